This is an optimization exercise on Yosys and OpenROAD, whose aim is small area and a short achievable clock period, not a production implementation. At most, simulation tests tie the RTL to the original design; equivalence was not proved. Order is by start time. A run may have started before the one above it ended, and the first run may already hold edits. Some runs may be left out. An edit can pass the tests and still lose a function that they never use. The RTL of runs 4 to 20, 22, 23, 25, 27, 30, 34, 36 to 38, 40, 44, 45, 52 and 54 to 56 was laid out without a check of its function. Power and IR drop assume default switching activity.

--- design/flow/design.v ---
`timescale 1ns / 1ps
module HalfAdder(
    input a,  
    input b,  
    output f,  
    output carryOut  
    );
    xor(f, a, b);
    and(carryOut, a, b);
endmodule
`timescale 1ns / 1ps
module FullAdder(
    input a,
    input b,
    input carryIn,
    output sum,
    output carryOut
    );
    wire ha1Sum, ha1CarryOut, ha2CarryOut;
    HalfAdder halfAdder1(a, b, ha1Sum, ha1CarryOut);
    HalfAdder halfAdder2(ha1Sum, carryIn, sum, ha2CarryOut);
    or(carryOut, ha1CarryOut, ha2CarryOut);
endmodule
`timescale 1ns / 1ps
module MultiAnd16(
    input [15:0] a,
    input b,
    output [15:0] c
    );
    and(c[0], a[0], b);
    and(c[1], a[1], b);
    and(c[2], a[2], b);
    and(c[3], a[3], b);
    and(c[4], a[4], b);
    and(c[5], a[5], b);
    and(c[6], a[6], b);
    and(c[7], a[7], b);
    and(c[8], a[8], b);
    and(c[9], a[9], b);
    and(c[10], a[10], b);
    and(c[11], a[11], b);
    and(c[12], a[12], b);
    and(c[13], a[13], b);
    and(c[14], a[14], b);
    and(c[15], a[15], b);
endmodule
`timescale 1ns / 1ps
module MultiAdd15(
    input [14:0] a,
    input [14:0] b,
    input [14:0] carryIn,
    output [14:0] sum,
    output [14:0] carryOut
    );
    FullAdder fa0(a[0], b[0], carryIn[0], sum[0], carryOut[0]);  
    FullAdder fa1(a[1], b[1], carryIn[1], sum[1], carryOut[1]);
    FullAdder fa2(a[2], b[2], carryIn[2], sum[2], carryOut[2]);
    FullAdder fa3(a[3], b[3], carryIn[3], sum[3], carryOut[3]);
    FullAdder fa4(a[4], b[4], carryIn[4], sum[4], carryOut[4]);
    FullAdder fa5(a[5], b[5], carryIn[5], sum[5], carryOut[5]);
    FullAdder fa6(a[6], b[6], carryIn[6], sum[6], carryOut[6]);
    FullAdder fa7(a[7], b[7], carryIn[7], sum[7], carryOut[7]);
    FullAdder fa8(a[8], b[8], carryIn[8], sum[8], carryOut[8]);
    FullAdder fa9(a[9], b[9], carryIn[9], sum[9], carryOut[9]);
    FullAdder fa10(a[10], b[10], carryIn[10], sum[10], carryOut[10]);
    FullAdder fa11(a[11], b[11], carryIn[11], sum[11], carryOut[11]);
    FullAdder fa12(a[12], b[12], carryIn[12], sum[12], carryOut[12]);
    FullAdder fa13(a[13], b[13], carryIn[13], sum[13], carryOut[13]);
    FullAdder fa14(a[14], b[14], carryIn[14], sum[14], carryOut[14]);
endmodule
`timescale 1ns / 1ps
module ArrayMultiplier(
    input [15:0] a,
    input [15:0] b,
    output [31:0] f
    );
    wire [15:0] tmpAnd [0:15];
    wire [14:0] tmpSum [0:14];
    wire [14:0] tmpCarry [0:15];
    MultiAnd16 and0(a, b[0], tmpAnd[0]);
    MultiAnd16 and1(a, b[1], tmpAnd[1]);
    MultiAnd16 and2(a, b[2], tmpAnd[2]);
    MultiAnd16 and3(a, b[3], tmpAnd[3]);
    MultiAnd16 and4(a, b[4], tmpAnd[4]);
    MultiAnd16 and5(a, b[5], tmpAnd[5]);
    MultiAnd16 and6(a, b[6], tmpAnd[6]);
    MultiAnd16 and7(a, b[7], tmpAnd[7]);
    MultiAnd16 and8(a, b[8], tmpAnd[8]);
    MultiAnd16 and9(a, b[9], tmpAnd[9]);
    MultiAnd16 and10(a, b[10], tmpAnd[10]);
    MultiAnd16 and11(a, b[11], tmpAnd[11]);
    MultiAnd16 and12(a, b[12], tmpAnd[12]);
    MultiAnd16 and13(a, b[13], tmpAnd[13]);
    MultiAnd16 and14(a, b[14], tmpAnd[14]);
    MultiAnd16 and15(a, b[15], tmpAnd[15]);
    MultiAdd15 add0(tmpAnd[0][15:1], tmpAnd[1][14:0], 15'd0, tmpSum[0], tmpCarry[0]);
    MultiAdd15 add1({tmpAnd[1][15], tmpSum[0][14:1]}, tmpAnd[2][14:0], tmpCarry[0], tmpSum[1], tmpCarry[1]);
    MultiAdd15 add2({tmpAnd[2][15], tmpSum[1][14:1]}, tmpAnd[3][14:0], tmpCarry[1], tmpSum[2], tmpCarry[2]);
    MultiAdd15 add3({tmpAnd[3][15], tmpSum[2][14:1]}, tmpAnd[4][14:0], tmpCarry[2], tmpSum[3], tmpCarry[3]);
    MultiAdd15 add4({tmpAnd[4][15], tmpSum[3][14:1]}, tmpAnd[5][14:0], tmpCarry[3], tmpSum[4], tmpCarry[4]);
    MultiAdd15 add5({tmpAnd[5][15], tmpSum[4][14:1]}, tmpAnd[6][14:0], tmpCarry[4], tmpSum[5], tmpCarry[5]);
    MultiAdd15 add6({tmpAnd[6][15], tmpSum[5][14:1]}, tmpAnd[7][14:0], tmpCarry[5], tmpSum[6], tmpCarry[6]);
    MultiAdd15 add7({tmpAnd[7][15], tmpSum[6][14:1]}, tmpAnd[8][14:0], tmpCarry[6], tmpSum[7], tmpCarry[7]);
    MultiAdd15 add8({tmpAnd[8][15], tmpSum[7][14:1]}, tmpAnd[9][14:0], tmpCarry[7], tmpSum[8], tmpCarry[8]);
    MultiAdd15 add9({tmpAnd[9][15], tmpSum[8][14:1]}, tmpAnd[10][14:0], tmpCarry[8], tmpSum[9], tmpCarry[9]);
    MultiAdd15 add10({tmpAnd[10][15], tmpSum[9][14:1]}, tmpAnd[11][14:0], tmpCarry[9], tmpSum[10], tmpCarry[10]);
    MultiAdd15 add11({tmpAnd[11][15], tmpSum[10][14:1]}, tmpAnd[12][14:0], tmpCarry[10], tmpSum[11], tmpCarry[11]);
    MultiAdd15 add12({tmpAnd[12][15], tmpSum[11][14:1]}, tmpAnd[13][14:0], tmpCarry[11], tmpSum[12], tmpCarry[12]);
    MultiAdd15 add13({tmpAnd[13][15], tmpSum[12][14:1]}, tmpAnd[14][14:0], tmpCarry[12], tmpSum[13], tmpCarry[13]);
    MultiAdd15 add14({tmpAnd[14][15], tmpSum[13][14:1]}, tmpAnd[15][14:0], tmpCarry[13], tmpSum[14], tmpCarry[14]);
    FullAdder add15(tmpSum[14][1], tmpCarry[14][0], 1'b0, f[16], tmpCarry[15][0]);
    FullAdder add16(tmpSum[14][2], tmpCarry[14][1], tmpCarry[15][0], f[17], tmpCarry[15][1]);
    FullAdder add17(tmpSum[14][3], tmpCarry[14][2], tmpCarry[15][1], f[18], tmpCarry[15][2]);
    FullAdder add18(tmpSum[14][4], tmpCarry[14][3], tmpCarry[15][2], f[19], tmpCarry[15][3]);
    FullAdder add19(tmpSum[14][5], tmpCarry[14][4], tmpCarry[15][3], f[20], tmpCarry[15][4]);
    FullAdder add20(tmpSum[14][6], tmpCarry[14][5], tmpCarry[15][4], f[21], tmpCarry[15][5]);
    FullAdder add21(tmpSum[14][7], tmpCarry[14][6], tmpCarry[15][5], f[22], tmpCarry[15][6]);
    FullAdder add22(tmpSum[14][8], tmpCarry[14][7], tmpCarry[15][6], f[23], tmpCarry[15][7]);
    FullAdder add23(tmpSum[14][9], tmpCarry[14][8], tmpCarry[15][7], f[24], tmpCarry[15][8]);
    FullAdder add24(tmpSum[14][10], tmpCarry[14][9], tmpCarry[15][8], f[25], tmpCarry[15][9]);
    FullAdder add25(tmpSum[14][11], tmpCarry[14][10], tmpCarry[15][9], f[26], tmpCarry[15][10]);
    FullAdder add26(tmpSum[14][12], tmpCarry[14][11], tmpCarry[15][10], f[27], tmpCarry[15][11]);
    FullAdder add27(tmpSum[14][13], tmpCarry[14][12], tmpCarry[15][11], f[28], tmpCarry[15][12]);
    FullAdder add28(tmpSum[14][14], tmpCarry[14][13], tmpCarry[15][12], f[29], tmpCarry[15][13]);
    FullAdder add29(tmpAnd[15][15], tmpCarry[14][14], tmpCarry[15][13], f[30], f[31]);
    assign f[0] = tmpAnd[0][0];
    assign f[1] = tmpSum[0][0];
    assign f[2] = tmpSum[1][0];
    assign f[3] = tmpSum[2][0];
    assign f[4] = tmpSum[3][0];
    assign f[5] = tmpSum[4][0];
    assign f[6] = tmpSum[5][0];
    assign f[7] = tmpSum[6][0];
    assign f[8] = tmpSum[7][0];
    assign f[9] = tmpSum[8][0];
    assign f[10] = tmpSum[9][0];
    assign f[11] = tmpSum[10][0];
    assign f[12] = tmpSum[11][0];
    assign f[13] = tmpSum[12][0];
    assign f[14] = tmpSum[13][0];
    assign f[15] = tmpSum[14][0];
endmodule
`timescale 1ns / 1ps
module RippleAdder8(
    input [7:0] a,
    input [7:0] b,
    input carryIn,
    output [7:0] sum,
    output carryOut
    );
    wire tmpCarry [0:6];
    FullAdder fa0(a[0], b[0], carryIn, sum[0], tmpCarry[0]);  
    FullAdder fa1(a[1], b[1], tmpCarry[0], sum[1], tmpCarry[1]);
    FullAdder fa2(a[2], b[2], tmpCarry[1], sum[2], tmpCarry[2]);
    FullAdder fa3(a[3], b[3], tmpCarry[2], sum[3], tmpCarry[3]);
    FullAdder fa4(a[4], b[4], tmpCarry[3], sum[4], tmpCarry[4]);
    FullAdder fa5(a[5], b[5], tmpCarry[4], sum[5], tmpCarry[5]);
    FullAdder fa6(a[6], b[6], tmpCarry[5], sum[6], tmpCarry[6]);
    FullAdder fa7(a[7], b[7], tmpCarry[6], sum[7], carryOut);  
endmodule
`timescale 1ns / 1ps
module Adder32(
    input [31:0] a,
    input [31:0] b,
    output [31:0] sum,
    output carryOut
    );
    wire tmpCarry [0:2];
    RippleAdder8 add0(a[7:0], b[7:0], 1'b0, sum[7:0], tmpCarry[0]);
    RippleAdder8 add1(a[15:8], b[15:8], tmpCarry[0], sum[15:8], tmpCarry[1]);
    RippleAdder8 add2(a[23:16], b[23:16], tmpCarry[1], sum[23:16], tmpCarry[2]);
    RippleAdder8 add3(a[31:24], b[31:24], tmpCarry[2], sum[31:24], carryOut);
endmodule
`timescale 1ns / 1ps
module MACRegister(
    input clk,
    input rst,
    input [1:0] opcode,
    input [15:0] a,
    input [15:0] b,
    output [31:0] dataOut
    );
    reg [31:0] register;
    assign dataOut = register;
    wire [31:0] product;
    wire [31:0] sum;
    ArrayMultiplier multiplier(a, b, product);
    Adder32 adder(register, product, sum);
    always @ (posedge clk) begin
        if (rst)
            register <= 32'd0;
        else case (opcode)
            2'd1:  
                register <= {a, b};
            2'd2:  
                register <= sum;
        endcase
    end
endmodule
--- design/flow/run.sh ---
#!/bin/bash
# synth_recipe.tcl (not shown) runs the flow's synth.tcl, then flattens the netlist and writes it again
# the make line also repeats each setting of config.mk as NAME=value (left out here)
make -C /OpenROAD-flow-scripts/flow DESIGN_CONFIG=/design/flow/config.mk WORK_HOME=/design/flow/orfs CLKGATE_MAP_FILE= SYNTH_SCRIPT=/design/flow/synth_recipe.tcl finish
--- design/flow/config.mk ---
export PLATFORM = sky130hd
export DESIGN_NAME = MACRegister
export DESIGN_NICKNAME = MACRegister
export VERILOG_FILES = /design/flow/design.v
export SDC_FILE = /design/flow/constraint.sdc
export NUM_CORES = 4
export LEC_CHECK = 0
export CAP_MARGIN = 20
export CORE_MARGIN = 2
export CORE_UTILIZATION = 40
export SETUP_SLACK_MARGIN = 1.0
export SLEW_MARGIN = 20
--- design/flow/constraint.sdc ---
create_clock -name core_clock -period 19.0 [get_ports {clk}]
set_input_delay 3.8000 -clock core_clock [delete_from_list [all_inputs] [get_ports {clk}]]
set_output_delay 3.8000 -clock core_clock [all_outputs]
set_load 0.01 [all_outputs]
==> results of run 1 <==
==> stage by stage <==
| stage | std cells | setup slack (ns) |
|---|---|---|
| floorplan | 934 | 1.008 |
| global placement | 1215 | 0.1704 |
| detailed placement | 1215 | 0.02410 |
| CTS | 1223 | 1.018 |
| global route | 1225 | 1.002 |
| finish | 1225 | 1.365 |
==> what timing repair did <==
action / in CTS / in global routing
buffers inserted: 0 / 1
resized for setup: 33 / 52
endpoints found under the setup margin: 3 / 3
hold buffers: 0 / 0
gates cloned: 0 / 1
pin swaps: 40 / 70
==> cell type report <==
type	instances	area (um2)	share of cell area [%]
Clock inverter	3	18.77	0.1843
Clock buffer	5	125.1	1.229
Inverter	161	604.3	5.935
Multi-Input combinational cell	658	7651	75.14
Timing Repair Buffer	81	785.8	7.717
Sequential cell	32	640.6	6.291
Tap cell	285	356.6	3.502
==> cells by family (layout without fill, tap and decap cells) <==
family          count (synthesis)  in the layout  share of synthesized area (%)
simple gates                  324            324                          18.76
buf+inv                       244            250                          11.67
mux                             2              2                         0.2316
xor+xnor                        1              1                        0.09537
flops                          32             32                          6.974
compound gates                 59             59                          4.455
fa+ha+maj                     272            272                          57.81
==> critical path, delay by kind of cell <==
kind / cells / cell delay [ns]
AND/OR/NAND/NOR: 2 / 0.26
buffers and inverters: 5 / 0.45
AO/OA/AOI/OAI: 1 / 0.12
adder cells (fa/ha/maj): 31 / 12.96
XOR/XNOR: 1 / 0.20
==> final timing paths <==
path	from	slack [ns]	cells past startpoint	end
worst max-delay path	b[0]	1.36	40	register[31]
worst min-delay path	register[3]	0.48	2	register[3]
worst max register to register	register[0]	6.16	35	register[31]
worst min register to register	register[3]	0.48	2	register[3]
==> layer usage <==
metal / vias up / track usage, % / share of wire (%)
li1: 2693 / - / -
met3: 6 / 1.667 / 2.0
met1: 3073 / 18.06 / 46
met4: 0 / 2.097 / 0.60
met2: 56 / 27.16 / 51
met5: - / 0 / 0
==> Yosys cell counts <==
library cell,number
nor2_1,29
mux2i_1,1
buf_6,4
a31oi_1,1
xor2_1,1
a21oi_1,27
and2_1,192
buf_2,5
nor3_1,3
mux2_2,1
a211oi_1,3
dfxtp_1,32
inv_1,161
nand2_1,92
buf_4,32
nand4_1,1
ha_1,18
fa_1,254
a211o_1,27
nor2b_1,6
nor4b_1,1
clkbuf_1,42
o311ai_0,1
==> impl_metrics.csv, run 1 <==
group,metric,value,unit
flow_run,cap_violations,0,
yosys,synth.distinct_cells,23,
detailed_routing,via_count,5828,
yosys,syn_inst,934,
worst_setup_path,cp_max_fo,9,
finish,stdcell_area,10180,um2
yosys,synth_top_area_cell,"fa_1",
clock_tree,cts_sinks,32,
die,io_pins,68,
yosys,seq_area_frac_synth,6.975,%
timing,fin_tns_setup,0,ns
worst_setup_path,cp_common_cell,"fa_2",
worst_setup_path,slowest_delay,0.59,ns
die,fp.dieW,155.5,um
timing,grt_setup_unrepaired,"false",
yosys,synthTopCellsByArea,"fa_1 (55%), and2_1 (13%), dfxtp_1 (7.0%)",
placement,gp_congestion,0.7584,
timing,setup_violations,0,
detailed_routing,firstDrtPassIters,4,
worst_setup_path,cp-start-kind,"input port",
timing,worstMarginPinSlew,0.6683,ns
finish,largestRegisters,"register x32",
yosys,synth_top_area_share,55.36,%
timing,hold_slack,0.4800,ns
finish,top_register,"register",
finish,fin_nets,1247,
yosys,ys_ff_latch,32,
global_route,grt_pass1_wl,29.20,mm
yosys,syn_area,9185,um2
detailed_routing,ant_nets,0,
yosys,synth_warnings,4,
worst_setup_path,worstSetupPathType,"in2reg",
finish,final_common_cell,"and2_1",
worst_hold_path,hold_class,"reg2reg",
clock_tree,cts.clk_slew.worst_paths,0.06,ns
clock_tree,cts_root_buffer,"clkbuf_16",
clock_tree,numCtsBuffers,5,
global_route,grt_usage,14.38,%
placement,port-buffer-count,67,
finish,mostFrequentLayoutCells,"and2_1 (192), fa_1 (190), inv_1 (159)",
worst_setup_path,cp-end-kind,"flip-flop",
timing,finalHoldViolations,0,
detailed_routing,drt-total-wl,15.51,mm
global_route,first_global_vias,6578,
finish,largest_register_ffs,32,
finish,fillCellCount,2219,
timing,period_share,92.82,%
detailed_routing,drt_iter0_drc,159,
worst_setup_path,cp.arrival,17.83,ns
finish,area_growth,10.86,%
timing,final_max_slew_viol_count,0,
yosys,syn_area_per_cell,9.834,um2
detailed_routing,wl_per_cell,12.66,um
finish,drive_gt1_share,10.74,%
die,start_util,40.69,%
detailed_routing,viasPerCell,4.758,
detailed_routing,drc,0,
placement,placed_area,9907,um2
timing,fin_crit,17.64,ns
worst_setup_path,cp.required,19.20,ns
worst_setup_path,slowest_stage,"fa_2",
die,rows,55,
global_route,antenna_found_initial,0,
global_route,grt_max_degree,65,
die,dieArea,24190,um2
timing,finClkSkew,0.003451,ns
run_status,status,"timing/DRC/antenna clean",
timing,clock.fmax,56.70,MHz
clock_tree,cts_buffer_depth,2,
clock_tree,cts_tree,"built",
die,core,22570,um2
global_route,grt-ovfl-total,0,
finish,final_util,45.11,%
clock_tree,h-tree-depth,2,
finish,antennaDiodeCount,0,
timing,max_slew_margin,55.45,%
clock_tree,clkLatencyLatePin,0.29,ns
die,die_h,155.5,um
placement,hpwl,13.55,mm
Power of run 1 is left out: the tool's default activity adds up to more than one toggle a clock period on the data nets, which glitch-free logic cannot reach.
--- run 2: outline of the changes from run 1 ---
design/flow/design.v: 199 -> 1226 lines; modules unchanged: 0
  HalfAdder: edited, 9 -> 9 lines
  HalfAdderN: new, 9 lines
  FullAdder: edited, 12 -> 10 lines, not shown
  MACRegister: edited, 25 -> 1195 lines, shown in part
  removed: MultiAnd16, MultiAdd15, ArrayMultiplier, RippleAdder8, Adder32
  code outside the modules changed too, not shown
==> module HalfAdder as of run 2 <==
module HalfAdder(
    input a,
    input b,
    output f,
    output carryOut
    );
    assign f = a ^ b;
    assign carryOut = a & b;
endmodule
==> module HalfAdderN as of run 2 <==
module HalfAdderN(
    input an,
    input bn,
    output fn,
    output carryOutN
    );
    assign fn = ~(an ^ bn);
    assign carryOutN = an | bn;
endmodule
==> module MACRegister, changes in run 2, first 14 of 1195 lines <==
@@ -9,16 +9,1186 @@
     reg [31:0] register;
     assign dataOut = register;
-    wire [31:0] product;
-    wire [31:0] sum;
-    ArrayMultiplier multiplier(a, b, product);
-    Adder32 adder(register, product, sum);
+    wire [31:0] rt;
+    assign rt = ~register;
+    wire pp_0_0 = ~(a[0] & b[0]);
+    wire pp_0_1 = ~(a[0] & b[1]);
+    wire pp_0_2 = ~(a[0] & b[2]);
+    wire pp_0_3 = ~(a[0] & b[3]);
+    wire pp_0_4 = ~(a[0] & b[4]);
--- a/design/flow/config.mk
+++ b/design/flow/config.mk
@@ -11,2 +11,4 @@
 export SETUP_SLACK_MARGIN = 1.0
 export SLEW_MARGIN = 20
+export SYNTH_HIERARCHICAL = 1
+export SYNTH_MINIMUM_KEEP_SIZE = 0
==> run 2 against run 1 <==
Routed wire length up 73%. Hold slack better by 0.013 ns. Via count grew 23%. First-iteration DRC count increased to 3.1 times the previous value. Cell count up 5.4%. Critical path type unchanged. Cell area fell by 2.0%. Non-clock buffer count grew 1. Synthesized cell count increased by 7.2%. Count of clock-buffer cells in the layout is 3 higher.
==> impl_metrics.csv, run 2 <==
group,metric,value,unit
clock_tree,cts_sinks,32,
yosys,synth_warnings,7,
global_route,antenna_found_initial,0,
clock_tree,h-tree-depth,2,
worst_setup_path,critPathBufInv,1,
worst_setup_path,cp_common_cell,"fa_1",
die,fp.dieW,154,um
finish,antennaDiodeCount,0,
detailed_routing,viasPerCell,5.571,
worst_setup_path,slowest_delay,1.12,ns
worst_setup_path,crit_start,"a[2]",
clock_tree,holdBufCountCts,0,
timing,max_slew_margin,28.65,%
placement,dp_slack,8.690,ns
global_route,grt_max_degree,58,
finish,stdcell_count,1291,
finish,final_common_cell,"nand2_1",
global_route,first_global_vias,7756,
die,dieArea,23720,um2
detailed_routing,wl_per_cell,20.81,um
flow_run,cap_violations,0,
worst_setup_path,cp.arrival,10.25,ns
yosys,synth_commonest_cells,"nand2_1 (275), fa_1 (229), inv_1 (111)",
placement,hpwl,19.67,mm
placement,port-buffer-count,67,
finish,area_growth,10.91,%
worst_hold_path,hold_class,"reg2reg",
global_route,grt_pass1_wl,43.30,mm
global_route,busiest_layer,"met2",
timing,final_max_slew_viol_count,0,
finish,fin_nets,1322,
timing,fin_tns_setup,0,ns
yosys,synth.distinct_cells,57,
die,core,21960,um2
yosys,synth_top_area_cell,"fa_1",
worst_setup_path,cp_cell_sequence,"clkdlybuf4s50_1 -> nand2_1 -> fa_1 -> fa_1 -> fa_1 -> fa_1 -> fa_1 -> fa_1 -> fa_1 -> ha_1 -> nand3_1 -> nand2_1 -> a221o_1 -> a22o_1 -> o31a_1 -> or3_1 -> a31oi_1 -> a31o_1",
global_route,grt_use_met1,32.31,%
timing,hold_slack,0.4927,ns
timing,grt_setup_unrepaired,"false",
yosys,ys.flop_type,"dfxtp_1",
global_route,grt_usage,23.83,%
yosys,synthTopCellsByArea,"fa_1 (51%), nand2_1 (11%), dfxtp_1 (7.1%)",
finish,top_register,"register",
detailed_routing,ant_nets,0,
die,start_util,40.99,%
global_route,grt-ovfl-total,0,
worst_setup_path,slowest_stage,"clkdlybuf4s50_1",
clock_tree,cts_buffer_depth,2,
clock_tree,cts_resized,0,
clock_tree,cts_tree,"built",
finish,largest_register_ffs,32,
yosys,synth_edf_count,0,
clock_tree,cts_root_buffer,"clkbuf_16",
die,rows,54,
timing,clock.fmax,99.82,MHz
finish,fillCellCount,2136,
timing,worstMarginPinSlew,1.066,ns
detailed_routing,drt-total-wl,26.86,mm
clock_tree,cts_setup_buffers,0,
timing,finalHoldViolations,0,
worst_setup_path,cp-end-kind,"flip-flop",
global_route,use_met2,40.74,%
detailed_routing,firstDrtPassIters,5,
yosys,seq_area_frac_synth,7.118,%
finish,drive_gt1_share,3.264,%
worst_setup_path,cp-start-kind,"input port",
timing,finalWorstSetupSlack,8.982,ns
worst_hold_path,hold_start,"register[19]",
clock_tree,numCtsBuffers,5,
detailed_routing,drt_iter0_drc,492,
yosys,syn_inst,1001,
global_route,grt_use_met3,3.044,%
worst_setup_path,cp.required,19.23,ns
worst_setup_path,r2r-start,"register[13]",
clock_tree,clkLatencyLatePin,0.29,ns
timing,finClkSkew,0.004353,ns
detailed_routing,drc,0,
placement,dp_cells,1283,
finish,largestRegisters,"register x32",
detailed_routing,via_count,7192,
yosys,ys_ff_latch,32,
yosys,syn_area,9000,um2
yosys,synth_top_area_share,50.94,%
finish,mostFrequentLayoutCells,"nand2_1 (275), fa_1 (229), inv_1 (111)",
timing,fin_crit,10.02,ns
clock_tree,cts.clk_slew.worst_paths,0.06,ns
die,die_h,154,um
worst_setup_path,cpLargestDelayFamily,"adder cells",
die,io_pins,68,
worst_setup_path,cp_max_fo,17,
placement,gp_congestion,0.8733,
run_status,status,"timing/DRC/antenna clean",
yosys,yosysMostFrequentCell,"nand2_1",
timing,setup_violations,0,
worst_setup_path,worstSetupPathType,"in2reg",
timing,period_share,52.73,%
yosys,syn_area_per_cell,8.991,um2
yosys,async_flop_share,0,%
==> run 2: worst reg2reg max path, delay by kind of cell (launching register included) <==
| family | cells | cell delay (ns) |
|---|---|---|
| fa+ha+maj | 8 | 3.44 |
| compound gates | 5 | 1.18 |
| simple gates | 3 | 0.51 |
| flops | 1 | 0.42 |
| buf+inv | 1 | 0.11 |
==> run 2: cells by family (layout without fill, tap and decap cells) <==
group	count (synthesis)	count (layout)	share of synthesized area [%]
and+or+nand+nor	363	363	16.50
adders and majority gates	276	276	57.47
buffers and inverters	191	201	7.966
AOI/OAI and AO/OA	125	125	9.565
DFF	32	32	7.118
xor gates and xnor gates	13	13	1.265
muxes	1	1	0.1112
==> run 2: final timing paths <==
check                                     to  slack [ns]  depth (start not counted)
worst max-delay path            register[29]        8.98                         18
worst min-delay path            register[19]        0.49                          2
worst max register to register  register[29]       13.30                         17
worst min register to register  register[19]        0.49                          2
==> run 2: layout make-up <==
type	instances	area, um2	share of cell area [%]
clock buffer	8	146.4	1.467
inverter	111	416.7	4.174
multi-input combinational	778	7645	76.59
sequential	32	640.6	6.418
tap	280	350.3	3.510
timing repair buffer	82	783.3	7.847
==> run 2: stage by stage <==
step	instance area [um2]	util [%]
3_3_place_gp	9836	44.79
6_report	9982	45.46
2_1_floorplan	9000	-
3_5_place_dp	9836	44.79
4_1_cts	9982	45.46
5_1_grt	9982	45.46
==> run 2: layer usage <==
metal | vias to the layer above | wire, um
met3 | 45 | 2019
met1 | 3694 | 10980
met2 | 313 | 13250
met5 | - | 0
met4 | 0 | 614
li1 | 3140 | -
==> run 2: per-module statistics from Yosys (local to each module, per instance) <==
module	area [um2]	cells inside
MACRegister	4075	697
HalfAdderN	27.53	5
FullAdder	20.02	1
Power of run 2 is left out for the same reason.
==> run 3, diff against run 2 <==
==> design/flow/flow/run.sh (new file) <==
#!/bin/bash
# Standard ORFS layout, with the port buffers made of buf_2 cells instead of the default choice.
set -euo pipefail
bash standard.sh "BUFFER_PORTS_ARGS=-buffer_cell sky130_fd_sc_hd__buf_2" finish > make_finish.log 2>&1
==> design/flow/standard.sh (new file) <==
#!/bin/bash
# synth_recipe.tcl (not shown) runs the flow's synth.tcl, then flattens the netlist and writes it again
# the make line also repeats each setting of config.mk as NAME=value (left out here)
make -C /OpenROAD-flow-scripts/flow DESIGN_CONFIG=/design/flow/config.mk WORK_HOME=/design/flow/orfs CLKGATE_MAP_FILE= SYNTH_SCRIPT=/design/flow/synth_recipe.tcl "${@:-finish}"
removed: design/flow/run.sh
==> run 3 against run 2 <==
First-iteration DRC count fell by 0.41%. Count of clock-buffer cells in the layout fell by 2. Fmax rose by 8.1%. Global-route usage rose by 0.13 points. Non-clock buffer count fell by 13. Cell count fell by 1.0%. Hold slack improved by 0.0018 ns. Critical endpoint unchanged.
==> impl_metrics.csv, run 3 <==
group,metric,value,unit
run_status,status,"timing/DRC/antenna clean",
global_route,grt-ovfl-total,0,
die,fp.dieW,154,um
detailed_routing,drt_iter0_drc,490,
detailed_routing,viasPerCell,5.628,
detailed_routing,firstDrtPassIters,5,
placement,hpwl,19.76,mm
clock_tree,numCtsBuffers,5,
yosys,syn_area_per_cell,8.991,um2
die,core,21960,um2
yosys,synth_top_area_cell,"fa_1",
clock_tree,holdBufCountCts,0,
detailed_routing,m1WireLength,11.05,mm
worst_setup_path,slowest_stage,"fa_1",
detailed_routing,dr_wl_met2,13.34,mm
detailed_routing,drc,0,
timing,hold_slack,0.4945,ns
yosys,synth.distinct_cells,57,
global_route,grt_usage,23.96,%
global_route,grt_pass1_wl,43.57,mm
yosys,ys.flop_type,"dfxtp_1",
worst_setup_path,crit_path_end,"register[29]",
yosys,ys_ff_latch,32,
detailed_routing,drt-total-wl,27.03,mm
worst_setup_path,cp.arrival,9.50,ns
timing,grt_setup_unrepaired,"false",
worst_setup_path,worstSetupPathType,"in2reg",
clock_tree,cts_resized,0,
placement,gp_congestion,0.8737,
yosys,syn_inst,1001,
worst_setup_path,cp_common_cell,"fa_1",
finish,mostFrequentLayoutCells,"nand2_1 (275), fa_1 (229), inv_1 (111)",
worst_setup_path,cp-start-kind,"input port",
clock_tree,clkLatencyLatePin,0.29,ns
timing,finClkSkew,0.008258,ns
detailed_routing,top_layer,"met4",
worst_setup_path,cp_max_fo,17,
yosys,synth_warnings,7,
worst_setup_path,cp-end-kind,"flip-flop",
clock_tree,cts_sinks,32,
detailed_routing,dr_wl_met3,1.959,mm
finish,fin_nets,1309,
yosys,seq_area_frac_synth,7.118,%
clock_tree,cts_tree,"built",
die,rows,54,
yosys,synthTopCellsByArea,"fa_1 (51%), nand2_1 (11%), dfxtp_1 (7.1%)",
placement,port-buffer-count,67,
worst_setup_path,rr_endpoint,"register[29]",
timing,finalHoldViolations,0,
clock_tree,cts_root_buffer,"clkbuf_16",
yosys,syn_area,9000,um2
yosys,synth_commonest_cells,"nand2_1 (275), fa_1 (229), inv_1 (111)",
timing,fin_crit,9.270,ns
timing,fin_tns_setup,0,ns
global_route,antenna_found_initial,0,
die,dieArea,23720,um2
global_route,grt_max_degree,58,
finish,fillCellCount,2165,
worst_setup_path,reg2reg_slack,13.32,ns
detailed_routing,ant_nets,0,
finish,largestRegisters,"register x32",
flow_run,cap_violations,0,
die,start_util,40.99,%
timing,setup_violations,0,
yosys,synth_edf_count,0,
yosys,yosysMostFrequentCell,"nand2_1",
finish,top_register,"register",
timing,worstMarginPinSlew,1.128,ns
worst_setup_path,cp.required,19.23,ns
timing,period_share,48.79,%
die,die_h,154,um
worst_setup_path,slowest_delay,0.53,ns
detailed_routing,wl_per_cell,21.15,um
yosys,synth_top_area_share,50.94,%
clock_tree,h-tree-depth,2,
finish,drive_gt1_share,8.918,%
finish,antennaDiodeCount,0,
die,io_pins,68,
clock_tree,cts.clk_slew.worst_paths,0.06,ns
finish,largest_register_ffs,32,
worst_setup_path,r2r-start,"register[13]",
yosys,async_flop_share,0,%
timing,clock.fmax,107.9,MHz
worst_hold_path,hold_class,"reg2reg",
timing,max_slew_margin,24.49,%
finish,area_growth,6.131,%
finish,final_common_cell,"nand2_1",
detailed_routing,via_count,7192,
clock_tree,cts_buffer_depth,2,
worst_setup_path,cp_cell_sequence,"buf_2 -> nand2_1 -> fa_1 -> fa_1 -> fa_1 -> fa_1 -> fa_1 -> fa_1 -> fa_1 -> ha_1 -> a21oi_1 -> nand2_1 -> a221o_1 -> a22o_1 -> o31a_1 -> or3_1 -> a31oi_1 -> a31o_1",
worst_setup_path,reg2reg_depth,17,
worst_setup_path,crit_start,"a[1]",
timing,final_max_slew_viol_count,0,
global_route,first_global_vias,7837,
finish,multiInputGateArea,7645,um2
finish,seq_area,640.6,um2
clock_tree,cts_setup_buffers,0,
## run 3: cell counts after synthesis
No cell type changed its count.
## run 3: layout make-up
type	instances	share of cell area, %
Tap cell	280	3.668
Inverter	111	4.362
Sequential cell	32	6.707
Clock buffer	6	1.454
Clock inverter	2	0.1048
Multi-Input combinational cell	778	80.04
Timing Repair Buffer	69	3.668
## run 3: metal layers
layer | GRT usage, % | up-vias
met5 | 0 | -
met4 | 6.320 | 0
met3 | 3.608 | 57
met2 | 41.19 | 330
met1 | 31.77 | 3688
li1 | - | 3117
## run 3: worst min path at each step
stage                 start  cells past startpoint      endpoint  slack [ns]
6_report       register[20]                      2  register[20]        0.49
5_1_grt        register[15]                      2  register[15]        0.51
4_1_cts        register[12]                      2  register[12]        0.49
3_5_place_dp   register[12]                      2  register[12]        0.48
3_3_place_gp   register[12]                      2  register[12]        0.47
2_1_floorplan  register[12]                      2  register[12]        0.50
## run 3: worst max-delay path: cells and delay by family
family	cells	cell delay [ns]
and+or+nand+nor	3	0.57
AOI/OAI and AO/OA	6	1.34
buffers and inverters	1	0.39
adders and majority gates	8	3.40
## run 3: cell families after synthesis
logic type | share of synthesized area [%]
AND/OR/NAND/NOR | 16.50
XOR/XNOR | 1.265
multiplexers | 0.1112
AO/OA/AOI/OAI | 9.565
adder cells (fa/ha/maj) | 57.47
buffers and inverters | 7.966
flip-flops | 7.118
## run 3: per-module statistics from Yosys, one instance, submodules excluded
module,cell area (um2),copies in the design
FullAdder,20.02,224
HalfAdderN,27.53,16
MACRegister,4075,1
## run 3: per-stage QoR
step | instance area (um2) | instances | worst slack (ns) | utilization [%]
finish | 9552 | 1278 | 9.730 | 43.50
global route | 9552 | 1278 | 9.457 | 43.50
CTS | 9552 | 1278 | 9.734 | 43.50
detailed placement | 9403 | 1270 | 9.436 | 42.82
global placement | 9403 | 1270 | 9.514 | 42.82
floorplan | 9000 | 1001 | 9.681 | -
Power of run 3 is left out for the same reason.
## Run 4: large edit since run 3, in outline
design/flow/design.v: 1226 -> 451 lines; modules unchanged: 2
  MACRegister: edited, 1195 -> 429 lines, shown in part
  removed: HalfAdderN
==> module MACRegister as of run 4, first 12 of 429 lines <==
module MACRegister(
    input clk,
    input rst,
    input [1:0] opcode,
    input [15:0] a,
    input [15:0] b,
    output [31:0] dataOut
    );
    reg [31:0] register;
    assign dataOut = register;
    wire [31:0] rt = ~register;
    wire pp0_0 = ~(a[0] & b[0]), pp0_1 = ~(a[0] & b[1]), pp0_2 = ~(a[0] & b[2]), pp0_3 = ~(a[0] & b[3]), pp0_4 = ~(a[0] & b[4]), pp0_5 = ~(a[0] & b[5]), pp0_6 = ~(a[0] & b[6]), pp0_7 = ~(a[0] & b[7]), pp0_8 = ~(a[0] & b[8]), pp0_9 = ~(a[0] & b[9]), pp0_10 = ~(a[0] & b[10]), pp0_11 = ~(a[0] & b[11]), pp0_12 = ~(a[0] & b[12]), pp0_13 = ~(a[0] & b[13]), pp0_14 = ~(a[0] & b[14]), pp0_15 = ~(a[0] & b[15]);
==> run 4 against run 3 <==
Still clean. Cell area shrank 1.1%. Synthesized cell count shrank 9.7%. Register-to-register slack lost 0.88 ns. Die area shrank 1.6%. Fmax shrank 8.4%. Worst setup slack lost 0.85 ns. Routed wire length shrank 12%. Count of clock-buffer cells in the layout is the same. Sequential cell count is the same. Hold slack gained 0.028 ns. Utilization shrank 0.089 points. Non-clock buffer count is the same. Critical endpoint is now register[31]. Highest routed layer unchanged.
==> impl_metrics.csv, run 4 <==
group,metric,value,unit
timing,fin_tns_setup,0,ns
worst_setup_path,slowest_delay,0.52,ns
worst_setup_path,cp_cell_sequence,"buf_2 -> nand2_1 -> fa_1 -> fa_1 -> fa_1 -> fa_1 -> fa_1 -> fa_1 -> fa_1 -> ha_1 -> and4_1 -> nand3_1 -> or3_4 -> a21boi_4 -> o31ai_4 -> o21ai_1 -> a31oi_1 -> fa_1 -> xor2_1 -> nor2_1 -> mux2i_1 -> nor2_1 -> a21oi_1 -> nor2_1",
clock_tree,h-tree-depth,2,
worst_setup_path,cp_max_fo,17,
timing,worstMarginPinSlew,0.7970,ns
worst_setup_path,worstSetupPathType,"in2reg",
timing,clock.fmax,98.79,MHz
yosys,synth_top_area_share,57.90,%
yosys,synth_edf_count,0,
worst_setup_path,slowest_stage,"fa_1",
worst_setup_path,rr_endpoint,"register[31]",
worst_setup_path,cp-end-kind,"flip-flop",
worst_setup_path,reg2reg_slack,12.44,ns
worst_setup_path,reg2reg_depth,23,
finish,area_growth,6.701,%
flow_run,cap_violations,0,
clock_tree,holdBufCountCts,0,
timing,final_max_slew_viol_count,0,
clock_tree,cts_root_buffer,"clkbuf_16",
clock_tree,cts.clk_slew.worst_paths,0.06,ns
finish,final_common_cell,"nand2_1",
worst_setup_path,crit_start,"a[10]",
worst_hold_path,hold_start,"register[15]",
yosys,synth_commonest_cells,"nand2_1 (263), fa_1 (256), clkbuf_1 (72)",
worst_setup_path,cp-start-kind,"input port",
yosys,synth_top_area_cell,"fa_1",
yosys,synth.distinct_cells,38,
placement,port-buffer-count,67,
clock_tree,cts_sinks,32,
die,io_pins,68,
clock_tree,cts_resized,0,
clock_tree,cts_tree,"built",
detailed_routing,drt-total-wl,23.81,mm
die,core,21760,um2
finish,largestRegisters,"register x32",
clock_tree,cts_setup_buffers,0,
global_route,grt-ovfl-total,0,
finish,largest_register_ffs,32,
finish,top_register,"register",
worst_setup_path,cp.required,19.15,ns
timing,grt_setup_unrepaired,"false",
yosys,syn_area,8851,um2
yosys,ys.flop_type,"dfxtp_1",
timing,finalHoldViolations,0,
detailed_routing,via_count,6412,
worst_hold_path,hold_class,"reg2reg",
timing,max_slew_margin,46.86,%
yosys,seq_area_frac_synth,7.238,%
worst_hold_path,whs_endpoint,"register[15]",
global_route,grt_usage,21.67,%
yosys,yosysMostFrequentCell,"nand2_1",
run_status,status,"timing/DRC/antenna clean",
yosys,ys_ff_latch,32,
worst_setup_path,cp_common_cell,"fa_1",
yosys,synth_warnings,7,
yosys,synthTopCellsByArea,"fa_1 (58%), nand2_1 (11%), dfxtp_1 (7.2%)",
clock_tree,numCtsBuffers,5,
worst_setup_path,critPathBufInv,1,
die,fp.dieW,152.8,um
timing,setup_violations,0,
timing,finClkSkew,0.007251,ns
yosys,syn_inst,904,
finish,drive_gt1_share,9.180,%
worst_setup_path,r2r-start,"register[12]",
global_route,grt_max_degree,65,
detailed_routing,viasPerCell,5.366,
clock_tree,cts_buffer_depth,2,
placement,gp_congestion,0.8981,
finish,fin_nets,1237,
clock_tree,clkLatencyLatePin,0.29,ns
finish,fillCellCount,2123,
die,rows,54,
timing,fin_crit,10.12,ns
worst_setup_path,cpLargestDelayFamily,"adder cells",
worst_hold_path,whs_path_depth,2,
detailed_routing,drt_iter0_drc,503,
detailed_routing,wl_per_cell,19.92,um
global_route,antenna_found_initial,0,
die,dieArea,23330,um2
die,start_util,40.68,%
detailed_routing,ant_nets,0,
finish,antennaDiodeCount,0,
placement,hpwl,18.36,mm
detailed_routing,firstDrtPassIters,5,
yosys,syn_area_per_cell,9.791,um2
worst_setup_path,cp.arrival,10.27,ns
die,die_h,152.8,um
yosys,async_flop_share,0,%
detailed_routing,drc,0,
global_route,first_global_vias,7074,
timing,period_share,53.28,%
global_route,grt_pass1_wl,39.41,mm
finish,mostFrequentLayoutCells,"nand2_1 (263), fa_1 (256), buf_2 (67)",
run 4: worst max-delay path by stage:
stage                               to  slack [ns]  depth (start not counted)
after detailed placement  register[31]        8.59                         24
final                     register[31]        8.88                         24
after CTS                 register[31]        8.87                         24
after global routing      register[31]        8.51                         24
after floorplan           register[31]        8.93                         25
after global placement    register[31]        8.74                         24
run 4: through the flow:
| stage | utilization [%] | worst slack (ns) | cells | hold slack, ns | instance area, um2 |
|---|---|---|---|---|---|
| after floorplan | - | 8.935 | 919 | 0.5321 | 8907 |
| after global placement | 42.79 | 8.737 | 1188 | 0.5032 | 9310 |
| after detailed placement | 42.79 | 8.586 | 1188 | 0.5104 | 9310 |
| after CTS | 43.41 | 8.865 | 1195 | 0.5282 | 9444 |
| after global routing | 43.41 | 8.514 | 1195 | 0.5648 | 9444 |
| final | 43.41 | 8.878 | 1195 | 0.5229 | 9444 |
run 4: logic make-up (layout without fill, tap and decap cells):
group | Yosys count | in the layout | share of synthesized area (%)
compound gates | 100 | 100 | 8.001
fa+ha+maj | 286 | 286 | 62.14
buf+inv | 144 | 140 | 6.107
flops | 32 | 32 | 7.238
xor+xnor | 15 | 15 | 1.484
simple gates | 320 | 320 | 14.31
other cells | 1 | 16 | 0.04237
mux | 6 | 6 | 0.6786
run 4: routing by layer:
metal  global-route usage, %  part of all wire (%)  up-vias
met1                   30.59                    42     3317
li1                        -                     -     2784
met5                       0                     0        -
met4                   7.496                   3.7        0
met3                   2.418                   6.7       49
met2                   35.06                    48      262
run 4: final cells by class:
class                      count  area, um2  share of cell area, %
multi-input combinational    743       7729                  81.84
sequential                    32      640.6                  6.783
timing repair buffer          69      350.3                  3.710
tap                          280      350.3                  3.710
inverter                      64      240.2                  2.544
clock buffer                   6      128.9                  1.365
clock inverter                 1      5.005                0.05299
run 4: worst register-to-register path: cells and delay by family, from the launching register on:
family | cells | cell delay [ns]
AOI/OAI and AO/OA | 5 | 0.85
xor gates and xnor gates | 1 | 0.18
and+or+nand+nor | 6 | 0.90
buffers and inverters | 1 | 0.10
DFF | 1 | 0.31
adders and majority gates | 9 | 3.92
muxes | 1 | 0.14
Power of run 4 is left out for the same reason.
==> run 5, diff against run 4 <==
--- a/design/flow/design.v
+++ b/design/flow/design.v
@@ -355,88 +355,134 @@
     wire G510 = g[31] | (p[31] & g[30]);
     wire P511 = p[31] & p[30];
-    wire G512 = G482 | (P483 & G481);
-    wire G513 = G486 | (P487 & G484);
-    wire P514 = P487 & P485;
-    wire G515 = G490 | (P491 & G488);
-    wire P516 = P491 & P489;
-    wire G517 = G494 | (P495 & G492);
-    wire P518 = P495 & P493;
-    wire G519 = G498 | (P499 & G496);
-    wire P520 = P499 & P497;
-    wire G521 = G502 | (P503 & G500);
-    wire P522 = P503 & P501;
-    wire G523 = G506 | (P507 & G504);
-    wire P524 = P507 & P505;
-    wire G525 = G510 | (P511 & G508);
-    wire P526 = P511 & P509;
-    wire G527 = G513 | (P514 & G512);
-    wire G528 = G517 | (P518 & G515);
-    wire P529 = P518 & P516;
-    wire G530 = G521 | (P522 & G519);
-    wire P531 = P522 & P520;
-    wire G532 = G525 | (P526 & G523);
-    wire P533 = P526 & P524;
-    wire G534 = G528 | (P529 & G527);
-    wire G535 = G532 | (P533 & G530);
-    wire P536 = P533 & P531;
-    wire G537 = G535 | (P536 & G534);
-    wire G538 = G530 | (P531 & G534);
-    wire G539 = G515 | (P516 & G527);
-    wire G540 = G519 | (P520 & G534);
-    wire G541 = G523 | (P524 & G538);
-    wire G542 = G484 | (P485 & G512);
-    wire G543 = G488 | (P489 & G527);
-    wire G544 = G492 | (P493 & G539);
-    wire G545 = G496 | (P497 & G534);
-    wire G546 = G500 | (P501 & G540);
-    wire G547 = G504 | (P505 & G538);
-    wire G548 = G508 | (P509 & G541);
-    wire G549 = g[2] | (p[2] & G481);
-    wire G550 = g[4] | (p[4] & G512);
-    wire G551 = g[6] | (p[6] & G542);
-    wire G552 = g[8] | (p[8] & G527);
-    wire G553 = g[10] | (p[10] & G543);
-    wire G554 = g[12] | (p[12] & G539);
-    wire G555 = g[14] | (p[14] & G544);
-    wire G556 = g[16] | (p[16] & G534);
-    wire G557 = g[18] | (p[18] & G545);
-    wire G558 = g[20] | (p[20] & G540);
-    wire G559 = g[22] | (p[22] & G546);
-    wire G560 = g[24] | (p[24] & G538);
-    wire G561 = g[26] | (p[26] & G547);
-    wire G562 = g[28] | (p[28] & G541);
-    wire G563 = g[30] | (p[30] & G548);
+    wire G512 = g[2] | (p[2] & G481);
+    wire G513 = G482 | (P483 & G481);
+    wire G514 = g[6] | (p[6] & G484);
+    wire P515 = p[6] & P485;
+    wire G516 = G486 | (P487 & G484);
+    wire P517 = P487 & P485;
+    wire G518 = g[10] | (p[10] & G488);
+    wire P519 = p[10] & P489;
+    wire G520 = G490 | (P491 & G488);
+    wire P521 = P491 & P489;
+    wire G522 = g[14] | (p[14] & G492);
+    wire P523 = p[14] & P493;
+    wire G524 = G494 | (P495 & G492);
+    wire P525 = P495 & P493;
+    wire G526 = g[18] | (p[18] & G496);
+    wire P527 = p[18] & P497;
+    wire G528 = G498 | (P499 & G496);
+    wire P529 = P499 & P497;
+    wire G530 = g[22] | (p[22] & G500);
+    wire P531 = p[22] & P501;
+    wire G532 = G502 | (P503 & G500);
+    wire P533 = P503 & P501;
+    wire G534 = g[26] | (p[26] & G504);
+    wire P535 = p[26] & P505;
+    wire G536 = G506 | (P507 & G504);
+    wire P537 = P507 & P505;
+    wire G538 = g[30] | (p[30] & G508);
+    wire P539 = p[30] & P509;
+    wire G540 = G510 | (P511 & G508);
+    wire P541 = P511 & P509;
+    wire G542 = g[4] | (p[4] & G513);
+    wire G543 = G484 | (P485 & G513);
+    wire G544 = G514 | (P515 & G513);
+    wire G545 = G516 | (P517 & G513);
+    wire G546 = g[12] | (p[12] & G520);
+    wire P547 = p[12] & P521;
+    wire G548 = G492 | (P493 & G520);
+    wire P549 = P493 & P521;
+    wire G550 = G522 | (P523 & G520);
+    wire P551 = P523 & P521;
+    wire G552 = G524 | (P525 & G520);
+    wire P553 = P525 & P521;
+    wire G554 = g[20] | (p[20] & G528);
+    wire P555 = p[20] & P529;
+    wire G556 = G500 | (P501 & G528);
+    wire P557 = P501 & P529;
+    wire G558 = G530 | (P531 & G528);
+    wire P559 = P531 & P529;
+    wire G560 = G532 | (P533 & G528);
+    wire P561 = P533 & P529;
+    wire G562 = g[28] | (p[28] & G536);
+    wire P563 = p[28] & P537;
+    wire G564 = G508 | (P509 & G536);
+    wire P565 = P509 & P537;
+    wire G566 = G538 | (P539 & G536);
+    wire P567 = P539 & P537;
+    wire G568 = G540 | (P541 & G536);
+    wire P569 = P541 & P537;
+    wire G570 = g[8] | (p[8] & G545);
+    wire G571 = G488 | (P489 & G545);
+    wire G572 = G518 | (P519 & G545);
+    wire G573 = G520 | (P521 & G545);
+    wire G574 = G546 | (P547 & G545);
+    wire G575 = G548 | (P549 & G545);
+    wire G576 = G550 | (P551 & G545);
+    wire G577 = G552 | (P553 & G545);
+    wire G578 = g[24] | (p[24] & G560);
+    wire P579 = p[24] & P561;
+    wire G580 = G504 | (P505 & G560);
+    wire P581 = P505 & P561;
+    wire G582 = G534 | (P535 & G560);
+    wire P583 = P535 & P561;
+    wire G584 = G536 | (P537 & G560);
+    wire P585 = P537 & P561;
+    wire G586 = G562 | (P563 & G560);
+    wire P587 = P563 & P561;
+    wire G588 = G564 | (P565 & G560);
+    wire P589 = P565 & P561;
+    wire G590 = G566 | (P567 & G560);
+    wire P591 = P567 & P561;
+    wire G592 = G568 | (P569 & G560);
+    wire P593 = P569 & P561;
+    wire G594 = g[16] | (p[16] & G577);
+    wire G595 = G496 | (P497 & G577);
+    wire G596 = G526 | (P527 & G577);
+    wire G597 = G528 | (P529 & G577);
+    wire G598 = G554 | (P555 & G577);
+    wire G599 = G556 | (P557 & G577);
+    wire G600 = G558 | (P559 & G577);
+    wire G601 = G560 | (P561 & G577);
+    wire G602 = G578 | (P579 & G577);
+    wire G603 = G580 | (P581 & G577);
+    wire G604 = G582 | (P583 & G577);
+    wire G605 = G584 | (P585 & G577);
+    wire G606 = G586 | (P587 & G577);
+    wire G607 = G588 | (P589 & G577);
+    wire G608 = G590 | (P591 & G577);
+    wire G609 = G592 | (P593 & G577);
     assign st[0] = p[0] ^ 1'b1;
     assign st[1] = p[1] ^ gc;
     assign st[2] = p[2] ^ G481;
-    assign st[3] = p[3] ^ G549;
-    assign st[4] = p[4] ^ G512;
-    assign st[5] = p[5] ^ G550;
-    assign st[6] = p[6] ^ G542;
-    assign st[7] = p[7] ^ G551;
-    assign st[8] = p[8] ^ G527;
-    assign st[9] = p[9] ^ G552;
-    assign st[10] = p[10] ^ G543;
-    assign st[11] = p[11] ^ G553;
-    assign st[12] = p[12] ^ G539;
-    assign st[13] = p[13] ^ G554;
-    assign st[14] = p[14] ^ G544;
-    assign st[15] = p[15] ^ G555;
-    assign st[16] = p[16] ^ G534;
-    assign st[17] = p[17] ^ G556;
-    assign st[18] = p[18] ^ G545;
-    assign st[19] = p[19] ^ G557;
-    assign st[20] = p[20] ^ G540;
-    assign st[21] = p[21] ^ G558;
-    assign st[22] = p[22] ^ G546;
-    assign st[23] = p[23] ^ G559;
-    assign st[24] = p[24] ^ G538;
-    assign st[25] = p[25] ^ G560;
-    assign st[26] = p[26] ^ G547;
-    assign st[27] = p[27] ^ G561;
-    assign st[28] = p[28] ^ G541;
-    assign st[29] = p[29] ^ G562;
-    assign st[30] = p[30] ^ G548;
-    assign st[31] = p[31] ^ G563;
+    assign st[3] = p[3] ^ G512;
+    assign st[4] = p[4] ^ G513;
+    assign st[5] = p[5] ^ G542;
+    assign st[6] = p[6] ^ G543;
+    assign st[7] = p[7] ^ G544;
+    assign st[8] = p[8] ^ G545;
+    assign st[9] = p[9] ^ G570;
+    assign st[10] = p[10] ^ G571;
+    assign st[11] = p[11] ^ G572;
+    assign st[12] = p[12] ^ G573;
+    assign st[13] = p[13] ^ G574;
+    assign st[14] = p[14] ^ G575;
+    assign st[15] = p[15] ^ G576;
+    assign st[16] = p[16] ^ G577;
+    assign st[17] = p[17] ^ G594;
+    assign st[18] = p[18] ^ G595;
+    assign st[19] = p[19] ^ G596;
+    assign st[20] = p[20] ^ G597;
+    assign st[21] = p[21] ^ G598;
+    assign st[22] = p[22] ^ G599;
+    assign st[23] = p[23] ^ G600;
+    assign st[24] = p[24] ^ G601;
+    assign st[25] = p[25] ^ G602;
+    assign st[26] = p[26] ^ G603;
+    assign st[27] = p[27] ^ G604;
+    assign st[28] = p[28] ^ G605;
+    assign st[29] = p[29] ^ G606;
+    assign st[30] = p[30] ^ G607;
+    assign st[31] = p[31] ^ G608;
     always @ (posedge clk) begin
         if (rst)
==> run 5 against run 4 <==
Still clean. Global-route usage increased by 2.3 points. Die area is 0.35% higher. Fmax is 7.6% higher. Cell area grew 0.45%. Utilization rose by 0.061 points. Synthesized area is 0.37% higher. Count of clock-buffer cells in the layout is the same. First-iteration DRC count down 17%. Cell count rose by 3.0%. Non-clock buffer count up 1. Register-to-register slack improved by 0.57 ns.
==> impl_metrics.csv, run 5 <==
group,metric,value,unit
worst_setup_path,rr_endpoint,"register[30]",
yosys,synth_compound_gate_area_share,9.690,%
die,core,21820,um2
worst_setup_path,cp_max_fo,17,
finish,area_growth,6.789,%
detailed_routing,drt-total-wl,26.59,mm
placement,hpwl,19.94,mm
global_route,grt_pass1_wl,42.67,mm
clock_tree,holdBufCountCts,0,
clock_tree,cts_buffer_depth,2,
yosys,synthTopCellsByArea,"fa_1 (55%), nand2_1 (12%), dfxtp_1 (7.2%)",
finish,fillCellCount,2144,
yosys,async_flop_share,0,%
yosys,synth_xor_area_share,1.282,%
clock_tree,cts_setup_buffers,0,
timing,period_share,49.53,%
die,dieArea,23420,um2
global_route,first_global_vias,7525,
yosys,syn_inst,938,
yosys,synth.distinct_cells,58,
clock_tree,cts_tree,"built",
placement,gp_congestion,0.8722,
worst_hold_path,whs_endpoint,"register[15]",
timing,final_max_slew_viol_count,0,
yosys,syn_area_per_cell,9.471,um2
timing,finClkSkew,0.01038,ns
clock_tree,cts_sinks,32,
detailed_routing,firstDrtPassIters,5,
yosys,seq_area_frac_synth,7.211,%
detailed_routing,drt_iter0_drc,415,
clock_tree,numCtsBuffers,5,
worst_hold_path,hold_start,"register[15]",
die,start_util,40.71,%
worst_setup_path,cp-end-kind,"flip-flop",
worst_setup_path,cp-start-kind,"input port",
worst_hold_path,hold_class,"reg2reg",
yosys,yosysMostFrequentCell,"nand2_1",
placement,port-buffer-count,67,
finish,final_common_cell,"nand2_1",
worst_setup_path,reg2reg_depth,17,
run_status,status,"timing/DRC/antenna clean",
worst_setup_path,reg2reg_slack,13.01,ns
finish,largestRegisters,"register x32",
timing,fin_crit,9.411,ns
finish,drive_gt1_share,9.263,%
yosys,syn_area,8884,um2
yosys,yosys.area_share.adder,59.58,%
detailed_routing,drc,0,
finish,mostFrequentLayoutCells,"nand2_1 (275), fa_1 (245), buf_2 (67)",
timing,max_slew_margin,38.17,%
clock_tree,h-tree-depth,2,
timing,worstMarginPinSlew,0.9241,ns
yosys,synth_mux_area_share,0.1127,%
yosys,yosys.area_share.simple,16.72,%
worst_setup_path,cp.required,19.17,ns
detailed_routing,viasPerCell,5.653,
detailed_routing,via_count,6959,
yosys,synth_warnings,7,
detailed_routing,wl_per_cell,21.60,um
yosys,synth_top_area_share,55.21,%
timing,fin_tns_setup,0,ns
clock_tree,cts_resized,0,
flow_run,cap_violations,0,
finish,multiInputGateArea,7825,um2
die,rows,54,
worst_setup_path,cp.arrival,9.58,ns
finish,largest_register_ffs,32,
worst_setup_path,worstSetupPathType,"in2reg",
worst_hold_path,whs_path_depth,2,
finish,fin_nets,1262,
yosys,synth_top_area_cell,"fa_1",
timing,grt_setup_unrepaired,"false",
timing,setup_violations,0,
clock_tree,cts_root_buffer,"clkbuf_16",
die,io_pins,68,
worst_setup_path,crit_start,"b[12]",
detailed_routing,ant_nets,0,
global_route,grt_max_degree,58,
worst_setup_path,r2r-start,"register[12]",
global_route,antenna_found_initial,0,
yosys,synth_edf_count,0,
yosys,ys_ff_latch,32,
yosys,synth_top_family_by_area,"adder cells",
die,fp.dieW,153.0,um
clock_tree,cts.clk_slew.worst_paths,0.07,ns
die,die_h,153.0,um
clock_tree,clkLatencyLatePin,0.31,ns
yosys,ys.flop_type,"dfxtp_1",
finish,top_register,"register",
timing,clock.fmax,106.3,MHz
global_route,grt_usage,23.97,%
finish,seq_area,640.6,um2
timing,finalHoldViolations,0,
yosys,synth_commonest_cells,"nand2_1 (275), fa_1 (245), clkbuf_1 (75)",
global_route,grt-ovfl-total,0,
==> run 5: modules after synthesis (local to each module, per instance) <==
module	times used	cells inside
MACRegister	1	698
FullAdder	240	1
==> run 5: through the flow <==
stage / hold slack, ns / setup slack (ns) / instance area, um2 / utilization (%) / cells
3_3_place_gp: 0.4679 / 9.396 / 9350 / 42.84 / 1223
5_1_grt: 0.5236 / 9.346 / 9484 / 43.46 / 1230
2_1_floorplan: 0.4978 / 9.539 / 8940 / - / 953
3_5_place_dp: 0.4714 / 9.329 / 9350 / 42.84 / 1223
4_1_cts: 0.4827 / 9.646 / 9484 / 43.46 / 1230
6_report: 0.4812 / 9.589 / 9487 / 43.47 / 1231
==> run 5: how the worst max path moves through the flow <==
stage / cells past startpoint / to
final: 18 / register[30]
after detailed placement: 18 / register[25]
after CTS: 18 / register[25]
after global placement: 18 / register[25]
after global routing: 18 / register[30]
after floorplan: 18 / register[25]
==> run 5: area by class of cell <==
class	instances	area share, %
clock buffer	6	1.358
clock inverter	1	0.05276
multi-input combinational	794	82.48
inverter	47	1.860
timing repair buffer	70	3.772
tap	280	3.693
antenna	1	0.02638
sequential	32	6.753
==> run 5: layer usage <==
metal  track usage, %  vias to the layer above  part of all wire, %
met1            32.83                     3630                   42
met5                0                        -                    0
met2            38.39                      284                   47
met3            3.487                       51                  6.7
li1                 -                     2994                    -
met4            10.05                        0                  4.0
==> run 5: cell families (layout without fill, tap and decap cells) <==
logic type | Yosys count | count (layout)
buffers and inverters | 127 | 124
flip-flops | 32 | 32
AND/OR/NAND/NOR | 363 | 363
adder cells (fa/ha/maj) | 276 | 276
AO/OA/AOI/OAI | 125 | 125
XOR/XNOR | 13 | 13
multiplexers | 1 | 1
other | 1 | 17
==> run 5: worst max-delay path, stage by stage <==
cell      delay, ns
buf_2          0.36
nand2_1        0.14
fa_1           0.44
fa_1           0.44
fa_1           0.45
fa_1           0.39
fa_1           0.53
fa_1           0.44
fa_1           0.46
ha_1           0.35
a21oi_1        0.17
o21a_1         0.15
o21ai_0        0.16
o211ai_1       0.51
nand3_1        0.25
and3_1         0.24
nor3_1         0.17
o22ai_1        0.10
Power of run 5 is left out for the same reason.
## Run 6: large edit since run 5, in outline
design/flow/design.v: 497 -> 433 lines; modules unchanged: 2
  MACRegister: edited, 475 -> 411 lines, shown in part
==> module MACRegister as of run 6, first 12 of 411 lines <==
module MACRegister(
    input clk,
    input rst,
    input [1:0] opcode,
    input [15:0] a,
    input [15:0] b,
    output [31:0] dataOut
    );
    reg [31:0] register;
    assign dataOut = register;
    wire [31:0] rt = ~register;
    wire pp0_0 = ~(a[0] & b[0]), pp0_1 = ~(a[0] & b[1]), pp0_2 = ~(a[0] & b[2]), pp0_3 = ~(a[0] & b[3]), pp0_4 = ~(a[0] & b[4]), pp0_5 = ~(a[0] & b[5]), pp0_6 = ~(a[0] & b[6]), pp0_7 = ~(a[0] & b[7]), pp0_8 = ~(a[0] & b[8]), pp0_9 = ~(a[0] & b[9]), pp0_10 = ~(a[0] & b[10]), pp0_11 = ~(a[0] & b[11]), pp0_12 = ~(a[0] & b[12]), pp0_13 = ~(a[0] & b[13]), pp0_14 = ~(a[0] & b[14]), pp0_15 = ~(a[0] & b[15]);
==> run 6 against run 5 <==
Still clean. Utilization up 0.36 points. Register-to-register slack worse by 0.41 ns. Worst setup slack worse by 0.53 ns. Clock skew up 0.0089 ns. Die area down 2.0%. Critical path depth up 3. Non-clock buffer count down 1. Global-route usage down 1.2 points. Sequential cell count unchanged. Fmax down 5.3%. Synthesized cell count down 6.0%. Cell count down 5.0%. Critical endpoint is now register[24]. Largest cell class unchanged.
==> impl_metrics.csv, run 6 <==
group,metric,value,unit
run_status,status,"timing/DRC/antenna clean",
worst_setup_path,rr_endpoint,"register[24]",
worst_setup_path,cp-end-kind,"flip-flop",
detailed_routing,wl_per_cell,20.78,um
global_route,grt_max_degree,65,
die,core,21220,um2
timing,clock.fmax,100.6,MHz
worst_setup_path,r2r-start,"register[2]",
worst_setup_path,cp-start-kind,"input port",
die,rows,53,
finish,final_common_cell,"nand2_1",
clock_tree,numCtsBuffers,5,
die,start_util,41.01,%
finish,largest_register_ffs,32,
finish,drive_gt1_share,9.060,%
clock_tree,cts_setup_buffers,0,
detailed_routing,drt_iter0_drc,364,
finish,fin_nets,1212,
timing,fin_crit,9.936,ns
timing,final_max_slew_viol_count,0,
timing,period_share,52.30,%
yosys,synth_top_area_cell,"fa_1",
yosys,yosys.area_share.adder,63.02,%
yosys,synth_xor_area_share,1.208,%
placement,gp_congestion,0.8134,
yosys,ys_ff_latch,32,
finish,largestRegisters,"register x32",
detailed_routing,drt-total-wl,24.29,mm
yosys,synth_warnings,7,
yosys,synthTopCellsByArea,"fa_1 (60%), nand2_1 (11%), dfxtp_1 (7.4%)",
clock_tree,cts_buffer_depth,2,
detailed_routing,viasPerCell,5.444,
detailed_routing,firstDrtPassIters,5,
yosys,syn_inst,882,
clock_tree,cts_tree,"built",
yosys,synth_commonest_cells,"nand2_1 (264), fa_1 (259), clkbuf_1 (68)",
detailed_routing,ant_nets,0,
clock_tree,cts_root_buffer,"clkbuf_16",
die,die_h,151.5,um
yosys,synth.distinct_cells,32,
timing,grt_setup_unrepaired,"false",
finish,top_register,"register",
yosys,synth_top_area_share,59.57,%
flow_run,cap_violations,0,
timing,max_slew_margin,27.38,%
clock_tree,cts_sinks,32,
worst_setup_path,cp.arrival,10.14,ns
clock_tree,clkLatencyLatePin,0.31,ns
global_route,grt_pass1_wl,38.78,mm
yosys,seq_area_frac_synth,7.361,%
worst_setup_path,cp_max_fo,17,
clock_tree,holdBufCountCts,0,
finish,area_growth,6.857,%
worst_setup_path,reg2reg_depth,20,
yosys,yosys.area_share.simple,14.78,%
worst_hold_path,hold_start,"register[24]",
die,io_pins,68,
worst_setup_path,worstSetupPathType,"in2reg",
global_route,first_global_vias,6855,
global_route,antenna_found_initial,0,
yosys,syn_area,8703,um2
worst_setup_path,cp.required,19.21,ns
yosys,ys.flop_type,"dfxtp_1",
yosys,syn_area_per_cell,9.868,um2
global_route,grt-ovfl-total,0,
finish,antennaDiodeCount,0,
placement,hpwl,18.15,mm
timing,fin_tns_setup,0,ns
placement,port-buffer-count,67,
global_route,grt_usage,22.76,%
worst_setup_path,reg2reg_slack,12.60,ns
die,dieArea,22950,um2
timing,finalHoldViolations,0,
timing,finClkSkew,0.01928,ns
timing,setup_violations,0,
clock_tree,cts.clk_slew.worst_paths,0.06,ns
yosys,yosysMostFrequentCell,"nand2_1",
detailed_routing,drc,0,
clock_tree,h-tree-depth,2,
yosys,synth_top_family_by_area,"adder cells",
worst_hold_path,whs_endpoint,"register[24]",
timing,worstMarginPinSlew,1.080,ns
finish,mostFrequentLayoutCells,"nand2_1 (264), fa_1 (259), buf_2 (67)",
yosys,async_flop_share,0,%
yosys,synth_compound_gate_area_share,6.095,%
clock_tree,cts_resized,0,
worst_hold_path,whs_path_depth,2,
yosys,synth_mux_area_share,1.265,%
die,fp.dieW,151.5,um
yosys,synth_edf_count,0,
detailed_routing,via_count,6364,
worst_hold_path,hold_class,"reg2reg",
==> run 6: area by class of cell <==
class | instances | area, um2
Clock buffer | 6 | 138.9
Clock inverter | 2 | 10.01
Fill cell | 2090 | 11920
Inverter | 63 | 236.5
Multi-Input combinational cell | 722 | 7580
Sequential cell | 32 | 640.6
Tap cell | 275 | 344.1
Timing Repair Buffer | 69 | 350.3
==> run 6: worst max-delay path by stage <==
stage | from | end | slack [ns]
final | a[0] | register[24] | 9.06
after global routing | a[0] | register[26] | 8.80
after CTS | a[0] | register[24] | 9.09
after detailed placement | a[0] | register[24] | 8.79
after global placement | a[0] | register[24] | 8.86
after floorplan | b[2] | register[31] | 9.29
==> run 6: logic make-up (layout without fill, tap and decap cells) <==
family                   Yosys count  after routing
other                              1             16
multiplexers                      11             11
flip-flops                        32             32
XOR/XNOR                          12             12
buffers and inverters            143            140
adder cells (fa/ha/maj)          283            283
AO/OA/AOI/OAI                     78             78
AND/OR/NAND/NOR                  322            322
==> run 6: metrics by stage <==
stage / instances / instance area [um2] / setup WS [ns] / utilization [%] / hold WS [ns]
global placement: 1161 / 9151 / 8.859 / 43.13 / 0.5001
CTS: 1169 / 9300 / 9.089 / 43.83 / 0.5285
floorplan: 897 / 8760 / 9.292 / - / 0.5293
detailed placement: 1161 / 9151 / 8.786 / 43.13 / 0.5214
finish: 1169 / 9300 / 9.064 / 43.83 / 0.5243
global route: 1169 / 9300 / 8.796 / 43.83 / 0.5415
==> run 6: worst max-delay path, cell delays in order <==
cell and delay (ns):
buf_2 0.31, nand2_1 0.14, fa_1 0.49, fa_1 0.40, fa_1 0.44, fa_1 0.42, fa_1 0.41, fa_1 0.49
inv_1 0.04, ha_1 0.18, fa_1 0.40, nand2b_1 0.23, a21oi_2 0.21, o2111ai_1 0.23, o31ai_1 0.92, nand3_1 0.15
nand2_1 0.13, fa_1 0.41, mux2i_1 0.14, nor2_1 0.05, a211oi_1 0.17
==> run 6: Yosys stat by module (local to each module, per instance) <==
module       cells inside  area, um2  copies in the design
MACRegister           636       3779                     1
FullAdder               1      20.02                   246
==> run 6: routing by layer <==
metal	wire, um	GRT usage [%]
met1	9918	30.97
met2	12330	39.03
met3	1596	2.754
met4	446	5.741
met5	0	0
Power of run 6 is left out for the same reason.
==> run 7, diff against run 6 <==
--- a/design/flow/design.v
+++ b/design/flow/design.v
@@ -357,68 +357,94 @@
     wire G516 = g[31] | (p[31] & g[30]);
     wire P517 = p[31] & p[30];
-    wire G518 = G494 | (P495 & G493);
-    wire G519 = G498 | (P499 & G496);
-    wire P520 = P499 & P497;
-    wire G521 = G502 | (P503 & G500);
-    wire P522 = P503 & P501;
-    wire G523 = G506 | (P507 & G504);
-    wire P524 = P507 & P505;
-    wire G525 = G510 | (P511 & G508);
-    wire P526 = P511 & P509;
-    wire G527 = G514 | (P515 & G512);
-    wire P528 = P515 & P513;
-    wire G529 = G519 | (P520 & G518);
-    wire G530 = G523 | (P524 & G521);
-    wire P531 = P524 & P522;
-    wire G532 = G527 | (P528 & G525);
-    wire P533 = P528 & P526;
-    wire G534 = G530 | (P531 & G529);
-    wire G535 = G532 | (P533 & G534);
-    wire G536 = G521 | (P522 & G529);
-    wire G537 = G525 | (P526 & G534);
-    wire G538 = G496 | (P497 & G518);
-    wire G539 = G500 | (P501 & G529);
-    wire G540 = G504 | (P505 & G536);
-    wire G541 = G508 | (P509 & G534);
-    wire G542 = G512 | (P513 & G537);
-    wire G543 = G516 | (P517 & G535);
-    wire G544 = g[8] | (p[8] & G493);
-    wire G545 = g[10] | (p[10] & G518);
-    wire G546 = g[12] | (p[12] & G538);
-    wire G547 = g[14] | (p[14] & G529);
-    wire G548 = g[16] | (p[16] & G539);
-    wire G549 = g[18] | (p[18] & G536);
-    wire G550 = g[20] | (p[20] & G540);
-    wire G551 = g[22] | (p[22] & G534);
-    wire G552 = g[24] | (p[24] & G541);
-    wire G553 = g[26] | (p[26] & G537);
-    wire G554 = g[28] | (p[28] & G542);
-    wire G555 = g[30] | (p[30] & G535);
+    wire G518 = g[8] | (p[8] & G493);
+    wire G519 = G494 | (P495 & G493);
+    wire G520 = g[12] | (p[12] & G496);
+    wire P521 = p[12] & P497;
+    wire G522 = G498 | (P499 & G496);
+    wire P523 = P499 & P497;
+    wire G524 = g[16] | (p[16] & G500);
+    wire P525 = p[16] & P501;
+    wire G526 = G502 | (P503 & G500);
+    wire P527 = P503 & P501;
+    wire G528 = g[20] | (p[20] & G504);
+    wire P529 = p[20] & P505;
+    wire G530 = G506 | (P507 & G504);
+    wire P531 = P507 & P505;
+    wire G532 = g[24] | (p[24] & G508);
+    wire P533 = p[24] & P509;
+    wire G534 = G510 | (P511 & G508);
+    wire P535 = P511 & P509;
+    wire G536 = g[28] | (p[28] & G512);
+    wire P537 = p[28] & P513;
+    wire G538 = G514 | (P515 & G512);
+    wire P539 = P515 & P513;
+    wire G540 = g[10] | (p[10] & G519);
+    wire G541 = G496 | (P497 & G519);
+    wire G542 = G520 | (P521 & G519);
+    wire G543 = G522 | (P523 & G519);
+    wire G544 = g[18] | (p[18] & G526);
+    wire P545 = p[18] & P527;
+    wire G546 = G504 | (P505 & G526);
+    wire P547 = P505 & P527;
+    wire G548 = G528 | (P529 & G526);
+    wire P549 = P529 & P527;
+    wire G550 = G530 | (P531 & G526);
+    wire P551 = P531 & P527;
+    wire G552 = g[26] | (p[26] & G534);
+    wire P553 = p[26] & P535;
+    wire G554 = G512 | (P513 & G534);
+    wire P555 = P513 & P535;
+    wire G556 = G536 | (P537 & G534);
+    wire P557 = P537 & P535;
+    wire G558 = G538 | (P539 & G534);
+    wire P559 = P539 & P535;
+    wire G560 = g[14] | (p[14] & G543);
+    wire G561 = G500 | (P501 & G543);
+    wire G562 = G524 | (P525 & G543);
+    wire G563 = G526 | (P527 & G543);
+    wire G564 = G544 | (P545 & G543);
+    wire G565 = G546 | (P547 & G543);
+    wire G566 = G548 | (P549 & G543);
+    wire G567 = G550 | (P551 & G543);
+    wire G568 = g[30] | (p[30] & G558);
+    wire P569 = p[30] & P559;
+    wire G570 = G516 | (P517 & G558);
+    wire P571 = P517 & P559;
+    wire G572 = g[22] | (p[22] & G567);
+    wire G573 = G508 | (P509 & G567);
+    wire G574 = G532 | (P533 & G567);
+    wire G575 = G534 | (P535 & G567);
+    wire G576 = G552 | (P553 & G567);
+    wire G577 = G554 | (P555 & G567);
+    wire G578 = G556 | (P557 & G567);
+    wire G579 = G558 | (P559 & G567);
+    wire G580 = G568 | (P569 & G567);
+    wire G581 = G570 | (P571 & G567);
     assign st[6] = p[6] ^ 1'b1;
     assign st[7] = p[7] ^ gc;
     assign st[8] = p[8] ^ G493;
-    assign st[9] = p[9] ^ G544;
-    assign st[10] = p[10] ^ G518;
-    assign st[11] = p[11] ^ G545;
-    assign st[12] = p[12] ^ G538;
-    assign st[13] = p[13] ^ G546;
-    assign st[14] = p[14] ^ G529;
-    assign st[15] = p[15] ^ G547;
-    assign st[16] = p[16] ^ G539;
-    assign st[17] = p[17] ^ G548;
-    assign st[18] = p[18] ^ G536;
-    assign st[19] = p[19] ^ G549;
-    assign st[20] = p[20] ^ G540;
-    assign st[21] = p[21] ^ G550;
-    assign st[22] = p[22] ^ G534;
-    assign st[23] = p[23] ^ G551;
-    assign st[24] = p[24] ^ G541;
-    assign st[25] = p[25] ^ G552;
-    assign st[26] = p[26] ^ G537;
-    assign st[27] = p[27] ^ G553;
-    assign st[28] = p[28] ^ G542;
-    assign st[29] = p[29] ^ G554;
-    assign st[30] = p[30] ^ G535;
-    assign st[31] = p[31] ^ G555;
+    assign st[9] = p[9] ^ G518;
+    assign st[10] = p[10] ^ G519;
+    assign st[11] = p[11] ^ G540;
+    assign st[12] = p[12] ^ G541;
+    assign st[13] = p[13] ^ G542;
+    assign st[14] = p[14] ^ G543;
+    assign st[15] = p[15] ^ G560;
+    assign st[16] = p[16] ^ G561;
+    assign st[17] = p[17] ^ G562;
+    assign st[18] = p[18] ^ G563;
+    assign st[19] = p[19] ^ G564;
+    assign st[20] = p[20] ^ G565;
+    assign st[21] = p[21] ^ G566;
+    assign st[22] = p[22] ^ G567;
+    assign st[23] = p[23] ^ G572;
+    assign st[24] = p[24] ^ G573;
+    assign st[25] = p[25] ^ G574;
+    assign st[26] = p[26] ^ G575;
+    assign st[27] = p[27] ^ G576;
+    assign st[28] = p[28] ^ G577;
+    assign st[29] = p[29] ^ G578;
+    assign st[30] = p[30] ^ G579;
+    assign st[31] = p[31] ^ G580;
     always @ (posedge clk) begin
         if (rst)
==> run 7 against run 6 <==
First-iteration DRC count up 18%. Sequential share of layout area about the same. Fmax up 3.0%. Cell count up 2.1%. Die area up 0.34%. Clock skew down 0.014 ns. Largest cell class unchanged. Synthesized cell count up 2.4%. Hold slack worse by 0.049 ns. Sequential cell count unchanged. Register-to-register slack better by 0.24 ns.
==> impl_metrics.csv, run 7 <==
group,metric,value,unit
run_status,status,"timing/DRC/antenna clean",
yosys,syn_inst,903,
placement,gp_congestion,0.8681,
detailed_routing,drt-total-wl,25.53,mm
yosys,synth_edf_count,0,
yosys,synth_top_area_share,57.54,%
global_route,grt_pass1_wl,41.67,mm
global_route,grt_use_met3,3.353,%
detailed_routing,drt_iter0_drc,428,
flow_run,cap_violations,0,
global_route,grt_usage,24.56,%
clock_tree,cts_setup_buffers,0,
detailed_routing,ant_nets,0,
detailed_routing,dr_wl_met2,12.45,mm
die,rows,54,
yosys,ys.flop_type,"dfxtp_1",
worst_hold_path,hold_start,"register[25]",
timing,fin_tns_setup,0,ns
yosys,seq_area_frac_synth,7.335,%
detailed_routing,drc,0,
timing,setup_violations,0,
worst_setup_path,cp_common_cell,"fa_1",
detailed_routing,m1WireLength,10.14,mm
worst_setup_path,cp.required,19.24,ns
finish,drive_gt1_share,9.628,%
timing,period_share,50.76,%
timing,finalWorstSetupSlack,9.355,ns
finish,stdcell_area,9343,um2
die,die_h,151.8,um
worst_setup_path,cp.arrival,9.88,ns
global_route,grt_use_met1,32.13,%
clock_tree,clkLatencyLatePin,0.30,ns
worst_setup_path,critPathBufInv,1,
die,fp.dieW,151.8,um
die,core,21620,um2
worst_setup_path,worstSetupPathType,"in2reg",
yosys,synthTopCellsByArea,"fa_1 (58%), nand2_1 (12%), dfxtp_1 (7.3%)",
global_route,use_met2,41.19,%
finish,area_growth,6.977,%
yosys,ys_ff_latch,32,
placement,hpwl,19.04,mm
die,dieArea,23030,um2
timing,fin_crit,9.645,ns
die,start_util,40.39,%
timing,finalHoldViolations,0,
detailed_routing,top_layer,"met4",
worst_setup_path,slowest_delay,0.53,ns
detailed_routing,wl_per_cell,21.38,um
timing,clock.fmax,103.7,MHz
clock_tree,cts_sinks,32,
finish,fin_nets,1225,
worst_setup_path,crit_start,"b[12]",
timing,final_max_slew_viol_count,0,
detailed_routing,dr_wl_met3,1.791,mm
global_route,first_global_vias,7376,
global_route,grt_max_degree,56,
yosys,syn_area_per_cell,9.672,um2
yosys,synth.distinct_cells,56,
yosys,syn_area,8733,um2
finish,final_util,43.21,%
yosys,synth_top_area_cell,"fa_1",
worst_setup_path,cp_max_fo,17,
clock_tree,holdBufCountCts,0,
worst_setup_path,cp_cell_sequence,"buf_2 -> nand2_1 -> fa_1 -> fa_1 -> fa_1 -> fa_1 -> fa_1 -> fa_1 -> fa_1 -> ha_1 -> nand2_1 -> o21ai_0 -> a31oi_1 -> a31oi_1 -> o21a_1 -> nor2_1 -> fa_1 -> xnor2_1 -> a211oi_1 -> a21oi_1 -> nor2_1",
finish,largest_register_ffs,32,
finish,largestRegisters,"register x32",
detailed_routing,via_count,6698,
timing,max_slew_margin,41.97,%
worst_setup_path,cp-start-kind,"input port",
clock_tree,numCtsBuffers,5,
worst_setup_path,r2r-start,"register[13]",
finish,final_common_cell,"nand2_1",
placement,port-buffer-count,67,
finish,mostFrequentLayoutCells,"nand2_1 (270), fa_1 (251), buf_2 (67)",
timing,worstMarginPinSlew,0.8695,ns
global_route,grt-ovfl-total,0,
global_route,antenna_found_initial,0,
die,io_pins,68,
clock_tree,cts_resized,0,
clock_tree,cts.clk_slew.worst_paths,0.06,ns
placement,placed_area,9175,um2
worst_setup_path,cp-end-kind,"flip-flop",
global_route,busiest_layer,"met2",
worst_setup_path,cpLargestDelayFamily,"adder cells",
yosys,yosysMostFrequentCell,"nand2_1",
finish,fillCellCount,2125,
placement,dp_slack,9.115,ns
clock_tree,h-tree-depth,2,
detailed_routing,viasPerCell,5.610,
clock_tree,cts_tree,"built",
detailed_routing,firstDrtPassIters,5,
clock_tree,cts_buffer_depth,2,
clock_tree,cts_root_buffer,"clkbuf_16",
finish,top_register,"register",
worst_setup_path,slowest_stage,"fa_1",
yosys,synth_warnings,7,
yosys,async_flop_share,0,%
worst_hold_path,hold_class,"reg2reg",
finish,antennaDiodeCount,0,
timing,grt_setup_unrepaired,"false",
timing,finClkSkew,0.005232,ns
yosys,synth_commonest_cells,"nand2_1 (270), fa_1 (251), clkbuf_1 (70)",
-- run 7: cell types whose count changed in the layout (fill, tap and decap cells not counted), moves of 8 or more --
cell      change
nor3_1        +9
inv_1         -8
mux2i_1      -11
nor2b_1       -8
fa_1          -8
a211oi_1     -12
-- run 7: cell type report --
| type | count | area, um2 | area share (%) |
|---|---|---|---|
| Clock buffer | 5 | 125.1 | 1.339 |
| Clock inverter | 3 | 42.54 | 0.4553 |
| Inverter | 55 | 206.4 | 2.210 |
| Multi-Input combinational cell | 750 | 7627 | 81.64 |
| Sequential cell | 32 | 640.6 | 6.857 |
| Tap cell | 280 | 350.3 | 3.750 |
| Timing Repair Buffer | 69 | 350.3 | 3.750 |
-- run 7: cell families after synthesis --
| group | count (synthesis) | synth area share [%] |
|---|---|---|
| and+or+nand+nor | 345 | 15.96 |
| adders and majority gates | 276 | 61.12 |
| buffers and inverters | 136 | 6.003 |
| AOI/OAI and AO/OA | 103 | 8.539 |
| DFF | 32 | 7.335 |
| xor gates and xnor gates | 10 | 1.003 |
| other | 1 | 0.04294 |
-- run 7: Yosys stat by module, one instance, submodules excluded --
| module | flops+latches | copies in the design | area [um2] |
|---|---|---|---|
| FullAdder | 0 | 246 | 20.02 |
| MACRegister | 32 | 1 | 3809 |
-- run 7: worst reg2reg max path: stages, from the launching register on --
cell,delay (ns)
dfxtp_1,0.44
inv_1,0.11
fa_1,0.45
fa_1,0.50
fa_1,0.45
fa_1,0.39
fa_1,0.50
fa_1,0.43
fa_1,0.47
ha_1,0.36
nand2_1,0.07
o21ai_0,0.30
a31oi_1,0.18
a31oi_1,0.30
o21a_1,0.17
nor2_1,0.05
fa_1,0.37
xnor2_1,0.14
a211oi_1,0.24
a21oi_1,0.07
nor2_1,0.11
-- run 7: per-stage QoR --
step / hold WS (ns) / cells
2_1_floorplan: 0.4978 / 918
3_3_place_gp: 0.4661 / 1186
3_5_place_dp: 0.4668 / 1186
4_1_cts: 0.4810 / 1194
5_1_grt: 0.5051 / 1194
6_report: 0.4751 / 1194
-- run 7: path summary, 6_finish.rpt --
kind / end / slack, ns / depth (start not counted)
max: register[23] / 9.36 / 21
min: register[25] / 0.48 / 2
max reg2reg: register[23] / 12.84 / 20
min reg2reg: register[25] / 0.48 / 2
Power of run 7 is left out for the same reason.
## Run 8: large edit since run 7, in outline
design/flow/design.v: 459 -> 429 lines; modules unchanged: 2
  MACRegister: edited, 437 -> 407 lines, shown in part
==> module MACRegister as of run 8, first 12 of 407 lines <==
module MACRegister(
    input clk,
    input rst,
    input [1:0] opcode,
    input [15:0] a,
    input [15:0] b,
    output [31:0] dataOut
    );
    reg [31:0] register;
    assign dataOut = register;
    wire [31:0] rt = ~register;
    wire pp0_0 = ~(a[0] & b[0]), pp0_1 = ~(a[0] & b[1]), pp0_2 = ~(a[0] & b[2]), pp0_3 = ~(a[0] & b[3]), pp0_4 = ~(a[0] & b[4]), pp0_5 = ~(a[0] & b[5]), pp0_6 = ~(a[0] & b[6]), pp0_7 = ~(a[0] & b[7]), pp0_8 = ~(a[0] & b[8]), pp0_9 = ~(a[0] & b[9]), pp0_10 = ~(a[0] & b[10]), pp0_11 = ~(a[0] & b[11]), pp0_12 = ~(a[0] & b[12]), pp0_13 = ~(a[0] & b[13]), pp0_14 = ~(a[0] & b[14]), pp0_15 = ~(a[0] & b[15]);
==> run 8 against run 7 <==
Worst setup slack got worse by 0.36 ns. Still clean on timing, DRC and antenna. Hold slack gained 0.046 ns. Die area is essentially flat. Largest cell class unchanged. Via count decreased by 4.0%.
==> impl_metrics.csv, run 8 <==
group,metric,value,unit
worst_setup_path,cp-end-kind,"flip-flop",
clock_tree,clkLatencyLatePin,0.30,ns
clock_tree,cts_tree,"built",
clock_tree,cts_setup_buffers,0,
finish,fillCellCount,2135,
clock_tree,cts_root_buffer,"clkbuf_16",
timing,worstMarginPinSlew,0.8154,ns
yosys,async_flop_share,0,%
die,fp.dieW,151.7,um
placement,port-buffer-count,67,
yosys,yosys.area_share.adder,62.77,%
worst_setup_path,cp.required,19.15,ns
die,rows,54,
global_route,grt_usage,23.82,%
yosys,yosys.area_share.simple,14.35,%
die,start_util,40.38,%
finish,largestRegisters,"register x32",
finish,largest_register_ffs,32,
detailed_routing,wl_per_cell,21.08,um
timing,setup_violations,0,
yosys,synth_mux_area_share,1.261,%
global_route,first_global_vias,7148,
worst_hold_path,hold_class,"reg2reg",
yosys,synthTopCellsByArea,"fa_1 (60%), nand2_1 (11%), dfxtp_1 (7.3%)",
finish,final_common_cell,"nand2_1",
placement,hpwl,18.23,mm
detailed_routing,firstDrtPassIters,5,
yosys,syn_area_per_cell,9.877,um2
timing,final_max_slew_viol_count,0,
yosys,synth_top_area_cell,"fa_1",
yosys,synth_top_family_by_area,"adder cells",
finish,top_register,"register",
timing,period_share,52.64,%
timing,finClkSkew,0.009082,ns
timing,finalHoldViolations,0,
global_route,grt_pass1_wl,40.25,mm
detailed_routing,drt_iter0_drc,323,
die,die_h,151.7,um
yosys,yosysMostFrequentCell,"nand2_1",
clock_tree,cts_sinks,32,
worst_setup_path,cp.arrival,10.15,ns
die,dieArea,23030,um2
worst_setup_path,worstSetupPathType,"in2reg",
die,core,21620,um2
finish,fin_nets,1213,
detailed_routing,drt-total-wl,24.79,mm
clock_tree,numCtsBuffers,5,
finish,multiInputGateArea,7594,um2
detailed_routing,viasPerCell,5.469,
yosys,ys.flop_type,"dfxtp_1",
yosys,syn_area,8731,um2
finish,area_growth,7.137,%
finish,drive_gt1_share,9.710,%
yosys,synth_xor_area_share,1.103,%
timing,grt_setup_unrepaired,"false",
yosys,syn_inst,884,
timing,fin_tns_setup,0,ns
flow_run,cap_violations,0,
global_route,grt_max_degree,65,
run_status,status,"timing/DRC/antenna clean",
global_route,grt-ovfl-total,0,
worst_setup_path,cp-start-kind,"input port",
timing,max_slew_margin,45.64,%
yosys,synth.distinct_cells,36,
worst_hold_path,whs_path_depth,2,
clock_tree,cts_resized,0,
finish,mostFrequentLayoutCells,"nand2_1 (261), fa_1 (260), buf_2 (67)",
clock_tree,holdBufCountCts,0,
detailed_routing,via_count,6432,
placement,gp_congestion,0.8612,
finish,seq_area,640.6,um2
detailed_routing,ant_nets,0,
clock_tree,cts_buffer_depth,2,
timing,fin_crit,10.00,ns
yosys,synth_commonest_cells,"nand2_1 (261), fa_1 (260), clkbuf_1 (67)",
die,io_pins,68,
yosys,ys_ff_latch,32,
finish,antennaDiodeCount,0,
clock_tree,cts.clk_slew.worst_paths,0.07,ns
yosys,synth_edf_count,0,
yosys,seq_area_frac_synth,7.337,%
worst_setup_path,reg2reg_depth,21,
clock_tree,h-tree-depth,2,
global_route,antenna_found_initial,1,
timing,clock.fmax,99.99,MHz
yosys,synth_top_area_share,59.62,%
yosys,synth_compound_gate_area_share,6.778,%
yosys,synth_warnings,7,
detailed_routing,drc,0,
worst_setup_path,cp_max_fo,17,
run 8: critical path, stage by stage:
cell      delay (ns)
buf_2           0.34
nand2_1         0.12
fa_1            0.52
fa_1            0.44
fa_1            0.44
fa_1            0.44
fa_1            0.44
fa_1            0.44
fa_1            0.42
fa_1            0.39
inv_1           0.06
ha_1            0.16
fa_1            0.22
nand2b_1        0.17
a21oi_2         0.09
o31ai_4         0.38
o21ai_2         0.14
a211o_1         0.32
fa_1            0.38
xnor2_1         0.14
a211oi_1        0.24
a211oi_1        0.06
run 8: path summary, 6_finish.rpt:
kind | slack (ns) | end | from
setup / recovery | 9.00 | register[29] | a[1]
hold / removal | 0.52 | register[11] | register[11]
setup reg to reg | 12.50 | register[29] | register[2]
hold reg to reg | 0.52 | register[11] | register[11]
run 8: metrics by stage:
step                instance area [um2]  setup slack (ns)  instances  hold WS, ns  util (%)
floorplan                          8787             8.918        899       0.5321         -
global placement                   9183             8.732       1168       0.5100     42.47
detailed placement                 9183             8.638       1168       0.5130     42.47
CTS                                9354             8.962       1176       0.5285     43.26
global route                       9354             8.665       1176       0.5590     43.26
finish                             9354             8.999       1176       0.5211     43.26
run 8: kinds of logic after synthesis:
family / count (synthesis)
and+or+nand+nor: 319
adders and majority gates: 282
buffers and inverters: 146
AOI/OAI and AO/OA: 82
DFF: 32
xor gates and xnor gates: 11
muxes: 11
other: 1
run 8: per-module statistics from Yosys, one instance, submodules excluded:
module	cell area, um2	flops+latches	cells
FullAdder	20.02	0	1
MACRegister	3766	32	636
run 8: final cells by class:
cell class | count | area share [%]
clock buffers | 5 | 1.338
clock inverters | 3 | 0.4949
inverters | 66 | 2.648
multi-input cells | 721 | 81.18
flip-flops and latches | 32 | 6.849
well taps | 280 | 3.745
repair buffers | 69 | 3.745
run 8: per-layer routing:
| metal | vias up | routed length, um | global-route usage (%) |
|---|---|---|---|
| met2 | 301 | 12020 | 39.10 |
| met3 | 71 | 2214 | 7.216 |
| li1 | 2699 | - | - |
| met5 | - | 13 | 0 |
| met4 | 2 | 784 | 7.546 |
| met1 | 3359 | 9751 | 30.39 |
Power of run 8 is left out for the same reason.
==> run 9, diff against run 8 <==
--- a/design/flow/design.v
+++ b/design/flow/design.v
@@ -357,64 +357,86 @@
     wire G518 = g[31] | (p[31] & g[30]);
     wire P519 = p[31] & p[30];
-    wire G520 = G498 | (P499 & G497);
-    wire G521 = G502 | (P503 & G500);
-    wire P522 = P503 & P501;
-    wire G523 = G506 | (P507 & G504);
-    wire P524 = P507 & P505;
-    wire G525 = G510 | (P511 & G508);
-    wire P526 = P511 & P509;
-    wire G527 = G514 | (P515 & G512);
-    wire P528 = P515 & P513;
-    wire G529 = G518 | (P519 & G516);
-    wire P530 = P519 & P517;
-    wire G531 = G521 | (P522 & G520);
-    wire G532 = G525 | (P526 & G523);
-    wire P533 = P526 & P524;
-    wire G534 = G529 | (P530 & G527);
-    wire P535 = P530 & P528;
-    wire G536 = G532 | (P533 & G531);
-    wire G537 = G534 | (P535 & G536);
-    wire G538 = G523 | (P524 & G531);
-    wire G539 = G527 | (P528 & G536);
-    wire G540 = G500 | (P501 & G520);
-    wire G541 = G504 | (P505 & G531);
-    wire G542 = G508 | (P509 & G538);
-    wire G543 = G512 | (P513 & G536);
-    wire G544 = G516 | (P517 & G539);
-    wire G545 = g[10] | (p[10] & G497);
-    wire G546 = g[12] | (p[12] & G520);
-    wire G547 = g[14] | (p[14] & G540);
-    wire G548 = g[16] | (p[16] & G531);
-    wire G549 = g[18] | (p[18] & G541);
-    wire G550 = g[20] | (p[20] & G538);
-    wire G551 = g[22] | (p[22] & G542);
-    wire G552 = g[24] | (p[24] & G536);
-    wire G553 = g[26] | (p[26] & G543);
-    wire G554 = g[28] | (p[28] & G539);
-    wire G555 = g[30] | (p[30] & G544);
+    wire G520 = g[10] | (p[10] & G497);
+    wire G521 = G498 | (P499 & G497);
+    wire G522 = g[14] | (p[14] & G500);
+    wire P523 = p[14] & P501;
+    wire G524 = G502 | (P503 & G500);
+    wire P525 = P503 & P501;
+    wire G526 = g[18] | (p[18] & G504);
+    wire P527 = p[18] & P505;
+    wire G528 = G506 | (P507 & G504);
+    wire P529 = P507 & P505;
+    wire G530 = g[22] | (p[22] & G508);
+    wire P531 = p[22] & P509;
+    wire G532 = G510 | (P511 & G508);
+    wire P533 = P511 & P509;
+    wire G534 = g[26] | (p[26] & G512);
+    wire P535 = p[26] & P513;
+    wire G536 = G514 | (P515 & G512);
+    wire P537 = P515 & P513;
+    wire G538 = g[30] | (p[30] & G516);
+    wire P539 = p[30] & P517;
+    wire G540 = G518 | (P519 & G516);
+    wire P541 = P519 & P517;
+    wire G542 = g[12] | (p[12] & G521);
+    wire G543 = G500 | (P501 & G521);
+    wire G544 = G522 | (P523 & G521);
+    wire G545 = G524 | (P525 & G521);
+    wire G546 = g[20] | (p[20] & G528);
+    wire P547 = p[20] & P529;
+    wire G548 = G508 | (P509 & G528);
+    wire P549 = P509 & P529;
+    wire G550 = G530 | (P531 & G528);
+    wire P551 = P531 & P529;
+    wire G552 = G532 | (P533 & G528);
+    wire P553 = P533 & P529;
+    wire G554 = g[28] | (p[28] & G536);
+    wire P555 = p[28] & P537;
+    wire G556 = G516 | (P517 & G536);
+    wire P557 = P517 & P537;
+    wire G558 = G538 | (P539 & G536);
+    wire P559 = P539 & P537;
+    wire G560 = G540 | (P541 & G536);
+    wire P561 = P541 & P537;
+    wire G562 = g[16] | (p[16] & G545);
+    wire G563 = G504 | (P505 & G545);
+    wire G564 = G526 | (P527 & G545);
+    wire G565 = G528 | (P529 & G545);
+    wire G566 = G546 | (P547 & G545);
+    wire G567 = G548 | (P549 & G545);
+    wire G568 = G550 | (P551 & G545);
+    wire G569 = G552 | (P553 & G545);
+    wire G570 = g[24] | (p[24] & G569);
+    wire G571 = G512 | (P513 & G569);
+    wire G572 = G534 | (P535 & G569);
+    wire G573 = G536 | (P537 & G569);
+    wire G574 = G554 | (P555 & G569);
+    wire G575 = G556 | (P557 & G569);
+    wire G576 = G558 | (P559 & G569);
+    wire G577 = G560 | (P561 & G569);
     assign st[8] = p[8] ^ 1'b1;
     assign st[9] = p[9] ^ gc;
     assign st[10] = p[10] ^ G497;
-    assign st[11] = p[11] ^ G545;
-    assign st[12] = p[12] ^ G520;
-    assign st[13] = p[13] ^ G546;
-    assign st[14] = p[14] ^ G540;
-    assign st[15] = p[15] ^ G547;
-    assign st[16] = p[16] ^ G531;
-    assign st[17] = p[17] ^ G548;
-    assign st[18] = p[18] ^ G541;
-    assign st[19] = p[19] ^ G549;
-    assign st[20] = p[20] ^ G538;
-    assign st[21] = p[21] ^ G550;
-    assign st[22] = p[22] ^ G542;
-    assign st[23] = p[23] ^ G551;
-    assign st[24] = p[24] ^ G536;
-    assign st[25] = p[25] ^ G552;
-    assign st[26] = p[26] ^ G543;
-    assign st[27] = p[27] ^ G553;
-    assign st[28] = p[28] ^ G539;
-    assign st[29] = p[29] ^ G554;
-    assign st[30] = p[30] ^ G544;
-    assign st[31] = p[31] ^ G555;
+    assign st[11] = p[11] ^ G520;
+    assign st[12] = p[12] ^ G521;
+    assign st[13] = p[13] ^ G542;
+    assign st[14] = p[14] ^ G543;
+    assign st[15] = p[15] ^ G544;
+    assign st[16] = p[16] ^ G545;
+    assign st[17] = p[17] ^ G562;
+    assign st[18] = p[18] ^ G563;
+    assign st[19] = p[19] ^ G564;
+    assign st[20] = p[20] ^ G565;
+    assign st[21] = p[21] ^ G566;
+    assign st[22] = p[22] ^ G567;
+    assign st[23] = p[23] ^ G568;
+    assign st[24] = p[24] ^ G569;
+    assign st[25] = p[25] ^ G570;
+    assign st[26] = p[26] ^ G571;
+    assign st[27] = p[27] ^ G572;
+    assign st[28] = p[28] ^ G573;
+    assign st[29] = p[29] ^ G574;
+    assign st[30] = p[30] ^ G575;
+    assign st[31] = p[31] ^ G576;
     always @ (posedge clk) begin
         if (rst)
==> run 9 against run 8 <==
Still clean on timing, DRC and antenna. Register-to-register slack improved by 0.17 ns. Die area fell by 0.87%. Cell count fell by 0.34%. Worst setup slack improved by 0.094 ns. Global-route usage rose by 0.56 points. Clock skew fell by 0.0026 ns. Count of clock-buffer cells in the layout did not move. Utilization rose by 0.55 points. Routed wire length rose by 2.9%. Sequential cell count did not move. Via count rose by 0.89%. Fmax rose by 0.95%.
==> impl_metrics.csv, run 9 <==
group,metric,value,unit
detailed_routing,via_count,6489,
global_route,antenna_found_initial,0,
yosys,synth_warnings,7,
timing,finalHoldViolations,0,
detailed_routing,top_layer,"met4",
clock_tree,cts_setup_buffers,0,
yosys,synth_edf_count,0,
yosys,syn_area_per_cell,9.756,um2
placement,gp_congestion,0.8542,
worst_setup_path,cp.required,19.21,ns
finish,multiInputGateArea,7594,um2
global_route,first_global_vias,7190,
clock_tree,clkLatencyLatePin,0.30,ns
clock_tree,cts_buffer_depth,2,
clock_tree,cts_resized,0,
finish,final_common_cell,"nand2_1",
worst_setup_path,slowest_stage,"fa_1",
finish,top_register,"register",
timing,fin_tns_setup,0,ns
run_status,status,"timing/DRC/antenna clean",
worst_setup_path,cpLargestDelayFamily,"adder cells",
yosys,seq_area_frac_synth,7.403,%
worst_hold_path,hold_class,"reg2reg",
detailed_routing,m1WireLength,10.38,mm
detailed_routing,dr_wl_met3,2.267,mm
timing,final_max_slew_viol_count,0,
finish,stdcell_count,1172,
clock_tree,holdBufCountCts,0,
finish,largest_register_ffs,32,
placement,port-buffer-count,67,
detailed_routing,viasPerCell,5.537,
worst_setup_path,worstSetupPathType,"in2reg",
die,rows,53,
yosys,synthTopCellsByArea,"fa_1 (59%), nand2_1 (12%), dfxtp_1 (7.4%)",
die,dieArea,22830,um2
detailed_routing,firstDrtPassIters,5,
global_route,grt_max_degree,61,
clock_tree,cts_root_buffer,"clkbuf_16",
timing,period_share,52.14,%
yosys,syn_area,8653,um2
clock_tree,h-tree-depth,2,
detailed_routing,wl_per_cell,21.76,um
placement,hpwl,18.38,mm
flow_run,cap_violations,0,
clock_tree,cts_tree,"built",
timing,grt_setup_unrepaired,"false",
timing,finClkSkew,0.006489,ns
die,start_util,40.91,%
yosys,async_flop_share,0,%
finish,largestRegisters,"register x32",
global_route,grt_pass1_wl,41.10,mm
finish,drive_gt1_share,9.699,%
die,io_pins,68,
detailed_routing,drt-total-wl,25.50,mm
worst_setup_path,cp-end-kind,"flip-flop",
timing,fin_crit,9.907,ns
finish,fillCellCount,2055,
timing,worstMarginPinSlew,0.8681,ns
yosys,synth_commonest_cells,"nand2_1 (270), fa_1 (253), clkbuf_1 (78)",
worst_setup_path,slowest_delay,0.50,ns
finish,stdcell_area,9269,um2
worst_setup_path,cp.arrival,10.12,ns
die,core,21150,um2
yosys,ys_ff_latch,32,
yosys,ys.flop_type,"dfxtp_1",
die,fp.dieW,151.1,um
global_route,grt_usage,24.38,%
worst_setup_path,critPathBufInv,2,
finish,seq_area,640.6,um2
clock_tree,numCtsBuffers,5,
finish,antennaDiodeCount,0,
worst_setup_path,cp_max_fo,17,
worst_setup_path,cp_common_cell,"fa_1",
yosys,synth_top_area_cell,"fa_1",
detailed_routing,dr_wl_met2,12.13,mm
yosys,synth_top_area_share,58.53,%
detailed_routing,drc,0,
detailed_routing,drt_iter0_drc,381,
finish,fin_nets,1208,
yosys,syn_inst,887,
timing,setup_violations,0,
finish,mostFrequentLayoutCells,"nand2_1 (270), fa_1 (253), buf_2 (67)",
placement,placed_area,9091,um2
clock_tree,cts.clk_slew.worst_paths,0.07,ns
yosys,yosysMostFrequentCell,"nand2_1",
global_route,grt-ovfl-total,0,
worst_setup_path,cp-start-kind,"input port",
detailed_routing,ant_nets,0,
die,die_h,151.1,um
clock_tree,cts_sinks,32,
finish,area_growth,7.114,%
yosys,synth.distinct_cells,46,
timing,max_slew_margin,41.77,%
placement,dp_cells,1164,
worst_setup_path,cp_cell_sequence,"buf_2 -> nand2_1 -> fa_1 -> fa_1 -> fa_1 -> fa_1 -> fa_1 -> fa_1 -> fa_1 -> fa_1 -> inv_1 -> ha_1 -> fa_1 -> nand2b_1 -> a211oi_2 -> o21ai_2 -> a21oi_2 -> o2111a_1 -> or4_4 -> a211o_1 -> o31ai_1",
timing,clock.fmax,100.9,MHz
==> run 9: changes by cell type after synthesis, moves of 6 or more <==
| cell | before | now |
|---|---|---|
| fa_1 | 260 | 253 |
| clkbuf_1 | 67 | 78 |
| inv_1 | 66 | 49 |
| a211oi_1 | 45 | 35 |
| buf_2 | 6 | 0 |
| nand2_1 | 261 | 270 |
| nor2b_1 | 14 | 7 |
| nor3_1 | 2 | 9 |
| mux2i_1 | 11 | 0 |
==> run 9: worst paths after layout <==
check / start / endpoint / slack [ns] / depth (start not counted)
max: a[1] / register[31] / 9.09 / 21
min: register[27] / register[27] / 0.49 / 2
max reg2reg: register[2] / register[31] / 12.67 / 20
min reg2reg: register[27] / register[27] / 0.49 / 2
==> run 9: kinds of logic (layout without fill, tap and decap cells) <==
group | after synthesis | after routing | share of synthesized area [%]
buf+inv | 130 | 125 | 5.639
other cells | 1 | 16 | 0.04334
fa+ha+maj | 276 | 276 | 61.86
flops | 32 | 32 | 7.403
compound gates | 96 | 96 | 8.257
xor+xnor | 11 | 11 | 1.113
simple gates | 341 | 341 | 15.69
==> run 9: per-layer routing <==
layer	up-vias	GRT usage, %
met3	58	5.000
met2	304	40.55
met5	-	0
met4	0	5.841
li1	2755	-
met1	3372	33.03
==> run 9: final cells by class <==
type,count,area share (%)
Multi-Input combinational cell,740,81.92
Sequential cell,32,6.911
Tap cell,275,3.712
Timing Repair Buffer,67,3.618
Inverter,50,2.025
Clock buffer,5,1.350
Clock inverter,3,0.4590
==> run 9: metrics by stage <==
| step | hold WS (ns) | utilization (%) | setup WS, ns |
|---|---|---|---|
| final | 0.4914 | 43.82 | 9.093 |
| after CTS | 0.4861 | 43.77 | 9.109 |
| after detailed placement | 0.4700 | 42.98 | 8.797 |
| after floorplan | 0.4978 | - | 9.080 |
| after global placement | 0.4739 | 42.98 | 8.899 |
| after global routing | 0.5195 | 43.82 | 8.777 |
==> run 9: Yosys stat by module, one instance, submodules excluded <==
module / flip-flops and latches / area [um2]
FullAdder: 0 / 20.02
MACRegister: 32 / 3689
Power of run 9 is left out for the same reason.
==> run 10, diff against run 9 <==
==> design/flow/design.v: back to that of run 6 <==
==> design/flow/flow/run.sh (replaced) <==
#!/bin/bash
# Standard ORFS layout, with the port buffers made of buf_4 cells instead of the default choice.
set -euo pipefail
bash standard.sh "BUFFER_PORTS_ARGS=-buffer_cell sky130_fd_sc_hd__buf_4" finish > make_finish.log 2>&1
==> run 10 against run 9 <==
Utilization rose by 0.96 points. Routed wire length fell by 2.7%. Still clean on timing, DRC and antenna. Cell count fell by 0.26%. Sequential cell count did not move. First-iteration DRC count rose by 8.4%. Global-route usage fell by 0.86 points. Worst setup slack improved by 0.13 ns.
==> impl_metrics.csv, run 10 <==
group,metric,value,unit
run_status,status,"timing/DRC/antenna clean",
placement,port-buffer-count,67,
die,fp.dieW,151.5,um
finish,area_growth,9.172,%
yosys,ys.flop_type,"dfxtp_1",
detailed_routing,drt-total-wl,24.80,mm
clock_tree,holdBufCountCts,0,
yosys,syn_area,8703,um2
yosys,synth_commonest_cells,"nand2_1 (264), fa_1 (259), clkbuf_1 (68)",
worst_setup_path,cp_cell_sequence,"buf_4 -> nand2_1 -> fa_1 -> fa_1 -> fa_1 -> fa_1 -> fa_1 -> fa_1 -> inv_1 -> ha_1 -> fa_1 -> nand2b_1 -> a21oi_2 -> o2111ai_1 -> o31ai_1 -> nand3_1 -> nand2_1 -> fa_1 -> mux2i_1 -> nor2_1 -> a211oi_1",
die,rows,53,
clock_tree,cts_resized,0,
worst_setup_path,slowest_stage,"o31ai_1",
detailed_routing,viasPerCell,5.423,
timing,final_max_slew_viol_count,0,
finish,mostFrequentLayoutCells,"nand2_1 (264), fa_1 (259), buf_4 (69)",
worst_setup_path,cp_common_cell,"fa_1",
yosys,ys_ff_latch,32,
clock_tree,clkLatencyLatePin,0.31,ns
worst_hold_path,hold_class,"reg2reg",
timing,grt_setup_unrepaired,"false",
timing,finalHoldViolations,0,
finish,stdcell_count,1169,
yosys,seq_area_frac_synth,7.361,%
yosys,synth_warnings,7,
die,core,21220,um2
yosys,yosysMostFrequentCell,"nand2_1",
timing,finClkSkew,0.02002,ns
worst_setup_path,reg2reg_slack,12.61,ns
detailed_routing,wl_per_cell,21.21,um
timing,fin_tns_setup,0,ns
clock_tree,cts_tree,"built",
global_route,first_global_vias,7218,
detailed_routing,firstDrtPassIters,5,
worst_setup_path,cp.arrival,9.99,ns
die,die_h,151.5,um
worst_setup_path,worstSetupPathType,"in2reg",
placement,dp_cells,1161,
finish,drive_gt1_share,9.060,%
flow_run,cap_violations,0,
clock_tree,numCtsBuffers,5,
worst_setup_path,cp-start-kind,"input port",
clock_tree,cts_root_buffer,"clkbuf_16",
clock_tree,cts.clk_slew.worst_paths,0.06,ns
die,io_pins,68,
worst_setup_path,rr_endpoint,"register[24]",
worst_setup_path,crit_start,"a[0]",
worst_setup_path,cpLargestDelayFamily,"adder cells",
yosys,synth_top_area_share,59.57,%
clock_tree,h-tree-depth,2,
detailed_routing,m1WireLength,9.789,mm
detailed_routing,top_layer,"met4",
detailed_routing,dr_wl_met3,1.634,mm
finish,stdcell_area,9502,um2
finish,fin_nets,1212,
global_route,grt-ovfl-total,0,
worst_setup_path,cp.required,19.22,ns
worst_setup_path,cp-end-kind,"flip-flop",
worst_setup_path,slowest_delay,0.85,ns
yosys,synthTopCellsByArea,"fa_1 (60%), nand2_1 (11%), dfxtp_1 (7.4%)",
yosys,synth_top_area_cell,"fa_1",
worst_setup_path,cp_max_fo,17,
timing,setup_violations,0,
detailed_routing,via_count,6339,
yosys,syn_area_per_cell,9.868,um2
worst_setup_path,cp.depth,21,
timing,worstMarginPinSlew,1.003,ns
clock_tree,cts_sinks,32,
placement,hpwl,18.37,mm
finish,top_register,"register",
timing,period_share,51.44,%
placement,placed_area,9319,um2
yosys,syn_inst,882,
timing,clock.fmax,102.3,MHz
finish,antennaDiodeCount,0,
timing,fin_crit,9.773,ns
finish,largest_register_ffs,32,
global_route,grt_usage,23.52,%
clock_tree,cts_setup_buffers,0,
die,dieArea,22950,um2
worst_setup_path,r2r-start,"register[2]",
placement,gp_congestion,0.8333,
yosys,async_flop_share,0,%
die,start_util,41.01,%
timing,max_slew_margin,32.53,%
detailed_routing,drt_iter0_drc,413,
finish,final_common_cell,"nand2_1",
worst_hold_path,hold_start,"register[30]",
detailed_routing,drc,0,
yosys,synth.distinct_cells,32,
yosys,synth_edf_count,0,
global_route,grt_max_degree,65,
clock_tree,cts_buffer_depth,2,
worst_setup_path,critPathBufInv,2,
worst_setup_path,crit_path_end,"register[24]",
global_route,grt_pass1_wl,39.91,mm
detailed_routing,dr_wl_met2,12.43,mm
finish,largestRegisters,"register x32",
worst_setup_path,reg2reg_depth,20,
detailed_routing,ant_nets,0,
global_route,antenna_found_initial,0,
[run 10: cell count changes after synthesis, sizes merged, moves of 7 or more]
cell    change
mux2i      +11
nor2b       +7
buf        +10
nor2       -11
a211oi      +9
inv        +14
nor3        -9
clkbuf     -10
[run 10: worst min-delay path by stage]
stage	cells past startpoint	to	slack, ns
finish	2	register[30]	0.53
global route	2	register[29]	0.56
CTS	2	register[30]	0.53
detailed placement	2	register[30]	0.52
global placement	2	register[9]	0.50
floorplan	2	register[12]	0.53
[run 10: per-module statistics from Yosys (local to each module, per instance)]
module | cells inside | area [um2]
MACRegister | 636 | 3779
FullAdder | 1 | 20.02
[run 10: cell families after synthesis]
logic type / synth area share (%)
AOI/OAI and AO/OA: 6.095
xor gates and xnor gates: 1.208
adders and majority gates: 63.02
buffers and inverters: 6.225
DFF: 7.361
muxes: 1.265
other: 0.04309
and+or+nand+nor: 14.78
[run 10: through the flow]
step / setup WS (ns) / hold slack, ns / util [%]
after global routing: 8.897 / 0.5614 / 44.78
after global placement: 8.994 / 0.5039 / 43.92
after floorplan: 9.292 / 0.5293 / -
after CTS: 9.191 / 0.5321 / 44.78
after detailed placement: 8.890 / 0.5222 / 43.92
final: 9.227 / 0.5258 / 44.78
[run 10: worst min-delay path: stages (launching register included)]
cell,delay [ns]
dfxtp_1,0.31
inv_1,0.09
a211oi_1,0.07
[run 10: layout make-up]
class / instances / area (um2)
clock buffers: 7 / 152.6
clock inverters: 1 / 30.03
fillers: 2087 / 11720
inverters: 63 / 236.5
repair buffers: 69 / 518.0
flip-flops and latches: 32 / 640.6
well taps: 275 / 344.1
multi-input cells: 722 / 7580
[run 10: metal layers]
metal	global-route usage (%)	vias up
met4	9.444	0
li1	-	2702
met5	0	-
met1	30.81	3322
met2	39.07	253
met3	4.132	62
Power of run 10 is left out for the same reason.
## Run 11: large edit since run 10, in outline
design/flow/design.v: 433 -> 636 lines; modules unchanged: 2
  Inv: new, 3 lines
  Nand2: new, 3 lines
  Nor2: new, 3 lines
  Aoi21: new, 3 lines, not shown
  Oai21: new, 3 lines, not shown
  Xor2: new, 3 lines
  MACRegister: edited, 411 -> 595 lines, shown in part
  code outside the modules changed too, not shown
==> module Inv as of run 11 <==
module Inv(input a, output y);
    assign y = ~a;
endmodule
==> module Nand2 as of run 11 <==
module Nand2(input a, input b, output y);
    assign y = ~(a & b);
endmodule
==> module Nor2 as of run 11 <==
module Nor2(input a, input b, output y);
    assign y = ~(a | b);
endmodule
==> module Xor2 as of run 11 <==
module Xor2(input a, input b, output y);
    assign y = a ^ b;
endmodule
==> module MACRegister as of run 11, first 11 of 595 lines <==
module MACRegister(
    input clk,
    input rst,
    input [1:0] opcode,
    input [15:0] a,
    input [15:0] b,
    output [31:0] dataOut
    );
    reg [31:0] register;
    assign dataOut = register;
    wire [31:0] rt = ~register;
==> design/flow/flow/run.sh (replaced) <==
#!/bin/bash
# Standard ORFS layout, with the port buffers made of buf_2 cells instead of the default choice.
set -euo pipefail
bash standard.sh "BUFFER_PORTS_ARGS=-buffer_cell sky130_fd_sc_hd__buf_2" finish > make_finish.log 2>&1
==> run 11 against run 10 <==
Die area rose by 7.9%. Critical path depth decreased by 3. Hold slack gained 0.0032 ns. Clock skew is 0.012 ns lower. Cell area up 5.2%. Synthesized cell count rose by 15%. Worst setup slack better by 0.38 ns. Sequential share of layout area shrank 0.33 points. Synthesized area is 8.1% higher. Via count increased by 14%. Largest cell class unchanged.
==> impl_metrics.csv, run 11 <==
group,metric,value,unit
die,io_pins,68,
clock_tree,cts_sinks,32,
worst_setup_path,cp.arrival,9.55,ns
worst_setup_path,cp_max_fo,17,
detailed_routing,drt_iter0_drc,476,
finish,area_growth,6.252,%
worst_setup_path,critPathBufInv,2,
placement,port-buffer-count,67,
finish,fin_nets,1301,
global_route,grt_max_degree,66,
yosys,syn_inst,1015,
flow_run,cap_violations,0,
clock_tree,clkLatencyLatePin,0.29,ns
yosys,synthTopCellsByArea,"fa_1 (51%), nand2_1 (13%), dfxtp_1 (6.8%)",
worst_setup_path,cpLargestDelayFamily,"adder cells",
worst_setup_path,cp-start-kind,"input port",
yosys,syn_area_per_cell,9.266,um2
finish,drive_gt1_share,13.56,%
global_route,grt-ovfl-total,0,
die,rows,56,
die,dieArea,24760,um2
yosys,seq_area_frac_synth,6.811,%
timing,fin_tns_setup,0,ns
clock_tree,cts_root_buffer,"clkbuf_16",
die,fp.dieW,157.3,um
global_route,grt_usage,22.65,%
worst_setup_path,cp_common_cell,"fa_1",
yosys,yosysMostFrequentCell,"nand2_1",
clock_tree,cts_buffer_depth,2,
detailed_routing,drc,0,
die,start_util,40.43,%
yosys,ys_ff_latch,32,
timing,setup_violations,0,
detailed_routing,via_count,7251,
finish,mostFrequentLayoutCells,"nand2_1 (317), fa_1 (240), buf_2 (67)",
worst_setup_path,rr_endpoint,"register[24]",
global_route,first_global_vias,7698,
yosys,synth_warnings,7,
clock_tree,cts.clk_slew.worst_paths,0.06,ns
yosys,syn_area,9405,um2
timing,max_slew_margin,45.32,%
worst_setup_path,cp-end-kind,"flip-flop",
worst_setup_path,worstSetupPathType,"in2reg",
worst_hold_path,hold_class,"reg2reg",
worst_setup_path,slowest_delay,0.53,ns
global_route,grt_pass1_wl,42.49,mm
die,die_h,157.3,um
clock_tree,cts_resized,0,
yosys,synth_commonest_cells,"nand2_1 (317), fa_1 (240), clkbuf_1 (65)",
worst_setup_path,cp.required,19.15,ns
detailed_routing,wl_per_cell,19.96,um
timing,worstMarginPinSlew,0.8202,ns
timing,finClkSkew,0.008110,ns
worst_hold_path,whs_path_depth,2,
finish,largestRegisters,"register x32",
finish,stdcell_count,1344,
clock_tree,numCtsBuffers,5,
timing,finalHoldViolations,0,
placement,hpwl,20.17,mm
finish,final_common_cell,"nand2_1",
detailed_routing,firstDrtPassIters,8,
worst_hold_path,whs_endpoint,"register[1]",
timing,hold_slack,0.5290,ns
timing,period_share,49.45,%
worst_setup_path,reg2reg_slack,13.12,ns
yosys,synth_edf_count,0,
detailed_routing,drt-total-wl,26.82,mm
worst_setup_path,cp_cell_sequence,"buf_2 -> nand2_1 -> fa_1 -> fa_1 -> fa_1 -> fa_1 -> fa_1 -> fa_1 -> fa_1 -> nor2_1 -> nor2_1 -> a21oi_2 -> o21ai_1 -> a21oi_2 -> inv_1 -> a21oi_2 -> xnor2_1 -> o221ai_2",
finish,antennaDiodeCount,0,
worst_setup_path,slowest_stage,"fa_1",
timing,fin_crit,9.396,ns
finish,largest_register_ffs,32,
timing,grt_setup_unrepaired,"false",
yosys,synth_top_area_cell,"fa_1",
detailed_routing,viasPerCell,5.395,
run_status,status,"timing/DRC/antenna clean",
finish,fillCellCount,2351,
finish,top_register,"register",
finish,final_util,42.96,%
timing,final_max_slew_viol_count,0,
clock_tree,cts_tree,"built",
clock_tree,holdBufCountCts,0,
global_route,antenna_found_initial,0,
yosys,ys.flop_type,"dfxtp_1",
worst_hold_path,hold_start,"register[1]",
placement,gp_congestion,0.8852,
die,core,23260,um2
timing,clock.fmax,106.4,MHz
yosys,synth.distinct_cells,25,
clock_tree,h-tree-depth,2,
placement,dp_cells,1336,
yosys,synth_top_area_share,51.08,%
yosys,async_flop_share,0,%
detailed_routing,ant_nets,0,
worst_setup_path,r2r-start,"register[12]",
worst_setup_path,reg2reg_depth,17,
clock_tree,cts_setup_buffers,0,
-- run 11: per-module statistics from Yosys, one instance, submodules excluded, excerpt --
module       cell area (um2)  flip-flops and latches  cells inside
Xor2                   8.758                       0             1
Nand2                  3.754                       0             1
MACRegister             3337                      32           536
Inv                    3.754                       0             1
FullAdder              20.02                       0             1
Aoi21                  8.758                       0             1
Oai21                  5.005                       0             1
-- run 11: stage by stage --
step,area (um2),setup WS [ns]
detailed placement,9847,9.321
CTS,9993,9.609
global placement,9847,9.343
finish,9993,9.604
floorplan,9462,9.827
global route,9993,9.279
-- run 11: worst max-delay path by stage --
stage / from / to / cells after the start
3_5_place_dp: b[7] / register[25] / 18
3_3_place_gp: a[11] / register[24] / 18
5_1_grt: a[4] / register[31] / 18
6_report: b[12] / register[24] / 18
2_1_floorplan: b[13] / register[28] / 19
4_1_cts: b[7] / register[25] / 18
-- run 11: final cells by class --
| cell class | count | area [um2] | area share [%] |
|---|---|---|---|
| Sequential cell | 32 | 640.6 | 6.410 |
| Inverter | 60 | 225.2 | 2.254 |
| Multi-Input combinational cell | 854 | 8217 | 82.22 |
| Tap cell | 319 | 399.1 | 3.994 |
| Timing Repair Buffer | 71 | 365.4 | 3.656 |
| Clock buffer | 8 | 146.4 | 1.465 |
-- run 11: worst register-to-register path: cells and delay by family, from the launching register on --
| kind | cells | cell delay (ns) |
|---|---|---|
| DFF | 1 | 0.36 |
| AOI/OAI and AO/OA | 5 | 1.10 |
| buffers and inverters | 2 | 0.57 |
| adders and majority gates | 7 | 3.29 |
| xor gates and xnor gates | 1 | 0.17 |
| and+or+nand+nor | 2 | 0.25 |
-- run 11: cell families after synthesis --
logic type | after synthesis | synth area share (%)
AOI/OAI and AO/OA | 107 | 9.765
DFF | 32 | 6.811
buffers and inverters | 144 | 6.452
muxes | 1 | 0.1064
other | 1 | 0.03987
xor gates and xnor gates | 63 | 5.867
adders and majority gates | 241 | 51.22
and+or+nand+nor | 426 | 19.74
-- run 11: layer usage --
layer  GRT usage (%)  routed length, um
met3           2.643               1601
met4           9.134               1136
met5               0                  0
met1           30.25              11020
met2           37.70              13070
Power of run 11 is left out for the same reason.
==> run 12, diff against run 11 <==
==> design/flow/design.v: back to that of run 6 <==
==> design/flow/flow/run.sh (replaced) <==
#!/bin/bash
# Standard ORFS layout, with the port buffers made of buf_1 cells instead of the default choice.
set -euo pipefail
bash standard.sh "BUFFER_PORTS_ARGS=-buffer_cell sky130_fd_sc_hd__buf_1" finish > make_finish.log 2>&1
==> run 12 against run 11 <==
Critical path depth is 6 higher. Still clean on timing, DRC and antenna. Largest cell class unchanged. Synthesized cell count is 13% lower. Cell count is 12% lower.
==> impl_metrics.csv, run 12 <==
group,metric,value,unit
run_status,status,"timing/DRC/antenna clean",
clock_tree,cts_buffer_depth,2,
detailed_routing,wl_per_cell,20.92,um
yosys,seq_area_frac_synth,7.361,%
worst_setup_path,cp_max_fo,17,
yosys,synth.distinct_cells,32,
yosys,synth_commonest_cells,"nand2_1 (264), fa_1 (259), clkbuf_1 (68)",
global_route,grt_max_degree,65,
yosys,synth_edf_count,0,
finish,mostFrequentLayoutCells,"nand2_1 (264), fa_1 (259), buf_1 (66)",
finish,fillCellCount,2093,
global_route,grt-ovfl-total,0,
yosys,syn_area_per_cell,9.868,um2
worst_setup_path,cp.depth,24,
timing,clock.fmax,96.24,MHz
clock_tree,cts_tree,"built",
detailed_routing,drc,0,
worst_hold_path,whs_path_depth,2,
yosys,synth_top_family_by_area,"adder cells",
worst_hold_path,whs_endpoint,"register[28]",
global_route,antenna_found_initial,0,
worst_hold_path,hold_start,"register[28]",
worst_setup_path,worstSetupPathType,"in2reg",
worst_setup_path,critPathBufInv,2,
die,io_pins,68,
timing,grt_setup_unrepaired,"false",
worst_setup_path,cp-end-kind,"flip-flop",
die,fp.dieW,151.5,um
die,core,21220,um2
timing,finClkSkew,0.01637,ns
worst_setup_path,cp_common_cell,"fa_1",
placement,placed_area,9211,um2
yosys,synthTopCellsByArea,"fa_1 (60%), nand2_1 (11%), dfxtp_1 (7.4%)",
global_route,grt_usage,22.77,%
worst_setup_path,reg2reg_depth,23,
die,start_util,41.01,%
finish,fin_nets,1231,
timing,final_max_slew_viol_count,0,
yosys,synth_warnings,7,
flow_run,cap_violations,0,
clock_tree,cts_resized,0,
yosys,syn_inst,882,
worst_setup_path,slowest_stage,"buf_1",
clock_tree,clkLatencyLatePin,0.30,ns
timing,finalHoldViolations,0,
finish,top_register,"register",
clock_tree,cts.clk_slew.worst_paths,0.06,ns
detailed_routing,drt-total-wl,24.85,mm
finish,area_growth,7.547,%
yosys,yosys.area_share.simple,14.78,%
finish,largestRegisters,"register x32",
finish,largest_register_ffs,32,
worst_setup_path,cp_cell_sequence,"buf_1 -> nand2_1 -> fa_1 -> fa_1 -> fa_1 -> fa_1 -> fa_1 -> fa_1 -> inv_1 -> ha_1 -> fa_1 -> nand2b_1 -> a21oi_2 -> o2111ai_1 -> or4_1 -> nand4b_1 -> o211ai_1 -> fa_1 -> xor2_1 -> nor2_1 -> mux2i_1 -> nor2_1 -> a21oi_1 -> nor2_1",
clock_tree,cts_setup_buffers,0,
timing,finalWorstSetupSlack,8.610,ns
yosys,yosys.area_share.adder,63.02,%
die,die_h,151.5,um
finish,stdcell_area,9360,um2
timing,period_share,54.69,%
clock_tree,cts_sinks,32,
yosys,synth_mux_area_share,1.265,%
detailed_routing,ant_nets,0,
global_route,first_global_vias,6816,
detailed_routing,firstDrtPassIters,5,
global_route,grt_pass1_wl,38.85,mm
worst_setup_path,reg2reg_slack,12.59,ns
timing,fin_tns_setup,0,ns
placement,dp_slack,8.360,ns
finish,drive_gt1_share,3.724,%
worst_setup_path,slowest_delay,0.72,ns
finish,antennaDiodeCount,0,
yosys,ys.flop_type,"dfxtp_1",
timing,fin_crit,10.39,ns
die,rows,53,
worst_hold_path,hold_class,"reg2reg",
yosys,async_flop_share,0,%
yosys,synth_top_area_cell,"fa_1",
detailed_routing,viasPerCell,5.423,
timing,setup_violations,0,
yosys,synth_xor_area_share,1.208,%
yosys,synth_compound_gate_area_share,6.095,%
clock_tree,holdBufCountCts,0,
placement,hpwl,18.08,mm
yosys,ys_ff_latch,32,
worst_setup_path,cp-start-kind,"input port",
placement,gp_congestion,0.8484,
worst_setup_path,rr_endpoint,"register[31]",
worst_setup_path,r2r-start,"register[2]",
worst_setup_path,cp.arrival,10.53,ns
yosys,synth_top_area_share,59.57,%
clock_tree,h-tree-depth,2,
yosys,syn_area,8703,um2
clock_tree,numCtsBuffers,5,
detailed_routing,via_count,6443,
timing,max_slew_margin,22.11,%
yosys,yosysMostFrequentCell,"nand2_1",
clock_tree,cts_root_buffer,"clkbuf_16",
worst_setup_path,cpLargestDelayFamily,"adder cells",
timing,worstMarginPinSlew,1.168,ns
finish,final_common_cell,"nand2_1",
timing,hold_slack,0.5284,ns
die,dieArea,22950,um2
placement,port-buffer-count,67,
worst_setup_path,cp.required,19.14,ns
detailed_routing,drt_iter0_drc,493,
==> run 12: cell type report <==
type	instances	area (um2)	area share (%)
tap	275	344.1	3.676
timing repair buffer	88	410.4	4.384
multi-input combinational	722	7580	80.98
sequential	32	640.6	6.844
inverter	63	236.5	2.526
clock buffer	6	138.9	1.484
clock inverter	2	10.01	0.1069
==> run 12: worst register-to-register path, stage by stage, from the launching register on <==
cell,delay [ns]
dfxtp_1,0.34
inv_1,0.08
fa_1,0.50
fa_1,0.41
fa_1,0.45
fa_1,0.40
fa_1,0.40
fa_1,0.49
inv_1,0.04
ha_1,0.18
fa_1,0.39
nand2b_1,0.21
a21oi_2,0.22
o2111ai_1,0.24
or4_1,0.61
nand4b_1,0.14
o211ai_1,0.12
fa_1,0.39
xor2_1,0.20
nor2_1,0.06
mux2i_1,0.13
nor2_1,0.05
a21oi_1,0.14
nor2_1,0.05
==> run 12: worst max-delay path by stage <==
stage               startpoint           end  slack, ns
floorplan                 b[2]  register[31]       9.29
global placement          a[0]  register[24]       8.44
detailed placement        a[1]  register[31]       8.36
CTS                       a[1]  register[31]       8.62
global route              a[1]  register[31]       8.25
finish                    a[1]  register[31]       8.61
==> run 12: per-stage QoR <==
| step | cells | utilization, % |
|---|---|---|
| 6_report | 1188 | 44.11 |
| 5_1_grt | 1188 | 44.11 |
| 4_1_cts | 1188 | 44.11 |
| 3_5_place_dp | 1180 | 43.41 |
| 3_3_place_gp | 1180 | 43.41 |
| 2_1_floorplan | 897 | - |
==> run 12: layer usage <==
metal	global-route usage (%)	wire length, um	vias to the layer above
li1	-	-	2739
met1	31.04	10090	3388
met2	38.53	12430	273
met3	3.293	1723	43
met4	5.880	601	0
met5	0	0	-
==> run 12: kinds of logic (layout without fill, tap and decap cells) <==
| family | count (synthesis) | in the layout |
|---|---|---|
| XOR/XNOR | 12 | 12 |
| other | 1 | 16 |
| adder cells (fa/ha/maj) | 283 | 283 |
| AO/OA/AOI/OAI | 78 | 78 |
| multiplexers | 11 | 11 |
| AND/OR/NAND/NOR | 322 | 322 |
| buffers and inverters | 143 | 159 |
| flip-flops | 32 | 32 |
==> run 12: Yosys stat by module (local to each module, per instance) <==
module | cell area (um2) | flip-flops and latches | copies in the design
FullAdder | 20.02 | 0 | 246
MACRegister | 3779 | 32 | 1
Power of run 12 is left out for the same reason.
## Run 13: large edit since run 12, in outline
design/flow/design.v: 433 -> 569 lines; modules unchanged: 2
  Inv: new, 3 lines
  Nand2: new, 3 lines
  Nor2: new, 3 lines
  Aoi21: new, 3 lines, not shown
  Oai21: new, 3 lines, not shown
  Xor2: new, 3 lines
  MACRegister: edited, 411 -> 528 lines, shown in part
  code outside the modules changed too, not shown
==> module Inv as of run 13 <==
module Inv(input a, output y);
    assign y = ~a;
endmodule
==> module Nand2 as of run 13 <==
module Nand2(input a, input b, output y);
    assign y = ~(a & b);
endmodule
==> module Nor2 as of run 13 <==
module Nor2(input a, input b, output y);
    assign y = ~(a | b);
endmodule
==> module Xor2 as of run 13 <==
module Xor2(input a, input b, output y);
    assign y = a ^ b;
endmodule
==> module MACRegister as of run 13, first 11 of 528 lines <==
module MACRegister(
    input clk,
    input rst,
    input [1:0] opcode,
    input [15:0] a,
    input [15:0] b,
    output [31:0] dataOut
    );
    reg [31:0] register;
    assign dataOut = register;
    wire mac = ~rst & (opcode == 2'd2);
==> design/flow/flow/run.sh (replaced) <==
#!/bin/bash
# Standard ORFS layout, with the port buffers made of buf_2 cells instead of the default choice.
set -euo pipefail
bash standard.sh "BUFFER_PORTS_ARGS=-buffer_cell sky130_fd_sc_hd__buf_2" finish > make_finish.log 2>&1
==> run 13 against run 12 <==
Non-clock buffer count down 3. Cell count up 4.1%. Utilization down 1.3 points. Hold slack better by 0.28 ns. Critical path type unchanged. Count of clock-buffer cells in the layout up 1. Register-to-register slack better by 0.88 ns. Die area up 5.6%. Via count up 1.8%. Global-route usage down 1.6 points. Still clean. Clock skew down 0.0050 ns. Highest routed layer unchanged. Routed wire length down 3.6%. Cell area up 3.5%.
==> impl_metrics.csv, run 13 <==
group,metric,value,unit
worst_setup_path,reg2reg_slack,13.47,ns
yosys,yosys.area_share.adder,53.51,%
finish,fin_nets,1233,
flow_run,cap_violations,0,
timing,max_slew_margin,34.80,%
clock_tree,cts_buffer_depth,2,
pwr,power,0.7176,mW
die,fp.dieW,155.7,um
detailed_routing,ant_nets,0,
finish,fillCellCount,2194,
placement,hpwl,18.49,mm
placement,dp_cells,1229,
yosys,syn_inst,924,
detailed_routing,drt_iter0_drc,530,
placement,gp_congestion,0.8527,
timing,setup_violations,0,
yosys,synth_mux_area_share,1.740,%
finish,top_register,"register",
yosys,synth_top_area_cell,"fa_1",
timing,clock.fmax,101.2,MHz
detailed_routing,viasPerCell,5.305,
worst_hold_path,hold_start,"register[0]",
yosys,ys.flop_type,"dfxtp_1",
finish,largest_register_ffs,32,
global_route,grt_usage,21.16,%
yosys,synthTopCellsByArea,"fa_1 (54%), nand2_1 (10%), dfxtp_1 (7.0%)",
worst_setup_path,r2r-start,"register[13]",
global_route,first_global_vias,7276,
detailed_routing,firstDrtPassIters,6,
finish,area_growth,5.261,%
timing,hold_slack,0.8126,ns
detailed_routing,wl_per_cell,19.37,um
yosys,yosysMostFrequentCell,"fa_1",
timing,worstMarginPinSlew,0.9780,ns
yosys,seq_area_frac_synth,6.960,%
timing,finalHoldViolations,0,
placement,port-buffer-count,67,
worst_setup_path,reg2reg_depth,16,
worst_setup_path,rr_endpoint,"register[25]",
clock_tree,cts_tree,"built",
yosys,synth_warnings,7,
global_route,grt-ovfl-total,0,
die,core,22640,um2
yosys,synth_xor_area_share,4.853,%
clock_tree,cts_setup_buffers,0,
yosys,ys_ff_latch,32,
clock_tree,numCtsBuffers,5,
timing,period_share,52.03,%
worst_setup_path,cp.required,19.23,ns
timing,fin_crit,9.885,ns
clock_tree,cts_root_buffer,"clkbuf_16",
yosys,syn_area_per_cell,9.961,um2
clock_tree,clkLatencyLatePin,0.31,ns
clock_tree,holdBufCountCts,0,
timing,grt_setup_unrepaired,"false",
finish,largestRegisters,"register x32",
global_route,grt_pass1_wl,39.37,mm
clock_tree,h-tree-depth,2,
timing,fin_tns_setup,0,ns
worst_setup_path,cp-start-kind,"input port",
die,start_util,40.65,%
yosys,synth_top_family_by_area,"adder cells",
detailed_routing,drc,0,
yosys,synth_compound_gate_area_share,4.880,%
yosys,yosys.area_share.simple,20.60,%
worst_hold_path,hold_class,"reg2reg",
finish,stdcell_count,1237,
timing,finClkSkew,0.01140,ns
yosys,synth_edf_count,0,
yosys,synth.distinct_cells,27,
worst_setup_path,worstSetupPathType,"in2reg",
global_route,grt_max_degree,50,
die,io_pins,68,
finish,final_common_cell,"fa_1",
finish,final_util,42.79,%
die,dieArea,24240,um2
worst_setup_path,cp-end-kind,"flip-flop",
yosys,async_flop_share,0,%
yosys,syn_area,9204,um2
worst_hold_path,whs_endpoint,"register[0]",
clock_tree,cts.clk_slew.worst_paths,0.06,ns
die,rows,55,
yosys,synth_top_area_share,53.51,%
pwr,p_leak,2.580,nW
finish,mostFrequentLayoutCells,"fa_1 (246), nand2_1 (244), buf_2 (67)",
pwr,vdd.ir_drop.worst,0.04131,mV
worst_setup_path,cp.arrival,10.12,ns
global_route,antenna_found_initial,0,
detailed_routing,via_count,6562,
worst_hold_path,whs_path_depth,3,
finish,antennaDiodeCount,0,
detailed_routing,drt-total-wl,23.96,mm
timing,final_max_slew_viol_count,0,
worst_setup_path,cp_max_fo,34,
run_status,status,"timing/DRC/antenna clean",
clock_tree,cts_resized,0,
die,die_h,155.7,um
pwr,power.density,74.07,nW/um2
finish,drive_gt1_share,17.23,%
yosys,synth_commonest_cells,"fa_1 (246), nand2_1 (244), nor2_1 (46)",
clock_tree,cts_sinks,32,
[run 13: worst max-delay path: stages]
cell and delay [ns]:
buf_2 0.40, and3b_1 0.87, nand2_1 0.18, fa_1 0.45
fa_1 0.50, fa_1 0.48, fa_1 0.40, fa_1 0.50
fa_1 0.43, fa_1 0.52, nor2_1 0.20, nor2_1 0.10
a21oi_2 0.21, o21ai_1 0.11, a21oi_2 0.37, inv_1 0.26
a21oi_2 0.18, xor2_1 0.15
[run 13: layout make-up]
cell class	instances	area, um2	share of cell area, %
inverter	27	101.3	1.046
sequential	32	640.6	6.612
multi-input combinational	800	7936	81.92
clock inverter	1	30.03	0.3100
clock buffer	7	152.6	1.576
tap	285	356.6	3.681
timing repair buffer	85	470.5	4.856
[run 13: worst max-delay path by stage]
stage	from	endpoint	slack, ns
after floorplan	rst	register[24]	10.03
final	opcode[1]	register[25]	9.11
after global routing	opcode[1]	register[27]	8.74
after CTS	opcode[1]	register[25]	9.09
after detailed placement	opcode[1]	register[25]	8.80
after global placement	opcode[1]	register[31]	8.96
[run 13: per-stage QoR]
| stage | instance area (um2) | worst slack (ns) |
|---|---|---|
| 6_report | 9688 | 9.115 |
| 5_1_grt | 9688 | 8.743 |
| 4_1_cts | 9688 | 9.094 |
| 3_5_place_dp | 9505 | 8.804 |
| 3_3_place_gp | 9505 | 8.958 |
| 2_1_floorplan | 9260 | 10.03 |
[run 13: logic make-up after synthesis]
logic type | after synthesis
adders and majority gates | 246
xor gates and xnor gates | 51
DFF | 32
muxes | 16
buffers and inverters | 107
and+or+nand+nor | 401
other | 1
AOI/OAI and AO/OA | 70
[run 13: power by group]
part | internal, mW | total (mW) | switching (mW) | leakage (nW)
logic | 0.203 | 0.478 | 0.276 | 2.22
clock network | 0.0693 | 0.108 | 0.0391 | 0.0901
registers | 0.102 | 0.131 | 0.0285 | 0.269
[run 13: routing by layer]
layer  up-vias  global-route usage [%]  share of wire [%]
met1      3351                   29.39                 42
met3        56                   3.083                6.9
met2       286                   33.67                 47
met4         0                   8.301                3.7
met5         -                       0                  0
li1       2869                       -                  -
==> run 14: too many edits to list; what changed since run 13 <==
design/flow/design.v: 569 -> 574 lines; modules unchanged: 8
  MACRegister: edited, 528 -> 533 lines, shown in part
==> module MACRegister, changes in run 14, first 8 of 58 lines <==
@@ -9,24 +9,21 @@
     reg [31:0] register;
     assign dataOut = register;
-    wire mac = ~rst & (opcode == 2'd2);
-    wire [31:0] base = rst ? 32'd0 : (opcode == 2'd1) ? {a, b} : register;
-    wire [15:0] bg = b & {16{mac}};
-    wire [31:0] rt = ~base;
-    wire pp0_0 = ~(a[0] & bg[0]), pp0_1 = ~(a[0] & bg[1]), pp0_2 = ~(a[0] & bg[2]), pp0_3 = ~(a[0] & bg[3]), pp0_4 = ~(a[0] & bg[4]), pp0_5 = ~(a[0] & bg[5]), pp0_6 = ~(a[0] & bg[6]), pp0_7 = ~(a[0] & bg[7]), pp0_8 = ~(a[0] & bg[8]), pp0_9 = ~(a[0] & bg[9]), pp0_10 = ~(a[0] & bg[10]), pp0_11 = ~(a[0] & bg[11]), pp0_12 = ~(a[0] & bg[12]), pp0_13 = ~(a[0] & bg[13]), pp0_14 = ~(a[0] & bg[14]), pp0_15 = ~(a[0] & bg[15]);
==> run 14 against run 13 <==
Highest routed layer unchanged. Routed wire length is 7.6% higher. Sequential share of layout area is essentially flat. First-iteration DRC count down 3.8%. Register-to-register slack worse by 0.17 ns. Fmax increased by 7.7%. Critical path depth unchanged. Critical endpoint is now register[30]. Still clean.
==> impl_metrics.csv, run 14 <==
group,metric,value,unit
die,start_util,40.63,%
worst_setup_path,cp-end-kind,"flip-flop",
die,io_pins,68,
yosys,ys_ff_latch,32,
yosys,synth_top_area_share,53.70,%
worst_setup_path,cp_cell_sequence,"buf_2 -> nand2_1 -> fa_1 -> fa_1 -> fa_1 -> fa_1 -> fa_1 -> fa_1 -> fa_1 -> nor2_1 -> o21ai_1 -> a21oi_2 -> o21ai_1 -> a21oi_2 -> inv_1 -> a21oi_2 -> xnor2_1 -> o221ai_2",
placement,hpwl,18.97,mm
detailed_routing,drt-total-wl,25.79,mm
die,core,22570,um2
worst_hold_path,hold_class,"reg2reg",
global_route,grt_max_degree,60,
global_route,grt_pass1_wl,41.81,mm
timing,worstMarginPinSlew,0.7851,ns
global_route,first_global_vias,7389,
detailed_routing,dr_wl_met3,1.604,mm
clock_tree,cts_setup_buffers,0,
finish,fin_nets,1253,
global_route,grt-ovfl-total,0,
timing,finClkSkew,0.01524,ns
flow_run,cap_violations,0,
run_status,status,"timing/DRC/antenna clean",
worst_setup_path,reg2reg_slack,13.30,ns
global_route,antenna_found_initial,0,
detailed_routing,via_count,6825,
detailed_routing,wl_per_cell,20.53,um
finish,antennaDiodeCount,0,
worst_setup_path,cp.required,19.15,ns
worst_setup_path,worstSetupPathType,"in2reg",
timing,final_max_slew_viol_count,0,
yosys,syn_area,9170,um2
timing,hold_slack,0.5263,ns
detailed_routing,top_layer,"met4",
yosys,synth_edf_count,0,
yosys,async_flop_share,0,%
timing,fin_crit,9.181,ns
worst_setup_path,slowest_stage,"fa_1",
timing,setup_violations,0,
yosys,synthTopCellsByArea,"fa_1 (54%), nand2_1 (12%), dfxtp_1 (7.0%)",
detailed_routing,ant_nets,0,
worst_setup_path,cp_max_fo,17,
clock_tree,cts_tree,"built",
detailed_routing,drc,0,
clock_tree,cts_resized,0,
timing,max_slew_margin,47.31,%
detailed_routing,viasPerCell,5.434,
timing,fin_tns_setup,0,ns
yosys,syn_area_per_cell,9.552,um2
worst_setup_path,cp-start-kind,"input port",
placement,gp_congestion,0.8480,
finish,drive_gt1_share,13.08,%
die,dieArea,24150,um2
finish,mostFrequentLayoutCells,"nand2_1 (302), fa_1 (246), buf_2 (67)",
global_route,grt_usage,22.76,%
finish,largestRegisters,"register x32",
clock_tree,cts_root_buffer,"clkbuf_16",
die,fp.dieW,155.4,um
detailed_routing,drt_iter0_drc,510,
worst_setup_path,cp_common_cell,"fa_1",
clock_tree,h-tree-depth,2,
finish,area_growth,6.072,%
clock_tree,cts.clk_slew.worst_paths,0.07,ns
finish,top_register,"register",
detailed_routing,firstDrtPassIters,6,
clock_tree,numCtsBuffers,5,
worst_setup_path,cpLargestDelayFamily,"adder cells",
finish,largest_register_ffs,32,
clock_tree,cts_sinks,32,
clock_tree,cts_buffer_depth,2,
timing,clock.fmax,108.9,MHz
clock_tree,clkLatencyLatePin,0.31,ns
clock_tree,holdBufCountCts,0,
yosys,synth_warnings,7,
timing,period_share,48.32,%
yosys,yosysMostFrequentCell,"nand2_1",
timing,finalHoldViolations,0,
placement,port-buffer-count,67,
worst_setup_path,critPathBufInv,2,
finish,final_common_cell,"nand2_1",
yosys,syn_inst,960,
detailed_routing,dr_wl_met2,12.77,mm
timing,grt_setup_unrepaired,"false",
detailed_routing,m1WireLength,10.68,mm
die,rows,55,
yosys,synth_top_area_cell,"fa_1",
yosys,seq_area_frac_synth,6.986,%
worst_setup_path,slowest_delay,0.53,ns
yosys,synth.distinct_cells,32,
die,die_h,155.4,um
yosys,ys.flop_type,"dfxtp_1",
yosys,synth_commonest_cells,"nand2_1 (302), fa_1 (246), clkbuf_1 (64)",
worst_setup_path,cp.arrival,9.33,ns
==> run 14: cell types whose count changed after synthesis, sizes merged, moves of 15 or more <==
| cell | before | now |
|---|---|---|
| or4b | 0 | 25 |
| and3b | 16 | 0 |
| buf | 71 | 13 |
| a31oi | 16 | 0 |
| nor2b | 33 | 7 |
| nor4bb | 16 | 0 |
| mux2i | 16 | 1 |
| inv | 27 | 54 |
| clkbuf | 9 | 69 |
==> run 14: worst register-to-register path, stage by stage (launching register included) <==
cell and delay (ns):
dfxtp_1 0.42, inv_1 0.09, fa_1 0.46, fa_1 0.45, fa_1 0.49, fa_1 0.39
fa_1 0.50, fa_1 0.45, fa_1 0.53, nor2_1 0.16, o21ai_1 0.14, a21oi_2 0.23
o21ai_1 0.11, a21oi_2 0.39, inv_1 0.27, a21oi_2 0.19, xnor2_1 0.15, o221ai_2 0.13
==> run 14: kinds of logic after synthesis <==
family	count (synthesis)	synth area share (%)
xor+xnor	51	4.871
compound gates	86	7.955
other cells	1	0.04089
simple gates	405	19.55
fa+ha+maj	247	53.84
flops	32	6.986
buf+inv	137	6.645
mux	1	0.1092
==> run 14: layout make-up <==
type / instances / area (um2)
multi-input cells: 806 / 7979
clock inverters: 1 / 30.03
repair buffers: 71 / 365.4
fillers: 2188 / 12840
well taps: 285 / 356.6
inverters: 54 / 202.7
flip-flops and latches: 32 / 640.6
clock buffers: 7 / 152.6
==> run 14: through the flow <==
stage | instance area (um2) | util (%) | setup WS (ns) | cells
detailed placement | 9544 | 42.28 | 9.515 | 1248
finish | 9727 | 43.09 | 9.819 | 1256
CTS | 9727 | 43.09 | 9.819 | 1256
global placement | 9544 | 42.28 | 9.597 | 1248
floorplan | 9226 | - | 10.00 | 975
global route | 9727 | 43.09 | 9.561 | 1256
==> run 14: layer usage <==
metal | GRT usage [%] | vias to the layer above
met1 | 30.42 | 3547
met5 | 0 | -
met2 | 39.11 | 261
met4 | 6.728 | 0
li1 | - | 2968
met3 | 2.730 | 49
==> run 14: worst paths after layout <==
path / endpoint / depth (start not counted) / startpoint
max: register[30] / 18 / a[11]
min: register[10] / 2 / register[10]
min reg2reg: register[10] / 2 / register[10]
max reg2reg: register[30] / 17 / register[12]
Power of run 14 is left out: the tool's default activity adds up to more than one toggle a clock period on the data nets, which glitch-free logic cannot reach.
## Run 15: large edit since run 14, in outline
design/flow/design.v: 574 -> 631 lines; modules unchanged: 8
  MACRegister: edited, 533 -> 590 lines, shown in part
==> module MACRegister as of run 15, first 15 of 590 lines <==
module MACRegister(
    input clk,
    input rst,
    input [1:0] opcode,
    input [15:0] a,
    input [15:0] b,
    output [31:0] dataOut
    );
    reg [31:0] register;
    assign dataOut = register;
    wire mac = ~rst & (opcode == 2'd2);
    wire [31:0] base = rst ? 32'd0 : (opcode == 2'd1) ? {a, b} : register;
    wire [15:0] bg = b & {16{mac}};
    wire [31:0] rt = ~base;
    wire pp0_0 = ~(a[0] & bg[0]), pp0_1 = ~(a[0] & bg[1]), pp0_2 = ~(a[0] & bg[2]), pp0_3 = ~(a[0] & bg[3]), pp0_4 = ~(a[0] & bg[4]), pp0_5 = ~(a[0] & bg[5]), pp0_6 = ~(a[0] & bg[6]), pp0_7 = ~(a[0] & bg[7]), pp0_8 = ~(a[0] & bg[8]), pp0_9 = ~(a[0] & bg[9]), pp0_10 = ~(a[0] & bg[10]), pp0_11 = ~(a[0] & bg[11]), pp0_12 = ~(a[0] & bg[12]), pp0_13 = ~(a[0] & bg[13]), pp0_14 = ~(a[0] & bg[14]), pp0_15 = ~(a[0] & bg[15]);
==> run 15 against run 14 <==
Global-route usage is 1.5 points lower. Via count is 0.40% higher. Utilization is 0.52 points lower. Worst setup slack worse by 1.1 ns. Critical endpoint is now register[31]. Count of clock-buffer cells in the layout stayed put. Largest cell class unchanged. Cell count is 5.5% higher. Fmax is 10% lower.
==> impl_metrics.csv, run 15 <==
group,metric,value,unit
run_status,status,"timing/DRC/antenna clean",
global_route,grt_usage,21.30,%
detailed_routing,wl_per_cell,18.62,um
finish,final_common_cell,"nand2_1",
timing,setup_violations,0,
worst_setup_path,reg2reg_depth,16,
yosys,seq_area_frac_synth,6.794,%
finish,inv_count,27,
worst_setup_path,r2r-start,"register[13]",
finish,stdcell_count,1325,
finish,drive_gt1_share,17.20,%
timing,final_max_slew_viol_count,0,
detailed_routing,viasPerCell,5.171,
die,fp.dieW,157.5,um
die,core,23330,um2
finish,multi_input_cells,854,
pwr,power.density,76.64,nW/um2
timing,grt_setup_unrepaired,"false",
timing,worstMarginPinSlew,0.9747,ns
die,dieArea,24820,um2
worst_setup_path,cp.arrival,10.43,ns
die,start_util,40.41,%
placement,dp_cells,1318,
die,taps,319,
finish,nonClockBufferCount,86,
clock_tree,cts.clk_slew.worst_paths,0.06,ns
pwr,vdd.ir_drop.worst,0.04950,mV
global_route,grt_use_met1,27.31,%
yosys,synth_top_area_share,50.96,%
finish,numSequentialCells,32,
clock_tree,numCtsBuffers,5,
worst_setup_path,cp_max_fo,34,
clock_tree,cts_root_buffer,"clkbuf_16",
yosys,ys_ff_latch,32,
finish,nonClkBufAreaFrac,4.812,%
worst_setup_path,cp_common_cell,"fa_1",
clock_tree,cts_resized,0,
worst_setup_path,crit_path_end,"register[31]",
yosys,synth_edf_count,0,
finish,area_growth,5.348,%
finish,multiInputGateArea,8162,um2
yosys,async_flop_share,0,%
die,rows,56,
finish,clock_cell_area_share,1.537,%
placement,dp_slack,8.496,ns
global_route,busiest_layer,"met2",
clock_tree,holdBufCountCts,0,
worst_setup_path,worstSetupPathType,"in2reg",
finish,multi_input_area_share,82.16,%
die,io_pins,68,
global_route,grt_max_degree,50,
global_route,grt_pass1_wl,39.95,mm
yosys,syn_inst,978,
yosys,synth_commonest_cells,"nand2_1 (256), fa_1 (240), nor2_1 (61)",
finish,stdcell_area,9933,um2
yosys,yosysMostFrequentCell,"nand2_1",
placement,gp_congestion,0.8810,
finish,top_register,"register",
pwr,p_leak,2.690,nW
finish,final_util,42.57,%
worst_setup_path,reg2reg_slack,13.12,ns
worst_setup_path,cp-start-kind,"input port",
timing,clock.fmax,97.60,MHz
placement,port-buffer-count,67,
placement,hpwl,19.25,mm
clock_tree,clkLatencyLatePin,0.30,ns
worst_hold_path,whs_path_depth,2,
global_route,grt-ovfl-total,0,
global_route,use_met2,35.48,%
finish,largest_register_ffs,32,
detailed_routing,drt_iter0_drc,412,
worst_setup_path,cp.required,19.19,ns
timing,finalWorstSetupSlack,8.754,ns
finish,seq_share,6.449,%
global_route,first_global_vias,7386,
detailed_routing,via_count,6852,
finish,largestRegisters,"register x32",
clock_tree,cts_setup_buffers,0,
yosys,syn_area,9429,um2
finish,fillCellCount,2268,
detailed_routing,drt-total-wl,24.68,mm
worst_hold_path,whs_endpoint,"register[0]",
finish,clockBufferCount,7,
finish,layout.cells.largest_class,"multi-input combinational cells",
yosys,ys.flop_type,"dfxtp_1",
timing,hold_slack,0.6524,ns
global_route,grt_use_met3,3.414,%
worst_setup_path,cp_cell_sequence,"buf_2 -> and3b_1 -> nand2_1 -> fa_1 -> fa_1 -> fa_1 -> fa_1 -> fa_1 -> fa_1 -> fa_1 -> nand2_1 -> o21ai_1 -> a21oi_2 -> o21ai_1 -> inv_1 -> o21ai_1 -> a21oi_2 -> xor2_1",
global_route,antenna_found_initial,0,
pwr,power,0.7613,mW
timing,finalHoldViolations,0,
clock_tree,cts_sinks,32,
finish,seq_area,640.6,um2
timing,fin_tns_setup,0,ns
detailed_routing,firstDrtPassIters,5,
timing,fin_crit,10.25,ns
worst_setup_path,cp-end-kind,"flip-flop",
worst_setup_path,rr_endpoint,"register[31]",
timing,finClkSkew,0.004312,ns
worst_setup_path,slowest_delay,0.86,ns
detailed_routing,ant_nets,0,
timing,max_slew_margin,35.02,%
run 15: changes by cell type in the layout (fill, tap and decap cells not counted), sizes merged, moves of 12 or more:
| cell | before | now |
|---|---|---|
| nor4bb | 0 | 16 |
| o211ai | 12 | 0 |
| or4b | 25 | 0 |
| nor2 | 46 | 61 |
| o21ai | 33 | 45 |
| nand3b | 12 | 0 |
| and3b | 0 | 16 |
| a31oi | 0 | 16 |
| buf | 71 | 86 |
| nor2b | 7 | 33 |
| mux2i | 1 | 16 |
| inv | 54 | 27 |
| o221ai | 13 | 0 |
run 15: report_power, final:
group	switching (mW)	total (mW)	internal, mW
clock network	0.0372	0.0924	0.0552
registers	0.0256	0.127	0.101
logic	0.323	0.542	0.219
total	0.385	0.761	0.376
run 15: critical path, delay by kind of cell:
family	cells	cell delay, ns
buf+inv	2	0.61
simple gates	3	1.14
xor+xnor	1	0.15
compound gates	5	1.39
fa+ha+maj	7	3.31
run 15: cells by family (layout without fill, tap and decap cells):
| kind of cell | Yosys count | after routing | share of synthesized area (%) |
|---|---|---|---|
| AOI/OAI and AO/OA | 91 | 91 | 6.237 |
| xor gates and xnor gates | 63 | 63 | 5.852 |
| adders and majority gates | 240 | 240 | 50.96 |
| buffers and inverters | 107 | 120 | 7.245 |
| DFF | 32 | 32 | 6.794 |
| muxes | 16 | 16 | 1.698 |
| other | 1 | 16 | 0.03977 |
| and+or+nand+nor | 428 | 428 | 21.18 |
run 15: layer usage:
| layer | vias to the layer above | share of wire (%) |
|---|---|---|
| li1 | 3053 | - |
| met1 | 3475 | 40 |
| met2 | 256 | 49 |
| met3 | 68 | 5.9 |
| met4 | 0 | 4.6 |
| met5 | - | 0 |
run 15: modules after synthesis, one instance, submodules excluded:
| module | flip-flops and latches | area, um2 |
|---|---|---|
| Oai21 | 0 | 5.005 |
| Nor2 | 0 | 3.754 |
| FullAdder | 0 | 20.02 |
| Inv | 0 | 3.754 |
| Aoi21 | 0 | 8.758 |
| Nand2 | 0 | 3.754 |
| MACRegister | 32 | 3361 |
| Xor2 | 0 | 8.758 |
==> run 16, diff against run 15 <==
==> design/flow/design.v: back to that of run 14 <==
==> design/flow/flow/run.sh (replaced) <==
#!/bin/bash
# Standard ORFS layout, with buf_2 port buffers, and timing repair aiming for 10 ns of
# setup slack at the design's clock period (i.e. a tighter internal target).
set -euo pipefail
bash standard.sh "BUFFER_PORTS_ARGS=-buffer_cell sky130_fd_sc_hd__buf_2" "SETUP_SLACK_MARGIN=10" finish > make_finish.log 2>&1
==> run 16 against run 15 <==
Worst setup slack gained 1.5 ns. Clock skew grew 0.012 ns. Fmax grew 17%. Cell count fell by 5.1%. Via count increased by 2.0%. Register-to-register slack improved by 0.41 ns. Sequential cell count stayed put. Synthesized cell count shrank 1.8%. Routed wire length is 3.6% higher. First-iteration DRC count increased by 34%. Sequential share of layout area up 0.070 points.
==> impl_metrics.csv, run 16 <==
group,metric,value,unit
flow_run,cap_violations,0,
global_route,grt_max_degree,60,
finish,final_common_cell,"nand2_1",
detailed_routing,drt_iter0_drc,551,
finish,final_util,43.54,%
yosys,ys_ff_latch,32,
timing,final_max_slew_viol_count,0,
yosys,syn_area,9170,um2
yosys,yosysMostFrequentCell,"nand2_1",
worst_setup_path,cp_max_fo,17,
placement,gp_congestion,0.8501,
global_route,grt-ovfl-total,0,
clock_tree,cts_root_buffer,"clkbuf_16",
yosys,synth_commonest_cells,"nand2_1 (302), fa_1 (246), clkbuf_1 (64)",
clock_tree,holdBufCountCts,0,
timing,setup_violations,0,
yosys,synth.distinct_cells,32,
worst_setup_path,cpLargestDelayFamily,"adder cells",
die,dieArea,24150,um2
worst_setup_path,cp_cell_sequence,"clkbuf_4 -> nand2_1 -> fa_1 -> fa_1 -> fa_1 -> fa_1 -> fa_1 -> fa_1 -> fa_1 -> nor2_1 -> o21ai_1 -> a21oi_2 -> o21ai_1 -> a21oi_4 -> inv_2 -> a21oi_2 -> xnor2_1 -> o221ai_2",
global_route,antenna_found_initial,0,
finish,area_growth,7.163,%
yosys,synth_top_area_share,53.70,%
yosys,synth_edf_count,0,
die,start_util,40.63,%
worst_setup_path,rr_endpoint,"register[31]",
placement,placed_area,9544,um2
worst_hold_path,whs_endpoint,"register[0]",
worst_hold_path,whs_path_depth,2,
detailed_routing,drt-total-wl,25.56,mm
clock_tree,cts_buffer_depth,2,
placement,port-buffer-count,67,
die,core,22570,um2
timing,fin_tns_setup,0,ns
timing,period_share,46.20,%
clock_tree,cts_sinks,32,
die,die_h,155.4,um
finish,stdcell_area,9827,um2
worst_setup_path,critPathBufInv,2,
global_route,first_global_vias,7339,
detailed_routing,drc,0,
finish,largest_register_ffs,32,
worst_setup_path,cp.required,19.16,ns
timing,finClkSkew,0.01616,ns
finish,largestRegisters,"register x32",
timing,grt_setup_unrepaired,"true",
detailed_routing,viasPerCell,5.556,
yosys,synthTopCellsByArea,"fa_1 (54%), nand2_1 (12%), dfxtp_1 (7.0%)",
worst_setup_path,cp-start-kind,"input port",
clock_tree,cts.clk_slew.worst_paths,0.07,ns
worst_hold_path,hold_class,"reg2reg",
worst_hold_path,hold_start,"register[0]",
timing,finalHoldViolations,0,
detailed_routing,ant_nets,0,
global_route,grt_usage,22.35,%
yosys,seq_area_frac_synth,6.986,%
yosys,synth_top_area_cell,"fa_1",
placement,hpwl,18.89,mm
yosys,async_flop_share,0,%
clock_tree,h-tree-depth,2,
yosys,synth_warnings,7,
timing,clock.fmax,113.9,MHz
worst_setup_path,cp.arrival,8.94,ns
finish,mostFrequentLayoutCells,"nand2_1 (302), fa_1 (246), inv_1 (52)",
run_status,status,"timing/DRC/antenna clean",
yosys,ys.flop_type,"dfxtp_1",
finish,antennaDiodeCount,0,
global_route,grt_pass1_wl,41.35,mm
finish,seq_area,640.6,um2
clock_tree,clkLatencyLatePin,0.31,ns
worst_setup_path,slowest_delay,0.53,ns
finish,top_register,"register",
worst_setup_path,slowest_stage,"fa_1",
finish,multiInputGateArea,7998,um2
worst_setup_path,cp_common_cell,"fa_1",
finish,drive_gt1_share,13.46,%
worst_setup_path,r2r-start,"register[12]",
worst_setup_path,worstSetupPathType,"in2reg",
finish,fillCellCount,2211,
die,rows,55,
worst_setup_path,reg2reg_depth,17,
worst_setup_path,reg2reg_slack,13.53,ns
timing,max_slew_margin,50.60,%
yosys,syn_area_per_cell,9.552,um2
timing,fin_crit,8.778,ns
die,fp.dieW,155.4,um
timing,worstMarginPinSlew,0.7410,ns
clock_tree,cts_tree,"built",
clock_tree,numCtsBuffers,5,
worst_setup_path,cp-end-kind,"flip-flop",
yosys,syn_inst,960,
timing,hold_slack,0.5280,ns
detailed_routing,wl_per_cell,20.32,um
detailed_routing,firstDrtPassIters,5,
die,io_pins,68,
detailed_routing,via_count,6990,
finish,fin_nets,1255,
-- run 16: how the worst max path moves through the flow --
stage / startpoint / end / slack [ns] / depth (start not counted)
finish: b[10] / register[31] / 10.22 / 18
global placement: b[12] / register[30] / 9.59 / 18
CTS: a[5] / register[31] / 10.0 / 18
floorplan: a[11] / register[24] / 10.00 / 19
global route: b[7] / register[25] / 10.0 / 18
detailed placement: b[12] / register[31] / 9.50 / 18
-- run 16: kinds of logic after synthesis --
logic type	Yosys count	synth area share, %
AND/OR/NAND/NOR	405	19.55
adder cells (fa/ha/maj)	247	53.84
AO/OA/AOI/OAI	86	7.955
flip-flops	32	6.986
other	1	0.04089
XOR/XNOR	51	4.871
buffers and inverters	137	6.645
multiplexers	1	0.1092
-- run 16: metal layers --
metal / part of all wire [%] / GRT usage, %
met5: 0 / 0
met4: 3.4 / 7.296
met3: 6.3 / 1.643
met2: 48 / 36.43
met1: 42 / 31.95
-- run 16: Yosys stat by module (local to each module, per instance) --
| module | flops+latches | copies in the design | cell area, um2 | cells |
|---|---|---|---|---|
| Oai21 | 0 | 33 | 5.005 | 1 |
| MACRegister | 32 | 1 | 3297 | 535 |
| Nand2 | 0 | 33 | 3.754 | 1 |
| FullAdder | 0 | 246 | 20.02 | 1 |
| Inv | 0 | 20 | 3.754 | 1 |
| Nor2 | 0 | 46 | 3.754 | 1 |
| Aoi21 | 0 | 21 | 8.758 | 1 |
| Xor2 | 0 | 26 | 8.758 | 1 |
-- run 16: metrics by stage --
| step | cells | setup slack, ns |
|---|---|---|
| 2_1_floorplan | 975 | 10.00 |
| 3_3_place_gp | 1248 | 9.595 |
| 3_5_place_dp | 1248 | 9.500 |
| 4_1_cts | 1256 | 9.999 |
| 5_1_grt | 1258 | 9.999 |
| 6_report | 1258 | 10.22 |
-- run 16: cell type report --
class,count,share of cell area [%]
multi-input combinational,806,81.39
clock inverter,1,0.3056
sequential,32,6.519
timing repair buffer,73,4.545
tap,285,3.629
inverter,54,2.063
clock buffer,7,1.553
-- run 16: what timing repair did --
item	4_1_cts	5_1_grt
pin swaps	0	1
setup buffers	0	2
gates resized for setup	5	28
setup endpoints to repair	7	9
Power of run 16 is left out: the tool's default activity adds up to more than one toggle a clock period on the data nets, which glitch-free logic cannot reach.
==> run 17, diff against run 16 <==
==> design/flow/flow/run.sh (replaced) <==
#!/bin/bash
# Standard ORFS layout, with buf_2 port buffers, and timing repair aiming for 11 ns of
# setup slack at the design's clock period (i.e. a tighter internal target).
set -euo pipefail
bash standard.sh "BUFFER_PORTS_ARGS=-buffer_cell sky130_fd_sc_hd__buf_2" "SETUP_SLACK_MARGIN=11" finish > make_finish.log 2>&1
==> run 17 against run 16 <==
Utilization rose by 9.7 points. Global-route usage up 3.2 points. Still clean on timing, DRC and antenna. Register-to-register slack gained 0.35 ns. Synthesized cell count did not move. Synthesized area stayed put. Sequential share of layout area down 1.2 points. Hold slack got worse by 0.0071 ns. Routed wire length up 15%. Count of clock-buffer cells in the layout fell by 1.
==> impl_metrics.csv, run 17 <==
group,metric,value,unit
run_status,status,"timing/DRC/antenna clean",
die,die_h,155.4,um
global_route,grt-ovfl-total,0,
finish,final_common_cell,"nand2_1",
finish,final_util,53.25,%
worst_setup_path,cp-start-kind,"input port",
yosys,seq_area_frac_synth,6.986,%
worst_setup_path,slowest_delay,0.55,ns
finish,area_growth,31.08,%
detailed_routing,viasPerCell,5.532,
yosys,async_flop_share,0,%
yosys,syn_area,9170,um2
timing,setup_violations,0,
timing,finalWorstSetupSlack,10.77,ns
timing,clock.fmax,121.5,MHz
global_route,antenna_found_initial,1,
worst_setup_path,slowest_stage,"fa_2",
placement,hpwl,18.63,mm
finish,fin_nets,1357,
yosys,synth_top_area_share,53.70,%
finish,stdcell_count,1360,
worst_setup_path,critPathBufInv,3,
timing,hold_slack,0.5209,ns
placement,placed_area,9661,um2
yosys,yosysMostFrequentCell,"nand2_1",
global_route,grt_pass1_wl,46.50,mm
clock_tree,cts.clk_slew.worst_paths,0.06,ns
detailed_routing,firstDrtPassIters,5,
timing,finClkSkew,0.01351,ns
global_route,grt_usage,25.57,%
worst_setup_path,cp_cell_sequence,"buf_16 -> nand2_4 -> fa_2 -> fa_2 -> fa_1 -> fa_2 -> fa_1 -> fa_2 -> fa_2 -> nor2_4 -> o21ai_4 -> a21oi_4 -> o21ai_2 -> a21oi_4 -> buf_12 -> inv_8 -> a21oi_2 -> xnor2_1 -> o221ai_2",
yosys,synth_commonest_cells,"nand2_1 (302), fa_1 (246), clkbuf_1 (64)",
timing,fin_tns_setup,0,ns
clock_tree,clkLatencyLatePin,0.31,ns
placement,dp_cells,1248,
worst_setup_path,cp.arrival,8.40,ns
detailed_routing,drt-total-wl,29.40,mm
worst_setup_path,worstSetupPathType,"in2reg",
die,start_util,40.63,%
detailed_routing,via_count,7524,
placement,port-buffer-count,67,
detailed_routing,drt_iter0_drc,578,
worst_setup_path,cp-end-kind,"flip-flop",
timing,final_max_slew_viol_count,0,
finish,mostFrequentLayoutCells,"nand2_1 (272), fa_1 (194), buf_4 (82)",
clock_tree,numCtsBuffers,5,
finish,fillCellCount,1942,
clock_tree,cts_sinks,32,
die,dieArea,24150,um2
yosys,synth_edf_count,0,
die,rows,55,
yosys,syn_area_per_cell,9.552,um2
detailed_routing,wl_per_cell,21.62,um
detailed_routing,drc,0,
worst_setup_path,cp_max_fo,6,
timing,grt_setup_unrepaired,"true",
die,fp.dieW,155.4,um
finish,antennaDiodeCount,0,
finish,largest_register_ffs,32,
flow_run,cap_violations,0,
die,io_pins,68,
worst_hold_path,hold_class,"reg2reg",
yosys,synth.distinct_cells,32,
worst_setup_path,cp.required,19.17,ns
finish,drive_gt1_share,33.49,%
timing,finalHoldViolations,0,
clock_tree,h-tree-depth,2,
yosys,synth_warnings,7,
clock_tree,cts_tree,"built",
global_route,grt_max_degree,60,
timing,worstMarginPinSlew,0.7767,ns
detailed_routing,ant_nets,0,
die,core,22570,um2
yosys,ys_ff_latch,32,
placement,gp_congestion,0.8215,
timing,fin_crit,8.229,ns
yosys,synthTopCellsByArea,"fa_1 (54%), nand2_1 (12%), dfxtp_1 (7.0%)",
placement,dp_slack,9.950,ns
yosys,syn_inst,960,
finish,top_register,"register",
worst_setup_path,cp_common_cell,"fa_2",
global_route,first_global_vias,8092,
yosys,ys.flop_type,"dfxtp_1",
clock_tree,cts_root_buffer,"clkbuf_16",
worst_setup_path,cpLargestDelayFamily,"adder cells",
timing,max_slew_margin,48.22,%
finish,largestRegisters,"register x32",
yosys,synth_top_area_cell,"fa_1",
timing,period_share,43.31,%
clock_tree,cts_buffer_depth,2,
finish,stdcell_area,12020,um2
## run 17: cell counts after synthesis
Identical to the previous run, type by type.
## run 17: timing repair
action	4_1_cts	5_1_grt
cloned	7	0
setup endpoints to repair	20	20
hold endpoints to repair	0	0
setup buffers	81	16
gates resized for setup	190	99
hold buffers	0	0
pin swaps	32	43
## run 17: final timing paths
kind | start | end | slack, ns | cells past startpoint
worst max-delay path | b[11] | register[24] | 10.77 | 19
worst min-delay path | register[8] | register[8] | 0.52 | 2
worst max register to register | register[15] | register[24] | 13.88 | 17
worst min register to register | register[8] | register[8] | 0.52 | 2
## run 17: cells by family after synthesis
family	share of synthesized area [%]
multiplexers	0.1092
buffers and inverters	6.645
flip-flops	6.986
other	0.04089
AO/OA/AOI/OAI	7.955
AND/OR/NAND/NOR	19.55
XOR/XNOR	4.871
adder cells (fa/ha/maj)	53.84
## run 17: final cells by class
cell class	instances	area, um2	area share [%]
multi-input cells	806	8594	71.50
repair buffers	175	2064	17.17
flip-flops and latches	32	640.6	5.329
well taps	285	356.6	2.967
inverters	54	215.2	1.790
clock buffers	6	138.9	1.155
clock inverters	2	10.01	0.08327
## run 17: modules after synthesis, one instance, submodules excluded, a selection
module  flops+latches  times used  cells  area [um2]
Xor2                0          26      1       8.758
Oai21               0          33      1       5.005
Aoi21               0          21      1       8.758
Nor2                0          46      1       3.754
Inv                 0          20      1       3.754
Nand2               0          33      1       3.754
## run 17: worst min-delay path, delay by kind of cell, from the launching register on
kind	cells	cell delay, ns
AND/OR/NAND/NOR	1	0.08
flip-flops	1	0.33
AO/OA/AOI/OAI	1	0.07
## run 17: per-layer routing
metal | track usage (%) | wire length [um] | share of wire [%] | vias to the layer above
li1 | - | - | - | 3177
met1 | 35.32 | 11810 | 40 | 3915
met2 | 40.71 | 14370 | 49 | 358
met3 | 4.373 | 2290 | 7.8 | 74
met4 | 9.480 | 931 | 3.2 | 0
met5 | 0 | 0 | 0 | -
Power of run 17 is left out for the same reason.
## Run 18: large edit since run 17, in outline
design/flow/design.v: 574 -> 367 lines; modules unchanged: 8
  HalfAdderN: new, 9 lines
  Xnor2: new, 3 lines
  Or2: new, 3 lines
  MACRegister: edited, 533 -> 311 lines, shown in part
==> module HalfAdderN as of run 18 <==
module HalfAdderN(
    input an,
    input bn,
    output fn,
    output carryOutN
    );
    Xnor2 x(an, bn, fn);
    Or2 o(an, bn, carryOutN);
endmodule
==> module Xnor2 as of run 18 <==
module Xnor2(input a, input b, output y);
    assign y = ~(a ^ b);
endmodule
==> module Or2 as of run 18 <==
module Or2(input a, input b, output y);
    assign y = a | b;
endmodule
==> module MACRegister as of run 18, first 11 of 311 lines <==
module MACRegister(
    input clk,
    input rst,
    input [1:0] opcode,
    input [15:0] a,
    input [15:0] b,
    output [31:0] dataOut
    );
    reg [31:0] register;
    assign dataOut = register;
    wire [31:0] rt = ~register;
==> design/flow/flow/run.sh (replaced) <==
#!/bin/bash
# Standard ORFS layout, with the port buffers made of buf_2 cells instead of the default choice.
set -euo pipefail
bash standard.sh "BUFFER_PORTS_ARGS=-buffer_cell sky130_fd_sc_hd__buf_2" finish > make_finish.log 2>&1
==> run 18 against run 17 <==
Sequential cell count unchanged. Synthesized area up 0.74%. Via count down 1.2%. First-iteration DRC count down 32%. Utilization down 10 points.
==> impl_metrics.csv, run 18 <==
group,metric,value,unit
global_route,grt_usage,23.63,%
timing,max_slew_margin,48.59,%
clock_tree,cts_tree,"built",
clock_tree,cts_sinks,32,
finish,area_growth,5.594,%
yosys,seq_area_frac_synth,6.935,%
clock_tree,cts_buffer_depth,2,
finish,final_common_cell,"nand2_1",
timing,final_max_slew_viol_count,0,
timing,finalHoldViolations,0,
die,die_h,156.0,um
detailed_routing,viasPerCell,5.716,
worst_setup_path,cp_max_fo,17,
flow_run,cap_violations,0,
clock_tree,cts_root_buffer,"clkbuf_16",
yosys,yosysMostFrequentCell,"nand2_1",
clock_tree,cts.clk_slew.worst_paths,0.06,ns
placement,gp_congestion,0.9246,
worst_setup_path,cp.arrival,9.16,ns
detailed_routing,wl_per_cell,20.69,um
detailed_routing,firstDrtPassIters,5,
yosys,syn_inst,1025,
finish,antennaDiodeCount,0,
finish,mostFrequentLayoutCells,"nand2_1 (298), fa_1 (225), buf_2 (67)",
die,io_pins,68,
detailed_routing,drt_iter0_drc,395,
worst_hold_path,hold_class,"reg2reg",
worst_setup_path,cp-start-kind,"input port",
clock_tree,h-tree-depth,2,
yosys,synth.distinct_cells,64,
finish,top_register,"register",
clock_tree,cts_resized,0,
worst_setup_path,cp.required,19.14,ns
global_route,first_global_vias,7998,
detailed_routing,top_layer,"met4",
worst_setup_path,worstSetupPathType,"in2reg",
clock_tree,cts_setup_buffers,0,
detailed_routing,dr_wl_met3,1.856,mm
finish,drive_gt1_share,9.449,%
detailed_routing,dr_wl_met2,13.36,mm
global_route,grt-ovfl-total,0,
timing,fin_crit,9.022,ns
global_route,grt_pass1_wl,44.22,mm
global_route,grt_max_degree,55,
die,start_util,40.80,%
clock_tree,numCtsBuffers,5,
yosys,synthTopCellsByArea,"fa_1 (49%), nand2_1 (12%), dfxtp_1 (6.9%)",
die,fp.dieW,156.0,um
timing,period_share,47.48,%
yosys,synth_edf_count,0,
timing,setup_violations,0,
yosys,syn_area,9238,um2
yosys,synth_commonest_cells,"nand2_1 (298), fa_1 (225), clkbuf_1 (77)",
finish,fillCellCount,2240,
clock_tree,holdBufCountCts,0,
timing,worstMarginPinSlew,0.7712,ns
yosys,syn_area_per_cell,9.012,um2
placement,port-buffer-count,67,
finish,largestRegisters,"register x32",
yosys,synth_warnings,7,
yosys,ys.flop_type,"dfxtp_1",
finish,largest_register_ffs,32,
timing,clock.fmax,110.8,MHz
yosys,async_flop_share,0,%
detailed_routing,m1WireLength,11.02,mm
die,rows,55,
timing,fin_tns_setup,0,ns
yosys,synth_top_area_share,48.76,%
detailed_routing,ant_nets,0,
yosys,ys_ff_latch,32,
placement,hpwl,20.62,mm
global_route,antenna_found_initial,0,
die,dieArea,24330,um2
finish,fin_nets,1309,
placement,dp_cells,1293,
die,core,22640,um2
timing,grt_setup_unrepaired,"false",
timing,finClkSkew,0.01001,ns
yosys,synth_top_area_cell,"fa_1",
detailed_routing,via_count,7437,
detailed_routing,drc,0,
finish,final_util,43.08,%
clock_tree,clkLatencyLatePin,0.29,ns
run_status,status,"timing/DRC/antenna clean",
worst_setup_path,cp-end-kind,"flip-flop",
detailed_routing,drt-total-wl,26.92,mm
finish,stdcell_count,1301,
==> run 18: changes by cell type after synthesis, sizes merged, moves of 11 or more <==
cell / delta
o211ai: -11
or2: +18
a211oi: +22
ha: +32
a21o: +15
or4b: -24
xnor2: +21
fa: -21
a21oi: +19
inv: -15
xor2: -30
==> run 18: path summary, 6_finish.rpt <==
kind,from,endpoint,slack (ns),cells past startpoint
min reg2reg,register[18],register[18],0.49,2
max,b[14],register[30],9.98,18
max reg2reg,register[14],register[30],13.52,17
min,register[18],register[18],0.49,2
==> run 18: cell families (layout without fill, tap and decap cells) <==
family,after synthesis,after routing,share of synthesized area (%)
AOI/OAI and AO/OA,148,148,11.13
DFF,32,32,6.935
adders and majority gates,258,258,53.23
muxes,3,3,0.3251
xor gates and xnor gates,42,42,3.982
buffers and inverters,125,116,5.486
and+or+nand+nor,417,417,18.91
==> run 18: Yosys stat by module (local to each module, per instance), a selection <==
module,copies in the design,area (um2)
Xnor2,16,8.758
FullAdder,224,20.02
Or2,16,6.256
MACRegister,1,4513
==> run 18: final cells by class <==
cell class	instances	area, um2	share of cell area [%]
inverters	39	146.4	1.501
flip-flops and latches	32	640.6	6.567
well taps	285	356.6	3.656
clock inverters	3	42.54	0.4361
multi-input cells	868	8093	82.97
clock buffers	5	125.1	1.283
repair buffers	69	350.3	3.592
==> run 18: routing by layer <==
metal	vias up	track usage [%]
met2	287	40.98
met3	46	4.194
li1	3264	-
met1	3840	30.80
met4	0	5.723
met5	-	0
==> run 18: critical path, cell delays in order <==
cell      delay (ns)
buf_2           0.36
nand2_1         0.15
fa_1            0.50
fa_1            0.51
fa_1            0.43
fa_1            0.40
fa_1            0.52
fa_1            0.42
ha_1            0.39
a21oi_2         0.20
o21ai_0         0.15
a21oi_1         0.20
nor2_1          0.06
a211oi_1        0.26
o41ai_2         0.19
a221o_1         0.33
xor2_1          0.13
o221ai_1        0.13
==> run 18: through the flow <==
stage	area [um2]	setup slack, ns	hold WS (ns)
after CTS	9754	10.00	0.4891
after global routing	9754	9.694	0.5360
after detailed placement	9587	9.718	0.4802
final	9754	9.978	0.4896
after floorplan	9238	10.01	0.4978
after global placement	9587	9.786	0.4776
Power of run 18 is left out for the same reason.
==> run 19, diff against run 18 <==
==> design/flow/design.v: back to that of run 13 <==
==> design/flow/flow/run.sh (replaced) <==
#!/bin/bash
# Standard ORFS layout, with buf_2 port buffers, and timing repair aiming for 10 ns of
# setup slack at the design's clock period (i.e. a tighter internal target).
set -euo pipefail
bash standard.sh "BUFFER_PORTS_ARGS=-buffer_cell sky130_fd_sc_hd__buf_2" "SETUP_SLACK_MARGIN=10" finish > make_finish.log 2>&1
==> run 19 against run 18 <==
Cell count rose by 0.77%. Hold slack improved by 0.33 ns. Routed wire length down 5.8%. Critical endpoint is now register[28]. Critical path depth grew 2. Worst setup slack improved by 0.22 ns. Critical path type unchanged. Clock skew rose by 0.0032 ns.
==> impl_metrics.csv, run 19 <==
group,metric,value,unit
yosys,async_flop_share,0,%
detailed_routing,wl_per_cell,19.34,um
die,start_util,40.65,%
placement,gp_congestion,0.8527,
yosys,synth.distinct_cells,27,
finish,fillCellCount,2123,
worst_setup_path,cp-start-kind,"input port",
flow_run,cap_violations,0,
worst_setup_path,reg2reg_depth,16,
die,fp.dieW,155.7,um
yosys,synth_edf_count,0,
timing,period_share,46.32,%
clock_tree,cts_buffer_depth,2,
yosys,synth_commonest_cells,"fa_1 (246), nand2_1 (244), nor2_1 (46)",
placement,dp_slack,8.804,ns
timing,grt_setup_unrepaired,"false",
timing,finalHoldViolations,0,
placement,placed_area,9505,um2
yosys,synth_top_area_cell,"fa_1",
die,io_pins,68,
finish,mostFrequentLayoutCells,"nand2_1 (243), fa_1 (243), buf_4 (72)",
run_status,status,"timing/DRC/antenna clean",
pwr,vdd.ir_drop.worst,0.04276,mV
global_route,grt_pass1_wl,40.43,mm
worst_setup_path,crit_path_end,"register[28]",
yosys,synthTopCellsByArea,"fa_1 (54%), nand2_1 (10%), dfxtp_1 (7.0%)",
worst_setup_path,reg2reg_slack,13.90,ns
yosys,syn_area,9204,um2
timing,hold_slack,0.8168,ns
timing,clock.fmax,113.6,MHz
yosys,yosysMostFrequentCell,"fa_1",
worst_setup_path,cp-end-kind,"flip-flop",
placement,port-buffer-count,67,
finish,final_util,46.74,%
clock_tree,clkLatencyLatePin,0.31,ns
detailed_routing,via_count,6970,
finish,drive_gt1_share,26.51,%
yosys,seq_area_frac_synth,6.960,%
finish,top_register,"register",
global_route,grt-ovfl-total,0,
worst_setup_path,slowest_delay,0.51,ns
placement,dp_cells,1229,
detailed_routing,drt-total-wl,25.36,mm
global_route,antenna_found_initial,0,
worst_setup_path,cpLargestDelayFamily,"adder cells",
detailed_routing,drt_iter0_drc,606,
worst_setup_path,slowest_stage,"fa_1",
pwr,power,0.7644,mW
worst_setup_path,cp.arrival,8.99,ns
die,rows,55,
timing,finalWorstSetupSlack,10.20,ns
die,dieArea,24240,um2
timing,setup_violations,0,
detailed_routing,firstDrtPassIters,7,
detailed_routing,ant_nets,0,
pwr,power.density,72.23,nW/um2
worst_setup_path,rr_endpoint,"register[28]",
yosys,ys.flop_type,"dfxtp_1",
yosys,synth_warnings,7,
worst_setup_path,cp_common_cell,"fa_1",
global_route,first_global_vias,7579,
worst_setup_path,worstSetupPathType,"in2reg",
finish,largest_register_ffs,32,
pwr,p_leak,2.999,nW
timing,fin_tns_setup,0,ns
die,die_h,155.7,um
finish,area_growth,14.98,%
timing,finClkSkew,0.01323,ns
worst_setup_path,cp_max_fo,25,
yosys,ys_ff_latch,32,
clock_tree,cts_setup_buffers,36,
timing,final_max_slew_viol_count,0,
yosys,synth_top_area_share,53.51,%
finish,stdcell_count,1311,
worst_setup_path,cp.depth,20,
finish,stdcell_area,10580,um2
yosys,syn_area_per_cell,9.961,um2
global_route,grt_max_degree,50,
timing,fin_crit,8.801,ns
finish,largestRegisters,"register x32",
yosys,syn_inst,924,
finish,antennaDiodeCount,0,
clock_tree,cts_sinks,32,
detailed_routing,viasPerCell,5.317,
clock_tree,cts_root_buffer,"clkbuf_16",
worst_setup_path,critPathBufInv,5,
worst_setup_path,cp.required,19.19,ns
die,core,22640,um2
placement,hpwl,18.49,mm
worst_setup_path,crit_start,"rst",
global_route,grt_usage,21.76,%
clock_tree,cts_resized,47,
worst_setup_path,r2r-start,"register[13]",
detailed_routing,drc,0,
clock_tree,holdBufCountCts,0,
worst_setup_path,cp_cell_sequence,"buf_2 -> buf_12 -> clkinvlp_4 -> buf_4 -> a31oi_1 -> fa_2 -> fa_1 -> fa_1 -> fa_1 -> fa_1 -> fa_1 -> fa_1 -> nor2_2 -> o21ai_2 -> a21oi_2 -> o21ai_2 -> a21oi_4 -> buf_6 -> o21ai_1 -> xnor2_1",
clock_tree,numCtsBuffers,5,
clock_tree,cts_tree,"built",
worst_hold_path,hold_class,"reg2reg",
clock_tree,cts.clk_slew.worst_paths,0.06,ns
clock_tree,h-tree-depth,2,
finish,fin_nets,1307,
## run 19: changes by cell type after synthesis, moves of 31 or more
cell | previous run | this run
xor2_1 | 8 | 39
nand2_2 | 1 | 45
nand2_1 | 298 | 244
ha_1 | 33 | 0
buf_2 | 0 | 42
o21ai_1 | 2 | 33
clkbuf_1 | 77 | 5
a21oi_1 | 38 | 0
## run 19: worst register-to-register path, delay by kind of cell, from the launching register on
| kind | cells | cell delay (ns) |
|---|---|---|
| DFF | 1 | 0.43 |
| AOI/OAI and AO/OA | 5 | 0.79 |
| adders and majority gates | 7 | 3.25 |
| buffers and inverters | 1 | 0.16 |
| xor gates and xnor gates | 1 | 0.14 |
| and+or+nand+nor | 2 | 0.22 |
## run 19: layer usage
| metal | part of all wire, % | wire [um] | track usage (%) |
|---|---|---|---|
| met1 | 41 | 10290 | 29.18 |
| met2 | 48 | 12220 | 34.85 |
| met3 | 6.6 | 1677 | 3.194 |
| met4 | 4.6 | 1173 | 10.57 |
| met5 | 0 | 0 | 0 |
## run 19: power by group
part | switching [mW] | total [mW] | internal, mW
Clock | 0.0393 | 0.109 | 0.0693
Combinational | 0.294 | 0.524 | 0.230
Sequential | 0.0296 | 0.132 | 0.102
## run 19: cell type report
cell class | count | area (um2) | share of cell area (%)
clock buffer | 7 | 152.6 | 1.442
multi-input combinational | 800 | 8110 | 76.64
sequential | 32 | 640.6 | 6.053
clock inverter | 1 | 30.03 | 0.2838
timing repair buffer | 159 | 1187 | 11.22
inverter | 27 | 105.1 | 0.9931
tap | 285 | 356.6 | 3.370
## run 19: cells by family (layout without fill, tap and decap cells)
logic type                 Yosys count  after routing  share of synthesized area, %
AOI/OAI and AO/OA                   70             70                         4.880
xor gates and xnor gates            51             51                         4.853
adders and majority gates          246            246                         53.51
buffers and inverters              107            194                         7.422
DFF                                 32             32                         6.960
muxes                               16             16                         1.740
other                                1             16                       0.04074
and+or+nand+nor                    401            401                         20.60
## run 19: worst min path at each step
stage	slack [ns]	to	cells past startpoint	startpoint
floorplan	0.80	register[0]	3	register[0]
global placement	0.81	register[0]	3	register[0]
detailed placement	0.80	register[0]	3	register[0]
CTS	0.81	register[0]	3	register[0]
global route	0.91	register[0]	3	register[0]
finish	0.82	register[0]	3	register[0]
==> run 20, diff against run 19 <==
==> design/flow/flow/run.sh (replaced) <==
#!/bin/bash
# Standard ORFS layout, with buf_2 port buffers, and timing repair aiming for 11 ns of
# setup slack at the design's clock period (i.e. a tighter internal target).
set -euo pipefail
bash standard.sh "BUFFER_PORTS_ARGS=-buffer_cell sky130_fd_sc_hd__buf_2" "SETUP_SLACK_MARGIN=11" finish > make_finish.log 2>&1
==> run 20 against run 19 <==
Register-to-register slack better by 0.15 ns. Hold slack better by 0.057 ns. Cell area is 14% higher. Power is 18% higher. Fmax is 2.4% higher. Sequential power hardly changed. Synthesized cell count stayed put. Via count is 11% higher. Still clean. Sequential cell count stayed put. Die area stayed put. Count of clock-buffer cells in the layout stayed put. Non-clock buffer count is 98 higher.
==> impl_metrics.csv, run 20 <==
group,metric,value,unit
detailed_routing,ant_nets,0,
yosys,synth_mux_area_share,1.740,%
worst_setup_path,crit_path_end,"register[23]",
finish,area_growth,31.63,%
worst_setup_path,slowest_stage,"fa_2",
clock_tree,cts_root_buffer,"clkbuf_16",
worst_hold_path,hold_class,"reg2reg",
pwr,power.density,74.16,nW/um2
die,start_util,40.65,%
yosys,syn_area,9204,um2
worst_setup_path,cp-start-kind,"input port",
finish,multiInputGateArea,8667,um2
detailed_routing,drt-total-wl,29.76,mm
worst_setup_path,cpLargestDelayFamily,"adder cells",
clock_tree,cts_buffer_depth,2,
worst_setup_path,reg2reg_depth,17,
yosys,synth_edf_count,0,
yosys,syn_inst,924,
worst_setup_path,cp.required,19.23,ns
yosys,syn_area_per_cell,9.961,um2
placement,port-buffer-count,67,
yosys,yosys.area_share.simple,20.60,%
worst_setup_path,slowest_delay,0.61,ns
flow_run,cap_violations,0,
timing,fin_crit,8.591,ns
clock_tree,holdBufCountCts,0,
yosys,yosysMostFrequentCell,"fa_1",
die,fp.dieW,155.7,um
placement,hpwl,18.59,mm
worst_setup_path,r2r-start,"register[16]",
finish,fin_nets,1409,
global_route,grt_pass1_wl,44.91,mm
worst_setup_path,cp_max_fo,8,
global_route,first_global_vias,8078,
timing,finalHoldViolations,0,
detailed_routing,via_count,7709,
timing,finClkSkew,0.01471,ns
finish,fillCellCount,1944,
die,dieArea,24240,um2
yosys,ys_ff_latch,32,
yosys,synth_xor_area_share,4.853,%
yosys,synth_top_family_by_area,"adder cells",
worst_setup_path,cp.depth,21,
worst_setup_path,cp.arrival,8.82,ns
finish,final_common_cell,"nand2_1",
worst_setup_path,rr_endpoint,"register[23]",
timing,clock.fmax,116.4,MHz
timing,final_max_slew_viol_count,0,
finish,largestRegisters,"register x32",
worst_setup_path,reg2reg_slack,14.05,ns
timing,setup_violations,0,
detailed_routing,drt_iter0_drc,697,
detailed_routing,drc,0,
die,rows,55,
worst_setup_path,cp_common_cell,"fa_2",
yosys,seq_area_frac_synth,6.960,%
finish,seq_area,640.6,um2
pwr,power,0.8985,mW
finish,stdcell_area,12120,um2
yosys,async_flop_share,0,%
timing,period_share,45.21,%
yosys,synth_compound_gate_area_share,4.880,%
placement,dp_cells,1228,
pwr,vdd.ir_drop.worst,0.05581,mV
detailed_routing,wl_per_cell,21.07,um
worst_setup_path,critPathBufInv,5,
finish,stdcell_count,1412,
yosys,ys.flop_type,"dfxtp_1",
global_route,grt_usage,24.51,%
die,core,22640,um2
finish,antennaDiodeCount,0,
finish,largest_register_ffs,32,
worst_setup_path,crit_start,"rst",
pwr,p_leak,3.767,nW
yosys,yosys.area_share.adder,53.51,%
clock_tree,cts.clk_slew.worst_paths,0.06,ns
detailed_routing,firstDrtPassIters,6,
finish,drive_gt1_share,41.61,%
yosys,synth_top_area_share,53.51,%
timing,fin_tns_setup,0,ns
clock_tree,h-tree-depth,2,
worst_setup_path,cp-end-kind,"flip-flop",
yosys,synth_warnings,7,
worst_setup_path,cp_cell_sequence,"buf_12 -> buf_16 -> nor2b_1 -> buf_6 -> nand2_1 -> fa_2 -> fa_1 -> fa_2 -> fa_2 -> fa_1 -> fa_2 -> fa_2 -> nor2_4 -> nor2_4 -> a21oi_4 -> o21ai_2 -> a21oi_4 -> buf_12 -> buf_6 -> o21ai_4 -> xnor2_1",
detailed_routing,viasPerCell,5.460,
global_route,grt-ovfl-total,0,
yosys,synth_top_area_cell,"fa_1",
clock_tree,clkLatencyLatePin,0.31,ns
timing,grt_setup_unrepaired,"true",
global_route,antenna_found_initial,0,
die,io_pins,68,
clock_tree,numCtsBuffers,5,
placement,placed_area,9646,um2
clock_tree,cts_sinks,32,
yosys,synthTopCellsByArea,"fa_1 (54%), nand2_1 (10%), dfxtp_1 (7.0%)",
global_route,grt_max_degree,39,
die,die_h,155.7,um
yosys,synth.distinct_cells,27,
placement,gp_congestion,0.8410,
run_status,status,"timing/DRC/antenna clean",
finish,top_register,"register",
clock_tree,cts_tree,"built",
yosys,synth_commonest_cells,"fa_1 (246), nand2_1 (244), nor2_1 (46)",
worst_setup_path,worstSetupPathType,"in2reg",
finish,mostFrequentLayoutCells,"nand2_1 (236), fa_1 (194), buf_4 (142)",
==> run 20: cell counts after synthesis <==
No cell type changed its count.
==> run 20: cell type report <==
type / instances / area share (%)
multi-input cells: 804 / 71.54
inverters: 27 / 0.9708
flip-flops and latches: 32 / 5.288
clock buffers: 7 / 1.260
repair buffers: 257 / 18.00
well taps: 285 / 2.943
==> run 20: how the worst min path moves through the flow <==
stage / end / slack [ns] / startpoint / cells past startpoint
after CTS: register[31] / 0.87 / register[31] / 4
after global placement: register[0] / 0.80 / register[0] / 3
after detailed placement: register[0] / 0.82 / register[0] / 3
after floorplan: register[0] / 0.80 / register[0] / 3
after global routing: register[31] / 0.93 / register[31] / 4
final: register[0] / 0.87 / register[0] / 3
==> run 20: stage by stage <==
stage	utilization [%]	setup slack [ns]	hold slack, ns
CTS	49.46	10.41	0.8671
global route	53.51	10.30	0.9262
finish	53.51	10.41	0.8739
floorplan	-	10.59	0.8041
global placement	42.60	9.187	0.8034
detailed placement	42.60	9.106	0.8157
==> run 20: per-module statistics from Yosys, one instance, submodules excluded <==
module / cell area, um2 / cells / copies in the design / flip-flops and latches
Aoi21: 8.758 / 1 / 21 / 0
Oai21: 5.005 / 1 / 33 / 0
Inv: 3.754 / 1 / 20 / 0
Nor2: 3.754 / 1 / 46 / 0
Nand2: 3.754 / 1 / 33 / 0
FullAdder: 20.02 / 1 / 246 / 0
Xor2: 8.758 / 1 / 26 / 0
MACRegister: 3331 / 499 / 1 / 32
==> run 20: what timing repair did <==
item	in CTS	in global routing
setup buffers	112	52
cloned	8	5
setup endpoints to repair	25	22
pin swaps	18	40
gates resized for setup	104	94
==> run 20: power breakdown <==
part | switching, mW | internal, mW | leakage (nW) | total [mW]
clock network | 0.0401 | 0.0554 | 0.0760 | 0.0955
registers | 0.0305 | 0.102 | 0.269 | 0.133
logic | 0.357 | 0.313 | 3.42 | 0.670
total | 0.427 | 0.471 | 3.77 | 0.898
==> run 20: per-layer routing <==
layer	global-route usage [%]	share of wire (%)	wire length, um
met1	31.28	38	11260
met2	41.26	50	14760
met3	4.472	7.5	2218
met4	10.22	5.1	1524
met5	0	0	0
## Run 21: large edit since run 20, in outline
design/flow/design.v: 569 -> 376 lines; modules unchanged: 8
  HalfAdderN: new, 9 lines
  Xnor2: new, 3 lines
  Or2: new, 3 lines
  MACRegister: edited, 528 -> 320 lines, shown in part
==> module HalfAdderN as of run 21 <==
module HalfAdderN(
    input an,
    input bn,
    output fn,
    output carryOutN
    );
    Xnor2 x(an, bn, fn);
    Or2 o(an, bn, carryOutN);
endmodule
==> module Xnor2 as of run 21 <==
module Xnor2(input a, input b, output y);
    assign y = ~(a ^ b);
endmodule
==> module Or2 as of run 21 <==
module Or2(input a, input b, output y);
    assign y = a | b;
endmodule
==> module MACRegister as of run 21, first 11 of 320 lines <==
module MACRegister(
    input clk,
    input rst,
    input [1:0] opcode,
    input [15:0] a,
    input [15:0] b,
    output [31:0] dataOut
    );
    reg [31:0] register;
    assign dataOut = register;
    wire [31:0] rt = ~register;
==> design/flow/flow/run.sh (replaced) <==
#!/bin/bash
# Standard ORFS layout, with the port buffers made of buf_2 cells instead of the default choice.
set -euo pipefail
bash standard.sh "BUFFER_PORTS_ARGS=-buffer_cell sky130_fd_sc_hd__buf_2" finish > make_finish.log 2>&1
==> run 21 against run 20 <==
Count of clock-buffer cells in the layout down 1. Highest routed layer unchanged. Die area shrank 1.8%. Synthesized cell count is 7.3% higher. Worst setup slack lost 0.53 ns. Still clean on timing, DRC and antenna. Non-clock buffer count down 190. Routed wire length is 11% lower. Register-to-register slack worse by 0.52 ns.
==> impl_metrics.csv, run 21 <==
group,metric,value,unit
run_status,status,"timing/DRC/antenna clean",
placement,hpwl,20.11,mm
worst_setup_path,cp.required,19.23,ns
detailed_routing,via_count,7207,
clock_tree,holdBufCountCts,0,
finish,largest_register_ffs,32,
placement,dp_cells,1251,
clock_tree,h-tree-depth,2,
clock_tree,cts_resized,0,
yosys,seq_area_frac_synth,7.093,%
finish,antennaDiodeCount,0,
worst_setup_path,critPathBufInv,1,
worst_setup_path,slowest_stage,"a311oi_1",
yosys,synth_top_area_share,51.21,%
finish,top_register,"register",
worst_hold_path,whs_path_depth,2,
detailed_routing,drt-total-wl,26.40,mm
timing,finClkSkew,0.006374,ns
clock_tree,cts_buffer_depth,2,
yosys,syn_area_per_cell,9.113,um2
worst_setup_path,worstSetupPathType,"in2reg",
worst_hold_path,hold_class,"reg2reg",
die,die_h,154.3,um
die,io_pins,68,
detailed_routing,drt_iter0_drc,457,
worst_setup_path,cp.arrival,9.35,ns
timing,finalHoldViolations,0,
yosys,synthTopCellsByArea,"fa_1 (51%), nand2_1 (12%), dfxtp_1 (7.1%)",
die,core,22030,um2
finish,final_util,43.37,%
global_route,grt-ovfl-total,0,
yosys,ys.flop_type,"dfxtp_1",
worst_setup_path,reg2reg_slack,13.53,ns
yosys,async_flop_share,0,%
timing,max_slew_margin,30.12,%
detailed_routing,drc,0,
clock_tree,cts_root_buffer,"clkbuf_16",
finish,stdcell_count,1259,
detailed_routing,viasPerCell,5.724,
detailed_routing,firstDrtPassIters,5,
worst_hold_path,whs_endpoint,"register[24]",
worst_setup_path,slowest_delay,0.46,ns
timing,clock.fmax,109.7,MHz
finish,drive_gt1_share,8.478,%
flow_run,cap_violations,0,
worst_setup_path,cp.depth,17,
yosys,syn_area,9031,um2
yosys,synth_top_area_cell,"fa_1",
worst_setup_path,cp_common_cell,"fa_1",
worst_setup_path,rr_endpoint,"register[16]",
finish,mostFrequentLayoutCells,"nand2_1 (284), fa_1 (231), buf_2 (67)",
timing,period_share,48.00,%
finish,area_growth,5.777,%
die,dieArea,23800,um2
clock_tree,clkLatencyLatePin,0.29,ns
finish,largestRegisters,"register x32",
finish,final_common_cell,"nand2_1",
global_route,first_global_vias,7684,
yosys,synth.distinct_cells,63,
timing,worstMarginPinSlew,1.048,ns
timing,fin_tns_setup,0,ns
worst_setup_path,cp_max_fo,17,
global_route,grt_usage,23.33,%
worst_hold_path,hold_start,"register[24]",
yosys,synth_edf_count,0,
clock_tree,cts_tree,"built",
worst_setup_path,r2r-start,"register[0]",
die,fp.dieW,154.3,um
worst_setup_path,cp_cell_sequence,"buf_2 -> nand2_1 -> or2_1 -> fa_1 -> fa_1 -> fa_1 -> fa_1 -> fa_1 -> fa_1 -> fa_1 -> a21o_1 -> a221o_1 -> a311oi_1 -> o21bai_1 -> or2_0 -> a311oi_1 -> a31o_1",
timing,fin_crit,9.119,ns
finish,stdcell_area,9553,um2
timing,final_max_slew_viol_count,0,
yosys,syn_inst,991,
global_route,antenna_found_initial,0,
worst_setup_path,crit_start,"a[0]",
timing,grt_setup_unrepaired,"false",
worst_setup_path,cp-end-kind,"flip-flop",
detailed_routing,ant_nets,0,
yosys,ys_ff_latch,32,
placement,placed_area,9389,um2
detailed_routing,wl_per_cell,20.97,um
placement,gp_congestion,0.8651,
worst_setup_path,cp-start-kind,"input port",
clock_tree,numCtsBuffers,5,
die,start_util,41.00,%
yosys,synth_commonest_cells,"nand2_1 (284), fa_1 (231), clkbuf_1 (81)",
timing,setup_violations,0,
clock_tree,cts.clk_slew.worst_paths,0.06,ns
worst_setup_path,cpLargestDelayFamily,"adder cells",
yosys,synth_warnings,7,
clock_tree,cts_setup_buffers,0,
clock_tree,cts_sinks,32,
die,rows,54,
worst_setup_path,reg2reg_depth,16,
placement,port-buffer-count,67,
global_route,grt_max_degree,53,
finish,fin_nets,1270,
global_route,grt_pass1_wl,42.95,mm
yosys,yosysMostFrequentCell,"nand2_1",
## run 21: modules after synthesis (local to each module, per instance), a selection
module | cell area [um2] | flops+latches | cells inside | times used
FullAdder | 20.02 | 0 | 1 | 229
MACRegister | 4192 | 32 | 728 | 1
Or2 | 6.256 | 0 | 1 | 17
Xnor2 | 8.758 | 0 | 1 | 17
## run 21: area by class of cell
| cell class | instances | area [um2] |
|---|---|---|
| multi-input cells | 829 | 7901 |
| clock buffers | 6 | 128.9 |
| inverters | 43 | 161.4 |
| flip-flops and latches | 32 | 640.6 |
| clock inverters | 2 | 35.03 |
| fillers | 2216 | 12470 |
| well taps | 280 | 350.3 |
| repair buffers | 67 | 335.3 |
## run 21: how the worst max path moves through the flow
stage,endpoint,slack [ns]
after floorplan,register[16],9.98
after global placement,register[22],9.67
after detailed placement,register[16],9.66
after CTS,register[16],9.91
after global routing,register[16],9.64
final,register[16],9.88
## run 21: worst min-delay path: stages, from the launching register on
cell	delay, ns
dfxtp_1	0.33
nand2_1	0.07
o21ai_1	0.05
## run 21: kinds of logic (layout without fill, tap and decap cells)
group,Yosys count,after routing,share of synthesized area [%]
muxes,5,5,0.5542
AOI/OAI and AO/OA,141,141,10.93
DFF,32,32,7.093
buffers and inverters,130,118,5.445
and+or+nand+nor,396,396,18.30
xor gates and xnor gates,31,31,3.006
adders and majority gates,256,256,54.67
## run 21: metrics by stage
stage,worst slack (ns),hold slack (ns)
final,9.881,0.4959
after detailed placement,9.655,0.4806
after global routing,9.643,0.5160
after global placement,9.671,0.4762
after CTS,9.906,0.4957
after floorplan,9.982,0.4825
## run 21: metal layers
metal | global-route usage (%) | vias up | wire (um)
met5 | 0 | - | 0
met4 | 5.423 | 0 | 473
met3 | 3.082 | 40 | 1420
met2 | 38.93 | 238 | 12880
met1 | 32.64 | 3780 | 11620
li1 | - | 3149 | -
Power of run 21 is not shown: default switching activity piles up to over one toggle a cycle in this logic, so the estimate is an artifact.
==> run 22, diff against run 21 <==
--- a/design/flow/design.v
+++ b/design/flow/design.v
@@ -112,5 +112,4 @@
     wire s449, c450, s451, c452, s453, c454, s455, c456, s457, c458, s459, c460, s461, c462, s463, c464;
     wire s465, c466, s467, c468, s469, c470, s471, c472, s473, c474, s475, c476, s477, c478, s479, c480;
-    wire s481, c482, s483, c484, s485, c486, s487, c488, s489, c490, s491, c492;
     HalfAdderN ha0(rt[12], pp0_12, s1, c2);
     FullAdder fa0(rt[13], pp0_13, pp10_3, s3, c4);
@@ -353,15 +352,7 @@
     FullAdder fa222(c364, s419, c418, s477, c478);
     FullAdder fa223(rt[30], pp15_15, c420, s479, c480);
-    HalfAdderN ha16(rt[0], pp0_0, s481, c482);
-    FullAdder fa224(pp1_0, c482, s421, s483, c484);
-    FullAdder fa225(c422, c484, s423, s485, c486);
-    FullAdder fa226(c424, s425, c486, s487, c488);
-    FullAdder fa227(c426, s427, c488, s489, c490);
-    FullAdder fa228(c428, s429, c490, s491, c492);
-    wire [31:0] x = {c480, c478, c476, c474, c472, c470, c468, c466, c464, c462, c460, c458, c456, c454, c452, c450, c448, c446, c444, c442, c440, c438, c436, c434, c432, c430, s491, s489, s487, s485, s483, s481};
-    wire [31:0] y = {rt[31], s479, s477, s475, s473, s471, s469, s467, s465, s463, s461, s459, s457, s455, s453, s451, s449, s447, s445, s443, s441, s439, s437, s435, s433, s431, 1'b1, 1'b1, 1'b1, 1'b1, 1'b1, 1'b1};
-    wire [31:0] st;
-    assign st[5:0] = x[5:0];
-    assign st[31:6] = x[31:6] + y[31:6] + c492;
+    wire [31:0] x = {c480, c478, c476, c474, c472, c470, c468, c466, c464, c462, c460, c458, c456, c454, c452, c450, c448, c446, c444, c442, c440, c438, c436, c434, c432, c430, c428, c426, c424, c422, s421, rt[0]};
+    wire [31:0] y = {rt[31], s479, s477, s475, s473, s471, s469, s467, s465, s463, s461, s459, s457, s455, s453, s451, s449, s447, s445, s443, s441, s439, s437, s435, s433, s431, s429, s427, s425, s423, pp1_0, pp0_0};
+    wire [31:0] st = x + y + 1'b1;
     always @ (posedge clk) begin
         if (rst)
==> design/flow/flow/run.sh (replaced) <==
#!/bin/bash
# Standard ORFS layout, with buf_2 port buffers, and timing repair aiming for 10.5 ns of
# setup slack at the design's clock period (i.e. a tighter internal target).
set -euo pipefail
bash standard.sh "BUFFER_PORTS_ARGS=-buffer_cell sky130_fd_sc_hd__buf_2" "SETUP_SLACK_MARGIN=10.5" finish > make_finish.log 2>&1
==> run 22 against run 21 <==
Worst setup slack gained 0.66 ns. Synthesized area grew 2.3%. Utilization grew 3.5 points. Largest cell class unchanged. Routed wire length grew 6.7%. Count of clock-buffer cells in the layout is the same. Synthesized cell count grew 3.4%. Critical endpoint is now register[31]. Non-clock buffer count grew 26. Still clean.
==> impl_metrics.csv, run 22 <==
group,metric,value,unit
run_status,status,"timing/DRC/antenna clean",
timing,fin_tns_setup,0,ns
yosys,synth_edf_count,0,
yosys,ys_ff_latch,32,
worst_setup_path,critPathBufInv,3,
finish,mostFrequentLayoutCells,"nand2_1 (291), fa_1 (215), nor2_1 (47)",
worst_setup_path,r2r-start,"register[16]",
yosys,syn_area_per_cell,9.012,um2
worst_setup_path,slowest_delay,0.54,ns
finish,largestRegisters,"register x32",
detailed_routing,viasPerCell,5.674,
worst_setup_path,cp.required,19.14,ns
worst_hold_path,hold_class,"reg2reg",
clock_tree,cts_sinks,32,
finish,top_register,"register",
timing,final_max_slew_viol_count,0,
worst_setup_path,cp.arrival,8.60,ns
timing,finalHoldViolations,0,
timing,worstMarginPinSlew,0.9397,ns
clock_tree,clkLatencyLatePin,0.29,ns
yosys,synth_commonest_cells,"nand2_1 (298), fa_1 (225), clkbuf_1 (77)",
clock_tree,numCtsBuffers,5,
timing,clock.fmax,118.2,MHz
global_route,grt_usage,24.27,%
yosys,ys.flop_type,"dfxtp_1",
finish,fillCellCount,2101,
detailed_routing,ant_nets,0,
yosys,syn_area,9238,um2
finish,largest_register_ffs,32,
timing,grt_setup_unrepaired,"true",
timing,hold_slack,0.4921,ns
placement,port-buffer-count,67,
detailed_routing,drt-total-wl,28.16,mm
detailed_routing,drt_iter0_drc,426,
clock_tree,cts_root_buffer,"clkbuf_16",
worst_setup_path,worstSetupPathType,"in2reg",
yosys,synth_warnings,7,
yosys,syn_inst,1025,
worst_hold_path,hold_start,"register[10]",
worst_hold_path,whs_endpoint,"register[10]",
flow_run,cap_violations,0,
detailed_routing,drc,0,
finish,final_util,46.86,%
worst_setup_path,slowest_stage,"fa_1",
detailed_routing,via_count,7518,
finish,fin_nets,1333,
die,io_pins,68,
detailed_routing,wl_per_cell,21.25,um
yosys,synth_top_area_cell,"fa_1",
yosys,synth.distinct_cells,64,
clock_tree,cts_buffer_depth,2,
clock_tree,h-tree-depth,2,
die,rows,55,
placement,placed_area,9691,um2
die,die_h,156.0,um
placement,dp_cells,1292,
placement,hpwl,20.95,mm
timing,max_slew_margin,37.36,%
yosys,yosysMostFrequentCell,"nand2_1",
worst_setup_path,reg2reg_slack,13.78,ns
yosys,async_flop_share,0,%
clock_tree,cts_tree,"built",
yosys,synthTopCellsByArea,"fa_1 (49%), nand2_1 (12%), dfxtp_1 (6.9%)",
finish,stdcell_count,1325,
die,fp.dieW,156.0,um
placement,dp_slack,9.863,ns
worst_setup_path,cp_cell_sequence,"buf_16 -> buf_4 -> nand2_2 -> fa_1 -> fa_1 -> fa_2 -> fa_2 -> fa_2 -> fa_1 -> ha_4 -> a211oi_2 -> o211ai_1 -> o21ai_1 -> o22ai_1 -> a21o_1 -> buf_4 -> nand4_1 -> o21ai_0 -> a221oi_1 -> o32ai_1",
worst_hold_path,whs_path_depth,2,
finish,drive_gt1_share,16.35,%
global_route,grt_max_degree,55,
worst_setup_path,cpLargestDelayFamily,"adder cells",
timing,period_share,44.54,%
detailed_routing,firstDrtPassIters,5,
timing,fin_crit,8.462,ns
worst_setup_path,cp-end-kind,"flip-flop",
timing,finalWorstSetupSlack,10.54,ns
die,start_util,40.80,%
die,dieArea,24330,um2
timing,finClkSkew,0.006714,ns
global_route,grt-ovfl-total,0,
worst_setup_path,cp-start-kind,"input port",
global_route,antenna_found_initial,0,
clock_tree,holdBufCountCts,0,
worst_setup_path,reg2reg_depth,18,
finish,antennaDiodeCount,0,
die,core,22640,um2
finish,final_common_cell,"nand2_1",
yosys,synth_top_area_share,48.76,%
timing,setup_violations,0,
finish,stdcell_area,10610,um2
placement,gp_congestion,0.9396,
worst_setup_path,rr_endpoint,"register[31]",
finish,area_growth,14.84,%
clock_tree,cts.clk_slew.worst_paths,0.06,ns
global_route,first_global_vias,8101,
yosys,seq_area_frac_synth,6.935,%
global_route,grt_pass1_wl,45.43,mm
worst_setup_path,cp_max_fo,5,
## run 22: cell count changes in the layout (fill, tap and decap cells not counted), moves of 6 or more
| cell | before | now |
|---|---|---|
| buf_6 | 0 | 15 |
| buf_2 | 67 | 35 |
| fa_1 | 231 | 215 |
| xnor2_1 | 25 | 33 |
| nand2_2 | 0 | 6 |
| buf_4 | 0 | 27 |
| buf_8 | 0 | 7 |
| o21ai_2 | 0 | 6 |
| fa_2 | 0 | 10 |
| nand2_1 | 284 | 291 |
| o211ai_1 | 9 | 1 |
| ha_4 | 0 | 8 |
## run 22: tightest hold or removal path, cell delays in order, from the launching register on
cell     delay, ns
dfxtp_1       0.33
nand2_1       0.06
o22ai_1       0.06
## run 22: layout make-up
| cell class | instances | area (um2) | share of cell area (%) |
|---|---|---|---|
| clock inverters | 2 | 35.03 | 0.3302 |
| flip-flops and latches | 32 | 640.6 | 6.038 |
| repair buffers | 93 | 862.1 | 8.126 |
| clock buffers | 6 | 128.9 | 1.215 |
| multi-input cells | 868 | 8439 | 79.55 |
| inverters | 39 | 146.4 | 1.380 |
| well taps | 285 | 356.6 | 3.361 |
## run 22: metal layers
metal	up-vias	global-route usage, %	wire length, um
li1	3318	-	-
met1	3856	31.34	11410
met2	296	42.48	14240
met3	48	3.778	1801
met4	0	6.640	701
met5	-	0	0
## run 22: worst max path at each step
stage          startpoint           end  slack, ns  cells after the start
2_1_floorplan        b[2]  register[26]      10.40                     19
3_3_place_gp         b[5]  register[31]       9.92                     17
3_5_place_dp         b[5]  register[29]       9.86                     17
4_1_cts             a[10]  register[30]      10.48                     18
5_1_grt              a[6]  register[31]      10.35                     16
6_report            a[10]  register[31]      10.54                     20
## run 22: repair_timing
action | CTS | global route
setup buffers | 17 | 8
resized for setup | 84 | 49
pin swaps | 20 | 17
endpoints found under the setup margin | 15 | 15
## run 22: kinds of logic (layout without fill, tap and decap cells)
group | count (synthesis) | count (layout) | synth area share [%]
AOI/OAI and AO/OA | 148 | 148 | 11.13
xor gates and xnor gates | 42 | 42 | 3.982
adders and majority gates | 258 | 258 | 53.23
buffers and inverters | 125 | 140 | 5.486
DFF | 32 | 32 | 6.935
muxes | 3 | 3 | 0.3251
and+or+nand+nor | 417 | 417 | 18.91
Power of run 22 is left out for the same reason.
==> run 23, diff against run 22 <==
==> design/flow/flow/run.sh (replaced) <==
#!/bin/bash
# Standard ORFS layout, with buf_2 port buffers, and timing repair aiming for 10 ns of
# setup slack at the design's clock period (i.e. a tighter internal target).
set -euo pipefail
bash standard.sh "BUFFER_PORTS_ARGS=-buffer_cell sky130_fd_sc_hd__buf_2" "SETUP_SLACK_MARGIN=10" finish > make_finish.log 2>&1
==> run 23 against run 22 <==
Hold slack got worse by 0.0025 ns. Still clean. Die area unchanged. Highest routed layer unchanged. Sequential cell count is the same. First-iteration DRC count fell by 7.7%.
==> impl_metrics.csv, run 23 <==
group,metric,value,unit
die,dieArea,24330,um2
timing,fin_tns_setup,0,ns
worst_hold_path,hold_class,"reg2reg",
worst_setup_path,cp.required,19.14,ns
finish,fillCellCount,2243,
clock_tree,holdBufCountCts,0,
clock_tree,cts.clk_slew.worst_paths,0.06,ns
timing,final_max_slew_viol_count,0,
finish,largestRegisters,"register x32",
flow_run,cap_violations,0,
die,fp.dieW,156.0,um
finish,area_growth,6.786,%
worst_setup_path,cpLargestDelayFamily,"adder cells",
clock_tree,cts_tree,"built",
finish,fin_nets,1310,
timing,max_slew_margin,48.23,%
placement,hpwl,20.62,mm
detailed_routing,wl_per_cell,20.81,um
yosys,synth.distinct_cells,64,
global_route,grt_max_degree,55,
timing,worstMarginPinSlew,0.7766,ns
clock_tree,numCtsBuffers,5,
run_status,status,"timing/DRC/antenna clean",
yosys,synth_top_area_share,48.76,%
die,io_pins,68,
global_route,first_global_vias,8000,
worst_setup_path,slowest_stage,"fa_1",
clock_tree,cts_sinks,32,
detailed_routing,via_count,7420,
global_route,grt-ovfl-total,0,
timing,finalWorstSetupSlack,10.22,ns
timing,setup_violations,0,
worst_setup_path,worstSetupPathType,"in2reg",
placement,port-buffer-count,67,
timing,finalHoldViolations,0,
finish,final_common_cell,"nand2_1",
finish,largest_register_ffs,32,
clock_tree,cts_buffer_depth,2,
finish,final_util,43.57,%
yosys,syn_area,9238,um2
yosys,yosysMostFrequentCell,"nand2_1",
yosys,syn_area_per_cell,9.012,um2
worst_setup_path,cp-start-kind,"input port",
finish,antennaDiodeCount,0,
finish,mostFrequentLayoutCells,"nand2_1 (297), fa_1 (225), nor2_1 (49)",
die,rows,55,
timing,period_share,46.20,%
detailed_routing,firstDrtPassIters,4,
clock_tree,cts_root_buffer,"clkbuf_16",
detailed_routing,ant_nets,0,
detailed_routing,drc,0,
placement,gp_congestion,0.9246,
timing,clock.fmax,113.9,MHz
global_route,grt_usage,23.64,%
timing,finClkSkew,0.007774,ns
die,core,22640,um2
yosys,seq_area_frac_synth,6.935,%
worst_setup_path,cp_common_cell,"fa_1",
worst_setup_path,cp.arrival,8.91,ns
finish,stdcell_area,9864,um2
die,die_h,156.0,um
yosys,synth_warnings,7,
finish,drive_gt1_share,10.13,%
yosys,ys_ff_latch,32,
yosys,ys.flop_type,"dfxtp_1",
global_route,antenna_found_initial,0,
yosys,synth_commonest_cells,"nand2_1 (298), fa_1 (225), clkbuf_1 (77)",
finish,top_register,"register",
detailed_routing,drt-total-wl,27.10,mm
timing,grt_setup_unrepaired,"true",
clock_tree,clkLatencyLatePin,0.29,ns
detailed_routing,drt_iter0_drc,393,
yosys,synth_edf_count,0,
placement,dp_slack,9.718,ns
worst_setup_path,slowest_delay,0.59,ns
worst_setup_path,cp_max_fo,17,
timing,fin_crit,8.778,ns
worst_setup_path,critPathBufInv,1,
die,start_util,40.80,%
yosys,synth_top_area_cell,"fa_1",
yosys,async_flop_share,0,%
yosys,synthTopCellsByArea,"fa_1 (49%), nand2_1 (12%), dfxtp_1 (6.9%)",
finish,multiInputGateArea,8124,um2
finish,seq_area,640.6,um2
detailed_routing,viasPerCell,5.699,
worst_setup_path,cp_cell_sequence,"buf_4 -> nand2_1 -> fa_1 -> fa_1 -> fa_1 -> fa_1 -> fa_1 -> fa_1 -> ha_1 -> nand2_2 -> o21ai_0 -> a21oi_1 -> nor2_1 -> a211oi_2 -> o41ai_4 -> a221o_1 -> xor2_1 -> o221ai_1",
global_route,grt_pass1_wl,44.23,mm
placement,placed_area,9587,um2
worst_setup_path,cp-end-kind,"flip-flop",
yosys,syn_inst,1025,
clock_tree,h-tree-depth,2,
run 23: cell counts after synthesis:
Identical to the previous run, type by type.
run 23: kinds of logic (layout without fill, tap and decap cells):
family,count (synthesis),after routing,synth area share [%]
simple gates,417,417,18.91
fa+ha+maj,258,258,53.23
flops,32,32,6.935
xor+xnor,42,42,3.982
buf+inv,125,117,5.486
compound gates,148,148,11.13
mux,3,3,0.3251
run 23: path summary, 6_finish.rpt:
path,startpoint,endpoint,slack (ns),cells after the start
worst max-delay path,a[12],register[30],10.22,18
worst min register to register,register[18],register[18],0.49,2
worst min-delay path,register[18],register[18],0.49,2
worst max register to register,register[16],register[30],13.58,17
run 23: metal layers:
| layer | up-vias | part of all wire, % | global-route usage (%) |
|---|---|---|---|
| met3 | 41 | 6.3 | 4.194 |
| met4 | 0 | 2.4 | 5.723 |
| met2 | 255 | 50 | 40.98 |
| li1 | 3267 | - | - |
| met5 | - | 0 | 0 |
| met1 | 3857 | 41 | 30.81 |
run 23: what timing repair did:
action                                  in CTS  in global routing
endpoints found under the setup margin       1                 11
buffers inserted                             0                  1
resized for setup                            1                 50
pin swaps                                    0                  0
run 23: stage by stage:
stage                     hold slack, ns  cells
after floorplan                   0.4978   1025
after global placement            0.4776   1293
after detailed placement          0.4802   1293
after CTS                         0.4891   1301
after global routing              0.5329   1302
final                             0.4896   1302
run 23: worst register-to-register path, cell delays in order (launching register included):
cell and delay (ns):
dfxtp_1 0.44, inv_1 0.11, fa_1 0.51, fa_1 0.54, fa_1 0.43, fa_1 0.40
fa_1 0.51, fa_1 0.41, ha_1 0.35, nand2_2 0.16, o21ai_0 0.13, a21oi_1 0.19
nor2_1 0.08, a211oi_2 0.27, o41ai_4 0.16, a221o_1 0.33, xor2_1 0.13, o221ai_1 0.13
run 23: layout make-up:
type / instances / share of cell area [%]
Sequential cell: 32 / 6.494
Inverter: 39 / 1.484
Clock buffer: 5 / 1.268
Tap cell: 285 / 3.615
Clock inverter: 3 / 0.4313
Timing Repair Buffer: 70 / 4.351
Multi-Input combinational cell: 868 / 82.36
run 23: per-module statistics from Yosys, one instance, submodules excluded, excerpt:
module | cell area (um2) | flip-flops and latches
FullAdder | 20.02 | 0
Or2 | 6.256 | 0
Xnor2 | 8.758 | 0
MACRegister | 4513 | 32
Power of run 23 is left out for the same reason.
==> run 24, diff against run 23 <==
--- a/design/flow/design.v
+++ b/design/flow/design.v
@@ -112,4 +112,5 @@
     wire s449, c450, s451, c452, s453, c454, s455, c456, s457, c458, s459, c460, s461, c462, s463, c464;
     wire s465, c466, s467, c468, s469, c470, s471, c472, s473, c474, s475, c476, s477, c478, s479, c480;
+    wire s481, c482, s483, c484, s485, c486, s487, c488, s489, c490, s491, c492;
     HalfAdderN ha0(rt[12], pp0_12, s1, c2);
     FullAdder fa0(rt[13], pp0_13, pp10_3, s3, c4);
@@ -352,7 +353,15 @@
     FullAdder fa222(c364, s419, c418, s477, c478);
     FullAdder fa223(rt[30], pp15_15, c420, s479, c480);
-    wire [31:0] x = {c480, c478, c476, c474, c472, c470, c468, c466, c464, c462, c460, c458, c456, c454, c452, c450, c448, c446, c444, c442, c440, c438, c436, c434, c432, c430, c428, c426, c424, c422, s421, rt[0]};
-    wire [31:0] y = {rt[31], s479, s477, s475, s473, s471, s469, s467, s465, s463, s461, s459, s457, s455, s453, s451, s449, s447, s445, s443, s441, s439, s437, s435, s433, s431, s429, s427, s425, s423, pp1_0, pp0_0};
-    wire [31:0] st = x + y + 1'b1;
+    HalfAdderN ha16(rt[0], pp0_0, s481, c482);
+    FullAdder fa224(pp1_0, c482, s421, s483, c484);
+    FullAdder fa225(c422, c484, s423, s485, c486);
+    FullAdder fa226(c424, s425, c486, s487, c488);
+    FullAdder fa227(c426, s427, c488, s489, c490);
+    FullAdder fa228(c428, s429, c490, s491, c492);
+    wire [31:0] x = {c480, c478, c476, c474, c472, c470, c468, c466, c464, c462, c460, c458, c456, c454, c452, c450, c448, c446, c444, c442, c440, c438, c436, c434, c432, c430, s491, s489, s487, s485, s483, s481};
+    wire [31:0] y = {rt[31], s479, s477, s475, s473, s471, s469, s467, s465, s463, s461, s459, s457, s455, s453, s451, s449, s447, s445, s443, s441, s439, s437, s435, s433, s431, 1'b1, 1'b1, 1'b1, 1'b1, 1'b1, 1'b1};
+    wire [31:0] st;
+    assign st[5:0] = x[5:0];
+    assign st[31:6] = x[31:6] + y[31:6] + c492;
     always @ (posedge clk) begin
         if (rst)
==> design/flow/flow/run.sh (replaced) <==
#!/bin/bash
# Standard ORFS layout, with the port buffers made of buf_2 cells instead of the default choice.
set -euo pipefail
bash standard.sh "BUFFER_PORTS_ARGS=-buffer_cell sky130_fd_sc_hd__buf_2" finish > make_finish.log 2>&1
--- a/design/flow/config.mk
+++ b/design/flow/config.mk
@@ -8,5 +8,6 @@
 export CAP_MARGIN = 20
 export CORE_MARGIN = 2
-export CORE_UTILIZATION = 40
+export CORE_UTILIZATION = 55
+export PLACE_DENSITY = 0.75
 export SETUP_SLACK_MARGIN = 1.0
 export SLEW_MARGIN = 20
==> run 24 against run 23 <==
Fmax decreased by 2.7%. Count of clock-buffer cells in the layout increased by 1. Worst setup slack got worse by 0.24 ns. Synthesized area decreased by 2.2%. First-iteration DRC count increased by 63%. Sequential share of layout area increased by 0.27 points. Sequential cell count unchanged. Still clean on timing, DRC and antenna. Cell area decreased by 4.0%. Global-route usage increased by 7.6 points. Utilization increased by 16 points. Hold slack improved by 0.0083 ns. Critical path depth decreased by 1.
==> impl_metrics.csv, run 24 <==
group,metric,value,unit
timing,final_max_slew_viol_count,0,
clock_tree,h-tree-depth,2,
timing,fin_crit,9.017,ns
global_route,grt-ovfl-total,0,
detailed_routing,drt_iter0_drc,639,
finish,top_register,"register",
clock_tree,clkLatencyLatePin,0.30,ns
yosys,synth_edf_count,0,
worst_setup_path,cp_max_fo,17,
clock_tree,cts_setup_buffers,0,
global_route,grt_use_met1,42.49,%
yosys,synth_warnings,7,
yosys,syn_area,9031,um2
die,dieArea,17460,um2
timing,finalHoldViolations,0,
finish,fillCellCount,1394,
worst_setup_path,cp-start-kind,"input port",
timing,setup_violations,0,
global_route,busiest_layer,"met2",
detailed_routing,drc,0,
worst_setup_path,cp-end-kind,"flip-flop",
yosys,ys_ff_latch,32,
finish,largestRegisters,"register x32",
clock_tree,cts_sinks,32,
run_status,status,"timing/DRC/antenna clean",
finish,final_util,59.42,%
detailed_routing,firstDrtPassIters,5,
finish,fin_nets,1270,
global_route,first_global_vias,7817,
die,fp.dieW,132.1,um
yosys,synth_top_area_share,51.21,%
global_route,use_met2,51.79,%
yosys,synth.distinct_cells,63,
global_route,antenna_found_initial,0,
yosys,syn_area_per_cell,9.113,um2
timing,finClkSkew,0.01243,ns
clock_tree,cts.clk_slew.worst_paths,0.06,ns
placement,gp_congestion,0.9676,
finish,mostFrequentLayoutCells,"nand2_1 (284), fa_1 (231), buf_2 (67)",
finish,final_common_cell,"nand2_1",
global_route,grt_pass1_wl,42.45,mm
timing,clock.fmax,110.9,MHz
yosys,synthTopCellsByArea,"fa_1 (51%), nand2_1 (12%), dfxtp_1 (7.1%)",
yosys,syn_inst,991,
yosys,synth_top_area_cell,"fa_1",
timing,hold_slack,0.4979,ns
detailed_routing,viasPerCell,6.175,
die,rows,46,
finish,area_growth,4.891,%
finish,stdcell_area,9473,um2
yosys,async_flop_share,0,%
clock_tree,cts_tree,"built",
yosys,seq_area_frac_synth,7.093,%
timing,finalWorstSetupSlack,9.983,ns
detailed_routing,drt-total-wl,25.55,mm
worst_setup_path,cp.required,19.15,ns
worst_setup_path,worstSetupPathType,"in2reg",
finish,largest_register_ffs,32,
yosys,yosysMostFrequentCell,"nand2_1",
global_route,grt_usage,31.21,%
clock_tree,cts_resized,0,
worst_setup_path,cp.arrival,9.16,ns
flow_run,cap_violations,0,
yosys,ys.flop_type,"dfxtp_1",
yosys,synth_commonest_cells,"nand2_1 (284), fa_1 (231), clkbuf_1 (81)",
global_route,grt_use_met3,5.921,%
worst_hold_path,hold_class,"reg2reg",
timing,max_slew_margin,33.58,%
finish,antennaDiodeCount,0,
detailed_routing,via_count,7379,
finish,stdcell_count,1195,
placement,dp_cells,1187,
timing,worstMarginPinSlew,0.9963,ns
timing,grt_setup_unrepaired,"false",
global_route,grt_max_degree,53,
detailed_routing,ant_nets,0,
detailed_routing,wl_per_cell,21.38,um
clock_tree,cts_buffer_depth,2,
finish,drive_gt1_share,8.478,%
die,io_pins,68,
clock_tree,holdBufCountCts,0,
timing,period_share,47.46,%
clock_tree,cts_root_buffer,"clkbuf_16",
placement,placed_area,9309,um2
die,die_h,132.1,um
clock_tree,numCtsBuffers,5,
placement,port-buffer-count,67,
placement,dp_slack,9.743,ns
die,core,15940,um2
die,start_util,56.65,%
timing,fin_tns_setup,0,ns
placement,hpwl,19.37,mm
## run 24: cell families (layout without fill, tap and decap cells)
logic type / count (synthesis) / count (layout) / share of synthesized area, %
flip-flops: 32 / 32 / 7.093
buffers and inverters: 130 / 118 / 5.445
XOR/XNOR: 31 / 31 / 3.006
adder cells (fa/ha/maj): 256 / 256 / 54.67
AO/OA/AOI/OAI: 141 / 141 / 10.93
AND/OR/NAND/NOR: 396 / 396 / 18.30
multiplexers: 5 / 5 / 0.5542
## run 24: final timing paths
| kind | cells past startpoint | startpoint | endpoint | slack, ns |
|---|---|---|---|---|
| worst max register to register | 16 | register[0] | register[20] | 13.55 |
| worst min register to register | 2 | register[28] | register[28] | 0.50 |
| worst max-delay path | 17 | a[0] | register[20] | 9.98 |
| worst min-delay path | 2 | register[28] | register[28] | 0.50 |
## run 24: layout make-up
| cell class | instances | area [um2] | area share [%] |
|---|---|---|---|
| Clock inverter | 2 | 35.03 | 0.3698 |
| Inverter | 43 | 161.4 | 1.704 |
| Tap cell | 216 | 270.3 | 2.853 |
| Timing Repair Buffer | 67 | 335.3 | 3.540 |
| Multi-Input combinational cell | 829 | 7901 | 83.41 |
| Sequential cell | 32 | 640.6 | 6.763 |
| Clock buffer | 6 | 128.9 | 1.360 |
## run 24: metal layers
metal	vias up	share of wire [%]
met5	-	0
met4	0	2.4
met3	54	9.0
met2	381	49
met1	3793	39
li1	3151	-
## run 24: worst max-delay path, cell delays in order
cell	delay (ns)
buf_2	0.35
nand2_1	0.14
or2_1	0.27
fa_1	0.41
fa_1	0.42
fa_1	0.38
fa_1	0.39
fa_1	0.39
fa_1	0.46
fa_1	0.44
a21o_1	0.23
a221o_1	0.37
a311oi_1	0.43
o21ai_0	0.23
xnor2_1	0.16
mux2i_1	0.17
o22ai_1	0.12
## run 24: modules after synthesis (local to each module, per instance), excerpt
module       cell area (um2)  flip-flops and latches  cells inside
MACRegister             4192                      32           728
FullAdder              20.02                       0             1
Or2                    6.256                       0             1
Xnor2                  8.758                       0             1
Power of run 24 is left out for the same reason.
==> run 25, diff against run 24 <==
--- a/design/flow/design.v
+++ b/design/flow/design.v
@@ -112,5 +112,4 @@
     wire s449, c450, s451, c452, s453, c454, s455, c456, s457, c458, s459, c460, s461, c462, s463, c464;
     wire s465, c466, s467, c468, s469, c470, s471, c472, s473, c474, s475, c476, s477, c478, s479, c480;
-    wire s481, c482, s483, c484, s485, c486, s487, c488, s489, c490, s491, c492;
     HalfAdderN ha0(rt[12], pp0_12, s1, c2);
     FullAdder fa0(rt[13], pp0_13, pp10_3, s3, c4);
@@ -353,15 +352,7 @@
     FullAdder fa222(c364, s419, c418, s477, c478);
     FullAdder fa223(rt[30], pp15_15, c420, s479, c480);
-    HalfAdderN ha16(rt[0], pp0_0, s481, c482);
-    FullAdder fa224(pp1_0, c482, s421, s483, c484);
-    FullAdder fa225(c422, c484, s423, s485, c486);
-    FullAdder fa226(c424, s425, c486, s487, c488);
-    FullAdder fa227(c426, s427, c488, s489, c490);
-    FullAdder fa228(c428, s429, c490, s491, c492);
-    wire [31:0] x = {c480, c478, c476, c474, c472, c470, c468, c466, c464, c462, c460, c458, c456, c454, c452, c450, c448, c446, c444, c442, c440, c438, c436, c434, c432, c430, s491, s489, s487, s485, s483, s481};
-    wire [31:0] y = {rt[31], s479, s477, s475, s473, s471, s469, s467, s465, s463, s461, s459, s457, s455, s453, s451, s449, s447, s445, s443, s441, s439, s437, s435, s433, s431, 1'b1, 1'b1, 1'b1, 1'b1, 1'b1, 1'b1};
-    wire [31:0] st;
-    assign st[5:0] = x[5:0];
-    assign st[31:6] = x[31:6] + y[31:6] + c492;
+    wire [31:0] x = {c480, c478, c476, c474, c472, c470, c468, c466, c464, c462, c460, c458, c456, c454, c452, c450, c448, c446, c444, c442, c440, c438, c436, c434, c432, c430, c428, c426, c424, c422, s421, rt[0]};
+    wire [31:0] y = {rt[31], s479, s477, s475, s473, s471, s469, s467, s465, s463, s461, s459, s457, s455, s453, s451, s449, s447, s445, s443, s441, s439, s437, s435, s433, s431, s429, s427, s425, s423, pp1_0, pp0_0};
+    wire [31:0] st = x + y + 1'b1;
     always @ (posedge clk) begin
         if (rst)
==> design/flow/flow/run.sh (replaced) <==
#!/bin/bash
# Standard ORFS layout, with buf_2 port buffers, and timing repair aiming for 10.25 ns of
# setup slack at the design's clock period (i.e. a tighter internal target).
set -euo pipefail
bash standard.sh "BUFFER_PORTS_ARGS=-buffer_cell sky130_fd_sc_hd__buf_2" "SETUP_SLACK_MARGIN=10.25" finish > make_finish.log 2>&1
--- a/design/flow/config.mk
+++ b/design/flow/config.mk
@@ -8,6 +8,5 @@
 export CAP_MARGIN = 20
 export CORE_MARGIN = 2
-export CORE_UTILIZATION = 55
-export PLACE_DENSITY = 0.75
+export CORE_UTILIZATION = 40
 export SETUP_SLACK_MARGIN = 1.0
 export SLEW_MARGIN = 20
==> run 25 against run 24 <==
Clock skew shrank 0.0026 ns. Register-to-register slack improved by 0.12 ns. Critical path type unchanged. Still clean on timing, DRC and antenna. Hold slack lost 0.0068 ns. Die area grew 39%. Sequential share of layout area decreased by 0.41 points. Largest cell class unchanged. Worst setup slack improved by 0.46 ns. Count of clock-buffer cells in the layout fell by 1.
==> impl_metrics.csv, run 25 <==
group,metric,value,unit
run_status,status,"timing/DRC/antenna clean",
flow_run,cap_violations,0,
timing,clock.fmax,116.9,MHz
placement,dp_cells,1292,
timing,final_max_slew_viol_count,0,
detailed_routing,viasPerCell,5.718,
worst_setup_path,cp-end-kind,"flip-flop",
yosys,syn_area,9238,um2
yosys,syn_area_per_cell,9.012,um2
finish,seq_area,640.6,um2
worst_setup_path,worstSetupPathType,"in2reg",
detailed_routing,wl_per_cell,21.34,um
yosys,synth_edf_count,0,
clock_tree,cts.clk_slew.worst_paths,0.06,ns
die,io_pins,68,
detailed_routing,drc,0,
finish,final_common_cell,"nand2_1",
yosys,synthTopCellsByArea,"fa_1 (49%), nand2_1 (12%), dfxtp_1 (6.9%)",
finish,top_register,"register",
clock_tree,numCtsBuffers,5,
finish,stdcell_count,1301,
die,start_util,40.80,%
placement,hpwl,20.93,mm
timing,finalHoldViolations,0,
finish,fillCellCount,2189,
yosys,ys.flop_type,"dfxtp_1",
timing,period_share,45.03,%
die,rows,55,
timing,fin_crit,8.556,ns
detailed_routing,firstDrtPassIters,5,
yosys,synth_top_area_cell,"fa_1",
timing,worstMarginPinSlew,0.9578,ns
yosys,async_flop_share,0,%
timing,finalWorstSetupSlack,10.44,ns
yosys,syn_inst,1025,
worst_hold_path,hold_class,"reg2reg",
clock_tree,cts_root_buffer,"clkbuf_16",
worst_setup_path,cp-start-kind,"input port",
clock_tree,cts_tree,"built",
yosys,yosysMostFrequentCell,"nand2_1",
timing,finClkSkew,0.009782,ns
detailed_routing,ant_nets,0,
finish,mostFrequentLayoutCells,"nand2_1 (296), fa_1 (224), nor2_1 (48)",
finish,area_growth,9.089,%
worst_setup_path,reg2reg_slack,13.67,ns
finish,multiInputGateArea,8218,um2
clock_tree,cts_buffer_depth,2,
global_route,antenna_found_initial,0,
yosys,ys_ff_latch,32,
placement,dp_slack,9.602,ns
timing,setup_violations,0,
yosys,synth_top_area_share,48.76,%
clock_tree,cts_sinks,32,
worst_setup_path,cp_max_fo,17,
timing,fin_tns_setup,0,ns
detailed_routing,drt_iter0_drc,496,
detailed_routing,drt-total-wl,27.77,mm
yosys,synth_warnings,7,
global_route,first_global_vias,7949,
finish,largestRegisters,"register x32",
placement,gp_congestion,0.9376,
yosys,seq_area_frac_synth,6.935,%
finish,antennaDiodeCount,0,
timing,grt_setup_unrepaired,"false",
finish,fin_nets,1309,
finish,final_util,44.51,%
clock_tree,h-tree-depth,2,
global_route,grt_max_degree,55,
timing,max_slew_margin,36.15,%
yosys,synth.distinct_cells,64,
worst_setup_path,cp_common_cell,"fa_1",
die,die_h,156.0,um
worst_setup_path,cp.required,19.15,ns
finish,largest_register_ffs,32,
global_route,grt_usage,23.96,%
die,fp.dieW,156.0,um
placement,port-buffer-count,67,
worst_setup_path,cp.arrival,8.70,ns
die,core,22640,um2
finish,drive_gt1_share,11.42,%
yosys,synth_commonest_cells,"nand2_1 (298), fa_1 (225), clkbuf_1 (77)",
clock_tree,clkLatencyLatePin,0.29,ns
worst_setup_path,slowest_delay,0.56,ns
worst_setup_path,slowest_stage,"fa_1",
global_route,grt-ovfl-total,0,
clock_tree,holdBufCountCts,0,
global_route,grt_pass1_wl,44.55,mm
die,dieArea,24330,um2
worst_setup_path,cp_cell_sequence,"buf_8 -> nand2_1 -> fa_1 -> fa_1 -> fa_1 -> fa_1 -> fa_1 -> fa_1 -> ha_4 -> a211oi_2 -> o211ai_1 -> o21ai_1 -> o22ai_1 -> a21o_1 -> nand4_1 -> o41ai_2 -> a211oi_1 -> o32ai_1",
detailed_routing,via_count,7439,
run 25: what timing repair did:
action | CTS | global route
buffers inserted | 0 | 1
resized for setup | 38 | 49
pin swaps | 0 | 10
endpoints found under the hold margin | 0 | 0
setup endpoints to repair | 13 | 15
run 25: final cells by class:
class / count / area share [%]
repair buffers: 69 / 5.401
flip-flops and latches: 32 / 6.357
well taps: 285 / 3.539
inverters: 39 / 1.453
clock buffers: 5 / 1.242
multi-input cells: 868 / 81.55
clock inverters: 3 / 0.4594
run 25: routing by layer:
metal  vias to the layer above  GRT usage, %  part of all wire, %
met1                      3859         32.05                   43
met3                        51         3.222                  5.2
li1                       3257             -                    -
met2                       272         41.02                   49
met4                         0         6.553                  2.8
met5                         -             0                    0
run 25: through the flow:
stage                     hold WS (ns)  cell area [um2]
after global placement          0.4879             9604
after detailed placement        0.4903             9604
after floorplan                 0.4978             9343
final                           0.4912            10080
after global routing            0.5135            10080
after CTS                       0.5003             9884
run 25: path summary, 6_finish.rpt:
path                            cells past startpoint    startpoint           end
worst max-delay path                               18          b[5]  register[31]
worst min-delay path                                2  register[12]  register[12]
worst max register to register                     17  register[16]  register[31]
worst min register to register                      2  register[12]  register[12]
run 25: cell families (layout without fill, tap and decap cells):
logic type	after synthesis	in the layout	synth area share, %
buffers and inverters	125	116	5.486
AND/OR/NAND/NOR	417	417	18.91
XOR/XNOR	42	42	3.982
flip-flops	32	32	6.935
adder cells (fa/ha/maj)	258	258	53.23
multiplexers	3	3	0.3251
AO/OA/AOI/OAI	148	148	11.13
run 25: worst max-delay path: cells and delay by family:
kind                       cells  cell delay, ns
adders and majority gates      7            3.10
buffers and inverters          1            0.16
and+or+nand+nor                2            0.24
AOI/OAI and AO/OA              8            1.37
run 25: modules after synthesis (local to each module, per instance), excerpt:
module       flops+latches  cells
FullAdder                0      1
MACRegister             32    769
Or2                      0      1
Xnor2                    0      1
Power of run 25 is left out for the same reason.
==> run 26, diff against run 25 <==
--- a/design/flow/design.v
+++ b/design/flow/design.v
@@ -112,4 +112,5 @@
     wire s449, c450, s451, c452, s453, c454, s455, c456, s457, c458, s459, c460, s461, c462, s463, c464;
     wire s465, c466, s467, c468, s469, c470, s471, c472, s473, c474, s475, c476, s477, c478, s479, c480;
+    wire s481, c482, s483, c484, s485, c486, s487, c488, s489, c490, s491, c492;
     HalfAdderN ha0(rt[12], pp0_12, s1, c2);
     FullAdder fa0(rt[13], pp0_13, pp10_3, s3, c4);
@@ -352,7 +353,15 @@
     FullAdder fa222(c364, s419, c418, s477, c478);
     FullAdder fa223(rt[30], pp15_15, c420, s479, c480);
-    wire [31:0] x = {c480, c478, c476, c474, c472, c470, c468, c466, c464, c462, c460, c458, c456, c454, c452, c450, c448, c446, c444, c442, c440, c438, c436, c434, c432, c430, c428, c426, c424, c422, s421, rt[0]};
-    wire [31:0] y = {rt[31], s479, s477, s475, s473, s471, s469, s467, s465, s463, s461, s459, s457, s455, s453, s451, s449, s447, s445, s443, s441, s439, s437, s435, s433, s431, s429, s427, s425, s423, pp1_0, pp0_0};
-    wire [31:0] st = x + y + 1'b1;
+    HalfAdderN ha16(rt[0], pp0_0, s481, c482);
+    FullAdder fa224(pp1_0, c482, s421, s483, c484);
+    FullAdder fa225(c422, c484, s423, s485, c486);
+    FullAdder fa226(c424, s425, c486, s487, c488);
+    FullAdder fa227(c426, s427, c488, s489, c490);
+    FullAdder fa228(c428, s429, c490, s491, c492);
+    wire [31:0] x = {c480, c478, c476, c474, c472, c470, c468, c466, c464, c462, c460, c458, c456, c454, c452, c450, c448, c446, c444, c442, c440, c438, c436, c434, c432, c430, s491, s489, s487, s485, s483, s481};
+    wire [31:0] y = {rt[31], s479, s477, s475, s473, s471, s469, s467, s465, s463, s461, s459, s457, s455, s453, s451, s449, s447, s445, s443, s441, s439, s437, s435, s433, s431, 1'b1, 1'b1, 1'b1, 1'b1, 1'b1, 1'b1};
+    wire [31:0] st;
+    assign st[5:0] = x[5:0];
+    assign st[31:6] = x[31:6] + y[31:6] + c492;
     always @ (posedge clk) begin
         if (rst)
==> design/flow/flow/run.sh (replaced) <==
#!/bin/bash
# Standard ORFS layout, with the port buffers made of buf_2 cells instead of the default choice.
set -euo pipefail
bash standard.sh "BUFFER_PORTS_ARGS=-buffer_cell sky130_fd_sc_hd__buf_2" finish > make_finish.log 2>&1
--- a/design/flow/config.mk
+++ b/design/flow/config.mk
@@ -8,5 +8,6 @@
 export CAP_MARGIN = 20
 export CORE_MARGIN = 2
-export CORE_UTILIZATION = 40
+export CORE_UTILIZATION = 70
+export PLACE_DENSITY = 0.85
 export SETUP_SLACK_MARGIN = 1.0
 export SLEW_MARGIN = 20
==> run 26 against run 25 <==
Still clean on timing, DRC and antenna. Critical path type unchanged. Hold slack worse by 0.0060 ns. Critical path depth fell by 1. Cell area fell by 6.5%. First-iteration DRC count increased by 81%. Non-clock buffer count fell by 2. Count of clock-buffer cells in the layout up 1. Register-to-register slack got worse by 0.07 ns. Highest routed layer unchanged. Worst setup slack worse by 0.53 ns. Via count increased by 2.5%. Cell count is 12% lower.
==> impl_metrics.csv, run 26 <==
group,metric,value,unit
yosys,synth.distinct_cells,63,
global_route,grt_usage,40.27,%
finish,antennaDiodeCount,0,
die,core,12620,um2
detailed_routing,drt-total-wl,25.99,mm
clock_tree,holdBufCountCts,0,
worst_setup_path,cp-start-kind,"input port",
yosys,syn_area,9031,um2
placement,gp_congestion,0.9397,
worst_setup_path,r2r-start,"register[0]",
global_route,grt_max_degree,53,
worst_setup_path,crit_start,"a[0]",
die,dieArea,13830,um2
worst_setup_path,critPathBufInv,1,
flow_run,cap_violations,0,
run_status,status,"timing/DRC/antenna clean",
worst_setup_path,slowest_delay,0.45,ns
clock_tree,cts.clk_slew.worst_paths,0.06,ns
global_route,grt_pass1_wl,42.92,mm
yosys,syn_inst,991,
yosys,synthTopCellsByArea,"fa_1 (51%), nand2_1 (12%), dfxtp_1 (7.1%)",
timing,fin_crit,9.082,ns
finish,largest_register_ffs,32,
worst_hold_path,hold_class,"reg2reg",
detailed_routing,wl_per_cell,22.58,um
finish,drive_gt1_share,8.478,%
worst_setup_path,cp-end-kind,"flip-flop",
die,fp.dieW,117.6,um
yosys,synth_edf_count,0,
worst_setup_path,cp_max_fo,17,
worst_setup_path,worstSetupPathType,"in2reg",
yosys,syn_area_per_cell,9.113,um2
finish,top_register,"register",
timing,final_max_slew_viol_count,0,
timing,clock.fmax,110.1,MHz
placement,hpwl,19.31,mm
worst_setup_path,slowest_stage,"fa_1",
detailed_routing,via_count,7626,
detailed_routing,drt_iter0_drc,896,
global_route,first_global_vias,8250,
finish,mostFrequentLayoutCells,"nand2_1 (284), fa_1 (231), buf_2 (67)",
worst_setup_path,reg2reg_depth,16,
timing,period_share,47.80,%
clock_tree,numCtsBuffers,5,
die,die_h,117.6,um
yosys,seq_area_frac_synth,7.093,%
yosys,ys_ff_latch,32,
die,rows,41,
timing,finClkSkew,0.002511,ns
clock_tree,h-tree-depth,2,
clock_tree,cts_root_buffer,"clkbuf_16",
yosys,synth_warnings,7,
worst_setup_path,cp_common_cell,"fa_1",
timing,worstMarginPinSlew,0.9792,ns
clock_tree,cts_tree,"built",
placement,placed_area,9254,um2
detailed_routing,ant_nets,0,
placement,port-buffer-count,67,
clock_tree,cts_buffer_depth,2,
finish,largestRegisters,"register x32",
worst_setup_path,crit_path_end,"register[16]",
finish,final_common_cell,"nand2_1",
timing,fin_tns_setup,0,ns
die,io_pins,68,
detailed_routing,firstDrtPassIters,5,
worst_setup_path,cp_cell_sequence,"buf_2 -> nand2_1 -> or2_1 -> fa_1 -> fa_1 -> fa_1 -> fa_1 -> fa_1 -> fa_1 -> fa_1 -> a21o_1 -> a221o_1 -> a311oi_1 -> o21bai_1 -> or2_0 -> a311oi_1 -> a31o_1",
worst_setup_path,cp.depth,17,
yosys,ys.flop_type,"dfxtp_1",
timing,finalHoldViolations,0,
global_route,grt-ovfl-total,0,
timing,grt_setup_unrepaired,"false",
clock_tree,cts_sinks,32,
die,start_util,71.56,%
finish,fin_nets,1270,
finish,fillCellCount,951,
yosys,synth_top_area_share,51.21,%
placement,dp_cells,1143,
detailed_routing,drc,0,
yosys,yosysMostFrequentCell,"nand2_1",
timing,max_slew_margin,34.72,%
finish,stdcell_area,9418,um2
worst_setup_path,reg2reg_slack,13.60,ns
clock_tree,cts_resized,0,
global_route,antenna_found_initial,0,
yosys,synth_top_area_cell,"fa_1",
worst_setup_path,cp.required,19.23,ns
yosys,async_flop_share,0,%
worst_setup_path,cp.arrival,9.31,ns
finish,stdcell_count,1151,
finish,area_growth,4.281,%
worst_setup_path,cpLargestDelayFamily,"adder cells",
timing,setup_violations,0,
clock_tree,cts_setup_buffers,0,
worst_setup_path,rr_endpoint,"register[16]",
yosys,synth_commonest_cells,"nand2_1 (284), fa_1 (231), clkbuf_1 (81)",
detailed_routing,viasPerCell,6.626,
clock_tree,clkLatencyLatePin,0.28,ns
==> run 26: changes by cell type after synthesis, sizes merged, moves of 4 or more <==
cell and change:
a21o -5, a21oi -4, a311oi +5, fa +6, ha -8, nand2 -15, nand3b -5, nor2 -6
o211ai +8, o21a -5, o221ai -5, o22ai -4, o31ai -4, xnor2 -9
==> run 26: kinds of logic after synthesis <==
logic type / after synthesis / synth area share [%]
AOI/OAI and AO/OA: 141 / 10.93
muxes: 5 / 0.5542
and+or+nand+nor: 396 / 18.30
xor gates and xnor gates: 31 / 3.006
buffers and inverters: 130 / 5.445
DFF: 32 / 7.093
adders and majority gates: 256 / 54.67
==> run 26: routing by layer <==
metal  wire length, um  vias to the layer above  global-route usage (%)
li1                  -                     3147                       -
met1              9045                     3816                   52.21
met2             12780                      540                   66.96
met3              2871                      123                   7.510
met4              1285                        0                   17.77
met5                 0                        -                       0
==> run 26: area by class of cell <==
class                   count  area [um2]  share of cell area, %
flip-flops and latches     32       640.6                  6.802
well taps                 172       215.2                  2.285
inverters                  43       161.4                  1.714
repair buffers             67       335.3                  3.561
clock buffers               6       128.9                  1.368
clock inverters             2       35.03                 0.3720
multi-input cells         829        7901                  83.90
==> run 26: worst min-delay path by stage <==
| stage | start | endpoint | slack, ns | cells after the start |
|---|---|---|---|---|
| 5_1_grt | register[24] | register[24] | 0.52 | 2 |
| 3_3_place_gp | register[24] | register[24] | 0.47 | 2 |
| 6_report | register[28] | register[28] | 0.49 | 2 |
| 4_1_cts | register[28] | register[28] | 0.49 | 2 |
| 3_5_place_dp | register[28] | register[28] | 0.48 | 2 |
| 2_1_floorplan | register[24] | register[24] | 0.48 | 2 |
==> run 26: modules after synthesis, one instance, submodules excluded, excerpt <==
module | cells inside | cell area, um2 | flops+latches
FullAdder | 1 | 20.02 | 0
Or2 | 1 | 6.256 | 0
Xnor2 | 1 | 8.758 | 0
MACRegister | 728 | 4192 | 32
==> run 26: metrics by stage <==
step	utilization (%)	hold WS [ns]	setup WS, ns
2_1_floorplan	-	0.4825	9.982
3_3_place_gp	73.33	0.4671	9.764
3_5_place_dp	73.33	0.4783	9.727
4_1_cts	74.63	0.4927	9.999
5_1_grt	74.63	0.5226	9.721
6_report	74.63	0.4851	9.918
Power of run 26 is left out for the same reason.
==> run 27, diff against run 26 <==
--- a/design/flow/design.v
+++ b/design/flow/design.v
@@ -112,5 +112,4 @@
     wire s449, c450, s451, c452, s453, c454, s455, c456, s457, c458, s459, c460, s461, c462, s463, c464;
     wire s465, c466, s467, c468, s469, c470, s471, c472, s473, c474, s475, c476, s477, c478, s479, c480;
-    wire s481, c482, s483, c484, s485, c486, s487, c488, s489, c490, s491, c492;
     HalfAdderN ha0(rt[12], pp0_12, s1, c2);
     FullAdder fa0(rt[13], pp0_13, pp10_3, s3, c4);
@@ -353,15 +352,112 @@
     FullAdder fa222(c364, s419, c418, s477, c478);
     FullAdder fa223(rt[30], pp15_15, c420, s479, c480);
-    HalfAdderN ha16(rt[0], pp0_0, s481, c482);
-    FullAdder fa224(pp1_0, c482, s421, s483, c484);
-    FullAdder fa225(c422, c484, s423, s485, c486);
-    FullAdder fa226(c424, s425, c486, s487, c488);
-    FullAdder fa227(c426, s427, c488, s489, c490);
-    FullAdder fa228(c428, s429, c490, s491, c492);
-    wire [31:0] x = {c480, c478, c476, c474, c472, c470, c468, c466, c464, c462, c460, c458, c456, c454, c452, c450, c448, c446, c444, c442, c440, c438, c436, c434, c432, c430, s491, s489, s487, s485, s483, s481};
-    wire [31:0] y = {rt[31], s479, s477, s475, s473, s471, s469, s467, s465, s463, s461, s459, s457, s455, s453, s451, s449, s447, s445, s443, s441, s439, s437, s435, s433, s431, 1'b1, 1'b1, 1'b1, 1'b1, 1'b1, 1'b1};
+    wire [31:0] x = {c480, c478, c476, c474, c472, c470, c468, c466, c464, c462, c460, c458, c456, c454, c452, c450, c448, c446, c444, c442, c440, c438, c436, c434, c432, c430, c428, c426, c424, c422, s421, rt[0]};
+    wire [31:0] y = {rt[31], s479, s477, s475, s473, s471, s469, s467, s465, s463, s461, s459, s457, s455, s453, s451, s449, s447, s445, s443, s441, s439, s437, s435, s433, s431, s429, s427, s425, s423, pp1_0, pp0_0};
+    wire [31:0] gn, tn, p;
+    Nand2 u_g0(x[0], y[0], gn[0]);
+    Nor2 u_t0(x[0], y[0], tn[0]);
+    Xor2 u_p0(x[0], y[0], p[0]);
+    Nand2 u_g1(x[1], y[1], gn[1]);
+    Nor2 u_t1(x[1], y[1], tn[1]);
+    Xor2 u_p1(x[1], y[1], p[1]);
+    Nand2 u_g2(x[2], y[2], gn[2]);
+    Nor2 u_t2(x[2], y[2], tn[2]);
+    Xor2 u_p2(x[2], y[2], p[2]);
+    Nand2 u_g3(x[3], y[3], gn[3]);
+    Nor2 u_t3(x[3], y[3], tn[3]);
+    Xor2 u_p3(x[3], y[3], p[3]);
+    Nand2 u_g4(x[4], y[4], gn[4]);
+    Nor2 u_t4(x[4], y[4], tn[4]);
+    Xor2 u_p4(x[4], y[4], p[4]);
+    Nand2 u_g5(x[5], y[5], gn[5]);
+    Nor2 u_t5(x[5], y[5], tn[5]);
+    Xor2 u_p5(x[5], y[5], p[5]);
+    Nand2 u_g6(x[6], y[6], gn[6]);
+    Nor2 u_t6(x[6], y[6], tn[6]);
+    Xor2 u_p6(x[6], y[6], p[6]);
+    Nand2 u_g7(x[7], y[7], gn[7]);
+    Nor2 u_t7(x[7], y[7], tn[7]);
+    Xor2 u_p7(x[7], y[7], p[7]);
+    Nand2 u_g8(x[8], y[8], gn[8]);
+    Nor2 u_t8(x[8], y[8], tn[8]);
+    Xor2 u_p8(x[8], y[8], p[8]);
+    Nand2 u_g9(x[9], y[9], gn[9]);
+    Nor2 u_t9(x[9], y[9], tn[9]);
+    Xor2 u_p9(x[9], y[9], p[9]);
+    Nand2 u_g10(x[10], y[10], gn[10]);
+    Nor2 u_t10(x[10], y[10], tn[10]);
+    Xor2 u_p10(x[10], y[10], p[10]);
+    Nand2 u_g11(x[11], y[11], gn[11]);
+    Nor2 u_t11(x[11], y[11], tn[11]);
+    Xor2 u_p11(x[11], y[11], p[11]);
+    Nand2 u_g12(x[12], y[12], gn[12]);
+    Nor2 u_t12(x[12], y[12], tn[12]);
+    Xor2 u_p12(x[12], y[12], p[12]);
+    Nand2 u_g13(x[13], y[13], gn[13]);
+    Nor2 u_t13(x[13], y[13], tn[13]);
+    Xor2 u_p13(x[13], y[13], p[13]);
+    Nand2 u_g14(x[14], y[14], gn[14]);
+    Nor2 u_t14(x[14], y[14], tn[14]);
+    Xor2 u_p14(x[14], y[14], p[14]);
+    Nand2 u_g15(x[15], y[15], gn[15]);
+    Nor2 u_t15(x[15], y[15], tn[15]);
+    Xor2 u_p15(x[15], y[15], p[15]);
+    Nand2 u_g16(x[16], y[16], gn[16]);
+    Nor2 u_t16(x[16], y[16], tn[16]);
+    Xor2 u_p16(x[16], y[16], p[16]);
+    Nand2 u_g17(x[17], y[17], gn[17]);
+    Nor2 u_t17(x[17], y[17], tn[17]);
+    Xor2 u_p17(x[17], y[17], p[17]);
+    Nand2 u_g18(x[18], y[18], gn[18]);
+    Nor2 u_t18(x[18], y[18], tn[18]);
+    Xor2 u_p18(x[18], y[18], p[18]);
+    Nand2 u_g19(x[19], y[19], gn[19]);
+    Nor2 u_t19(x[19], y[19], tn[19]);
+    Xor2 u_p19(x[19], y[19], p[19]);
+    Nand2 u_g20(x[20], y[20], gn[20]);
+    Nor2 u_t20(x[20], y[20], tn[20]);
+    Xor2 u_p20(x[20], y[20], p[20]);
+    Nand2 u_g21(x[21], y[21], gn[21]);
+    Nor2 u_t21(x[21], y[21], tn[21]);
+    Xor2 u_p21(x[21], y[21], p[21]);
+    Nand2 u_g22(x[22], y[22], gn[22]);
+    Nor2 u_t22(x[22], y[22], tn[22]);
+    Xor2 u_p22(x[22], y[22], p[22]);
+    Nand2 u_g23(x[23], y[23], gn[23]);
+    Nor2 u_t23(x[23], y[23], tn[23]);
+    Xor2 u_p23(x[23], y[23], p[23]);
+    Nand2 u_g24(x[24], y[24], gn[24]);
+    Nor2 u_t24(x[24], y[24], tn[24]);
+    Xor2 u_p24(x[24], y[24], p[24]);
+    Nand2 u_g25(x[25], y[25], gn[25]);
+    Nor2 u_t25(x[25], y[25], tn[25]);
+    Xor2 u_p25(x[25], y[25], p[25]);
+    Nand2 u_g26(x[26], y[26], gn[26]);
+    Nor2 u_t26(x[26], y[26], tn[26]);
+    Xor2 u_p26(x[26], y[26], p[26]);
+    Nand2 u_g27(x[27], y[27], gn[27]);
+    Nor2 u_t27(x[27], y[27], tn[27]);
+    Xor2 u_p27(x[27], y[27], p[27]);
+    Nand2 u_g28(x[28], y[28], gn[28]);
+    Nor2 u_t28(x[28], y[28], tn[28]);
+    Xor2 u_p28(x[28], y[28], p[28]);
+    Nand2 u_g29(x[29], y[29], gn[29]);
+    Nor2 u_t29(x[29], y[29], tn[29]);
+    Xor2 u_p29(x[29], y[29], p[29]);
+    Nand2 u_g30(x[30], y[30], gn[30]);
+    Nor2 u_t30(x[30], y[30], tn[30]);
+    Xor2 u_p30(x[30], y[30], p[30]);
+    Nand2 u_g31(x[31], y[31], gn[31]);
+    Nor2 u_t31(x[31], y[31], tn[31]);
+    Xor2 u_p31(x[31], y[31], p[31]);
+    wire [31:0] g = ~gn, t = ~tn;
+    wire [32:0] c;   
+    assign c[0] = 1'b1;
+    genvar k;
+    generate for (k = 0; k < 32; k = k + 1) begin : carries
+        assign c[k + 1] = g[k] | (t[k] & c[k]);
+    end endgenerate
     wire [31:0] st;
-    assign st[5:0] = x[5:0];
-    assign st[31:6] = x[31:6] + y[31:6] + c492;
+    assign st[31:0] = p ^ c[31:0];
     always @ (posedge clk) begin
         if (rst)
--- a/design/flow/config.mk
+++ b/design/flow/config.mk
@@ -8,6 +8,5 @@
 export CAP_MARGIN = 20
 export CORE_MARGIN = 2
-export CORE_UTILIZATION = 70
-export PLACE_DENSITY = 0.85
+export CORE_UTILIZATION = 40
 export SETUP_SLACK_MARGIN = 1.0
 export SLEW_MARGIN = 20
==> run 27 against run 26 <==
Fmax is 0.15% lower. Synthesized cell count grew 2.7%. Via count decreased by 5.0%. Non-clock buffer count grew 1. Cell area is 0.81% higher. Routed wire length up 7.4%. Cell count rose by 13%. Synthesized area is 0.91% lower. Sequential cell count unchanged. Global-route usage is 16 points lower. Critical path type unchanged. Highest routed layer unchanged.
==> impl_metrics.csv, run 27 <==
group,metric,value,unit
run_status,status,"timing/DRC/antenna clean",
timing,max_slew_margin,30.65,%
placement,dp_cells,1287,
clock_tree,cts.clk_slew.worst_paths,0.06,ns
placement,port-buffer-count,67,
finish,top_register,"register",
timing,period_share,47.87,%
yosys,yosysMostFrequentCell,"nand2_1",
die,rows,54,
yosys,synth_top_area_share,50.11,%
yosys,synth_commonest_cells,"nand2_1 (305), fa_1 (224), clkbuf_1 (74)",
yosys,synthTopCellsByArea,"fa_1 (50%), nand2_1 (13%), dfxtp_1 (7.2%)",
flow_run,cap_violations,0,
detailed_routing,wl_per_cell,21.55,um
detailed_routing,via_count,7245,
yosys,synth_edf_count,0,
die,dieArea,23580,um2
detailed_routing,viasPerCell,5.595,
clock_tree,clkLatencyLatePin,0.29,ns
die,start_util,40.88,%
yosys,syn_area_per_cell,8.790,um2
finish,largest_register_ffs,32,
clock_tree,cts_tree,"built",
clock_tree,numCtsBuffers,5,
detailed_routing,ant_nets,0,
timing,grt_setup_unrepaired,"false",
global_route,grt-ovfl-total,0,
global_route,grt_max_degree,53,
worst_setup_path,slowest_stage,"fa_1",
timing,setup_violations,0,
detailed_routing,drt_iter0_drc,574,
yosys,seq_area_frac_synth,7.159,%
worst_setup_path,cp-end-kind,"flip-flop",
clock_tree,cts_buffer_depth,2,
timing,final_max_slew_viol_count,0,
worst_hold_path,whs_path_depth,2,
yosys,ys_ff_latch,32,
worst_setup_path,cp.required,19.14,ns
finish,fin_nets,1275,
clock_tree,holdBufCountCts,0,
finish,largestRegisters,"register x32",
worst_setup_path,reg2reg_slack,13.49,ns
yosys,syn_inst,1018,
worst_hold_path,hold_start,"register[8]",
clock_tree,cts_resized,0,
placement,hpwl,20.84,mm
worst_setup_path,crit_start,"b[5]",
timing,hold_slack,0.4889,ns
timing,finalHoldViolations,0,
global_route,grt_pass1_wl,44.51,mm
detailed_routing,drt-total-wl,27.91,mm
yosys,ys.flop_type,"dfxtp_1",
finish,drive_gt1_share,8.571,%
finish,antennaDiodeCount,0,
worst_setup_path,crit_path_end,"register[27]",
timing,fin_tns_setup,0,ns
yosys,synth.distinct_cells,52,
timing,finClkSkew,0.006646,ns
finish,fillCellCount,2186,
die,die_h,153.6,um
worst_setup_path,r2r-start,"register[15]",
timing,fin_crit,9.096,ns
worst_setup_path,reg2reg_depth,16,
finish,final_common_cell,"nand2_1",
yosys,synth_top_area_cell,"fa_1",
die,fp.dieW,153.6,um
die,io_pins,68,
global_route,antenna_found_initial,0,
clock_tree,cts_setup_buffers,0,
clock_tree,cts_sinks,32,
clock_tree,h-tree-depth,2,
detailed_routing,drc,0,
worst_setup_path,worstSetupPathType,"in2reg",
finish,mostFrequentLayoutCells,"nand2_1 (305), fa_1 (224), nor2_1 (72)",
yosys,async_flop_share,0,%
worst_hold_path,hold_class,"reg2reg",
global_route,grt_usage,24.62,%
global_route,first_global_vias,7632,
timing,clock.fmax,109.9,MHz
detailed_routing,firstDrtPassIters,5,
yosys,synth_warnings,7,
placement,gp_congestion,0.8881,
worst_setup_path,cp_max_fo,17,
timing,worstMarginPinSlew,1.040,ns
finish,stdcell_count,1295,
worst_setup_path,cp_common_cell,"fa_1",
worst_setup_path,cp-start-kind,"input port",
worst_setup_path,rr_endpoint,"register[27]",
yosys,syn_area,8949,um2
die,core,21890,um2
worst_hold_path,whs_endpoint,"register[8]",
worst_setup_path,slowest_delay,0.55,ns
finish,area_growth,6.096,%
worst_setup_path,cp_cell_sequence,"buf_2 -> nand2_1 -> fa_1 -> fa_1 -> fa_1 -> fa_1 -> fa_1 -> fa_1 -> nand2_1 -> a21o_1 -> a2111oi_4 -> a21oi_2 -> or3_4 -> o21a_1 -> o21ai_1 -> mux2i_1 -> o32ai_1",
clock_tree,cts_root_buffer,"clkbuf_16",
worst_setup_path,cp.arrival,9.23,ns
-- run 27: changes by cell type in the layout (fill, tap and decap cells not counted), sizes merged, moves of 5 or more --
| cell | previous run | this run |
|---|---|---|
| a21o | 10 | 3 |
| a21oi | 36 | 30 |
| a311oi | 5 | 0 |
| and2 | 6 | 1 |
| fa | 231 | 224 |
| ha | 25 | 1 |
| nand2 | 284 | 305 |
| nand3 | 10 | 4 |
| nor2 | 45 | 72 |
| o21a | 2 | 12 |
| xnor2 | 25 | 30 |
| xor2 | 6 | 46 |
-- run 27: cells by family (layout without fill, tap and decap cells) --
kind of cell               count (synthesis)  in the layout  share of synthesized area [%]
buffers and inverters                    122            119                          5.117
DFF                                       32             32                          7.159
and+or+nand+nor                          430            430                          19.49
adders and majority gates                225            225                          50.25
AOI/OAI and AO/OA                        131            131                          10.32
xor gates and xnor gates                  76             76                          7.438
muxes                                      2              2                         0.2237
-- run 27: cell type report --
class | instances | area, um2 | area share [%]
multi-input cells | 864 | 7853 | 82.71
flip-flops and latches | 32 | 640.6 | 6.747
well taps | 280 | 350.3 | 3.690
repair buffers | 68 | 342.8 | 3.611
inverters | 43 | 161.4 | 1.700
clock buffers | 8 | 146.4 | 1.542
-- run 27: critical path, delay by kind of cell --
kind	cells	cell delay, ns
AOI/OAI and AO/OA	6	1.24
adders and majority gates	6	2.89
and+or+nand+nor	3	0.69
buffers and inverters	1	0.41
muxes	1	0.20
-- run 27: metrics by stage --
step | cell area (um2) | utilization, % | setup WS, ns
finish | 9494 | 43.37 | 9.904
CTS | 9494 | 43.37 | 9.916
global placement | 9348 | 42.70 | 9.680
floorplan | 8949 | - | 9.867
global route | 9494 | 43.37 | 9.646
detailed placement | 9348 | 42.70 | 9.624
-- run 27: per-layer routing --
| layer | GRT usage [%] | routed length [um] | part of all wire (%) | vias to the layer above |
|---|---|---|---|---|
| met4 | 8.825 | 1024 | 3.7 | 0 |
| met5 | 0 | 0 | 0 | - |
| met2 | 40.66 | 13670 | 49 | 331 |
| met3 | 3.241 | 2136 | 7.7 | 54 |
| met1 | 33.49 | 11080 | 40 | 3677 |
| li1 | - | - | - | 3183 |
Power of run 27 is left out for the same reason.
==> run 28, diff against run 27 <==
==> design/flow/design.v: back to that of run 21 <==
==> design/flow/flow/run.sh (replaced) <==
#!/bin/bash
# Standard ORFS layout, with buf_2 port buffers; timing repair aims for 10 ns of setup slack
# at the design's clock period, then power recovery downsizes cells off the critical paths.
set -euo pipefail
bash standard.sh "BUFFER_PORTS_ARGS=-buffer_cell sky130_fd_sc_hd__buf_2" "SETUP_SLACK_MARGIN=10" "RECOVER_POWER=100" finish > make_finish.log 2>&1
--- a/design/flow/config.mk
+++ b/design/flow/config.mk
@@ -8,5 +8,6 @@
 export CAP_MARGIN = 20
 export CORE_MARGIN = 2
-export CORE_UTILIZATION = 40
+export CORE_UTILIZATION = 55
+export PLACE_DENSITY = 0.75
 export SETUP_SLACK_MARGIN = 1.0
 export SLEW_MARGIN = 20
==> run 28 against run 27 <==
The layout now fails its checks (max-capacitance violations, max-slew violations). Fmax shrank 7.5%. First-iteration DRC count rose by 24%. Via count is 2.9% higher. Clock skew down 0.0023 ns. Cell area about the same. Critical endpoint is now register[26]. Synthesized cell count decreased by 2.7%. Register-to-register slack worse by 0.20 ns. Die area shrank 26%. Cell count shrank 7.6%.
==> impl_metrics.csv, run 28 <==
group,metric,value,unit
detailed_routing,via_count,7453,
timing,clock.fmax,101.7,MHz
clock_tree,h-tree-depth,2,
global_route,grt-ovfl-total,0,
yosys,synth.distinct_cells,63,
timing,finalHoldViolations,0,
clock_tree,numCtsBuffers,5,
clock_tree,clkLatencyLatePin,0.28,ns
detailed_routing,drt-total-wl,25.71,mm
timing,fin_tns_setup,0,ns
placement,placed_area,9316,um2
yosys,synth_mux_area_share,0.5542,%
flow_run,cap_violations,2,
finish,mostFrequentLayoutCells,"nand2_1 (284), fa_1 (231), nor2_1 (45)",
yosys,yosys.area_share.adder,54.67,%
die,io_pins,68,
timing,grt_setup_unrepaired,"false",
die,dieArea,17460,um2
timing,period_share,51.77,%
yosys,synth_commonest_cells,"nand2_1 (284), fa_1 (231), clkbuf_1 (81)",
finish,stdcell_area,9495,um2
timing,final_max_slew_viol_count,103,
worst_setup_path,cp-start-kind,"input port",
yosys,synth_top_area_share,51.21,%
clock_tree,cts_root_buffer,"clkbuf_16",
clock_tree,cts_tree,"built",
die,fp.dieW,132.1,um
yosys,syn_inst,991,
yosys,syn_area,9031,um2
finish,fin_nets,1271,
timing,fin_crit,9.836,ns
yosys,synth_edf_count,0,
yosys,synth_warnings,7,
finish,stdcell_count,1196,
run_status,so_faults,"max-capacitance violations, max-slew violations",
worst_setup_path,cp.arrival,10.05,ns
die,core,15940,um2
yosys,ys.flop_type,"dfxtp_1",
detailed_routing,ant_nets,0,
placement,hpwl,19.13,mm
yosys,synth_compound_gate_area_share,10.93,%
yosys,synth_top_area_cell,"fa_1",
timing,setup_violations,0,
global_route,grt_max_degree,53,
clock_tree,cts.clk_slew.worst_paths,0.06,ns
detailed_routing,wl_per_cell,21.50,um
detailed_routing,drt_iter0_drc,713,
clock_tree,cts_sinks,32,
yosys,seq_area_frac_synth,7.093,%
yosys,ys_ff_latch,32,
finish,antennaDiodeCount,0,
worst_setup_path,worstSetupPathType,"in2reg",
worst_setup_path,cp.required,19.21,ns
worst_hold_path,hold_class,"reg2reg",
yosys,synth_xor_area_share,3.006,%
detailed_routing,viasPerCell,6.232,
timing,worstMarginPinSlew,2.187,ns
clock_tree,cts_buffer_depth,2,
detailed_routing,firstDrtPassIters,6,
finish,area_growth,5.140,%
yosys,syn_area_per_cell,9.113,um2
finish,largestRegisters,"register x32",
global_route,first_global_vias,7929,
yosys,yosys.area_share.simple,18.30,%
yosys,synthTopCellsByArea,"fa_1 (51%), nand2_1 (12%), dfxtp_1 (7.1%)",
yosys,yosysMostFrequentCell,"nand2_1",
finish,final_common_cell,"nand2_1",
timing,finClkSkew,0.004309,ns
placement,gp_congestion,0.9339,
finish,largest_register_ffs,32,
yosys,async_flop_share,0,%
placement,port-buffer-count,67,
timing,max_slew_margin,-45.81,%
finish,drive_gt1_share,4.898,%
global_route,antenna_found_initial,0,
clock_tree,cts_setup_buffers,0,
die,rows,46,
placement,dp_cells,1188,
worst_setup_path,cp_max_fo,17,
clock_tree,holdBufCountCts,0,
die,die_h,132.1,um
detailed_routing,drc,0,
die,start_util,56.65,%
run_status,status,"finished with violations",
worst_setup_path,reg2reg_depth,16,
worst_hold_path,whs_path_depth,2,
finish,top_register,"register",
global_route,grt_usage,31.04,%
worst_setup_path,cp-end-kind,"flip-flop",
yosys,synth_top_family_by_area,"adder cells",
global_route,grt_pass1_wl,42.40,mm
[run 28: cell families (layout without fill, tap and decap cells)]
logic type	after synthesis	after routing
AND/OR/NAND/NOR	396	396
adder cells (fa/ha/maj)	256	256
AO/OA/AOI/OAI	141	141
buffers and inverters	130	119
flip-flops	32	32
XOR/XNOR	31	31
multiplexers	5	5
[run 28: layout make-up]
type	count	area [um2]
clock buffers	7	152.6
clock inverters	1	30.03
fillers	1410	6447
inverters	43	161.4
multi-input cells	829	7888
flip-flops and latches	32	640.6
well taps	216	270.3
repair buffers	68	352.8
[run 28: what timing repair did]
item	4_1_cts	5_1_grt
gates resized for setup	4	27
endpoints found under the setup margin	5	10
pin swaps	0	2
[run 28: final timing paths]
check | start | end | slack (ns)
max | a[0] | register[26] | 9.16
min | register[28] | register[28] | 0.50
max reg2reg | register[0] | register[26] | 13.29
min reg2reg | register[28] | register[28] | 0.50
[run 28: modules after synthesis (local to each module, per instance), excerpt]
module | times used | flip-flops and latches | cells
Or2 | 17 | 0 | 1
Xnor2 | 17 | 0 | 1
FullAdder | 229 | 0 | 1
MACRegister | 1 | 32 | 728
[run 28: routing by layer]
metal | global-route usage [%] | wire, um | vias to the layer above
met5 | 0 | 0 | -
met1 | 41.71 | 10090 | 3840
li1 | - | - | 3147
met4 | 11.17 | 964 | 0
met2 | 51.71 | 12590 | 391
met3 | 4.614 | 2075 | 75
[run 28: per-stage QoR]
step	setup slack, ns	utilization, %	hold WS (ns)
2_1_floorplan	10.01	-	0.4825
3_3_place_gp	9.740	58.44	0.4689
3_5_place_dp	9.687	58.44	0.4707
4_1_cts	10.05	59.67	0.4785
5_1_grt	8.934	59.56	0.5314
6_report	9.165	59.56	0.4965
[run 28: worst max-delay path, stage by stage]
cell      delay, ns
clkbuf_1       0.74
nand2_1        0.21
or2_0          0.31
fa_1           0.44
fa_1           0.42
fa_1           0.38
fa_1           0.39
fa_1           0.39
fa_1           0.46
fa_1           0.44
a21o_1         0.24
a221o_1        0.40
a211oi_1       0.47
o21ai_0        0.29
xor2_1         0.20
a211o_1        0.31
a21oi_1        0.13
Power of run 28 is left out for the same reason.
==> run 29, diff against run 28 <==
==> design/flow/flow/run.sh (replaced) <==
#!/bin/bash
# Standard ORFS layout, with buf_2 port buffers, and timing repair aiming for 10 ns of
# setup slack at the design's clock period (i.e. a tighter internal target).
set -euo pipefail
bash standard.sh "BUFFER_PORTS_ARGS=-buffer_cell sky130_fd_sc_hd__buf_2" "SETUP_SLACK_MARGIN=10" finish > make_finish.log 2>&1
--- a/design/flow/config.mk
+++ b/design/flow/config.mk
@@ -8,6 +8,5 @@
 export CAP_MARGIN = 20
 export CORE_MARGIN = 2
-export CORE_UTILIZATION = 55
-export PLACE_DENSITY = 0.75
+export CORE_UTILIZATION = 40
 export SETUP_SLACK_MARGIN = 1.0
 export SLEW_MARGIN = 20
==> run 29 against run 28 <==
The run now finishes clean. Fmax rose by 12%. Global-route usage decreased by 7.5 points. Count of clock-buffer cells in the layout decreased by 1. Highest routed layer unchanged.
==> impl_metrics.csv, run 29 <==
group,metric,value,unit
run_status,status,"timing/DRC/antenna clean",
global_route,antenna_found_initial,0,
yosys,synth_top_area_share,51.21,%
die,start_util,41.00,%
die,io_pins,68,
timing,fin_tns_setup,0,ns
global_route,grt_pass1_wl,43.44,mm
finish,antennaDiodeCount,0,
global_route,first_global_vias,7767,
yosys,async_flop_share,0,%
yosys,syn_inst,991,
finish,fin_nets,1271,
worst_setup_path,cp_max_fo,17,
clock_tree,cts_tree,"built",
finish,final_common_cell,"nand2_1",
detailed_routing,viasPerCell,5.736,
die,die_h,154.3,um
timing,final_max_slew_viol_count,0,
die,core,22030,um2
yosys,syn_area_per_cell,9.113,um2
finish,top_register,"register",
yosys,synthTopCellsByArea,"fa_1 (51%), nand2_1 (12%), dfxtp_1 (7.1%)",
clock_tree,numCtsBuffers,5,
die,rows,54,
detailed_routing,drc,0,
worst_setup_path,cp-start-kind,"input port",
clock_tree,h-tree-depth,2,
placement,gp_congestion,0.8620,
global_route,grt-ovfl-total,0,
finish,fillCellCount,2178,
detailed_routing,drt-total-wl,26.70,mm
timing,finalHoldViolations,0,
yosys,ys.flop_type,"dfxtp_1",
finish,largest_register_ffs,32,
global_route,grt_max_degree,53,
global_route,grt_usage,23.54,%
yosys,seq_area_frac_synth,7.093,%
clock_tree,cts.clk_slew.worst_paths,0.06,ns
worst_setup_path,worstSetupPathType,"in2reg",
timing,finClkSkew,0.008704,ns
clock_tree,cts_root_buffer,"clkbuf_16",
flow_run,cap_violations,0,
finish,area_growth,7.135,%
yosys,synth_warnings,7,
die,fp.dieW,154.3,um
yosys,synth_edf_count,0,
detailed_routing,wl_per_cell,21.19,um
yosys,synth.distinct_cells,63,
timing,max_slew_margin,32.45,%
timing,fin_crit,8.801,ns
die,dieArea,23800,um2
placement,port-buffer-count,67,
worst_setup_path,cp-end-kind,"flip-flop",
yosys,ys_ff_latch,32,
yosys,synth_top_area_cell,"fa_1",
worst_setup_path,cp.required,19.19,ns
detailed_routing,firstDrtPassIters,5,
worst_setup_path,cp.arrival,8.99,ns
timing,clock.fmax,113.6,MHz
detailed_routing,ant_nets,0,
detailed_routing,drt_iter0_drc,524,
finish,mostFrequentLayoutCells,"nand2_1 (284), fa_1 (230), buf_2 (46)",
timing,worstMarginPinSlew,1.013,ns
clock_tree,cts_sinks,32,
timing,hold_slack,0.4920,ns
finish,final_util,43.93,%
clock_tree,holdBufCountCts,0,
worst_hold_path,hold_class,"reg2reg",
clock_tree,clkLatencyLatePin,0.29,ns
clock_tree,cts_buffer_depth,2,
yosys,yosysMostFrequentCell,"nand2_1",
timing,period_share,46.32,%
placement,hpwl,20.11,mm
finish,largestRegisters,"register x32",
timing,setup_violations,0,
finish,drive_gt1_share,9.184,%
yosys,synth_commonest_cells,"nand2_1 (284), fa_1 (231), clkbuf_1 (81)",
timing,grt_setup_unrepaired,"false",
yosys,syn_area,9031,um2
detailed_routing,via_count,7227,
## run 29: cell counts after synthesis
No cell type changed its count.
## run 29: per-stage QoR
step / area [um2] / instances / setup slack, ns
3_3_place_gp: 9397 / 1252 / 9.785
3_5_place_dp: 9397 / 1252 / 9.573
5_1_grt: 9676 / 1260 / 10.02
6_report: 9676 / 1260 / 10.20
2_1_floorplan: 9034 / 991 / 10.01
4_1_cts: 9573 / 1260 / 10.00
## run 29: critical path, stage by stage
cell,delay [ns]
buf_2,0.41
nand2_1,0.15
fa_1,0.45
fa_1,0.44
fa_1,0.51
fa_1,0.40
fa_1,0.53
fa_1,0.42
ha_1,0.29
or3_1,0.39
a31o_2,0.25
a31oi_4,0.24
o21bai_2,0.10
or3_1,0.35
a32o_1,0.26
## run 29: logic make-up after synthesis
logic type	share of synthesized area [%]
muxes	0.5542
AOI/OAI and AO/OA	10.93
adders and majority gates	54.67
and+or+nand+nor	18.30
buffers and inverters	5.445
xor gates and xnor gates	3.006
DFF	7.093
## run 29: worst paths after layout
check,start,end,slack (ns),depth (start not counted)
setup / recovery,b[13],register[23],10.20,15
hold / removal,register[24],register[24],0.49,2
setup reg to reg,register[0],register[26],13.64,16
hold reg to reg,register[24],register[24],0.49,2
## run 29: modules after synthesis (local to each module, per instance), a selection
module	flip-flops and latches	times used	cell area (um2)
MACRegister	32	1	4192
FullAdder	0	229	20.02
Xnor2	0	17	8.758
Or2	0	17	6.256
## run 29: layer usage
layer	part of all wire, %	global-route usage, %	vias to the layer above
li1	-	-	3154
met1	43	32.59	3778
met2	50	39.48	255
met3	5.3	2.998	40
met4	2.0	6.129	0
met5	0	0	-
## run 29: area by class of cell
class / count / area [um2] / area share (%)
multi-input cells: 829 / 7945 / 82.12
well taps: 280 / 350.3 / 3.621
inverters: 43 / 161.4 / 1.668
flip-flops and latches: 32 / 640.6 / 6.621
clock inverters: 2 / 35.03 / 0.3621
clock buffers: 6 / 128.9 / 1.332
repair buffers: 68 / 414.1 / 4.280
## run 29: repair_timing
item,CTS,global route
gates resized for setup,5,31
pin swaps,0,1
setup endpoints to repair,5,12
setup buffers,0,0
hold endpoints to repair,0,0
Power of run 29 is left out for the same reason.
==> run 30, diff against run 29 <==
--- a/design/flow/design.v
+++ b/design/flow/design.v
@@ -361,7 +361,93 @@
     wire [31:0] x = {c480, c478, c476, c474, c472, c470, c468, c466, c464, c462, c460, c458, c456, c454, c452, c450, c448, c446, c444, c442, c440, c438, c436, c434, c432, c430, s491, s489, s487, s485, s483, s481};
     wire [31:0] y = {rt[31], s479, s477, s475, s473, s471, s469, s467, s465, s463, s461, s459, s457, s455, s453, s451, s449, s447, s445, s443, s441, s439, s437, s435, s433, s431, 1'b1, 1'b1, 1'b1, 1'b1, 1'b1, 1'b1};
+    wire [31:6] gn, tn, p;
+    Nand2 u_g6(x[6], y[6], gn[6]);
+    Nor2 u_t6(x[6], y[6], tn[6]);
+    Xor2 u_p6(x[6], y[6], p[6]);
+    Nand2 u_g7(x[7], y[7], gn[7]);
+    Nor2 u_t7(x[7], y[7], tn[7]);
+    Xor2 u_p7(x[7], y[7], p[7]);
+    Nand2 u_g8(x[8], y[8], gn[8]);
+    Nor2 u_t8(x[8], y[8], tn[8]);
+    Xor2 u_p8(x[8], y[8], p[8]);
+    Nand2 u_g9(x[9], y[9], gn[9]);
+    Nor2 u_t9(x[9], y[9], tn[9]);
+    Xor2 u_p9(x[9], y[9], p[9]);
+    Nand2 u_g10(x[10], y[10], gn[10]);
+    Nor2 u_t10(x[10], y[10], tn[10]);
+    Xor2 u_p10(x[10], y[10], p[10]);
+    Nand2 u_g11(x[11], y[11], gn[11]);
+    Nor2 u_t11(x[11], y[11], tn[11]);
+    Xor2 u_p11(x[11], y[11], p[11]);
+    Nand2 u_g12(x[12], y[12], gn[12]);
+    Nor2 u_t12(x[12], y[12], tn[12]);
+    Xor2 u_p12(x[12], y[12], p[12]);
+    Nand2 u_g13(x[13], y[13], gn[13]);
+    Nor2 u_t13(x[13], y[13], tn[13]);
+    Xor2 u_p13(x[13], y[13], p[13]);
+    Nand2 u_g14(x[14], y[14], gn[14]);
+    Nor2 u_t14(x[14], y[14], tn[14]);
+    Xor2 u_p14(x[14], y[14], p[14]);
+    Nand2 u_g15(x[15], y[15], gn[15]);
+    Nor2 u_t15(x[15], y[15], tn[15]);
+    Xor2 u_p15(x[15], y[15], p[15]);
+    Nand2 u_g16(x[16], y[16], gn[16]);
+    Nor2 u_t16(x[16], y[16], tn[16]);
+    Xor2 u_p16(x[16], y[16], p[16]);
+    Nand2 u_g17(x[17], y[17], gn[17]);
+    Nor2 u_t17(x[17], y[17], tn[17]);
+    Xor2 u_p17(x[17], y[17], p[17]);
+    Nand2 u_g18(x[18], y[18], gn[18]);
+    Nor2 u_t18(x[18], y[18], tn[18]);
+    Xor2 u_p18(x[18], y[18], p[18]);
+    Nand2 u_g19(x[19], y[19], gn[19]);
+    Nor2 u_t19(x[19], y[19], tn[19]);
+    Xor2 u_p19(x[19], y[19], p[19]);
+    Nand2 u_g20(x[20], y[20], gn[20]);
+    Nor2 u_t20(x[20], y[20], tn[20]);
+    Xor2 u_p20(x[20], y[20], p[20]);
+    Nand2 u_g21(x[21], y[21], gn[21]);
+    Nor2 u_t21(x[21], y[21], tn[21]);
+    Xor2 u_p21(x[21], y[21], p[21]);
+    Nand2 u_g22(x[22], y[22], gn[22]);
+    Nor2 u_t22(x[22], y[22], tn[22]);
+    Xor2 u_p22(x[22], y[22], p[22]);
+    Nand2 u_g23(x[23], y[23], gn[23]);
+    Nor2 u_t23(x[23], y[23], tn[23]);
+    Xor2 u_p23(x[23], y[23], p[23]);
+    Nand2 u_g24(x[24], y[24], gn[24]);
+    Nor2 u_t24(x[24], y[24], tn[24]);
+    Xor2 u_p24(x[24], y[24], p[24]);
+    Nand2 u_g25(x[25], y[25], gn[25]);
+    Nor2 u_t25(x[25], y[25], tn[25]);
+    Xor2 u_p25(x[25], y[25], p[25]);
+    Nand2 u_g26(x[26], y[26], gn[26]);
+    Nor2 u_t26(x[26], y[26], tn[26]);
+    Xor2 u_p26(x[26], y[26], p[26]);
+    Nand2 u_g27(x[27], y[27], gn[27]);
+    Nor2 u_t27(x[27], y[27], tn[27]);
+    Xor2 u_p27(x[27], y[27], p[27]);
+    Nand2 u_g28(x[28], y[28], gn[28]);
+    Nor2 u_t28(x[28], y[28], tn[28]);
+    Xor2 u_p28(x[28], y[28], p[28]);
+    Nand2 u_g29(x[29], y[29], gn[29]);
+    Nor2 u_t29(x[29], y[29], tn[29]);
+    Xor2 u_p29(x[29], y[29], p[29]);
+    Nand2 u_g30(x[30], y[30], gn[30]);
+    Nor2 u_t30(x[30], y[30], tn[30]);
+    Xor2 u_p30(x[30], y[30], p[30]);
+    Nand2 u_g31(x[31], y[31], gn[31]);
+    Nor2 u_t31(x[31], y[31], tn[31]);
+    Xor2 u_p31(x[31], y[31], p[31]);
+    wire [31:6] g = ~gn, t = ~tn;
+    wire [32:6] c;   
+    assign c[6] = c492;
+    genvar k;
+    generate for (k = 6; k < 32; k = k + 1) begin : carries
+        assign c[k + 1] = g[k] | (t[k] & c[k]);
+    end endgenerate
     wire [31:0] st;
     assign st[5:0] = x[5:0];
-    assign st[31:6] = x[31:6] + y[31:6] + c492;
+    assign st[31:6] = p ^ c[31:6];
     always @ (posedge clk) begin
         if (rst)
==> design/flow/flow/run.sh (replaced) <==
#!/bin/bash
# Standard ORFS layout, with the port buffers made of buf_2 cells instead of the default choice.
set -euo pipefail
bash standard.sh "BUFFER_PORTS_ARGS=-buffer_cell sky130_fd_sc_hd__buf_2" finish > make_finish.log 2>&1
==> run 30 against run 29 <==
Synthesized cell count fell by 1.6%. Utilization fell by 0.82 points. Global-route usage is 0.42 points lower. First-iteration DRC count fell by 2.9%. Critical path type unchanged. Largest cell class unchanged.
==> impl_metrics.csv, run 30 <==
group,metric,value,unit
clock_tree,numCtsBuffers,5,
timing,fin_crit,9.118,ns
worst_setup_path,crit_path_end,"register[21]",
global_route,antenna_found_initial,0,
timing,finalHoldViolations,0,
yosys,syn_area_per_cell,8.996,um2
timing,fin_tns_setup,0,ns
finish,fillCellCount,2147,
die,core,21690,um2
finish,final_util,43.11,%
yosys,synth_top_area_cell,"fa_1",
worst_setup_path,cp.required,19.22,ns
global_route,first_global_vias,7286,
detailed_routing,via_count,6842,
yosys,synth_top_area_share,52.27,%
die,die_h,152.1,um
finish,fin_nets,1239,
yosys,synth_warnings,7,
detailed_routing,drt_iter0_drc,509,
finish,mostFrequentLayoutCells,"nand2_1 (296), fa_1 (229), buf_2 (67)",
finish,area_growth,6.591,%
run_status,status,"timing/DRC/antenna clean",
worst_setup_path,reg2reg_depth,15,
yosys,seq_area_frac_synth,7.304,%
timing,final_max_slew_viol_count,0,
timing,finClkSkew,0.01504,ns
detailed_routing,ant_nets,0,
worst_setup_path,reg2reg_slack,13.34,ns
yosys,synth_commonest_cells,"nand2_1 (296), fa_1 (229), clkbuf_1 (75)",
yosys,synth.distinct_cells,50,
flow_run,cap_violations,0,
timing,max_slew_margin,33.75,%
timing,hold_slack,0.5212,ns
finish,largestRegisters,"register x32",
detailed_routing,drc,0,
yosys,syn_area,8771,um2
clock_tree,h-tree-depth,2,
die,fp.dieW,152.1,um
global_route,grt-ovfl-total,0,
detailed_routing,drt-total-wl,25.87,mm
yosys,synth_edf_count,0,
die,rows,54,
global_route,grt_usage,23.12,%
placement,gp_congestion,0.8693,
finish,antennaDiodeCount,0,
clock_tree,cts.clk_slew.worst_paths,0.06,ns
finish,stdcell_count,1254,
yosys,async_flop_share,0,%
yosys,ys_ff_latch,32,
detailed_routing,wl_per_cell,20.63,um
finish,drive_gt1_share,9.240,%
clock_tree,cts_buffer_depth,2,
worst_setup_path,cp.arrival,9.34,ns
placement,hpwl,19.75,mm
detailed_routing,viasPerCell,5.456,
clock_tree,holdBufCountCts,0,
worst_setup_path,worstSetupPathType,"in2reg",
yosys,yosysMostFrequentCell,"nand2_1",
clock_tree,cts_sinks,32,
global_route,grt_pass1_wl,41.51,mm
worst_setup_path,cp-end-kind,"flip-flop",
placement,port-buffer-count,67,
timing,clock.fmax,109.7,MHz
die,start_util,40.44,%
timing,grt_setup_unrepaired,"false",
yosys,synthTopCellsByArea,"fa_1 (52%), nand2_1 (13%), dfxtp_1 (7.3%)",
detailed_routing,firstDrtPassIters,5,
clock_tree,clkLatencyLatePin,0.30,ns
clock_tree,cts_setup_buffers,0,
timing,setup_violations,0,
die,dieArea,23130,um2
timing,period_share,47.99,%
placement,dp_cells,1246,
finish,top_register,"register",
timing,worstMarginPinSlew,0.9901,ns
yosys,ys.flop_type,"dfxtp_1",
yosys,syn_inst,975,
worst_setup_path,crit_start,"b[6]",
global_route,grt_max_degree,57,
worst_setup_path,cp-start-kind,"input port",
clock_tree,cts_resized,0,
clock_tree,cts_root_buffer,"clkbuf_16",
worst_setup_path,cp_max_fo,17,
worst_setup_path,rr_endpoint,"register[21]",
worst_hold_path,hold_class,"reg2reg",
die,io_pins,68,
finish,largest_register_ffs,32,
clock_tree,cts_tree,"built",
finish,final_common_cell,"nand2_1",
worst_setup_path,r2r-start,"register[16]",
run 30: critical path, cell delays in order:
cell	delay, ns
buf_2	0.36
nand2_1	0.14
fa_1	0.51
fa_1	0.55
fa_1	0.46
fa_1	0.40
fa_1	0.50
fa_1	0.46
nor2_1	0.21
o21a_1	0.19
o21ai_0	0.20
nor4_1	0.61
o311ai_2	0.23
a21o_1	0.22
a311o_1	0.35
a21oi_1	0.14
run 30: how the worst min path moves through the flow:
stage	to	slack, ns	cells past startpoint	start
after floorplan	register[15]	0.50	2	register[15]
after global placement	register[12]	0.49	2	register[12]
after detailed placement	register[13]	0.51	1	register[13]
after CTS	register[7]	0.52	2	register[7]
after global routing	register[3]	0.54	2	register[3]
final	register[3]	0.52	2	register[3]
run 30: per-module statistics from Yosys, one instance, submodules excluded, excerpt:
module / flip-flops and latches / copies in the design / cells inside
FullAdder: 0 / 229 / 1
MACRegister: 32 / 1 / 636
Nand2: 0 / 25 / 1
Nor2: 0 / 25 / 1
Or2: 0 / 17 / 1
Xnor2: 0 / 17 / 1
Xor2: 0 / 26 / 1
run 30: logic make-up after synthesis:
group	Yosys count	share of synthesized area, %
xor+xnor	63	6.291
buf+inv	125	5.350
compound gates	115	9.030
fa+ha+maj	230	52.41
mux	9	1.027
simple gates	401	18.59
flops	32	7.304
run 30: final cells by class:
cell class                      count  area, um2  area share, %
Clock inverter                      2      35.03         0.3747
Tap cell                          280      350.3          3.747
Inverter                           46      172.7          1.847
Timing Repair Buffer               70      357.8          3.828
Multi-Input combinational cell    818       7664          81.97
Clock buffer                        6      128.9          1.378
Sequential cell                    32      640.6          6.852
run 30: through the flow:
stage | setup WS (ns) | instance area [um2]
floorplan | 10.05 | 8771
global placement | 9.681 | 9185
detailed placement | 9.620 | 9185
CTS | 9.899 | 9349
global route | 9.597 | 9349
finish | 9.882 | 9349
run 30: layer usage:
metal	wire [um]	up-vias	global-route usage (%)
met3	1390	41	2.767
met4	746	0	7.388
met1	11180	3539	32.31
met5	0	-	0
met2	12550	237	37.86
li1	-	3025	-
Power of run 30 is left out for the same reason.
==> run 31: too many edits to list; what changed since run 30 <==
design/flow/design.v: 462 -> 656 lines; modules unchanged: 11
  Ao21: new, 3 lines
  Ao22: new, 3 lines
  MACRegister: edited, 406 -> 594 lines, not shown
==> module Ao21 as of run 31 <==
module Ao21(input a, input b, input c, output y);
    assign y = (a & b) | c;
endmodule
==> module Ao22 as of run 31 <==
module Ao22(input a, input b, input c, input d, output y);
    assign y = (a & b) | (c & d);
endmodule
==> design/flow/flow/run.sh (replaced) <==
#!/bin/bash
# Standard ORFS layout, with buf_2 port buffers, and timing repair aiming for 10 ns of
# setup slack at the design's clock period (i.e. a tighter internal target).
set -euo pipefail
bash standard.sh "BUFFER_PORTS_ARGS=-buffer_cell sky130_fd_sc_hd__buf_2" "SETUP_SLACK_MARGIN=10" finish > make_finish.log 2>&1
--- a/design/flow/config.mk
+++ b/design/flow/config.mk
@@ -8,5 +8,6 @@
 export CAP_MARGIN = 20
 export CORE_MARGIN = 2
-export CORE_UTILIZATION = 40
+export CORE_UTILIZATION = 55
+export PLACE_DENSITY = 0.75
 export SETUP_SLACK_MARGIN = 1.0
 export SLEW_MARGIN = 20
==> run 31 against run 30 <==
Utilization up 14 points. Critical path depth up 1. Global-route usage up 4.4 points. Register-to-register slack better by 0.41 ns. Cell area down 2.5%. Fmax up 4.3%.
==> impl_metrics.csv, run 31 <==
group,metric,value,unit
timing,worstMarginPinSlew,0.5196,ns
worst_setup_path,slowest_stage,"fa_1",
die,fp.dieW,132,um
yosys,synth_warnings,7,
detailed_routing,drt_iter0_drc,594,
detailed_routing,wl_per_cell,19.16,um
global_route,grt_pass1_wl,37.19,mm
worst_setup_path,cp-end-kind,"flip-flop",
yosys,synthTopCellsByArea,"fa_1 (51%), nand2_1 (12%), dfxtp_1 (7.1%)",
finish,fin_nets,1209,
clock_tree,numCtsBuffers,5,
worst_setup_path,worstSetupPathType,"in2reg",
yosys,syn_area_per_cell,9.710,um2
yosys,synth_top_area_cell,"fa_1",
timing,fin_tns_setup,0,ns
finish,top_register,"register",
worst_setup_path,cp-start-kind,"input port",
yosys,synth.distinct_cells,20,
finish,area_growth,1.194,%
global_route,antenna_found_initial,0,
die,io_pins,68,
clock_tree,clkLatencyLatePin,0.30,ns
die,start_util,56.52,%
clock_tree,cts_sinks,32,
clock_tree,h-tree-depth,2,
detailed_routing,drc,0,
worst_setup_path,reg2reg_slack,13.75,ns
worst_setup_path,critPathBufInv,2,
global_route,grt_max_degree,33,
placement,gp_congestion,0.8903,
timing,grt_setup_unrepaired,"false",
global_route,grt-ovfl-total,0,
yosys,synth_top_area_share,50.87,%
global_route,first_global_vias,6978,
detailed_routing,ant_nets,0,
flow_run,cap_violations,0,
worst_setup_path,crit_start,"a[11]",
timing,period_share,46.02,%
finish,final_common_cell,"nand2_1",
detailed_routing,viasPerCell,5.670,
worst_setup_path,slowest_delay,0.57,ns
clock_tree,cts_setup_buffers,0,
detailed_routing,drt-total-wl,22.19,mm
yosys,seq_area_frac_synth,7.109,%
clock_tree,cts_tree,"built",
yosys,yosysMostFrequentCell,"nand2_1",
worst_setup_path,cp.required,19.19,ns
clock_tree,holdBufCountCts,0,
timing,finalHoldViolations,0,
timing,max_slew_margin,65.32,%
worst_hold_path,whs_path_depth,2,
worst_setup_path,cp_cell_sequence,"buf_2 -> nand2_1 -> fa_1 -> fa_1 -> fa_1 -> fa_1 -> fa_1 -> fa_1 -> nor2_1 -> nor2_1 -> a21oi_2 -> o21ai_1 -> a21oi_2 -> inv_1 -> a21oi_2 -> xor2_1 -> a21o_1",
run_status,status,"timing/DRC/antenna clean",
clock_tree,cts_resized,0,
finish,largestRegisters,"register x32",
worst_hold_path,hold_class,"reg2reg",
die,core,15940,um2
placement,port-buffer-count,67,
worst_setup_path,cp.arrival,8.93,ns
global_route,grt_usage,27.50,%
timing,clock.fmax,114.4,MHz
worst_setup_path,cp.depth,17,
worst_setup_path,reg2reg_depth,16,
placement,hpwl,16.93,mm
die,die_h,132,um
detailed_routing,firstDrtPassIters,5,
clock_tree,cts.clk_slew.worst_paths,0.06,ns
worst_setup_path,cp_common_cell,"fa_1",
yosys,ys.flop_type,"dfxtp_1",
yosys,syn_area,9011,um2
worst_setup_path,rr_endpoint,"register[24]",
yosys,async_flop_share,0,%
timing,fin_crit,8.743,ns
worst_hold_path,whs_endpoint,"register[31]",
worst_setup_path,cpLargestDelayFamily,"adder cells",
worst_hold_path,hold_start,"register[31]",
yosys,synth_edf_count,0,
finish,drive_gt1_share,11.04,%
clock_tree,cts_buffer_depth,2,
yosys,syn_inst,928,
timing,final_max_slew_viol_count,0,
worst_setup_path,cp_max_fo,17,
timing,finClkSkew,0.006437,ns
finish,mostFrequentLayoutCells,"nand2_1 (287), fa_1 (229), buf_2 (67)",
timing,setup_violations,0,
clock_tree,cts_root_buffer,"clkbuf_16",
die,dieArea,17420,um2
finish,largest_register_ffs,32,
finish,antennaDiodeCount,0,
yosys,ys_ff_latch,32,
yosys,synth_commonest_cells,"nand2_1 (287), fa_1 (229), inv_1 (57)",
worst_setup_path,r2r-start,"register[15]",
die,rows,46,
detailed_routing,via_count,6566,
## run 31: final cells by class
cell class,count,area (um2)
Inverter,57,214.0
Timing Repair Buffer,71,365.4
Fill cell,1417,6824
Multi-Input combinational cell,775,7495
Clock buffer,6,128.9
Tap cell,216,270.3
Sequential cell,32,640.6
Clock inverter,1,5.005
## run 31: per-stage QoR
| step | cells | hold WS [ns] | instance area [um2] | utilization, % | worst slack [ns] |
|---|---|---|---|---|---|
| 3_5_place_dp | 1151 | 0.5494 | 8985 | 56.36 | 9.975 |
| 3_3_place_gp | 1151 | 0.5493 | 8985 | 56.36 | 10.15 |
| 4_1_cts | 1158 | 0.5706 | 9119 | 57.20 | 10.27 |
| 2_1_floorplan | 928 | 0.6041 | 9011 | - | 10.78 |
| 6_report | 1158 | 0.5720 | 9119 | 57.20 | 10.26 |
| 5_1_grt | 1158 | 0.5941 | 9119 | 57.20 | 10.02 |
## run 31: modules after synthesis, one instance, submodules excluded, a selection
module	area, um2	cells	times used
Ao22	8.758	1	32
Aoi21	8.758	1	21
Xor2	8.758	1	38
Or2	6.256	1	17
Oai21	5.005	1	34
Nand2	3.754	1	34
## run 31: layer usage
metal  track usage [%]  share of wire [%]
met4             10.69                4.2
met2             43.75                 48
met3             6.113                9.3
met5                 0                  0
met1             37.14                 39
## run 31: cells by family (layout without fill, tap and decap cells)
logic type               count (synthesis)  in the layout  synth area share, %
flip-flops                              32             32                7.109
AO/OA/AOI/OAI                          119            119                9.706
buffers and inverters                  121            135                9.775
XOR/XNOR                                69             69                6.706
adder cells (fa/ha/maj)                231            231                51.15
AND/OR/NAND/NOR                        356            356                15.55
## run 31: worst max path at each step
stage,endpoint
final,register[24]
after global routing,register[27]
after CTS,register[25]
after detailed placement,register[27]
after global placement,register[31]
after floorplan,register[24]
## run 31: tightest hold or removal path, delay by kind of cell (launching register included)
family             cells  cell delay [ns]
AOI/OAI and AO/OA      2             0.20
DFF                    1             0.34
Power of run 31 is left out for the same reason.
==> run 32, diff against run 31 <==
==> design/flow/design.v: back to that of run 21 <==
==> design/flow/flow/run.sh (replaced) <==
#!/bin/bash
# Standard ORFS layout, with buf_2 port buffers; timing repair aims for 9.5 ns of setup slack
# at the design's clock period, then power recovery downsizes cells off the critical paths.
set -euo pipefail
bash standard.sh "BUFFER_PORTS_ARGS=-buffer_cell sky130_fd_sc_hd__buf_2" "SETUP_SLACK_MARGIN=9.5" "RECOVER_POWER=100" finish > make_finish.log 2>&1
==> run 32 against run 31 <==
The layout now fails its checks (max-capacitance violations, max-slew violations). Clock skew is 0.0047 ns higher. Fmax is 8.7% lower. Cell area is 3.0% higher.
==> impl_metrics.csv, run 32 <==
group,metric,value,unit
run_status,status,"finished with violations",
run_status,so_faults,"max-capacitance violations, max-slew violations",
yosys,syn_area,9031,um2
finish,largestRegisters,"register x32",
clock_tree,holdBufCountCts,0,
timing,worstMarginPinSlew,1.751,ns
global_route,grt-ovfl-total,0,
timing,final_max_slew_viol_count,103,
yosys,synth_edf_count,0,
clock_tree,numCtsBuffers,5,
placement,hpwl,19.37,mm
finish,area_growth,4.045,%
die,fp.dieW,132.1,um
yosys,async_flop_share,0,%
die,start_util,56.65,%
yosys,synth_top_area_share,51.21,%
clock_tree,clkLatencyLatePin,0.29,ns
timing,fin_tns_setup,0,ns
timing,grt_setup_unrepaired,"false",
global_route,antenna_found_initial,0,
yosys,synth_top_area_cell,"fa_1",
yosys,seq_area_frac_synth,7.093,%
worst_setup_path,reg2reg_slack,13.40,ns
clock_tree,cts_resized,0,
finish,drive_gt1_share,4.597,%
timing,max_slew_margin,-16.73,%
detailed_routing,ant_nets,0,
worst_setup_path,cp_max_fo,17,
yosys,synth.distinct_cells,63,
clock_tree,h-tree-depth,2,
finish,fin_nets,1270,
timing,setup_violations,0,
global_route,grt_usage,31.21,%
timing,period_share,50.41,%
finish,top_register,"register",
yosys,synthTopCellsByArea,"fa_1 (51%), nand2_1 (12%), dfxtp_1 (7.1%)",
global_route,first_global_vias,7817,
clock_tree,cts_root_buffer,"clkbuf_16",
detailed_routing,via_count,7394,
yosys,syn_area_per_cell,9.113,um2
detailed_routing,drt_iter0_drc,577,
die,rows,46,
worst_setup_path,rr_endpoint,"register[26]",
clock_tree,cts_sinks,32,
detailed_routing,viasPerCell,6.187,
yosys,ys.flop_type,"dfxtp_1",
worst_setup_path,cp.required,19.22,ns
yosys,synth_warnings,7,
placement,port-buffer-count,67,
worst_hold_path,hold_class,"reg2reg",
detailed_routing,wl_per_cell,21.39,um
worst_setup_path,cp-end-kind,"flip-flop",
clock_tree,cts.clk_slew.worst_paths,0.07,ns
finish,antennaDiodeCount,0,
worst_setup_path,reg2reg_depth,16,
global_route,grt_pass1_wl,42.45,mm
worst_setup_path,r2r-start,"register[0]",
worst_setup_path,crit_start,"b[0]",
die,dieArea,17460,um2
detailed_routing,drc,0,
worst_setup_path,cp.arrival,9.80,ns
clock_tree,cts_tree,"built",
worst_setup_path,crit_path_end,"register[26]",
die,io_pins,68,
flow_run,cap_violations,2,
timing,finClkSkew,0.01113,ns
finish,final_common_cell,"nand2_1",
finish,final_util,58.94,%
yosys,yosysMostFrequentCell,"nand2_1",
timing,finalHoldViolations,0,
worst_setup_path,worstSetupPathType,"in2reg",
yosys,syn_inst,991,
die,die_h,132.1,um
worst_setup_path,cp-start-kind,"input port",
global_route,grt_max_degree,53,
detailed_routing,drt-total-wl,25.56,mm
detailed_routing,firstDrtPassIters,5,
yosys,synth_commonest_cells,"nand2_1 (284), fa_1 (231), clkbuf_1 (81)",
finish,mostFrequentLayoutCells,"nand2_1 (284), fa_1 (231), nor2_1 (45)",
clock_tree,cts_setup_buffers,0,
timing,clock.fmax,104.4,MHz
placement,gp_congestion,0.9676,
clock_tree,cts_buffer_depth,2,
die,core,15940,um2
finish,largest_register_ffs,32,
yosys,ys_ff_latch,32,
timing,fin_crit,9.579,ns
==> run 32: layout make-up <==
type	instances	area [um2]
multi-input cells	829	7866
fillers	1418	6546
flip-flops and latches	32	640.6
repair buffers	67	294.0
well taps	216	270.3
inverters	43	161.4
clock buffers	6	128.9
clock inverters	2	35.03
==> run 32: layer usage <==
layer	share of wire, %	routed length (um)	vias to the layer above	GRT usage (%)
met5	0	0	-	0
met4	2.4	609	0	8.273
met3	8.4	2155	52	5.921
met2	50	12700	366	51.79
met1	39	10090	3820	42.49
li1	-	-	3156	-
==> run 32: Yosys stat by module, one instance, submodules excluded, a selection <==
module	cells	flops+latches
FullAdder	1	0
MACRegister	728	32
Or2	1	0
Xnor2	1	0
==> run 32: through the flow <==
step           worst slack, ns  cells  hold slack [ns]  cell area, um2
6_report                 9.421   1195           0.4968            9397
5_1_grt                  9.191   1195           0.5372            9397
4_1_cts                  10.05   1195           0.4834            9473
3_5_place_dp             9.743   1187           0.4754            9309
3_3_place_gp             9.816   1187           0.4688            9309
2_1_floorplan            9.982    991           0.4825            9031
==> run 32: logic make-up after synthesis <==
family / after synthesis / synth area share (%)
and+or+nand+nor: 396 / 18.30
DFF: 32 / 7.093
AOI/OAI and AO/OA: 141 / 10.93
adders and majority gates: 256 / 54.67
buffers and inverters: 130 / 5.445
muxes: 5 / 0.5542
xor gates and xnor gates: 31 / 3.006
==> run 32: critical path, cell delays in order <==
cell and delay [ns]:
clkbuf_1 0.71, nand2_1 0.18, or2_0 0.29, fa_1 0.42, fa_1 0.42, fa_1 0.38
fa_1 0.39, fa_1 0.39, fa_1 0.45, fa_1 0.44, a21o_1 0.23, a221o_1 0.36
a211oi_1 0.41, o21ai_0 0.29, xor2_1 0.20, a211o_1 0.30, a21oi_1 0.13
==> run 32: how the worst min path moves through the flow <==
stage / cells after the start / from / endpoint
5_1_grt: 2 / register[27] / register[27]
2_1_floorplan: 2 / register[24] / register[24]
3_3_place_gp: 2 / register[24] / register[24]
3_5_place_dp: 2 / register[24] / register[24]
6_report: 2 / register[27] / register[27]
4_1_cts: 2 / register[24] / register[24]
Power of run 32 is left out for the same reason.
==> run 33, diff against run 32 <==
==> design/flow/design.v: back to that of run 31 <==
==> design/flow/flow/run.sh (replaced) <==
#!/bin/bash
# Standard ORFS layout, with the port buffers made of buf_2 cells instead of the default choice.
set -euo pipefail
bash standard.sh "BUFFER_PORTS_ARGS=-buffer_cell sky130_fd_sc_hd__buf_2" finish > make_finish.log 2>&1
==> run 33 against run 32 <==
Synthesized area is 0.22% lower. Cell area is 3.0% lower. Sequential cell count stayed put. Largest cell class unchanged. Cell count is 3.1% lower. Worst setup slack better by 0.84 ns. The run now finishes clean. Routed wire length is 13% lower. Register-to-register slack better by 0.35 ns. Via count is 11% lower. Clock skew is 0.0047 ns lower. Die area is 0.21% lower. Count of clock-buffer cells in the layout stayed put.
==> impl_metrics.csv, run 33 <==
group,metric,value,unit
finish,seq_area,640.6,um2
global_route,grt-ovfl-total,0,
worst_setup_path,cp.required,19.19,ns
clock_tree,numCtsBuffers,5,
clock_tree,cts_resized,0,
yosys,yosys.area_share.simple,15.55,%
worst_setup_path,cp.arrival,8.93,ns
finish,top_register,"register",
worst_setup_path,cp_max_fo,17,
die,io_pins,68,
timing,grt_setup_unrepaired,"false",
yosys,ys_ff_latch,32,
detailed_routing,viasPerCell,5.670,
yosys,synth_xor_area_share,6.706,%
worst_setup_path,critPathBufInv,2,
flow_run,cap_violations,0,
worst_setup_path,slowest_delay,0.57,ns
timing,fin_crit,8.743,ns
worst_hold_path,whs_path_depth,2,
finish,fillCellCount,1417,
die,start_util,56.52,%
clock_tree,cts_tree,"built",
yosys,synth_edf_count,0,
finish,antennaDiodeCount,0,
worst_setup_path,cp-start-kind,"input port",
timing,finClkSkew,0.006437,ns
finish,largest_register_ffs,32,
clock_tree,h-tree-depth,2,
clock_tree,clkLatencyLatePin,0.30,ns
worst_setup_path,cpLargestDelayFamily,"adder cells",
yosys,synthTopCellsByArea,"fa_1 (51%), nand2_1 (12%), dfxtp_1 (7.1%)",
detailed_routing,drt-total-wl,22.19,mm
worst_setup_path,slowest_stage,"fa_1",
global_route,grt_usage,27.50,%
timing,setup_violations,0,
yosys,synth.distinct_cells,20,
yosys,yosysMostFrequentCell,"nand2_1",
yosys,synth_top_area_cell,"fa_1",
detailed_routing,drc,0,
detailed_routing,firstDrtPassIters,5,
worst_setup_path,worstSetupPathType,"in2reg",
yosys,synth_top_family_by_area,"adder cells",
timing,period_share,46.02,%
clock_tree,cts_root_buffer,"clkbuf_16",
yosys,synth_mux_area_share,0,%
finish,mostFrequentLayoutCells,"nand2_1 (287), fa_1 (229), buf_2 (67)",
timing,fin_tns_setup,0,ns
detailed_routing,ant_nets,0,
die,die_h,132,um
clock_tree,cts_sinks,32,
die,core,15940,um2
placement,port-buffer-count,67,
yosys,synth_top_area_share,50.87,%
global_route,grt_max_degree,33,
finish,drive_gt1_share,11.04,%
clock_tree,holdBufCountCts,0,
yosys,syn_area,9011,um2
die,fp.dieW,132,um
timing,clock.fmax,114.4,MHz
worst_setup_path,cp.depth,17,
worst_setup_path,cp_cell_sequence,"buf_2 -> nand2_1 -> fa_1 -> fa_1 -> fa_1 -> fa_1 -> fa_1 -> fa_1 -> nor2_1 -> nor2_1 -> a21oi_2 -> o21ai_1 -> a21oi_2 -> inv_1 -> a21oi_2 -> xor2_1 -> a21o_1",
yosys,synth_commonest_cells,"nand2_1 (287), fa_1 (229), inv_1 (57)",
die,rows,46,
worst_hold_path,hold_start,"register[31]",
yosys,syn_inst,928,
placement,hpwl,16.93,mm
finish,multiInputGateArea,7495,um2
worst_setup_path,cp_common_cell,"fa_1",
global_route,first_global_vias,6978,
finish,final_common_cell,"nand2_1",
yosys,synth_warnings,7,
run_status,status,"timing/DRC/antenna clean",
clock_tree,cts_setup_buffers,0,
worst_setup_path,r2r-start,"register[15]",
worst_setup_path,cp-end-kind,"flip-flop",
die,dieArea,17420,um2
yosys,async_flop_share,0,%
finish,area_growth,1.194,%
yosys,synth_compound_gate_area_share,9.706,%
clock_tree,cts_buffer_depth,2,
yosys,seq_area_frac_synth,7.109,%
detailed_routing,drt_iter0_drc,594,
finish,fin_nets,1209,
timing,finalHoldViolations,0,
detailed_routing,via_count,6566,
timing,final_max_slew_viol_count,0,
worst_setup_path,crit_start,"a[11]",
yosys,syn_area_per_cell,9.710,um2
yosys,ys.flop_type,"dfxtp_1",
timing,worstMarginPinSlew,0.5196,ns
timing,max_slew_margin,65.32,%
clock_tree,cts.clk_slew.worst_paths,0.06,ns
yosys,yosys.area_share.adder,51.15,%
worst_hold_path,hold_class,"reg2reg",
worst_setup_path,reg2reg_depth,16,
detailed_routing,wl_per_cell,19.16,um
placement,gp_congestion,0.8903,
global_route,antenna_found_initial,0,
global_route,grt_pass1_wl,37.19,mm
finish,largestRegisters,"register x32",
==> run 33: changes by cell type after synthesis, moves of 21 or more <==
cell | before | now
clkbuf_1 | 81 | 0
a21oi_1 | 36 | 0
buf_6 | 0 | 43
o21ai_1 | 2 | 34
a211oi_1 | 22 | 0
a21oi_2 | 0 | 21
xor2_1 | 6 | 38
ha_1 | 25 | 2
a22o_1 | 1 | 32
==> run 33: metrics by stage <==
stage / area (um2) / utilization, % / cells / setup WS [ns] / hold WS (ns)
after floorplan: 9011 / - / 928 / 10.78 / 0.6041
after global placement: 8985 / 56.36 / 1151 / 10.15 / 0.5493
after detailed placement: 8985 / 56.36 / 1151 / 9.975 / 0.5494
after CTS: 9119 / 57.20 / 1158 / 10.27 / 0.5706
after global routing: 9119 / 57.20 / 1158 / 10.02 / 0.5941
final: 9119 / 57.20 / 1158 / 10.26 / 0.5720
==> run 33: worst paths after layout <==
| path | endpoint | slack [ns] |
|---|---|---|
| hold / removal | register[31] | 0.57 |
| hold reg to reg | register[31] | 0.57 |
| setup reg to reg | register[24] | 13.75 |
| setup / recovery | register[24] | 10.26 |
==> run 33: modules after synthesis (local to each module, per instance), a selection <==
module       copies in the design  cells inside  flip-flops and latches  cell area, um2
Ao21                           26             1                       0           7.507
Aoi21                          21             1                       0           8.758
FullAdder                     229             1                       0           20.02
Inv                            22             1                       0           3.754
MACRegister                     1           398                      32            2504
Nand2                          34             1                       0           3.754
Nor2                           46             1                       0           3.754
Oai21                          34             1                       0           5.005
Xnor2                          31             1                       0           8.758
Xor2                           38             1                       0           8.758
==> run 33: final cells by class <==
type / instances / share of cell area [%]
multi-input combinational: 775 / 82.19
tap: 216 / 2.964
inverter: 57 / 2.346
clock buffer: 6 / 1.413
sequential: 32 / 7.025
clock inverter: 1 / 0.05488
timing repair buffer: 71 / 4.007
==> run 33: routing by layer <==
layer | share of wire [%] | GRT usage (%) | up-vias | routed length [um]
met5 | 0 | 0 | - | 0
met4 | 4.2 | 10.69 | 0 | 928
met3 | 9.3 | 6.113 | 67 | 2069
met2 | 48 | 43.75 | 350 | 10580
met1 | 39 | 37.14 | 3292 | 8616
li1 | - | - | 2857 | -
Power of run 33 is left out for the same reason.
## Run 34: large edit since run 33, in outline
design/flow/design.v: 656 -> 598 lines; modules unchanged: 13
  MACRegister: edited, 594 -> 536 lines, shown in part
==> module MACRegister, changes in run 34, first 5 of 181 lines <==
@@ -9,21 +9,24 @@
     reg [31:0] register;
     assign dataOut = register;
-    wire [31:0] rt = ~register;
-    wire pp0_0 = ~(a[0] & b[0]), pp0_1 = ~(a[0] & b[1]), pp0_2 = ~(a[0] & b[2]), pp0_3 = ~(a[0] & b[3]), pp0_4 = ~(a[0] & b[4]), pp0_5 = ~(a[0] & b[5]), pp0_6 = ~(a[0] & b[6]), pp0_7 = ~(a[0] & b[7]), pp0_8 = ~(a[0] & b[8]), pp0_9 = ~(a[0] & b[9]), pp0_10 = ~(a[0] & b[10]), pp0_11 = ~(a[0] & b[11]), pp0_12 = ~(a[0] & b[12]), pp0_13 = ~(a[0] & b[13]), pp0_14 = ~(a[0] & b[14]), pp0_15 = ~(a[0] & b[15]);
==> design/flow/flow/run.sh (replaced) <==
#!/bin/bash
# Standard ORFS layout, with buf_2 port buffers, and timing repair aiming for 10 ns of
# setup slack at the design's clock period (i.e. a tighter internal target).
set -euo pipefail
bash standard.sh "BUFFER_PORTS_ARGS=-buffer_cell sky130_fd_sc_hd__buf_2" "SETUP_SLACK_MARGIN=10" finish > make_finish.log 2>&1
==> run 34 against run 33 <==
Register-to-register slack better by 0.18 ns. Cell area up 5.4%. Utilization up 3.5 points. Synthesized cell count up 1.7%. Worst setup slack worse by 0.011 ns. Highest routed layer unchanged. Cell count up 2.7%. Die area down 1.2%. Sequential share of layout area down 0.36 points. Synthesized area down 1.3%. Count of clock-buffer cells in the layout up 1.
==> impl_metrics.csv, run 34 <==
group,metric,value,unit
run_status,status,"timing/DRC/antenna clean",
finish,largest_register_ffs,32,
timing,clock.fmax,114.2,MHz
detailed_routing,top_layer,"met4",
detailed_routing,drt-total-wl,23.50,mm
finish,stdcell_area,9609,um2
timing,worstMarginPinSlew,0.9614,ns
placement,port-buffer-count,67,
global_route,antenna_found_initial,0,
clock_tree,cts_sinks,32,
pwr,power.density,57.05,nW/um2
timing,hold_slack,0.6471,ns
clock_tree,numCtsBuffers,5,
finish,antennaDiodeCount,0,
yosys,seq_area_frac_synth,7.201,%
detailed_routing,drc,0,
global_route,grt_max_degree,50,
worst_setup_path,slowest_stage,"fa_1",
clock_tree,cts.clk_slew.worst_paths,0.05,ns
die,die_h,131.2,um
die,fp.dieW,131.2,um
worst_setup_path,worstSetupPathType,"in2reg",
worst_setup_path,cp.required,19.22,ns
detailed_routing,via_count,6889,
yosys,synth.distinct_cells,26,
timing,fin_crit,8.754,ns
yosys,syn_inst,944,
detailed_routing,dr_wl_met2,11.32,mm
placement,dp_slack,8.874,ns
timing,finClkSkew,0.007818,ns
finish,final_common_cell,"nand2_1",
worst_setup_path,slowest_delay,0.61,ns
yosys,synthTopCellsByArea,"fa_1 (52%), nand2_1 (12%), dfxtp_1 (7.2%)",
yosys,synth_edf_count,0,
timing,finalHoldViolations,0,
yosys,yosysMostFrequentCell,"nand2_1",
detailed_routing,firstDrtPassIters,7,
finish,area_growth,8.017,%
timing,fin_tns_setup,0,ns
worst_setup_path,cp_cell_sequence,"clkbuf_4 -> and4bb_4 -> nand2_1 -> fa_1 -> fa_1 -> fa_1 -> fa_1 -> fa_1 -> fa_1 -> nor2_1 -> nor2_1 -> a21oi_2 -> o21ai_1 -> a21oi_4 -> inv_1 -> a21oi_2 -> xor2_1",
worst_setup_path,critPathBufInv,2,
worst_setup_path,cp_common_cell,"fa_1",
flow_run,cap_violations,0,
detailed_routing,ant_nets,0,
yosys,synth_commonest_cells,"nand2_1 (290), fa_1 (229), nor2_1 (46)",
finish,stdcell_count,1189,
finish,fin_nets,1238,
timing,final_max_slew_viol_count,0,
worst_setup_path,cpLargestDelayFamily,"adder cells",
global_route,grt_pass1_wl,38.02,mm
finish,top_register,"register",
global_route,first_global_vias,7191,
detailed_routing,drt_iter0_drc,632,
pwr,vdd.ir_drop.worst,0.03525,mV
placement,hpwl,17.85,mm
pwr,power,0.5482,mW
worst_setup_path,cp_max_fo,38,
timing,period_share,46.08,%
yosys,async_flop_share,0,%
yosys,synth_top_area_cell,"fa_1",
placement,placed_area,9188,um2
finish,largestRegisters,"register x32",
die,dieArea,17210,um2
yosys,ys.flop_type,"dfxtp_1",
placement,dp_cells,1160,
finish,seq_area,640.6,um2
placement,gp_congestion,0.8972,
timing,setup_violations,0,
die,start_util,56.21,%
clock_tree,h-tree-depth,2,
clock_tree,cts_buffer_depth,2,
pwr,p_leak,2.651,nW
timing,grt_setup_unrepaired,"false",
detailed_routing,m1WireLength,9.018,mm
finish,mostFrequentLayoutCells,"nand2_1 (290), fa_1 (229), buf_2 (64)",
worst_setup_path,cp.arrival,8.98,ns
die,rows,46,
clock_tree,clkLatencyLatePin,0.30,ns
die,core,15830,um2
finish,drive_gt1_share,16.86,%
detailed_routing,wl_per_cell,19.76,um
global_route,grt-ovfl-total,0,
yosys,synth_top_area_share,51.53,%
finish,multiInputGateArea,7820,um2
finish,final_util,60.71,%
yosys,syn_area,8896,um2
clock_tree,cts_tree,"built",
clock_tree,cts_root_buffer,"clkbuf_16",
yosys,synth_warnings,7,
worst_hold_path,hold_class,"reg2reg",
yosys,ys_ff_latch,32,
detailed_routing,viasPerCell,5.794,
timing,finalWorstSetupSlack,10.25,ns
detailed_routing,dr_wl_met3,2.249,mm
die,io_pins,68,
finish,fillCellCount,1321,
worst_setup_path,cp-start-kind,"input port",
timing,max_slew_margin,35.62,%
worst_setup_path,cp-end-kind,"flip-flop",
yosys,syn_area_per_cell,9.424,um2
global_route,grt_usage,28.28,%
==> run 34: cell types whose count changed after synthesis, sizes merged, moves of 21 or more <==
cell	previous run	this run
inv	57	28
clkbuf	4	41
a22o	32	0
a21o	26	0
nor2b	2	28
buf	60	39
==> run 34: layout make-up <==
cell class                      count  share of cell area [%]
Inverter                           29                   1.159
Multi-Input combinational cell    804                   81.38
Sequential cell                    32                   6.667
Clock buffer                        7                   1.589
Tap cell                          216                   2.812
Timing Repair Buffer              101                   6.393
==> run 34: logic make-up (layout without fill, tap and decap cells) <==
logic type	Yosys count	count (layout)	share of synthesized area (%)
compound gates	73	73	5.246
simple gates	418	419	21.74
buf+inv	109	137	5.907
fa+ha+maj	229	229	51.53
flops	32	32	7.201
mux	14	14	1.575
xor+xnor	69	69	6.793
==> run 34: power by group <==
part           switching (mW)  internal [mW]
combinational           0.194          0.147
clock                  0.0342         0.0551
sequential             0.0234         0.0946
total                   0.252          0.296
==> run 34: final timing paths <==
| kind | slack (ns) | start | end | cells after the start |
|---|---|---|---|---|
| worst max-delay path | 10.25 | opcode[0] | register[25] | 17 |
| worst min register to register | 0.65 | register[0] | register[0] | 3 |
| worst min-delay path | 0.65 | register[0] | register[0] | 3 |
| worst max register to register | 13.93 | register[16] | register[25] | 16 |
==> run 34: Yosys stat by module (local to each module, per instance), a selection <==
module / times used / cell area (um2) / flops+latches
Aoi21: 21 / 8.758 / 0
MACRegister: 1 / 2864 / 32
Nand2: 34 / 3.754 / 0
Oai21: 34 / 5.005 / 0
Or2: 17 / 6.256 / 0
Xnor2: 31 / 8.758 / 0
Xor2: 38 / 8.758 / 0
==> run 34: worst min-delay path, stage by stage (launching register included) <==
cell	delay [ns]
dfxtp_1	0.33
a31oi_1	0.11
xnor2_1	0.13
inv_1	0.05
==> run 34: layer usage <==
layer / vias up / GRT usage, %
met2: 414 / 44.77
met1: 3444 / 38.32
li1: 2955 / -
met3: 76 / 5.594
met5: - / 0
met4: 0 / 12.20
==> run 34: what timing repair did <==
item | in CTS | in global routing
gates resized for setup | 13 | 25
buffers inserted | 0 | 21
setup endpoints to repair | 13 | 9
hold buffers | 0 | 0
pin swaps | 0 | 2
cloned | 1 | 0
==> run 35, diff against run 34 <==
==> design/flow/design.v: back to that of run 31 <==
==> design/flow/flow/run.sh (replaced) <==
#!/bin/bash
# Standard ORFS layout, with buf_2 port buffers, and timing repair aiming for 10.5 ns of
# setup slack at the design's clock period (i.e. a tighter internal target).
set -euo pipefail
bash standard.sh "BUFFER_PORTS_ARGS=-buffer_cell sky130_fd_sc_hd__buf_2" "SETUP_SLACK_MARGIN=10.5" finish > make_finish.log 2>&1
==> run 35 against run 34 <==
Hold slack worse by 0.075 ns. Critical path depth stayed put. Largest cell class unchanged. Highest routed layer unchanged. Die area is 1.3% higher.
==> impl_metrics.csv, run 35 <==
group,metric,value,unit
finish,seq_area,640.6,um2
yosys,synth_warnings,7,
detailed_routing,wl_per_cell,19.19,um
timing,finClkSkew,0.005852,ns
timing,period_share,43.81,%
worst_setup_path,slowest_stage,"fa_1",
die,rows,46,
finish,final_common_cell,"nand2_1",
yosys,synth_top_area_share,50.87,%
finish,largest_register_ffs,32,
yosys,synthTopCellsByArea,"fa_1 (51%), nand2_1 (12%), dfxtp_1 (7.1%)",
die,dieArea,17420,um2
placement,port-buffer-count,67,
detailed_routing,drt_iter0_drc,589,
clock_tree,cts_root_buffer,"clkbuf_16",
clock_tree,holdBufCountCts,0,
die,fp.dieW,132,um
finish,multiInputGateArea,7510,um2
detailed_routing,firstDrtPassIters,7,
yosys,synth.distinct_cells,20,
finish,antennaDiodeCount,0,
yosys,ys.flop_type,"dfxtp_1",
finish,fin_nets,1212,
finish,mostFrequentLayoutCells,"nand2_1 (287), fa_1 (229), inv_1 (56)",
placement,hpwl,16.93,mm
timing,finalHoldViolations,0,
detailed_routing,drt-total-wl,22.28,mm
finish,fillCellCount,1398,
worst_setup_path,cp-end-kind,"flip-flop",
die,die_h,132,um
placement,gp_congestion,0.8903,
clock_tree,numCtsBuffers,5,
worst_setup_path,cp_common_cell,"fa_1",
timing,fin_tns_setup,0,ns
timing,fin_crit,8.324,ns
yosys,async_flop_share,0,%
worst_setup_path,cp.arrival,8.52,ns
finish,top_register,"register",
worst_setup_path,worstSetupPathType,"in2reg",
finish,area_growth,2.222,%
die,io_pins,68,
timing,grt_setup_unrepaired,"false",
clock_tree,cts_sinks,32,
yosys,synth_edf_count,0,
clock_tree,cts_tree,"built",
yosys,synth_commonest_cells,"nand2_1 (287), fa_1 (229), inv_1 (57)",
clock_tree,cts.clk_slew.worst_paths,0.06,ns
clock_tree,clkLatencyLatePin,0.30,ns
timing,max_slew_margin,66.14,%
die,start_util,56.52,%
global_route,grt-ovfl-total,0,
run_status,status,"timing/DRC/antenna clean",
yosys,syn_area_per_cell,9.710,um2
yosys,syn_inst,928,
timing,clock.fmax,120.1,MHz
finish,drive_gt1_share,11.75,%
finish,largestRegisters,"register x32",
detailed_routing,ant_nets,0,
worst_setup_path,cp_cell_sequence,"buf_4 -> nand2_1 -> fa_1 -> fa_1 -> fa_1 -> fa_1 -> fa_1 -> fa_1 -> nor2_1 -> nor2_1 -> a21oi_2 -> o21ai_1 -> a21oi_4 -> buf_4 -> o21ai_1 -> xnor2_1 -> a21o_1",
clock_tree,cts_buffer_depth,2,
detailed_routing,drc,0,
worst_setup_path,r2r-start,"register[15]",
worst_setup_path,critPathBufInv,2,
clock_tree,h-tree-depth,2,
timing,worstMarginPinSlew,0.5073,ns
worst_setup_path,cp.required,19.19,ns
worst_setup_path,cp-start-kind,"input port",
yosys,ys_ff_latch,32,
global_route,first_global_vias,6981,
global_route,grt_pass1_wl,37.19,mm
worst_setup_path,slowest_delay,0.57,ns
timing,setup_violations,0,
worst_hold_path,hold_class,"reg2reg",
global_route,antenna_found_initial,0,
worst_setup_path,crit_start,"a[11]",
worst_hold_path,hold_start,"register[31]",
detailed_routing,via_count,6583,
yosys,synth_top_area_cell,"fa_1",
yosys,yosysMostFrequentCell,"nand2_1",
global_route,grt_usage,27.51,%
global_route,grt_max_degree,33,
detailed_routing,viasPerCell,5.670,
worst_setup_path,cp_max_fo,17,
timing,final_max_slew_viol_count,0,
flow_run,cap_violations,0,
die,core,15940,um2
worst_setup_path,cpLargestDelayFamily,"adder cells",
yosys,syn_area,9011,um2
yosys,seq_area_frac_synth,7.109,%
## run 35: cell types whose count changed after synthesis, moves of 14 or more
cell      change
clkbuf_1     -39
mux2i_1      -14
buf_2        -27
a31oi_1      -18
a22o_1       +32
nor2b_1      -26
buf_6        +37
inv_1        +29
a21o_1       +26
## run 35: through the flow
step                      util, %  worst slack [ns]  std cells  area (um2)  hold slack (ns)
final                       57.78             10.68       1161        9211           0.5725
after global routing        57.78             10.50       1161        9211           0.5941
after CTS                   57.39             10.51       1158        9149           0.5706
after detailed placement    56.36             9.975       1151        8985           0.5494
after global placement      56.36             10.15       1151        8985           0.5493
after floorplan                 -             10.78        928        9011           0.6041
## run 35: per-module statistics from Yosys, one instance, submodules excluded, a selection
module | cells inside | copies in the design | flops+latches
Inv | 1 | 22 | 0
Aoi21 | 1 | 21 | 0
Ao22 | 1 | 32 | 0
Nand2 | 1 | 34 | 0
Oai21 | 1 | 34 | 0
Xor2 | 1 | 38 | 0
Or2 | 1 | 17 | 0
Nor2 | 1 | 46 | 0
## run 35: cell families after synthesis
family                   Yosys count  synth area share [%]
AND/OR/NAND/NOR                  356                 15.55
XOR/XNOR                          69                 6.706
flip-flops                        32                 7.109
AO/OA/AOI/OAI                    119                 9.706
adder cells (fa/ha/maj)          231                 51.15
buffers and inverters            121                 9.775
## run 35: path summary, 6_finish.rpt
check | to | slack [ns] | cells after the start
setup / recovery | register[28] | 10.68 | 17
hold / removal | register[31] | 0.57 | 2
setup reg to reg | register[28] | 14.03 | 16
hold reg to reg | register[31] | 0.57 | 2
## run 35: repair_timing
action                                 in CTS  in global routing
setup endpoints to repair                   9                  9
endpoints found under the hold margin       0                  0
setup buffers                               0                  3
pin swaps                                   0                  1
resized for setup                          10                 17
## run 35: layout make-up
class	count	area share, %
clock buffers	6	1.399
repair buffers	74	4.808
clock inverters	1	0.05433
inverters	57	2.323
flip-flops and latches	32	6.955
well taps	216	2.934
multi-input cells	775	81.53
## run 35: per-layer routing
layer / share of wire [%] / GRT usage, % / vias up / routed length, um
li1: - / - / 2863 / -
met1: 39 / 37.11 / 3332 / 8771
met2: 48 / 43.66 / 325 / 10630
met3: 8.7 / 6.113 / 63 / 1949
met4: 4.2 / 10.99 / 0 / 928
met5: 0 / 0 / - / 0
Power of run 35 is not shown: default switching activity piles up to over one toggle a cycle in this logic, so the estimate is an artifact.
==> run 36: too many edits to list; what changed since run 35 <==
design/flow/design.v: 656 -> 371 lines; modules unchanged: 11
  MACRegister: edited, 594 -> 315 lines, shown in part
  removed: Ao21, Ao22
==> module MACRegister as of run 36, first 14 of 315 lines <==
module MACRegister(
    input clk,
    input rst,
    input [1:0] opcode,
    input [15:0] a,
    input [15:0] b,
    output [31:0] dataOut
    );
    reg [31:0] register;
    assign dataOut = register;
    wire mac = ~rst & (opcode == 2'd2);
    wire [31:0] base = rst ? 32'd0 : (opcode == 2'd1) ? {a, b} : register;
    wire [15:0] bg = b & {16{mac}};
    wire [31:0] rt = ~base;
==> design/flow/flow/run.sh (replaced) <==
#!/bin/bash
# Standard ORFS layout, with buf_2 port buffers, and timing repair aiming for 10 ns of
# setup slack at the design's clock period (i.e. a tighter internal target).
set -euo pipefail
bash standard.sh "BUFFER_PORTS_ARGS=-buffer_cell sky130_fd_sc_hd__buf_2" "SETUP_SLACK_MARGIN=10" finish > make_finish.log 2>&1
==> run 36 against run 35 <==
Still clean on timing, DRC and antenna. Sequential cell count unchanged. Fmax down 7.3%. First-iteration DRC count shrank 2.0%. Clock skew is 0.0031 ns lower. Worst setup slack worse by 0.65 ns. Cell area rose by 8.4%. Synthesized cell count rose by 1.8%. Cell count rose by 4.0%. Hold slack gained 0.056 ns. Critical path depth is 2 higher. Sequential share of layout area fell by 0.54 points.
==> impl_metrics.csv, run 36 <==
group,metric,value,unit
worst_setup_path,r2r-start,"register[14]",
die,die_h,130.5,um
placement,dp_slack,8.934,ns
timing,period_share,47.24,%
yosys,syn_area_per_cell,9.317,um2
clock_tree,cts_sinks,32,
placement,gp_congestion,0.9533,
worst_setup_path,cp-end-kind,"flip-flop",
worst_hold_path,whs_path_depth,4,
worst_hold_path,whs_endpoint,"register[0]",
yosys,seq_area_frac_synth,7.276,%
worst_setup_path,reg2reg_depth,15,
clock_tree,cts_tree,"built",
run_status,status,"timing/DRC/antenna clean",
pwr,power,0.8355,mW
timing,clock.fmax,111.4,MHz
detailed_routing,wl_per_cell,21.45,um
timing,setup_violations,0,
clock_tree,clkLatencyLatePin,0.28,ns
timing,finalWorstSetupSlack,10.02,ns
finish,area_growth,13.46,%
finish,antennaDiodeCount,0,
finish,drive_gt1_share,19.56,%
yosys,syn_inst,945,
yosys,async_flop_share,0,%
clock_tree,h-tree-depth,2,
worst_setup_path,slowest_stage,"fa_2",
global_route,grt-ovfl-total,0,
detailed_routing,ant_nets,0,
finish,final_common_cell,"nand2_1",
yosys,synth.distinct_cells,49,
die,rows,46,
timing,worstMarginPinSlew,0.6323,ns
timing,fin_tns_setup,0,ns
timing,max_slew_margin,57.40,%
finish,top_register,"register",
worst_hold_path,hold_class,"reg2reg",
worst_setup_path,rr_endpoint,"register[21]",
flow_run,cap_violations,0,
die,start_util,55.83,%
yosys,yosysMostFrequentCell,"nand2_1",
placement,port-buffer-count,67,
yosys,ys.flop_type,"dfxtp_1",
global_route,antenna_found_initial,0,
timing,fin_crit,8.975,ns
clock_tree,cts.clk_slew.worst_paths,0.05,ns
global_route,grt_max_degree,35,
worst_setup_path,reg2reg_slack,13.92,ns
detailed_routing,firstDrtPassIters,7,
clock_tree,cts_buffer_depth,2,
detailed_routing,drt_iter0_drc,577,
timing,hold_slack,0.6284,ns
detailed_routing,viasPerCell,6.033,
yosys,synth_edf_count,0,
die,io_pins,68,
yosys,synthTopCellsByArea,"fa_1 (53%), nand2_1 (14%), dfxtp_1 (7.3%)",
placement,placed_area,9131,um2
global_route,grt_usage,31.82,%
yosys,synth_commonest_cells,"nand2_1 (331), fa_1 (231), clkbuf_1 (69)",
worst_setup_path,slowest_delay,0.60,ns
global_route,grt_pass1_wl,39.94,mm
yosys,syn_area,8805,um2
detailed_routing,via_count,7288,
yosys,synth_top_area_share,52.52,%
detailed_routing,drc,0,
yosys,ys_ff_latch,32,
die,core,15770,um2
timing,finalHoldViolations,0,
die,dieArea,17040,um2
clock_tree,numCtsBuffers,5,
yosys,synth_warnings,7,
timing,final_max_slew_viol_count,0,
worst_setup_path,cp-start-kind,"input port",
worst_setup_path,cp_max_fo,34,
placement,dp_cells,1146,
die,fp.dieW,130.5,um
worst_setup_path,cp_common_cell,"fa_1",
timing,finClkSkew,0.002777,ns
finish,largestRegisters,"register x32",
finish,fin_nets,1282,
pwr,p_leak,2.681,nW
clock_tree,cts_root_buffer,"clkbuf_16",
pwr,power.density,83.63,nW/um2
worst_setup_path,cp.arrival,9.14,ns
finish,final_util,63.35,%
finish,stdcell_count,1208,
global_route,first_global_vias,7542,
worst_setup_path,cp.required,19.17,ns
pwr,vdd.ir_drop.worst,0.06944,mV
finish,mostFrequentLayoutCells,"nand2_1 (331), fa_1 (216), buf_2 (66)",
detailed_routing,drt-total-wl,25.91,mm
worst_setup_path,worstSetupPathType,"in2reg",
finish,largest_register_ffs,32,
worst_setup_path,cp_cell_sequence,"buf_8 -> nor3b_4 -> buf_6 -> buf_4 -> and2_4 -> buf_4 -> nand2_1 -> fa_2 -> fa_1 -> fa_1 -> fa_1 -> fa_1 -> ha_1 -> o21a_1 -> o21ai_0 -> o31ai_4 -> a211oi_4 -> o21bai_1 -> xnor2_1",
worst_hold_path,hold_start,"register[0]",
timing,grt_setup_unrepaired,"true",
yosys,synth_top_area_cell,"fa_1",
finish,stdcell_area,9990,um2
placement,hpwl,19.37,mm
-- run 36: per-layer routing --
metal  part of all wire, %  track usage, %  vias up
li1                      -               -     3045
met1                    34           38.02     3677
met2                    50           52.11      445
met3                   8.5           6.596      121
met4                   7.4           21.71        0
met5                     0               0        -
-- run 36: what timing repair did --
item | CTS | global route
pin swaps | 9 | 19
endpoints found under the hold margin | 0 | 0
hold buffers | 0 | 0
setup buffers | 26 | 27
resized for setup | 34 | 46
endpoints found under the setup margin | 17 | 12
gates cloned | 0 | 1
-- run 36: worst max-delay path, delay by kind of cell --
kind / cells / cell delay (ns)
xor+xnor: 1 / 0.14
simple gates: 3 / 0.61
compound gates: 5 / 1.13
buf+inv: 4 / 0.61
fa+ha+maj: 6 / 2.81
-- run 36: worst max-delay path by stage --
stage | slack, ns | depth (start not counted) | endpoint | start
2_1_floorplan | 10.00 | 21 | register[26] | rst
3_3_place_gp | 9.03 | 18 | register[26] | rst
3_5_place_dp | 8.93 | 17 | register[31] | rst
4_1_cts | 10.00 | 20 | register[26] | rst
5_1_grt | 9.87 | 18 | register[21] | rst
6_report | 10.02 | 19 | register[24] | rst
-- run 36: cells by family (layout without fill, tap and decap cells) --
family	Yosys count	count (layout)	share of synthesized area, %
and+or+nand+nor	407	407	19.17
adders and majority gates	255	255	55.93
AOI/OAI and AO/OA	112	112	9.109
buffers and inverters	98	145	4.391
xor gates and xnor gates	38	38	3.780
DFF	32	32	7.276
muxes	3	3	0.3411
-- run 36: power breakdown --
| group | internal [mW] | total, mW | switching (mW) |
|---|---|---|---|
| Clock | 0.0690 | 0.100 | 0.0313 |
| Combinational | 0.267 | 0.612 | 0.345 |
| Sequential | 0.102 | 0.124 | 0.0213 |
-- run 36: final cells by class --
| cell class | instances | area (um2) |
|---|---|---|
| clock buffers | 7 | 152.6 |
| clock inverters | 1 | 30.03 |
| fillers | 1335 | 5781 |
| inverters | 14 | 52.55 |
| multi-input cells | 815 | 8020 |
| flip-flops and latches | 32 | 640.6 |
| well taps | 216 | 270.3 |
| repair buffers | 123 | 823.3 |
==> run 37: too many edits to list; what changed since run 36 <==
design/flow/design.v: 371 -> 715 lines; modules unchanged: 11
  Ao21: new, 3 lines
  Ao22: new, 3 lines
  MACRegister: edited, 315 -> 653 lines, shown in part
==> module Ao21 as of run 37 <==
module Ao21(input a, input b, input c, output y);
    assign y = (a & b) | c;
endmodule
==> module Ao22 as of run 37 <==
module Ao22(input a, input b, input c, input d, output y);
    assign y = (a & b) | (c & d);
endmodule
==> module MACRegister as of run 37, first 12 of 653 lines <==
module MACRegister(
    input clk,
    input rst,
    input [1:0] opcode,
    input [15:0] a,
    input [15:0] b,
    output [31:0] dataOut
    );
    reg [31:0] register;
    assign dataOut = register;
    wire [31:0] rt = ~register;
    wire pp0_0 = ~(a[0] & b[0]), pp0_1 = ~(a[0] & b[1]), pp0_2 = ~(a[0] & b[2]), pp0_3 = ~(a[0] & b[3]), pp0_4 = ~(a[0] & b[4]), pp0_5 = ~(a[0] & b[5]), pp0_6 = ~(a[0] & b[6]), pp0_7 = ~(a[0] & b[7]), pp0_8 = ~(a[0] & b[8]), pp0_9 = ~(a[0] & b[9]), pp0_10 = ~(a[0] & b[10]), pp0_11 = ~(a[0] & b[11]), pp0_12 = ~(a[0] & b[12]), pp0_13 = ~(a[0] & b[13]), pp0_14 = ~(a[0] & b[14]), pp0_15 = ~(a[0] & b[15]);
==> run 37 against run 36 <==
Sequential share of layout area up 0.39 points. Clock skew grew 0.0040 ns. First-iteration DRC count down 6.6%. Utilization down 6.6 points. Die area up 5.8%. Critical path type unchanged. Critical endpoint is now register[28]. Highest routed layer unchanged.
==> impl_metrics.csv, run 37 <==
group,metric,value,unit
run_status,status,"timing/DRC/antenna clean",
yosys,synth_commonest_cells,"nand2_1 (285), fa_1 (224), buf_6 (62)",
yosys,synth_edf_count,0,
detailed_routing,drt-total-wl,23.81,mm
global_route,grt_use_met1,36.82,%
yosys,synth.distinct_cells,17,
clock_tree,h-tree-depth,2,
worst_setup_path,cp.required,19.20,ns
worst_setup_path,cp-end-kind,"flip-flop",
yosys,yosysMostFrequentCell,"nand2_1",
finish,stdcell_area,9415,um2
clock_tree,cts_root_buffer,"clkbuf_16",
detailed_routing,drt_iter0_drc,539,
placement,dp_slack,9.771,ns
detailed_routing,firstDrtPassIters,5,
worst_setup_path,cp.arrival,8.95,ns
finish,drive_gt1_share,12.96,%
detailed_routing,top_layer,"met4",
yosys,synthTopCellsByArea,"fa_1 (48%), nand2_1 (11%), buf_6 (7.5%)",
yosys,syn_area_per_cell,9.512,um2
yosys,ys_ff_latch,32,
finish,mostFrequentLayoutCells,"nand2_1 (285), fa_1 (224), buf_2 (67)",
detailed_routing,ant_nets,0,
global_route,busiest_layer,"met2",
worst_setup_path,worstSetupPathType,"in2reg",
finish,fin_nets,1256,
placement,hpwl,18.08,mm
worst_setup_path,cp-start-kind,"input port",
yosys,seq_area_frac_synth,6.865,%
clock_tree,cts.clk_slew.worst_paths,0.06,ns
yosys,ys.flop_type,"dfxtp_1",
global_route,use_met2,46.43,%
die,core,16580,um2
finish,seq_area,640.6,um2
global_route,first_global_vias,7318,
detailed_routing,drc,0,
placement,gp_congestion,0.8854,
detailed_routing,dr_wl_met3,1.799,mm
worst_hold_path,hold_class,"reg2reg",
global_route,grt_use_met3,4.422,%
yosys,synth_warnings,7,
worst_setup_path,reg2reg_depth,16,
timing,max_slew_margin,42.32,%
timing,worstMarginPinSlew,0.8595,ns
timing,fin_crit,8.753,ns
die,dieArea,18020,um2
global_route,antenna_found_initial,0,
yosys,syn_inst,981,
finish,area_growth,0.8984,%
global_route,grt_pass1_wl,38.52,mm
detailed_routing,viasPerCell,5.724,
yosys,syn_area,9331,um2
clock_tree,cts_buffer_depth,2,
die,fp.dieW,134.3,um
die,start_util,56.27,%
yosys,synth_top_area_cell,"fa_1",
finish,top_register,"register",
finish,largestRegisters,"register x32",
die,die_h,134.3,um
finish,multiInputGateArea,7749,um2
global_route,grt_max_degree,33,
timing,clock.fmax,114.2,MHz
timing,finalHoldViolations,0,
worst_hold_path,whs_path_depth,2,
finish,largest_register_ffs,32,
timing,finalWorstSetupSlack,10.25,ns
finish,final_common_cell,"nand2_1",
yosys,async_flop_share,0,%
timing,fin_tns_setup,0,ns
worst_setup_path,cp_max_fo,17,
timing,setup_violations,0,
timing,grt_setup_unrepaired,"false",
finish,fillCellCount,1470,
yosys,synth_top_area_share,48.06,%
timing,finClkSkew,0.006736,ns
detailed_routing,m1WireLength,9.254,mm
die,rows,47,
die,io_pins,68,
detailed_routing,wl_per_cell,19.60,um
placement,placed_area,9234,um2
detailed_routing,via_count,6955,
clock_tree,numCtsBuffers,5,
global_route,grt-ovfl-total,0,
clock_tree,holdBufCountCts,0,
timing,period_share,46.07,%
placement,port-buffer-count,67,
flow_run,cap_violations,0,
global_route,grt_usage,27.91,%
finish,antennaDiodeCount,0,
detailed_routing,dr_wl_met2,11.90,mm
clock_tree,clkLatencyLatePin,0.30,ns
clock_tree,cts_sinks,32,
timing,final_max_slew_viol_count,0,
clock_tree,cts_tree,"built",
run 37: cell count changes in the layout (fill, tap and decap cells not counted), sizes merged, moves of 31 or more:
cell / delta
a22o: +32
buf: -53
inv: +46
xor2: +41
nand2: -31
o21ai: +35
nor2: +43
run 37: metrics by stage:
stage	std cells	hold WS [ns]	util (%)
final	1215	0.5716	56.78
after global routing	1215	0.5970	56.78
after CTS	1215	0.5720	56.69
after detailed placement	1207	0.5542	55.68
after global placement	1207	0.5500	55.68
after floorplan	981	0.6053	-
run 37: critical path, cell delays in order:
cell     delay, ns
buf_2         0.42
nand2_2       0.10
fa_1          0.49
fa_1          0.55
fa_1          0.46
fa_1          0.40
fa_1          0.46
fa_1          0.57
nor2_1        0.08
o21ai_1       0.32
a21oi_2       0.16
o21ai_2       0.38
inv_1         0.16
o21ai_1       0.19
a21oi_2       0.05
xor2_1        0.18
a21o_1        0.15
run 37: path summary, 6_finish.rpt:
| check | from | to | slack [ns] |
|---|---|---|---|
| worst min-delay path | register[27] | register[27] | 0.57 |
| worst max-delay path | b[6] | register[28] | 10.25 |
| worst min register to register | register[27] | register[27] | 0.57 |
| worst max register to register | register[15] | register[28] | 13.76 |
run 37: final cells by class:
cell class | count | area share (%)
multi-input cells | 825 | 82.30
well taps | 220 | 2.924
flip-flops and latches | 32 | 6.804
clock buffers | 5 | 1.329
inverters | 60 | 2.392
clock inverters | 3 | 0.4518
repair buffers | 70 | 3.801
run 37: cells by family after synthesis:
group,count (synthesis),synth area share (%)
AOI/OAI and AO/OA,139,10.81
xor gates and xnor gates,79,7.415
adders and majority gates,226,48.32
buffers and inverters,124,10.32
DFF,32,6.865
and+or+nand+nor,381,16.26
run 37: modules after synthesis (local to each module, per instance), a selection:
module       times used  cells inside  flip-flops and latches  cell area, um2
Nor2                 61             1                       0           3.754
Xor2                 48             1                       0           8.758
Oai21                45             1                       0           5.005
FullAdder           224             1                       0           20.02
Nand2                45             1                       0           3.754
Ao21                 32             1                       0           7.507
MACRegister           1           391                      32            2551
Inv                  26             1                       0           3.754
Ao22                 32             1                       0           8.758
run 37: timing repair:
item | 4_1_cts | 5_1_grt
setup buffers | 0 | 0
resized for setup | 0 | 3
setup endpoints to repair | 0 | 8
Power of run 37 is not shown: default switching activity piles up to over one toggle a cycle in this logic, so the estimate is an artifact.
## Run 38: large edit since run 37, in outline
design/flow/design.v: 715 -> 653 lines; modules unchanged: 13
  And2: new, 3 lines
  Aoi22: new, 3 lines
  MACRegister: edited, 653 -> 585 lines, shown in part
==> module And2 as of run 38 <==
module And2(input a, input b, output y);
    assign y = a & b;
endmodule
==> module Aoi22 as of run 38 <==
module Aoi22(input a, input b, input c, input d, output y);
    assign y = ~((a & b) | (c & d));
endmodule
==> module MACRegister as of run 38, first 18 of 585 lines <==
module MACRegister(
    input clk,
    input rst,
    input [1:0] opcode,
    input [15:0] a,
    input [15:0] b,
    output [31:0] dataOut
    );
    reg [31:0] register;
    assign dataOut = register;
    wire mac = ~rst & (opcode == 2'd2);
    wire sL = ~rst & (opcode == 2'd1);
    wire sH = ~rst & (opcode != 2'd1);   
    wire [15:0] bg;
    wire [31:0] rt;   
    And2 u_bg0(b[0], mac, bg[0]);
    And2 u_bg1(b[1], mac, bg[1]);
    And2 u_bg2(b[2], mac, bg[2]);
==> design/flow/flow/run.sh (replaced) <==
#!/bin/bash
# Standard ORFS layout, with buf_2 port buffers, and timing repair aiming for 10.5 ns of
# setup slack at the design's clock period (i.e. a tighter internal target).
set -euo pipefail
bash standard.sh "BUFFER_PORTS_ARGS=-buffer_cell sky130_fd_sc_hd__buf_2" "SETUP_SLACK_MARGIN=10.5" finish > make_finish.log 2>&1
==> run 38 against run 37 <==
Still clean on timing, DRC and antenna. Critical path depth is 4 higher. Routed wire length is 0.99% higher. Hold slack better by 0.027 ns. Fmax is 2.2% higher. Sequential share of layout area is 0.43 points lower. Cell count is 2.1% lower. Synthesized area is 4.0% lower. Worst setup slack better by 0.19 ns. Largest cell class unchanged.
==> impl_metrics.csv, run 38 <==
group,metric,value,unit
yosys,syn_area_per_cell,10.16,um2
finish,top_register,"register",
worst_setup_path,cp.arrival,8.74,ns
pwr,vdd.ir_drop.worst,0.04356,mV
timing,setup_violations,0,
detailed_routing,firstDrtPassIters,5,
pwr,seqPwrFrac,19.8,%
worst_setup_path,worstSetupPathType,"in2reg",
yosys,ys.flop_type,"dfxtp_1",
die,io_pins,68,
die,start_util,56.42,%
global_route,antenna_found_initial,0,
detailed_routing,drt-total-wl,24.05,mm
finish,fin_nets,1237,
clock_tree,cts_tree,"built",
pwr,comb_cell_power,0.382,mW
worst_hold_path,whs_endpoint,"register[0]",
timing,fin_crit,8.561,ns
detailed_routing,viasPerCell,5.741,
die,fp.dieW,131.7,um
clock_tree,cts_root_buffer,"clkbuf_16",
finish,mostFrequentLayoutCells,"nand2_1 (264), fa_1 (198), buf_2 (64)",
worst_setup_path,cp-start-kind,"input port",
die,dieArea,17330,um2
yosys,synth_warnings,7,
detailed_routing,drt_iter0_drc,674,
detailed_routing,wl_per_cell,20.23,um
placement,gp_congestion,0.8616,
yosys,ys_ff_latch,32,
clock_tree,clkLatencyLatePin,0.30,ns
finish,stdcell_count,1189,
worst_setup_path,reg2reg_slack,14.34,ns
worst_setup_path,rr_endpoint,"register[22]",
finish,largestRegisters,"register x32",
timing,grt_setup_unrepaired,"true",
clock_tree,cts_sinks,32,
timing,fin_tns_setup,0,ns
yosys,synth_edf_count,0,
pwr,power.internal,0.3109,mW
yosys,synthTopCellsByArea,"fa_1 (51%), nand2_1 (11%), buf_6 (7.7%)",
pwr,power-top-group,"combinational cells",
flow_run,cap_violations,0,
detailed_routing,via_count,6826,
timing,worstMarginPinSlew,0.5292,ns
placement,dp_cells,1105,
clock_tree,cts_resized,66,
pwr,p_seq,0.115,mW
die,rows,46,
yosys,syn_area,8962,um2
pwr,power,0.5817,mW
yosys,synth.distinct_cells,19,
worst_setup_path,reg2reg_depth,16,
placement,hpwl,16.42,mm
yosys,yosysMostFrequentCell,"nand2_1",
yosys,synth_top_area_cell,"fa_1",
clock_tree,h-tree-depth,2,
worst_setup_path,r2r-start,"register[15]",
finish,final_util,63.26,%
finish,antennaDiodeCount,0,
global_route,grt_usage,28.13,%
pwr,p_clk_share,14.5,%
yosys,syn_inst,882,
die,die_h,131.7,um
pwr,netSwitchingPower,0.2708,mW
placement,dp_slack,9.431,ns
pwr,power.density,57.89,nW/um2
global_route,first_global_vias,7215,
finish,drive_gt1_share,32.17,%
timing,period_share,45.06,%
finish,stdcell_area,10050,um2
finish,final_common_cell,"nand2_1",
finish,area_growth,12.12,%
pwr,p_leak,2.759,nW
worst_setup_path,cp-end-kind,"flip-flop",
clock_tree,holdBufCountCts,0,
pwr,p_comb_share,65.7,%
placement,placed_area,8941,um2
worst_setup_path,cp_max_fo,8,
worst_setup_path,cp.required,19.18,ns
worst_hold_path,hold_start,"register[0]",
pwr,switching_share,46.55,%
timing,final_max_slew_viol_count,0,
global_route,grt_max_degree,33,
timing,max_slew_margin,64.72,%
clock_tree,cts_buffer_depth,2,
timing,finClkSkew,0.008592,ns
clock_tree,numCtsBuffers,5,
global_route,grt-ovfl-total,0,
yosys,synth_top_area_share,51.15,%
timing,finalHoldViolations,0,
clock_tree,cts_setup_buffers,56,
run_status,status,"timing/DRC/antenna clean",
worst_hold_path,hold_class,"reg2reg",
placement,port-buffer-count,67,
worst_hold_path,whs_path_depth,3,
detailed_routing,ant_nets,0,
timing,clock.fmax,116.8,MHz
finish,largest_register_ffs,32,
global_route,grt_pass1_wl,37.82,mm
timing,finalWorstSetupSlack,10.44,ns
clock_tree,cts.clk_slew.worst_paths,0.06,ns
yosys,async_flop_share,0,%
timing,hold_slack,0.5981,ns
pwr,power_clock,0.0844,mW
die,core,15890,um2
detailed_routing,drc,0,
yosys,seq_area_frac_synth,7.148,%
yosys,synth_commonest_cells,"nand2_1 (273), fa_1 (229), buf_6 (61)",
[run 38: cell types whose count changed after synthesis, sizes merged, moves of 5 or more]
cell   previous run  this run
inv              60        29
o21ai            45        34
a22o             32         0
a22oi             0        32
a21o             32         0
and2              0        16
nand2           301       290
a21oi            30        22
fa              224       229
xor2             48        38
nor2             61        46
[run 38: Yosys stat by module (local to each module, per instance), a selection]
module,area (um2),copies in the design
Xnor2,8.758,31
Nor2,3.754,46
Or2,6.256,17
Aoi21,8.758,21
Nand2,3.754,34
And2,6.256,16
FullAdder,20.02,229
Aoi22,12.51,32
MACRegister,2430,1
Oai21,5.005,34
Inv,3.754,22
[run 38: layout make-up]
| cell class | instances | area (um2) |
|---|---|---|
| clock buffers | 5 | 125.1 |
| clock inverters | 3 | 18.77 |
| fillers | 1268 | 5837 |
| inverters | 29 | 113.9 |
| multi-input cells | 761 | 7843 |
| flip-flops and latches | 32 | 640.6 |
| well taps | 216 | 270.3 |
| repair buffers | 143 | 1037 |
[run 38: critical path: stages]
cell and delay [ns]:
buf_12 0.11, nor3_4 0.22, buf_6 0.13, buf_8 0.12, and2_4 0.22, nand2_1 0.10, fa_2 0.47, fa_1 0.58
fa_2 0.45, fa_2 0.36, fa_1 0.48, fa_2 0.58, nor2_2 0.06, nor2_2 0.14, nand2_2 0.11, o21ai_4 0.19
a21oi_4 0.05, buf_12 0.15, buf_6 0.12, buf_4 0.13, xor2_1 0.16
[run 38: how the worst max path moves through the flow]
stage | end | start | depth (start not counted)
global placement | register[24] | opcode[1] | 20
floorplan | register[24] | opcode[0] | 16
detailed placement | register[24] | opcode[1] | 20
finish | register[22] | rst | 21
global route | register[22] | rst | 22
CTS | register[22] | opcode[0] | 21
[run 38: kinds of logic (layout without fill, tap and decap cells)]
kind of cell    Yosys count  count (layout)  share of synthesized area [%]
compound gates           88              88                          8.474
xor+xnor                 69              69                          6.743
fa+ha+maj               229             229                          51.15
buf+inv                  93             180                          9.493
flops                    32              32                          7.148
simple gates            371             375                          16.99
[run 38: routing by layer]
metal	GRT usage (%)	share of wire [%]	vias up
li1	-	-	2870
met1	37.28	38	3483
met2	46.39	49	400
met3	5.594	9.6	73
met4	9.903	3.6	0
met5	0	0	-
==> run 39, diff against run 38 <==
==> design/flow/design.v: back to that of run 31 <==
--- a/design/flow/config.mk
+++ b/design/flow/config.mk
@@ -9,4 +9,5 @@
 export CORE_MARGIN = 2
 export CORE_UTILIZATION = 55
+export CTS_BUF_LIST = sky130_fd_sc_hd__clkbuf_4 sky130_fd_sc_hd__clkbuf_8
 export PLACE_DENSITY = 0.75
 export SETUP_SLACK_MARGIN = 1.0
==> run 39 against run 38 <==
Cell count down 2.4%. Sequential share of layout area up 0.62 points. Fmax up 2.9%. Utilization down 5.8 points. Routed wire length down 7.2%.
==> impl_metrics.csv, run 39 <==
group,metric,value,unit
run_status,status,"timing/DRC/antenna clean",
placement,gp_congestion,0.8903,
worst_setup_path,cp-start-kind,"input port",
yosys,synth_top_area_share,50.87,%
worst_setup_path,cp_cell_sequence,"clkbuf_4 -> nand2_1 -> fa_1 -> fa_1 -> fa_1 -> fa_1 -> fa_1 -> fa_1 -> nor2_1 -> o21ai_1 -> a21oi_2 -> o21ai_1 -> a21oi_4 -> buf_4 -> o21ai_1 -> xnor2_1 -> a21o_1",
yosys,synth_edf_count,0,
yosys,synth.distinct_cells,20,
yosys,async_flop_share,0,%
die,die_h,132,um
worst_setup_path,rr_endpoint,"register[28]",
worst_hold_path,whs_endpoint,"register[31]",
detailed_routing,dr_wl_met3,1.964,mm
clock_tree,cts.clk_slew.worst_paths,0.08,ns
die,dieArea,17420,um2
finish,area_growth,1.611,%
timing,final_max_slew_viol_count,0,
die,fp.dieW,132,um
worst_hold_path,hold_class,"reg2reg",
detailed_routing,wl_per_cell,19.22,um
clock_tree,cts_root_buffer,"clkbuf_8",
worst_setup_path,cpLargestDelayFamily,"adder cells",
placement,hpwl,16.93,mm
finish,fillCellCount,1411,
global_route,first_global_vias,6969,
worst_setup_path,slowest_stage,"fa_1",
timing,period_share,43.80,%
global_route,grt_use_met3,6.305,%
global_route,grt-ovfl-total,0,
timing,finClkSkew,0.01028,ns
finish,multiInputGateArea,7507,um2
yosys,syn_inst,928,
clock_tree,clkLatencyLatePin,0.32,ns
die,start_util,56.52,%
yosys,seq_area_frac_synth,7.109,%
worst_setup_path,cp_common_cell,"fa_1",
clock_tree,cts_sinks,32,
finish,top_register,"register",
clock_tree,numCtsBuffers,5,
worst_setup_path,cp_max_fo,17,
detailed_routing,m1WireLength,8.695,mm
finish,antennaDiodeCount,0,
yosys,syn_area_per_cell,9.710,um2
yosys,yosysMostFrequentCell,"nand2_1",
global_route,grt_max_degree,33,
clock_tree,cts_buffer_depth,2,
clock_tree,holdBufCountCts,0,
timing,finalHoldViolations,0,
worst_setup_path,cp-end-kind,"flip-flop",
timing,clock.fmax,120.2,MHz
worst_setup_path,reg2reg_slack,13.99,ns
flow_run,cap_violations,0,
timing,fin_tns_setup,0,ns
worst_setup_path,worstSetupPathType,"in2reg",
worst_setup_path,reg2reg_depth,16,
worst_setup_path,cp.required,19.22,ns
detailed_routing,dr_wl_met2,10.73,mm
yosys,syn_area,9011,um2
yosys,ys_ff_latch,32,
finish,fin_nets,1212,
finish,mostFrequentLayoutCells,"nand2_1 (287), fa_1 (229), inv_1 (56)",
global_route,grt_usage,27.43,%
yosys,synthTopCellsByArea,"fa_1 (51%), nand2_1 (12%), dfxtp_1 (7.1%)",
placement,port-buffer-count,67,
detailed_routing,drt_iter0_drc,548,
detailed_routing,drt-total-wl,22.31,mm
worst_setup_path,r2r-start,"register[15]",
global_route,grt_pass1_wl,37.08,mm
finish,largestRegisters,"register x32",
yosys,synth_top_area_cell,"fa_1",
finish,drive_gt1_share,11.75,%
die,rows,46,
finish,seq_area,640.6,um2
worst_hold_path,hold_start,"register[31]",
detailed_routing,drc,0,
die,io_pins,68,
timing,grt_setup_unrepaired,"false",
worst_setup_path,slowest_delay,0.54,ns
worst_setup_path,cp.arrival,8.54,ns
yosys,synth_warnings,7,
detailed_routing,viasPerCell,5.675,
detailed_routing,via_count,6589,
die,core,15940,um2
global_route,use_met2,43.78,%
worst_setup_path,critPathBufInv,2,
timing,setup_violations,0,
yosys,ys.flop_type,"dfxtp_1",
clock_tree,cts_tree,"built",
finish,final_common_cell,"nand2_1",
clock_tree,h-tree-depth,2,
detailed_routing,firstDrtPassIters,6,
global_route,busiest_layer,"met2",
detailed_routing,top_layer,"met4",
finish,largest_register_ffs,32,
global_route,grt_use_met1,36.69,%
yosys,synth_commonest_cells,"nand2_1 (287), fa_1 (229), inv_1 (57)",
timing,worstMarginPinSlew,0.5322,ns
timing,max_slew_margin,64.48,%
global_route,antenna_found_initial,0,
detailed_routing,ant_nets,0,
timing,fin_crit,8.321,ns
worst_hold_path,whs_path_depth,2,
## run 39: changes by cell type after synthesis, sizes merged, moves of 2 or more
cell    previous run  this run
nor2b              0         2
and2              16         0
ha                 0         2
a22oi             32         0
a21o               0        26
a22o               0        32
buf               64        60
clkbuf             0         4
inv               29        57
o21bai             0         6
## run 39: worst max path at each step
stage,startpoint,to,slack (ns),cells past startpoint
finish,b[14],register[28],10.68,17
global route,b[14],register[28],10.51,17
CTS,b[15],register[25],10.51,17
detailed placement,a[11],register[27],9.97,17
global placement,a[0],register[31],10.15,17
floorplan,a[11],register[24],10.78,18
## run 39: logic make-up after synthesis
| logic type | synth area share [%] |
|---|---|
| buffers and inverters | 9.775 |
| AO/OA/AOI/OAI | 9.706 |
| adder cells (fa/ha/maj) | 51.15 |
| AND/OR/NAND/NOR | 15.55 |
| XOR/XNOR | 6.706 |
| flip-flops | 7.109 |
## run 39: stage by stage
step                      worst slack [ns]  hold slack [ns]  instances  utilization, %  cell area [um2]
after floorplan                      10.78           0.6041        928               -             9011
after global placement               10.15           0.5493       1151           56.36             8985
after CTS                            10.51           0.5758       1158           56.99             9086
after global routing                 10.51           0.5997       1161           57.43             9156
final                                10.68           0.5776       1161           57.43             9156
after detailed placement             9.975           0.5494       1151           56.36             8985
## run 39: what timing repair did
| item | 4_1_cts | 5_1_grt |
|---|---|---|
| setup endpoints to repair | 6 | 8 |
| gates resized for setup | 6 | 20 |
| buffers inserted | 0 | 3 |
| pin swaps | 0 | 1 |
## run 39: cell type report
class                   instances  share of cell area (%)
clock inverters                 1                 0.05466
multi-input cells             775                   81.99
flip-flops and latches         32                   6.996
inverters                      57                   2.337
repair buffers                 74                   4.837
clock buffers                   6                  0.8336
well taps                     216                   2.952
## run 39: per-module statistics from Yosys (local to each module, per instance), excerpt
module       cells  area [um2]  copies in the design
Oai21            1       5.005                    34
Nor2             1       3.754                    46
MACRegister    398        2504                     1
Ao22             1       8.758                    32
FullAdder        1       20.02                   229
Inv              1       3.754                    22
Aoi21            1       8.758                    21
Power of run 39 is left out: the tool's default activity adds up to more than one toggle a clock period on the data nets, which glitch-free logic cannot reach.
## Run 40: large edit since run 39, in outline
design/flow/design.v: 656 -> 682 lines; modules unchanged: 13
  And2: new, 3 lines
  Aoi22: new, 3 lines
  MACRegister: edited, 594 -> 614 lines, shown in part
==> module And2 as of run 40 <==
module And2(input a, input b, output y);
    assign y = a & b;
endmodule
==> module Aoi22 as of run 40 <==
module Aoi22(input a, input b, input c, input d, output y);
    assign y = ~((a & b) | (c & d));
endmodule
==> module MACRegister, changes in run 40, first 3 of 535 lines <==
@@ -56,5 +56,5 @@
     wire s449, c450, s451, c452, s453, c454, s455, c456, s457, c458, s459, c460, s461, c462, s463, c464;
     wire s465, c466, s467, c468, s469, c470, s471, c472, s473, c474, s475, c476, s477, c478, s479, c480;
==> design/flow/flow/run.sh (replaced) <==
#!/bin/bash
# Standard ORFS layout, with buf_2 port buffers, and timing repair aiming for 10.75 ns of
# setup slack at the design's clock period (i.e. a tighter internal target).
set -euo pipefail
bash standard.sh "BUFFER_PORTS_ARGS=-buffer_cell sky130_fd_sc_hd__buf_2" "SETUP_SLACK_MARGIN=10.75" finish > make_finish.log 2>&1
--- a/design/flow/config.mk
+++ b/design/flow/config.mk
@@ -9,5 +9,4 @@
 export CORE_MARGIN = 2
 export CORE_UTILIZATION = 55
-export CTS_BUF_LIST = sky130_fd_sc_hd__clkbuf_4 sky130_fd_sc_hd__clkbuf_8
 export PLACE_DENSITY = 0.75
 export SETUP_SLACK_MARGIN = 1.0
==> run 40 against run 39 <==
Still clean on timing, DRC and antenna. Non-clock buffer count did not move. First-iteration DRC count grew 5.1%. Sequential cell count did not move. Largest cell class unchanged.
==> impl_metrics.csv, run 40 <==
group,metric,value,unit
yosys,synth_xor_area_share,7.041,%
yosys,synth_top_area_cell,"fa_1",
yosys,async_flop_share,0,%
worst_setup_path,cp_cell_sequence,"buf_6 -> nand2_1 -> fa_1 -> fa_1 -> fa_1 -> fa_1 -> fa_1 -> fa_1 -> nor2_2 -> nor2_1 -> a21oi_2 -> o21ai_2 -> a21oi_4 -> buf_6 -> o21ai_1 -> xnor2_1 -> a21o_1",
finish,final_util,59.07,%
worst_setup_path,cp_max_fo,17,
yosys,synth.distinct_cells,20,
yosys,synth_warnings,7,
clock_tree,clkLatencyLatePin,0.30,ns
worst_setup_path,cp_common_cell,"fa_1",
die,core,16000,um2
worst_setup_path,slowest_stage,"fa_1",
finish,drive_gt1_share,13.08,%
finish,largestRegisters,"register x32",
yosys,yosys.area_share.adder,50.32,%
global_route,first_global_vias,7241,
finish,largest_register_ffs,32,
worst_setup_path,cp-end-kind,"flip-flop",
run_status,status,"timing/DRC/antenna clean",
finish,multiInputGateArea,7631,um2
timing,finClkSkew,0.005752,ns
global_route,grt_max_degree,33,
yosys,ys.flop_type,"dfxtp_1",
yosys,synth_top_family_by_area,"adder cells",
timing,worstMarginPinSlew,0.5253,ns
timing,hold_slack,0.5751,ns
die,io_pins,68,
flow_run,cap_violations,0,
detailed_routing,drt-total-wl,22.94,mm
worst_setup_path,slowest_delay,0.57,ns
detailed_routing,viasPerCell,5.739,
yosys,synth_compound_gate_area_share,10.04,%
worst_hold_path,hold_class,"reg2reg",
finish,seq_area,640.6,um2
timing,grt_setup_unrepaired,"true",
detailed_routing,firstDrtPassIters,5,
yosys,syn_inst,946,
finish,top_register,"register",
worst_setup_path,worstSetupPathType,"in2reg",
die,dieArea,17550,um2
yosys,synth_commonest_cells,"nand2_1 (291), fa_1 (227), inv_1 (59)",
die,fp.dieW,132.5,um
timing,fin_crit,8.125,ns
clock_tree,holdBufCountCts,0,
die,die_h,132.5,um
timing,fin_tns_setup,0,ns
die,start_util,56.76,%
clock_tree,cts_tree,"built",
yosys,ys_ff_latch,32,
detailed_routing,via_count,6766,
clock_tree,h-tree-depth,2,
global_route,grt_usage,27.74,%
yosys,synth_edf_count,0,
placement,gp_congestion,0.8964,
global_route,grt-ovfl-total,0,
detailed_routing,wl_per_cell,19.46,um
clock_tree,cts_buffer_depth,2,
worst_setup_path,reg2reg_depth,16,
placement,port-buffer-count,67,
timing,finalHoldViolations,0,
finish,final_common_cell,"nand2_1",
clock_tree,cts_sinks,32,
clock_tree,numCtsBuffers,5,
timing,max_slew_margin,64.94,%
clock_tree,cts.clk_slew.worst_paths,0.06,ns
timing,setup_violations,0,
worst_hold_path,whs_path_depth,2,
finish,fillCellCount,1389,
timing,final_max_slew_viol_count,0,
finish,fin_nets,1228,
yosys,synthTopCellsByArea,"fa_1 (50%), nand2_1 (12%), dfxtp_1 (7.1%)",
detailed_routing,drc,0,
finish,area_growth,4.078,%
global_route,antenna_found_initial,0,
finish,mostFrequentLayoutCells,"nand2_1 (291), fa_1 (226), inv_1 (58)",
placement,hpwl,17.09,mm
clock_tree,cts_root_buffer,"clkbuf_16",
timing,clock.fmax,123.1,MHz
yosys,syn_area_per_cell,9.600,um2
worst_setup_path,cp-start-kind,"input port",
worst_setup_path,cp.arrival,8.32,ns
worst_setup_path,cp.required,19.19,ns
detailed_routing,drt_iter0_drc,576,
yosys,yosysMostFrequentCell,"nand2_1",
yosys,synth_mux_area_share,0,%
detailed_routing,ant_nets,0,
yosys,yosys.area_share.simple,15.76,%
finish,antennaDiodeCount,0,
yosys,seq_area_frac_synth,7.054,%
yosys,synth_top_area_share,50.04,%
global_route,grt_pass1_wl,37.78,mm
timing,period_share,42.76,%
die,rows,46,
yosys,syn_area,9081,um2
==> run 40: path summary, 6_finish.rpt <==
check | endpoint | slack, ns | startpoint
worst min register to register | register[20] | 0.58 | register[20]
worst min-delay path | register[20] | 0.58 | register[20]
worst max register to register | register[24] | 14.17 | register[15]
worst max-delay path | register[24] | 10.87 | b[5]
==> run 40: area by class of cell <==
type | instances | share of cell area (%)
Multi-Input combinational cell | 791 | 80.74
Tap cell | 216 | 2.859
Timing Repair Buffer | 74 | 5.864
Inverter | 59 | 2.343
Clock buffer | 6 | 1.364
Clock inverter | 1 | 0.05295
Sequential cell | 32 | 6.778
==> run 40: stage by stage <==
stage	instances	instance area (um2)	worst slack, ns
floorplan	946	9085	10.78
global placement	1169	9059	10.12
detailed placement	1169	9059	9.972
CTS	1178	9291	10.76
global route	1179	9452	10.69
finish	1179	9452	10.87
==> run 40: per-layer routing <==
metal  global-route usage, %  share of wire [%]  up-vias
met3                   4.483                8.2       64
met1                   36.56                 38     3445
li1                        -                  -     2923
met5                       0                  0        -
met2                   46.52                 51      334
met4                   10.57                3.5        0
==> run 40: Yosys stat by module, one instance, submodules excluded, excerpt <==
module	cell area [um2]	cells inside	flops+latches	copies in the design
MACRegister	2489	396	32	1
FullAdder	20.02	1	0	227
Xor2	8.758	1	0	40
Ao22	8.758	1	0	32
Xnor2	8.758	1	0	33
Nor2	3.754	1	0	50
Inv	3.754	1	0	24
==> run 40: repair_timing <==
action                     in CTS  in global routing
resized for setup              31                 44
setup buffers                   2                  1
setup endpoints to repair      12                 12
cloned                          0                  0
pin swaps                       1                  2
==> run 40: cells by family after synthesis <==
| family | Yosys count |
|---|---|
| AND/OR/NAND/NOR | 364 |
| adder cells (fa/ha/maj) | 229 |
| AO/OA/AOI/OAI | 125 |
| buffers and inverters | 123 |
| XOR/XNOR | 73 |
| flip-flops | 32 |
==> run 40: worst max-delay path: cells and delay by family <==
family / cells / cell delay [ns]
and+or+nand+nor: 3 / 0.35
xor gates and xnor gates: 1 / 0.15
adders and majority gates: 6 / 2.85
buffers and inverters: 2 / 0.35
AOI/OAI and AO/OA: 5 / 0.79
Power of run 40 is left out for the same reason.
==> run 41, diff against run 40 <==
==> design/flow/design.v: back to that of run 31 <==
==> design/flow/flow/run.sh (replaced) <==
#!/bin/bash
# Standard ORFS layout, with buf_1 port buffers, and timing repair aiming for 10.75 ns of
# setup slack at the design's clock period (i.e. a tighter internal target).
set -euo pipefail
bash standard.sh "BUFFER_PORTS_ARGS=-buffer_cell sky130_fd_sc_hd__buf_1" "SETUP_SLACK_MARGIN=10.75" finish > make_finish.log 2>&1
==> run 41 against run 40 <==
Non-clock buffer count increased by 55. Routed wire length increased by 3.7%. Fmax decreased by 0.72%.
==> impl_metrics.csv, run 41 <==
group,metric,value,unit
run_status,status,"timing/DRC/antenna clean",
clock_tree,cts_setup_buffers,2,
timing,max_slew_margin,65.23,%
yosys,syn_inst,928,
timing,fin_tns_setup,0,ns
yosys,synthTopCellsByArea,"fa_1 (51%), nand2_1 (12%), dfxtp_1 (7.1%)",
worst_setup_path,cp.arrival,8.38,ns
global_route,grt_pass1_wl,37.67,mm
die,rows,46,
finish,top_register,"register",
die,start_util,56.52,%
finish,largest_register_ffs,32,
global_route,grt_max_degree,33,
clock_tree,cts_resized,82,
finish,stdcell_count,1217,
worst_hold_path,hold_class,"reg2reg",
clock_tree,numCtsBuffers,5,
yosys,ys.flop_type,"dfxtp_1",
detailed_routing,drt_iter0_drc,668,
yosys,synth_top_area_share,50.87,%
worst_hold_path,whs_endpoint,"register[31]",
worst_hold_path,whs_path_depth,2,
yosys,synth_warnings,7,
timing,finClkSkew,0.005735,ns
clock_tree,cts_tree,"built",
finish,stdcell_area,9782,um2
die,die_h,132,um
yosys,yosys.area_share.simple,15.55,%
detailed_routing,viasPerCell,5.765,
clock_tree,cts.clk_slew.worst_paths,0.06,ns
yosys,yosysMostFrequentCell,"nand2_1",
yosys,synth_compound_gate_area_share,9.706,%
yosys,syn_area_per_cell,9.710,um2
finish,antennaDiodeCount,0,
yosys,async_flop_share,0,%
finish,area_growth,8.553,%
worst_setup_path,cp-end-kind,"flip-flop",
global_route,antenna_found_initial,0,
finish,final_common_cell,"nand2_1",
detailed_routing,firstDrtPassIters,5,
yosys,synth_xor_area_share,6.706,%
yosys,synth_edf_count,0,
global_route,first_global_vias,7376,
die,io_pins,68,
worst_hold_path,hold_start,"register[31]",
placement,dp_slack,9.733,ns
die,fp.dieW,132,um
clock_tree,holdBufCountCts,0,
worst_setup_path,worstSetupPathType,"in2reg",
timing,fin_crit,8.184,ns
clock_tree,cts_sinks,32,
worst_setup_path,cp_max_fo,6,
worst_setup_path,rr_endpoint,"register[28]",
yosys,synth_top_area_cell,"fa_1",
finish,fin_nets,1267,
timing,finalHoldViolations,0,
timing,period_share,43.07,%
worst_setup_path,cp.required,19.19,ns
detailed_routing,drt-total-wl,23.79,mm
finish,drive_gt1_share,13.89,%
worst_setup_path,cp-start-kind,"input port",
finish,largestRegisters,"register x32",
placement,port-buffer-count,67,
detailed_routing,wl_per_cell,19.54,um
yosys,synth_mux_area_share,0,%
clock_tree,clkLatencyLatePin,0.30,ns
placement,hpwl,17.10,mm
yosys,yosys.area_share.adder,51.15,%
global_route,grt_usage,27.65,%
clock_tree,h-tree-depth,2,
yosys,seq_area_frac_synth,7.109,%
finish,mostFrequentLayoutCells,"nand2_1 (286), fa_1 (223), inv_1 (56)",
yosys,synth_top_family_by_area,"adder cells",
timing,finalWorstSetupSlack,10.82,ns
global_route,grt-ovfl-total,0,
detailed_routing,via_count,7016,
worst_setup_path,reg2reg_depth,16,
timing,setup_violations,0,
die,dieArea,17420,um2
placement,gp_congestion,0.8895,
die,core,15940,um2
placement,dp_cells,1166,
yosys,ys_ff_latch,32,
timing,grt_setup_unrepaired,"false",
timing,worstMarginPinSlew,0.5210,ns
worst_setup_path,reg2reg_slack,14.17,ns
yosys,synth_commonest_cells,"nand2_1 (287), fa_1 (229), inv_1 (57)",
flow_run,cap_violations,0,
timing,hold_slack,0.5719,ns
timing,clock.fmax,122.2,MHz
detailed_routing,ant_nets,0,
yosys,synth.distinct_cells,20,
worst_setup_path,r2r-start,"register[15]",
detailed_routing,drc,0,
placement,placed_area,9014,um2
clock_tree,cts_root_buffer,"clkbuf_16",
clock_tree,cts_buffer_depth,2,
yosys,syn_area,9011,um2
timing,final_max_slew_viol_count,0,
finish,final_util,61.36,%
==> run 41: cell types whose count changed after synthesis, sizes merged <==
cell and change:
a21o -2, o21ai -4, xor2 -2, nand2 -4
a21oi -2, xnor2 -2, fa +2, o21bai +2
nor2 -4, inv -2
==> run 41: cells by family (layout without fill, tap and decap cells) <==
logic type | Yosys count | in the layout
AOI/OAI and AO/OA | 119 | 119
DFF | 32 | 32
buffers and inverters | 121 | 194
adders and majority gates | 231 | 231
xor gates and xnor gates | 69 | 69
and+or+nand+nor | 356 | 356
==> run 41: Yosys stat by module, one instance, submodules excluded, a selection <==
module	flip-flops and latches	times used	cells inside	area [um2]
MACRegister	32	1	398	2504
FullAdder	0	229	1	20.02
Or2	0	17	1	6.256
Ao21	0	26	1	7.507
Xor2	0	38	1	8.758
Aoi21	0	21	1	8.758
Xnor2	0	31	1	8.758
Ao22	0	32	1	8.758
==> run 41: metal layers <==
metal / track usage (%) / routed length, um / vias up / share of wire, %
li1: - / - / 2977 / -
met2: 44.82 / 11560 / 392 / 49
met3: 6.305 / 2215 / 92 / 9.3
met1: 35.23 / 8794 / 3555 / 37
met5: 0 / 0 / - / 0
met4: 13.53 / 1211 / 0 / 5.1
==> run 41: final cells by class <==
cell class | count | area, um2
clock buffers | 7 | 152.6
multi-input cells | 775 | 7585
well taps | 216 | 270.3
fillers | 1351 | 6161
flip-flops and latches | 32 | 640.6
inverters | 57 | 214.0
repair buffers | 129 | 889.6
clock inverters | 1 | 30.03
==> run 41: worst max path at each step <==
stage | cells after the start | to | from
after global routing | 19 | register[28] | b[4]
after CTS | 18 | register[28] | a[10]
final | 18 | register[28] | a[10]
after global placement | 20 | register[27] | b[0]
after floorplan | 18 | register[24] | a[11]
after detailed placement | 17 | register[30] | a[0]
==> run 41: worst max-delay path, cell delays in order <==
cell,delay (ns)
clkbuf_2,0.13
clkbuf_4,0.23
nand2_2,0.09
fa_1,0.45
fa_1,0.53
fa_1,0.43
fa_1,0.39
fa_1,0.50
fa_1,0.47
nor2_2,0.20
o21ai_4,0.10
a21oi_4,0.18
o21ai_2,0.11
a21oi_4,0.21
buf_4,0.17
o21ai_1,0.09
xnor2_1,0.15
a21o_1,0.16
Power of run 41 is left out for the same reason.
==> run 42, diff against run 41 <==
==> design/flow/flow/run.sh (replaced) <==
#!/bin/bash
# Standard ORFS layout, with buf_2 port buffers; before floorplanning, logic cells are set to
# drive strength 1 (flow/downsize.tcl), and timing repair aims for 10.75 ns of setup slack at
# the design's clock period (a tighter internal target), sizing up only what needs it.
set -euo pipefail
export PRE_FLOORPLAN_TCL="$(pwd)/flow/downsize.tcl"
bash standard.sh "BUFFER_PORTS_ARGS=-buffer_cell sky130_fd_sc_hd__buf_2" "SETUP_SLACK_MARGIN=10.75" finish > make_finish.log 2>&1
==> design/flow/flow/downsize.tcl (new file) <==
# Before floorplanning: give every logic cell that synthesis sized up the drive strength 1 of
# its family (same function and pins). The timing repair later in the flow sizes up again
# only the cells on paths that need it. Flip-flops and clock cells are left alone.
set db [ord::get_db]
set n 0
foreach inst [[ord::get_db_block] getInsts] {
  set m [[$inst getMaster] getName]
  if {![regexp {^(sky130_fd_sc_hd__[a-z0-9]+)_([0-9]+)$} $m -> base sz]} { continue }
  if {$sz <= 1} { continue }
  if {[regexp {__(df|sdf|edf|dl|clk|buf|conb|tap|fill|decap)} $base]} { continue }
  set small [$db findMaster ${base}_1]
  if {$small eq "NULL" || $small eq ""} { continue }
  $inst swapMaster $small
  incr n
}
puts "downsize.tcl: $n cells set to drive strength 1"
==> run 42 against run 41 <==
Cell count decreased by 4.7%. Count of clock-buffer cells in the layout did not move. Clock skew about the same. First-iteration DRC count decreased by 28%. Die area is 1.0% lower. Sequential share of layout area rose by 0.29 points. Cell area fell by 4.3%. Largest cell class unchanged. Highest routed layer unchanged.
==> impl_metrics.csv, run 42 <==
group,metric,value,unit
worst_setup_path,cp.required,19.20,ns
die,start_util,56.14,%
timing,setup_violations,0,
worst_setup_path,cpLargestDelayFamily,"adder cells",
worst_setup_path,cp-end-kind,"flip-flop",
clock_tree,h-tree-depth,2,
worst_hold_path,hold_class,"reg2reg",
finish,largestRegisters,"register x32",
detailed_routing,ant_nets,0,
finish,top_register,"register",
timing,max_slew_margin,56.59,%
finish,mostFrequentLayoutCells,"nand2_1 (289), fa_1 (225), inv_1 (56)",
timing,finClkSkew,0.005628,ns
global_route,first_global_vias,7281,
worst_setup_path,cp.arrival,8.33,ns
flow_run,cap_violations,0,
detailed_routing,via_count,6619,
finish,antennaDiodeCount,0,
clock_tree,cts.clk_slew.worst_paths,0.06,ns
worst_setup_path,cp_common_cell,"fa_1",
finish,drive_gt1_share,11.12,%
clock_tree,clkLatencyLatePin,0.30,ns
timing,fin_crit,8.135,ns
die,die_h,131.3,um
detailed_routing,viasPerCell,5.706,
yosys,syn_inst,928,
detailed_routing,drt-total-wl,23.02,mm
clock_tree,cts_tree,"built",
worst_setup_path,cp_max_fo,17,
timing,clock.fmax,122.9,MHz
worst_setup_path,slowest_delay,0.53,ns
global_route,grt_max_degree,33,
die,io_pins,68,
finish,fin_nets,1210,
worst_setup_path,critPathBufInv,2,
finish,fillCellCount,1389,
detailed_routing,firstDrtPassIters,5,
detailed_routing,drt_iter0_drc,480,
timing,worstMarginPinSlew,0.6505,ns
global_route,grt_pass1_wl,37.81,mm
die,dieArea,17250,um2
timing,fin_tns_setup,0,ns
clock_tree,cts_buffer_depth,2,
run_status,status,"timing/DRC/antenna clean",
worst_setup_path,cp_cell_sequence,"buf_6 -> nand2_1 -> fa_1 -> fa_1 -> fa_1 -> fa_1 -> fa_1 -> fa_1 -> nor2_2 -> o21ai_2 -> a21oi_2 -> o21ai_2 -> a21oi_4 -> inv_2 -> a21oi_1 -> xor2_1 -> a21o_1",
placement,gp_congestion,0.8950,
timing,final_max_slew_viol_count,0,
worst_setup_path,cp-start-kind,"input port",
global_route,antenna_found_initial,1,
clock_tree,numCtsBuffers,5,
detailed_routing,wl_per_cell,19.85,um
placement,port-buffer-count,67,
timing,finalHoldViolations,0,
global_route,grt-ovfl-total,0,
detailed_routing,drc,0,
global_route,grt_usage,28.39,%
die,core,15890,um2
finish,final_common_cell,"nand2_1",
die,rows,46,
clock_tree,cts_root_buffer,"clkbuf_16",
timing,grt_setup_unrepaired,"false",
timing,period_share,42.82,%
clock_tree,cts_sinks,32,
worst_setup_path,worstSetupPathType,"in2reg",
worst_setup_path,slowest_stage,"fa_1",
finish,largest_register_ffs,32,
clock_tree,holdBufCountCts,0,
placement,hpwl,16.99,mm
die,fp.dieW,131.3,um
yosys,synth_warnings,7,
run 42: area by class of cell:
type	instances	area, um2	area share (%)
Inverter	57	214.0	2.285
Clock buffer	7	152.6	1.631
Sequential cell	32	640.6	6.843
Timing Repair Buffer	72	561.8	6.001
Tap cell	216	270.3	2.887
Clock inverter	1	30.03	0.3208
Multi-Input combinational cell	775	7492	80.03
run 42: tightest hold or removal path, delay by kind of cell (launching register included):
family / cells / cell delay, ns
DFF: 1 / 0.35
AOI/OAI and AO/OA: 2 / 0.20
run 42: layer usage:
metal | GRT usage, % | vias up | wire, um
li1 | - | 2861 | -
met1 | 36.84 | 3371 | 8954
met2 | 47.81 | 312 | 11280
met3 | 5.671 | 75 | 2009
met4 | 10.14 | 0 | 777
met5 | 0 | - | 0
run 42: timing repair:
| action | in CTS | in global routing |
|---|---|---|
| endpoints found under the setup margin | 13 | 10 |
| cloned | 0 | 0 |
| resized for setup | 27 | 55 |
| buffers inserted | 1 | 1 |
| pin swaps | 0 | 5 |
run 42: path summary, 6_finish.rpt:
| path | from | end | slack (ns) | cells after the start |
|---|---|---|---|---|
| max | a[0] | register[27] | 10.86 | 17 |
| min | register[9] | register[9] | 0.57 | 2 |
| max reg2reg | register[15] | register[27] | 14.16 | 16 |
| min reg2reg | register[9] | register[9] | 0.57 | 2 |
run 42: metrics by stage:
stage               setup WS (ns)  std cells  instance area [um2]  utilization [%]  hold WS, ns
floorplan                   10.81        928                 8925                -       0.6041
global placement            10.11       1149                 8884            55.92       0.5483
detailed placement          10.06       1150                 8911            56.10       0.5565
CTS                         10.75       1159                 9180            57.79       0.5723
global route                10.69       1160                 9361            58.93       0.5996
finish                      10.86       1160                 9361            58.93       0.5714
Power of run 42 is left out for the same reason.
==> run 43, diff against run 42 <==
==> design/flow/flow/run.sh (replaced) <==
#!/bin/bash
# Standard ORFS layout, with buf_2 port buffers, and timing repair aiming for 11 ns of
# setup slack at the design's clock period (i.e. a tighter internal target).
set -euo pipefail
bash standard.sh "BUFFER_PORTS_ARGS=-buffer_cell sky130_fd_sc_hd__buf_2" "SETUP_SLACK_MARGIN=11" finish > make_finish.log 2>&1
removed: design/flow/flow/downsize.tcl
==> run 43 against run 42 <==
Worst setup slack gained 0.18 ns. First-iteration DRC count up 21%. Non-clock buffer count rose by 34. Routed wire length increased by 1.1%. Register-to-register slack improved by 0.02 ns. Cell count increased by 2.8%. Hold slack gained 0.0024 ns. Utilization is 4.2 points higher. Critical endpoint is now register[24]. Largest cell class unchanged. Highest routed layer unchanged.
==> impl_metrics.csv, run 43 <==
group,metric,value,unit
run_status,status,"timing/DRC/antenna clean",
finish,largest_register_ffs,32,
timing,clock.fmax,125.7,MHz
clock_tree,cts_tree,"built",
die,start_util,56.52,%
yosys,synth_top_area_cell,"fa_1",
timing,fin_tns_setup,0,ns
finish,multiInputGateArea,7745,um2
placement,hpwl,16.86,mm
detailed_routing,drt-total-wl,23.28,mm
timing,setup_violations,0,
worst_setup_path,cp-end-kind,"flip-flop",
yosys,synth_edf_count,0,
detailed_routing,wl_per_cell,19.51,um
global_route,grt_usage,27.51,%
finish,top_register,"register",
die,core,15940,um2
yosys,synth_top_area_share,50.87,%
die,fp.dieW,132,um
detailed_routing,viasPerCell,5.711,
global_route,first_global_vias,7105,
yosys,syn_area_per_cell,9.710,um2
global_route,grt_max_degree,33,
worst_setup_path,worstSetupPathType,"in2reg",
worst_setup_path,rr_endpoint,"register[24]",
worst_hold_path,whs_endpoint,"register[23]",
die,die_h,132,um
timing,fin_crit,7.957,ns
worst_setup_path,cp-start-kind,"input port",
worst_setup_path,cp_max_fo,16,
worst_setup_path,slowest_stage,"fa_1",
global_route,grt-ovfl-total,0,
finish,final_common_cell,"nand2_1",
yosys,seq_area_frac_synth,7.109,%
finish,fillCellCount,1269,
worst_setup_path,reg2reg_slack,14.18,ns
detailed_routing,drc,0,
yosys,synthTopCellsByArea,"fa_1 (51%), nand2_1 (12%), dfxtp_1 (7.1%)",
finish,area_growth,11.76,%
finish,largestRegisters,"register x32",
worst_hold_path,hold_class,"reg2reg",
yosys,synth_commonest_cells,"nand2_1 (287), fa_1 (229), inv_1 (57)",
finish,drive_gt1_share,19.96,%
yosys,synth_warnings,7,
detailed_routing,drt_iter0_drc,580,
worst_setup_path,reg2reg_depth,16,
worst_setup_path,cp.required,19.20,ns
clock_tree,clkLatencyLatePin,0.30,ns
worst_setup_path,cp_common_cell,"fa_1",
finish,fin_nets,1244,
clock_tree,holdBufCountCts,0,
yosys,syn_inst,928,
timing,finalHoldViolations,0,
worst_setup_path,cp.arrival,8.15,ns
timing,grt_setup_unrepaired,"true",
timing,finClkSkew,0.008103,ns
clock_tree,numCtsBuffers,5,
worst_setup_path,r2r-start,"register[15]",
yosys,syn_area,9011,um2
clock_tree,cts_buffer_depth,2,
finish,seq_area,640.6,um2
clock_tree,cts_root_buffer,"clkbuf_16",
finish,mostFrequentLayoutCells,"nand2_1 (273), fa_1 (209), inv_1 (55)",
timing,final_max_slew_viol_count,0,
timing,max_slew_margin,30.75,%
yosys,ys.flop_type,"dfxtp_1",
die,dieArea,17420,um2
yosys,ys_ff_latch,32,
clock_tree,h-tree-depth,2,
global_route,grt_pass1_wl,37.27,mm
die,rows,46,
detailed_routing,firstDrtPassIters,5,
placement,port-buffer-count,67,
worst_setup_path,slowest_delay,0.55,ns
worst_hold_path,hold_start,"register[23]",
worst_setup_path,cp_cell_sequence,"buf_16 -> nand2_4 -> fa_1 -> fa_1 -> fa_1 -> fa_2 -> fa_1 -> fa_2 -> nor2_4 -> nor2_4 -> a21oi_4 -> o21ai_4 -> a21oi_4 -> inv_4 -> a21oi_2 -> xor2_1 -> a21o_1",
global_route,antenna_found_initial,0,
detailed_routing,ant_nets,0,
clock_tree,cts_sinks,32,
finish,antennaDiodeCount,0,
worst_hold_path,whs_path_depth,2,
clock_tree,cts.clk_slew.worst_paths,0.07,ns
die,io_pins,68,
timing,period_share,41.88,%
detailed_routing,via_count,6813,
flow_run,cap_violations,0,
timing,worstMarginPinSlew,1.032,ns
yosys,synth.distinct_cells,20,
placement,gp_congestion,0.8910,
yosys,yosysMostFrequentCell,"nand2_1",
yosys,async_flop_share,0,%
-- run 43: worst max-delay path, delay by kind of cell --
kind / cells / cell delay [ns]
compound gates: 5 / 0.92
simple gates: 3 / 0.31
fa+ha+maj: 6 / 2.79
xor+xnor: 1 / 0.08
buf+inv: 2 / 0.23
-- run 43: worst max path at each step --
stage	startpoint	cells after the start	endpoint
global placement	a[0]	19	register[30]
detailed placement	a[1]	16	register[24]
finish	b[4]	17	register[24]
global route	b[4]	17	register[25]
floorplan	a[11]	18	register[27]
CTS	a[13]	17	register[30]
-- run 43: area by class of cell --
cell class	count	share of cell area, %
flip-flops and latches	32	6.361
well taps	216	2.684
clock buffers	7	1.516
multi-input cells	775	76.90
repair buffers	106	10.39
inverters	57	2.149
-- run 43: per-layer routing --
metal	GRT usage, %	part of all wire [%]	wire length (um)
met4	11.29	3.4	802
met2	45.08	50	11700
met1	36.50	39	8975
met3	4.921	7.7	1800
met5	0	0	0
-- run 43: Yosys stat by module, one instance, submodules excluded, excerpt --
module / cells inside / cell area [um2]
Or2: 1 / 6.256
Oai21: 1 / 5.005
FullAdder: 1 / 20.02
Inv: 1 / 3.754
MACRegister: 398 / 2504
Xnor2: 1 / 8.758
Ao21: 1 / 7.507
Ao22: 1 / 8.758
Nand2: 1 / 3.754
Nor2: 1 / 3.754
Xor2: 1 / 8.758
Aoi21: 1 / 8.758
-- run 43: timing repair --
item	CTS	global route
endpoints found under the setup margin	18	15
buffers inserted	3	33
gates cloned	0	1
gates resized for setup	62	86
pin swaps	1	21
-- run 43: kinds of logic after synthesis --
group | synth area share [%]
AOI/OAI and AO/OA | 9.706
xor gates and xnor gates | 6.706
adders and majority gates | 51.15
buffers and inverters | 9.775
DFF | 7.109
and+or+nand+nor | 15.55
-- run 43: through the flow --
stage               util (%)  instances  hold WS (ns)  area (um2)  setup slack, ns
floorplan                  -        928        0.6041        9090            10.92
global placement       56.69       1149        0.5506        9037            10.17
detailed placement     56.69       1149        0.5550        9037            10.09
CTS                    59.14       1159        0.5752        9428            11.00
global route           63.17       1193        0.5991       10070            10.90
finish                 63.17       1193        0.5738       10070            11.04
Power of run 43 is left out for the same reason.
--- run 44: outline of the changes from run 43 ---
design/flow/design.v: 656 -> 646 lines; modules unchanged: 13
  And2: new, 3 lines
  Aoi22: new, 3 lines
  MACRegister: edited, 594 -> 578 lines, shown in part
==> module And2 as of run 44 <==
module And2(input a, input b, output y);
    assign y = a & b;
endmodule
==> module Aoi22 as of run 44 <==
module Aoi22(input a, input b, input c, input d, output y);
    assign y = ~((a & b) | (c & d));
endmodule
==> module MACRegister, changes in run 44, first 6 of 491 lines <==
@@ -56,5 +56,5 @@
     wire s449, c450, s451, c452, s453, c454, s455, c456, s457, c458, s459, c460, s461, c462, s463, c464;
     wire s465, c466, s467, c468, s469, c470, s471, c472, s473, c474, s475, c476, s477, c478, s479, c480;
-    wire s481, c482, s483, c484, s485, c486, s487, c488, s489, c490, s491, c492;
+    wire s481, c482, s483, c484, s485, c486, s487, c488, s489, c490, s491, c492, s493, c494, s495, c496;
     HalfAdderN ha0(rt[12], pp0_12, s1, c2);
==> design/flow/flow/run.sh (replaced) <==
#!/bin/bash
# Standard ORFS layout, with buf_2 port buffers, and timing repair aiming for 10.75 ns of
# setup slack at the design's clock period (i.e. a tighter internal target).
set -euo pipefail
bash standard.sh "BUFFER_PORTS_ARGS=-buffer_cell sky130_fd_sc_hd__buf_2" "SETUP_SLACK_MARGIN=10.75" finish > make_finish.log 2>&1
==> run 44 against run 43 <==
Still clean. Synthesized cell count fell by 1.8%. Global-route usage rose by 2.0 points. Non-clock buffer count fell by 20. Worst setup slack got worse by 0.16 ns. Critical endpoint is now register[29]. Via count fell by 1.5%.
==> impl_metrics.csv, run 44 <==
group,metric,value,unit
detailed_routing,wl_per_cell,20.28,um
yosys,ys_ff_latch,32,
worst_setup_path,cp-start-kind,"input port",
global_route,antenna_found_initial,0,
yosys,ys.flop_type,"dfxtp_1",
worst_setup_path,r2r-start,"register[2]",
worst_setup_path,cp-end-kind,"flip-flop",
placement,port-buffer-count,67,
finish,final_common_cell,"nand2_1",
placement,hpwl,17.03,mm
finish,drive_gt1_share,16.19,%
yosys,synth_warnings,7,
placement,dp_slack,10.17,ns
die,rows,46,
clock_tree,clkLatencyLatePin,0.30,ns
worst_setup_path,crit_path_end,"register[29]",
die,io_pins,68,
yosys,yosysMostFrequentCell,"nand2_1",
clock_tree,holdBufCountCts,0,
timing,fin_crit,8.117,ns
detailed_routing,firstDrtPassIters,5,
yosys,syn_area,8800,um2
finish,multiInputGateArea,7577,um2
global_route,grt_use_met1,36.99,%
yosys,syn_inst,911,
worst_setup_path,crit_start,"a[0]",
finish,seq_area,640.6,um2
timing,finalWorstSetupSlack,10.88,ns
worst_setup_path,cp_max_fo,6,
clock_tree,numCtsBuffers,5,
yosys,synthTopCellsByArea,"fa_1 (53%), nand2_1 (12%), dfxtp_1 (7.3%)",
yosys,synth_commonest_cells,"nand2_1 (287), fa_1 (231), inv_1 (55)",
global_route,grt_usage,29.51,%
global_route,use_met2,49.91,%
clock_tree,cts_root_buffer,"clkbuf_16",
worst_hold_path,hold_start,"register[17]",
detailed_routing,drc,0,
timing,clock.fmax,123.2,MHz
die,core,15770,um2
worst_setup_path,worstSetupPathType,"in2reg",
yosys,async_flop_share,0,%
global_route,first_global_vias,7287,
die,start_util,55.80,%
timing,finClkSkew,0.006989,ns
yosys,synth_top_area_cell,"fa_1",
worst_hold_path,whs_path_depth,2,
finish,stdcell_count,1155,
detailed_routing,ant_nets,0,
finish,antennaDiodeCount,0,
die,fp.dieW,130.5,um
detailed_routing,drt-total-wl,23.43,mm
timing,max_slew_margin,29.59,%
finish,largest_register_ffs,32,
finish,fin_nets,1208,
worst_setup_path,cp.arrival,8.30,ns
finish,area_growth,8.858,%
clock_tree,cts_resized,23,
timing,hold_slack,0.5751,ns
worst_setup_path,rr_endpoint,"register[29]",
timing,final_max_slew_viol_count,0,
global_route,grt_pass1_wl,37.62,mm
global_route,busiest_layer,"met2",
die,die_h,130.5,um
yosys,seq_area_frac_synth,7.280,%
placement,dp_cells,1129,
detailed_routing,drt_iter0_drc,533,
worst_hold_path,hold_class,"reg2reg",
global_route,grt_use_met3,5.252,%
clock_tree,cts_sinks,32,
worst_setup_path,reg2reg_depth,20,
timing,period_share,42.72,%
yosys,syn_area_per_cell,9.659,um2
global_route,grt_max_degree,33,
finish,largestRegisters,"register x32",
run_status,status,"timing/DRC/antenna clean",
yosys,synth_top_area_share,52.55,%
clock_tree,cts_buffer_depth,2,
clock_tree,cts.clk_slew.worst_paths,0.06,ns
finish,mostFrequentLayoutCells,"nand2_1 (283), fa_1 (221), inv_1 (52)",
worst_setup_path,reg2reg_slack,14.08,ns
detailed_routing,viasPerCell,5.812,
die,dieArea,17030,um2
yosys,synth_edf_count,0,
placement,gp_congestion,0.9149,
yosys,synth.distinct_cells,21,
clock_tree,cts_tree,"built",
clock_tree,cts_setup_buffers,1,
timing,finalHoldViolations,0,
timing,setup_violations,0,
timing,fin_tns_setup,0,ns
flow_run,cap_violations,0,
timing,worstMarginPinSlew,1.055,ns
clock_tree,h-tree-depth,2,
global_route,grt-ovfl-total,0,
finish,top_register,"register",
worst_setup_path,cp.required,19.18,ns
finish,fillCellCount,1331,
detailed_routing,via_count,6713,
timing,grt_setup_unrepaired,"false",
==> run 44: area by class of cell <==
| cell class | instances | share of cell area, % |
|---|---|---|
| clock buffers | 7 | 1.594 |
| inverters | 55 | 2.155 |
| multi-input cells | 759 | 79.10 |
| flip-flops and latches | 32 | 6.688 |
| well taps | 216 | 2.821 |
| repair buffers | 86 | 7.641 |
==> run 44: modules after synthesis (local to each module, per instance), excerpt <==
module	area, um2	times used	cells
Aoi21	8.758	18	1
Or2	6.256	17	1
FullAdder	20.02	231	1
MACRegister	2381	1	401
Xnor2	8.758	31	1
Nor2	3.754	41	1
Ao22	8.758	32	1
Xor2	8.758	34	1
Oai21	5.005	31	1
Inv	3.754	20	1
Nand2	3.754	31	1
Ao21	7.507	24	1
==> run 44: layer usage <==
metal / vias to the layer above / wire length (um)
met1: 3461 / 8726
met2: 337 / 11780
met5: - / 0
met3: 86 / 1799
met4: 0 / 1120
li1: 2829 / -
==> run 44: worst max-delay path, stage by stage <==
cell,delay (ns)
buf_16,0.09
nand2_2,0.07
xnor2_2,0.14
fa_1,0.51
fa_2,0.38
fa_2,0.37
fa_2,0.38
fa_2,0.38
fa_2,0.39
fa_2,0.40
inv_2,0.07
o21ai_2,0.09
inv_2,0.08
o21ai_4,0.06
a21oi_4,0.23
o21ai_4,0.13
a21oi_4,0.23
inv_2,0.09
a21oi_2,0.15
xor2_1,0.08
a21o_1,0.16
==> run 44: cells by family (layout without fill, tap and decap cells) <==
family,after synthesis,count (layout),synth area share (%)
xor+xnor,65,65,6.470
fa+ha+maj,233,233,52.84
simple gates,348,348,15.56
compound gates,113,113,9.896
buf+inv,120,148,7.962
flops,32,32,7.280
==> run 44: worst min-delay path by stage <==
stage                         to  slack, ns
floorplan           register[10]       0.61
global placement    register[11]       0.55
detailed placement  register[10]       0.55
CTS                 register[10]       0.58
global route        register[17]       0.60
finish              register[17]       0.58
==> run 44: stage by stage <==
step | util [%] | cell area, um2
6_report | 60.74 | 9579
5_1_grt | 60.74 | 9579
4_1_cts | 58.17 | 9174
3_5_place_dp | 56.76 | 8951
2_1_floorplan | - | 8882
3_3_place_gp | 56.76 | 8951
Power of run 44 is left out for the same reason.
==> run 45, diff against run 44 <==
==> design/flow/design.v: back to that of run 38 <==
==> design/flow/flow/run.sh (replaced) <==
#!/bin/bash
# Standard ORFS layout, with buf_2 port buffers; before floorplanning, logic cells are set to
# drive strength 1 (flow/downsize.tcl), and timing repair aims for 10.75 ns of setup slack at
# the design's clock period (a tighter internal target), sizing up only what needs it.
set -euo pipefail
export PRE_FLOORPLAN_TCL="$(pwd)/flow/downsize.tcl"
bash standard.sh "BUFFER_PORTS_ARGS=-buffer_cell sky130_fd_sc_hd__buf_2" "SETUP_SLACK_MARGIN=10.75" finish > make_finish.log 2>&1
==> design/flow/flow/downsize.tcl (new file) <==
# Before floorplanning: give every logic cell that synthesis sized up the drive strength 1 of
# its family (same function and pins). The timing repair later in the flow sizes up again
# only the cells on paths that need it. Flip-flops and clock cells are left alone.
set db [ord::get_db]
set n 0
foreach inst [[ord::get_db_block] getInsts] {
  set m [[$inst getMaster] getName]
  if {![regexp {^(sky130_fd_sc_hd__[a-z0-9]+)_([0-9]+)$} $m -> base sz]} { continue }
  if {$sz <= 1} { continue }
  if {[regexp {__(df|sdf|edf|dl|clk|buf|conb|tap|fill|decap)} $base]} { continue }
  set small [$db findMaster ${base}_1]
  if {$small eq "NULL" || $small eq ""} { continue }
  $inst swapMaster $small
  incr n
}
puts "downsize.tcl: $n cells set to drive strength 1"
==> run 45 against run 44 <==
Synthesized cell count decreased by 3.2%. Register-to-register slack gained 0.31 ns. Utilization up 3.0 points. Global-route usage rose by 0.46 points. Cell area grew 1.9%. Cell count rose by 1.7%. Die area is 1.3% lower. Worst setup slack worse by 0.43 ns. Critical path depth increased by 3. Still clean on timing, DRC and antenna.
==> impl_metrics.csv, run 45 <==
group,metric,value,unit
finish,fin_nets,1228,
placement,placed_area,8673,um2
clock_tree,cts.clk_slew.worst_paths,0.06,ns
timing,fin_tns_setup,0,ns
worst_setup_path,cp_cell_sequence,"buf_8 -> inv_6 -> nor3_4 -> buf_6 -> buf_12 -> and2_4 -> buf_6 -> buf_6 -> nand2_2 -> fa_2 -> fa_2 -> fa_2 -> fa_2 -> fa_1 -> fa_1 -> nor2_2 -> o21ai_2 -> a21oi_4 -> o21ai_4 -> a21oi_4 -> buf_12 -> buf_6 -> buf_6 -> xor2_1",
die,dieArea,16800,um2
timing,final_max_slew_viol_count,0,
placement,port-buffer-count,67,
finish,antennaDiodeCount,0,
die,core,15310,um2
die,start_util,56.68,%
timing,finClkSkew,0.004765,ns
detailed_routing,viasPerCell,5.881,
pwr,vdd.ir_drop.worst,0.05045,mV
die,rows,45,
die,io_pins,68,
clock_tree,cts_tree,"built",
finish,stdcell_area,9761,um2
detailed_routing,drt_iter0_drc,786,
flow_run,cap_violations,0,
worst_setup_path,cp.arrival,8.74,ns
pwr,power.density,58.76,nW/um2
worst_setup_path,cp-end-kind,"flip-flop",
timing,worstMarginPinSlew,0.4980,ns
clock_tree,cts_sinks,32,
timing,period_share,45.01,%
finish,drive_gt1_share,25.62,%
finish,top_register,"register",
worst_setup_path,slowest_delay,0.56,ns
detailed_routing,ant_nets,0,
detailed_routing,via_count,6910,
finish,stdcell_count,1175,
run_status,status,"timing/DRC/antenna clean",
clock_tree,numCtsBuffers,5,
detailed_routing,drt-total-wl,24.28,mm
global_route,grt-ovfl-total,0,
timing,fin_crit,8.551,ns
die,fp.dieW,129.6,um
placement,gp_congestion,0.8419,
worst_setup_path,cp_max_fo,8,
timing,finalHoldViolations,0,
worst_setup_path,cp-start-kind,"input port",
detailed_routing,drc,0,
detailed_routing,firstDrtPassIters,5,
clock_tree,h-tree-depth,2,
worst_setup_path,cp.required,19.18,ns
finish,fillCellCount,1216,
clock_tree,cts_buffer_depth,2,
timing,max_slew_margin,66.80,%
global_route,grt_pass1_wl,37.79,mm
timing,clock.fmax,116.9,MHz
worst_hold_path,hold_class,"reg2reg",
yosys,syn_inst,882,
yosys,synth_warnings,7,
timing,grt_setup_unrepaired,"true",
placement,hpwl,16.15,mm
clock_tree,clkLatencyLatePin,0.30,ns
placement,dp_cells,1098,
worst_setup_path,cp_common_cell,"buf_6",
global_route,antenna_found_initial,0,
timing,setup_violations,0,
global_route,grt_usage,29.97,%
finish,mostFrequentLayoutCells,"nand2_1 (279), fa_1 (203), buf_2 (64)",
finish,final_common_cell,"nand2_1",
die,die_h,129.6,um
detailed_routing,wl_per_cell,20.66,um
clock_tree,cts_root_buffer,"clkbuf_16",
worst_setup_path,worstSetupPathType,"in2reg",
finish,largestRegisters,"register x32",
finish,final_util,63.73,%
pwr,p_leak,2.702,nW
worst_setup_path,slowest_stage,"fa_1",
finish,largest_register_ffs,32,
global_route,first_global_vias,7248,
global_route,grt_max_degree,33,
-- run 45: path summary, 6_finish.rpt --
check / cells past startpoint / end / from / slack (ns)
worst max-delay path: 24 / register[22] / opcode[1] / 10.45
worst min-delay path: 3 / register[0] / register[0] / 0.62
worst max register to register: 16 / register[22] / register[14] / 14.39
worst min register to register: 3 / register[0] / register[0] / 0.62
-- run 45: worst max-delay path: cells and delay by family --
kind,cells,cell delay [ns]
AOI/OAI and AO/OA,4,0.58
xor gates and xnor gates,1,0.13
adders and majority gates,6,2.71
buffers and inverters,9,0.96
and+or+nand+nor,4,0.56
-- run 45: layout make-up --
class	instances	area [um2]	area share, %
sequential	32	640.6	6.563
clock buffer	6	128.9	1.320
tap	211	264.0	2.705
multi-input combinational	759	7589	77.75
timing repair buffer	136	987.2	10.11
inverter	29	116.4	1.192
clock inverter	2	35.03	0.3589
-- run 45: what timing repair did --
action                                  CTS  global route
cloned                                    1             2
endpoints found under the setup margin   23            21
hold buffers                              0             0
gates resized for setup                  70            55
buffers inserted                         52            14
pin swaps                                39            31
-- run 45: per-stage QoR --
step	hold slack [ns]	setup WS [ns]	total power, mW
floorplan	0.6438	10.36	0.3510
global placement	0.5921	9.157	0.4196
detailed placement	0.6244	9.070	0.4253
CTS	0.6426	10.52	0.5480
global route	0.6868	10.33	0.6159
finish	0.6216	10.45	0.5735
-- run 45: report_power, final --
group          internal, mW  total (mW)  switching (mW)
Clock                0.0618      0.0974          0.0356
Combinational         0.158       0.364           0.206
Sequential           0.0942       0.112          0.0178
-- run 45: layer usage --
metal | vias to the layer above | part of all wire, % | GRT usage [%]
met2 | 450 | 48 | 47.55
met1 | 3509 | 36 | 39.46
met5 | - | 0 | 0
met4 | 0 | 4.6 | 12.71
met3 | 95 | 11 | 7.762
li1 | 2856 | - | -
==> run 46, diff against run 45 <==
==> design/flow/design.v: back to that of run 31 <==
==> design/flow/flow/run.sh (replaced) <==
#!/bin/bash
# Standard ORFS layout, with buf_2 port buffers, and timing repair aiming for 10.75 ns of
# setup slack at the design's clock period (i.e. a tighter internal target).
set -euo pipefail
bash standard.sh "BUFFER_PORTS_ARGS=-buffer_cell sky130_fd_sc_hd__buf_2" "SETUP_SLACK_MARGIN=10.75" finish > make_finish.log 2>&1
--- a/design/flow/config.mk
+++ b/design/flow/config.mk
@@ -9,4 +9,5 @@
 export CORE_MARGIN = 2
 export CORE_UTILIZATION = 55
+export CTS_BUF_LIST = sky130_fd_sc_hd__clkbuf_4 sky130_fd_sc_hd__clkbuf_8
 export PLACE_DENSITY = 0.75
 export SETUP_SLACK_MARGIN = 1.0
removed: design/flow/flow/downsize.tcl
==> run 46 against run 45 <==
Still clean. Non-clock buffer count shrank 61. Utilization shrank 5.6 points. Fmax increased by 5.4%. Critical path depth down 7. Clock skew rose by 0.0047 ns. Cell area decreased by 5.1%. Die area up 3.7%. Global-route usage fell by 2.5 points. Routed wire length shrank 7.8%. Cell count shrank 1.1%. Register-to-register slack got worse by 0.24 ns.
==> impl_metrics.csv, run 46 <==
group,metric,value,unit
timing,finalHoldViolations,0,
yosys,synth_top_area_share,50.87,%
placement,hpwl,16.93,mm
die,start_util,56.52,%
detailed_routing,wl_per_cell,19.26,um
die,fp.dieW,132,um
clock_tree,cts_sinks,32,
detailed_routing,drt-total-wl,22.38,mm
yosys,syn_area,9011,um2
worst_setup_path,cp.arrival,8.34,ns
worst_setup_path,cp-end-kind,"flip-flop",
yosys,ys.flop_type,"dfxtp_1",
placement,gp_congestion,0.8903,
detailed_routing,firstDrtPassIters,5,
detailed_routing,ant_nets,0,
timing,grt_setup_unrepaired,"false",
die,core,15940,um2
worst_setup_path,slowest_stage,"fa_1",
global_route,grt-ovfl-total,0,
finish,drive_gt1_share,12.79,%
detailed_routing,drc,0,
finish,largest_register_ffs,32,
worst_setup_path,cp_max_fo,17,
worst_hold_path,hold_class,"reg2reg",
clock_tree,numCtsBuffers,5,
yosys,yosysMostFrequentCell,"nand2_1",
clock_tree,cts_tree,"built",
worst_setup_path,critPathBufInv,2,
yosys,ys_ff_latch,32,
timing,max_slew_margin,66.54,%
global_route,grt_usage,27.49,%
flow_run,cap_violations,0,
global_route,first_global_vias,6983,
yosys,synth_warnings,7,
finish,stdcell_count,1162,
placement,dp_cells,1151,
clock_tree,h-tree-depth,2,
run_status,status,"timing/DRC/antenna clean",
clock_tree,cts_root_buffer,"clkbuf_8",
yosys,synthTopCellsByArea,"fa_1 (51%), nand2_1 (12%), dfxtp_1 (7.1%)",
finish,largestRegisters,"register x32",
finish,area_growth,2.805,%
finish,fillCellCount,1396,
worst_setup_path,cp_common_cell,"fa_1",
finish,mostFrequentLayoutCells,"nand2_1 (286), fa_1 (229), inv_1 (56)",
worst_setup_path,cpLargestDelayFamily,"adder cells",
yosys,syn_inst,928,
worst_setup_path,worstSetupPathType,"in2reg",
placement,placed_area,8985,um2
global_route,antenna_found_initial,0,
timing,fin_crit,8.115,ns
detailed_routing,via_count,6611,
finish,final_common_cell,"nand2_1",
clock_tree,clkLatencyLatePin,0.32,ns
finish,stdcell_area,9264,um2
clock_tree,cts.clk_slew.worst_paths,0.08,ns
global_route,grt_pass1_wl,37.18,mm
die,rows,46,
detailed_routing,viasPerCell,5.689,
worst_setup_path,cp-start-kind,"input port",
die,die_h,132,um
yosys,syn_area_per_cell,9.710,um2
timing,fin_tns_setup,0,ns
timing,worstMarginPinSlew,0.5013,ns
timing,finClkSkew,0.009434,ns
finish,fin_nets,1213,
finish,antennaDiodeCount,0,
clock_tree,cts_buffer_depth,2,
global_route,grt_max_degree,33,
finish,top_register,"register",
clock_tree,holdBufCountCts,0,
die,io_pins,68,
yosys,synth_edf_count,0,
yosys,seq_area_frac_synth,7.109,%
yosys,synth_top_area_cell,"fa_1",
yosys,synth_commonest_cells,"nand2_1 (287), fa_1 (229), inv_1 (57)",
timing,clock.fmax,123.2,MHz
worst_setup_path,slowest_delay,0.55,ns
timing,period_share,42.71,%
worst_setup_path,cp_cell_sequence,"buf_4 -> nand2_1 -> fa_1 -> fa_1 -> fa_1 -> fa_1 -> fa_1 -> fa_1 -> nor2_1 -> nor2_2 -> nand2_1 -> nor2_2 -> a21oi_4 -> buf_4 -> o21ai_1 -> xnor2_1 -> a21o_1",
yosys,async_flop_share,0,%
detailed_routing,drt_iter0_drc,507,
timing,final_max_slew_viol_count,0,
worst_setup_path,cp.required,19.22,ns
die,dieArea,17420,um2
yosys,synth.distinct_cells,20,
placement,port-buffer-count,67,
timing,setup_violations,0,
==> run 46: kinds of logic (layout without fill, tap and decap cells) <==
| group | count (synthesis) | after routing | share of synthesized area (%) |
|---|---|---|---|
| AOI/OAI and AO/OA | 119 | 119 | 9.706 |
| buffers and inverters | 121 | 139 | 9.775 |
| xor gates and xnor gates | 69 | 69 | 6.706 |
| and+or+nand+nor | 356 | 356 | 15.55 |
| adders and majority gates | 231 | 231 | 51.15 |
| DFF | 32 | 32 | 7.109 |
==> run 46: repair_timing <==
action | 4_1_cts | 5_1_grt
gates resized for setup | 23 | 35
setup endpoints to repair | 10 | 11
pin swaps | 0 | 5
setup buffers | 2 | 2
==> run 46: final timing paths <==
kind / depth (start not counted) / end / slack (ns) / startpoint
max reg2reg: 16 / register[28] / 14.15 / register[15]
max: 17 / register[28] / 10.89 / b[6]
min: 2 / register[29] / 0.58 / register[29]
min reg2reg: 2 / register[29] / 0.58 / register[29]
==> run 46: metrics by stage <==
stage | hold slack, ns | setup WS (ns) | utilization [%]
after floorplan | 0.6041 | 10.78 | -
after global placement | 0.5493 | 10.15 | 56.36
after detailed placement | 0.5494 | 9.975 | 56.36
after CTS | 0.5758 | 10.75 | 57.34
after global routing | 0.5998 | 10.72 | 58.11
final | 0.5763 | 10.89 | 58.11
==> run 46: layout make-up <==
| cell class | instances | area (um2) | share of cell area, % |
|---|---|---|---|
| multi-input cells | 775 | 7533 | 81.32 |
| flip-flops and latches | 32 | 640.6 | 6.915 |
| repair buffers | 75 | 524.3 | 5.659 |
| well taps | 216 | 270.3 | 2.917 |
| inverters | 57 | 214.0 | 2.310 |
| clock buffers | 6 | 76.32 | 0.8239 |
| clock inverters | 1 | 5.005 | 0.05402 |
==> run 46: worst register-to-register path, delay by kind of cell, from the launching register on <==
family	cells	cell delay (ns)
adder cells (fa/ha/maj)	6	2.91
AND/OR/NAND/NOR	2	0.24
XOR/XNOR	1	0.15
flip-flops	1	0.41
buffers and inverters	2	0.25
AO/OA/AOI/OAI	5	0.78
==> run 46: routing by layer <==
metal / GRT usage [%] / part of all wire [%] / vias up
li1: - / - / 2862
met1: 36.69 / 40 / 3367
met2: 43.84 / 48 / 312
met3: 6.421 / 8.4 / 70
met4: 10.99 / 4.4 / 0
met5: 0 / 0 / -
Power of run 46 is left out: the tool's default activity adds up to more than one toggle a clock period on the data nets, which glitch-free logic cannot reach.
==> run 47, diff against run 46 <==
--- a/design/flow/config.mk
+++ b/design/flow/config.mk
@@ -9,5 +9,4 @@
 export CORE_MARGIN = 2
 export CORE_UTILIZATION = 55
-export CTS_BUF_LIST = sky130_fd_sc_hd__clkbuf_4 sky130_fd_sc_hd__clkbuf_8
 export PLACE_DENSITY = 0.75
 export SETUP_SLACK_MARGIN = 1.0
==> run 47 against run 46 <==
Highest routed layer unchanged. Die area is the same. Cell count barely moved. Critical endpoint is now register[23]. Still clean. Global-route usage up 0.086 points.
==> impl_metrics.csv, run 47 <==
group,metric,value,unit
clock_tree,cts_root_buffer,"clkbuf_16",
yosys,synthTopCellsByArea,"fa_1 (51%), nand2_1 (12%), dfxtp_1 (7.1%)",
detailed_routing,wl_per_cell,19.32,um
yosys,syn_area_per_cell,9.710,um2
placement,hpwl,16.93,mm
yosys,async_flop_share,0,%
finish,antennaDiodeCount,0,
finish,stdcell_count,1163,
clock_tree,clkLatencyLatePin,0.30,ns
finish,area_growth,3.929,%
finish,drive_gt1_share,13.31,%
die,fp.dieW,132,um
detailed_routing,viasPerCell,5.667,
yosys,synth_commonest_cells,"nand2_1 (287), fa_1 (229), inv_1 (57)",
global_route,first_global_vias,6998,
yosys,syn_area,9011,um2
yosys,synth_edf_count,0,
die,die_h,132,um
clock_tree,cts.clk_slew.worst_paths,0.06,ns
clock_tree,cts_sinks,32,
global_route,grt_use_met3,6.228,%
detailed_routing,drt-total-wl,22.47,mm
die,core,15940,um2
clock_tree,cts_buffer_depth,2,
worst_setup_path,cp-start-kind,"input port",
global_route,grt_use_met1,37.11,%
worst_setup_path,cp.arrival,8.31,ns
detailed_routing,drc,0,
die,rows,46,
timing,grt_setup_unrepaired,"false",
finish,largestRegisters,"register x32",
timing,max_slew_margin,67.22,%
detailed_routing,via_count,6591,
finish,top_register,"register",
placement,dp_cells,1151,
flow_run,cap_violations,0,
worst_hold_path,whs_path_depth,2,
placement,gp_congestion,0.8903,
yosys,synth_warnings,7,
worst_setup_path,cp.required,19.19,ns
finish,mostFrequentLayoutCells,"nand2_1 (286), fa_1 (226), inv_1 (56)",
worst_setup_path,worstSetupPathType,"in2reg",
die,io_pins,68,
worst_setup_path,reg2reg_depth,16,
yosys,synth_top_area_share,50.87,%
yosys,ys_ff_latch,32,
yosys,synth_top_area_cell,"fa_1",
finish,fillCellCount,1372,
global_route,grt-ovfl-total,0,
timing,worstMarginPinSlew,0.4911,ns
yosys,syn_inst,928,
run_status,status,"timing/DRC/antenna clean",
yosys,seq_area_frac_synth,7.109,%
timing,finClkSkew,0.007248,ns
finish,final_common_cell,"nand2_1",
detailed_routing,drt_iter0_drc,549,
detailed_routing,firstDrtPassIters,5,
die,start_util,56.52,%
die,dieArea,17420,um2
timing,fin_crit,8.119,ns
worst_hold_path,hold_class,"reg2reg",
worst_setup_path,cp-end-kind,"flip-flop",
global_route,grt_max_degree,33,
global_route,grt_usage,27.58,%
global_route,use_met2,43.72,%
finish,fin_nets,1214,
placement,port-buffer-count,67,
yosys,ys.flop_type,"dfxtp_1",
timing,setup_violations,0,
yosys,synth.distinct_cells,20,
timing,finalHoldViolations,0,
timing,period_share,42.73,%
clock_tree,cts_tree,"built",
yosys,yosysMostFrequentCell,"nand2_1",
finish,largest_register_ffs,32,
clock_tree,h-tree-depth,2,
detailed_routing,ant_nets,0,
global_route,busiest_layer,"met2",
timing,clock.fmax,123.2,MHz
worst_setup_path,cp_max_fo,17,
timing,fin_tns_setup,0,ns
timing,final_max_slew_viol_count,0,
global_route,grt_pass1_wl,37.29,mm
clock_tree,numCtsBuffers,5,
global_route,antenna_found_initial,0,
timing,hold_slack,0.5748,ns
run 47: changes by cell type in the layout (fill, tap and decap cells not counted), sizes merged:
cell / change
clkbuf: -2
buf: +3
run 47: path summary, 6_finish.rpt:
kind	startpoint	end	slack, ns
min reg2reg	register[9]	register[9]	0.57
max	b[15]	register[23]	10.88
min	register[9]	register[9]	0.57
max reg2reg	register[15]	register[23]	14.13
run 47: layout make-up:
| cell class | count | area [um2] | area share (%) |
|---|---|---|---|
| clock buffers | 6 | 128.9 | 1.376 |
| multi-input cells | 775 | 7547 | 80.59 |
| well taps | 216 | 270.3 | 2.886 |
| inverters | 57 | 214.0 | 2.285 |
| flip-flops and latches | 32 | 640.6 | 6.840 |
| repair buffers | 76 | 559.3 | 5.972 |
| clock inverters | 1 | 5.005 | 0.05344 |
run 47: per-layer routing:
| metal | routed length [um] | part of all wire [%] | vias to the layer above |
|---|---|---|---|
| met5 | 0 | 0 | - |
| met4 | 1061 | 4.7 | 0 |
| met3 | 2131 | 9.5 | 78 |
| met2 | 10660 | 47 | 364 |
| met1 | 8619 | 38 | 3281 |
| li1 | - | - | 2868 |
run 47: stage by stage:
step,area [um2],setup slack [ns],util [%]
finish,9365,10.88,58.74
global route,9365,10.77,58.74
CTS,9223,10.76,57.85
detailed placement,8985,9.975,56.36
global placement,8985,10.15,56.36
floorplan,9011,10.78,-
run 47: repair_timing:
action,in CTS,in global routing
setup endpoints to repair,10,11
setup buffers,2,3
resized for setup,33,36
hold buffers,0,0
pin swaps,0,8
run 47: worst max-delay path, cell delays in order:
cell and delay, ns:
buf_6 0.16, nand2_1 0.09, fa_1 0.49, fa_1 0.55, fa_1 0.45, fa_1 0.41
fa_1 0.48, fa_1 0.53, nor2_2 0.15, nor2_1 0.09, a21oi_2 0.21, o21ai_2 0.10
a21oi_4 0.23, buf_4 0.17, o21ai_1 0.08, xnor2_1 0.14, a21o_1 0.16
run 47: kinds of logic (layout without fill, tap and decap cells):
| logic type | count (synthesis) | in the layout | share of synthesized area, % |
|---|---|---|---|
| simple gates | 356 | 356 | 15.55 |
| fa+ha+maj | 231 | 231 | 51.15 |
| flops | 32 | 32 | 7.109 |
| xor+xnor | 69 | 69 | 6.706 |
| compound gates | 119 | 119 | 9.706 |
| buf+inv | 121 | 140 | 9.775 |
Power of run 47 is left out for the same reason.
==> run 48, diff against run 47 <==
==> design/flow/flow/run.sh (replaced) <==
#!/bin/bash
# Standard ORFS layout, with buf_2 port buffers, and timing repair aiming for 11 ns of
# setup slack at the design's clock period (i.e. a tighter internal target).
set -euo pipefail
bash standard.sh "BUFFER_PORTS_ARGS=-buffer_cell sky130_fd_sc_hd__buf_2" "SETUP_SLACK_MARGIN=11" finish > make_finish.log 2>&1
--- a/design/flow/config.mk
+++ b/design/flow/config.mk
@@ -9,4 +9,5 @@
 export CORE_MARGIN = 2
 export CORE_UTILIZATION = 55
+export CTS_BUF_LIST = sky130_fd_sc_hd__clkbuf_4 sky130_fd_sc_hd__clkbuf_8
 export PLACE_DENSITY = 0.75
 export SETUP_SLACK_MARGIN = 1.0
==> run 48 against run 47 <==
Still clean on timing, DRC and antenna. Sequential share of layout area decreased by 0.24 points. Synthesized cell count stayed put. Count of clock-buffer cells in the layout is 1 higher. Synthesized area is the same. Register-to-register slack better by 0.09 ns. First-iteration DRC count shrank 2.4%. Via count increased by 1.0%. Worst setup slack better by 0.18 ns. Sequential cell count is the same. Utilization rose by 2.1 points. Routed wire length rose by 0.93%.
==> impl_metrics.csv, run 48 <==
group,metric,value,unit
worst_setup_path,cp.arrival,8.17,ns
worst_setup_path,cp_common_cell,"fa_1",
worst_setup_path,cp-start-kind,"input port",
timing,clock.fmax,126.0,MHz
clock_tree,h-tree-depth,2,
clock_tree,cts_sinks,32,
finish,seq_area,640.6,um2
worst_hold_path,hold_class,"reg2reg",
yosys,synth_edf_count,0,
worst_hold_path,hold_start,"register[7]",
timing,finClkSkew,0.01104,ns
clock_tree,numCtsBuffers,5,
worst_setup_path,slowest_stage,"fa_2",
finish,antennaDiodeCount,0,
run_status,status,"timing/DRC/antenna clean",
clock_tree,cts_tree,"built",
detailed_routing,via_count,6660,
yosys,syn_area_per_cell,9.710,um2
detailed_routing,drc,0,
detailed_routing,ant_nets,0,
clock_tree,cts_buffer_depth,2,
die,die_h,132,um
yosys,synth_top_area_share,50.87,%
detailed_routing,drt-total-wl,22.68,mm
placement,port-buffer-count,67,
timing,max_slew_margin,27.93,%
global_route,grt-ovfl-total,0,
worst_setup_path,reg2reg_depth,16,
timing,setup_violations,0,
worst_setup_path,cp_max_fo,17,
worst_setup_path,cpLargestDelayFamily,"adder cells",
timing,period_share,41.76,%
worst_setup_path,rr_endpoint,"register[22]",
yosys,yosysMostFrequentCell,"nand2_1",
detailed_routing,drt_iter0_drc,536,
worst_hold_path,whs_endpoint,"register[7]",
die,core,15940,um2
worst_setup_path,reg2reg_slack,14.22,ns
yosys,synth_commonest_cells,"nand2_1 (287), fa_1 (229), inv_1 (57)",
placement,gp_congestion,0.8910,
timing,worstMarginPinSlew,1.074,ns
flow_run,cap_violations,0,
finish,drive_gt1_share,17.63,%
worst_setup_path,critPathBufInv,3,
finish,multiInputGateArea,7735,um2
global_route,grt_max_degree,33,
worst_setup_path,r2r-start,"register[15]",
detailed_routing,viasPerCell,5.697,
die,dieArea,17420,um2
global_route,grt_usage,27.46,%
finish,fin_nets,1220,
worst_setup_path,cp_cell_sequence,"buf_6 -> nand2_1 -> or2_1 -> fa_1 -> fa_1 -> fa_1 -> fa_1 -> fa_2 -> nand2_2 -> o21ai_4 -> a21oi_4 -> o21ai_4 -> a21oi_4 -> buf_6 -> buf_4 -> xor2_2 -> a21o_1",
die,start_util,56.52,%
finish,fillCellCount,1336,
worst_hold_path,whs_path_depth,2,
timing,fin_tns_setup,0,ns
global_route,first_global_vias,7069,
yosys,synth.distinct_cells,20,
timing,finalHoldViolations,0,
die,io_pins,68,
finish,largest_register_ffs,32,
clock_tree,cts.clk_slew.worst_paths,0.09,ns
timing,grt_setup_unrepaired,"true",
yosys,ys_ff_latch,32,
die,fp.dieW,132,um
worst_setup_path,cp.required,19.23,ns
yosys,synth_top_area_cell,"fa_1",
yosys,seq_area_frac_synth,7.109,%
finish,largestRegisters,"register x32",
finish,final_common_cell,"nand2_1",
worst_setup_path,slowest_delay,0.62,ns
global_route,grt_pass1_wl,37.21,mm
worst_setup_path,cp-end-kind,"flip-flop",
die,rows,46,
timing,fin_crit,7.935,ns
global_route,antenna_found_initial,0,
yosys,synthTopCellsByArea,"fa_1 (51%), nand2_1 (12%), dfxtp_1 (7.1%)",
yosys,syn_inst,928,
yosys,syn_area,9011,um2
finish,mostFrequentLayoutCells,"nand2_1 (276), fa_1 (208), inv_1 (55)",
worst_setup_path,worstSetupPathType,"in2reg",
clock_tree,cts_root_buffer,"clkbuf_8",
yosys,ys.flop_type,"dfxtp_1",
clock_tree,clkLatencyLatePin,0.33,ns
yosys,synth_warnings,7,
placement,hpwl,16.86,mm
yosys,async_flop_share,0,%
detailed_routing,firstDrtPassIters,5,
finish,top_register,"register",
timing,final_max_slew_viol_count,0,
finish,area_growth,7.678,%
detailed_routing,wl_per_cell,19.40,um
[run 48: changes by cell type in the layout (fill, tap and decap cells not counted), moves of 5 or more]
cell,delta
clkbuf_8,+7
buf_12,+9
clkbuf_16,-5
nor2_4,+8
buf_6,-10
fa_1,-18
fa_2,+18
nand2_2,+7
buf_8,+5
clkbuf_4,+6
nand2_1,-10
[run 48: metrics by stage]
stage               worst slack [ns]  cell area [um2]  cells  util (%)  hold slack, ns
CTS                            11.00             9323   1158     58.48          0.5806
finish                         11.07             9703   1169     60.86          0.5789
detailed placement             10.09             9037   1149     56.69          0.5550
global placement               10.17             9037   1149     56.69          0.5506
global route                   10.93             9703   1169     60.86          0.6065
floorplan                      10.92             9090    928         -          0.6041
[run 48: cell families (layout without fill, tap and decap cells)]
kind of cell	after synthesis	after routing	share of synthesized area, %
compound gates	119	119	9.706
buf+inv	121	146	9.775
simple gates	356	356	15.55
xor+xnor	69	69	6.706
fa+ha+maj	231	231	51.15
flops	32	32	7.109
[run 48: cell type report]
type	count	share of cell area [%]
multi-input combinational	775	79.72
sequential	32	6.602
tap	216	2.785
timing repair buffer	82	7.698
inverter	57	2.205
clock buffer	7	0.9929
[run 48: worst max path at each step]
stage	from	endpoint	slack [ns]	cells past startpoint
floorplan	a[11]	register[27]	10.92	18
global placement	a[0]	register[30]	10.17	19
detailed placement	a[1]	register[24]	10.09	16
CTS	a[15]	register[30]	11.00	17
global route	b[12]	register[25]	10.93	17
finish	b[12]	register[22]	11.07	17
[run 48: worst min-delay path: stages (launching register included)]
cell,delay [ns]
dfxtp_1,0.35
a22o_1,0.13
a21o_1,0.07
[run 48: routing by layer]
metal	part of all wire, %	up-vias	track usage (%)	routed length [um]
met5	0	-	0	0
met4	3.3	0	11.17	755
met2	49	280	44.85	11100
li1	-	2886	-	-
met1	40	3437	36.52	9088
met3	7.6	57	5.037	1733
[run 48: timing repair]
item | CTS | global route
endpoints found under the setup margin | 18 | 14
gates cloned | 0 | 0
resized for setup | 50 | 77
hold buffers | 0 | 0
hold endpoints to repair | 0 | 0
setup buffers | 2 | 11
pin swaps | 2 | 13
Power of run 48 is left out for the same reason.
==> run 49, diff against run 48 <==
==> design/flow/flow/run.sh (replaced) <==
#!/bin/bash
# Standard ORFS layout, with buf_2 port buffers, and timing repair aiming for 10.75 ns of
# setup slack at the design's clock period (i.e. a tighter internal target).
set -euo pipefail
bash standard.sh "BUFFER_PORTS_ARGS=-buffer_cell sky130_fd_sc_hd__buf_2" "SETUP_SLACK_MARGIN=10.75" finish > make_finish.log 2>&1
--- a/design/flow/config.mk
+++ b/design/flow/config.mk
@@ -8,7 +8,7 @@
 export CAP_MARGIN = 20
 export CORE_MARGIN = 2
-export CORE_UTILIZATION = 55
+export CORE_UTILIZATION = 65
 export CTS_BUF_LIST = sky130_fd_sc_hd__clkbuf_4 sky130_fd_sc_hd__clkbuf_8
-export PLACE_DENSITY = 0.75
+export PLACE_DENSITY = 0.85
 export SETUP_SLACK_MARGIN = 1.0
 export SLEW_MARGIN = 20
==> run 49 against run 48 <==
Register-to-register slack worse by 0.13 ns. Critical path type unchanged. Hold slack worse by 0.0060 ns. Synthesized cell count unchanged. Fmax down 2.7%. Worst setup slack worse by 0.22 ns. Sequential share of layout area up 0.30 points. Routed wire length down 2.2%. Via count up 0.93%. Die area down 15%. Highest routed layer unchanged.
==> impl_metrics.csv, run 49 <==
group,metric,value,unit
die,die_h,121.7,um
placement,gp_congestion,0.9367,
yosys,synth_edf_count,0,
finish,fillCellCount,1038,
worst_hold_path,hold_class,"reg2reg",
timing,setup_violations,0,
worst_setup_path,rr_endpoint,"register[26]",
yosys,async_flop_share,0,%
worst_setup_path,cp_cell_sequence,"buf_6 -> nand2_1 -> fa_1 -> fa_1 -> fa_1 -> fa_1 -> fa_1 -> fa_2 -> nor2_2 -> o21ai_2 -> a21oi_2 -> o21ai_2 -> a21oi_4 -> buf_6 -> o21ai_1 -> xnor2_1 -> a21o_1",
worst_setup_path,reg2reg_depth,16,
worst_hold_path,hold_start,"register[31]",
timing,fin_crit,8.159,ns
clock_tree,holdBufCountCts,0,
die,core,13720,um2
yosys,syn_area,9011,um2
worst_setup_path,r2r-start,"register[14]",
finish,drive_gt1_share,12.79,%
clock_tree,numCtsBuffers,5,
worst_setup_path,cp.required,19.22,ns
global_route,grt_pass1_wl,36.57,mm
yosys,synth_top_area_cell,"fa_1",
clock_tree,cts.clk_slew.worst_paths,0.08,ns
detailed_routing,drt-total-wl,22.17,mm
worst_setup_path,cp-start-kind,"input port",
finish,largest_register_ffs,32,
clock_tree,h-tree-depth,2,
timing,finClkSkew,0.005453,ns
die,start_util,65.68,%
detailed_routing,wl_per_cell,19.69,um
yosys,syn_area_per_cell,9.710,um2
finish,multiInputGateArea,7532,um2
finish,mostFrequentLayoutCells,"nand2_1 (287), fa_1 (227), inv_1 (56)",
worst_setup_path,cp.arrival,8.38,ns
worst_setup_path,cp_max_fo,17,
yosys,synth_commonest_cells,"nand2_1 (287), fa_1 (229), inv_1 (57)",
worst_setup_path,critPathBufInv,2,
detailed_routing,via_count,6722,
finish,final_common_cell,"nand2_1",
detailed_routing,drt_iter0_drc,593,
global_route,grt_usage,32.72,%
worst_setup_path,cp-end-kind,"flip-flop",
worst_hold_path,whs_endpoint,"register[31]",
die,fp.dieW,121.7,um
die,dieArea,14820,um2
die,rows,43,
placement,port-buffer-count,67,
timing,worstMarginPinSlew,1.119,ns
yosys,yosysMostFrequentCell,"nand2_1",
timing,hold_slack,0.5729,ns
clock_tree,cts_tree,"built",
die,io_pins,68,
clock_tree,clkLatencyLatePin,0.32,ns
finish,seq_area,640.6,um2
timing,grt_setup_unrepaired,"false",
worst_setup_path,slowest_delay,0.55,ns
worst_setup_path,slowest_stage,"fa_1",
clock_tree,cts_root_buffer,"clkbuf_8",
detailed_routing,firstDrtPassIters,5,
timing,finalHoldViolations,0,
yosys,synth.distinct_cells,20,
timing,period_share,42.94,%
finish,area_growth,3.041,%
global_route,first_global_vias,7166,
finish,antennaDiodeCount,0,
timing,final_max_slew_viol_count,0,
yosys,synth_top_area_share,50.87,%
detailed_routing,drc,0,
timing,fin_tns_setup,0,ns
finish,fin_nets,1212,
timing,clock.fmax,122.6,MHz
global_route,grt_max_degree,33,
run_status,status,"timing/DRC/antenna clean",
clock_tree,cts_buffer_depth,2,
finish,top_register,"register",
finish,largestRegisters,"register x32",
global_route,grt-ovfl-total,0,
yosys,ys.flop_type,"dfxtp_1",
yosys,synthTopCellsByArea,"fa_1 (51%), nand2_1 (12%), dfxtp_1 (7.1%)",
flow_run,cap_violations,0,
yosys,syn_inst,928,
finish,stdcell_area,9285,um2
finish,stdcell_count,1126,
detailed_routing,viasPerCell,5.970,
clock_tree,cts_sinks,32,
yosys,synth_warnings,7,
placement,dp_slack,10.06,ns
finish,final_util,67.68,%
detailed_routing,ant_nets,0,
global_route,antenna_found_initial,0,
placement,dp_cells,1114,
worst_setup_path,cp_common_cell,"fa_1",
worst_setup_path,cpLargestDelayFamily,"adder cells",
placement,hpwl,16.79,mm
yosys,ys_ff_latch,32,
placement,placed_area,8932,um2
timing,max_slew_margin,25.32,%
worst_setup_path,worstSetupPathType,"in2reg",
worst_hold_path,whs_path_depth,2,
worst_setup_path,reg2reg_slack,14.09,ns
timing,finalWorstSetupSlack,10.84,ns
yosys,seq_area_frac_synth,7.109,%
[run 49: cell types whose count changed in the layout (fill, tap and decap cells not counted), moves of 8 or more]
cell and delta:
fa_1 +19, fa_2 -19, buf_6 +14, nand2_1 +11
buf_12 -9, nand2_2 -8, nor2_4 -8
[run 49: timing repair]
item                                    CTS  global route
setup buffers                             1             3
pin swaps                                 0             6
gates resized for setup                  22            45
endpoints found under the setup margin    9            11
[run 49: how the worst max path moves through the flow]
| stage | startpoint | end | slack, ns | cells after the start |
|---|---|---|---|---|
| 6_report | b[14] | register[26] | 10.84 | 17 |
| 5_1_grt | b[14] | register[26] | 10.74 | 17 |
| 4_1_cts | a[10] | register[27] | 10.76 | 17 |
| 3_5_place_dp | a[0] | register[27] | 10.06 | 17 |
| 3_3_place_gp | a[0] | register[31] | 10.16 | 17 |
| 2_1_floorplan | a[11] | register[24] | 10.78 | 18 |
[run 49: modules after synthesis (local to each module, per instance), a selection]
module	copies in the design	flops+latches
Inv	22	0
Aoi21	21	0
Nand2	34	0
Or2	17	0
Xnor2	31	0
Oai21	34	0
Nor2	46	0
FullAdder	229	0
Xor2	38	0
Ao21	26	0
Ao22	32	0
[run 49: final cells by class]
cell class              instances  area share [%]
multi-input cells             775           81.12
flip-flops and latches         32           6.899
repair buffers                 74           5.862
well taps                     180           2.426
inverters                      57           2.331
clock buffers                   7           1.038
clock inverters                 1          0.3234
[run 49: per-layer routing]
metal	global-route usage, %	vias up	routed length (um)
met1	43.00	3393	8119
met5	0	-	0
met2	53.46	377	10930
met3	5.712	89	2012
met4	15.30	0	1110
li1	-	2863	-
[run 49: kinds of logic (layout without fill, tap and decap cells)]
family	count (synthesis)	in the layout	share of synthesized area [%]
AND/OR/NAND/NOR	356	356	15.55
AO/OA/AOI/OAI	119	119	9.706
buffers and inverters	121	139	9.775
adder cells (fa/ha/maj)	231	231	51.15
XOR/XNOR	69	69	6.706
flip-flops	32	32	7.109
[run 49: worst reg2reg max path, delay by kind of cell (launching register included)]
| kind | cells | cell delay, ns |
|---|---|---|
| adders and majority gates | 6 | 2.87 |
| AOI/OAI and AO/OA | 6 | 0.98 |
| DFF | 1 | 0.38 |
| buffers and inverters | 2 | 0.27 |
| and+or+nand+nor | 1 | 0.17 |
| xor gates and xnor gates | 1 | 0.15 |
Power of run 49 is left out for the same reason.
==> run 50, diff against run 49 <==
==> design/flow/flow/run.sh (replaced) <==
#!/bin/bash
# Standard ORFS layout, with buf_2 port buffers (buf_1 on the outputs, flow/outbuf.tcl after
# global placement), and timing repair aiming for 11.25 ns of setup slack at the design's clock
# period (a tighter internal target), working on the worst paths only (TNS_END_PERCENT=0).
set -euo pipefail
export POST_GLOBAL_PLACE_TCL="$(pwd)/flow/outbuf.tcl"
bash standard.sh "BUFFER_PORTS_ARGS=-buffer_cell sky130_fd_sc_hd__buf_2" "SETUP_SLACK_MARGIN=11.25" "TNS_END_PERCENT=0" finish > make_finish.log 2>&1
==> design/flow/flow/outbuf.tcl (new file) <==
# After global placement: the buffers that buffer_ports put on the output ports drive only
# the port's load, so give them drive strength 1.
set db [ord::get_db]
set small [$db findMaster sky130_fd_sc_hd__buf_1]
set n 0
foreach bterm [[ord::get_db_block] getBTerms] {
  if {[$bterm getIoType] ne "OUTPUT"} { continue }
  set net [$bterm getNet]
  foreach iterm [$net getITerms] {
    if {![$iterm isOutputSignal]} { continue }
    set inst [$iterm getInst]
    if {[string match sky130_fd_sc_hd__buf_* [[$inst getMaster] getName]]} {
      $inst swapMaster $small
      incr n
    }
  }
}
puts "outbuf.tcl: $n output port buffers set to buf_1"
--- a/design/flow/config.mk
+++ b/design/flow/config.mk
@@ -8,7 +8,7 @@
 export CAP_MARGIN = 20
 export CORE_MARGIN = 2
-export CORE_UTILIZATION = 65
-export CTS_BUF_LIST = sky130_fd_sc_hd__clkbuf_4 sky130_fd_sc_hd__clkbuf_8
-export PLACE_DENSITY = 0.85
+export CORE_UTILIZATION = 55
+export CTS_BUF_LIST = sky130_fd_sc_hd__clkbuf_8
+export PLACE_DENSITY = 0.75
 export SETUP_SLACK_MARGIN = 1.0
 export SLEW_MARGIN = 20
==> run 50 against run 49 <==
First-iteration DRC count shrank 12%. Global-route usage shrank 3.7 points. Critical path depth is the same. Via count grew 1.3%. Sequential share of layout area shrank 0.13 points. Critical path type unchanged. Largest cell class unchanged. Highest routed layer unchanged.
==> impl_metrics.csv, run 50 <==
group,metric,value,unit
finish,largestRegisters,"register x32",
detailed_routing,drt_iter0_drc,523,
worst_setup_path,reg2reg_depth,16,
finish,largest_register_ffs,32,
worst_setup_path,cp_cell_sequence,"buf_8 -> nand2_1 -> fa_2 -> fa_1 -> fa_1 -> fa_2 -> fa_1 -> fa_1 -> nor2_2 -> nor2_2 -> nand2_1 -> o21ai_2 -> a21oi_4 -> inv_4 -> a21oi_2 -> xor2_1 -> a21o_1",
clock_tree,holdBufCountCts,0,
yosys,synth.distinct_cells,20,
worst_hold_path,hold_start,"register[9]",
detailed_routing,via_count,6811,
timing,max_slew_margin,56.31,%
timing,finClkSkew,0.004915,ns
global_route,grt_usage,28.98,%
finish,mostFrequentLayoutCells,"nand2_1 (287), fa_1 (217), inv_1 (55)",
timing,setup_violations,0,
global_route,grt-ovfl-total,0,
yosys,synth_top_area_share,50.87,%
detailed_routing,viasPerCell,5.856,
detailed_routing,drt-total-wl,23.21,mm
placement,port-buffer-count,67,
global_route,antenna_found_initial,0,
die,core,15940,um2
worst_setup_path,cpLargestDelayFamily,"adder cells",
die,fp.dieW,132,um
yosys,synth_edf_count,0,
timing,clock.fmax,126.8,MHz
worst_setup_path,critPathBufInv,2,
detailed_routing,firstDrtPassIters,5,
detailed_routing,drc,0,
clock_tree,cts.clk_slew.worst_paths,0.09,ns
timing,fin_tns_setup,0,ns
yosys,seq_area_frac_synth,7.109,%
worst_hold_path,hold_class,"reg2reg",
die,dieArea,17420,um2
die,start_util,56.52,%
worst_setup_path,cp-start-kind,"input port",
timing,worstMarginPinSlew,0.6544,ns
yosys,synth_commonest_cells,"nand2_1 (287), fa_1 (229), inv_1 (57)",
clock_tree,cts_sinks,32,
finish,final_common_cell,"nand2_1",
timing,fin_crit,7.886,ns
clock_tree,h-tree-depth,2,
die,rows,46,
worst_setup_path,cp_common_cell,"fa_1",
worst_setup_path,cp.arrival,8.11,ns
timing,period_share,41.51,%
detailed_routing,wl_per_cell,19.96,um
worst_setup_path,cp.required,19.22,ns
yosys,yosysMostFrequentCell,"nand2_1",
finish,top_register,"register",
worst_setup_path,r2r-start,"register[15]",
clock_tree,cts_tree,"built",
yosys,synthTopCellsByArea,"fa_1 (51%), nand2_1 (12%), dfxtp_1 (7.1%)",
worst_setup_path,cp_max_fo,17,
run_status,status,"timing/DRC/antenna clean",
yosys,ys_ff_latch,32,
die,die_h,132,um
global_route,grt_max_degree,33,
timing,final_max_slew_viol_count,0,
clock_tree,numCtsBuffers,5,
yosys,synth_top_area_cell,"fa_1",
timing,grt_setup_unrepaired,"true",
yosys,synth_warnings,7,
clock_tree,cts_resized,98,
clock_tree,cts_buffer_depth,2,
clock_tree,cts_setup_buffers,6,
finish,drive_gt1_share,11.19,%
worst_setup_path,slowest_delay,0.58,ns
clock_tree,cts_root_buffer,"clkbuf_8",
timing,finalHoldViolations,0,
detailed_routing,ant_nets,0,
yosys,ys.flop_type,"dfxtp_1",
finish,fin_nets,1214,
worst_setup_path,rr_endpoint,"register[25]",
worst_hold_path,whs_endpoint,"register[9]",
finish,fillCellCount,1354,
worst_hold_path,whs_path_depth,2,
global_route,grt_pass1_wl,39.12,mm
yosys,async_flop_share,0,%
die,io_pins,68,
global_route,first_global_vias,7519,
worst_setup_path,cp-end-kind,"flip-flop",
worst_setup_path,slowest_stage,"fa_2",
clock_tree,clkLatencyLatePin,0.32,ns
finish,area_growth,4.957,%
finish,final_util,59.32,%
flow_run,cap_violations,0,
yosys,syn_inst,928,
yosys,syn_area_per_cell,9.710,um2
placement,hpwl,16.76,mm
finish,antennaDiodeCount,0,
yosys,syn_area,9011,um2
worst_setup_path,reg2reg_slack,14.32,ns
worst_setup_path,worstSetupPathType,"in2reg",
run 50: stage by stage:
step / worst slack (ns) / cell area, um2 / hold WS, ns / cells
2_1_floorplan: 10.91 / 9039 / 0.6041 / 928
3_3_place_gp: 10.33 / 8997 / 0.5514 / 1149
3_5_place_dp: 10.25 / 8957 / 0.5593 / 1149
4_1_cts: 11.12 / 9429 / 0.5817 / 1162
5_1_grt: 10.93 / 9458 / 0.6062 / 1163
6_report: 11.11 / 9458 / 0.5834 / 1163
run 50: how the worst max path moves through the flow:
stage                               to  startpoint  cells after the start  slack, ns
after floorplan           register[24]        b[5]                     18      10.91
after global placement    register[31]        a[0]                     19      10.33
after detailed placement  register[25]       b[15]                     17      10.25
after CTS                 register[25]        b[5]                     17      11.12
after global routing      register[24]        b[6]                     17      10.93
final                     register[24]        b[5]                     17      11.11
run 50: final cells by class:
cell class / count / area, um2 / area share, %
multi-input cells: 775 / 7594 / 80.29
clock buffers: 7 / 96.34 / 1.019
flip-flops and latches: 32 / 640.6 / 6.773
repair buffers: 76 / 640.6 / 6.773
well taps: 216 / 270.3 / 2.858
inverters: 57 / 216.5 / 2.289
run 50: worst register-to-register path: cells and delay by family, from the launching register on:
family	cells	cell delay (ns)
flip-flops	1	0.41
AO/OA/AOI/OAI	5	0.83
XOR/XNOR	1	0.08
buffers and inverters	2	0.22
adder cells (fa/ha/maj)	6	2.84
AND/OR/NAND/NOR	2	0.23
run 50: kinds of logic after synthesis:
kind of cell	share of synthesized area, %
simple gates	15.55
fa+ha+maj	51.15
buf+inv	9.775
compound gates	9.706
xor+xnor	6.706
flops	7.109
run 50: per-layer routing:
metal  global-route usage (%)  up-vias  wire length, um
met5                   0.2778        -                0
met4                    11.53        0              748
li1                         -     2872                -
met3                    6.728       65             2285
met1                    37.18     3497             8799
met2                    47.86      377            11380
run 50: modules after synthesis, one instance, submodules excluded, excerpt:
module       cell area (um2)  copies in the design  cells inside
FullAdder              20.02                   229             1
Oai21                  5.005                    34             1
Ao22                   8.758                    32             1
Aoi21                  8.758                    21             1
Nor2                   3.754                    46             1
Xor2                   8.758                    38             1
Inv                    3.754                    22             1
MACRegister             2504                     1           398
Power of run 50 is left out for the same reason.
==> run 51, diff against run 50 <==
==> design/flow/flow/run.sh (replaced) <==
#!/bin/bash
# Standard ORFS layout, with buf_2 port buffers (buf_1 on the outputs, flow/outbuf.tcl after
# global placement), and timing repair aiming for 11.5 ns of setup slack at the design's clock
# period (a tighter internal target), working on the worst paths only (TNS_END_PERCENT=0).
set -euo pipefail
export POST_GLOBAL_PLACE_TCL="$(pwd)/flow/outbuf.tcl"
bash standard.sh "BUFFER_PORTS_ARGS=-buffer_cell sky130_fd_sc_hd__buf_2" "SETUP_SLACK_MARGIN=11.5" "TNS_END_PERCENT=0" finish > make_finish.log 2>&1
==> run 51 against run 50 <==
Hold slack stayed put. Cell count unchanged. Register-to-register slack hardly changed.
==> impl_metrics.csv, run 51 <==
group,metric,value,unit
yosys,async_flop_share,0,%
detailed_routing,ant_nets,0,
yosys,syn_inst,928,
worst_hold_path,whs_path_depth,2,
die,die_h,132,um
die,core,15940,um2
worst_setup_path,slowest_delay,0.58,ns
worst_setup_path,crit_path_end,"register[24]",
yosys,ys.flop_type,"dfxtp_1",
timing,fin_crit,7.886,ns
worst_setup_path,reg2reg_depth,16,
worst_setup_path,cp-start-kind,"input port",
flow_run,cap_violations,0,
yosys,ys_ff_latch,32,
placement,port-buffer-count,67,
clock_tree,numCtsBuffers,5,
global_route,grt_pass1_wl,39.12,mm
die,io_pins,68,
finish,top_register,"register",
timing,fin_tns_setup,0,ns
yosys,synth_top_area_share,50.87,%
worst_hold_path,hold_class,"reg2reg",
finish,fin_nets,1214,
worst_setup_path,cp-end-kind,"flip-flop",
finish,area_growth,4.957,%
run_status,status,"timing/DRC/antenna clean",
worst_setup_path,cp.required,19.22,ns
detailed_routing,via_count,6811,
yosys,syn_area_per_cell,9.710,um2
global_route,antenna_found_initial,0,
finish,mostFrequentLayoutCells,"nand2_1 (287), fa_1 (217), inv_1 (55)",
finish,drive_gt1_share,11.19,%
finish,multiInputGateArea,7594,um2
worst_setup_path,cp.arrival,8.11,ns
worst_setup_path,worstSetupPathType,"in2reg",
finish,seq_area,640.6,um2
clock_tree,holdBufCountCts,0,
worst_setup_path,r2r-start,"register[15]",
yosys,synth_top_area_cell,"fa_1",
yosys,synth_edf_count,0,
placement,hpwl,16.76,mm
worst_setup_path,reg2reg_slack,14.32,ns
worst_setup_path,cp_cell_sequence,"buf_8 -> nand2_1 -> fa_2 -> fa_1 -> fa_1 -> fa_2 -> fa_1 -> fa_1 -> nor2_2 -> nor2_2 -> nand2_1 -> o21ai_2 -> a21oi_4 -> inv_4 -> a21oi_2 -> xor2_1 -> a21o_1",
clock_tree,cts.clk_slew.worst_paths,0.09,ns
finish,largest_register_ffs,32,
worst_setup_path,crit_start,"b[5]",
timing,worstMarginPinSlew,0.6544,ns
finish,largestRegisters,"register x32",
detailed_routing,viasPerCell,5.856,
timing,finClkSkew,0.004915,ns
timing,period_share,41.51,%
worst_setup_path,cp_common_cell,"fa_1",
global_route,grt_usage,28.98,%
worst_setup_path,cp.depth,17,
timing,setup_violations,0,
worst_setup_path,slowest_stage,"fa_2",
timing,clock.fmax,126.8,MHz
worst_setup_path,cp_max_fo,17,
global_route,grt-ovfl-total,0,
timing,finalHoldViolations,0,
clock_tree,h-tree-depth,2,
timing,max_slew_margin,56.31,%
worst_setup_path,critPathBufInv,2,
clock_tree,cts_buffer_depth,2,
yosys,synth_warnings,7,
clock_tree,clkLatencyLatePin,0.32,ns
yosys,synth_commonest_cells,"nand2_1 (287), fa_1 (229), inv_1 (57)",
detailed_routing,drt-total-wl,23.21,mm
finish,antennaDiodeCount,0,
detailed_routing,wl_per_cell,19.96,um
die,rows,46,
clock_tree,cts_sinks,32,
detailed_routing,drt_iter0_drc,523,
timing,final_max_slew_viol_count,0,
die,dieArea,17420,um2
global_route,first_global_vias,7519,
timing,grt_setup_unrepaired,"true",
global_route,grt_max_degree,33,
die,start_util,56.52,%
yosys,syn_area,9011,um2
finish,final_common_cell,"nand2_1",
clock_tree,cts_root_buffer,"clkbuf_8",
worst_setup_path,rr_endpoint,"register[25]",
yosys,synth.distinct_cells,20,
yosys,synthTopCellsByArea,"fa_1 (51%), nand2_1 (12%), dfxtp_1 (7.1%)",
worst_setup_path,cpLargestDelayFamily,"adder cells",
detailed_routing,drc,0,
finish,fillCellCount,1354,
die,fp.dieW,132,um
yosys,seq_area_frac_synth,7.109,%
clock_tree,cts_tree,"built",
yosys,yosysMostFrequentCell,"nand2_1",
detailed_routing,firstDrtPassIters,5,
[run 51: cell counts after synthesis]
No cell type changed its count.
[run 51: stage by stage]
| step | instance area (um2) | instances | utilization (%) | setup WS (ns) | hold slack, ns |
|---|---|---|---|---|---|
| global route | 9458 | 1163 | 59.32 | 10.93 | 0.6062 |
| detailed placement | 8957 | 1149 | 56.18 | 10.25 | 0.5593 |
| CTS | 9429 | 1162 | 59.14 | 11.12 | 0.5817 |
| floorplan | 9039 | 928 | - | 10.91 | 0.6041 |
| finish | 9458 | 1163 | 59.32 | 11.11 | 0.5834 |
| global placement | 8997 | 1149 | 56.44 | 10.33 | 0.5514 |
[run 51: worst min-delay path by stage]
| stage | endpoint | slack, ns | start |
|---|---|---|---|
| 6_report | register[9] | 0.58 | register[9] |
| 3_3_place_gp | register[13] | 0.55 | register[13] |
| 2_1_floorplan | register[0] | 0.60 | register[0] |
| 5_1_grt | register[29] | 0.61 | register[29] |
| 4_1_cts | register[8] | 0.58 | register[8] |
| 3_5_place_dp | register[22] | 0.56 | register[22] |
[run 51: what timing repair did]
item | in CTS | in global routing
gates resized for setup | 98 | 5
setup buffers | 6 | 1
endpoints found under the setup margin | 21 | 21
pin swaps | 10 | 6
[run 51: routing by layer]
metal  part of all wire (%)  vias up  wire length (um)  global-route usage, %
met5                      0        -                 0                 0.2778
met4                    3.2        0               748                  11.53
met3                    9.8       65              2285                  6.728
met2                     49      377             11380                  47.86
met1                     38     3497              8799                  37.18
li1                       -     2872                 -                      -
[run 51: logic make-up (layout without fill, tap and decap cells)]
kind of cell | count (synthesis) | after routing | share of synthesized area, %
simple gates | 356 | 356 | 15.55
xor+xnor | 69 | 69 | 6.706
fa+ha+maj | 231 | 231 | 51.15
compound gates | 119 | 119 | 9.706
flops | 32 | 32 | 7.109
buf+inv | 121 | 140 | 9.775
[run 51: area by class of cell]
cell class | instances | area share (%)
well taps | 216 | 2.858
multi-input cells | 775 | 80.29
flip-flops and latches | 32 | 6.773
inverters | 57 | 2.289
repair buffers | 76 | 6.773
clock buffers | 7 | 1.019
Power of run 51 is left out for the same reason.
--- run 52: outline of the changes from run 51 ---
design/flow/design.v: 656 -> 670 lines; modules unchanged: 13
  And2: new, 3 lines
  Aoi22: new, 3 lines, not shown
  Aoi21b: new, 3 lines
  Oai21b: new, 3 lines, not shown
  MACRegister: edited, 594 -> 596 lines, not shown
==> module And2 as of run 52 <==
module And2(input a, input b, output y);
    assign y = a & b;
endmodule
==> module Aoi21b as of run 52 <==
module Aoi21b(input a, input b, input cn, output y);
    assign y = ~((a & b) | ~cn);
endmodule
==> design/flow/flow/run.sh (replaced) <==
#!/bin/bash
# Standard ORFS layout, with buf_2 port buffers (buf_1 on the outputs, flow/outbuf.tcl after
# global placement), and timing repair aiming for 11 ns of setup slack at the design's clock
# period (a tighter internal target), working on the worst paths only (TNS_END_PERCENT=0).
set -euo pipefail
export POST_GLOBAL_PLACE_TCL="$(pwd)/flow/outbuf.tcl"
bash standard.sh "BUFFER_PORTS_ARGS=-buffer_cell sky130_fd_sc_hd__buf_2" "SETUP_SLACK_MARGIN=11" "TNS_END_PERCENT=0" finish > make_finish.log 2>&1
==> run 52 against run 51 <==
Still clean. Cell area is 0.73% lower. Utilization down 0.64 points. Clock skew rose by 0.0037 ns. Sequential share of layout area about the same. Via count up 0.73%. Cell count is the same. Routed wire length increased by 2.3%. Synthesized area rose by 0.82%. Global-route usage decreased by 0.35 points. Critical path depth unchanged. Hold slack worse by 0.0049 ns. Register-to-register slack worse by 0.14 ns. Critical endpoint is now register[27]. Largest cell class unchanged.
==> impl_metrics.csv, run 52 <==
group,metric,value,unit
yosys,synthTopCellsByArea,"fa_1 (50%), nand2_1 (12%), dfxtp_1 (7.1%)",
finish,top_register,"register",
timing,fin_crit,8.052,ns
timing,grt_setup_unrepaired,"true",
finish,seq_area,640.6,um2
die,dieArea,17560,um2
timing,finClkSkew,0.008573,ns
yosys,syn_inst,929,
timing,worstMarginPinSlew,0.6773,ns
run_status,status,"timing/DRC/antenna clean",
yosys,yosysMostFrequentCell,"nand2_1",
yosys,synth_commonest_cells,"nand2_1 (289), fa_1 (229), inv_1 (58)",
timing,period_share,42.38,%
die,start_util,56.78,%
clock_tree,clkLatencyLatePin,0.33,ns
worst_setup_path,cp-start-kind,"input port",
placement,port-buffer-count,67,
yosys,async_flop_share,0,%
yosys,synth_top_area_cell,"fa_1",
yosys,ys.flop_type,"dfxtp_1",
worst_setup_path,cp.required,19.22,ns
finish,nonClkBufAreaFrac,5.983,%
clock_tree,numCtsBuffers,5,
detailed_routing,via_count,6861,
global_route,grt_max_degree,33,
detailed_routing,drt-total-wl,23.74,mm
finish,multi_input_area_share,81.17,%
finish,area_growth,3.347,%
finish,clockBufferCount,5,
clock_tree,holdBufCountCts,0,
global_route,grt_usage,28.63,%
die,core,16000,um2
finish,fin_nets,1214,
finish,stdcell_area,9389,um2
placement,hpwl,17.05,mm
timing,hold_slack,0.5785,ns
finish,fillCellCount,1439,
finish,clock_cell_area_share,0.8262,%
timing,clock.fmax,124.2,MHz
detailed_routing,firstDrtPassIters,6,
clock_tree,cts.clk_slew.worst_paths,0.08,ns
yosys,synth_warnings,7,
flow_run,cap_violations,0,
yosys,syn_area_per_cell,9.779,um2
die,io_pins,68,
yosys,synth.distinct_cells,21,
finish,final_common_cell,"nand2_1",
detailed_routing,viasPerCell,5.899,
finish,multi_input_cells,775,
detailed_routing,ant_nets,0,
finish,layout.cells.largest_class,"multi-input combinational cells",
finish,drive_gt1_share,10.03,%
yosys,seq_area_frac_synth,7.051,%
die,rows,46,
global_route,antenna_found_initial,0,
finish,largestRegisters,"register x32",
clock_tree,cts_tree,"built",
timing,finalHoldViolations,0,
finish,mostFrequentLayoutCells,"nand2_1 (288), fa_1 (228), inv_1 (58)",
detailed_routing,wl_per_cell,20.42,um
finish,numSequentialCells,32,
timing,setup_violations,0,
yosys,synth_top_area_share,50.46,%
finish,nonClockBufferCount,75,
worst_hold_path,hold_class,"reg2reg",
clock_tree,h-tree-depth,2,
timing,final_max_slew_viol_count,0,
finish,antennaDiodeCount,0,
finish,multiInputGateArea,7621,um2
placement,placed_area,9015,um2
worst_setup_path,cp-end-kind,"flip-flop",
yosys,ys_ff_latch,32,
yosys,synth_edf_count,0,
detailed_routing,drt_iter0_drc,531,
timing,fin_tns_setup,0,ns
global_route,grt_pass1_wl,38.78,mm
clock_tree,cts_sinks,32,
finish,inv_count,58,
worst_setup_path,worstSetupPathType,"in2reg",
timing,max_slew_margin,54.78,%
die,taps,216,
global_route,first_global_vias,7374,
clock_tree,cts_root_buffer,"clkbuf_8",
global_route,grt-ovfl-total,0,
detailed_routing,drc,0,
finish,seq_share,6.823,%
worst_setup_path,cp.arrival,8.27,ns
die,fp.dieW,132.5,um
die,die_h,132.5,um
clock_tree,cts_buffer_depth,2,
worst_setup_path,cp_max_fo,17,
yosys,syn_area,9085,um2
finish,largest_register_ffs,32,
-- run 52: changes by cell type after synthesis, sizes merged, moves of 8 or more --
cell    previous run  this run
a21boi             0        14
a21oi             21        11
o21bai             6        14
o21ai             34        22
-- run 52: cells by family (layout without fill, tap and decap cells) --
| kind of cell | count (synthesis) | in the layout | share of synthesized area (%) |
|---|---|---|---|
| fa+ha+maj | 231 | 231 | 50.74 |
| xor+xnor | 69 | 69 | 6.652 |
| buf+inv | 122 | 140 | 9.737 |
| flops | 32 | 32 | 7.051 |
| compound gates | 119 | 119 | 10.40 |
| simple gates | 356 | 356 | 15.42 |
-- run 52: per-module statistics from Yosys, one instance, submodules excluded, excerpt --
module | cells | times used
Aoi21b | 1 | 14
Oai21b | 1 | 8
FullAdder | 1 | 229
Xnor2 | 1 | 29
Oai21 | 1 | 22
Or2 | 1 | 17
Xor2 | 1 | 40
Aoi21 | 1 | 11
Ao22 | 1 | 32
-- run 52: routing by layer --
metal  routed length, um  vias to the layer above  GRT usage, %
li1                    -                     2868             -
met1                8840                     3493         36.49
met2               11420                      404         46.57
met3                2289                       96         6.437
met4                1190                        0         13.92
met5                   0                        -             0
-- run 52: path summary, 6_finish.rpt --
path                start      endpoint  slack (ns)  cells after the start
max reg2reg  register[15]  register[27]       14.18                     16
max                 b[12]  register[27]       10.95                     17
min          register[30]  register[30]        0.58                      2
min reg2reg  register[30]  register[30]        0.58                      2
-- run 52: critical path, cell delays in order --
cell      delay [ns]
buf_6           0.19
nand2_1         0.12
or2_1           0.28
fa_1            0.54
fa_1            0.44
fa_1            0.39
fa_1            0.47
fa_1            0.65
nand2_1         0.13
o21ai_2         0.24
a21oi_2         0.12
o21ai_1         0.18
o21bai_4        0.15
buf_12          0.16
a21oi_2         0.06
xor2_1          0.16
a21o_1          0.16
-- run 52: what timing repair did --
action,CTS,global route
pin swaps,3,6
setup buffers,5,1
gates resized for setup,52,21
setup endpoints to repair,18,17
-- run 52: metrics by stage --
stage | setup WS [ns] | std cells | util [%]
final | 10.95 | 1163 | 58.68
after floorplan | 10.82 | 929 | -
after global placement | 10.27 | 1150 | 56.59
after detailed placement | 10.19 | 1150 | 56.34
after global routing | 10.82 | 1163 | 58.68
after CTS | 10.99 | 1162 | 58.20
Power of run 52 is left out for the same reason.
==> run 53, diff against run 52 <==
==> design/flow/design.v: back to that of run 31 <==
==> run 53 against run 52 <==
Routed wire length decreased by 2.8%. Synthesized cell count down 0.11%. Highest routed layer unchanged. Global-route usage rose by 0.14 points.
==> impl_metrics.csv, run 53 <==
group,metric,value,unit
placement,dp_cells,1149,
yosys,yosysMostFrequentCell,"nand2_1",
clock_tree,cts_root_buffer,"clkbuf_8",
timing,hold_slack,0.5784,ns
worst_setup_path,cp_max_fo,17,
global_route,grt_usage,28.77,%
finish,fin_nets,1210,
yosys,synth_top_area_cell,"fa_1",
timing,max_slew_margin,56.94,%
yosys,syn_area_per_cell,9.710,um2
placement,dp_slack,10.25,ns
global_route,grt-ovfl-total,0,
die,core,15940,um2
die,dieArea,17420,um2
die,start_util,56.52,%
detailed_routing,viasPerCell,5.781,
clock_tree,numCtsBuffers,5,
timing,finClkSkew,0.007945,ns
yosys,synth.distinct_cells,20,
placement,placed_area,8957,um2
worst_hold_path,hold_class,"reg2reg",
global_route,first_global_vias,7471,
detailed_routing,via_count,6700,
timing,final_max_slew_viol_count,0,
global_route,antenna_found_initial,0,
detailed_routing,drt-total-wl,23.07,mm
finish,top_register,"register",
worst_setup_path,cp.required,19.23,ns
finish,stdcell_area,9366,um2
yosys,seq_area_frac_synth,7.109,%
finish,drive_gt1_share,10.92,%
finish,mostFrequentLayoutCells,"nand2_1 (286), fa_1 (217), inv_1 (55)",
die,rows,46,
timing,setup_violations,0,
finish,final_common_cell,"nand2_1",
clock_tree,cts_tree,"built",
placement,hpwl,16.76,mm
timing,clock.fmax,125.4,MHz
clock_tree,clkLatencyLatePin,0.32,ns
yosys,synth_top_area_share,50.87,%
placement,port-buffer-count,67,
die,die_h,132,um
global_route,grt_max_degree,33,
finish,final_util,58.75,%
yosys,syn_area,9011,um2
detailed_routing,ant_nets,0,
flow_run,cap_violations,0,
timing,fin_crit,7.977,ns
finish,area_growth,3.943,%
clock_tree,cts.clk_slew.worst_paths,0.09,ns
detailed_routing,firstDrtPassIters,5,
yosys,synthTopCellsByArea,"fa_1 (51%), nand2_1 (12%), dfxtp_1 (7.1%)",
yosys,synth_edf_count,0,
yosys,synth_commonest_cells,"nand2_1 (287), fa_1 (229), inv_1 (57)",
die,fp.dieW,132,um
finish,stdcell_count,1159,
detailed_routing,drc,0,
worst_setup_path,cp.arrival,8.20,ns
clock_tree,cts_buffer_depth,2,
yosys,synth_warnings,7,
timing,finalWorstSetupSlack,11.02,ns
timing,grt_setup_unrepaired,"true",
detailed_routing,drt_iter0_drc,468,
finish,antennaDiodeCount,0,
yosys,syn_inst,928,
finish,fillCellCount,1370,
worst_setup_path,worstSetupPathType,"in2reg",
timing,finalHoldViolations,0,
worst_setup_path,cp-start-kind,"input port",
die,io_pins,68,
yosys,ys_ff_latch,32,
yosys,ys.flop_type,"dfxtp_1",
detailed_routing,wl_per_cell,19.91,um
run_status,status,"timing/DRC/antenna clean",
timing,fin_tns_setup,0,ns
timing,period_share,41.99,%
timing,worstMarginPinSlew,0.6449,ns
yosys,async_flop_share,0,%
finish,largest_register_ffs,32,
global_route,grt_pass1_wl,38.87,mm
worst_setup_path,cp-end-kind,"flip-flop",
clock_tree,h-tree-depth,2,
worst_setup_path,reg2reg_slack,14.28,ns
finish,largestRegisters,"register x32",
clock_tree,cts_sinks,32,
[run 53: per-layer routing]
| layer | wire length, um | track usage [%] | vias up |
|---|---|---|---|
| met1 | 8873 | 37.41 | 3405 |
| met2 | 11290 | 47.57 | 365 |
| met4 | 788 | 11.35 | 0 |
| met5 | 0 | 0.2778 | - |
| li1 | - | - | 2865 |
| met3 | 2123 | 5.921 | 65 |
[run 53: logic make-up after synthesis]
| group | after synthesis | share of synthesized area, % |
|---|---|---|
| simple gates | 356 | 15.55 |
| fa+ha+maj | 231 | 51.15 |
| buf+inv | 121 | 9.775 |
| compound gates | 119 | 9.706 |
| xor+xnor | 69 | 6.706 |
| flops | 32 | 7.109 |
[run 53: timing repair]
item	4_1_cts	5_1_grt
gates resized for setup	55	35
hold buffers	0	0
pin swaps	4	7
setup endpoints to repair	17	15
setup buffers	1	2
[run 53: per-module statistics from Yosys, one instance, submodules excluded, a selection]
module | flip-flops and latches | cell area (um2) | times used
Aoi21 | 0 | 8.758 | 21
Inv | 0 | 3.754 | 22
Nand2 | 0 | 3.754 | 34
Xnor2 | 0 | 8.758 | 31
Ao22 | 0 | 8.758 | 32
Or2 | 0 | 6.256 | 17
MACRegister | 32 | 2504 | 1
Oai21 | 0 | 5.005 | 34
Xor2 | 0 | 8.758 | 38
Ao21 | 0 | 7.507 | 26
FullAdder | 0 | 20.02 | 229
Nor2 | 0 | 3.754 | 46
[run 53: final cells by class]
type	count	area, um2	share of cell area, %
clock buffer	7	96.34	1.029
multi-input combinational	775	7599	81.12
inverter	57	216.5	2.311
timing repair buffer	72	544.3	5.811
sequential	32	640.6	6.839
tap	216	270.3	2.885
[run 53: worst max-delay path: stages]
cell and delay [ns]:
buf_8 0.16, nand2_1 0.10, fa_1 0.47, fa_2 0.59, fa_2 0.43, fa_1 0.42, fa_1 0.52, fa_2 0.47
nor2_2 0.22, nor2_4 0.08, nand2_1 0.11, o21ai_2 0.08, a21oi_4 0.25, inv_4 0.09, a21oi_2 0.15, xor2_1 0.08
a21o_1 0.15
[run 53: worst paths after layout]
path	from	endpoint	cells after the start
max	a[15]	register[25]	17
max reg2reg	register[15]	register[25]	16
min reg2reg	register[9]	register[9]	2
min	register[9]	register[9]	2
Power of run 53 is left out for the same reason.
==> run 54: too many edits to list; what changed since run 53 <==
design/flow/design.v: 656 -> 693 lines; modules unchanged: 13
  And2: new, 3 lines
  Aoi22: new, 3 lines
  Aoi21b: new, 3 lines
  Oai21b: new, 3 lines
  MACRegister: edited, 594 -> 619 lines, shown in part
==> module And2 as of run 54 <==
module And2(input a, input b, output y);
    assign y = a & b;
endmodule
==> module Aoi22 as of run 54 <==
module Aoi22(input a, input b, input c, input d, output y);
    assign y = ~((a & b) | (c & d));
endmodule
==> module Aoi21b as of run 54 <==
module Aoi21b(input a, input b, input cn, output y);
    assign y = ~((a & b) | ~cn);
endmodule
==> module Oai21b as of run 54 <==
module Oai21b(input a, input b, input cn, output y);
    assign y = ~((a | b) & ~cn);
endmodule
==> module MACRegister, changes in run 54, first 3 of 366 lines <==
@@ -305,5 +305,5 @@
     wire [31:0] x = {c480, c478, c476, c474, c472, c470, c468, c466, c464, c462, c460, c458, c456, c454, c452, c450, c448, c446, c444, c442, c440, c438, c436, c434, c432, c430, s491, s489, s487, s485, s483, s481};
     wire [31:0] y = {rt[31], s479, s477, s475, s473, s471, s469, s467, s465, s463, s461, s459, s457, s455, s453, s451, s449, s447, s445, s443, s441, s439, s437, s435, s433, s431, 1'b1, 1'b1, 1'b1, 1'b1, 1'b1, 1'b1};
==> run 54 against run 53 <==
Die area increased by 1.1%. Routed wire length up 6.0%. Critical endpoint is now register[23]. Fmax shrank 0.87%. Register-to-register slack lost 0.10 ns.
==> impl_metrics.csv, run 54 <==
group,metric,value,unit
yosys,syn_area_per_cell,9.582,um2
finish,stdcell_area,9987,um2
detailed_routing,firstDrtPassIters,5,
worst_hold_path,hold_class,"reg2reg",
global_route,grt_usage,28.35,%
flow_run,cap_violations,0,
worst_hold_path,whs_path_depth,2,
die,die_h,132.7,um
finish,fin_nets,1269,
timing,max_slew_margin,61.94,%
detailed_routing,ant_nets,0,
timing,clock.fmax,124.3,MHz
yosys,yosysMostFrequentCell,"nand2_1",
detailed_routing,drt_iter0_drc,495,
clock_tree,numCtsBuffers,5,
worst_hold_path,whs_endpoint,"register[26]",
die,core,16410,um2
clock_tree,cts_buffer_depth,2,
placement,hpwl,17.13,mm
finish,antennaDiodeCount,0,
clock_tree,cts_tree,"built",
timing,finClkSkew,0.009946,ns
placement,port-buffer-count,67,
worst_setup_path,reg2reg_depth,17,
die,fp.dieW,132.7,um
yosys,ys_ff_latch,32,
clock_tree,clkLatencyLatePin,0.32,ns
global_route,grt-ovfl-total,0,
timing,period_share,42.36,%
yosys,synth.distinct_cells,20,
worst_setup_path,cp.required,19.27,ns
detailed_routing,via_count,6968,
yosys,seq_area_frac_synth,7.030,%
global_route,antenna_found_initial,0,
global_route,grt_max_degree,33,
timing,finalHoldViolations,0,
worst_setup_path,cp_max_fo,17,
timing,final_max_slew_viol_count,0,
finish,largest_register_ffs,32,
worst_setup_path,r2r-start,"register[17]",
worst_setup_path,cp-start-kind,"input port",
yosys,ys.flop_type,"dfxtp_1",
timing,worstMarginPinSlew,0.5674,ns
global_route,grt_pass1_wl,38.63,mm
yosys,async_flop_share,0,%
clock_tree,h-tree-depth,2,
timing,setup_violations,0,
timing,fin_tns_setup,0,ns
finish,top_register,"register",
finish,area_growth,9.598,%
worst_setup_path,rr_endpoint,"register[23]",
clock_tree,cts.clk_slew.worst_paths,0.09,ns
finish,drive_gt1_share,14.56,%
detailed_routing,drt-total-wl,24.45,mm
yosys,synth_top_area_share,50.31,%
die,io_pins,68,
yosys,synth_warnings,7,
timing,hold_slack,0.5816,ns
run_status,status,"timing/DRC/antenna clean",
die,rows,47,
die,start_util,55.54,%
finish,largestRegisters,"register x32",
worst_setup_path,reg2reg_slack,14.18,ns
yosys,syn_area,9112,um2
timing,fin_crit,8.048,ns
yosys,synth_top_area_cell,"fa_1",
detailed_routing,wl_per_cell,19.99,um
worst_setup_path,cp-end-kind,"flip-flop",
clock_tree,cts_root_buffer,"clkbuf_8",
finish,final_common_cell,"nand2_1",
global_route,first_global_vias,7410,
timing,grt_setup_unrepaired,"true",
finish,mostFrequentLayoutCells,"nand2_1 (281), fa_1 (217), inv_1 (81)",
detailed_routing,drc,0,
die,dieArea,17610,um2
yosys,synthTopCellsByArea,"fa_1 (50%), nand2_1 (12%), dfxtp_1 (7.0%)",
worst_setup_path,cp.arrival,8.31,ns
yosys,synth_edf_count,0,
detailed_routing,viasPerCell,5.697,
clock_tree,cts_sinks,32,
yosys,synth_commonest_cells,"nand2_1 (289), fa_1 (229), inv_1 (80)",
worst_setup_path,worstSetupPathType,"in2reg",
yosys,syn_inst,951,
worst_hold_path,hold_start,"register[26]",
placement,placed_area,9047,um2
[run 54: worst max-delay path: stages]
cell and delay (ns):
buf_6 0.18, nand2_1 0.10, fa_1 0.48, fa_1 0.52
fa_1 0.43, fa_1 0.41, fa_1 0.52, fa_1 0.50
nor2_4 0.18, o21ai_4 0.09, a21oi_2 0.14, o21ai_1 0.07
inv_1 0.09, o21ai_4 0.10, buf_12 0.17, a21oi_4 0.14
xor2_1 0.20, a21o_1 0.15
[run 54: final cells by class]
type	count	area, um2
timing repair buffer	108	1010
multi-input combinational	775	7671
sequential	32	640.6
fill	1381	6420
clock inverter	2	7.507
clock buffer	6	82.58
inverter	80	300.3
tap	220	275.3
[run 54: cell families after synthesis]
kind of cell | count (synthesis) | share of synthesized area, %
flops | 32 | 7.030
xor+xnor | 69 | 6.632
compound gates | 119 | 9.762
simple gates | 356 | 15.38
buf+inv | 144 | 10.61
fa+ha+maj | 231 | 50.58
[run 54: per-stage QoR]
stage	utilization, %	cells	setup WS, ns
final	60.87	1223	10.95
after global routing	60.87	1223	10.77
after CTS	56.91	1187	10.98
after detailed placement	55.14	1176	10.16
after global placement	55.39	1176	10.20
after floorplan	-	951	10.79
[run 54: layer usage]
layer	up-vias	routed length [um]	global-route usage, %
li1	2986	-	-
met1	3542	9222	36.89
met2	369	12340	47.01
met3	71	2129	6.284
met4	0	756	10.33
met5	-	0	0
[run 54: worst max path at each step]
| stage | start | end | slack [ns] | cells past startpoint |
|---|---|---|---|---|
| 6_report | b[8] | register[23] | 10.95 | 18 |
| 5_1_grt | a[0] | register[23] | 10.77 | 18 |
| 4_1_cts | a[1] | register[23] | 10.98 | 18 |
| 3_5_place_dp | a[0] | register[23] | 10.16 | 17 |
| 3_3_place_gp | b[12] | register[31] | 10.20 | 17 |
| 2_1_floorplan | a[14] | register[23] | 10.79 | 18 |
[run 54: repair_timing]
action	in CTS	in global routing
hold buffers	0	0
pin swaps	3	32
setup endpoints to repair	17	17
resized for setup	54	73
gates cloned	0	4
setup buffers	3	31
Power of run 54 is left out for the same reason.
==> run 55: too many edits to list; what changed since run 54 <==
design/flow/design.v: 693 -> 656 lines; modules unchanged: 13
  MACRegister: edited, 619 -> 594 lines, shown in part
  removed: And2, Aoi22, Aoi21b, Oai21b
==> module MACRegister as of run 55, first 12 of 594 lines <==
module MACRegister(
    input clk,
    input rst,
    input [1:0] opcode,
    input [15:0] a,
    input [15:0] b,
    output [31:0] dataOut
    );
    reg [31:0] register;
    assign dataOut = register;
    wire [31:0] rt = ~register;
    wire pp0_0 = ~(a[0] & b[0]), pp0_1 = ~(a[0] & b[1]), pp0_2 = ~(a[0] & b[2]), pp0_3 = ~(a[0] & b[3]), pp0_4 = ~(a[0] & b[4]), pp0_5 = ~(a[0] & b[5]), pp0_6 = ~(a[0] & b[6]), pp0_7 = ~(a[0] & b[7]), pp0_8 = ~(a[0] & b[8]), pp0_9 = ~(a[0] & b[9]), pp0_10 = ~(a[0] & b[10]), pp0_11 = ~(a[0] & b[11]), pp0_12 = ~(a[0] & b[12]), pp0_13 = ~(a[0] & b[13]), pp0_14 = ~(a[0] & b[14]), pp0_15 = ~(a[0] & b[15]);
==> run 55 against run 54 <==
Cell area fell by 3.9%. Via count fell by 3.2%. Hold slack got worse by 0.0011 ns. Non-clock buffer count fell by 24. Still clean on timing, DRC and antenna. Clock skew fell by 0.0023 ns. Synthesized area fell by 1.1%. Register-to-register slack improved by 0.37 ns. Largest cell class unchanged. Utilization fell by 0.66 points.
==> impl_metrics.csv, run 55 <==
group,metric,value,unit
global_route,antenna_found_initial,0,
timing,period_share,42.28,%
clock_tree,h-tree-depth,2,
finish,largest_register_ffs,32,
die,io_pins,68,
worst_setup_path,worstSetupPathType,"in2reg",
yosys,synth_edf_count,0,
yosys,async_flop_share,0,%
worst_setup_path,reg2reg_depth,20,
worst_setup_path,cp.arrival,8.25,ns
worst_setup_path,reg2reg_slack,14.55,ns
yosys,syn_area,9011,um2
finish,fillCellCount,1369,
timing,setup_violations,0,
yosys,synth_compound_gate_area_share,9.706,%
clock_tree,cts_root_buffer,"clkbuf_8",
finish,antennaDiodeCount,0,
detailed_routing,firstDrtPassIters,5,
timing,finalHoldViolations,0,
worst_setup_path,cp_max_fo,17,
yosys,synth_top_area_share,50.87,%
global_route,grt_pass1_wl,37.01,mm
finish,final_common_cell,"nand2_1",
timing,clock.fmax,124.5,MHz
global_route,first_global_vias,7061,
finish,mostFrequentLayoutCells,"nand2_1 (280), fa_1 (216), inv_1 (55)",
flow_run,cap_violations,0,
worst_setup_path,cp-start-kind,"input port",
clock_tree,cts_buffer_depth,2,
yosys,ys_ff_latch,32,
timing,worstMarginPinSlew,1.013,ns
yosys,synth_xor_area_share,6.706,%
yosys,synth_top_family_by_area,"adder cells",
detailed_routing,drc,0,
yosys,syn_inst,928,
yosys,synth_warnings,7,
die,fp.dieW,132,um
timing,final_max_slew_viol_count,0,
worst_hold_path,whs_endpoint,"register[8]",
worst_setup_path,cp_cell_sequence,"buf_12 -> nand2_1 -> fa_1 -> fa_1 -> fa_1 -> fa_2 -> fa_1 -> fa_1 -> nand2_2 -> o21ai_4 -> a21oi_2 -> o21ai_4 -> a21oi_4 -> buf_12 -> inv_4 -> a21oi_2 -> xor2_1 -> a21o_1",
clock_tree,clkLatencyLatePin,0.32,ns
yosys,synth.distinct_cells,20,
finish,largestRegisters,"register x32",
finish,drive_gt1_share,13.09,%
yosys,synth_top_area_cell,"fa_1",
worst_hold_path,hold_start,"register[8]",
finish,seq_area,640.6,um2
timing,grt_setup_unrepaired,"true",
die,dieArea,17420,um2
timing,fin_crit,8.034,ns
worst_setup_path,slowest_stage,"fa_1",
placement,port-buffer-count,67,
worst_setup_path,crit_path_end,"register[25]",
finish,area_growth,6.526,%
global_route,grt_max_degree,33,
timing,max_slew_margin,32.03,%
yosys,ys.flop_type,"dfxtp_1",
worst_setup_path,crit_start,"b[13]",
die,start_util,56.52,%
timing,finClkSkew,0.007667,ns
finish,stdcell_area,9599,um2
detailed_routing,ant_nets,0,
detailed_routing,wl_per_cell,19.23,um
clock_tree,cts_sinks,32,
detailed_routing,via_count,6746,
worst_setup_path,r2r-start,"register[0]",
die,die_h,132,um
yosys,seq_area_frac_synth,7.109,%
yosys,synth_commonest_cells,"nand2_1 (287), fa_1 (229), inv_1 (57)",
worst_setup_path,cp-end-kind,"flip-flop",
detailed_routing,viasPerCell,5.761,
worst_hold_path,hold_class,"reg2reg",
run_status,status,"timing/DRC/antenna clean",
yosys,synthTopCellsByArea,"fa_1 (51%), nand2_1 (12%), dfxtp_1 (7.1%)",
worst_setup_path,slowest_delay,0.63,ns
finish,multiInputGateArea,7656,um2
clock_tree,holdBufCountCts,0,
worst_hold_path,whs_path_depth,2,
placement,placed_area,8965,um2
worst_setup_path,cp_common_cell,"fa_1",
die,rows,46,
timing,fin_tns_setup,0,ns
yosys,yosys.area_share.adder,51.15,%
clock_tree,cts.clk_slew.worst_paths,0.08,ns
detailed_routing,drt_iter0_drc,596,
yosys,syn_area_per_cell,9.710,um2
yosys,yosys.area_share.simple,15.55,%
die,core,15940,um2
finish,fin_nets,1222,
detailed_routing,drt-total-wl,22.52,mm
yosys,synth_mux_area_share,0,%
finish,top_register,"register",
yosys,yosysMostFrequentCell,"nand2_1",
placement,hpwl,16.48,mm
worst_setup_path,rr_endpoint,"register[25]",
global_route,grt_usage,27.15,%
clock_tree,numCtsBuffers,5,
clock_tree,cts_tree,"built",
worst_setup_path,cp.required,19.21,ns
global_route,grt-ovfl-total,0,
==> run 55: logic make-up (layout without fill, tap and decap cells) <==
logic type	after synthesis	in the layout
AND/OR/NAND/NOR	356	356
adder cells (fa/ha/maj)	231	231
buffers and inverters	121	148
AO/OA/AOI/OAI	119	119
XOR/XNOR	69	69
flip-flops	32	32
==> run 55: cell type report <==
class	instances	area share [%]
clock buffer	7	1.004
sequential	32	6.674
inverter	57	2.255
tap	216	2.815
timing repair buffer	84	7.495
multi-input combinational	775	79.76
==> run 55: critical path: cells and delay by family <==
family | cells | cell delay, ns
buffers and inverters | 3 | 0.36
XOR/XNOR | 1 | 0.16
AND/OR/NAND/NOR | 2 | 0.19
adder cells (fa/ha/maj) | 6 | 2.94
AO/OA/AOI/OAI | 6 | 0.79
==> run 55: timing repair <==
action / 4_1_cts / 5_1_grt
buffers inserted: 9 / 5
endpoints found under the setup margin: 15 / 15
gates resized for setup: 62 / 57
pin swaps: 15 / 28
endpoints found under the hold margin: 0 / 0
==> run 55: metrics by stage <==
stage / setup WS, ns / hold slack, ns / instances / utilization (%)
floorplan: 10.85 / 0.6053 / 928 / -
global placement: 10.19 / 0.5540 / 1150 / 56.48
detailed placement: 10.12 / 0.5564 / 1150 / 56.23
CTS: 11.00 / 0.5847 / 1166 / 58.54
global route: 10.83 / 0.6167 / 1171 / 60.21
finish: 10.97 / 0.5805 / 1171 / 60.21
==> run 55: per-layer routing <==
metal  vias up  part of all wire (%)  track usage [%]
met5         -                     0                0
met1      3429                    39            36.99
met3        58                   8.5            4.575
met2       367                    49            44.79
met4         0                   3.1            8.696
li1       2892                     -                -
==> run 55: modules after synthesis, one instance, submodules excluded, excerpt <==
module | times used | area (um2)
Nand2 | 34 | 3.754
Inv | 22 | 3.754
MACRegister | 1 | 2504
Or2 | 17 | 6.256
Oai21 | 34 | 5.005
FullAdder | 229 | 20.02
Xnor2 | 31 | 8.758
Ao22 | 32 | 8.758
Xor2 | 38 | 8.758
Ao21 | 26 | 7.507
Aoi21 | 21 | 8.758
Nor2 | 46 | 3.754
Power of run 55 is left out for the same reason.
==> run 56: too many edits to list; what changed since run 55 <==
design/flow/design.v: 656 -> 648 lines; modules unchanged: 13
  MACRegister: edited, 594 -> 586 lines, shown in part
==> module MACRegister as of run 56, first 12 of 586 lines <==
module MACRegister(
    input clk,
    input rst,
    input [1:0] opcode,
    input [15:0] a,
    input [15:0] b,
    output [31:0] dataOut
    );
    reg [31:0] register;
    assign dataOut = register;
    wire [31:0] rt = ~register;
    wire pp0_0 = ~(a[0] & b[0]), pp0_1 = ~(a[0] & b[1]), pp0_2 = ~(a[0] & b[2]), pp0_3 = ~(a[0] & b[3]), pp0_4 = ~(a[0] & b[4]), pp0_5 = ~(a[0] & b[5]), pp0_6 = ~(a[0] & b[6]), pp0_7 = ~(a[0] & b[7]), pp0_8 = ~(a[0] & b[8]), pp0_9 = ~(a[0] & b[9]), pp0_10 = ~(a[0] & b[10]), pp0_11 = ~(a[0] & b[11]), pp0_12 = ~(a[0] & b[12]), pp0_13 = ~(a[0] & b[13]), pp0_14 = ~(a[0] & b[14]), pp0_15 = ~(a[0] & b[15]);
==> run 56 against run 55 <==
Still clean on timing, DRC and antenna. Sequential share of layout area is 0.19 points lower. Cell count rose by 0.77%. Count of clock-buffer cells in the layout decreased by 2.
==> impl_metrics.csv, run 56 <==
group,metric,value,unit
run_status,status,"timing/DRC/antenna clean",
finish,mostFrequentLayoutCells,"nand2_1 (279), fa_1 (209), inv_1 (53)",
finish,stdcell_area,9874,um2
timing,max_slew_margin,25.65,%
worst_setup_path,cpLargestDelayFamily,"adder cells",
die,fp.dieW,131.1,um
global_route,grt_pass1_wl,38.01,mm
yosys,synth.distinct_cells,22,
timing,finalHoldViolations,0,
worst_setup_path,cp-start-kind,"input port",
global_route,grt_usage,30.02,%
clock_tree,cts_sinks,32,
worst_setup_path,critPathBufInv,2,
detailed_routing,drt-total-wl,24.17,mm
finish,final_util,62.39,%
timing,grt_setup_unrepaired,"true",
yosys,async_flop_share,0,%
timing,period_share,41.88,%
clock_tree,cts.clk_slew.worst_paths,0.09,ns
finish,stdcell_count,1180,
timing,clock.fmax,125.7,MHz
global_route,grt_max_degree,33,
yosys,syn_area_per_cell,9.640,um2
finish,fillCellCount,1252,
detailed_routing,ant_nets,0,
timing,fin_tns_setup,0,ns
timing,final_max_slew_viol_count,0,
detailed_routing,via_count,6820,
clock_tree,cts_tree,"built",
worst_setup_path,cp_max_fo,17,
worst_setup_path,cp.arrival,8.18,ns
global_route,antenna_found_initial,0,
clock_tree,holdBufCountCts,0,
yosys,synth_warnings,7,
timing,worstMarginPinSlew,1.108,ns
worst_hold_path,hold_class,"reg2reg",
worst_setup_path,cp_cell_sequence,"buf_8 -> nand2_1 -> fa_1 -> fa_1 -> fa_1 -> fa_1 -> fa_1 -> fa_2 -> nand2_1 -> o21ai_2 -> a21oi_4 -> o21ai_2 -> a21oi_4 -> buf_4 -> o21ai_1 -> xnor2_1 -> a21o_1",
global_route,first_global_vias,7188,
yosys,ys_ff_latch,32,
timing,hold_slack,0.5845,ns
detailed_routing,drc,0,
detailed_routing,drt_iter0_drc,524,
clock_tree,h-tree-depth,2,
timing,finClkSkew,0.02085,ns
worst_setup_path,worstSetupPathType,"in2reg",
placement,dp_slack,10.36,ns
clock_tree,cts_buffer_depth,2,
timing,finalWorstSetupSlack,11.04,ns
yosys,synth_commonest_cells,"nand2_1 (287), fa_1 (230), inv_1 (55)",
finish,largest_register_ffs,32,
worst_setup_path,r2r-start,"register[15]",
die,rows,46,
die,io_pins,68,
yosys,yosysMostFrequentCell,"nand2_1",
finish,drive_gt1_share,16.20,%
timing,setup_violations,0,
worst_setup_path,cp-end-kind,"flip-flop",
finish,largestRegisters,"register x32",
worst_setup_path,slowest_stage,"fa_2",
die,die_h,131.1,um
worst_setup_path,cp.required,19.22,ns
yosys,syn_inst,921,
placement,port-buffer-count,67,
yosys,synth_top_area_share,51.86,%
worst_setup_path,slowest_delay,0.58,ns
worst_setup_path,cp_common_cell,"fa_1",
worst_hold_path,hold_start,"register[30]",
placement,placed_area,8975,um2
flow_run,cap_violations,0,
worst_setup_path,crit_start,"b[14]",
timing,fin_crit,7.957,ns
clock_tree,numCtsBuffers,5,
placement,hpwl,17.11,mm
die,dieArea,17180,um2
die,core,15830,um2
finish,final_common_cell,"nand2_1",
yosys,synth_top_area_cell,"fa_1",
clock_tree,clkLatencyLatePin,0.33,ns
detailed_routing,firstDrtPassIters,6,
finish,fin_nets,1230,
detailed_routing,wl_per_cell,20.48,um
yosys,synth_edf_count,0,
yosys,ys.flop_type,"dfxtp_1",
finish,area_growth,11.22,%
finish,top_register,"register",
global_route,grt-ovfl-total,0,
detailed_routing,viasPerCell,5.780,
yosys,synthTopCellsByArea,"fa_1 (52%), nand2_1 (12%), dfxtp_1 (7.2%)",
yosys,seq_area_frac_synth,7.215,%
yosys,syn_area,8879,um2
die,start_util,56.09,%
placement,dp_cells,1139,
clock_tree,cts_root_buffer,"clkbuf_8",
==> run 56: cell types whose count changed after synthesis, moves of 4 or more <==
| cell | change |
|---|---|
| clkbuf_2 | +31 |
| buf_4 | -16 |
| buf_6 | -11 |
| o21bai_1 | -6 |
| o21bai_2 | +6 |
| clkbuf_8 | -4 |
==> run 56: timing repair <==
action,4_1_cts,5_1_grt
gates cloned,0,1
setup buffers,3,28
gates resized for setup,38,101
endpoints found under the setup margin,16,18
pin swaps,2,28
==> run 56: per-layer routing <==
metal | global-route usage, % | up-vias | part of all wire, %
li1 | - | 2892 | -
met1 | 38.20 | 3527 | 37
met2 | 50.75 | 328 | 50
met3 | 6.128 | 73 | 8.3
met4 | 11.95 | 0 | 4.1
met5 | 0 | - | 0
==> run 56: logic make-up after synthesis <==
kind of cell | after synthesis | share of synthesized area [%]
AO/OA/AOI/OAI | 117 | 10.08
XOR/XNOR | 67 | 6.609
flip-flops | 32 | 7.215
adder cells (fa/ha/maj) | 232 | 52.14
AND/OR/NAND/NOR | 353 | 15.68
buffers and inverters | 120 | 8.272
==> run 56: per-module statistics from Yosys (local to each module, per instance), a selection <==
module / area (um2) / cells / flip-flops and latches
Ao21: 7.507 / 1 / 0
Aoi21: 8.758 / 1 / 0
MACRegister: 2409 / 400 / 32
Nor2: 3.754 / 1 / 0
Or2: 6.256 / 1 / 0
Xnor2: 8.758 / 1 / 0
Xor2: 8.758 / 1 / 0
==> run 56: layout make-up <==
cell class	count	area, um2	area share (%)
clock buffer	5	68.82	0.6969
clock inverter	3	38.79	0.3928
sequential	32	640.6	6.488
timing repair buffer	99	948.4	9.605
tap	216	270.3	2.737
antenna	1	2.502	0.02534
multi-input combinational	769	7699	77.96
inverter	55	206.4	2.091
==> run 56: final timing paths <==
check / slack [ns] / depth (start not counted) / end
setup / recovery: 11.04 / 17 / register[27]
hold / removal: 0.58 / 2 / register[30]
setup reg to reg: 14.14 / 16 / register[27]
hold reg to reg: 0.58 / 2 / register[30]
==> run 56: worst min-delay path, stage by stage, from the launching register on <==
cell	delay, ns
dfxtp_1	0.36
a22o_1	0.13
a21o_1	0.07
Power of run 56 is left out for the same reason.

## static timing again, ports no longer ideal
In the flow no input, the clock included, has a driving cell. The finished layouts below were timed again as built, in two steps. Step 1 assumes that a clkbuf_16 drives the clock port and a buf_2 every other input. Step 2 moves the port delays by t, midway between the first and last clock arrival at a register: inputs arrive t later, outputs are due t later. That takes back most of the time a late clock gives input paths. Three values: ideal, step 1, step 2; two values: the first two.
run	t (ns)	setup WS [ns]	worst register clock-pin slew, ns
run 1	0.329	1.365 / 1.386 / 1.058	0.06 / 0.06
run 2	0.324	8.982 / 8.988 / 8.664	0.06 / 0.06
run 3	0.326	9.730 / 9.737 / 9.411	0.06 / 0.06
run 4	0.323	8.878 / 8.884 / 8.561	0.06 / 0.06
run 5	0.343	9.589 / 9.608 / 9.266	0.07 / 0.07
run 6	0.337	9.064 / 9.076 / 8.740	0.08 / 0.08
run 7	0.343	9.355 / 9.377 / 9.035	0.07 / 0.07
run 8	0.345	8.999 / 8.985 / 8.640	0.07 / 0.07
run 9	0.334	9.093 / 9.082 / 8.749	0.07 / 0.07
run 10	0.342	9.227 / 9.242 / 8.900	0.08 / 0.08
run 11	0.327	9.604 / 9.622 / 9.295	0.07 / 0.07
run 12	0.335	8.610 / 8.617 / 8.283	0.07 / 0.07
run 13	0.349	9.115 / 9.138 / 8.790	0.07 / 0.07
run 14	0.338	9.819 / 9.834 / 9.496	0.07 / 0.07
run 15	0.348	8.754 / 8.774 / 8.426	0.06 / 0.06
run 16	0.338	10.223 / 10.204 / 9.866	0.08 / 0.08
run 17	0.344	10.771 / 10.601 / 10.257	0.07 / 0.07
run 18	0.316	9.978 / 9.990 / 9.674	0.06 / 0.06
run 19	0.350	10.199 / 10.225 / 9.875	0.07 / 0.07
run 20	0.348	10.409 / 10.404 / 10.057	0.07 / 0.07
run 21	0.329	9.881 / 9.894 / 9.566	0.06 / 0.06
run 22	0.324	10.538 / 10.493 / 10.169	0.06 / 0.06
run 23	0.316	10.222 / 10.230 / 9.914	0.06 / 0.06
run 24	0.327	9.983 / 9.989 / 9.663	0.07 / 0.07
run 25	0.324	10.444 / 10.434 / 10.110	0.07 / 0.07
run 26	0.320	9.918 / 9.928 / 9.608	0.06 / 0.06
run 27	0.320	9.904 / 9.918 / 9.599	0.06 / 0.06
run 28	0.319	9.165 / 9.164 / 8.845	0.06 / 0.06
run 29	0.323	10.199 / 10.212 / 9.890	0.06 / 0.06
run 30	0.331	9.882 / 9.897 / 9.567	0.07 / 0.07
run 31	0.338	10.257 / 10.278 / 9.940	0.06 / 0.06
run 32	0.326	9.421 / 9.428 / 9.103	0.07 / 0.07
run 33	0.338	10.257 / 10.278 / 9.940	0.06 / 0.06
run 34	0.338	10.246 / 10.265 / 9.927	0.06 / 0.06
run 35	0.339	10.676 / 10.694 / 10.355	0.06 / 0.06
run 36	0.318	10.025 / 10.023 / 9.706	0.05 / 0.05
run 37	0.339	10.247 / 10.263 / 9.924	0.07 / 0.07
run 38	0.341	10.439 / 10.429 / 10.089	0.06 / 0.06
run 39	0.358	10.679 / 10.690 / 10.332	0.09 / 0.09
run 40	0.337	10.875 / 10.880 / 10.543	0.06 / 0.06
run 41	0.336	10.816 / 10.834 / 10.498	0.06 / 0.06
run 42	0.336	10.865 / 10.870 / 10.534	0.06 / 0.06
run 43	0.344	11.043 / 10.956 / 10.612	0.07 / 0.07
run 44	0.333	10.883 / 10.837 / 10.505	0.06 / 0.06
run 45	0.340	10.449 / 10.439 / 10.100	0.06 / 0.06
run 46	0.359	10.885 / 10.894 / 10.535	0.09 / 0.09
run 47	0.338	10.881 / 10.872 / 10.534	0.07 / 0.07
run 48	0.368	11.065 / 11.051 / 10.683	0.09 / 0.09
run 49	0.351	10.841 / 10.821 / 10.470	0.08 / 0.08
run 50	0.356	11.114 / 11.103 / 10.747	0.09 / 0.09
run 51	0.356	11.114 / 11.103 / 10.747	0.09 / 0.09
run 52	0.361	10.948 / 10.938 / 10.577	0.09 / 0.09
run 53	0.357	11.023 / 11.011 / 10.654	0.09 / 0.09
run 54	0.354	10.952 / 10.870 / 10.516	0.09 / 0.09
run 55	0.362	10.966 / 10.943 / 10.581	0.08 / 0.08
run 56	0.364	11.043 / 10.945 / 10.581	0.09 / 0.09
For run 17, which loses most, drivers alone change the setup slack by -0.170 ns; drivers and shift together by -0.514 ns.
